Context: an optimization exercise on an open-source flow, tuned for small area. The choices shown serve that exercise and are no tape-out recipe. RTL that was checked went through simulation tests only; none was proved equivalent to the original. Order is by start time. A run may have started before the one above it ended, and the first run may already hold edits. Some runs may be left out. An edit can pass the tests and still lose a function that they never use. For runs 13, 17, 23 and 24, only the layout was checked, not whether the RTL still works.

==> flow/design.v <==
module cordiciter(input clk,input signed  [15:0] Xin,input signed  [15:0] Yin,input   [15:0] Zin,input signed[15:0] prev_angle,output reg [15:0] Xout,output reg [15:0] Yout,output reg [15:0] Zout,input [2:0] i);
always @(posedge clk)
begin
    Xout<=Yin[15]? Xin-(Yin>>>i) : Xin+(Yin>>>i);
    Yout<=Yin[15]? Yin+(Xin>>>i) : Yin-(Xin>>>i);
    Zout<=Yin[15]? Zin-prev_angle : Zin+prev_angle;
end
endmodule
module Cordic(input clk,input signed  [15:0] Xin, input signed  [15:0] Yin, output reg signed  [15:0]norm, output reg signed  [15:0]inclination);
   localparam signed [17:0] allcosmulfactor = 18'sd40108;
   wire[15:0] Xi[0:7];  
   assign Xi[0]=Xin[15]?-Xin:Xin;  
   wire[15:0] Yi[0:7];  
   assign Yi[0]=Yin;
   wire[15:0] Z[0:7];  
   assign Z[0]=0;   
   wire signed [15:0]Xf;
   wire signed [15:0]Yf;
   wire [15:0] angle_rotated_total;
   wire [15:0] angles [0:7];
	assign angles[0] = 16'b0010000000000000; 
   assign angles[1] = 16'b0001001011100100; 
   assign angles[2] = 16'b0000100111111011; 
   assign angles[3] = 16'b0000010100010001; 
   assign angles[4] = 16'b0000001010001011;
   assign angles[5] = 16'b0000000101000101;
   assign angles[6] = 16'b0000000010100010;
   assign angles[7] = 16'b0000000001010001;
   reg [7:0] xsign;
   always @(posedge clk)
      xsign <= {xsign[6:0], Xin[15]};
   cordiciter c0(clk,Xi[0],Yi[0],Z[0],angles[0],Xi[1],Yi[1],Z[1],3'd0);
   cordiciter c1(clk,Xi[1],Yi[1],Z[1],angles[1],Xi[2],Yi[2],Z[2],3'd1);
   cordiciter c2(clk,Xi[2],Yi[2],Z[2],angles[2],Xi[3],Yi[3],Z[3],3'd2);
   cordiciter c3(clk,Xi[3],Yi[3],Z[3],angles[3],Xi[4],Yi[4],Z[4],3'd3);
   cordiciter c4(clk,Xi[4],Yi[4],Z[4],angles[4],Xi[5],Yi[5],Z[5],3'd4);
   cordiciter c5(clk,Xi[5],Yi[5],Z[5],angles[5],Xi[6],Yi[6],Z[6],3'd5);
   cordiciter c6(clk,Xi[6],Yi[6],Z[6],angles[6],Xi[7],Yi[7],Z[7],3'd6);
   cordiciter c7(clk,Xi[7],Yi[7],Z[7],angles[7],Xf,Yf,angle_rotated_total,3'd7);
   wire signed [33:0] norm_scaled = Xf*allcosmulfactor + 34'sd32768;
   always @(posedge clk)
   begin
        inclination<=xsign[7]?16'b1000000000000000-angle_rotated_total:angle_rotated_total;
        norm<=norm_scaled[31:16];
   end
endmodule
==> flow/run.sh <==
#!/bin/bash
# synth_recipe.tcl (not shown) runs the flow's synth.tcl, then flattens the netlist and writes it again
# the make line also repeats each setting of config.mk as NAME=value (left out here)
make -C /OpenROAD-flow-scripts/flow DESIGN_CONFIG=/design/flow/config.mk WORK_HOME=/design/flow/orfs CLKGATE_MAP_FILE= SYNTH_SCRIPT=/design/flow/synth_recipe.tcl finish
==> flow/config.mk <==
export PLATFORM = sky130hd
export DESIGN_NAME = Cordic
export DESIGN_NICKNAME = Cordic
export VERILOG_FILES = /design/flow/design.v
export SDC_FILE = /design/flow/constraint.sdc
export NUM_CORES = 4
export LEC_CHECK = 0
export CAP_MARGIN = 20
export CORE_MARGIN = 2
export CORE_UTILIZATION = 40
export SLEW_MARGIN = 20
==> flow/constraint.sdc <==
create_clock -name core_clock -period 7.0 [get_ports {clk}]
set_input_delay 1.4000 -clock core_clock [delete_from_list [all_inputs] [get_ports {clk}]]
set_output_delay 1.4000 -clock core_clock [all_outputs]
set_load 0.01 [all_outputs]
==> flow_metrics.py, run 1 <==
metrics = {
    "floorplan": {
        "die_area_um2": 76000,
        "core_um2": 73100,
        "die_y_um": 276,
        "die_w_um": 276,
        "rows": 99,
        "io_pins": 65,
        "initial_core_util_pct": 40.4,
    },
    "grt": {
        "grt_pass1_vias": 21800,
        "grt.total_usage_pct": 16.4,
        "grt_pass1_wl_um": 104000,
        "antenna_found_initial": 2,
        "grt_max_degree": 39,
        "grt_overflow": 0,
    },
    "logic_synthesis": {
        "synth_top_family_by_area": "adder cells",
        "synth-compound-area-share_pct": 14.8,
        "synth.avg_cell_area_um2": 8.67,
        "syn_nets": 3999,
        "synth.most_common_cell": "ha_1",
        "ys_seq_area_share_pct": 24.7,
        "ys_seq_elements": 364,
        "yosysTopAreaCell": "dfxtp_1",
        "synthMuxAreaShare_pct": 0.644,
        "synth-simple-area-share_pct": 14.7,
        "synth_ff_type": "dfxtp_1",
        "synth_edf_count": 0,
        "synthTopCellsByArea": "dfxtp_1 (25%), ha_1 (19%), xnor2_1 (8.5%)",
        "synth_top_area_share_pct": 24.7,
        "synth_common_cells": "ha_1 (449), inv_1 (432), dfxtp_1 (364), xnor2_1 (288), nor2_1 (275)",
        "synthAdderAreaFrac_pct": 26.5,
        "postSynth.asyncResetShare_pct": 0,
        "synth.distinct_cells": 77,
        "syn_inst": 3407,
        "yosysWarnings": 2,
        "syn_area_um2": 29500,
        "synthXorXnorAreaFrac_pct": 12.6,
    },
    "clocking": {
        "clk_path_buf_depth": 3,
        "cts_tree": "yes",
        "htreeDepth": 2,
        "post-cts-setup-buffer-count": 0,
        "cts-root-buf": "clkbuf_16",
        "numCtsBuffers": 45,
        "hold_buffers": 0,
        "clk_latency_ps": 590,
        "postCtsResizedCells": 0,
        "cts.sinks": 364,
        "clk_pin_slew_ps": 50,
    },
    "placement": {
        "port_buffers": 63,
        "dp_cells": 4394,
        "place.gp.congestion": 0.876,
        "hpwlAfterDp_um": 50400,
    },
    "sta": {
        "rsz0062_at_grt": "no",
        "period_needed_ps": 6400,
        "fmax_ghz": 0.156,
        "relSlewSlack_pct": 45.0,
        "slew_viol_final": 0,
        "whs_ps": 325,
        "clock_skew_ps": 26.0,
        "post-route-period-util_pct": 91.5,
        "worstMarginPinSlew_ps": 823,
        "setup_viol": 0,
        "setup_tns_ps": 0,
        "timing.final.hold_violations": 0,
    },
    "cells_and_area": {
        "antenna_cells": 0,
        "seqCellArea_um2": 7290,
        "nNetsFinal": 4074,
        "drive_above_1_share_pct": 3.39,
        "fillers": 7228,
        "multi_input_comb_area_um2": 20500,
        "fin_cells": 4474,
        "syn_to_final_growth_pct": 11.2,
    },
    "setup_path": {
        "cp_common_cell": "fa_1",
        "cp-start-kind": "flip-flop",
        "crit_fanout": 7,
        "path_delay_family": "adder cells",
        "reg2reg_to": "norm[14]$_DFF_P_",
        "required_ps": 7510,
        "worstPathArrival_ps": 6910,
        "crit_buf_inv": 4,
        "cp.depth": 21,
        "cp_cell_sequence": "ha_1 > inv_1 > fa_1 > inv_1 > fa_1 > fa_1 > fa_1 > inv_1 > fa_1 > inv_1 > ha_1 > and4_4 > a21boi_1 > a211o_4 > a211oi_2 > nor2_2 > nor4_2 > nand4_4 > a211o_1 > a221oi_2 > xnor2_1",
        "criticalPathCategory": "reg2reg",
        "r2r_cells": 21,
        "cp_slowest_cell": "nor4_2",
        "cp-end-kind": "flip-flop",
        "reg2reg_from": "c7.Xout[12]$_DFF_P_",
        "cp_slowest_stage_delay_ps": 560,
        "reg2reg_slack_ps": 600,
    },
    "routing": {
        "antenna_left": 0,
        "drcViolationCount": 0,
        "drt-pass1-iter-count": 18,
        "routed_wl_um": 61200,
        "wl_per_cell_um": 13.7,
        "avgViaCountPerCell": 4.94,
        "drt_iter0_markers": 999,
        "vias": 22100,
    },
    "min_path": {
        "holdCritStartpoint": "xsign[5]$_DFF_P_",
        "hold_class": "reg2reg",
        "holdPathEnd": "xsign[6]$_DFF_P_",
        "holdPathStages": 0,
    },
    "flow_run": {
        "cap_violations": 0,
    },
    "outcome": {
        "outcome": "no timing/DRC/antenna violations",
    },
}
cells in the final DEF, fill, tap and decap left out, types with 19 or more instances in the layout:
cell               n
xor2_1           138
and3_1            26
nor3b_1           29
a21o_1            49
o31ai_1           21
clkdlybuf4s50_1   63
fa_1             110
or3_1             38
ha_1             449
a21oi_1          228
dfxtp_1          364
or4_1             19
o21ai_0           88
clkbuf_16         46
nor3_1           114
o21ai_1           59
o21bai_1          34
and2_1            26
inv_1            432
nand2_1          158
nor2b_1           52
xnor2_1          288
nand2b_1          37
o21a_1            19
nand3_1           57
nor2_1           275
final cells by class:
type	instances	share of cell area (%)
Clock buffer	63	4.04
Clock inverter	17	0.751
Inverter	432	4.94
Multi-Input combinational cell	2567	62.3
Sequential cell	364	22.2
Tap cell	959	3.65
Timing Repair Buffer	72	2.13
logic make-up after synthesis:
| logic type | Yosys count |
|---|---|
| and+or+nand+nor | 884 |
| AOI/OAI and AO/OA | 679 |
| adders and majority gates | 559 |
| buffers and inverters | 476 |
| xor gates and xnor gates | 426 |
| DFF | 364 |
| muxes | 18 |
| other | 1 |
sequential cells by signal (all words and copies together), names as in the netlist, 16 cells and up:
| signal | count |
|---|---|
| c0.Xout | 16 |
| c1.Xout | 16 |
| c1.Yout | 16 |
| c2.Xout | 16 |
| c2.Yout | 16 |
| c3.Xout | 16 |
| c3.Yout | 16 |
| c4.Xout | 16 |
| c4.Yout | 16 |
| c5.Xout | 16 |
| c5.Yout | 16 |
| c6.Xout | 16 |
| c7.Xout | 16 |
| norm | 16 |
through the flow:
| stage | setup WS, ps | instance area, um^2 | util [%] |
|---|---|---|---|
| after floorplan | 1030 | 29500 | - |
| after global placement | 685 | 31300 | 42.8 |
| after detailed placement | 586 | 31300 | 42.8 |
| after CTS | 575 | 32800 | 44.9 |
| after global routing | 236 | 32800 | 44.9 |
| final | 598 | 32800 | 44.9 |
worst max-delay path by stage:
stage / start / endpoint / slack [ps]
6_report: c7.Xout[12]$_DFF_P_ / norm[14]$_DFF_P_ / 600
5_1_grt: c7.Xout[12]$_DFF_P_ / norm[11]$_DFF_P_ / 240
4_1_cts: c7.Xout[12]$_DFF_P_ / norm[14]$_DFF_P_ / 580
3_5_place_dp: c7.Xout[12]$_DFF_P_ / norm[14]$_DFF_P_ / 590
3_3_place_gp: c7.Xout[12]$_DFF_P_ / norm[14]$_DFF_P_ / 680
2_1_floorplan: c7.Xout[7]$_DFF_P_ / norm[14]$_DFF_P_ / 1030
layer usage:
metal  global-route usage [%]  wire (um)  part of all wire [%]  up-vias
met2                     29.0      29300                    48      273
met1                     20.7      28400                    46     9979
met5                        0          0                     0        -
met4                     5.38       1630                   2.7        0
li1                         -          -                     -    11800
met3                     2.03       1830                   3.0       96
worst register-to-register path, stage by stage (launching register included):
cell      delay, ps
dfxtp_1         520
ha_1            330
inv_1            80
fa_1            400
inv_1            80
fa_1            430
fa_1            480
fa_1            540
inv_1            50
fa_1            490
inv_1            40
ha_1            330
and4_4          210
a21boi_1        130
a211o_4         360
a211oi_2        340
nor2_2          100
nor4_2          560
nand4_4         200
a211o_1         280
a221oi_2        230
xnor2_1         140
Power of run 1 is not shown: default switching activity piles up to over one toggle a cycle in this logic, so the estimate is an artifact.
==> run 2, diff against run 1 <==
==> flow/design.v (replaced) <==
module Cordic(input clk, input signed [15:0] Xin, input signed [15:0] Yin, output signed [15:0] norm, output signed [15:0] inclination);
  reg r1_9;
  reg r1_10;
  reg r1_11;
  reg r1_12;
  reg r1_13;
  reg r1_14;
  reg r1_15;
  reg r2_15;
  reg r3_15;
  reg r4_15;
  reg r5_15;
  reg r6_15;
  reg r7_15;
  reg r8_15;
  reg r9_15;
  reg r1_16;
  reg r1_25;
  reg r1_26;
  reg r1_27;
  reg r1_28;
  reg r1_29;
  reg r1_30;
  reg r1_31;
  reg r1_32;
  reg r2_32;
  reg r3_32;
  reg r4_32;
  reg r5_32;
  reg r6_32;
  reg r7_32;
  reg r8_32;
  reg r9_32;
  reg r1_33;
  reg r1_34;
  reg r1_35;
  reg r1_36;
  reg r1_54;
  reg r1_56;
  reg r1_58;
  reg r1_60;
  reg r1_62;
  reg r2_62;
  reg r1_64;
  reg r2_64;
  reg r1_66;
  reg r2_66;
  reg r1_68;
  reg r2_68;
  reg r1_69;
  reg r2_70;
  reg r2_72;
  reg r2_74;
  reg r2_76;
  reg r2_78;
  reg r2_80;
  reg r2_95;
  reg r3_95;
  reg r4_95;
  reg r5_95;
  reg r6_95;
  reg r7_95;
  reg r8_95;
  reg r1_127;
  reg r1_131;
  reg r1_135;
  reg r1_139;
  reg r1_143;
  reg r2_145;
  reg r1_147;
  reg r2_149;
  reg r1_151;
  reg r2_153;
  reg r1_155;
  reg r2_157;
  reg r1_159;
  reg r1_160;
  reg r2_161;
  reg r2_165;
  reg r2_169;
  reg r2_173;
  reg r2_177;
  reg r2_181;
  reg r2_185;
  reg r2_187;
  reg r9_189;
  reg r2_190;
  reg r2_205;
  reg r2_207;
  reg r2_209;
  reg r2_211;
  reg r2_212;
  reg r3_217;
  reg r3_219;
  reg r3_221;
  reg r3_223;
  reg r3_225;
  reg r3_227;
  reg r3_229;
  reg r3_231;
  reg r3_233;
  reg r3_235;
  reg r2_253;
  reg r2_255;
  reg r2_257;
  reg r2_259;
  reg r2_261;
  reg r2_262;
  reg r3_263;
  reg r3_265;
  reg r3_267;
  reg r3_269;
  reg r3_271;
  reg r3_273;
  reg r3_275;
  reg r3_277;
  reg r3_279;
  reg r3_281;
  reg r3_296;
  reg r4_296;
  reg r5_296;
  reg r6_296;
  reg r7_296;
  reg r8_296;
  reg r9_297;
  reg r3_298;
  reg r3_312;
  reg r3_314;
  reg r3_316;
  reg r3_318;
  reg r3_320;
  reg r4_320;
  reg r3_322;
  reg r4_322;
  reg r3_323;
  reg r4_324;
  reg r4_326;
  reg r4_328;
  reg r4_330;
  reg r4_332;
  reg r4_334;
  reg r4_336;
  reg r4_338;
  reg r4_340;
  reg r4_342;
  reg r3_359;
  reg r3_361;
  reg r3_363;
  reg r3_365;
  reg r3_367;
  reg r3_368;
  reg r4_371;
  reg r4_373;
  reg r4_375;
  reg r4_377;
  reg r4_379;
  reg r4_381;
  reg r4_383;
  reg r4_385;
  reg r4_387;
  reg r4_402;
  reg r5_402;
  reg r6_402;
  reg r7_402;
  reg r8_402;
  reg r9_403;
  reg r4_404;
  reg r4_417;
  reg r4_419;
  reg r4_421;
  reg r5_421;
  reg r4_423;
  reg r5_423;
  reg r4_424;
  reg r5_425;
  reg r5_427;
  reg r5_429;
  reg r5_431;
  reg r5_433;
  reg r5_435;
  reg r5_437;
  reg r5_439;
  reg r5_441;
  reg r5_443;
  reg r5_445;
  reg r5_447;
  reg r4_463;
  reg r4_465;
  reg r4_467;
  reg r4_469;
  reg r4_471;
  reg r4_473;
  reg r4_474;
  reg r5_475;
  reg r5_477;
  reg r5_479;
  reg r5_481;
  reg r5_483;
  reg r5_485;
  reg r5_487;
  reg r5_489;
  reg r5_491;
  reg r5_506;
  reg r6_507;
  reg r7_507;
  reg r8_507;
  reg r9_507;
  reg r5_508;
  reg r5_520;
  reg r5_522;
  reg r5_523;
  reg r6_524;
  reg r6_526;
  reg r6_528;
  reg r6_530;
  reg r6_532;
  reg r6_534;
  reg r6_536;
  reg r6_538;
  reg r6_540;
  reg r6_542;
  reg r6_544;
  reg r6_546;
  reg r6_548;
  reg r6_550;
  reg r5_565;
  reg r5_567;
  reg r5_569;
  reg r5_571;
  reg r5_573;
  reg r5_575;
  reg r5_576;
  reg r6_577;
  reg r6_579;
  reg r6_581;
  reg r6_583;
  reg r6_585;
  reg r6_587;
  reg r6_589;
  reg r6_591;
  reg r6_593;
  reg r6_608;
  reg r7_608;
  reg r8_608;
  reg r9_609;
  reg r6_610;
  reg r6_621;
  reg r6_623;
  reg r6_624;
  reg r7_627;
  reg r7_629;
  reg r7_631;
  reg r7_633;
  reg r7_635;
  reg r7_637;
  reg r7_639;
  reg r7_641;
  reg r7_643;
  reg r7_645;
  reg r7_647;
  reg r7_649;
  reg r7_651;
  reg r6_663;
  reg r6_665;
  reg r6_667;
  reg r6_669;
  reg r6_671;
  reg r6_673;
  reg r6_675;
  reg r6_676;
  reg r7_679;
  reg r7_681;
  reg r7_683;
  reg r7_685;
  reg r7_687;
  reg r7_689;
  reg r7_691;
  reg r7_693;
  reg r7_708;
  reg r8_708;
  reg r9_709;
  reg r7_710;
  reg r7_720;
  reg r7_722;
  reg r7_724;
  reg r7_725;
  reg r8_738;
  reg r8_740;
  reg r8_742;
  reg r8_744;
  reg r8_746;
  reg r8_748;
  reg r8_750;
  reg r7_759;
  reg r7_761;
  reg r7_776;
  reg r7_795;
  reg r7_796;
  reg r8_806;
  reg r9_807;
  reg r8_817;
  reg r8_819;
  reg r8_821;
  reg r8_823;
  reg r8_825;
  reg r8_827;
  reg r8_829;
  reg r8_831;
  reg r8_833;
  reg r8_834;
  reg r9_849;
  reg r9_857;
  reg r9_863;
  reg r9_866;
  reg r9_867;
  reg r9_868;
  reg r8_920;
  reg r8_922;
  reg r8_923;
  reg r8_924;
  reg r8_925;
  reg r8_928;
  reg r9_958;
  reg r9_962;
  reg r9_968;
  reg r9_974;
  reg r9_978;
  reg r9_982;
  reg r9_986;
  reg r9_988;
  reg r9_989;
  reg r9_1056;
  reg r9_1062;
  reg r9_1068;
  reg r9_1069;
  reg r9_1072;
  reg r9_1073;
  reg r9_1076;
  reg r9_1082;
  reg r9_1088;
  reg r9_1089;
  wire n0 = Xin[0];
  wire n1 = Xin[1];
  wire n2 = Xin[2];
  wire n3 = Xin[3];
  wire n4 = Xin[4];
  wire n5 = Xin[5];
  wire n6 = Xin[6];
  wire n7 = Xin[7];
  wire n8 = Xin[8];
  wire n9 = Xin[9];
  wire n10 = Xin[10];
  wire n11 = Xin[11];
  wire n12 = Xin[12];
  wire n13 = Xin[13];
  wire n14 = Xin[14];
  wire n15 = Xin[15];
  wire n16 = Yin[0];
  wire n17 = Yin[1];
  wire n18 = Yin[2];
  wire n19 = Yin[3];
  wire n20 = Yin[4];
  wire n21 = Yin[5];
  wire n22 = Yin[6];
  wire n23 = Yin[7];
  wire n24 = Yin[8];
  wire n25 = Yin[9];
  wire n26 = Yin[10];
  wire n27 = Yin[11];
  wire n28 = Yin[12];
  wire n29 = Yin[13];
  wire n30 = Yin[14];
  wire n31 = Yin[15];
  wire n32 = ~(n15 ^ n31);
  wire n33 = n32;
  wire n34 = n15;
  wire n35 = n31;
  wire n36 = n0 ^ n33;
  wire n37 = n1 ^ n33;
  wire n38 = n2 ^ n33;
  wire n39 = n3 ^ n33;
  wire n40 = n4 ^ n33;
  wire n41 = n5 ^ n33;
  wire n42 = n6 ^ n33;
  wire n43 = n7 ^ n33;
  wire n44 = n8 ^ n33;
  wire n45 = r1_9 ^ r1_33;
  wire n46 = r1_10 ^ r1_33;
  wire n47 = r1_11 ^ r1_33;
  wire n48 = r1_12 ^ r1_33;
  wire n49 = r1_13 ^ r1_33;
  wire n50 = r1_14 ^ r1_33;
  wire n51 = r1_15 ^ r1_33;
  wire n52 = r1_16 ^ r1_33 ^ r1_36;
  wire n53 = (n16 & n33) | (n36 & (n16 ^ n33));
  wire n54 = n17 ^ n37 ^ n53;
  wire n55 = (n17 & n37) | (n53 & (n17 ^ n37));
  wire n56 = n18 ^ n38 ^ n55;
  wire n57 = (n18 & n38) | (n55 & (n18 ^ n38));
  wire n58 = n19 ^ n39 ^ n57;
  wire n59 = (n19 & n39) | (n57 & (n19 ^ n39));
  wire n60 = n20 ^ n40 ^ n59;
  wire n61 = (n20 & n40) | (n59 & (n20 ^ n40));
  wire n62 = n21 ^ n41 ^ n61;
  wire n63 = (n21 & n41) | (n61 & (n21 ^ n41));
  wire n64 = n22 ^ n42 ^ n63;
  wire n65 = (n22 & n42) | (n63 & (n22 ^ n42));
  wire n66 = n23 ^ n43 ^ n65;
  wire n67 = (n23 & n43) | (n65 & (n23 ^ n43));
  wire n68 = n24 ^ n44 ^ n67;
  wire n69 = (n24 & n44) | (n67 & (n24 ^ n44));
  wire n70 = r1_25 ^ n45 ^ r1_69;
  wire n71 = (r1_25 & n45) | (r1_69 & (r1_25 ^ n45));
  wire n72 = r1_26 ^ n46 ^ n71;
  wire n73 = (r1_26 & n46) | (n71 & (r1_26 ^ n46));
  wire n74 = r1_27 ^ n47 ^ n73;
  wire n75 = (r1_27 & n47) | (n73 & (r1_27 ^ n47));
  wire n76 = r1_28 ^ n48 ^ n75;
  wire n77 = (r1_28 & n48) | (n75 & (r1_28 ^ n48));
  wire n78 = r1_29 ^ n49 ^ n77;
  wire n79 = (r1_29 & n49) | (n77 & (r1_29 ^ n49));
  wire n80 = r1_30 ^ n50 ^ n79;
  wire n82 = r1_26 & n46;
  wire n83 = r1_26 | n46;
  wire n84 = (r1_27 & n47) | (n82 & (r1_27 ^ n47));
  wire n85 = (r1_27 & n47) | (n83 & (r1_27 ^ n47));
  wire n86 = (r1_28 & n48) | (n84 & (r1_28 ^ n48));
  wire n87 = (r1_28 & n48) | (n85 & (r1_28 ^ n48));
  wire n88 = (r1_29 & n49) | (n86 & (r1_29 ^ n49));
  wire n89 = (r1_29 & n49) | (n87 & (r1_29 ^ n49));
  wire n90 = (r1_30 & n50) | (n88 & (r1_30 ^ n50));
  wire n91 = (r1_30 & n50) | (n89 & (r1_30 ^ n50));
  wire n92 = n71 & n91;
  wire n93 = n90 | n92;
  wire n94 = r1_31 ^ n51;
  wire n95 = n93 ^ n94;
  wire n96 = n0 ^ n34;
  wire n97 = r1_16 ^ r1_35;
  wire n98 = n1 ^ n34;
  wire n99 = n17 ^ n35;
  wire n100 = n2 ^ n34;
  wire n101 = n18 ^ n35;
  wire n102 = n3 ^ n34;
  wire n103 = n19 ^ n35;
  wire n104 = n4 ^ n34;
  wire n105 = n20 ^ n35;
  wire n106 = n5 ^ n34;
  wire n107 = n21 ^ n35;
  wire n108 = n6 ^ n34;
  wire n109 = n22 ^ n35;
  wire n110 = n7 ^ n34;
  wire n111 = n23 ^ n35;
  wire n112 = n8 ^ n34;
  wire n113 = n24 ^ n35;
  wire n114 = r1_9 ^ r1_34;
  wire n115 = r1_25 ^ r1_35;
  wire n116 = r1_10 ^ r1_34;
  wire n117 = r1_26 ^ r1_35;
  wire n118 = r1_11 ^ r1_34;
  wire n119 = r1_27 ^ r1_35;
  wire n120 = r1_12 ^ r1_34;
  wire n121 = r1_28 ^ r1_35;
  wire n122 = r1_13 ^ r1_34;
  wire n123 = r1_29 ^ r1_35;
  wire n124 = r1_14 ^ r1_34;
  wire n125 = r1_30 ^ r1_35;
  wire n126 = r1_15 ^ r1_34;
  wire n127 = n15 ^ n31 ^ n96;
  wire n128 = (n15 & n31) | (n96 & (n15 ^ n31));
  wire n129 = n97 ^ r1_127;
  wire n130 = n97 & r1_127;
  wire n131 = n98 ^ n99 ^ n128;
  wire n132 = (n98 & n99) | (n128 & (n98 ^ n99));
  wire n133 = n130 ^ r1_131;
  wire n134 = n130 & r1_131;
  wire n135 = n100 ^ n101 ^ n132;
  wire n136 = (n100 & n101) | (n132 & (n100 ^ n101));
  wire n137 = n134 ^ r1_135;
  wire n138 = n134 & r1_135;
  wire n139 = n102 ^ n103 ^ n136;
  wire n140 = (n102 & n103) | (n136 & (n102 ^ n103));
  wire n141 = n138 ^ r1_139;
  wire n142 = n138 & r1_139;
  wire n143 = n104 ^ n105 ^ n140;
  wire n144 = (n104 & n105) | (n140 & (n104 ^ n105));
  wire n145 = n142 ^ r1_143;
  wire n146 = n142 & r1_143;
  wire n147 = n106 ^ n107 ^ n144;
  wire n148 = (n106 & n107) | (n144 & (n106 ^ n107));
  wire n149 = n146 ^ r1_147;
  wire n150 = n146 & r1_147;
  wire n151 = n108 ^ n109 ^ n148;
  wire n152 = (n108 & n109) | (n148 & (n108 ^ n109));
  wire n153 = n150 ^ r1_151;
  wire n154 = n150 & r1_151;
  wire n155 = n110 ^ n111 ^ n152;
  wire n156 = (n110 & n111) | (n152 & (n110 ^ n111));
  wire n157 = n154 ^ r1_155;
  wire n158 = n154 & r1_155;
  wire n159 = n112 ^ n113 ^ n156;
  wire n160 = (n112 & n113) | (n156 & (n112 ^ n113));
  wire n161 = n158 ^ r1_159;
  wire n162 = n158 & r1_159;
  wire n163 = n114 ^ n115 ^ r1_160;
  wire n164 = (n114 & n115) | (r1_160 & (n114 ^ n115));
  wire n165 = n162 ^ n163;
  wire n166 = n162 & n163;
  wire n167 = n116 ^ n117 ^ n164;
  wire n168 = (n116 & n117) | (n164 & (n116 ^ n117));
  wire n169 = n166 ^ n167;
  wire n170 = n166 & n167;
  wire n171 = n118 ^ n119 ^ n168;
  wire n172 = (n118 & n119) | (n168 & (n118 ^ n119));
  wire n173 = n170 ^ n171;
  wire n174 = n170 & n171;
  wire n175 = n120 ^ n121 ^ n172;
  wire n176 = (n120 & n121) | (n172 & (n120 ^ n121));
  wire n177 = n174 ^ n175;
  wire n178 = n174 & n175;
  wire n179 = n122 ^ n123 ^ n176;
  wire n180 = (n122 & n123) | (n176 & (n122 ^ n123));
  wire n181 = n178 ^ n179;
  wire n182 = n178 & n179;
  wire n183 = n124 ^ n125 ^ n180;
  wire n184 = (n124 & n125) | (n180 & (n124 ^ n125));
  wire n185 = n182 ^ n183;
  wire n186 = n182 & n183;
  wire n187 = n126 ^ n184 ^ n186;
  wire n189 = ~(r8_15 ^ r8_95);
  wire n190 = n95;
  wire n191 = r1_54 ^ n190;
  wire n192 = r1_56 ^ n190;
  wire n193 = r1_58 ^ n190;
  wire n194 = r1_60 ^ n190;
  wire n195 = r2_62 ^ r2_190;
  wire n196 = r2_64 ^ r2_190;
  wire n197 = r2_66 ^ r2_190;
  wire n198 = r2_68 ^ r2_190;
  wire n199 = r2_70 ^ r2_190;
  wire n200 = r2_72 ^ r2_190;
  wire n201 = r2_74 ^ r2_190;
  wire n202 = r2_76 ^ r2_190;
  wire n203 = r2_78 ^ r2_190;
  wire n204 = r2_80 ^ r2_190;
  wire n205 = n95 ^ n129 ^ n191;
  wire n206 = (n95 & n129) | (n191 & (n95 ^ n129));
  wire n207 = n133 ^ n192 ^ n206;
  wire n208 = (n133 & n192) | (n206 & (n133 ^ n192));
  wire n209 = n137 ^ n193 ^ n208;
  wire n210 = (n137 & n193) | (n208 & (n137 ^ n193));
  wire n211 = n141 ^ n194 ^ n210;
  wire n212 = (n141 & n194) | (n210 & (n141 ^ n194));
  wire n213 = r2_145 ^ n195 ^ r2_212;
  wire n214 = (r2_145 & n195) | (r2_212 & (r2_145 ^ n195));
  wire n215 = r2_149 ^ n196 ^ n214;
  wire n216 = (r2_149 & n196) | (n214 & (r2_149 ^ n196));
  wire n217 = r2_153 ^ n197 ^ n216;
  wire n218 = (r2_153 & n197) | (n216 & (r2_153 ^ n197));
  wire n219 = r2_157 ^ n198 ^ n218;
  wire n220 = (r2_157 & n198) | (n218 & (r2_157 ^ n198));
  wire n221 = r2_161 ^ n199 ^ n220;
  wire n222 = (r2_161 & n199) | (n220 & (r2_161 ^ n199));
  wire n223 = r2_165 ^ n200 ^ n222;
  wire n224 = (r2_165 & n200) | (n222 & (r2_165 ^ n200));
  wire n225 = r2_169 ^ n201 ^ n224;
  wire n226 = (r2_169 & n201) | (n224 & (r2_169 ^ n201));
  wire n227 = r2_173 ^ n202 ^ n226;
  wire n228 = (r2_173 & n202) | (n226 & (r2_173 ^ n202));
  wire n229 = r2_177 ^ n203 ^ n228;
  wire n230 = (r2_177 & n203) | (n228 & (r2_177 ^ n203));
  wire n231 = r2_181 ^ n204 ^ n230;
  wire n232 = (r2_181 & n204) | (n230 & (r2_181 ^ n204));
  wire n233 = r2_185 ^ n232;
  wire n234 = r2_185 & n232;
  wire n235 = r2_187 ^ n234;
  wire n237 = ~(n133 ^ n190);
  wire n238 = ~(n137 ^ n190);
  wire n239 = ~(n141 ^ n190);
  wire n240 = ~(n145 ^ n190);
  wire n241 = ~(n149 ^ n190);
  wire n242 = ~(r2_153 ^ r2_190);
  wire n243 = ~(r2_157 ^ r2_190);
  wire n244 = ~(r2_161 ^ r2_190);
  wire n245 = ~(r2_165 ^ r2_190);
  wire n246 = ~(r2_169 ^ r2_190);
  wire n247 = ~(r2_173 ^ r2_190);
  wire n248 = ~(r2_177 ^ r2_190);
  wire n249 = ~(r2_181 ^ r2_190);
  wire n250 = ~(r2_185 ^ r2_190);
  wire n251 = ~(r2_187 ^ r2_190);
  wire n252 = ~n95;
  wire n253 = n52 ^ n237 ^ n252;
  wire n254 = (n52 & n237) | (n252 & (n52 ^ n237));
  wire n255 = r1_54 ^ n238 ^ n254;
  wire n256 = (r1_54 & n238) | (n254 & (r1_54 ^ n238));
  wire n257 = r1_56 ^ n239 ^ n256;
  wire n258 = (r1_56 & n239) | (n256 & (r1_56 ^ n239));
  wire n259 = r1_58 ^ n240 ^ n258;
  wire n260 = (r1_58 & n240) | (n258 & (r1_58 ^ n240));
  wire n261 = r1_60 ^ n241 ^ n260;
  wire n262 = (r1_60 & n241) | (n260 & (r1_60 ^ n241));
  wire n263 = r2_62 ^ n242 ^ r2_262;
  wire n264 = (r2_62 & n242) | (r2_262 & (r2_62 ^ n242));
  wire n265 = r2_64 ^ n243 ^ n264;
  wire n266 = (r2_64 & n243) | (n264 & (r2_64 ^ n243));
  wire n267 = r2_66 ^ n244 ^ n266;
  wire n268 = (r2_66 & n244) | (n266 & (r2_66 ^ n244));
  wire n269 = r2_68 ^ n245 ^ n268;
  wire n270 = (r2_68 & n245) | (n268 & (r2_68 ^ n245));
  wire n271 = r2_70 ^ n246 ^ n270;
  wire n272 = (r2_70 & n246) | (n270 & (r2_70 ^ n246));
  wire n273 = r2_72 ^ n247 ^ n272;
  wire n274 = (r2_72 & n247) | (n272 & (r2_72 ^ n247));
  wire n275 = r2_74 ^ n248 ^ n274;
  wire n276 = (r2_74 & n248) | (n274 & (r2_74 ^ n248));
  wire n277 = r2_76 ^ n249 ^ n276;
  wire n278 = (r2_76 & n249) | (n276 & (r2_76 ^ n249));
  wire n279 = r2_78 ^ n250 ^ n278;
  wire n280 = (r2_78 & n250) | (n278 & (r2_78 ^ n250));
  wire n281 = r2_80 ^ n251 ^ n280;
  wire n283 = r2_72 & n247;
  wire n284 = r2_72 | n247;
  wire n285 = (r2_74 & n248) | (n283 & (r2_74 ^ n248));
  wire n286 = (r2_74 & n248) | (n284 & (r2_74 ^ n248));
  wire n287 = (r2_76 & n249) | (n285 & (r2_76 ^ n249));
  wire n288 = (r2_76 & n249) | (n286 & (r2_76 ^ n249));
  wire n289 = (r2_78 & n250) | (n287 & (r2_78 ^ n250));
  wire n290 = (r2_78 & n250) | (n288 & (r2_78 ^ n250));
  wire n291 = (r2_80 & n251) | (n289 & (r2_80 ^ n251));
  wire n292 = (r2_80 & n251) | (n290 & (r2_80 ^ n251));
  wire n293 = n272 & n292;
  wire n294 = n291 | n293;
  wire n295 = r2_95 ^ n251;
  wire n296 = n294 ^ n295;
  wire n297 = ~(r8_15 ^ r8_296);
  wire n298 = n296;
  wire n299 = r2_257 ^ n298;
  wire n300 = r2_259 ^ n298;
  wire n301 = r2_261 ^ n298;
  wire n302 = n263 ^ n298;
  wire n303 = n265 ^ n298;
  wire n304 = n267 ^ n298;
  wire n305 = r3_269 ^ r3_298;
  wire n306 = r3_271 ^ r3_298;
  wire n307 = r3_273 ^ r3_298;
  wire n308 = r3_275 ^ r3_298;
  wire n309 = r3_277 ^ r3_298;
  wire n310 = r3_279 ^ r3_298;
  wire n311 = r3_281 ^ r3_298;
  wire n312 = r2_205 ^ n296 ^ n299;
  wire n313 = (r2_205 & n296) | (n299 & (r2_205 ^ n296));
  wire n314 = r2_207 ^ n300 ^ n313;
  wire n315 = (r2_207 & n300) | (n313 & (r2_207 ^ n300));
  wire n316 = r2_209 ^ n301 ^ n315;
  wire n317 = (r2_209 & n301) | (n315 & (r2_209 ^ n301));
  wire n318 = r2_211 ^ n302 ^ n317;
  wire n319 = (r2_211 & n302) | (n317 & (r2_211 ^ n302));
  wire n320 = n213 ^ n303 ^ n319;
  wire n321 = (n213 & n303) | (n319 & (n213 ^ n303));
  wire n322 = n215 ^ n304 ^ n321;
  wire n323 = (n215 & n304) | (n321 & (n215 ^ n304));
  wire n324 = r3_217 ^ n305 ^ r3_323;
  wire n325 = (r3_217 & n305) | (r3_323 & (r3_217 ^ n305));
  wire n326 = r3_219 ^ n306 ^ n325;
  wire n327 = (r3_219 & n306) | (n325 & (r3_219 ^ n306));
  wire n328 = r3_221 ^ n307 ^ n327;
  wire n329 = (r3_221 & n307) | (n327 & (r3_221 ^ n307));
  wire n330 = r3_223 ^ n308 ^ n329;
  wire n331 = (r3_223 & n308) | (n329 & (r3_223 ^ n308));
  wire n332 = r3_225 ^ n309 ^ n331;
  wire n333 = (r3_225 & n309) | (n331 & (r3_225 ^ n309));
  wire n334 = r3_227 ^ n310 ^ n333;
  wire n335 = (r3_227 & n310) | (n333 & (r3_227 ^ n310));
  wire n336 = r3_229 ^ n311 ^ n335;
  wire n337 = (r3_229 & n311) | (n335 & (r3_229 ^ n311));
  wire n338 = r3_231 ^ n337;
  wire n339 = r3_231 & n337;
  wire n340 = r3_233 ^ n339;
  wire n341 = r3_233 & n339;
  wire n342 = r3_235 ^ n341;
  wire n344 = ~(r2_209 ^ n298);
  wire n345 = ~(r2_211 ^ n298);
  wire n346 = ~(n213 ^ n298);
  wire n347 = ~(n215 ^ n298);
  wire n348 = ~(n217 ^ n298);
  wire n349 = ~(r3_219 ^ r3_298);
  wire n350 = ~(r3_221 ^ r3_298);
  wire n351 = ~(r3_223 ^ r3_298);
  wire n352 = ~(r3_225 ^ r3_298);
  wire n353 = ~(r3_227 ^ r3_298);
  wire n354 = ~(r3_229 ^ r3_298);
  wire n355 = ~(r3_231 ^ r3_298);
  wire n356 = ~(r3_233 ^ r3_298);
  wire n357 = ~(r3_235 ^ r3_298);
  wire n358 = ~n296;
  wire n359 = r2_253 ^ n344 ^ n358;
  wire n360 = (r2_253 & n344) | (n358 & (r2_253 ^ n344));
  wire n361 = r2_255 ^ n345 ^ n360;
  wire n362 = (r2_255 & n345) | (n360 & (r2_255 ^ n345));
  wire n363 = r2_257 ^ n346 ^ n362;
  wire n364 = (r2_257 & n346) | (n362 & (r2_257 ^ n346));
  wire n365 = r2_259 ^ n347 ^ n364;
  wire n366 = (r2_259 & n347) | (n364 & (r2_259 ^ n347));
  wire n367 = r2_261 ^ n348 ^ n366;
  wire n368 = (r2_261 & n348) | (n366 & (r2_261 ^ n348));
  wire n369 = r3_263 ^ n349 ^ r3_368;
  wire n370 = (r3_263 & n349) | (r3_368 & (r3_263 ^ n349));
  wire n371 = r3_265 ^ n350 ^ n370;
  wire n372 = (r3_265 & n350) | (n370 & (r3_265 ^ n350));
  wire n373 = r3_267 ^ n351 ^ n372;
  wire n374 = (r3_267 & n351) | (n372 & (r3_267 ^ n351));
  wire n375 = r3_269 ^ n352 ^ n374;
  wire n376 = (r3_269 & n352) | (n374 & (r3_269 ^ n352));
  wire n377 = r3_271 ^ n353 ^ n376;
  wire n378 = (r3_271 & n353) | (n376 & (r3_271 ^ n353));
  wire n379 = r3_273 ^ n354 ^ n378;
  wire n380 = (r3_273 & n354) | (n378 & (r3_273 ^ n354));
  wire n381 = r3_275 ^ n355 ^ n380;
  wire n382 = (r3_275 & n355) | (n380 & (r3_275 ^ n355));
  wire n383 = r3_277 ^ n356 ^ n382;
  wire n384 = (r3_277 & n356) | (n382 & (r3_277 ^ n356));
  wire n385 = r3_279 ^ n357 ^ n384;
  wire n386 = (r3_279 & n357) | (n384 & (r3_279 ^ n357));
  wire n387 = r3_281 ^ n357 ^ n386;
  wire n389 = r3_273 & n354;
  wire n390 = r3_273 | n354;
  wire n391 = (r3_275 & n355) | (n389 & (r3_275 ^ n355));
  wire n392 = (r3_275 & n355) | (n390 & (r3_275 ^ n355));
  wire n393 = (r3_277 & n356) | (n391 & (r3_277 ^ n356));
  wire n394 = (r3_277 & n356) | (n392 & (r3_277 ^ n356));
  wire n395 = (r3_279 & n357) | (n393 & (r3_279 ^ n357));
  wire n396 = (r3_279 & n357) | (n394 & (r3_279 ^ n357));
  wire n397 = (r3_281 & n357) | (n395 & (r3_281 ^ n357));
  wire n398 = (r3_281 & n357) | (n396 & (r3_281 ^ n357));
  wire n399 = n378 & n398;
  wire n400 = n397 | n399;
  wire n401 = r3_296 ^ n357;
  wire n402 = n400 ^ n401;
  wire n403 = ~(r8_15 ^ r8_402);
  wire n404 = n402;
  wire n405 = r3_365 ^ n404;
  wire n406 = r3_367 ^ n404;
  wire n407 = n369 ^ n404;
  wire n408 = n371 ^ n404;
  wire n409 = r4_373 ^ r4_404;
  wire n410 = r4_375 ^ r4_404;
  wire n411 = r4_377 ^ r4_404;
  wire n412 = r4_379 ^ r4_404;
  wire n413 = r4_381 ^ r4_404;
  wire n414 = r4_383 ^ r4_404;
  wire n415 = r4_385 ^ r4_404;
  wire n416 = r4_387 ^ r4_404;
  wire n417 = r3_312 ^ n402 ^ n405;
  wire n418 = (r3_312 & n402) | (n405 & (r3_312 ^ n402));
  wire n419 = r3_314 ^ n406 ^ n418;
  wire n420 = (r3_314 & n406) | (n418 & (r3_314 ^ n406));
  wire n421 = r3_316 ^ n407 ^ n420;
  wire n422 = (r3_316 & n407) | (n420 & (r3_316 ^ n407));
  wire n423 = r3_318 ^ n408 ^ n422;
  wire n424 = (r3_318 & n408) | (n422 & (r3_318 ^ n408));
  wire n425 = r4_320 ^ n409 ^ r4_424;
  wire n426 = (r4_320 & n409) | (r4_424 & (r4_320 ^ n409));
  wire n427 = r4_322 ^ n410 ^ n426;
  wire n428 = (r4_322 & n410) | (n426 & (r4_322 ^ n410));
  wire n429 = r4_324 ^ n411 ^ n428;
  wire n430 = (r4_324 & n411) | (n428 & (r4_324 ^ n411));
  wire n431 = r4_326 ^ n412 ^ n430;
  wire n432 = (r4_326 & n412) | (n430 & (r4_326 ^ n412));
  wire n433 = r4_328 ^ n413 ^ n432;
  wire n434 = (r4_328 & n413) | (n432 & (r4_328 ^ n413));
  wire n435 = r4_330 ^ n414 ^ n434;
  wire n436 = (r4_330 & n414) | (n434 & (r4_330 ^ n414));
  wire n437 = r4_332 ^ n415 ^ n436;
  wire n438 = (r4_332 & n415) | (n436 & (r4_332 ^ n415));
  wire n439 = r4_334 ^ n416 ^ n438;
  wire n440 = (r4_334 & n416) | (n438 & (r4_334 ^ n416));
  wire n441 = r4_336 ^ n440;
  wire n442 = r4_336 & n440;
  wire n443 = r4_338 ^ n442;
  wire n444 = r4_338 & n442;
  wire n445 = r4_340 ^ n444;
  wire n446 = r4_340 & n444;
  wire n447 = r4_342 ^ n446;
  wire n449 = ~(r3_318 ^ n404);
  wire n450 = ~(r3_320 ^ n404);
  wire n451 = ~(r3_322 ^ n404);
  wire n452 = ~(n324 ^ n404);
  wire n453 = ~(n326 ^ n404);
  wire n454 = ~(n328 ^ n404);
  wire n455 = ~(r4_330 ^ r4_404);
  wire n456 = ~(r4_332 ^ r4_404);
  wire n457 = ~(r4_334 ^ r4_404);
  wire n458 = ~(r4_336 ^ r4_404);
  wire n459 = ~(r4_338 ^ r4_404);
  wire n460 = ~(r4_340 ^ r4_404);
  wire n461 = ~(r4_342 ^ r4_404);
  wire n462 = ~n402;
  wire n463 = r3_359 ^ n449 ^ n462;
  wire n464 = (r3_359 & n449) | (n462 & (r3_359 ^ n449));
  wire n465 = r3_361 ^ n450 ^ n464;
  wire n466 = (r3_361 & n450) | (n464 & (r3_361 ^ n450));
  wire n467 = r3_363 ^ n451 ^ n466;
  wire n468 = (r3_363 & n451) | (n466 & (r3_363 ^ n451));
  wire n469 = r3_365 ^ n452 ^ n468;
  wire n470 = (r3_365 & n452) | (n468 & (r3_365 ^ n452));
  wire n471 = r3_367 ^ n453 ^ n470;
  wire n472 = (r3_367 & n453) | (n470 & (r3_367 ^ n453));
  wire n473 = n369 ^ n454 ^ n472;
  wire n474 = (n369 & n454) | (n472 & (n369 ^ n454));
  wire n475 = r4_371 ^ n455 ^ r4_474;
  wire n476 = (r4_371 & n455) | (r4_474 & (r4_371 ^ n455));
  wire n477 = r4_373 ^ n456 ^ n476;
  wire n478 = (r4_373 & n456) | (n476 & (r4_373 ^ n456));
  wire n479 = r4_375 ^ n457 ^ n478;
  wire n480 = (r4_375 & n457) | (n478 & (r4_375 ^ n457));
  wire n481 = r4_377 ^ n458 ^ n480;
  wire n482 = (r4_377 & n458) | (n480 & (r4_377 ^ n458));
  wire n483 = r4_379 ^ n459 ^ n482;
  wire n484 = (r4_379 & n459) | (n482 & (r4_379 ^ n459));
  wire n485 = r4_381 ^ n460 ^ n484;
  wire n486 = (r4_381 & n460) | (n484 & (r4_381 ^ n460));
  wire n487 = r4_383 ^ n461 ^ n486;
  wire n488 = (r4_383 & n461) | (n486 & (r4_383 ^ n461));
  wire n489 = r4_385 ^ n461 ^ n488;
  wire n490 = (r4_385 & n461) | (n488 & (r4_385 ^ n461));
  wire n491 = r4_387 ^ n461 ^ n490;
  wire n493 = r4_379 & n459;
  wire n494 = r4_379 | n459;
  wire n495 = (r4_381 & n460) | (n493 & (r4_381 ^ n460));
  wire n496 = (r4_381 & n460) | (n494 & (r4_381 ^ n460));
  wire n497 = (r4_383 & n461) | (n495 & (r4_383 ^ n461));
  wire n498 = (r4_383 & n461) | (n496 & (r4_383 ^ n461));
  wire n499 = (r4_385 & n461) | (n497 & (r4_385 ^ n461));
  wire n500 = (r4_385 & n461) | (n498 & (r4_385 ^ n461));
  wire n501 = (r4_387 & n461) | (n499 & (r4_387 ^ n461));
  wire n502 = (r4_387 & n461) | (n500 & (r4_387 ^ n461));
  wire n503 = n482 & n502;
  wire n504 = n501 | n503;
  wire n505 = r4_402 ^ n461;
  wire n506 = n504 ^ n505;
  wire n507 = ~(r5_15 ^ r5_506);
  wire n508 = n506;
  wire n509 = r4_471 ^ n508;
  wire n510 = r4_473 ^ n508;
  wire n511 = r5_475 ^ r5_508;
  wire n512 = r5_477 ^ r5_508;
  wire n513 = r5_479 ^ r5_508;
  wire n514 = r5_481 ^ r5_508;
  wire n515 = r5_483 ^ r5_508;
  wire n516 = r5_485 ^ r5_508;
  wire n517 = r5_487 ^ r5_508;
  wire n518 = r5_489 ^ r5_508;
  wire n519 = r5_491 ^ r5_508;
  wire n520 = r4_417 ^ n506 ^ n509;
  wire n521 = (r4_417 & n506) | (n509 & (r4_417 ^ n506));
  wire n522 = r4_419 ^ n510 ^ n521;
  wire n523 = (r4_419 & n510) | (n521 & (r4_419 ^ n510));
  wire n524 = r5_421 ^ n511 ^ r5_523;
  wire n525 = (r5_421 & n511) | (r5_523 & (r5_421 ^ n511));
  wire n526 = r5_423 ^ n512 ^ n525;
  wire n527 = (r5_423 & n512) | (n525 & (r5_423 ^ n512));
  wire n528 = r5_425 ^ n513 ^ n527;
  wire n529 = (r5_425 & n513) | (n527 & (r5_425 ^ n513));
  wire n530 = r5_427 ^ n514 ^ n529;
  wire n531 = (r5_427 & n514) | (n529 & (r5_427 ^ n514));
  wire n532 = r5_429 ^ n515 ^ n531;
  wire n533 = (r5_429 & n515) | (n531 & (r5_429 ^ n515));
  wire n534 = r5_431 ^ n516 ^ n533;
  wire n535 = (r5_431 & n516) | (n533 & (r5_431 ^ n516));
  wire n536 = r5_433 ^ n517 ^ n535;
  wire n537 = (r5_433 & n517) | (n535 & (r5_433 ^ n517));
  wire n538 = r5_435 ^ n518 ^ n537;
  wire n539 = (r5_435 & n518) | (n537 & (r5_435 ^ n518));
  wire n540 = r5_437 ^ n519 ^ n539;
  wire n541 = (r5_437 & n519) | (n539 & (r5_437 ^ n519));
  wire n542 = r5_439 ^ n541;
  wire n543 = r5_439 & n541;
  wire n544 = r5_441 ^ n543;
  wire n545 = r5_441 & n543;
  wire n546 = r5_443 ^ n545;
  wire n547 = r5_443 & n545;
  wire n548 = r5_445 ^ n547;
  wire n549 = r5_445 & n547;
  wire n550 = r5_447 ^ n549;
  wire n552 = ~(n425 ^ n508);
  wire n553 = ~(n427 ^ n508);
  wire n554 = ~(n429 ^ n508);
  wire n555 = ~(n431 ^ n508);
  wire n556 = ~(n433 ^ n508);
  wire n557 = ~(n435 ^ n508);
  wire n558 = ~(r5_437 ^ r5_508);
  wire n559 = ~(r5_439 ^ r5_508);
  wire n560 = ~(r5_441 ^ r5_508);
  wire n561 = ~(r5_443 ^ r5_508);
  wire n562 = ~(r5_445 ^ r5_508);
  wire n563 = ~(r5_447 ^ r5_508);
  wire n564 = ~n506;
  wire n565 = r4_463 ^ n552 ^ n564;
  wire n566 = (r4_463 & n552) | (n564 & (r4_463 ^ n552));
  wire n567 = r4_465 ^ n553 ^ n566;
  wire n568 = (r4_465 & n553) | (n566 & (r4_465 ^ n553));
  wire n569 = r4_467 ^ n554 ^ n568;
  wire n570 = (r4_467 & n554) | (n568 & (r4_467 ^ n554));
  wire n571 = r4_469 ^ n555 ^ n570;
  wire n572 = (r4_469 & n555) | (n570 & (r4_469 ^ n555));
  wire n573 = r4_471 ^ n556 ^ n572;
  wire n574 = (r4_471 & n556) | (n572 & (r4_471 ^ n556));
  wire n575 = r4_473 ^ n557 ^ n574;
  wire n576 = (r4_473 & n557) | (n574 & (r4_473 ^ n557));
  wire n577 = r5_475 ^ n558 ^ r5_576;
  wire n578 = (r5_475 & n558) | (r5_576 & (r5_475 ^ n558));
  wire n579 = r5_477 ^ n559 ^ n578;
  wire n580 = (r5_477 & n559) | (n578 & (r5_477 ^ n559));
  wire n581 = r5_479 ^ n560 ^ n580;
  wire n582 = (r5_479 & n560) | (n580 & (r5_479 ^ n560));
  wire n583 = r5_481 ^ n561 ^ n582;
  wire n584 = (r5_481 & n561) | (n582 & (r5_481 ^ n561));
  wire n585 = r5_483 ^ n562 ^ n584;
  wire n586 = (r5_483 & n562) | (n584 & (r5_483 ^ n562));
  wire n587 = r5_485 ^ n563 ^ n586;
  wire n588 = (r5_485 & n563) | (n586 & (r5_485 ^ n563));
  wire n589 = r5_487 ^ n563 ^ n588;
  wire n590 = (r5_487 & n563) | (n588 & (r5_487 ^ n563));
  wire n591 = r5_489 ^ n563 ^ n590;
  wire n592 = (r5_489 & n563) | (n590 & (r5_489 ^ n563));
  wire n593 = r5_491 ^ n563 ^ n592;
  wire n595 = r5_483 & n562;
  wire n596 = r5_483 | n562;
  wire n597 = (r5_485 & n563) | (n595 & (r5_485 ^ n563));
  wire n598 = (r5_485 & n563) | (n596 & (r5_485 ^ n563));
  wire n599 = (r5_487 & n563) | (n597 & (r5_487 ^ n563));
  wire n600 = (r5_487 & n563) | (n598 & (r5_487 ^ n563));
  wire n601 = (r5_489 & n563) | (n599 & (r5_489 ^ n563));
  wire n602 = (r5_489 & n563) | (n600 & (r5_489 ^ n563));
  wire n603 = (r5_491 & n563) | (n601 & (r5_491 ^ n563));
  wire n604 = (r5_491 & n563) | (n602 & (r5_491 ^ n563));
  wire n605 = n584 & n604;
  wire n606 = n603 | n605;
  wire n607 = r5_506 ^ n563;
  wire n608 = n606 ^ n607;
  wire n609 = ~(r8_15 ^ r8_608);
  wire n610 = n608;
  wire n611 = r5_575 ^ n610;
  wire n612 = n577 ^ n610;
  wire n613 = r6_579 ^ r6_610;
  wire n614 = r6_581 ^ r6_610;
  wire n615 = r6_583 ^ r6_610;
  wire n616 = r6_585 ^ r6_610;
  wire n617 = r6_587 ^ r6_610;
  wire n618 = r6_589 ^ r6_610;
  wire n619 = r6_591 ^ r6_610;
  wire n620 = r6_593 ^ r6_610;
  wire n621 = r5_520 ^ n608 ^ n611;
  wire n622 = (r5_520 & n608) | (n611 & (r5_520 ^ n608));
  wire n623 = r5_522 ^ n612 ^ n622;
  wire n624 = (r5_522 & n612) | (n622 & (r5_522 ^ n612));
  wire n625 = r6_524 ^ n613 ^ r6_624;
  wire n626 = (r6_524 & n613) | (r6_624 & (r6_524 ^ n613));
  wire n627 = r6_526 ^ n614 ^ n626;
  wire n628 = (r6_526 & n614) | (n626 & (r6_526 ^ n614));
  wire n629 = r6_528 ^ n615 ^ n628;
  wire n630 = (r6_528 & n615) | (n628 & (r6_528 ^ n615));
  wire n631 = r6_530 ^ n616 ^ n630;
  wire n632 = (r6_530 & n616) | (n630 & (r6_530 ^ n616));
  wire n633 = r6_532 ^ n617 ^ n632;
  wire n634 = (r6_532 & n617) | (n632 & (r6_532 ^ n617));
  wire n635 = r6_534 ^ n618 ^ n634;
  wire n636 = (r6_534 & n618) | (n634 & (r6_534 ^ n618));
  wire n637 = r6_536 ^ n619 ^ n636;
  wire n638 = (r6_536 & n619) | (n636 & (r6_536 ^ n619));
  wire n639 = r6_538 ^ n620 ^ n638;
  wire n640 = (r6_538 & n620) | (n638 & (r6_538 ^ n620));
  wire n641 = r6_540 ^ n640;
  wire n642 = r6_540 & n640;
  wire n643 = r6_542 ^ n642;
  wire n644 = r6_542 & n642;
  wire n645 = r6_544 ^ n644;
  wire n646 = r6_544 & n644;
  wire n647 = r6_546 ^ n646;
  wire n648 = r6_546 & n646;
  wire n649 = r6_548 ^ n648;
  wire n650 = r6_548 & n648;
  wire n651 = r6_550 ^ n650;
  wire n653 = ~(n530 ^ n610);
  wire n654 = ~(n532 ^ n610);
  wire n655 = ~(n534 ^ n610);
  wire n656 = ~(n536 ^ n610);
  wire n657 = ~(n538 ^ n610);
  wire n658 = ~(n540 ^ n610);
  wire n659 = ~(r6_542 ^ r6_610);
  wire n660 = ~(r6_544 ^ r6_610);
  wire n661 = ~(r6_546 ^ r6_610);
  wire n662 = ~(r6_548 ^ r6_610);
  wire n663 = ~(n550 ^ n610);
  wire n664 = ~n608;
  wire n665 = r5_565 ^ n653 ^ n664;
  wire n666 = (r5_565 & n653) | (n664 & (r5_565 ^ n653));
  wire n667 = r5_567 ^ n654 ^ n666;
  wire n668 = (r5_567 & n654) | (n666 & (r5_567 ^ n654));
  wire n669 = r5_569 ^ n655 ^ n668;
  wire n670 = (r5_569 & n655) | (n668 & (r5_569 ^ n655));
  wire n671 = r5_571 ^ n656 ^ n670;
  wire n672 = (r5_571 & n656) | (n670 & (r5_571 ^ n656));
  wire n673 = r5_573 ^ n657 ^ n672;
  wire n674 = (r5_573 & n657) | (n672 & (r5_573 ^ n657));
  wire n675 = r5_575 ^ n658 ^ n674;
  wire n676 = (r5_575 & n658) | (n674 & (r5_575 ^ n658));
  wire n677 = r6_577 ^ n659 ^ r6_676;
  wire n678 = (r6_577 & n659) | (r6_676 & (r6_577 ^ n659));
  wire n679 = r6_579 ^ n660 ^ n678;
  wire n680 = (r6_579 & n660) | (n678 & (r6_579 ^ n660));
  wire n681 = r6_581 ^ n661 ^ n680;
  wire n682 = (r6_581 & n661) | (n680 & (r6_581 ^ n661));
  wire n683 = r6_583 ^ n662 ^ n682;
  wire n684 = (r6_583 & n662) | (n682 & (r6_583 ^ n662));
  wire n685 = r6_585 ^ r6_663 ^ n684;
  wire n686 = (r6_585 & r6_663) | (n684 & (r6_585 ^ r6_663));
  wire n687 = r6_587 ^ r6_663 ^ n686;
  wire n688 = (r6_587 & r6_663) | (n686 & (r6_587 ^ r6_663));
  wire n689 = r6_589 ^ r6_663 ^ n688;
  wire n690 = (r6_589 & r6_663) | (n688 & (r6_589 ^ r6_663));
  wire n691 = r6_591 ^ r6_663 ^ n690;
  wire n692 = (r6_591 & r6_663) | (n690 & (r6_591 ^ r6_663));
  wire n693 = r6_593 ^ r6_663 ^ n692;
  wire n695 = r6_585 & r6_663;
  wire n696 = r6_585 | r6_663;
  wire n697 = (r6_587 & r6_663) | (n695 & (r6_587 ^ r6_663));
  wire n698 = (r6_587 & r6_663) | (n696 & (r6_587 ^ r6_663));
  wire n699 = (r6_589 & r6_663) | (n697 & (r6_589 ^ r6_663));
  wire n700 = (r6_589 & r6_663) | (n698 & (r6_589 ^ r6_663));
  wire n701 = (r6_591 & r6_663) | (n699 & (r6_591 ^ r6_663));
  wire n702 = (r6_591 & r6_663) | (n700 & (r6_591 ^ r6_663));
  wire n703 = (r6_593 & r6_663) | (n701 & (r6_593 ^ r6_663));
  wire n704 = (r6_593 & r6_663) | (n702 & (r6_593 ^ r6_663));
  wire n705 = n684 & n704;
  wire n706 = n703 | n705;
  wire n707 = r6_608 ^ r6_663;
  wire n708 = n706 ^ n707;
  wire n709 = ~(r8_15 ^ r8_708);
  wire n710 = n708;
  wire n711 = n677 ^ n710;
  wire n712 = n679 ^ n710;
  wire n713 = n681 ^ n710;
  wire n714 = r7_683 ^ r7_710;
  wire n715 = r7_685 ^ r7_710;
  wire n716 = r7_687 ^ r7_710;
  wire n717 = r7_689 ^ r7_710;
  wire n718 = r7_691 ^ r7_710;
  wire n719 = r7_693 ^ r7_710;
  wire n720 = r6_621 ^ n708 ^ n711;
  wire n721 = (r6_621 & n708) | (n711 & (r6_621 ^ n708));
  wire n722 = r6_623 ^ n712 ^ n721;
  wire n723 = (r6_623 & n712) | (n721 & (r6_623 ^ n712));
  wire n724 = n625 ^ n713 ^ n723;
  wire n725 = (n625 & n713) | (n723 & (n625 ^ n713));
  wire n726 = r7_627 ^ n714 ^ r7_725;
  wire n727 = (r7_627 & n714) | (r7_725 & (r7_627 ^ n714));
  wire n728 = r7_629 ^ n715 ^ n727;
  wire n729 = (r7_629 & n715) | (n727 & (r7_629 ^ n715));
  wire n730 = r7_631 ^ n716 ^ n729;
  wire n731 = (r7_631 & n716) | (n729 & (r7_631 ^ n716));
  wire n732 = r7_633 ^ n717 ^ n731;
  wire n733 = (r7_633 & n717) | (n731 & (r7_633 ^ n717));
  wire n734 = r7_635 ^ n718 ^ n733;
  wire n735 = (r7_635 & n718) | (n733 & (r7_635 ^ n718));
  wire n736 = r7_637 ^ n719 ^ n735;
  wire n737 = (r7_637 & n719) | (n735 & (r7_637 ^ n719));
  wire n738 = r7_639 ^ n737;
  wire n739 = r7_639 & n737;
  wire n740 = r7_641 ^ n739;
  wire n741 = r7_641 & n739;
  wire n742 = r7_643 ^ n741;
  wire n743 = r7_643 & n741;
  wire n744 = r7_645 ^ n743;
  wire n745 = r7_645 & n743;
  wire n746 = r7_647 ^ n745;
  wire n747 = r7_647 & n745;
  wire n748 = r7_649 ^ n747;
  wire n749 = r7_649 & n747;
  wire n750 = r7_651 ^ n749;
  wire n752 = ~(n633 ^ n710);
  wire n753 = ~(n635 ^ n710);
  wire n754 = ~(n637 ^ n710);
  wire n755 = ~(n639 ^ n710);
  wire n756 = ~(n641 ^ n710);
  wire n757 = ~(n643 ^ n710);
  wire n758 = ~(n645 ^ n710);
  wire n759 = ~(n647 ^ n710);
  wire n760 = ~(r7_649 ^ r7_710);
  wire n761 = ~(n651 ^ n710);
  wire n762 = ~n708;
  wire n764 = (r6_665 & n752) | (n762 & (r6_665 ^ n752));
  wire n766 = (r6_667 & n753) | (n764 & (r6_667 ^ n753));
  wire n768 = (r6_669 & n754) | (n766 & (r6_669 ^ n754));
  wire n770 = (r6_671 & n755) | (n768 & (r6_671 ^ n755));
  wire n772 = (r6_673 & n756) | (n770 & (r6_673 ^ n756));
  wire n774 = (r6_675 & n757) | (n772 & (r6_675 ^ n757));
  wire n776 = (n677 & n758) | (n774 & (n677 ^ n758));
  wire n777 = r7_679 ^ r7_759 ^ r7_776;
  wire n778 = (r7_679 & r7_759) | (r7_776 & (r7_679 ^ r7_759));
  wire n779 = r7_681 ^ n760 ^ n778;
  wire n780 = (r7_681 & n760) | (n778 & (r7_681 ^ n760));
  wire n781 = r7_683 ^ r7_761 ^ n780;
  wire n782 = (r7_683 & r7_761) | (n780 & (r7_683 ^ r7_761));
  wire n783 = r7_685 ^ r7_761 ^ n782;
  wire n784 = (r7_685 & r7_761) | (n782 & (r7_685 ^ r7_761));
  wire n785 = r7_687 ^ r7_761 ^ n784;
  wire n786 = (r7_687 & r7_761) | (n784 & (r7_687 ^ r7_761));
  wire n787 = r7_689 ^ r7_761 ^ n786;
  wire n788 = (r7_689 & r7_761) | (n786 & (r7_689 ^ r7_761));
  wire n789 = r7_691 ^ r7_761 ^ n788;
  wire n790 = (r7_691 & r7_761) | (n788 & (r7_691 ^ r7_761));
  wire n791 = r7_693 ^ r7_761 ^ n790;
  wire n793 = n685 & n761;
  wire n794 = n685 | n761;
  wire n795 = (n687 & n761) | (n793 & (n687 ^ n761));
  wire n796 = (n687 & n761) | (n794 & (n687 ^ n761));
  wire n797 = (r7_689 & r7_761) | (r7_795 & (r7_689 ^ r7_761));
  wire n798 = (r7_689 & r7_761) | (r7_796 & (r7_689 ^ r7_761));
  wire n799 = (r7_691 & r7_761) | (n797 & (r7_691 ^ r7_761));
  wire n800 = (r7_691 & r7_761) | (n798 & (r7_691 ^ r7_761));
  wire n801 = (r7_693 & r7_761) | (n799 & (r7_693 ^ r7_761));
  wire n802 = (r7_693 & r7_761) | (n800 & (r7_693 ^ r7_761));
  wire n803 = n782 & n802;
  wire n804 = n801 | n803;
  wire n805 = r7_708 ^ r7_761;
  wire n806 = n804 ^ n805;
  wire n807 = ~(r8_15 ^ r8_806);
  wire n808 = n806;
  wire n809 = n777 ^ n808;
  wire n810 = n779 ^ n808;
  wire n811 = n781 ^ n808;
  wire n812 = n783 ^ n808;
  wire n813 = n785 ^ n808;
  wire n814 = n787 ^ n808;
  wire n815 = n789 ^ n808;
  wire n816 = n791 ^ n808;
  wire n817 = r7_720 ^ n806 ^ n809;
  wire n818 = (r7_720 & n806) | (n809 & (r7_720 ^ n806));
  wire n819 = r7_722 ^ n810 ^ n818;
  wire n820 = (r7_722 & n810) | (n818 & (r7_722 ^ n810));
  wire n821 = r7_724 ^ n811 ^ n820;
  wire n822 = (r7_724 & n811) | (n820 & (r7_724 ^ n811));
  wire n823 = n726 ^ n812 ^ n822;
  wire n824 = (n726 & n812) | (n822 & (n726 ^ n812));
  wire n825 = n728 ^ n813 ^ n824;
  wire n826 = (n728 & n813) | (n824 & (n728 ^ n813));
  wire n827 = n730 ^ n814 ^ n826;
  wire n828 = (n730 & n814) | (n826 & (n730 ^ n814));
  wire n829 = n732 ^ n815 ^ n828;
  wire n830 = (n732 & n815) | (n828 & (n732 ^ n815));
  wire n831 = n734 ^ n816 ^ n830;
  wire n832 = (n734 & n816) | (n830 & (n734 ^ n816));
  wire n833 = n736 ^ n832;
  wire n834 = n736 & n832;
  wire n835 = r8_738 ^ r8_834;
  wire n836 = r8_738 & r8_834;
  wire n837 = r8_740 ^ n836;
  wire n838 = r8_740 & n836;
  wire n839 = r8_742 ^ n838;
  wire n840 = r8_742 & n838;
  wire n841 = r8_744 ^ n840;
  wire n842 = r8_744 & n840;
  wire n843 = r8_746 ^ n842;
  wire n844 = r8_746 & n842;
  wire n845 = r8_748 ^ n844;
  wire n846 = r8_748 & n844;
  wire n847 = r8_750 ^ n846;
  wire n849 = n297 ^ n403 ^ r8_507;
  wire n850 = (n297 & n403) | (r8_507 & (n297 ^ n403));
  wire n851 = r9_609 ^ r9_807 ^ r9_849;
  wire n852 = (n609 & n807) | (n849 & (n609 ^ n807));
  wire n853 = ~(n297 ^ r8_507);
  wire n854 = n297 | r8_507;
  wire n855 = n709 ^ n850 ^ n853;
  wire n856 = (n709 & n850) | (n853 & (n709 ^ n850));
  wire n857 = n852 ^ n855;
  wire n858 = n852 & n855;
  wire n859 = ~(n189 ^ n854);
  wire n860 = n189 | n854;
  wire n861 = n609 ^ n856 ^ n859;
  wire n862 = (n609 & n856) | (n859 & (n609 ^ n856));
  wire n863 = n858 ^ n861;
  wire n864 = n858 & n861;
  wire n865 = n297 ^ r8_507 ^ n860;
  wire n866 = (n297 & r8_507) | (n860 & (n297 ^ r8_507));
  wire n867 = n862 ^ n864 ^ n865;
  wire n868 = (n862 & n864) | (n865 & (n862 ^ n864));
  wire n869 = r9_297 ^ r9_403 ^ r9_866;
  wire n870 = (r9_297 & r9_403) | (r9_866 & (r9_297 ^ r9_403));
  wire n871 = r9_807 ^ r9_868 ^ n869;
  wire n872 = (r9_807 & r9_868) | (n869 & (r9_807 ^ r9_868));
  wire n873 = ~(r9_189 ^ r9_297);
  wire n874 = r9_189 | r9_297;
  wire n875 = r9_709 ^ n870 ^ n873;
  wire n876 = (r9_709 & n870) | (n873 & (r9_709 ^ n870));
  wire n877 = n872 ^ n875;
  wire n878 = n872 & n875;
  wire n879 = r9_189 ^ r9_297 ^ n874;
  wire n880 = (r9_189 & r9_297) | (n874 & (r9_189 ^ r9_297));
  wire n881 = r9_609 ^ n876 ^ n879;
  wire n882 = (r9_609 & n876) | (n879 & (r9_609 ^ n876));
  wire n883 = r9_807 ^ n878 ^ n881;
  wire n884 = (r9_807 & n878) | (n881 & (r9_807 ^ n878));
  wire n885 = r9_507 ^ n873 ^ n880;
  wire n886 = (r9_507 & n873) | (n880 & (r9_507 ^ n873));
  wire n887 = r9_709 ^ n882 ^ n885;
  wire n888 = (r9_709 & n882) | (n885 & (r9_709 ^ n882));
  wire n889 = n884 ^ n887;
  wire n890 = n884 & n887;
  wire n891 = r9_297 ^ r9_403 ^ n874;
  wire n892 = (r9_297 & r9_403) | (n874 & (r9_297 ^ r9_403));
  wire n893 = r9_609 ^ n886 ^ n891;
  wire n894 = (r9_609 & n886) | (n891 & (r9_609 ^ n886));
  wire n895 = n888 ^ n890 ^ n893;
  wire n896 = (n888 & n890) | (n893 & (n888 ^ n890));
  wire n897 = r9_189 ^ r9_507 ^ n892;
  wire n898 = (r9_189 & r9_507) | (n892 & (r9_189 ^ r9_507));
  wire n899 = n894 ^ n896 ^ n897;
  wire n900 = (n894 & n896) | (n897 & (n894 ^ n896));
  wire n901 = ~(r9_403 ^ n898);
  wire n902 = r9_403 | n898;
  wire n903 = n900 ^ n901;
  wire n904 = n900 & n901;
  wire n905 = ~(r9_297 ^ n902);
  wire n906 = r9_297 | n902;
  wire n907 = n904 ^ n905;
  wire n908 = n904 & n905;
  wire n909 = ~(r9_189 ^ n906);
  wire n910 = r9_189 | n906;
  wire n911 = n908 ^ n909;
  wire n912 = n908 & n909;
  wire n913 = r9_32 ^ n910 ^ n912;
  wire n914 = (r9_32 & n910) | (n912 & (r9_32 ^ n910));
  wire n915 = ~(r9_15 ^ n914);
  wire n917 = ~n847;
  wire n918 = r8_817 ^ r8_821;
  wire n919 = n817 & n821;
  wire n920 = n819 ^ n823 ^ n919;
  wire n921 = (n819 & n823) | (n919 & (n819 ^ n823));
  wire n922 = n821 ^ n825 ^ n921;
  wire n923 = (n821 & n825) | (n921 & (n821 ^ n825));
  wire n924 = n817 ^ n823 ^ n827;
  wire n925 = (n817 & n823) | (n827 & (n817 ^ n823));
  wire n926 = r8_923 ^ r8_924;
  wire n927 = r8_923 & r8_924;
  wire n928 = n819 ^ n825 ^ n829;
  wire n929 = (r8_819 & r8_825) | (r8_829 & (r8_819 ^ r8_825));
  wire n930 = r8_925 ^ n927 ^ r8_928;
  wire n931 = (r8_925 & n927) | (r8_928 & (r8_925 ^ n927));
  wire n932 = r8_821 ^ r8_827 ^ r8_831;
  wire n933 = (r8_821 & r8_827) | (r8_831 & (r8_821 ^ r8_827));
  wire n934 = n929 ^ n931 ^ n932;
  wire n935 = (n929 & n931) | (n932 & (n929 ^ n931));
  wire n936 = r8_823 ^ r8_829 ^ r8_833;
  wire n937 = (r8_823 & r8_829) | (r8_833 & (r8_823 ^ r8_829));
  wire n938 = n933 ^ n935 ^ n936;
  wire n939 = (n933 & n935) | (n936 & (n933 ^ n935));
  wire n940 = r8_825 ^ r8_831 ^ n835;
  wire n941 = (r8_825 & r8_831) | (n835 & (r8_825 ^ r8_831));
  wire n942 = n937 ^ n939 ^ n940;
  wire n943 = (n937 & n939) | (n940 & (n937 ^ n939));
  wire n944 = r8_827 ^ r8_833 ^ n837;
  wire n945 = (r8_827 & r8_833) | (n837 & (r8_827 ^ r8_833));
  wire n946 = n941 ^ n943 ^ n944;
  wire n947 = (n941 & n943) | (n944 & (n941 ^ n943));
  wire n948 = r8_829 ^ n835 ^ n839;
  wire n949 = (r8_829 & n835) | (n839 & (r8_829 ^ n835));
  wire n950 = n945 ^ n947 ^ n948;
  wire n951 = (n945 & n947) | (n948 & (n945 ^ n947));
  wire n952 = r8_831 ^ n837 ^ n841;
  wire n953 = (r8_831 & n837) | (n841 & (r8_831 ^ n837));
  wire n954 = n949 ^ n951 ^ n952;
  wire n955 = (n949 & n951) | (n952 & (n949 ^ n951));
  wire n956 = r8_833 ^ n839 ^ n843;
  wire n957 = (r8_833 & n839) | (n843 & (r8_833 ^ n839));
  wire n958 = n953 ^ n955 ^ n956;
  wire n959 = (n953 & n955) | (n956 & (n953 ^ n955));
  wire n960 = n835 ^ n841 ^ n845;
  wire n961 = (n835 & n841) | (n845 & (n835 ^ n841));
  wire n962 = n957 ^ n959 ^ n960;
  wire n963 = (n957 & n959) | (n960 & (n957 ^ n959));
  wire n964 = ~(n837 ^ n843);
  wire n965 = n837 | n843;
  wire n966 = n917 ^ n961 ^ n964;
  wire n967 = (n917 & n961) | (n964 & (n917 ^ n961));
  wire n968 = n963 ^ n966;
  wire n969 = n963 & n966;
  wire n970 = ~(n839 ^ n965);
  wire n971 = n839 | n965;
  wire n972 = n845 ^ n967 ^ n970;
  wire n973 = (n845 & n967) | (n970 & (n845 ^ n967));
  wire n974 = n969 ^ n972;
  wire n975 = n969 & n972;
  wire n976 = n841 ^ n917 ^ n971;
  wire n977 = (n841 & n917) | (n971 & (n841 ^ n917));
  wire n978 = n973 ^ n975 ^ n976;
  wire n979 = (n973 & n975) | (n976 & (n973 ^ n975));
  wire n980 = ~(n843 ^ n977);
  wire n981 = n843 | n977;
  wire n982 = n979 ^ n980;
  wire n983 = n979 & n980;
  wire n984 = ~(n845 ^ n981);
  wire n985 = n845 | n981;
  wire n986 = n983 ^ n984;
  wire n987 = n983 & n984;
  wire n988 = n917 ^ n985 ^ n987;
  wire n989 = (n917 & n985) | (n987 & (n917 ^ n985));
  wire n990 = ~r9_989;
  wire n991 = ~r8_817;
  wire n992 = ~r8_819;
  wire n993 = ~n918;
  wire n994 = ~r8_920;
  wire n995 = ~r8_922;
  wire n996 = ~n926;
  wire n997 = ~n930;
  wire n998 = ~n934;
  wire n999 = ~n938;
  wire n1000 = ~n942;
  wire n1001 = ~n946;
  wire n1002 = ~n950;
  wire n1003 = ~n954;
  wire n1004 = ~n958;
  wire n1005 = ~n962;
  wire n1006 = ~n968;
  wire n1007 = ~n974;
  wire n1008 = ~n978;
  wire n1009 = ~r9_982;
  wire n1010 = ~r9_986;
  wire n1011 = ~r9_988;
  wire n1013 = n991 & n992;
  wire n1015 = n993 & n1013;
  wire n1017 = n994 & n1015;
  wire n1019 = (r8_817 & n995) | (n1017 & (r8_817 ^ n995));
  wire n1021 = (r8_819 & n996) | (n1019 & (r8_819 ^ n996));
  wire n1023 = (n918 & n997) | (n1021 & (n918 ^ n997));
  wire n1025 = (r8_920 & n998) | (n1023 & (r8_920 ^ n998));
  wire n1026 = r8_817 ^ r8_922 ^ n999;
  wire n1027 = (r8_817 & r8_922) | (n999 & (r8_817 ^ r8_922));
  wire n1029 = n1025 & n1026;
  wire n1030 = r8_819 ^ n926 ^ n1000;
  wire n1031 = (r8_819 & n926) | (n1000 & (r8_819 ^ n926));
  wire n1033 = (n1027 & n1029) | (n1030 & (n1027 ^ n1029));
  wire n1034 = n918 ^ n930 ^ n1001;
  wire n1035 = (n918 & n930) | (n1001 & (n918 ^ n930));
  wire n1037 = (n1031 & n1033) | (n1034 & (n1031 ^ n1033));
  wire n1038 = r8_920 ^ n934 ^ n1002;
  wire n1039 = (r8_920 & n934) | (n1002 & (r8_920 ^ n934));
  wire n1041 = (n1035 & n1037) | (n1038 & (n1035 ^ n1037));
  wire n1042 = r8_922 ^ n938 ^ n1003;
  wire n1043 = (r8_922 & n938) | (n1003 & (r8_922 ^ n938));
  wire n1045 = (n1039 & n1041) | (n1042 & (n1039 ^ n1041));
  wire n1046 = ~(n926 ^ n942);
  wire n1047 = n926 | n942;
  wire n1048 = n1004 ^ n1043 ^ n1046;
  wire n1049 = (n1004 & n1043) | (n1046 & (n1004 ^ n1043));
  wire n1051 = n1045 & n1048;
  wire n1052 = n930 ^ n946 ^ n1047;
  wire n1053 = (n930 & n946) | (n1047 & (n930 ^ n946));
  wire n1054 = n1005 ^ n1049 ^ n1052;
  wire n1055 = (n1005 & n1049) | (n1052 & (n1005 ^ n1049));
  wire n1056 = n1051 ^ n1054;
  wire n1057 = n1051 & n1054;
  wire n1058 = n934 ^ n950 ^ n1053;
  wire n1059 = (n934 & n950) | (n1053 & (n934 ^ n950));
  wire n1060 = n1006 ^ n1055 ^ n1058;
  wire n1061 = (n1006 & n1055) | (n1058 & (n1006 ^ n1055));
  wire n1062 = n1057 ^ n1060;
  wire n1063 = n1057 & n1060;
  wire n1064 = n938 ^ n954 ^ n1059;
  wire n1065 = (n938 & n954) | (n1059 & (n938 ^ n954));
  wire n1066 = n1007 ^ n1061 ^ n1064;
  wire n1067 = (n1007 & n1061) | (n1064 & (n1007 ^ n1061));
  wire n1068 = n1063 ^ n1066;
  wire n1069 = n1063 & n1066;
  wire n1070 = n942 ^ n958 ^ n1065;
  wire n1071 = (n942 & n958) | (n1065 & (n942 ^ n958));
  wire n1072 = n1008 ^ n1067 ^ n1070;
  wire n1073 = (n1008 & n1067) | (n1070 & (n1008 ^ n1067));
  wire n1074 = r9_1069 ^ r9_1072;
  wire n1075 = r9_1069 & r9_1072;
  wire n1076 = n946 ^ n962 ^ n1071;
  wire n1077 = (n946 & n962) | (n1071 & (n946 ^ n962));
  wire n1078 = n1009 ^ r9_1073 ^ r9_1076;
  wire n1079 = (n1009 & r9_1073) | (r9_1076 & (n1009 ^ r9_1073));
  wire n1080 = n1075 ^ n1078;
  wire n1081 = n1075 & n1078;
  wire n1082 = n950 ^ n968 ^ n1077;
  wire n1083 = (n950 & n968) | (n1077 & (n950 ^ n968));
  wire n1084 = n1010 ^ n1079 ^ r9_1082;
  wire n1085 = (n1010 & n1079) | (r9_1082 & (n1010 ^ n1079));
  wire n1086 = n1081 ^ n1084;
  wire n1087 = n1081 & n1084;
  wire n1088 = n954 ^ n974 ^ n1083;
  wire n1089 = (n954 & n974) | (n1083 & (n954 ^ n974));
  wire n1090 = n1011 ^ n1085 ^ r9_1088;
  wire n1091 = (n1011 & n1085) | (r9_1088 & (n1011 ^ n1085));
  wire n1092 = n1087 ^ n1090;
  wire n1093 = n1087 & n1090;
  wire n1094 = ~(r9_958 ^ r9_978);
  wire n1095 = r9_958 | r9_978;
  wire n1096 = n990 ^ r9_1089 ^ n1094;
  wire n1097 = (n990 & r9_1089) | (n1094 & (n990 ^ r9_1089));
  wire n1098 = n1091 ^ n1093 ^ n1096;
  wire n1099 = (n1091 & n1093) | (n1096 & (n1091 ^ n1093));
  wire n1100 = ~(r9_962 ^ n1095);
  wire n1101 = r9_962 | n1095;
  wire n1102 = r9_982 ^ n1097 ^ n1100;
  wire n1103 = (r9_982 & n1097) | (n1100 & (r9_982 ^ n1097));
  wire n1104 = n1099 ^ n1102;
  wire n1105 = n1099 & n1102;
  wire n1106 = ~(r9_968 ^ n1101);
  wire n1107 = r9_968 | n1101;
  wire n1108 = r9_986 ^ n1103 ^ n1106;
  wire n1109 = (r9_986 & n1103) | (n1106 & (r9_986 ^ n1103));
  wire n1110 = n1105 ^ n1108;
  wire n1111 = n1105 & n1108;
  wire n1112 = ~(r9_974 ^ n1107);
  wire n1113 = r9_974 | n1107;
  wire n1114 = r9_988 ^ n1109 ^ n1112;
  wire n1115 = (r9_988 & n1109) | (n1112 & (r9_988 ^ n1109));
  wire n1116 = n1111 ^ n1114;
  wire n1117 = n1111 & n1114;
  wire n1118 = r9_978 ^ r9_989 ^ n1113;
  wire n1119 = (r9_978 & r9_989) | (n1113 & (r9_978 ^ r9_989));
  wire n1120 = n1115 ^ n1117 ^ n1118;
  wire n1121 = (n1115 & n1117) | (n1118 & (n1115 ^ n1117));
  wire n1122 = ~(r9_982 ^ n1119);
  wire n1123 = r9_982 | n1119;
  wire n1124 = n1121 ^ n1122;
  wire n1125 = n1121 & n1122;
  wire n1126 = ~(r9_986 ^ n1123);
  wire n1127 = r9_986 | n1123;
  wire n1128 = n1125 ^ n1126;
  wire n1129 = n1125 & n1126;
  wire n1130 = ~(r9_988 ^ n1127);
  wire n1131 = r9_988 | n1127;
  wire n1132 = n1129 ^ n1130;
  wire n1133 = n1129 & n1130;
  wire n1134 = r9_989 ^ n1131 ^ n1133;
  always @(posedge clk) begin
    r1_9 <= n9;
    r1_10 <= n10;
    r1_11 <= n11;
    r1_12 <= n12;
    r1_13 <= n13;
    r1_14 <= n14;
    r1_15 <= n15;
    r2_15 <= r1_15;
    r3_15 <= r2_15;
    r4_15 <= r3_15;
    r5_15 <= r4_15;
    r6_15 <= r5_15;
    r7_15 <= r6_15;
    r8_15 <= r7_15;
    r9_15 <= r8_15;
    r1_16 <= n16;
    r1_25 <= n25;
    r1_26 <= n26;
    r1_27 <= n27;
    r1_28 <= n28;
    r1_29 <= n29;
    r1_30 <= n30;
    r1_31 <= n31;
    r1_32 <= n32;
    r2_32 <= r1_32;
    r3_32 <= r2_32;
    r4_32 <= r3_32;
    r5_32 <= r4_32;
    r6_32 <= r5_32;
    r7_32 <= r6_32;
    r8_32 <= r7_32;
    r9_32 <= r8_32;
    r1_33 <= n33;
    r1_34 <= n34;
    r1_35 <= n35;
    r1_36 <= n36;
    r1_54 <= n54;
    r1_56 <= n56;
    r1_58 <= n58;
    r1_60 <= n60;
    r1_62 <= n62;
    r2_62 <= r1_62;
    r1_64 <= n64;
    r2_64 <= r1_64;
    r1_66 <= n66;
    r2_66 <= r1_66;
    r1_68 <= n68;
    r2_68 <= r1_68;
    r1_69 <= n69;
    r2_70 <= n70;
    r2_72 <= n72;
    r2_74 <= n74;
    r2_76 <= n76;
    r2_78 <= n78;
    r2_80 <= n80;
    r2_95 <= n95;
    r3_95 <= r2_95;
    r4_95 <= r3_95;
    r5_95 <= r4_95;
    r6_95 <= r5_95;
    r7_95 <= r6_95;
    r8_95 <= r7_95;
    r1_127 <= n127;
    r1_131 <= n131;
    r1_135 <= n135;
    r1_139 <= n139;
    r1_143 <= n143;
    r2_145 <= n145;
    r1_147 <= n147;
    r2_149 <= n149;
    r1_151 <= n151;
    r2_153 <= n153;
    r1_155 <= n155;
    r2_157 <= n157;
    r1_159 <= n159;
    r1_160 <= n160;
    r2_161 <= n161;
    r2_165 <= n165;
    r2_169 <= n169;
    r2_173 <= n173;
    r2_177 <= n177;
    r2_181 <= n181;
    r2_185 <= n185;
    r2_187 <= n187;
    r9_189 <= n189;
    r2_190 <= n190;
    r2_205 <= n205;
    r2_207 <= n207;
    r2_209 <= n209;
    r2_211 <= n211;
    r2_212 <= n212;
    r3_217 <= n217;
    r3_219 <= n219;
    r3_221 <= n221;
    r3_223 <= n223;
    r3_225 <= n225;
    r3_227 <= n227;
    r3_229 <= n229;
    r3_231 <= n231;
    r3_233 <= n233;
    r3_235 <= n235;
    r2_253 <= n253;
    r2_255 <= n255;
    r2_257 <= n257;
    r2_259 <= n259;
    r2_261 <= n261;
    r2_262 <= n262;
    r3_263 <= n263;
    r3_265 <= n265;
    r3_267 <= n267;
    r3_269 <= n269;
    r3_271 <= n271;
    r3_273 <= n273;
    r3_275 <= n275;
    r3_277 <= n277;
    r3_279 <= n279;
    r3_281 <= n281;
    r3_296 <= n296;
    r4_296 <= r3_296;
    r5_296 <= r4_296;
    r6_296 <= r5_296;
    r7_296 <= r6_296;
    r8_296 <= r7_296;
    r9_297 <= n297;
    r3_298 <= n298;
    r3_312 <= n312;
    r3_314 <= n314;
    r3_316 <= n316;
    r3_318 <= n318;
    r3_320 <= n320;
    r4_320 <= r3_320;
    r3_322 <= n322;
    r4_322 <= r3_322;
    r3_323 <= n323;
    r4_324 <= n324;
    r4_326 <= n326;
    r4_328 <= n328;
    r4_330 <= n330;
    r4_332 <= n332;
    r4_334 <= n334;
    r4_336 <= n336;
    r4_338 <= n338;
    r4_340 <= n340;
    r4_342 <= n342;
    r3_359 <= n359;
    r3_361 <= n361;
    r3_363 <= n363;
    r3_365 <= n365;
    r3_367 <= n367;
    r3_368 <= n368;
    r4_371 <= n371;
    r4_373 <= n373;
    r4_375 <= n375;
    r4_377 <= n377;
    r4_379 <= n379;
    r4_381 <= n381;
    r4_383 <= n383;
    r4_385 <= n385;
    r4_387 <= n387;
    r4_402 <= n402;
    r5_402 <= r4_402;
    r6_402 <= r5_402;
    r7_402 <= r6_402;
    r8_402 <= r7_402;
    r9_403 <= n403;
    r4_404 <= n404;
    r4_417 <= n417;
    r4_419 <= n419;
    r4_421 <= n421;
    r5_421 <= r4_421;
    r4_423 <= n423;
    r5_423 <= r4_423;
    r4_424 <= n424;
    r5_425 <= n425;
    r5_427 <= n427;
    r5_429 <= n429;
    r5_431 <= n431;
    r5_433 <= n433;
    r5_435 <= n435;
    r5_437 <= n437;
    r5_439 <= n439;
    r5_441 <= n441;
    r5_443 <= n443;
    r5_445 <= n445;
    r5_447 <= n447;
    r4_463 <= n463;
    r4_465 <= n465;
    r4_467 <= n467;
    r4_469 <= n469;
    r4_471 <= n471;
    r4_473 <= n473;
    r4_474 <= n474;
    r5_475 <= n475;
    r5_477 <= n477;
    r5_479 <= n479;
    r5_481 <= n481;
    r5_483 <= n483;
    r5_485 <= n485;
    r5_487 <= n487;
    r5_489 <= n489;
    r5_491 <= n491;
    r5_506 <= n506;
    r6_507 <= n507;
    r7_507 <= r6_507;
    r8_507 <= r7_507;
    r9_507 <= r8_507;
    r5_508 <= n508;
    r5_520 <= n520;
    r5_522 <= n522;
    r5_523 <= n523;
    r6_524 <= n524;
    r6_526 <= n526;
    r6_528 <= n528;
    r6_530 <= n530;
    r6_532 <= n532;
    r6_534 <= n534;
    r6_536 <= n536;
    r6_538 <= n538;
    r6_540 <= n540;
    r6_542 <= n542;
    r6_544 <= n544;
    r6_546 <= n546;
    r6_548 <= n548;
    r6_550 <= n550;
    r5_565 <= n565;
    r5_567 <= n567;
    r5_569 <= n569;
    r5_571 <= n571;
    r5_573 <= n573;
    r5_575 <= n575;
    r5_576 <= n576;
    r6_577 <= n577;
    r6_579 <= n579;
    r6_581 <= n581;
    r6_583 <= n583;
    r6_585 <= n585;
    r6_587 <= n587;
    r6_589 <= n589;
    r6_591 <= n591;
    r6_593 <= n593;
    r6_608 <= n608;
    r7_608 <= r6_608;
    r8_608 <= r7_608;
    r9_609 <= n609;
    r6_610 <= n610;
    r6_621 <= n621;
    r6_623 <= n623;
    r6_624 <= n624;
    r7_627 <= n627;
    r7_629 <= n629;
    r7_631 <= n631;
    r7_633 <= n633;
    r7_635 <= n635;
    r7_637 <= n637;
    r7_639 <= n639;
    r7_641 <= n641;
    r7_643 <= n643;
    r7_645 <= n645;
    r7_647 <= n647;
    r7_649 <= n649;
    r7_651 <= n651;
    r6_663 <= n663;
    r6_665 <= n665;
    r6_667 <= n667;
    r6_669 <= n669;
    r6_671 <= n671;
    r6_673 <= n673;
    r6_675 <= n675;
    r6_676 <= n676;
    r7_679 <= n679;
    r7_681 <= n681;
    r7_683 <= n683;
    r7_685 <= n685;
    r7_687 <= n687;
    r7_689 <= n689;
    r7_691 <= n691;
    r7_693 <= n693;
    r7_708 <= n708;
    r8_708 <= r7_708;
    r9_709 <= n709;
    r7_710 <= n710;
    r7_720 <= n720;
    r7_722 <= n722;
    r7_724 <= n724;
    r7_725 <= n725;
    r8_738 <= n738;
    r8_740 <= n740;
    r8_742 <= n742;
    r8_744 <= n744;
    r8_746 <= n746;
    r8_748 <= n748;
    r8_750 <= n750;
    r7_759 <= n759;
    r7_761 <= n761;
    r7_776 <= n776;
    r7_795 <= n795;
    r7_796 <= n796;
    r8_806 <= n806;
    r9_807 <= n807;
    r8_817 <= n817;
    r8_819 <= n819;
    r8_821 <= n821;
    r8_823 <= n823;
    r8_825 <= n825;
    r8_827 <= n827;
    r8_829 <= n829;
    r8_831 <= n831;
    r8_833 <= n833;
    r8_834 <= n834;
    r9_849 <= n849;
    r9_857 <= n857;
    r9_863 <= n863;
    r9_866 <= n866;
    r9_867 <= n867;
    r9_868 <= n868;
    r8_920 <= n920;
    r8_922 <= n922;
    r8_923 <= n923;
    r8_924 <= n924;
    r8_925 <= n925;
    r8_928 <= n928;
    r9_958 <= n958;
    r9_962 <= n962;
    r9_968 <= n968;
    r9_974 <= n974;
    r9_978 <= n978;
    r9_982 <= n982;
    r9_986 <= n986;
    r9_988 <= n988;
    r9_989 <= n989;
    r9_1056 <= n1056;
    r9_1062 <= n1062;
    r9_1068 <= n1068;
    r9_1069 <= n1069;
    r9_1072 <= n1072;
    r9_1073 <= n1073;
    r9_1076 <= n1076;
    r9_1082 <= n1082;
    r9_1088 <= n1088;
    r9_1089 <= n1089;
  end
  assign norm = {n1134, n1132, n1128, n1124, n1120, n1116, n1110, n1104, n1098, n1092, n1086, n1080, n1074, r9_1068, r9_1062, r9_1056};
  assign inclination = {n915, n913, n911, n907, n903, n899, n895, n889, n883, n877, n871, r9_867, r9_863, r9_857, n851, 1'b1};
endmodule
==> flow_metrics.py, run 2 <==
metrics = {
    "clocking": {
        "clk_pin_slew_ps": 50,
        "post-cts-setup-buffer-count": 0,
        "clk_latency_ps": 540,
        "htreeDepth": 2,
        "clk_path_buf_depth": 3,
        "cts_tree": "yes",
        "numCtsBuffers": 39,
        "cts.sinks": 331,
        "cts-root-buf": "clkbuf_16",
        "hold_buffers": 0,
        "postCtsResizedCells": 0,
    },
    "cells_and_area": {
        "nNetsFinal": 1973,
        "final_common_cell": "inv_1",
        "drive_above_1_share_pct": 5.44,
        "final_cell_mix": "inv_1 (352), dfxtp_1 (331), fa_1 (238)",
        "fillers": 4100,
        "antenna_cells": 0,
        "syn_to_final_growth_pct": 13.1,
    },
    "flow_run": {
        "cap_violations": 0,
    },
    "logic_synthesis": {
        "yosysWarnings": 1,
        "synthTopCellsByArea": "dfxtp_1 (36%), fa_1 (26%), ha_1 (9.9%)",
        "synth_common_cells": "inv_1 (352), dfxtp_1 (331), fa_1 (238), ha_1 (147), xnor2_1 (100)",
        "syn_area_um2": 18500,
        "synth.distinct_cells": 56,
        "syn_inst": 1505,
        "synth.most_common_cell": "inv_1",
        "syn_nets": 1923,
        "ys_seq_elements": 331,
        "synth.avg_cell_area_um2": 12.3,
        "synth_top_area_share_pct": 35.7,
        "postSynth.asyncResetShare_pct": 0,
        "synth_ff_type": "dfxtp_1",
        "synth_edf_count": 0,
        "yosysTopAreaCell": "dfxtp_1",
        "ys_seq_area_share_pct": 35.7,
    },
    "setup_path": {
        "cp_cell_sequence": "inv_1 > ha_1 > fa_1 > fa_1 > fa_1 > inv_1 > ha_1 > inv_1 > fa_1 > fa_1 > inv_1 > ha_1 > ha_1 > ha_1 > fa_1 > xnor2_1 > clkdlybuf4s50_1",
        "required_ps": 5600,
        "worstPathArrival_ps": 5200,
        "criticalPathCategory": "reg2out",
        "cp_slowest_cell": "clkdlybuf4s50_1",
        "crit_fanout": 4,
        "cp_common_cell": "fa_1",
        "cp-end-kind": "primary output",
        "cp_slowest_stage_delay_ps": 570,
        "cp-start-kind": "flip-flop",
        "reg2reg_slack_ps": 1000,
    },
    "grt": {
        "grt_overflow": 0,
        "grt.total_usage_pct": 14.0,
        "grt_pass1_vias": 10700,
        "grt_max_degree": 21,
        "antenna_found_initial": 0,
        "grt_pass1_wl_um": 52400,
    },
    "placement": {
        "hpwlAfterDp_um": 25300,
        "place.gp.congestion": 0.783,
        "port_buffers": 63,
    },
    "routing": {
        "wl_per_cell_um": 14.0,
        "drcViolationCount": 0,
        "antenna_left": 0,
        "drt_iter0_markers": 304,
        "avgViaCountPerCell": 4.30,
        "drt-pass1-iter-count": 4,
        "routed_wl_um": 30600,
        "vias": 9374,
    },
    "floorplan": {
        "io_pins": 65,
        "die_y_um": 219,
        "die_area_um2": 48100,
        "die_w_um": 219,
        "rows": 78,
        "core_um2": 45600,
        "initial_core_util_pct": 40.7,
    },
    "sta": {
        "setup_tns_ps": 0,
        "post-route-period-util_pct": 94.3,
        "timing.final.hold_violations": 0,
        "relSlewSlack_pct": 47.2,
        "clock_skew_ps": 9.93,
        "slew_viol_final": 0,
        "fmax_ghz": 0.152,
        "rsz0062_at_grt": "no",
        "period_needed_ps": 6600,
        "setup_viol": 0,
        "worstMarginPinSlew_ps": 787,
    },
    "min_path": {
        "hold_class": "reg2reg",
    },
    "outcome": {
        "outcome": "no timing/DRC/antenna violations",
    },
}
run 2: changes by cell type after synthesis, moves of 42 or more:
cell     delta
o21ai_1    -59
nand3_1    -56
xnor2_1   -188
nor2b_1    -43
o21ai_0    -81
inv_1      -80
nor2_1    -262
a21oi_1   -217
nand2_1   -148
xor2_1     -42
ha_1      -302
nor3_1    -108
fa_1      +128
run 2: layer usage:
| metal | share of wire [%] | vias up | track usage, % |
|---|---|---|---|
| met5 | 0 | - | 0 |
| met1 | 44 | 4639 | 17.1 |
| met4 | 2.3 | 0 | 4.82 |
| met3 | 3.9 | 39 | 2.47 |
| met2 | 50 | 124 | 24.6 |
| li1 | - | 4572 | - |
run 2: area by class of cell:
type	count	area, um^2	share of cell area (%)
Clock buffer	51	1120	5.36
Clock inverter	15	239	1.14
Inverter	354	1340	6.37
Multi-Input combinational cell	759	10200	48.7
Sequential cell	331	6630	31.6
Tap cell	600	751	3.58
Timing Repair Buffer	70	683	3.26
run 2: logic make-up (layout without fill, tap and decap cells):
group,count (synthesis),after routing,share of synthesized area [%]
DFF,331,331,35.7
xor gates and xnor gates,239,239,14.5
adders and majority gates,385,385,35.6
other,1,1,0.0202
muxes,2,2,0.115
AOI/OAI and AO/OA,74,74,3.09
buffers and inverters,415,490,9.25
and+or+nand+nor,58,58,1.68
run 2: worst max-delay path: cells and delay by family (launching register included):
family                     cells  cell delay (ps)
xor gates and xnor gates       1              210
adders and majority gates     11             3180
DFF                            1              430
buffers and inverters          5              820
run 2: path summary, 6_finish.rpt:
check                               startpoint              end  depth (start not counted)
worst max-delay path            r9_297$_DFF_P_  inclination[15]                         17
worst min-delay path             r4_32$_DFF_P_    r5_32$_DFF_P_                          0
worst max register to register  r7_710$_DFF_P_   r8_833$_DFF_P_                         16
worst min register to register   r4_32$_DFF_P_    r5_32$_DFF_P_                          0
run 2: stage by stage:
step | std cells | utilization [%] | instance area, um^2 | worst slack [ps] | hold slack (ps)
2_1_floorplan | 1505 | - | 18500 | 1100 | 310
3_3_place_gp | 2114 | 43.0 | 19600 | 949 | 310
3_5_place_dp | 2114 | 43.0 | 19600 | 940 | 312
4_1_cts | 2180 | 46.0 | 21000 | 305 | 326
5_1_grt | 2180 | 46.0 | 21000 | 101 | 331
6_report | 2180 | 46.0 | 21000 | 399 | 324
Power of run 2 is left out for the same reason.
==> run 3, diff against run 2 <==
--- a/flow/config.mk
+++ b/flow/config.mk
@@ -10,2 +10,4 @@
 export CORE_UTILIZATION = 40
+export CTS_BUF_LIST = sky130_fd_sc_hd__clkbuf_8
+export CTS_CLUSTER_SIZE = 30
 export SLEW_MARGIN = 20
==> flow_metrics.py, run 3 <==
metrics = {
    "grt": {
        "antenna_found_initial": 0,
        "grt_max_degree": 21,
        "grt_pass1_vias": 10800,
        "grt.total_usage_pct": 14.0,
        "grt_pass1_wl_um": 52900,
        "grt_overflow": 0,
    },
    "setup_path": {
        "crit_fanout": 4,
        "r2r_cells": 16,
        "worstPathArrival_ps": 5250,
        "reg2reg_to": "r8_833$_DFF_P_",
        "cp-start-kind": "flip-flop",
        "required_ps": 5600,
        "worstSetupStartpoint": "r9_297$_DFF_P_",
        "cp-end-kind": "primary output",
        "crit_end": "inclination[15]",
        "reg2reg_from": "r7_710$_DFF_P_",
        "reg2reg_slack_ps": 1020,
        "criticalPathCategory": "reg2out",
    },
    "logic_synthesis": {
        "ys_seq_elements": 331,
        "synthMuxAreaShare_pct": 0.115,
        "synth_top_area_share_pct": 35.7,
        "synth.most_common_cell": "inv_1",
        "synth_top_family_by_area": "adder cells",
        "syn_area_um2": 18500,
        "synth-simple-area-share_pct": 1.68,
        "synth.distinct_cells": 56,
        "synthAdderAreaFrac_pct": 35.6,
        "synth_common_cells": "inv_1 (352), dfxtp_1 (331), fa_1 (238), ha_1 (147), xnor2_1 (100)",
        "synth.avg_cell_area_um2": 12.3,
        "synth_edf_count": 0,
        "synthTopCellsByArea": "dfxtp_1 (36%), fa_1 (26%), ha_1 (9.9%)",
        "synth_ff_type": "dfxtp_1",
        "yosysTopAreaCell": "dfxtp_1",
        "syn_nets": 1923,
        "postSynth.asyncResetShare_pct": 0,
        "synthXorXnorAreaFrac_pct": 14.5,
        "yosysWarnings": 1,
        "syn_inst": 1505,
        "synth-compound-area-share_pct": 3.09,
        "ys_seq_area_share_pct": 35.7,
    },
    "sta": {
        "period_needed_ps": 6650,
        "rsz0062_at_grt": "no",
        "clock_skew_ps": 45.8,
        "setup_tns_ps": 0,
        "slew_viol_final": 0,
        "worstMarginPinSlew_ps": 797,
        "fmax_ghz": 0.150,
        "relSlewSlack_pct": 46.5,
        "timing.final.hold_violations": 0,
        "setup_viol": 0,
        "post-route-period-util_pct": 95.0,
    },
    "routing": {
        "routed_wl_um": 30800,
        "drcViolationCount": 0,
        "drt_iter0_markers": 290,
        "avgViaCountPerCell": 4.27,
        "antenna_left": 0,
        "vias": 9472,
        "wl_per_cell_um": 13.9,
        "drt-pass1-iter-count": 4,
    },
    "floorplan": {
        "die_w_um": 219,
        "io_pins": 65,
        "core_um2": 45600,
        "initial_core_util_pct": 40.7,
        "rows": 78,
        "die_area_um2": 48100,
        "die_y_um": 219,
    },
    "placement": {
        "hpwlAfterDp_um": 25300,
        "port_buffers": 63,
        "place.gp.congestion": 0.783,
        "dp_cells": 2114,
        "placed_cell_area_um2": 19600,
    },
    "cells_and_area": {
        "fillers": 4130,
        "final_util_pct": 45.8,
        "nNetsFinal": 1991,
        "final_common_cell": "inv_1",
        "syn_to_final_growth_pct": 12.6,
        "antenna_cells": 0,
        "fin_cells": 2218,
        "drive_above_1_share_pct": 7.29,
        "final_cell_mix": "inv_1 (362), dfxtp_1 (331), fa_1 (238)",
        "postLayoutCellArea_um2": 20900,
    },
    "clocking": {
        "clk_path_buf_depth": 3,
        "post-cts-setup-buffer-count": 0,
        "cts.sinks": 331,
        "cts_tree": "yes",
        "postCtsResizedCells": 0,
        "htreeDepth": 2,
        "numCtsBuffers": 57,
        "clk_pin_slew_ps": 60,
        "hold_buffers": 0,
        "clk_latency_ps": 650,
        "cts-root-buf": "clkbuf_8",
    },
    "min_path": {
        "hold_class": "reg2reg",
    },
    "outcome": {
        "outcome": "no timing/DRC/antenna violations",
    },
    "flow_run": {
        "cap_violations": 0,
    },
}
-- run 3: cell counts after synthesis --
No cell type changed its count.
-- run 3: worst min-delay path by stage --
stage                  start       endpoint  slack, ps  depth (start not counted)
3_3_place_gp   r5_32$_DFF_P_  r6_32$_DFF_P_        310                          0
2_1_floorplan  r1_62$_DFF_P_  r2_62$_DFF_P_        310                          0
3_5_place_dp   r3_32$_DFF_P_  r4_32$_DFF_P_        310                          0
6_report       r7_15$_DFF_P_  r8_15$_DFF_P_        320                          0
4_1_cts        r7_15$_DFF_P_  r8_15$_DFF_P_        320                          0
5_1_grt        r4_15$_DFF_P_  r5_15$_DFF_P_        330                          0
-- run 3: cell families (layout without fill, tap and decap cells) --
group                      after synthesis  count (layout)
DFF                                    331             331
AOI/OAI and AO/OA                       74              74
buffers and inverters                  415             528
other                                    1               1
and+or+nand+nor                         58              58
xor gates and xnor gates               239             239
adders and majority gates              385             385
muxes                                    2               2
-- run 3: layout make-up --
type / count / area, um^2 / share of cell area [%]
Inverter: 354 / 1340 / 6.40
Tap cell: 600 / 751 / 3.59
Sequential cell: 331 / 6630 / 31.7
Clock buffer: 80 / 1100 / 5.27
Timing Repair Buffer: 70 / 683 / 3.27
Multi-Input combinational cell: 759 / 10200 / 48.9
Clock inverter: 24 / 176 / 0.845
-- run 3: stage by stage --
step                      hold slack [ps]  setup WS (ps)
after floorplan                       310           1100
after global placement                310            949
after detailed placement              312            940
after CTS                             322            220
after global routing                  331           18.3
final                                 319            349
-- run 3: per-layer routing --
| layer | share of wire (%) | track usage [%] | up-vias | wire length (um) |
|---|---|---|---|---|
| li1 | - | - | 4624 | - |
| met1 | 44 | 17.1 | 4666 | 13600 |
| met2 | 49 | 24.6 | 143 | 15200 |
| met3 | 4.6 | 2.99 | 39 | 1410 |
| met4 | 2.0 | 4.59 | 0 | 617 |
| met5 | 0 | 0 | - | 0 |
-- run 3: worst max-delay path, cell delays in order (launching register included) --
cell             delay (ps)
dfxtp_1                 420
inv_1                   100
ha_1                    330
fa_1                    430
fa_1                    430
fa_1                    510
inv_1                    40
ha_1                    160
inv_1                    70
fa_1                    200
fa_1                    170
inv_1                    40
ha_1                    180
ha_1                    190
ha_1                    200
fa_1                    380
xnor2_1                 210
clkdlybuf4s50_1         570
Power of run 3 is left out for the same reason.
==> run 4, diff against run 3 <==
--- a/flow/config.mk
+++ b/flow/config.mk
@@ -10,4 +10,3 @@
 export CORE_UTILIZATION = 40
-export CTS_BUF_LIST = sky130_fd_sc_hd__clkbuf_8
-export CTS_CLUSTER_SIZE = 30
+export CTS_BUF_LIST = sky130_fd_sc_hd__clkbuf_4
 export SLEW_MARGIN = 20
==> flow_metrics.py, run 4 <==
metrics = {
    "setup_path": {
        "cp-start-kind": "flip-flop",
        "worstPathArrival_ps": 5250,
        "reg2reg_from": "r7_710$_DFF_P_",
        "criticalPathCategory": "reg2out",
        "crit_fanout": 2,
        "cp-end-kind": "primary output",
        "reg2reg_slack_ps": 980,
        "reg2reg_to": "r8_833$_DFF_P_",
        "required_ps": 5600,
        "r2r_cells": 16,
    },
    "cells_and_area": {
        "multi_input_comb_area_um2": 10200,
        "postLayoutCellArea_um2": 20700,
        "drive_above_1_share_pct": 9.26,
        "syn_to_final_growth_pct": 11.5,
        "fillers": 4181,
        "nNetsFinal": 2021,
        "seqCellArea_um2": 6630,
        "final_cell_mix": "inv_1 (352), dfxtp_1 (329), fa_1 (238)",
        "final_common_cell": "inv_1",
    },
    "clocking": {
        "clk_pin_slew_ps": 60,
        "clk_latency_ps": 770,
        "htreeDepth": 3,
        "cts-root-buf": "clkbuf_4",
        "clk_path_buf_depth": 3,
        "post-cts-setup-buffer-count": 0,
        "numCtsBuffers": 87,
        "cts_tree": "yes",
        "postCtsResizedCells": 0,
        "cts.sinks": 331,
        "hold_buffers": 0,
    },
    "placement": {
        "hpwlAfterDp_um": 25300,
        "place.gp.congestion": 0.783,
        "placed_cell_area_um2": 19600,
        "port_buffers": 63,
    },
    "sta": {
        "rsz0062_at_grt": "no",
        "fmax_ghz": 0.150,
        "period_needed_ps": 6650,
        "clock_skew_ps": 56.5,
        "post-route-period-util_pct": 95.1,
        "relSlewSlack_pct": 47.5,
        "slew_viol_final": 0,
        "setup_viol": 0,
        "timing.final.hold_violations": 0,
        "worstMarginPinSlew_ps": 782,
        "whs_ps": 320,
        "setup_tns_ps": 0,
    },
    "logic_synthesis": {
        "synth_ff_type": "dfxtp_1",
        "syn_nets": 1923,
        "synth.most_common_cell": "inv_1",
        "synth.distinct_cells": 56,
        "synth.avg_cell_area_um2": 12.3,
        "syn_inst": 1505,
        "ys_seq_area_share_pct": 35.7,
        "synth_edf_count": 0,
        "yosysTopAreaCell": "dfxtp_1",
        "syn_area_um2": 18500,
        "synth_top_area_share_pct": 35.7,
        "postSynth.asyncResetShare_pct": 0,
        "ys_seq_elements": 331,
        "synth_common_cells": "inv_1 (352), dfxtp_1 (331), fa_1 (238), ha_1 (147), xnor2_1 (100)",
        "synthTopCellsByArea": "dfxtp_1 (36%), fa_1 (26%), ha_1 (9.9%)",
        "yosysWarnings": 1,
    },
    "flow_run": {
        "cap_violations": 0,
    },
    "routing": {
        "drt_iter0_markers": 292,
        "avgViaCountPerCell": 4.27,
        "drt-pass1-iter-count": 4,
        "vias": 9667,
        "wl_per_cell_um": 13.6,
        "antenna_left": 0,
        "drcViolationCount": 0,
        "routed_wl_um": 30800,
    },
    "floorplan": {
        "die_w_um": 219,
        "rows": 78,
        "initial_core_util_pct": 40.7,
        "die_y_um": 219,
        "core_um2": 45600,
        "io_pins": 65,
        "die_area_um2": 48100,
    },
    "min_path": {
        "holdPathStages": 0,
        "holdCritStartpoint": "r6_95$_DFF_P_",
        "holdPathEnd": "r7_95$_DFF_P_",
        "hold_class": "reg2reg",
    },
    "grt": {
        "use_met1_pct": 16.9,
        "grt_most_used_layer": "met2",
        "antenna_found_initial": 1,
        "met3_usage_pct": 3.22,
        "grt_max_degree": 21,
        "grt_pass1_wl_um": 52900,
        "use_met2_pct": 24.6,
        "grt_pass1_vias": 11000,
        "grt.total_usage_pct": 14.1,
        "grt_overflow": 0,
    },
    "outcome": {
        "outcome": "no timing/DRC/antenna violations",
    },
}
[run 4: cell counts after synthesis]
Identical to the previous run, type by type.
[run 4: kinds of logic (layout without fill, tap and decap cells)]
group           after synthesis  count (layout)  synth area share [%]
buf+inv                     415             573                  9.25
compound gates               74              74                  3.09
flops                       331             331                  35.7
xor+xnor                    239             239                  14.5
simple gates                 58              58                  1.68
mux                           2               2                 0.115
fa+ha+maj                   385             385                  35.6
other cells                   1               2                0.0202
[run 4: cell type report]
class	count	area share, %
clock inverter	29	0.810
tap	600	3.63
multi-input combinational	759	49.4
clock buffer	120	4.35
sequential	331	32.0
inverter	354	6.46
antenna	1	0.0121
timing repair buffer	70	3.33
[run 4: stage by stage]
step | worst slack (ps) | std cells | utilization, %
5_1_grt | 6.61 | 2264 | 45.4
4_1_cts | 55.6 | 2263 | 45.4
2_1_floorplan | 1100 | 1505 | -
3_3_place_gp | 949 | 2114 | 43.0
3_5_place_dp | 940 | 2114 | 43.0
6_report | 346 | 2264 | 45.4
[run 4: worst max path at each step]
stage	start	end	slack, ps	cells after the start
after CTS	r9_297$_DFF_P_	inclination[15]	60	17
after global routing	r9_978$_DFF_P_	norm[15]	7	15
after detailed placement	r9_297$_DFF_P_	inclination[15]	940	17
after floorplan	r3_298$_DFF_P_	r4_473$_DFF_P_	1100	22
final	r9_978$_DFF_P_	norm[15]	350	15
after global placement	r9_297$_DFF_P_	inclination[15]	950	17
[run 4: worst max-delay path, cell delays in order (launching register included)]
cell and delay [ps]:
dfxtp_1 310, inv_1 70, ha_1 290, fa_1 410, fa_1 430, fa_1 430
fa_1 510, inv_1 50, ha_1 190, fa_1 390, ha_1 210, ha_1 200
ha_1 200, xor2_1 160, xnor2_1 140, clkdlybuf4s50_1 550
[run 4: per-layer routing]
layer  wire, um  up-vias
li1           -     4720
met1      13600     4756
met2      15400      141
met3       1110       50
met4        648        0
met5          0        -
Power of run 4 is left out for the same reason.
--- run 5: outline of the changes from run 4 ---
flow/design.v: 1785 -> 1801 lines; modules unchanged: 0
  Cordic: edited, 1785 -> 1801 lines, shown in part
==> module Cordic, changes in run 5, first 115 of 3409 lines <==
@@ -1,2 +1,6 @@
 module Cordic(input clk, input signed [15:0] Xin, input signed [15:0] Yin, output signed [15:0] norm, output signed [15:0] inclination);
+  reg r1_5;
+  reg r1_6;
+  reg r1_7;
+  reg r1_8;
   reg r1_9;
@@ -8,11 +12,14 @@
   reg r1_15;
-  reg r2_15;
-  reg r3_15;
-  reg r4_15;
-  reg r5_15;
-  reg r6_15;
-  reg r7_15;
-  reg r8_15;
-  reg r9_15;
   reg r1_16;
+  reg r2_16;
+  reg r3_16;
+  reg r4_16;
+  reg r5_16;
+  reg r6_16;
+  reg r7_16;
+  reg r8_16;
+  reg r1_21;
+  reg r1_22;
+  reg r1_23;
+  reg r1_24;
   reg r1_25;
@@ -25,14 +32,12 @@
   reg r1_32;
-  reg r2_32;
-  reg r3_32;
-  reg r4_32;
-  reg r5_32;
-  reg r6_32;
-  reg r7_32;
-  reg r8_32;
-  reg r9_32;
-  reg r1_33;
-  reg r1_34;
+  reg r2_33;
+  reg r3_33;
+  reg r4_33;
+  reg r5_33;
+  reg r6_33;
+  reg r7_33;
+  reg r8_33;
   reg r1_35;
   reg r1_36;
+  reg r1_37;
   reg r1_54;
@@ -41,11 +46,7 @@
   reg r1_60;
-  reg r1_62;
+  reg r1_61;
   reg r2_62;
-  reg r1_64;
   reg r2_64;
-  reg r1_66;
   reg r2_66;
-  reg r1_68;
   reg r2_68;
-  reg r1_69;
   reg r2_70;
@@ -56,10 +57,10 @@
   reg r2_80;
-  reg r2_95;
-  reg r3_95;
-  reg r4_95;
-  reg r5_95;
-  reg r6_95;
-  reg r7_95;
-  reg r8_95;
-  reg r1_127;
+  reg r2_82;
+  reg r2_97;
+  reg r3_97;
+  reg r4_97;
+  reg r5_97;
+  reg r6_97;
+  reg r7_97;
+  reg r8_97;
   reg r1_131;
@@ -67,167 +68,139 @@
   reg r1_139;
-  reg r1_143;
-  reg r2_145;
-  reg r1_147;
-  reg r2_149;
-  reg r1_151;
-  reg r2_153;
-  reg r1_155;
-  reg r2_157;
-  reg r1_159;
-  reg r1_160;
-  reg r2_161;
-  reg r2_165;
-  reg r2_169;
-  reg r2_173;
-  reg r2_177;
-  reg r2_181;
-  reg r2_185;
+  reg r1_140;
+  reg r1_141;
+  reg r1_142;
+  reg r2_143;
+  reg r2_147;
+  reg r2_151;
+  reg r2_155;
+  reg r2_159;
+  reg r2_163;
+  reg r2_167;
+  reg r2_171;
removed: flow/run.sh
==> flow/flow/run.sh (new file) <==
#!/bin/bash
# The standard layout, except that Yosys's generic "abc -fast" step before
# full-adder extraction is skipped (SYNTH_ARGS=-noabc), so the ripple-carry
# adders written in the RTL map straight onto sky130 fa/ha cells.
set -euo pipefail
export SYNTH_ARGS=-noabc
bash standard.sh > standard.log 2>&1
==> flow/standard.sh (new file) <==
#!/bin/bash
# synth_recipe.tcl (not shown) runs the flow's synth.tcl, then flattens the netlist and writes it again
# the make line also repeats each setting of config.mk as NAME=value (left out here)
make -C /OpenROAD-flow-scripts/flow DESIGN_CONFIG=/design/flow/config.mk WORK_HOME=/design/flow/orfs CLKGATE_MAP_FILE= SYNTH_SCRIPT=/design/flow/synth_recipe.tcl "${@:-finish}"
--- a/flow/config.mk
+++ b/flow/config.mk
@@ -10,3 +10,2 @@
 export CORE_UTILIZATION = 40
-export CTS_BUF_LIST = sky130_fd_sc_hd__clkbuf_4
 export SLEW_MARGIN = 20
==> flow_metrics.py, run 5 <==
metrics = {
    "sta": {
        "rsz0062_at_grt": "no",
        "timing.final.hold_violations": 0,
        "clock_skew_ps": 8.54,
        "whs_ps": 324,
        "setup_tns_ps": 0,
        "worstMarginPinSlew_ps": 756,
        "post-route-period-util_pct": 92.7,
        "fmax_ghz": 0.154,
        "setup_viol": 0,
        "slew_viol_final": 0,
        "period_needed_ps": 6490,
        "relSlewSlack_pct": 49.2,
    },
    "cells_and_area": {
        "nNetsFinal": 1812,
        "antenna_cells": 0,
        "multi_input_comb_area_um2": 10600,
        "final_util_pct": 46.3,
        "syn_to_final_growth_pct": 14.3,
        "final_cell_mix": "dfxtp_1 (330), fa_1 (254), ha_1 (156)",
        "final_common_cell": "dfxtp_1",
        "drive_above_1_share_pct": 6.66,
        "fillers": 3954,
        "seqCellArea_um2": 6610,
    },
    "min_path": {
        "hold_class": "reg2reg",
        "holdPathEnd": "r8_550$_DFF_P_",
        "holdPathStages": 0,
        "holdCritStartpoint": "r7_550$_DFF_P_",
    },
    "setup_path": {
        "r2r_cells": 24,
        "crit_fanout": 2,
        "cp-start-kind": "flip-flop",
        "cp-end-kind": "primary output",
        "reg2reg_from": "r6_585$_DFF_P_",
        "worstSetupStartpoint": "r9_1070$_DFF_P_",
        "reg2reg_slack_ps": 690,
        "reg2reg_to": "r7_849$_DFF_P_",
        "required_ps": 5600,
        "worstPathArrival_ps": 5090,
        "criticalPathCategory": "reg2out",
    },
    "grt": {
        "grt_overflow": 0,
        "antenna_found_initial": 0,
        "grt.total_usage_pct": 13.3,
        "grt_pass1_vias": 10000,
        "grt_max_degree": 23,
        "grt_pass1_wl_um": 49600,
    },
    "floorplan": {
        "io_pins": 65,
        "die_w_um": 216,
        "rows": 77,
        "initial_core_util_pct": 40.5,
        "die_y_um": 216,
        "die_area_um2": 46500,
        "core_um2": 44200,
    },
    "logic_synthesis": {
        "yosysTopAreaCell": "dfxtp_1",
        "synth_edf_count": 0,
        "syn_inst": 1299,
        "postSynth.asyncResetShare_pct": 0,
        "synth.distinct_cells": 44,
        "synth_top_area_share_pct": 36.9,
        "ys_seq_elements": 330,
        "synth_common_cells": "dfxtp_1 (330), fa_1 (254), ha_1 (156), xnor2_1 (153), xor2_1 (134)",
        "synth.most_common_cell": "dfxtp_1",
        "syn_nets": 1742,
        "syn_area_um2": 17900,
        "yosysWarnings": 1,
        "ys_seq_area_share_pct": 36.9,
        "synth_ff_type": "dfxtp_1",
        "synthTopCellsByArea": "dfxtp_1 (37%), fa_1 (28%), ha_1 (11%)",
        "synth.avg_cell_area_um2": 13.8,
    },
    "placement": {
        "port_buffers": 63,
        "hpwlAfterDp_um": 23700,
        "place.gp.congestion": 0.775,
    },
    "outcome": {
        "outcome": "no timing/DRC/antenna violations",
    },
    "routing": {
        "drt-pass1-iter-count": 4,
        "routed_wl_um": 28500,
        "wl_per_cell_um": 14.3,
        "avgViaCountPerCell": 4.29,
        "vias": 8533,
        "wl_met1_um": 11100,
        "antenna_left": 0,
        "top_layer_used": "met4",
        "wl_met3_um": 938,
        "drt_iter0_markers": 160,
        "dr_wl_met2_um": 15800,
        "drcViolationCount": 0,
    },
    "clocking": {
        "htreeDepth": 2,
        "clk_pin_slew_ps": 60,
        "post-cts-setup-buffer-count": 0,
        "cts_tree": "yes",
        "numCtsBuffers": 39,
        "clk_path_buf_depth": 3,
        "clk_latency_ps": 540,
        "cts-root-buf": "clkbuf_16",
        "cts.sinks": 330,
    },
    "flow_run": {
        "cap_violations": 0,
    },
}
run 5: changes by cell type after synthesis, sizes merged, moves of 5 or more:
cell,previous run,this run
buf,47,42
or2,5,0
nor2,13,2
xnor2,100,157
xor2,97,134
ha,147,156
o211ai,5,0
a21o,10,15
xnor3,39,14
nor2b,9,3
o21a,11,5
fa,238,254
inv,353,106
run 5: cell type report:
cell class	instances	area share (%)
clock buffer	52	5.46
multi-input combinational	809	51.7
sequential	330	32.3
inverter	107	1.99
tap	592	3.62
clock inverter	16	1.17
timing repair buffer	82	3.79
run 5: per-stage QoR:
step	instances	cell area, um^2	setup slack (ps)
after global routing	1988	20500	255
after CTS	1988	20500	182
final	1988	20500	514
after detailed placement	1920	19100	697
after global placement	1920	19100	822
after floorplan	1299	17900	190
run 5: logic make-up after synthesis:
kind of cell / Yosys count / share of synthesized area, %
adder cells (fa/ha/maj): 410 / 39.3
flip-flops: 330 / 36.9
XOR/XNOR: 305 / 16.2
buffers and inverters: 160 / 3.98
AO/OA/AOI/OAI: 60 / 2.45
AND/OR/NAND/NOR: 33 / 1.12
other: 1 / 0.0209
run 5: timing repair:
item / CTS / global route
hold buffers: 0 / 0
hold endpoints to repair: 0 / 0
resized for setup: 0 / 1
endpoints found under the setup margin: 0 / 1
run 5: worst max path at each step:
stage	slack (ps)	cells past startpoint	endpoint
2_1_floorplan	190	19	r4_509$_DFF_P_
4_1_cts	180	16	norm[15]
3_5_place_dp	700	24	r7_849$_DFF_P_
5_1_grt	260	14	norm[14]
3_3_place_gp	820	24	r7_849$_DFF_P_
6_report	510	14	norm[14]
run 5: metal layers:
layer	vias up	track usage, %
met3	49	2.76
met1	4215	14.5
met4	0	4.09
met2	90	25.8
met5	-	0
li1	4179	-
run 5: worst max-delay path, cell delays in order (launching register included):
cell and delay (ps):
dfxtp_1 350, inv_1 100, fa_1 390, fa_1 420, fa_1 470, ha_1 220
fa_1 390, ha_1 210, ha_1 200, ha_1 210, fa_1 400, ha_1 210
ha_1 190, ha_1 280, clkdlybuf4s50_1 520
Power of run 5 is left out for the same reason.
==> run 6, diff against run 5 <==
--- a/flow/config.mk
+++ b/flow/config.mk
@@ -10,2 +10,5 @@
 export CORE_UTILIZATION = 40
+export CTS_BUF_LIST = sky130_fd_sc_hd__clkbuf_16
+export CTS_CLUSTER_DIAMETER = 100
+export CTS_CLUSTER_SIZE = 25
 export SLEW_MARGIN = 20
==> flow_metrics.py, run 6 <==
metrics = {
    "logic_synthesis": {
        "synth.avg_cell_area_um2": 13.8,
        "synth_ff_type": "dfxtp_1",
        "yosysWarnings": 1,
        "ys_seq_elements": 330,
        "synth.distinct_cells": 44,
        "syn_nets": 1742,
        "postSynth.asyncResetShare_pct": 0,
        "syn_area_um2": 17900,
        "synth_top_area_share_pct": 36.9,
        "synthTopCellsByArea": "dfxtp_1 (37%), fa_1 (28%), ha_1 (11%)",
        "yosysTopAreaCell": "dfxtp_1",
        "synth_common_cells": "dfxtp_1 (330), fa_1 (254), ha_1 (156), xnor2_1 (153), xor2_1 (134)",
        "ys_seq_area_share_pct": 36.9,
        "syn_inst": 1299,
        "synth_edf_count": 0,
        "synth.most_common_cell": "dfxtp_1",
    },
    "routing": {
        "vias": 8369,
        "avgViaCountPerCell": 4.31,
        "drt-pass1-iter-count": 4,
        "wl_met1_um": 11100,
        "routed_wl_um": 27800,
        "drt_iter0_markers": 144,
        "top_layer_used": "met4",
        "wl_per_cell_um": 14.3,
        "dr_wl_met2_um": 15600,
        "wl_met3_um": 477,
        "drcViolationCount": 0,
        "antenna_left": 0,
    },
    "setup_path": {
        "crit_fanout": 2,
        "cp-end-kind": "primary output",
        "cp_common_cell": "ha_1",
        "cp-start-kind": "flip-flop",
        "reg2reg_to": "r7_849$_DFF_P_",
        "worstPathArrival_ps": 5080,
        "r2r_cells": 24,
        "path_delay_family": "adder cells",
        "reg2reg_slack_ps": 670,
        "cp_slowest_stage_delay_ps": 520,
        "crit_buf_inv": 2,
        "reg2reg_from": "r6_585$_DFF_P_",
        "cp_slowest_cell": "clkdlybuf4s50_1",
        "criticalPathCategory": "reg2out",
        "required_ps": 5600,
        "cp_cell_sequence": "inv_1 > fa_1 > fa_1 > fa_1 > ha_1 > fa_1 > ha_1 > ha_1 > ha_1 > fa_1 > ha_1 > ha_1 > ha_1 > clkdlybuf4s50_1",
    },
    "sta": {
        "timing.final.hold_violations": 0,
        "clock_skew_ps": 15.9,
        "setup_viol": 0,
        "rsz0062_at_grt": "no",
        "whs_ps": 327,
        "slew_viol_final": 0,
        "period_needed_ps": 6480,
        "relSlewSlack_pct": 49.2,
        "fmax_ghz": 0.154,
        "post-route-period-util_pct": 92.6,
        "worstMarginPinSlew_ps": 756,
        "setup_tns_ps": 0,
    },
    "clocking": {
        "cts-root-buf": "clkbuf_16",
        "clk_path_buf_depth": 3,
        "cts_tree": "yes",
        "numCtsBuffers": 17,
        "htreeDepth": 1,
        "clk_pin_slew_ps": 90,
        "post-cts-setup-buffer-count": 0,
        "hold_buffers": 0,
        "clk_latency_ps": 510,
        "cts.sinks": 330,
    },
    "cells_and_area": {
        "fillers": 4030,
        "final_common_cell": "dfxtp_1",
        "final_cell_mix": "dfxtp_1 (330), fa_1 (254), ha_1 (156)",
        "antenna_cells": 0,
        "final_util_pct": 44.2,
        "syn_to_final_growth_pct": 9.29,
        "nNetsFinal": 1790,
        "drive_above_1_share_pct": 3.85,
    },
    "floorplan": {
        "initial_core_util_pct": 40.5,
        "die_y_um": 216,
        "io_pins": 65,
        "die_w_um": 216,
        "rows": 77,
        "core_um2": 44200,
        "die_area_um2": 46500,
    },
    "grt": {
        "grt_pass1_vias": 9824,
        "grt.total_usage_pct": 12.9,
        "grt_pass1_wl_um": 48700,
        "antenna_found_initial": 0,
        "grt_overflow": 0,
        "grt_max_degree": 26,
    },
    "placement": {
        "port_buffers": 63,
        "hpwlAfterDp_um": 23700,
        "place.gp.congestion": 0.775,
    },
    "min_path": {
        "holdCritStartpoint": "r5_433$_DFF_P_",
        "holdPathEnd": "r6_433$_DFF_P_",
        "holdPathStages": 0,
        "hold_class": "reg2reg",
    },
    "outcome": {
        "outcome": "no timing/DRC/antenna violations",
    },
    "flow_run": {
        "cap_violations": 0,
    },
}
run 6: area by class of cell:
class / count / area (um^2) / area share [%]
inverter: 107 / 407 / 2.08
timing repair buffer: 82 / 776 / 3.96
clock inverter: 4 / 27.5 / 0.141
sequential: 330 / 6610 / 33.8
multi-input combinational: 809 / 10600 / 54.1
clock buffer: 17 / 425 / 2.17
tap: 592 / 741 / 3.79
run 6: per-stage QoR:
step | std cells | setup slack, ps | instance area [um^2]
2_1_floorplan | 1299 | 190 | 17900
3_3_place_gp | 1920 | 822 | 19100
3_5_place_dp | 1920 | 697 | 19100
4_1_cts | 1941 | 187 | 19600
5_1_grt | 1941 | 255 | 19600
6_report | 1941 | 517 | 19600
run 6: worst max path at each step:
| stage | from | endpoint | slack [ps] | cells after the start |
|---|---|---|---|---|
| after global routing | r9_1070$_DFF_P_ | norm[14] | 260 | 14 |
| after CTS | r9_1070$_DFF_P_ | norm[15] | 190 | 16 |
| after detailed placement | r6_585$_DFF_P_ | r7_849$_DFF_P_ | 700 | 24 |
| after floorplan | r3_314$_DFF_P_ | r4_509$_DFF_P_ | 190 | 19 |
| after global placement | r6_585$_DFF_P_ | r7_849$_DFF_P_ | 820 | 24 |
| final | r9_1070$_DFF_P_ | norm[14] | 520 | 14 |
run 6: layer usage:
metal,GRT usage (%),vias up
met4,3.22,0
met5,0,-
met1,14.4,4148
li1,-,4118
met2,25.8,69
met3,1.30,34
run 6: worst register-to-register path, stage by stage, from the launching register on:
cell and delay (ps):
dfxtp_1 340, xnor2_1 150, fa_1 410, fa_1 430
fa_1 430, fa_1 460, or4b_1 190, a21oi_1 50
a221oi_4 330, xnor2_2 230, xor2_1 210, ha_1 250
a21o_1 160, ha_1 270, a21o_1 160, ha_1 270
a21o_1 170, ha_1 270, a21o_1 150, ha_1 270
a21o_1 160, ha_1 270, a21o_1 160, ha_1 270
a21o_1 170
run 6: what timing repair did:
action / 4_1_cts / 5_1_grt
endpoints found under the hold margin: 0 / 0
endpoints found under the setup margin: 0 / 1
resized for setup: 0 / 1
run 6: cell families after synthesis:
group / synth area share, %
xor gates and xnor gates: 16.2
and+or+nand+nor: 1.12
DFF: 36.9
AOI/OAI and AO/OA: 2.45
other: 0.0209
adders and majority gates: 39.3
buffers and inverters: 3.98
Power of run 6 is left out for the same reason.
--- run 7: outline of the changes from run 6 ---
flow/design.v: 1801 -> 1794 lines; modules unchanged: 0
  Cordic: edited, 1801 -> 1794 lines, shown in part
==> module Cordic, changes in run 7, first 115 of 3410 lines <==
@@ -1,13 +1,2 @@
 module Cordic(input clk, input signed [15:0] Xin, input signed [15:0] Yin, output signed [15:0] norm, output signed [15:0] inclination);
-  reg r1_5;
-  reg r1_6;
-  reg r1_7;
-  reg r1_8;
-  reg r1_9;
-  reg r1_10;
-  reg r1_11;
-  reg r1_12;
-  reg r1_13;
-  reg r1_14;
-  reg r1_15;
   reg r1_16;
@@ -20,13 +9,2 @@
   reg r8_16;
-  reg r1_21;
-  reg r1_22;
-  reg r1_23;
-  reg r1_24;
-  reg r1_25;
-  reg r1_26;
-  reg r1_27;
-  reg r1_28;
-  reg r1_29;
-  reg r1_30;
-  reg r1_31;
   reg r1_32;
@@ -39,28 +17,26 @@
   reg r8_33;
-  reg r1_35;
-  reg r1_36;
-  reg r1_37;
-  reg r1_54;
-  reg r1_56;
-  reg r1_58;
+  reg r1_34;
+  reg r1_45;
+  reg r1_46;
+  reg r1_47;
+  reg r1_48;
+  reg r1_49;
+  reg r1_50;
   reg r1_60;
   reg r1_61;
-  reg r2_62;
-  reg r2_64;
-  reg r2_66;
-  reg r2_68;
-  reg r2_70;
-  reg r2_72;
-  reg r2_74;
-  reg r2_76;
-  reg r2_78;
-  reg r2_80;
-  reg r2_82;
-  reg r2_97;
-  reg r3_97;
-  reg r4_97;
-  reg r5_97;
-  reg r6_97;
-  reg r7_97;
-  reg r8_97;
+  reg r1_62;
+  reg r1_63;
+  reg r1_64;
+  reg r1_65;
+  reg r1_84;
+  reg r1_86;
+  reg r1_88;
+  reg r1_90;
+  reg r1_92;
+  reg r1_94;
+  reg r1_96;
+  reg r1_98;
+  reg r1_100;
+  reg r1_101;
+  reg r1_127;
   reg r1_131;
@@ -68,9 +44,9 @@
   reg r1_139;
-  reg r1_140;
-  reg r1_141;
-  reg r1_142;
-  reg r2_143;
-  reg r2_147;
-  reg r2_151;
-  reg r2_155;
+  reg r1_143;
+  reg r1_147;
+  reg r1_151;
+  reg r1_152;
+  reg r1_153;
+  reg r1_157;
+  reg r1_158;
   reg r2_159;
@@ -82,185 +58,206 @@
   reg r2_183;
+  reg r2_185;
   reg r2_187;
-  reg r2_189;
-  reg r2_192;
-  reg r2_209;
+  reg r3_187;
+  reg r4_187;
+  reg r5_187;
+  reg r6_187;
+  reg r7_187;
+  reg r8_187;
+  reg r2_198;
+  reg r2_199;
+  reg r2_200;
+  reg r2_201;
+  reg r2_202;
+  reg r2_203;
==> flow/flow/run.sh (replaced) <==
#!/bin/bash
# Layout flow: the standard ORFS flow (same config.mk, same synth_recipe.tcl,
# same registers), except that
#  - flow/premap.py first maps the RTL's explicit full/half adders (wires fs/fc,
#    hs/hc) onto sky130 fa_1/ha_1 cells, and
#  - Yosys's generic "abc -fast" pass before adder extraction is skipped
#    (SYNTH_ARGS=-noabc).
# Each tool's output goes to a log file in this folder (and ORFS's own logs
# under orfs/logs).
set -euo pipefail
W=$(pwd)
python3 flow/premap.py design.v premapped.v > premap.log 2>&1
export SYNTH_ARGS=-noabc
export BUFFER_PORTS_ARGS="-buffer_cell sky130_fd_sc_hd__buf_1"
make -C "$FLOW_HOME" DESIGN_CONFIG="$W/config.mk" WORK_HOME="$W/orfs" CLKGATE_MAP_FILE= \
  SYNTH_SCRIPT="$W/synth_recipe.tcl" VERILOG_FILES="$W/premapped.v" finish > make.log 2>&1
R="$W/orfs/results/$FLOW_PLATFORM/Cordic/base"
: # left out here: write the final layout as DEF
==> flow/flow/premap.py (new file) <==
#!/usr/bin/env python3
"""Replace the full/half adders of the generated RTL (wires fs<n>/fc<n> and
hs<n>/hc<n> with the same operands) by sky130 fa_1/ha_1 cell instances, so that
synthesis keeps them as written.  Everything else, including every register, is
left as it is.  Usage: premap.py design.v out.v"""
import re, sys
src = open(sys.argv[1]).read()
pat = re.compile(r'^\s*wire\s+(f[sc]|h[sc])(\d+)\s*=\s*(.*?);\s*$', re.M)
fa_s, fa_c, ha_s, ha_c = {}, {}, {}, {}
for m in pat.finditer(src):
    kind, num, e = m.group(1), m.group(2), m.group(3)
    name = kind + num
    if kind == 'fs':
        ops = [x.strip() for x in e.split('^')]
        assert len(ops) == 3, e
        fa_s[tuple(sorted(ops))] = (name, ops)
    elif kind == 'fc':
        mm = re.match(r'\((\S+) & (\S+)\) \| \((\S+) & \((\S+) \^ (\S+)\)\)$', e)
        assert mm, e
        ops = [mm.group(1), mm.group(2), mm.group(3)]
        fa_c[tuple(sorted(ops))] = (name, ops)
    elif kind == 'hs':
        ops = [x.strip() for x in e.split('^')]
        ha_s[tuple(sorted(ops))] = (name, ops)
    else:
        ops = [x.strip() for x in e.split('&')]
        ha_c[tuple(sorted(ops))] = (name, ops)
mapped = set(); cells = []
k = 0
for key, (sn, ops) in fa_s.items():
    if key in fa_c:
        cn = fa_c[key][0]
        mapped |= {sn, cn}
        cells.append('  sky130_fd_sc_hd__fa_1 pfa%d (.A(%s), .B(%s), .CIN(%s), .SUM(%s), .COUT(%s));' % (k, ops[0], ops[1], ops[2], sn, cn))
        k += 1
for key, (sn, ops) in ha_s.items():
    if key in ha_c:
        cn = ha_c[key][0]
        mapped |= {sn, cn}
        cells.append('  sky130_fd_sc_hd__ha_1 pha%d (.A(%s), .B(%s), .SUM(%s), .COUT(%s));' % (k, ops[0], ops[1], sn, cn))
        k += 1
def repl(m):
    name = m.group(1) + m.group(2)
    if name in mapped: return '  wire %s;' % name
    return m.group(0)
out = pat.sub(repl, src)
out = out.replace('endmodule', '\n'.join(cells) + '\nendmodule', 1)
open(sys.argv[2], 'w').write(out)
print('premap: %d cells, %d wires' % (k, len(mapped)))
--- a/flow/config.mk
+++ b/flow/config.mk
@@ -7,2 +7,3 @@
 export LEC_CHECK = 0
+export ABC_AREA = 1
 export CAP_MARGIN = 20
==> flow_metrics.py, run 7 <==
metrics = {
    "sta": {
        "timing.final.hold_violations": 0,
        "fmax_ghz": 0.159,
        "period_needed_ps": 6300,
        "worstMarginPinSlew_ps": 741,
        "relSlewSlack_pct": 50.2,
        "setup_tns_ps": 0,
        "clock_skew_ps": 23.6,
        "whs_ps": 330,
        "rsz0062_at_grt": "no",
        "setup_viol": 0,
        "post-route-period-util_pct": 89.9,
        "slew_viol_final": 0,
    },
    "routing": {
        "drt_iter0_markers": 184,
        "vias": 7273,
        "antenna_left": 0,
        "routed_wl_um": 22300,
        "avgViaCountPerCell": 4.13,
        "drcViolationCount": 0,
        "wl_per_cell_um": 12.7,
        "drt-pass1-iter-count": 5,
    },
    "clocking": {
        "numCtsBuffers": 17,
        "cts_tree": "yes",
        "post-cts-setup-buffer-count": 0,
        "htreeDepth": 1,
        "cts-root-buf": "clkbuf_16",
        "postCtsResizedCells": 0,
        "cts.sinks": 326,
        "clk_pin_slew_ps": 100,
        "clk_latency_ps": 510,
        "clk_path_buf_depth": 3,
        "hold_buffers": 0,
    },
    "cells_and_area": {
        "nNetsFinal": 1646,
        "multi_input_comb_area_um2": 8530,
        "drive_above_1_share_pct": 2.83,
        "fillers": 3720,
        "seqCellArea_um2": 6530,
        "antenna_cells": 0,
        "final_common_cell": "dfxtp_1",
        "syn_to_final_growth_pct": 7.42,
        "final_cell_mix": "dfxtp_1 (326), fa_1 (249), inv_1 (189)",
    },
    "logic_synthesis": {
        "synth_ff_type": "dfxtp_1",
        "yosysTopAreaCell": "dfxtp_1",
        "ys_seq_elements": 326,
        "synth_common_cells": "dfxtp_1 (326), fa_1 (249), inv_1 (188), ha_1 (128), xor2_1 (112)",
        "synth.most_common_cell": "dfxtp_1",
        "syn_area_um2": 16000,
        "synth_top_area_share_pct": 40.8,
        "synth.distinct_cells": 24,
        "syn_nets": 1588,
        "syn_inst": 1178,
        "synthTopCellsByArea": "dfxtp_1 (41%), fa_1 (31%), ha_1 (10%)",
        "ys_seq_area_share_pct": 40.8,
        "synth_edf_count": 0,
        "synth.avg_cell_area_um2": 13.6,
        "postSynth.asyncResetShare_pct": 0,
        "yosysWarnings": 1,
    },
    "min_path": {
        "hold_class": "reg2reg",
    },
    "setup_path": {
        "crit_buf_inv": 3,
        "cp_slowest_cell": "fa_1",
        "cp_common_cell": "ha_1",
        "cp-start-kind": "flip-flop",
        "cp_slowest_stage_delay_ps": 470,
        "cp-end-kind": "primary output",
        "worstPathArrival_ps": 4900,
        "cp_cell_sequence": "inv_1 > fa_1 > fa_1 > fa_1 > ha_1 > fa_1 > ha_1 > ha_1 > ha_1 > fa_1 > ha_1 > ha_1 > ha_1 > xor2_1 > inv_1 > buf_1",
        "required_ps": 5600,
        "criticalPathCategory": "reg2out",
        "path_delay_family": "adder cells",
        "crit_fanout": 2,
    },
    "floorplan": {
        "die_y_um": 204,
        "die_area_um2": 41600,
        "io_pins": 65,
        "die_w_um": 204,
        "core_um2": 39600,
        "initial_core_util_pct": 40.4,
        "rows": 73,
    },
    "placement": {
        "hpwlAfterDp_um": 19000,
        "port_buffers": 63,
        "place.gp.congestion": 0.793,
    },
    "flow_run": {
        "cap_violations": 0,
    },
    "grt": {
        "grt.total_usage_pct": 11.8,
        "antenna_found_initial": 0,
        "grt_pass1_wl_um": 39700,
        "grt_max_degree": 26,
        "grt_overflow": 0,
        "grt_pass1_vias": 8516,
    },
    "outcome": {
        "outcome": "no timing/DRC/antenna violations",
    },
}
## run 7: cell count changes after synthesis, moves of 6 or more
cell      before  now
xnor2_1      153   56
xnor3_1       14    0
clkbuf_1      11    4
inv_1        106  188
a21oi_1       14    8
nand2_1        7   29
a21o_1        15    6
buf_2          8    2
xor2_1       134  112
nor2_1         2    8
buf_1         10    0
ha_1         156  128
## run 7: cells by family (layout without fill, tap and decap cells)
logic type / count (synthesis) / after routing / share of synthesized area, %
compound gates: 35 / 35 / 1.33
buf+inv: 222 / 282 / 5.86
other cells: 1 / 1 / 0.0234
xor+xnor: 173 / 173 / 9.71
fa+ha+maj: 377 / 377 / 41.2
flops: 326 / 326 / 40.8
simple gates: 44 / 44 / 1.10
## run 7: worst reg2reg max path: cells and delay by family, from the launching register on
kind / cells / cell delay [ps]
AOI/OAI and AO/OA: 3 / 460
xor gates and xnor gates: 2 / 670
adders and majority gates: 11 / 4410
buffers and inverters: 2 / 140
DFF: 1 / 350
and+or+nand+nor: 2 / 150
## run 7: final cells by class
class                           count  share of cell area [%]
Sequential cell                   326                    38.0
Clock inverter                      4                   0.189
Timing Repair Buffer               71                    1.73
Inverter                          190                    4.15
Tap cell                          525                    3.82
Multi-Input combinational cell    630                    49.7
Clock buffer                       17                    2.48
## run 7: path summary, 6_finish.rpt
path / endpoint / depth (start not counted) / slack, ps / from
worst min register to register: r7_315$_DFF_P_ / 0 / 330 / r6_315$_DFF_P_
worst max-delay path: norm[15] / 16 / 700 / r9_1029$_DFF_P_
worst min-delay path: r7_315$_DFF_P_ / 0 / 330 / r6_315$_DFF_P_
worst max register to register: r8_864$_DFF_P_ / 20 / 710 / r7_668$_DFF_P_
## run 7: stage by stage
stage	setup slack (ps)	std cells	area [um^2]	utilization, %
finish	704	1763	17200	43.3
global route	251	1763	17200	43.3
CTS	629	1763	17200	43.3
detailed placement	683	1742	16700	42.2
global placement	795	1742	16700	42.2
floorplan	947	1178	16000	-
## run 7: layer usage
layer | GRT usage, % | vias to the layer above | routed length, um
met5 | 0 | - | 0
met3 | 1.59 | 28 | 639
met4 | 2.95 | 0 | 435
li1 | - | 3618 | -
met1 | 12.3 | 3557 | 8340
met2 | 24.3 | 70 | 12900
Power of run 7 is left out for the same reason.
==> run 8, diff against run 7 <==
--- a/flow/flow/run.sh
+++ b/flow/flow/run.sh
@@ -13,3 +13,2 @@
 export SYNTH_ARGS=-noabc
-export BUFFER_PORTS_ARGS="-buffer_cell sky130_fd_sc_hd__buf_1"
 make -C "$FLOW_HOME" DESIGN_CONFIG="$W/config.mk" WORK_HOME="$W/orfs" CLKGATE_MAP_FILE= \
==> flow_metrics.py, run 8 <==
metrics = {
    "clocking": {
        "postCtsResizedCells": 0,
        "hold_buffers": 0,
        "cts.sinks": 326,
        "htreeDepth": 1,
        "clk_pin_slew_ps": 90,
        "clk_path_buf_depth": 3,
        "numCtsBuffers": 17,
        "post-cts-setup-buffer-count": 0,
        "cts_tree": "yes",
        "clk_latency_ps": 500,
        "cts-root-buf": "clkbuf_16",
    },
    "routing": {
        "vias": 7293,
        "avgViaCountPerCell": 4.13,
        "drt_iter0_markers": 103,
        "wl_per_cell_um": 12.5,
        "antenna_left": 0,
        "routed_wl_um": 22100,
        "drcViolationCount": 0,
        "drt-pass1-iter-count": 5,
    },
    "logic_synthesis": {
        "postSynth.asyncResetShare_pct": 0,
        "syn_inst": 1178,
        "synth.distinct_cells": 24,
        "synth_top_area_share_pct": 40.8,
        "synth_edf_count": 0,
        "syn_area_um2": 16000,
        "synthTopCellsByArea": "dfxtp_1 (41%), fa_1 (31%), ha_1 (10%)",
        "synth_ff_type": "dfxtp_1",
        "syn_nets": 1588,
        "ys_seq_elements": 326,
        "ys_seq_area_share_pct": 40.8,
        "yosysTopAreaCell": "dfxtp_1",
        "synth.avg_cell_area_um2": 13.6,
        "synth_common_cells": "dfxtp_1 (326), fa_1 (249), inv_1 (188), ha_1 (128), xor2_1 (112)",
        "yosysWarnings": 1,
        "synth.most_common_cell": "dfxtp_1",
    },
    "sta": {
        "setup_viol": 0,
        "clock_skew_ps": 11.2,
        "fmax_ghz": 0.151,
        "post-route-period-util_pct": 94.9,
        "relSlewSlack_pct": 49.4,
        "rsz0062_at_grt": "no",
        "period_needed_ps": 6640,
        "timing.final.hold_violations": 0,
        "worstMarginPinSlew_ps": 754,
        "setup_slack_ps": 356,
        "setup_tns_ps": 0,
        "slew_viol_final": 0,
    },
    "cells_and_area": {
        "final_cell_mix": "dfxtp_1 (326), fa_1 (249), inv_1 (189)",
        "final_common_cell": "dfxtp_1",
        "drive_above_1_share_pct": 2.99,
        "fin_cells": 1764,
        "syn_to_final_growth_pct": 9.94,
        "nNetsFinal": 1647,
        "antenna_cells": 0,
    },
    "setup_path": {
        "required_ps": 5600,
        "r2r_cells": 20,
        "crit_fanout": 2,
        "cp-end-kind": "primary output",
        "worstPathArrival_ps": 5240,
        "criticalPathCategory": "reg2out",
        "cp-start-kind": "flip-flop",
    },
    "min_path": {
        "hold_class": "reg2reg",
        "holdPathStages": 0,
    },
    "flow_run": {
        "cap_violations": 0,
    },
    "placement": {
        "place.gp.congestion": 0.778,
        "dp_cells": 1743,
        "place_ws_ps": 666,
        "hpwlAfterDp_um": 18900,
        "port_buffers": 63,
    },
    "floorplan": {
        "die_y_um": 204,
        "core_um2": 39600,
        "die_area_um2": 41600,
        "initial_core_util_pct": 40.4,
        "die_w_um": 204,
        "rows": 73,
        "io_pins": 65,
    },
    "grt": {
        "grt.total_usage_pct": 11.3,
        "grt_overflow": 0,
        "grt_pass1_vias": 8360,
        "grt_pass1_wl_um": 37800,
        "grt_max_degree": 26,
        "antenna_found_initial": 0,
    },
    "outcome": {
        "outcome": "no timing/DRC/antenna violations",
    },
}
run 8: cell counts after synthesis:
Identical to the previous run, type by type.
run 8: cell families (layout without fill, tap and decap cells):
logic type,count (synthesis),in the layout,share of synthesized area [%]
AND/OR/NAND/NOR,44,44,1.10
adder cells (fa/ha/maj),377,377,41.2
XOR/XNOR,173,173,9.71
flip-flops,326,326,40.8
AO/OA/AOI/OAI,35,35,1.33
buffers and inverters,222,283,5.86
other,1,1,0.0234
run 8: path summary, 6_finish.rpt:
path / to / from / slack (ps)
worst min register to register: r7_405$_DFF_P_ / r6_405$_DFF_P_ / 330
worst min-delay path: r7_405$_DFF_P_ / r6_405$_DFF_P_ / 330
worst max register to register: r8_969$_DFF_P_ / r7_668$_DFF_P_ / 670
worst max-delay path: norm[15] / r9_1029$_DFF_P_ / 360
run 8: worst max-delay path, cell delays in order, from the launching register on:
cell	delay, ps
dfxtp_1	380
inv_1	100
fa_1	400
fa_1	450
fa_1	460
ha_1	210
fa_1	390
ha_1	200
ha_1	200
ha_1	210
fa_1	390
ha_1	210
ha_1	200
ha_1	200
xor2_1	150
inv_1	50
clkdlybuf4s50_1	520
run 8: area by class of cell:
class	count	area [um^2]
Inverter	190	713
Timing Repair Buffer	72	698
Clock buffer	17	425
Multi-Input combinational cell	630	8530
Fill cell	3688	22100
Clock inverter	4	33.8
Tap cell	525	657
Sequential cell	326	6530
run 8: metal layers:
layer	vias to the layer above	global-route usage [%]	part of all wire [%]
met5	-	0	0
met4	0	2.67	2.4
met3	28	1.66	2.6
met2	69	24.6	58
met1	3572	10.8	37
li1	3624	-	-
run 8: metrics by stage:
step | cell area [um^2] | hold slack, ps | util, %
2_1_floorplan | 16000 | 310 | -
3_3_place_gp | 17100 | 312 | 43.2
3_5_place_dp | 17100 | 312 | 43.2
4_1_cts | 17600 | 327 | 44.4
5_1_grt | 17600 | 337 | 44.4
6_report | 17600 | 328 | 44.4
Power of run 8 is left out for the same reason.
==> run 9, diff against run 8 <==
==> flow/flow/run.sh (replaced) <==
#!/bin/bash
# Layout flow: the standard ORFS flow (same config.mk, same synth_recipe.tcl,
# same registers), except that
#  - flow/premap.py first maps the RTL's explicit full/half adders (wires fs/fc,
#    hs/hc) onto sky130 fa_1/ha_1 cells, so Yosys's adder extraction and its
#    generic "abc -fast" pass are not needed (ADDER_MAP_FILE empty,
#    SYNTH_ARGS=-noabc); ABC still maps all the other logic;
#  - the port buffers that ORFS puts on every input and output are buf_1.
# Each tool's output goes to a log file in this folder (and ORFS's own logs
# under orfs/logs).
set -euo pipefail
W=$(pwd)
python3 flow/premap.py design.v premapped.v > premap.log 2>&1
export SYNTH_ARGS=-noabc
export BUFFER_PORTS_ARGS="-buffer_cell sky130_fd_sc_hd__buf_1"
make -C "$FLOW_HOME" DESIGN_CONFIG="$W/config.mk" WORK_HOME="$W/orfs" CLKGATE_MAP_FILE= \
  SYNTH_SCRIPT="$W/synth_recipe.tcl" VERILOG_FILES="$W/premapped.v" ADDER_MAP_FILE= \
  finish > make.log 2>&1
R="$W/orfs/results/$FLOW_PLATFORM/Cordic/base"
: # left out here: write the final layout as DEF
--- a/flow/config.mk
+++ b/flow/config.mk
@@ -7,3 +7,2 @@
 export LEC_CHECK = 0
-export ABC_AREA = 1
 export CAP_MARGIN = 20
==> flow_metrics.py, run 9 <==
metrics = {
    "outcome": {
        "outcome": "no timing/DRC/antenna violations",
    },
    "sta": {
        "whs_ps": 327,
        "setup_viol": 0,
        "relSlewSlack_pct": 44.4,
        "post-route-period-util_pct": 92.3,
        "slew_viol_final": 0,
        "period_needed_ps": 6460,
        "timing.final.hold_violations": 0,
        "worstMarginPinSlew_ps": 828,
        "setup_tns_ps": 0,
        "clock_skew_ps": 13.0,
        "fmax_ghz": 0.155,
        "rsz0062_at_grt": "no",
    },
    "setup_path": {
        "cp_slowest_stage_delay_ps": 460,
        "crit_fanout": 3,
        "cp-end-kind": "primary output",
        "criticalPathCategory": "reg2out",
        "reg2reg_slack_ps": 610,
        "cp_common_cell": "ha_1",
        "cp_cell_sequence": "inv_1 > fa_1 > fa_1 > fa_1 > ha_1 > fa_1 > ha_1 > ha_1 > ha_1 > fa_1 > ha_1 > ha_1 > ha_1 > xor2_1 > xnor2_1 > buf_1",
        "required_ps": 5600,
        "cp-start-kind": "flip-flop",
        "worstPathArrival_ps": 5060,
        "cp_slowest_cell": "fa_1",
    },
    "routing": {
        "routed_wl_um": 21600,
        "drt_iter0_markers": 168,
        "vias": 7046,
        "wl_per_cell_um": 12.9,
        "drcViolationCount": 0,
        "avgViaCountPerCell": 4.20,
        "drt-pass1-iter-count": 4,
        "antenna_left": 0,
    },
    "clocking": {
        "post-cts-setup-buffer-count": 0,
        "postCtsResizedCells": 0,
        "htreeDepth": 1,
        "clk_path_buf_depth": 3,
        "clk_latency_ps": 500,
        "hold_buffers": 0,
        "cts_tree": "yes",
        "numCtsBuffers": 17,
        "cts-root-buf": "clkbuf_16",
        "cts.sinks": 326,
        "clk_pin_slew_ps": 90,
    },
    "placement": {
        "hpwlAfterDp_um": 18400,
        "port_buffers": 63,
        "placed_cell_area_um2": 16200,
        "place.gp.congestion": 0.791,
    },
    "logic_synthesis": {
        "syn_area_um2": 15400,
        "synth.most_common_cell": "dfxtp_1",
        "yosysTopAreaCell": "dfxtp_1",
        "postSynth.asyncResetShare_pct": 0,
        "ys_seq_elements": 326,
        "synth-simple-area-share_pct": 2.45,
        "ys_seq_area_share_pct": 42.3,
        "synth_common_cells": "dfxtp_1 (326), fa_1 (249), inv_1 (116), xor2_1 (115), xnor2_1 (78)",
        "yosysWarnings": 1,
        "synth.distinct_cells": 50,
        "synth_ff_type": "dfxtp_1",
        "synth-compound-area-share_pct": 1.79,
        "synthMuxAreaShare_pct": 0.340,
        "synth_top_family_by_area": "adder cells",
        "synthAdderAreaFrac_pct": 37.9,
        "synthTopCellsByArea": "dfxtp_1 (42%), fa_1 (32%), xor2_1 (6.5%)",
        "syn_nets": 1450,
        "synthXorXnorAreaFrac_pct": 10.9,
        "syn_inst": 1107,
        "synth_edf_count": 0,
        "synth_top_area_share_pct": 42.3,
        "synth.avg_cell_area_um2": 14.0,
    },
    "floorplan": {
        "die_area_um2": 40200,
        "die_w_um": 201,
        "rows": 71,
        "initial_core_util_pct": 40.8,
        "io_pins": 65,
        "core_um2": 37800,
        "die_y_um": 201,
    },
    "grt": {
        "antenna_found_initial": 0,
        "grt_max_degree": 26,
        "grt.total_usage_pct": 11.6,
        "grt_pass1_vias": 8295,
        "grt_overflow": 0,
        "grt_pass1_wl_um": 38300,
    },
    "cells_and_area": {
        "nNetsFinal": 1509,
        "final_cell_mix": "dfxtp_1 (326), fa_1 (249), inv_1 (116)",
        "multi_input_comb_area_um2": 8260,
        "seqCellArea_um2": 6530,
        "antenna_cells": 0,
        "drive_above_1_share_pct": 3.51,
        "final_common_cell": "dfxtp_1",
        "postLayoutCellArea_um2": 16600,
        "fillers": 3525,
        "syn_to_final_growth_pct": 7.74,
    },
    "flow_run": {
        "cap_violations": 0,
    },
    "min_path": {
        "hold_class": "reg2reg",
    },
}
## run 9: stage by stage
step / utilization (%) / worst slack [ps] / cells
floorplan: - / 784 / 1107
global placement: 42.8 / 680 / 1658
detailed placement: 42.8 / 566 / 1658
CTS: 44.0 / 443 / 1679
global route: 44.0 / 244 / 1679
finish: 44.0 / 540 / 1679
## run 9: kinds of logic (layout without fill, tap and decap cells)
logic type / Yosys count / count (layout)
flops: 326 / 326
fa+ha+maj: 321 / 321
xor+xnor: 193 / 193
buf+inv: 151 / 212
simple gates: 75 / 75
compound gates: 36 / 36
mux: 4 / 4
other cells: 1 / 1
## run 9: metal layers
metal | wire length (um) | up-vias | global-route usage [%]
met5 | 0 | - | 0
met3 | 518 | 45 | 1.61
met2 | 12300 | 84 | 23.8
met1 | 8010 | 3431 | 11.6
li1 | - | 3486 | -
met4 | 803 | 0 | 4.52
## run 9: worst paths after layout
path	from	endpoint	cells past startpoint
setup reg to reg	r7_668$_DFF_P_	r8_969$_DFF_P_	17
hold / removal	r7_187$_DFF_P_	r8_187$_DFF_P_	0
hold reg to reg	r7_187$_DFF_P_	r8_187$_DFF_P_	0
setup / recovery	r9_1029$_DFF_P_	norm[15]	16
## run 9: cell type report
class | instances | share of cell area (%)
Timing Repair Buffer | 73 | 1.87
Clock inverter | 4 | 0.180
Tap cell | 511 | 3.84
Sequential cell | 326 | 39.2
Multi-Input combinational cell | 630 | 49.7
Inverter | 118 | 2.66
Clock buffer | 17 | 2.56
## run 9: worst max-delay path, delay by kind of cell (launching register included)
kind                     cells  cell delay, ps
XOR/XNOR                     2             330
flip-flops                   1             410
buffers and inverters        2             280
adder cells (fa/ha/maj)     12            3530
Power of run 9 is left out for the same reason.
==> run 10, diff against run 9 <==
--- a/flow/config.mk
+++ b/flow/config.mk
@@ -12,3 +12,3 @@
 export CTS_CLUSTER_DIAMETER = 100
-export CTS_CLUSTER_SIZE = 25
+export CTS_CLUSTER_SIZE = 32
 export SLEW_MARGIN = 20
==> flow_metrics.py, run 10 <==
metrics = {
    "outcome": {
        "outcome": "no timing/DRC/antenna violations",
    },
    "grt": {
        "grt_pass1_wl_um": 38300,
        "grt_pass1_vias": 8268,
        "use_met1_pct": 11.7,
        "use_met2_pct": 23.8,
        "grt_most_used_layer": "met2",
        "grt_max_degree": 33,
        "grt_overflow": 0,
        "grt.total_usage_pct": 11.6,
        "met3_usage_pct": 1.62,
        "antenna_found_initial": 0,
    },
    "logic_synthesis": {
        "synth_top_area_share_pct": 42.3,
        "yosysWarnings": 1,
        "syn_inst": 1107,
        "postSynth.asyncResetShare_pct": 0,
        "syn_nets": 1450,
        "syn_area_um2": 15400,
        "synth_ff_type": "dfxtp_1",
        "synthTopCellsByArea": "dfxtp_1 (42%), fa_1 (32%), xor2_1 (6.5%)",
        "synth_common_cells": "dfxtp_1 (326), fa_1 (249), inv_1 (116), xor2_1 (115), xnor2_1 (78)",
        "yosysTopAreaCell": "dfxtp_1",
        "synth.most_common_cell": "dfxtp_1",
        "synth.distinct_cells": 50,
        "synth_edf_count": 0,
        "synth.avg_cell_area_um2": 14.0,
        "ys_seq_area_share_pct": 42.3,
        "ys_seq_elements": 326,
    },
    "placement": {
        "port_buffers": 63,
        "hpwlAfterDp_um": 18400,
        "place.gp.congestion": 0.791,
    },
    "clocking": {
        "cts-root-buf": "clkbuf_16",
        "clk_pin_slew_ps": 110,
        "clk_latency_ps": 500,
        "postCtsResizedCells": 0,
        "clk_path_buf_depth": 3,
        "cts.sinks": 326,
        "cts_tree": "yes",
        "htreeDepth": 1,
        "post-cts-setup-buffer-count": 0,
        "hold_buffers": 0,
        "numCtsBuffers": 15,
    },
    "floorplan": {
        "initial_core_util_pct": 40.8,
        "rows": 71,
        "io_pins": 65,
        "die_area_um2": 40200,
        "die_y_um": 201,
        "die_w_um": 201,
        "core_um2": 37800,
    },
    "cells_and_area": {
        "drive_above_1_share_pct": 3.60,
        "nNetsFinal": 1507,
        "final_common_cell": "dfxtp_1",
        "fillers": 3530,
        "antenna_cells": 0,
        "syn_to_final_growth_pct": 7.69,
        "final_cell_mix": "dfxtp_1 (326), fa_1 (249), inv_1 (116)",
    },
    "sta": {
        "rsz0062_at_grt": "no",
        "fmax_ghz": 0.154,
        "setup_viol": 0,
        "slew_viol_final": 0,
        "relSlewSlack_pct": 45.1,
        "timing.final.hold_violations": 0,
        "whs_ps": 336,
        "setup_tns_ps": 0,
        "post-route-period-util_pct": 92.6,
        "clock_skew_ps": 23.1,
        "period_needed_ps": 6480,
        "worstMarginPinSlew_ps": 818,
    },
    "routing": {
        "antenna_left": 0,
        "drt_iter0_markers": 185,
        "avgViaCountPerCell": 4.20,
        "vias": 7053,
        "wl_per_cell_um": 12.9,
        "drt-pass1-iter-count": 4,
        "routed_wl_um": 21600,
        "drcViolationCount": 0,
    },
    "setup_path": {
        "cp-end-kind": "primary output",
        "cp-start-kind": "flip-flop",
        "required_ps": 5600,
        "crit_fanout": 3,
        "criticalPathCategory": "reg2out",
        "worstPathArrival_ps": 5080,
    },
    "min_path": {
        "hold_class": "reg2reg",
    },
    "flow_run": {
        "cap_violations": 0,
    },
}
-- run 10: final cells by class --
cell class | instances | area, um^2 | area share (%)
Multi-Input combinational cell | 630 | 8260 | 49.7
Sequential cell | 326 | 6530 | 39.2
Tap cell | 511 | 639 | 3.84
Inverter | 118 | 443 | 2.66
Clock buffer | 15 | 375 | 2.26
Timing Repair Buffer | 73 | 312 | 1.87
Clock inverter | 6 | 72.6 | 0.436
-- run 10: path summary, 6_finish.rpt --
check                  start              to  slack, ps  cells after the start
max          r9_1029$_DFF_P_        norm[15]        520                     16
min           r5_405$_DFF_P_  r6_405$_DFF_P_        340                      0
max reg2reg    r1_60$_DFF_P_  r2_222$_DFF_P_        590                     16
min reg2reg   r5_405$_DFF_P_  r6_405$_DFF_P_        340                      0
-- run 10: logic make-up (layout without fill, tap and decap cells) --
family	after synthesis	after routing	synth area share [%]
compound gates	36	36	1.79
xor+xnor	193	193	10.9
fa+ha+maj	321	321	37.9
buf+inv	151	212	4.26
simple gates	75	75	2.45
flops	326	326	42.3
other cells	1	1	0.0243
mux	4	4	0.340
-- run 10: stage by stage --
| stage | util [%] | area, um^2 | setup WS, ps | std cells |
|---|---|---|---|---|
| global placement | 42.8 | 16200 | 680 | 1658 |
| CTS | 43.9 | 16600 | 424 | 1679 |
| finish | 43.9 | 16600 | 519 | 1679 |
| detailed placement | 42.8 | 16200 | 566 | 1658 |
| floorplan | - | 15400 | 784 | 1107 |
| global route | 43.9 | 16600 | 221 | 1679 |
-- run 10: routing by layer --
layer | share of wire [%] | wire [um]
met4 | 3.7 | 790
met5 | 0 | 0
met3 | 2.5 | 532
met1 | 37 | 8030
met2 | 57 | 12300
-- run 10: critical path, cell delays in order (launching register included) --
cell and delay [ps]:
dfxtp_1 420, inv_1 120, fa_1 400, fa_1 450
fa_1 460, ha_1 210, fa_1 390, ha_1 200
ha_1 190, ha_1 210, fa_1 390, ha_1 220
ha_1 200, ha_1 210, xor2_1 200, xnor2_1 130
buf_1 160
Power of run 10 is left out for the same reason.
==> run 11, diff against run 10 <==
--- a/flow/config.mk
+++ b/flow/config.mk
@@ -10,5 +10,5 @@
 export CORE_UTILIZATION = 40
-export CTS_BUF_LIST = sky130_fd_sc_hd__clkbuf_16
+export CTS_BUF_LIST = sky130_fd_sc_hd__clkbuf_8
 export CTS_CLUSTER_DIAMETER = 100
-export CTS_CLUSTER_SIZE = 32
+export CTS_CLUSTER_SIZE = 18
 export SLEW_MARGIN = 20
==> flow_metrics.py, run 11 <==
metrics = {
    "logic_synthesis": {
        "synth_edf_count": 0,
        "synth_common_cells": "dfxtp_1 (326), fa_1 (249), inv_1 (116), xor2_1 (115), xnor2_1 (78)",
        "postSynth.asyncResetShare_pct": 0,
        "syn_area_um2": 15400,
        "yosysTopAreaCell": "dfxtp_1",
        "syn_nets": 1450,
        "ys_seq_elements": 326,
        "synth.distinct_cells": 50,
        "yosysWarnings": 1,
        "synth.avg_cell_area_um2": 14.0,
        "ys_seq_area_share_pct": 42.3,
        "syn_inst": 1107,
        "synth.most_common_cell": "dfxtp_1",
        "synthTopCellsByArea": "dfxtp_1 (42%), fa_1 (32%), xor2_1 (6.5%)",
        "synth_top_area_share_pct": 42.3,
        "synth_ff_type": "dfxtp_1",
    },
    "setup_path": {
        "required_ps": 5600,
        "worstPathArrival_ps": 5120,
        "cp-start-kind": "flip-flop",
        "criticalPathCategory": "reg2out",
        "cp-end-kind": "primary output",
        "crit_fanout": 3,
    },
    "floorplan": {
        "io_pins": 65,
        "die_y_um": 201,
        "rows": 71,
        "die_area_um2": 40200,
        "core_um2": 37800,
        "die_w_um": 201,
        "initial_core_util_pct": 40.8,
    },
    "routing": {
        "drt_iter0_markers": 141,
        "drt-pass1-iter-count": 5,
        "avgViaCountPerCell": 4.23,
        "vias": 7112,
        "antenna_left": 0,
        "drcViolationCount": 0,
        "routed_wl_um": 21900,
        "wl_per_cell_um": 13.0,
    },
    "clocking": {
        "numCtsBuffers": 22,
        "clk_path_buf_depth": 3,
        "cts_tree": "yes",
        "postCtsResizedCells": 0,
        "hold_buffers": 0,
        "cts.sinks": 326,
        "clk_latency_ps": 560,
        "clk_pin_slew_ps": 100,
        "post-cts-setup-buffer-count": 0,
        "htreeDepth": 1,
        "cts-root-buf": "clkbuf_8",
    },
    "grt": {
        "grt_pass1_vias": 8346,
        "grt_max_degree": 19,
        "antenna_found_initial": 0,
        "grt_overflow": 0,
        "grt.total_usage_pct": 11.7,
        "grt_pass1_wl_um": 38600,
    },
    "placement": {
        "place.gp.congestion": 0.791,
        "placed_cell_area_um2": 16200,
        "hpwlAfterDp_um": 18400,
        "port_buffers": 63,
        "place_ws_ps": 566,
    },
    "cells_and_area": {
        "final_cell_mix": "dfxtp_1 (326), fa_1 (249), inv_1 (116)",
        "antenna_cells": 0,
        "postLayoutCellArea_um2": 16500,
        "syn_to_final_growth_pct": 7.14,
        "drive_above_1_share_pct": 4.01,
        "final_common_cell": "dfxtp_1",
        "nNetsFinal": 1514,
    },
    "outcome": {
        "outcome": "no timing/DRC/antenna violations",
    },
    "sta": {
        "clock_skew_ps": 22.6,
        "worstMarginPinSlew_ps": 819,
        "rsz0062_at_grt": "no",
        "relSlewSlack_pct": 45.0,
        "whs_ps": 315,
        "setup_viol": 0,
        "setup_tns_ps": 0,
        "post-route-period-util_pct": 93.2,
        "setup_slack_ps": 476,
        "timing.final.hold_violations": 0,
        "period_needed_ps": 6520,
        "slew_viol_final": 0,
        "fmax_ghz": 0.153,
    },
    "flow_run": {
        "cap_violations": 0,
    },
    "min_path": {
        "hold_class": "reg2reg",
    },
}
run 11: cell counts after synthesis:
Identical to the previous run, type by type.
run 11: stage by stage:
| step | instances | util, % |
|---|---|---|
| after floorplan | 1107 | - |
| after global routing | 1683 | 43.7 |
| after detailed placement | 1658 | 42.8 |
| after CTS | 1683 | 43.7 |
| final | 1683 | 43.7 |
| after global placement | 1658 | 42.8 |
run 11: path summary, 6_finish.rpt:
check | slack (ps) | from | depth (start not counted) | to
worst min-delay path | 320 | r3_187$_DFF_P_ | 0 | r4_187$_DFF_P_
worst max register to register | 580 | r7_668$_DFF_P_ | 17 | r8_864$_DFF_P_
worst min register to register | 320 | r3_187$_DFF_P_ | 0 | r4_187$_DFF_P_
worst max-delay path | 480 | r9_1029$_DFF_P_ | 16 | norm[15]
run 11: worst max-delay path, cell delays in order (launching register included):
cell	delay (ps)
dfxtp_1	420
inv_1	120
fa_1	400
fa_1	450
fa_1	460
ha_1	210
fa_1	390
ha_1	200
ha_1	190
ha_1	210
fa_1	390
ha_1	220
ha_1	200
ha_1	210
xor2_1	200
xnor2_1	130
buf_1	160
run 11: logic make-up (layout without fill, tap and decap cells):
family / Yosys count / after routing / share of synthesized area [%]
buffers and inverters: 151 / 216 / 4.26
adders and majority gates: 321 / 321 / 37.9
muxes: 4 / 4 / 0.340
AOI/OAI and AO/OA: 36 / 36 / 1.79
DFF: 326 / 326 / 42.3
xor gates and xnor gates: 193 / 193 / 10.9
other: 1 / 1 / 0.0243
and+or+nand+nor: 75 / 75 / 2.45
run 11: per-layer routing:
metal / up-vias / global-route usage (%) / routed length, um
li1: 3489 / - / -
met4: 0 / 4.47 / 905
met5: - / 0 / 0
met1: 3475 / 11.7 / 8070
met2: 95 / 24.0 / 12300
met3: 53 / 1.69 / 593
run 11: final cells by class:
cell class                 count  area [um^2]
clock buffer                  23          317
clock inverter                 2         46.3
fill                        3538        21300
inverter                     118          443
multi-input combinational    630         8260
sequential                   326         6530
tap                          511          639
timing repair buffer          73          312
Power of run 11 is left out for the same reason.
--- run 12: outline of the changes from run 11 ---
flow/design.v: 1794 -> 1780 lines; modules unchanged: 0
  Cordic: edited, 1794 -> 1780 lines, shown in part
==> module Cordic, changes in run 12, first 119 of 2437 lines <==
@@ -10,3 +10,3 @@
   reg r1_32;
-  reg r2_33;
+  reg r2_32;
   reg r3_33;
@@ -17,6 +17,2 @@
   reg r8_33;
-  reg r1_34;
-  reg r1_45;
-  reg r1_46;
-  reg r1_47;
   reg r1_48;
@@ -24,5 +20,2 @@
   reg r1_50;
-  reg r1_60;
-  reg r1_61;
-  reg r1_62;
   reg r1_63;
@@ -30,2 +23,6 @@
   reg r1_65;
+  reg r1_66;
+  reg r1_79;
+  reg r1_80;
+  reg r1_81;
   reg r1_84;
@@ -39,3 +36,8 @@
   reg r1_100;
-  reg r1_101;
+  reg r1_102;
+  reg r1_104;
+  reg r1_106;
+  reg r1_107;
+  reg r1_123;
+  reg r2_124;
   reg r1_127;
@@ -47,11 +49,9 @@
   reg r1_151;
-  reg r1_152;
-  reg r1_153;
-  reg r1_157;
-  reg r1_158;
-  reg r2_159;
-  reg r2_163;
-  reg r2_167;
-  reg r2_171;
-  reg r2_175;
+  reg r1_155;
+  reg r1_159;
+  reg r1_163;
+  reg r1_167;
+  reg r1_170;
+  reg r1_171;
+  reg r1_172;
   reg r2_179;
@@ -59,3 +59,2 @@
   reg r2_185;
-  reg r2_187;
   reg r3_187;
@@ -66,7 +65,2 @@
   reg r8_187;
-  reg r2_198;
-  reg r2_199;
-  reg r2_200;
-  reg r2_201;
-  reg r2_202;
   reg r2_203;
@@ -81,9 +75,8 @@
   reg r2_222;
-  reg r3_222;
-  reg r2_223;
-  reg r3_224;
-  reg r3_226;
-  reg r3_228;
-  reg r3_230;
-  reg r3_232;
+  reg r2_224;
+  reg r2_226;
+  reg r2_228;
+  reg r2_230;
+  reg r2_232;
+  reg r2_233;
   reg r3_234;
@@ -91,20 +84,22 @@
   reg r3_238;
-  reg r2_255;
-  reg r2_258;
-  reg r2_260;
-  reg r2_262;
-  reg r2_264;
-  reg r2_266;
-  reg r2_268;
+  reg r2_253;
+  reg r2_254;
   reg r2_270;
-  reg r2_271;
-  reg r3_297;
-  reg r4_297;
-  reg r3_308;
-  reg r3_309;
-  reg r3_310;
-  reg r3_311;
-  reg r3_312;
-  reg r3_313;
-  reg r3_314;
+  reg r2_274;
+  reg r2_276;
+  reg r2_278;
+  reg r2_280;
+  reg r2_281;
+  reg r2_296;
+  reg r2_299;
+  reg r2_300;
+  reg r2_301;
+  reg r2_302;
+  reg r2_303;
+  reg r2_304;
+  reg r2_305;
+  reg r2_306;
+  reg r2_308;
--- a/flow/config.mk
+++ b/flow/config.mk
@@ -12,3 +12,3 @@
 export CTS_CLUSTER_DIAMETER = 100
-export CTS_CLUSTER_SIZE = 18
+export CTS_CLUSTER_SIZE = 16
 export SLEW_MARGIN = 20
==> flow_metrics.py, run 12 <==
metrics = {
    "cells_and_area": {
        "syn_to_final_growth_pct": 6.91,
        "fillers": 3519,
        "postLayoutCellArea_um2": 16400,
        "nNetsFinal": 1519,
        "final_util_pct": 43.5,
        "final_cell_mix": "dfxtp_1 (319), fa_1 (243), inv_1 (130)",
        "final_common_cell": "dfxtp_1",
        "antenna_cells": 0,
        "drive_above_1_share_pct": 4.27,
    },
    "floorplan": {
        "die_area_um2": 39900,
        "core_um2": 37700,
        "die_y_um": 200,
        "rows": 71,
        "io_pins": 65,
        "die_w_um": 200,
        "initial_core_util_pct": 40.7,
    },
    "min_path": {
        "hold_class": "reg2reg",
    },
    "logic_synthesis": {
        "synth_top_family_by_area": "adder cells",
        "synthMuxAreaShare_pct": 0.131,
        "synth_edf_count": 0,
        "ys_seq_area_share_pct": 41.7,
        "postSynth.asyncResetShare_pct": 0,
        "synth.avg_cell_area_um2": 13.8,
        "synth.distinct_cells": 47,
        "synth_common_cells": "dfxtp_1 (319), fa_1 (251), inv_1 (129), xor2_1 (109), xnor2_1 (86)",
        "synth-simple-area-share_pct": 2.22,
        "synth.most_common_cell": "dfxtp_1",
        "synthXorXnorAreaFrac_pct": 11.3,
        "synth_ff_type": "dfxtp_1",
        "ys_seq_elements": 319,
        "synth_top_area_share_pct": 41.7,
        "synth-compound-area-share_pct": 1.55,
        "synthAdderAreaFrac_pct": 38.3,
        "syn_area_um2": 15300,
        "syn_nets": 1457,
        "yosysWarnings": 1,
        "yosysTopAreaCell": "dfxtp_1",
        "synthTopCellsByArea": "dfxtp_1 (42%), fa_1 (33%), xor2_1 (6.2%)",
        "syn_inst": 1111,
    },
    "clocking": {
        "clk_latency_ps": 560,
        "cts.sinks": 319,
        "cts_tree": "yes",
        "postCtsResizedCells": 0,
        "cts-root-buf": "clkbuf_8",
        "clk_path_buf_depth": 3,
        "hold_buffers": 0,
        "clk_pin_slew_ps": 100,
        "post-cts-setup-buffer-count": 0,
        "numCtsBuffers": 23,
        "htreeDepth": 1,
    },
    "routing": {
        "wl_per_cell_um": 12.6,
        "drcViolationCount": 0,
        "drt-pass1-iter-count": 4,
        "avgViaCountPerCell": 4.12,
        "routed_wl_um": 21200,
        "drt_iter0_markers": 155,
        "antenna_left": 0,
        "vias": 6942,
    },
    "grt": {
        "met3_usage_pct": 1.76,
        "grt_overflow": 0,
        "use_met2_pct": 23.7,
        "grt.total_usage_pct": 11.8,
        "grt_most_used_layer": "met2",
        "use_met1_pct": 12.4,
        "grt_max_degree": 17,
        "grt_pass1_vias": 8040,
        "grt_pass1_wl_um": 37600,
        "antenna_found_initial": 0,
    },
    "sta": {
        "post-route-period-util_pct": 93.9,
        "timing.final.hold_violations": 0,
        "worstMarginPinSlew_ps": 872,
        "relSlewSlack_pct": 41.9,
        "rsz0062_at_grt": "no",
        "setup_viol": 0,
        "period_needed_ps": 6570,
        "clock_skew_ps": 20.0,
        "whs_ps": 324,
        "slew_viol_final": 0,
        "fmax_ghz": 0.152,
    },
    "setup_path": {
        "criticalPathCategory": "reg2reg",
        "crit_fanout": 5,
        "worstPathArrival_ps": 7010,
        "cp-end-kind": "flip-flop",
        "required_ps": 7440,
        "cp-start-kind": "flip-flop",
    },
    "placement": {
        "place.gp.congestion": 0.789,
        "port_buffers": 63,
        "hpwlAfterDp_um": 17600,
        "placed_cell_area_um2": 16100,
    },
    "outcome": {
        "outcome": "no timing/DRC/antenna violations",
    },
    "flow_run": {
        "cap_violations": 0,
    },
}
run 12: cell type report:
type | count | area, um^2 | share of cell area, %
clock inverter | 1 | 3.75 | 0.0229
inverter | 129 | 484 | 2.96
multi-input combinational | 626 | 8230 | 50.2
timing repair buffer | 74 | 319 | 1.95
clock buffer | 23 | 317 | 1.93
sequential | 319 | 6390 | 39.0
tap | 511 | 639 | 3.90
run 12: worst paths after layout:
check,startpoint,end,slack [ps],depth (start not counted)
worst max-delay path,r7_850$_DFF_P_,r8_1125$_DFF_P_,430,15
worst min-delay path,r3_426$_DFF_P_,r4_426$_DFF_P_,320,0
worst max register to register,r7_850$_DFF_P_,r8_1125$_DFF_P_,430,15
worst min register to register,r3_426$_DFF_P_,r4_426$_DFF_P_,320,0
run 12: critical path, cell delays in order (launching register included):
cell and delay [ps]:
dfxtp_1 390, ha_1 230, fa_1 380, fa_1 370, ha_1 220, fa_1 420, fa_1 420, fa_1 430
fa_1 430, fa_1 420, fa_1 420, fa_1 420, fa_1 430, fa_1 550, fa_1 450, fa_1 470
run 12: logic make-up after synthesis:
| group | count (synthesis) |
|---|---|
| compound gates | 35 |
| xor+xnor | 196 |
| fa+ha+maj | 320 |
| buf+inv | 166 |
| flops | 319 |
| mux | 2 |
| other cells | 1 |
| simple gates | 72 |
run 12: layer usage:
metal / vias to the layer above / part of all wire, %
met2: 70 / 56
met3: 38 / 2.9
met4: 0 / 3.0
li1: 3460 / -
met1: 3374 / 38
met5: - / 0
run 12: stage by stage:
step	worst slack, ps	setup TNS, ps	cells
floorplan	-14.1	-14.1	1111
global placement	21.5	0	1659
detailed placement	-92.8	-136	1659
CTS	358	0	1683
global route	162	0	1683
finish	426	0	1683
Power of run 12 is left out for the same reason.
==> run 13, diff against run 12 <==
--- a/flow/design.v
+++ b/flow/design.v
@@ -9,4 +9,5 @@
   reg r8_16;
-  reg r1_32;
-  reg r2_32;
+  reg r9_16;
+  reg r1_33;
+  reg r2_33;
   reg r3_33;
@@ -17,6 +18,5 @@
   reg r8_33;
-  reg r1_48;
+  reg r9_33;
   reg r1_49;
   reg r1_50;
-  reg r1_63;
   reg r1_64;
@@ -24,7 +24,4 @@
   reg r1_66;
-  reg r1_79;
   reg r1_80;
   reg r1_81;
-  reg r1_84;
-  reg r1_86;
   reg r1_88;
@@ -33,11 +30,6 @@
   reg r1_94;
-  reg r1_96;
   reg r1_98;
-  reg r1_100;
-  reg r1_102;
   reg r1_104;
   reg r1_106;
-  reg r1_107;
-  reg r1_123;
-  reg r2_124;
+  reg r1_109;
   reg r1_127;
@@ -45,16 +37,16 @@
   reg r1_135;
-  reg r1_139;
-  reg r1_143;
-  reg r1_147;
-  reg r1_151;
-  reg r1_155;
-  reg r1_159;
-  reg r1_163;
-  reg r1_167;
-  reg r1_170;
-  reg r1_171;
-  reg r1_172;
-  reg r2_179;
-  reg r2_183;
-  reg r2_185;
+  reg r1_136;
+  reg r1_137;
+  reg r1_141;
+  reg r1_145;
+  reg r1_149;
+  reg r1_153;
+  reg r1_157;
+  reg r1_161;
+  reg r1_165;
+  reg r1_169;
+  reg r1_173;
+  reg r1_174;
+  reg r1_187;
+  reg r2_187;
   reg r3_187;
@@ -65,4 +57,11 @@
   reg r8_187;
-  reg r2_203;
-  reg r2_204;
+  reg r1_189;
+  reg r1_190;
+  reg r1_191;
+  reg r1_196;
+  reg r1_198;
+  reg r1_199;
+  reg r1_202;
+  reg r9_205;
+  reg r1_207;
   reg r2_208;
@@ -80,16 +79,12 @@
   reg r2_232;
-  reg r2_233;
-  reg r3_234;
-  reg r3_236;
-  reg r3_238;
-  reg r2_253;
-  reg r2_254;
-  reg r2_270;
-  reg r2_274;
-  reg r2_276;
-  reg r2_278;
-  reg r2_280;
-  reg r2_281;
-  reg r2_296;
-  reg r2_299;
+  reg r2_234;
+  reg r2_236;
+  reg r2_238;
+  reg r2_297;
+  reg r3_297;
+  reg r4_297;
+  reg r5_297;
+  reg r6_297;
+  reg r7_297;
+  reg r8_297;
   reg r2_300;
@@ -101,9 +96,12 @@
   reg r2_306;
+  reg r2_307;
   reg r2_308;
-  reg r3_315;
-  reg r4_315;
-  reg r5_315;
-  reg r6_315;
-  reg r7_315;
-  reg r8_315;
+  reg r2_309;
+  reg r2_310;
+  reg r2_311;
+  reg r2_312;
+  reg r2_313;
+  reg r2_314;
+  reg r9_315;
+  reg r3_317;
   reg r3_319;
@@ -120,9 +118,6 @@
   reg r3_341;
-  reg r3_342;
-  reg r3_372;
-  reg r3_378;
-  reg r3_382;
-  reg r3_384;
-  reg r3_392;
-  reg r3_405;
+  reg r3_343;
+  reg r3_345;
+  reg r3_347;
+  reg r3_404;
   reg r4_405;
@@ -132,8 +127,13 @@
   reg r8_405;
-  reg r3_407;
+  reg r9_405;
+  reg r3_409;
   reg r3_410;
   reg r3_411;
+  reg r3_412;
   reg r3_413;
   reg r3_414;
+  reg r3_415;
   reg r3_416;
+  reg r3_417;
+  reg r3_418;
   reg r3_419;
@@ -141,5 +141,4 @@
   reg r3_421;
-  reg r3_426;
+  reg r3_422;
   reg r4_426;
-  reg r3_427;
   reg r4_428;
@@ -160,4 +159,3 @@
   reg r3_471;
-  reg r3_474;
-  reg r3_475;
+  reg r3_472;
   reg r4_513;
@@ -179,2 +177,3 @@
   reg r4_530;
+  reg r9_531;
   reg r5_533;
@@ -200,6 +199,2 @@
   reg r5_618;
-  reg r6_619;
-  reg r7_619;
-  reg r8_619;
-  reg r5_626;
   reg r5_627;
@@ -234,5 +229,7 @@
   reg r5_690;
-  reg r5_691;
+  reg r5_692;
+  reg r5_693;
   reg r6_725;
-  reg r6_733;
+  reg r7_725;
+  reg r8_725;
   reg r6_734;
@@ -246,6 +243,3 @@
   reg r6_742;
-  reg r7_743;
-  reg r8_743;
-  reg r7_757;
-  reg r7_759;
+  reg r9_743;
   reg r7_761;
@@ -258,7 +252,6 @@
   reg r7_775;
-  reg r6_797;
-  reg r7_829;
-  reg r8_829;
-  reg r7_845;
-  reg r7_846;
+  reg r6_801;
+  reg r7_828;
+  reg r8_828;
+  reg r9_829;
   reg r7_850;
@@ -269,20 +262,15 @@
   reg r7_860;
-  reg r7_861;
+  reg r7_862;
+  reg r7_864;
+  reg r7_865;
   reg r8_880;
-  reg r9_887;
-  reg r9_893;
-  reg r9_900;
-  reg r9_905;
-  reg r9_909;
-  reg r9_916;
-  reg r9_924;
-  reg r9_930;
-  reg r9_937;
-  reg r9_941;
-  reg r9_945;
-  reg r9_950;
-  reg r9_954;
-  reg r9_957;
-  reg r9_959;
-  reg r8_997;
+  reg r9_882;
+  reg r9_883;
+  reg r6_885;
+  reg r7_885;
+  reg r8_885;
+  reg r9_885;
+  reg r9_891;
+  reg r9_892;
+  reg r9_918;
   reg r8_1001;
@@ -293,10 +281,10 @@
   reg r8_1029;
-  reg r8_1030;
-  reg r8_1031;
   reg r8_1032;
-  reg r8_1094;
+  reg r8_1033;
+  reg r8_1035;
+  reg r8_1085;
+  reg r8_1087;
+  reg r8_1089;
   reg r9_1094;
-  reg r8_1095;
-  reg r8_1099;
-  reg r8_1100;
+  reg r8_1096;
   reg r9_1101;
@@ -309,4 +297,5 @@
   reg r8_1125;
-  reg r8_1126;
   reg r9_1130;
+  reg r8_1132;
+  reg r8_1133;
   reg r9_1136;
@@ -353,3 +342,3 @@
   wire n32 = Yin[15];
-  wire n33 = r2_16 ^ r2_32;
+  wire n33 = n16 ^ n32;
   wire n34 = n16;
@@ -402,3 +391,3 @@
   wire n81 = ~n65;
-  wire n82 = ~r1_66;
+  wire n82 = ~n66;
   wire n83 = ~n16;
@@ -428,6 +417,6 @@
   wire fc107 = (n47 & n78) | (fc105 & (n47 ^ n78));
-  wire fs108 = r1_48 ^ r1_79 ^ r1_107;
-  wire fc109 = (r1_48 & r1_79) | (r1_107 & (r1_48 ^ r1_79));
-  wire fs110 = r1_49 ^ r1_80 ^ fc109;
-  wire fc111 = (r1_49 & r1_80) | (fc109 & (r1_49 ^ r1_80));
+  wire fs108 = n48 ^ n79 ^ fc107;
+  wire fc109 = (n48 & n79) | (fc107 & (n48 ^ n79));
+  wire fs110 = r1_49 ^ r1_80 ^ r1_109;
+  wire fc111 = (r1_49 & r1_80) | (r1_109 & (r1_49 ^ r1_80));
   wire fs112 = r1_50 ^ r1_81 ^ fc111;
@@ -443,3 +432,3 @@
   wire n123 = ~n120 & ~n122;
-  wire n124 = n82 ^ r1_123;
+  wire n124 = n82 ^ n123;
   wire fs125 = n16 ^ n32 ^ n51;
@@ -458,42 +447,42 @@
   wire fc138 = (n39 & n54) | (fc134 & (n39 ^ n54));
-  wire hs139 = hc136 ^ fs137;
-  wire hc140 = hc136 & fs137;
+  wire hs139 = r1_136 ^ r1_137;
+  wire hc140 = r1_136 & r1_137;
   wire fs141 = n40 ^ n55 ^ fc138;
   wire fc142 = (n40 & n55) | (fc138 & (n40 ^ n55));
-  wire hs143 = hc140 ^ fs141;
-  wire hc144 = hc140 & fs141;
+  wire hs143 = hc140 ^ r1_141;
+  wire hc144 = hc140 & r1_141;
   wire fs145 = n41 ^ n56 ^ fc142;
   wire fc146 = (n41 & n56) | (fc142 & (n41 ^ n56));
-  wire hs147 = hc144 ^ fs145;
-  wire hc148 = hc144 & fs145;
+  wire hs147 = hc144 ^ r1_145;
+  wire hc148 = hc144 & r1_145;
   wire fs149 = n42 ^ n57 ^ fc146;
   wire fc150 = (n42 & n57) | (fc146 & (n42 ^ n57));
-  wire hs151 = hc148 ^ fs149;
-  wire hc152 = hc148 & fs149;
+  wire hs151 = hc148 ^ r1_149;
+  wire hc152 = hc148 & r1_149;
   wire fs153 = n43 ^ n58 ^ fc150;
   wire fc154 = (n43 & n58) | (fc150 & (n43 ^ n58));
-  wire hs155 = hc152 ^ fs153;
-  wire hc156 = hc152 & fs153;
+  wire hs155 = hc152 ^ r1_153;
+  wire hc156 = hc152 & r1_153;
   wire fs157 = n44 ^ n59 ^ fc154;
   wire fc158 = (n44 & n59) | (fc154 & (n44 ^ n59));
-  wire hs159 = hc156 ^ fs157;
-  wire hc160 = hc156 & fs157;
+  wire hs159 = hc156 ^ r1_157;
+  wire hc160 = hc156 & r1_157;
   wire fs161 = n45 ^ n60 ^ fc158;
   wire fc162 = (n45 & n60) | (fc158 & (n45 ^ n60));
-  wire hs163 = hc160 ^ fs161;
-  wire hc164 = hc160 & fs161;
+  wire hs163 = hc160 ^ r1_161;
+  wire hc164 = hc160 & r1_161;
   wire fs165 = n46 ^ n61 ^ fc162;
   wire fc166 = (n46 & n61) | (fc162 & (n46 ^ n61));
-  wire hs167 = hc164 ^ fs165;
-  wire hc168 = hc164 & fs165;
+  wire hs167 = hc164 ^ r1_165;
+  wire hc168 = hc164 & r1_165;
   wire fs169 = n47 ^ n62 ^ fc166;
   wire fc170 = (n47 & n62) | (fc166 & (n47 ^ n62));
-  wire hs171 = hc168 ^ fs169;
-  wire hc172 = hc168 & fs169;
-  wire fs173 = r1_48 ^ r1_63 ^ r1_170;
-  wire fc174 = (r1_48 & r1_63) | (r1_170 & (r1_48 ^ r1_63));
-  wire hs175 = r1_172 ^ fs173;
-  wire hc176 = r1_172 & fs173;
-  wire fs177 = r1_49 ^ r1_64 ^ fc174;
-  wire fc178 = (r1_49 & r1_64) | (fc174 & (r1_49 ^ r1_64));
+  wire hs171 = hc168 ^ r1_169;
+  wire hc172 = hc168 & r1_169;
+  wire fs173 = n48 ^ n63 ^ fc170;
+  wire fc174 = (n48 & n63) | (fc170 & (n48 ^ n63));
+  wire hs175 = hc172 ^ r1_173;
+  wire hc176 = hc172 & r1_173;
+  wire fs177 = r1_49 ^ r1_64 ^ r1_174;
+  wire fc178 = (r1_49 & r1_64) | (r1_174 & (r1_49 ^ r1_64));
   wire hs179 = hc176 ^ fs177;
@@ -505,25 +494,25 @@
   wire fs185 = r1_66 ^ fc182 ^ hc184;
-  wire n187 = r2_32 ^ r2_124;
-  wire n188 = n82 ~^ r1_123;
+  wire n187 = n32 ^ n124;
+  wire n188 = n82 ~^ n123;
   wire n189 = n188;
-  wire n190 = r1_84 ^ n189;
-  wire n191 = r1_86 ^ n189;
-  wire n192 = r1_88 ^ n189;
-  wire n193 = r1_90 ^ n189;
-  wire n194 = r1_92 ^ n189;
-  wire n195 = r1_94 ^ n189;
-  wire n196 = r1_96 ^ n189;
-  wire n197 = r1_98 ^ n189;
-  wire n198 = r1_100 ^ n189;
-  wire n199 = r1_102 ^ n189;
-  wire n200 = r1_104 ^ n189;
-  wire n201 = r1_106 ^ n189;
+  wire n190 = fs84 ^ n189;
+  wire n191 = fs86 ^ n189;
+  wire n192 = r1_88 ^ r1_189;
+  wire n193 = r1_90 ^ r1_189;
+  wire n194 = r1_92 ^ r1_189;
+  wire n195 = r1_94 ^ r1_189;
+  wire n196 = fs96 ^ n189;
+  wire n197 = r1_98 ^ r1_189;
+  wire n198 = fs100 ^ n189;
+  wire n199 = fs102 ^ n189;
+  wire n200 = r1_104 ^ r1_189;
+  wire n201 = r1_106 ^ r1_189;
   wire n202 = fs108 ^ n189;
-  wire n203 = fs110 ^ n189;
-  wire n204 = fs112 ^ n189;
+  wire n203 = fs110 ^ r1_189;
+  wire n204 = fs112 ^ r1_189;
   wire n205 = r8_16 ^ r8_187;
-  wire n206 = r1_32 ~^ n124;
+  wire n206 = n32 ~^ n124;
   wire n207 = n206;
-  wire fs208 = r1_127 ^ n191 ^ n207;
-  wire fc209 = (r1_127 & n191) | (n207 & (r1_127 ^ n191));
+  wire fs208 = r1_127 ^ r1_191 ^ r1_207;
+  wire fc209 = (r1_127 & r1_191) | (r1_207 & (r1_127 ^ r1_191));
   wire fs210 = r1_131 ^ n192 ^ fc209;
@@ -532,38 +521,38 @@
   wire fc213 = (r1_135 & n193) | (fc211 & (r1_135 ^ n193));
-  wire fs214 = r1_139 ^ n194 ^ fc213;
-  wire fc215 = (r1_139 & n194) | (fc213 & (r1_139 ^ n194));
-  wire fs216 = r1_143 ^ n195 ^ fc215;
-  wire fc217 = (r1_143 & n195) | (fc215 & (r1_143 ^ n195));
-  wire fs218 = r1_147 ^ n196 ^ fc217;
-  wire fc219 = (r1_147 & n196) | (fc217 & (r1_147 ^ n196));
-  wire fs220 = r1_151 ^ n197 ^ fc219;
-  wire fc221 = (r1_151 & n197) | (fc219 & (r1_151 ^ n197));
-  wire fs222 = r1_155 ^ n198 ^ fc221;
-  wire fc223 = (r1_155 & n198) | (fc221 & (r1_155 ^ n198));
-  wire fs224 = r1_159 ^ n199 ^ fc223;
-  wire fc225 = (r1_159 & n199) | (fc223 & (r1_159 ^ n199));
-  wire fs226 = r1_163 ^ n200 ^ fc225;
-  wire fc227 = (r1_163 & n200) | (fc225 & (r1_163 ^ n200));
-  wire fs228 = r1_167 ^ n201 ^ fc227;
-  wire fc229 = (r1_167 & n201) | (fc227 & (r1_167 ^ n201));
-  wire fs230 = r1_171 ^ n202 ^ fc229;
-  wire fc231 = (r1_171 & n202) | (fc229 & (r1_171 ^ n202));
+  wire fs214 = hs139 ^ n194 ^ fc213;
+  wire fc215 = (hs139 & n194) | (fc213 & (hs139 ^ n194));
+  wire fs216 = hs143 ^ n195 ^ fc215;
+  wire fc217 = (hs143 & n195) | (fc215 & (hs143 ^ n195));
+  wire fs218 = hs147 ^ r1_196 ^ fc217;
+  wire fc219 = (hs147 & r1_196) | (fc217 & (hs147 ^ r1_196));
+  wire fs220 = hs151 ^ n197 ^ fc219;
+  wire fc221 = (hs151 & n197) | (fc219 & (hs151 ^ n197));
+  wire fs222 = hs155 ^ r1_198 ^ fc221;
+  wire fc223 = (hs155 & r1_198) | (fc221 & (hs155 ^ r1_198));
+  wire fs224 = hs159 ^ r1_199 ^ fc223;
+  wire fc225 = (hs159 & r1_199) | (fc223 & (hs159 ^ r1_199));
+  wire fs226 = hs163 ^ n200 ^ fc225;
+  wire fc227 = (hs163 & n200) | (fc225 & (hs163 ^ n200));
+  wire fs228 = hs167 ^ n201 ^ fc227;
+  wire fc229 = (hs167 & n201) | (fc227 & (hs167 ^ n201));
+  wire fs230 = hs171 ^ r1_202 ^ fc229;
+  wire fc231 = (hs171 & r1_202) | (fc229 & (hs171 ^ r1_202));
   wire fs232 = hs175 ^ n203 ^ fc231;
   wire fc233 = (hs175 & n203) | (fc231 & (hs175 ^ n203));
-  wire fs234 = r2_179 ^ r2_204 ^ r2_233;
-  wire fc235 = (r2_179 & r2_204) | (r2_233 & (r2_179 ^ r2_204));
-  wire hs236 = r2_183 ^ fc235;
-  wire hc237 = r2_183 & fc235;
-  wire hs238 = r2_185 ^ hc237;
+  wire fs234 = hs179 ^ n204 ^ fc233;
+  wire fc235 = (hs179 & n204) | (fc233 & (hs179 ^ n204));
+  wire hs236 = hs183 ^ fc235;
+  wire hc237 = hs183 & fc235;
+  wire hs238 = fs185 ^ hc237;
   wire n240 = ~r1_131;
   wire n241 = ~r1_135;
-  wire n242 = ~r1_139;
-  wire n243 = ~r1_143;
-  wire n244 = ~r1_147;
-  wire n245 = ~r1_151;
-  wire n246 = ~r1_155;
-  wire n247 = ~r1_159;
-  wire n248 = ~r1_163;
-  wire n249 = ~r1_167;
-  wire n250 = ~r1_171;
+  wire n242 = ~hs139;
+  wire n243 = ~hs143;
+  wire n244 = ~hs147;
+  wire n245 = ~hs151;
+  wire n246 = ~hs155;
+  wire n247 = ~hs159;
+  wire n248 = ~hs163;
+  wire n249 = ~hs167;
+  wire n250 = ~hs171;
   wire n251 = ~hs175;
@@ -572,7 +561,7 @@
   wire n254 = ~fs185;
-  wire n255 = n190 ^ n240;
-  wire n256 = ~n190 & ~n240;
+  wire n255 = r1_190 ^ n240;
+  wire n256 = ~r1_190 & ~n240;
   wire n257 = ~n256;
-  wire fs258 = n191 ^ n241 ^ n257;
-  wire fc259 = (n191 & n241) | (n257 & (n191 ^ n241));
+  wire fs258 = r1_191 ^ n241 ^ n257;
+  wire fc259 = (r1_191 & n241) | (n257 & (r1_191 ^ n241));
   wire fs260 = n192 ^ n242 ^ fc259;
@@ -585,10 +574,10 @@
   wire fc267 = (n195 & n245) | (fc265 & (n195 ^ n245));
-  wire fs268 = n196 ^ n246 ^ fc267;
-  wire fc269 = (n196 & n246) | (fc267 & (n196 ^ n246));
+  wire fs268 = r1_196 ^ n246 ^ fc267;
+  wire fc269 = (r1_196 & n246) | (fc267 & (r1_196 ^ n246));
   wire fs270 = n197 ^ n247 ^ fc269;
   wire fc271 = (n197 & n247) | (fc269 & (n197 ^ n247));
-  wire fs272 = n198 ^ n248 ^ fc271;
-  wire fc273 = (n198 & n248) | (fc271 & (n198 ^ n248));
-  wire fs274 = n199 ^ n249 ^ fc273;
-  wire fc275 = (n199 & n249) | (fc273 & (n199 ^ n249));
+  wire fs272 = r1_198 ^ n248 ^ fc271;
+  wire fc273 = (r1_198 & n248) | (fc271 & (r1_198 ^ n248));
+  wire fs274 = r1_199 ^ n249 ^ fc273;
+  wire fc275 = (r1_199 & n249) | (fc273 & (r1_199 ^ n249));
   wire fs276 = n200 ^ n250 ^ fc275;
@@ -597,11 +586,11 @@
   wire fc279 = (n201 & n251) | (fc277 & (n201 ^ n251));
-  wire fs280 = n202 ^ n252 ^ fc279;
-  wire fc281 = (n202 & n252) | (fc279 & (n202 ^ n252));
-  wire fs282 = r2_203 ^ r2_253 ^ r2_281;
-  wire fc283 = (r2_203 & r2_253) | (r2_281 & (r2_203 ^ r2_253));
-  wire fs284 = r2_204 ^ r2_254 ^ fc283;
+  wire fs280 = r1_202 ^ n252 ^ fc279;
+  wire fc281 = (r1_202 & n252) | (fc279 & (r1_202 ^ n252));
+  wire fs282 = n203 ^ n253 ^ fc281;
+  wire fc283 = (n203 & n253) | (fc281 & (n203 ^ n253));
+  wire fs284 = n204 ^ n254 ^ fc283;
   wire n286 = n201 & n251;
   wire n287 = ~n201 & ~n251;
-  wire n288 = (n202 & n252) | (n286 & (n202 ^ n252));
-  wire n289 = (n202 & n252) | (~n287 & (n202 ^ n252));
+  wire n288 = (r1_202 & n252) | (n286 & (r1_202 ^ n252));
+  wire n289 = (r1_202 & n252) | (~n287 & (r1_202 ^ n252));
   wire n290 = (n203 & n253) | (n288 & (n203 ^ n253));
@@ -613,3 +602,3 @@
   wire n296 = n254 ^ n295;
-  wire n297 = n187 ^ r2_296;
+  wire n297 = r1_187 ^ n296;
   wire n298 = n254 ~^ n295;
@@ -623,12 +612,12 @@
   wire n306 = fs268 ^ n299;
-  wire n307 = r2_270 ^ r2_299;
+  wire n307 = fs270 ^ n299;
   wire n308 = fs272 ^ n299;
-  wire n309 = r2_274 ^ r2_299;
-  wire n310 = r2_276 ^ r2_299;
-  wire n311 = r2_278 ^ r2_299;
-  wire n312 = r2_280 ^ r2_299;
-  wire n313 = fs282 ^ r2_299;
-  wire n314 = fs284 ^ r2_299;
-  wire n315 = r2_16 ^ n297;
-  wire n316 = n297;
+  wire n309 = fs274 ^ n299;
+  wire n310 = fs276 ^ n299;
+  wire n311 = fs278 ^ n299;
+  wire n312 = fs280 ^ n299;
+  wire n313 = fs282 ^ n299;
+  wire n314 = fs284 ^ n299;
+  wire n315 = r8_16 ^ r8_297;
+  wire n316 = r2_297;
   wire fs317 = r2_208 ^ r2_302 ^ n316;
@@ -643,23 +632,23 @@
   wire fc326 = (r2_216 & r2_306) | (fc324 & (r2_216 ^ r2_306));
-  wire fs327 = r2_218 ^ n307 ^ fc326;
-  wire fc328 = (r2_218 & n307) | (fc326 & (r2_218 ^ n307));
+  wire fs327 = r2_218 ^ r2_307 ^ fc326;
+  wire fc328 = (r2_218 & r2_307) | (fc326 & (r2_218 ^ r2_307));
   wire fs329 = r2_220 ^ r2_308 ^ fc328;
   wire fc330 = (r2_220 & r2_308) | (fc328 & (r2_220 ^ r2_308));
-  wire fs331 = r2_222 ^ n309 ^ fc330;
-  wire fc332 = (r2_222 & n309) | (fc330 & (r2_222 ^ n309));
-  wire fs333 = r2_224 ^ n310 ^ fc332;
-  wire fc334 = (r2_224 & n310) | (fc332 & (r2_224 ^ n310));
-  wire fs335 = r2_226 ^ n311 ^ fc334;
-  wire fc336 = (r2_226 & n311) | (fc334 & (r2_226 ^ n311));
-  wire fs337 = r2_228 ^ n312 ^ fc336;
-  wire fc338 = (r2_228 & n312) | (fc336 & (r2_228 ^ n312));
-  wire fs339 = r2_230 ^ n313 ^ fc338;
-  wire fc340 = (r2_230 & n313) | (fc338 & (r2_230 ^ n313));
-  wire fs341 = r2_232 ^ n314 ^ fc340;
-  wire fc342 = (r2_232 & n314) | (fc340 & (r2_232 ^ n314));
-  wire hs343 = r3_234 ^ r3_342;
-  wire hc344 = r3_234 & r3_342;
-  wire hs345 = r3_236 ^ hc344;
-  wire hc346 = r3_236 & hc344;
-  wire hs347 = r3_238 ^ hc346;
+  wire fs331 = r2_222 ^ r2_309 ^ fc330;
+  wire fc332 = (r2_222 & r2_309) | (fc330 & (r2_222 ^ r2_309));
+  wire fs333 = r2_224 ^ r2_310 ^ fc332;
+  wire fc334 = (r2_224 & r2_310) | (fc332 & (r2_224 ^ r2_310));
+  wire fs335 = r2_226 ^ r2_311 ^ fc334;
+  wire fc336 = (r2_226 & r2_311) | (fc334 & (r2_226 ^ r2_311));
+  wire fs337 = r2_228 ^ r2_312 ^ fc336;
+  wire fc338 = (r2_228 & r2_312) | (fc336 & (r2_228 ^ r2_312));
+  wire fs339 = r2_230 ^ r2_313 ^ fc338;
+  wire fc340 = (r2_230 & r2_313) | (fc338 & (r2_230 ^ r2_313));
+  wire fs341 = r2_232 ^ r2_314 ^ fc340;
+  wire fc342 = (r2_232 & r2_314) | (fc340 & (r2_232 ^ r2_314));
+  wire hs343 = r2_234 ^ fc342;
+  wire hc344 = r2_234 & fc342;
+  wire hs345 = r2_236 ^ hc344;
+  wire hc346 = r2_236 & hc344;
+  wire hs347 = r2_238 ^ hc346;
   wire n349 = ~r2_212;
@@ -675,5 +664,5 @@
   wire n359 = ~r2_232;
-  wire n360 = ~fs234;
-  wire n361 = ~hs236;
-  wire n362 = ~hs238;
+  wire n360 = ~r2_234;
+  wire n361 = ~r2_236;
+  wire n362 = ~r2_238;
   wire n363 = r2_300 ^ n349;
@@ -693,25 +682,25 @@
   wire fc377 = (r2_306 & n355) | (fc375 & (r2_306 ^ n355));
-  wire fs378 = n307 ^ n356 ^ fc377;
-  wire fc379 = (n307 & n356) | (fc377 & (n307 ^ n356));
+  wire fs378 = r2_307 ^ n356 ^ fc377;
+  wire fc379 = (r2_307 & n356) | (fc377 & (r2_307 ^ n356));
   wire fs380 = r2_308 ^ n357 ^ fc379;
   wire fc381 = (r2_308 & n357) | (fc379 & (r2_308 ^ n357));
-  wire fs382 = n309 ^ n358 ^ fc381;
-  wire fc383 = (n309 & n358) | (fc381 & (n309 ^ n358));
-  wire fs384 = n310 ^ n359 ^ fc383;
-  wire fc385 = (n310 & n359) | (fc383 & (n310 ^ n359));
-  wire fs386 = n311 ^ n360 ^ fc385;
-  wire fc387 = (n311 & n360) | (fc385 & (n311 ^ n360));
-  wire fs388 = n312 ^ n361 ^ fc387;
-  wire fc389 = (n312 & n361) | (fc387 & (n312 ^ n361));
-  wire fs390 = n313 ^ n362 ^ fc389;
-  wire fc391 = (n313 & n362) | (fc389 & (n313 ^ n362));
-  wire fs392 = n314 ^ n362 ^ fc391;
-  wire n394 = n311 & n360;
-  wire n395 = ~n311 & ~n360;
-  wire n396 = (n312 & n361) | (n394 & (n312 ^ n361));
-  wire n397 = (n312 & n361) | (~n395 & (n312 ^ n361));
-  wire n398 = (n313 & n362) | (n396 & (n313 ^ n362));
-  wire n399 = (n313 & n362) | (n397 & (n313 ^ n362));
-  wire n400 = (n314 & n362) | (n398 & (n314 ^ n362));
-  wire n401 = (n314 & n362) | (n399 & (n314 ^ n362));
+  wire fs382 = r2_309 ^ n358 ^ fc381;
+  wire fc383 = (r2_309 & n358) | (fc381 & (r2_309 ^ n358));
+  wire fs384 = r2_310 ^ n359 ^ fc383;
+  wire fc385 = (r2_310 & n359) | (fc383 & (r2_310 ^ n359));
+  wire fs386 = r2_311 ^ n360 ^ fc385;
+  wire fc387 = (r2_311 & n360) | (fc385 & (r2_311 ^ n360));
+  wire fs388 = r2_312 ^ n361 ^ fc387;
+  wire fc389 = (r2_312 & n361) | (fc387 & (r2_312 ^ n361));
+  wire fs390 = r2_313 ^ n362 ^ fc389;
+  wire fc391 = (r2_313 & n362) | (fc389 & (r2_313 ^ n362));
+  wire fs392 = r2_314 ^ n362 ^ fc391;
+  wire n394 = r2_311 & n360;
+  wire n395 = ~r2_311 & ~n360;
+  wire n396 = (r2_312 & n361) | (n394 & (r2_312 ^ n361));
+  wire n397 = (r2_312 & n361) | (~n395 & (r2_312 ^ n361));
+  wire n398 = (r2_313 & n362) | (n396 & (r2_313 ^ n362));
+  wire n399 = (r2_313 & n362) | (n397 & (r2_313 ^ n362));
+  wire n400 = (r2_314 & n362) | (n398 & (r2_314 ^ n362));
+  wire n401 = (r2_314 & n362) | (n399 & (r2_314 ^ n362));
   wire n402 = fc385 & n401;
@@ -719,3 +708,3 @@
   wire n404 = n362 ^ n403;
-  wire n405 = n297 ^ n404;
+  wire n405 = r3_297 ^ r3_404;
   wire n406 = n362 ~^ n403;
@@ -726,9 +715,9 @@
   wire n411 = fs370 ^ n407;
-  wire n412 = r3_372 ^ r3_407;
+  wire n412 = fs372 ^ n407;
   wire n413 = fs374 ^ n407;
   wire n414 = fs376 ^ n407;
-  wire n415 = r3_378 ^ r3_407;
+  wire n415 = fs378 ^ n407;
   wire n416 = fs380 ^ n407;
-  wire n417 = r3_382 ^ r3_407;
-  wire n418 = r3_384 ^ r3_407;
+  wire n417 = fs382 ^ n407;
+  wire n418 = fs384 ^ n407;
   wire n419 = fs386 ^ n407;
@@ -736,10 +725,10 @@
   wire n421 = fs390 ^ n407;
-  wire n422 = r3_392 ^ r3_407;
-  wire n423 = r8_16 ^ r8_405;
-  wire n424 = n297 ~^ n404;
+  wire n422 = fs392 ^ n407;
+  wire n423 = r9_16 ^ r9_405;
+  wire n424 = r3_297 ~^ r3_404;
   wire n425 = n424;
-  wire fs426 = fs317 ^ n411 ^ n425;
-  wire fc427 = (fs317 & n411) | (n425 & (fs317 ^ n411));
-  wire fs428 = r3_319 ^ n412 ^ r3_427;
-  wire fc429 = (r3_319 & n412) | (r3_427 & (r3_319 ^ n412));
+  wire fs426 = r3_317 ^ r3_411 ^ n425;
+  wire fc427 = (r3_317 & r3_411) | (n425 & (r3_317 ^ r3_411));
+  wire fs428 = r3_319 ^ r3_412 ^ fc427;
+  wire fc429 = (r3_319 & r3_412) | (fc427 & (r3_319 ^ r3_412));
   wire fs430 = r3_321 ^ r3_413 ^ fc429;
@@ -748,10 +737,10 @@
   wire fc433 = (r3_323 & r3_414) | (fc431 & (r3_323 ^ r3_414));
-  wire fs434 = r3_325 ^ n415 ^ fc433;
-  wire fc435 = (r3_325 & n415) | (fc433 & (r3_325 ^ n415));
+  wire fs434 = r3_325 ^ r3_415 ^ fc433;
+  wire fc435 = (r3_325 & r3_415) | (fc433 & (r3_325 ^ r3_415));
   wire fs436 = r3_327 ^ r3_416 ^ fc435;
   wire fc437 = (r3_327 & r3_416) | (fc435 & (r3_327 ^ r3_416));
-  wire fs438 = r3_329 ^ n417 ^ fc437;
-  wire fc439 = (r3_329 & n417) | (fc437 & (r3_329 ^ n417));
-  wire fs440 = r3_331 ^ n418 ^ fc439;
-  wire fc441 = (r3_331 & n418) | (fc439 & (r3_331 ^ n418));
+  wire fs438 = r3_329 ^ r3_417 ^ fc437;
+  wire fc439 = (r3_329 & r3_417) | (fc437 & (r3_329 ^ r3_417));
+  wire fs440 = r3_331 ^ r3_418 ^ fc439;
+  wire fc441 = (r3_331 & r3_418) | (fc439 & (r3_331 ^ r3_418));
   wire fs442 = r3_333 ^ r3_419 ^ fc441;
@@ -762,13 +751,13 @@
   wire fc447 = (r3_337 & r3_421) | (fc445 & (r3_337 ^ r3_421));
-  wire fs448 = r3_339 ^ n422 ^ fc447;
-  wire fc449 = (r3_339 & n422) | (fc447 & (r3_339 ^ n422));
+  wire fs448 = r3_339 ^ r3_422 ^ fc447;
+  wire fc449 = (r3_339 & r3_422) | (fc447 & (r3_339 ^ r3_422));
   wire hs450 = r3_341 ^ fc449;
   wire hc451 = r3_341 & fc449;
-  wire hs452 = hs343 ^ hc451;
-  wire hc453 = hs343 & hc451;
-  wire hs454 = hs345 ^ hc453;
-  wire hc455 = hs345 & hc453;
-  wire hs456 = hs347 ^ hc455;
+  wire hs452 = r3_343 ^ hc451;
+  wire hc453 = r3_343 & hc451;
+  wire hs454 = r3_345 ^ hc453;
+  wire hc455 = r3_345 & hc453;
+  wire hs456 = r3_347 ^ hc455;
   wire n458 = ~fs323;
-  wire n459 = ~fs325;
+  wire n459 = ~r3_325;
   wire n460 = ~r3_327;
@@ -781,16 +770,16 @@
   wire n467 = ~r3_341;
-  wire n468 = ~hs343;
-  wire n469 = ~hs345;
-  wire n470 = ~hs347;
+  wire n468 = ~r3_343;
+  wire n469 = ~r3_345;
+  wire n470 = ~r3_347;
   wire n471 = n408 ^ n458;
   wire n472 = ~n408 & ~n458;
-  wire n473 = ~n472;
-  wire fs474 = n409 ^ n459 ^ n473;
-  wire fc475 = (n409 & n459) | (n473 & (n409 ^ n459));
-  wire fs476 = r3_410 ^ n460 ^ r3_475;
-  wire fc477 = (r3_410 & n460) | (r3_475 & (r3_410 ^ n460));
+  wire n473 = ~r3_472;
+  wire fs474 = r3_409 ^ n459 ^ n473;
+  wire fc475 = (r3_409 & n459) | (n473 & (r3_409 ^ n459));
+  wire fs476 = r3_410 ^ n460 ^ fc475;
+  wire fc477 = (r3_410 & n460) | (fc475 & (r3_410 ^ n460));
   wire fs478 = r3_411 ^ n461 ^ fc477;
   wire fc479 = (r3_411 & n461) | (fc477 & (r3_411 ^ n461));
-  wire fs480 = n412 ^ n462 ^ fc479;
-  wire fc481 = (n412 & n462) | (fc479 & (n412 ^ n462));
+  wire fs480 = r3_412 ^ n462 ^ fc479;
+  wire fc481 = (r3_412 & n462) | (fc479 & (r3_412 ^ n462));
   wire fs482 = r3_413 ^ n463 ^ fc481;
@@ -799,10 +788,10 @@
   wire fc485 = (r3_414 & n464) | (fc483 & (r3_414 ^ n464));
-  wire fs486 = n415 ^ n465 ^ fc485;
-  wire fc487 = (n415 & n465) | (fc485 & (n415 ^ n465));
+  wire fs486 = r3_415 ^ n465 ^ fc485;
+  wire fc487 = (r3_415 & n465) | (fc485 & (r3_415 ^ n465));
   wire fs488 = r3_416 ^ n466 ^ fc487;
   wire fc489 = (r3_416 & n466) | (fc487 & (r3_416 ^ n466));
-  wire fs490 = n417 ^ n467 ^ fc489;
-  wire fc491 = (n417 & n467) | (fc489 & (n417 ^ n467));
-  wire fs492 = n418 ^ n468 ^ fc491;
-  wire fc493 = (n418 & n468) | (fc491 & (n418 ^ n468));
+  wire fs490 = r3_417 ^ n467 ^ fc489;
+  wire fc491 = (r3_417 & n467) | (fc489 & (r3_417 ^ n467));
+  wire fs492 = r3_418 ^ n468 ^ fc491;
+  wire fc493 = (r3_418 & n468) | (fc491 & (r3_418 ^ n468));
   wire fs494 = r3_419 ^ n469 ^ fc493;
@@ -813,3 +802,3 @@
   wire fc499 = (r3_421 & n470) | (fc497 & (r3_421 ^ n470));
-  wire fs500 = n422 ^ n470 ^ fc499;
+  wire fs500 = r3_422 ^ n470 ^ fc499;
   wire n502 = r3_419 & n469;
@@ -820,4 +809,4 @@
   wire n507 = (r3_421 & n470) | (n505 & (r3_421 ^ n470));
-  wire n508 = (n422 & n470) | (n506 & (n422 ^ n470));
-  wire n509 = (n422 & n470) | (n507 & (n422 ^ n470));
+  wire n508 = (r3_422 & n470) | (n506 & (r3_422 ^ n470));
+  wire n509 = (r3_422 & n470) | (n507 & (r3_422 ^ n470));
   wire n510 = fc493 & n509;
@@ -825,3 +814,3 @@
   wire n512 = n470 ^ n511;
-  wire n513 = r3_405 ^ n512;
+  wire n513 = n405 ^ n512;
   wire n514 = n470 ~^ n511;
@@ -829,3 +818,3 @@
   wire n516 = r3_471 ^ n515;
-  wire n517 = r3_474 ^ n515;
+  wire n517 = fs474 ^ n515;
   wire n518 = fs476 ^ n515;
@@ -984,3 +973,3 @@
   wire n675 = ~fs549;
-  wire n676 = ~r5_551;
+  wire n676 = ~fs551;
   wire n677 = ~r5_553;
@@ -1000,6 +989,6 @@
   wire fc691 = (n625 & n675) | (fc689 & (n625 ^ n675));
-  wire fs692 = r5_626 ^ n676 ^ r5_691;
-  wire fc693 = (r5_626 & n676) | (r5_691 & (r5_626 ^ n676));
-  wire fs694 = r5_627 ^ n677 ^ fc693;
-  wire fc695 = (r5_627 & n677) | (fc693 & (r5_627 ^ n677));
+  wire fs692 = n626 ^ n676 ^ fc691;
+  wire fc693 = (n626 & n676) | (fc691 & (n626 ^ n676));
+  wire fs694 = r5_627 ^ n677 ^ r5_693;
+  wire fc695 = (r5_627 & n677) | (r5_693 & (r5_627 ^ n677));
   wire fs696 = r5_628 ^ n678 ^ fc695;
@@ -1039,3 +1028,3 @@
   wire n731 = r5_690 ^ n727;
-  wire n732 = fs692 ^ n727;
+  wire n732 = r5_692 ^ n727;
   wire n733 = fs694 ^ n727;
@@ -1050,3 +1039,3 @@
   wire n742 = fs712 ^ n727;
-  wire n743 = r6_16 ^ r6_725;
+  wire n743 = r8_16 ^ r8_725;
   wire n744 = r6_725;
@@ -1088,4 +1077,4 @@
   wire n781 = ~hs660;
-  wire n782 = ~r6_662;
-  wire n783 = ~r6_664;
+  wire n782 = ~hs662;
+  wire n783 = ~hs664;
   wire n784 = ~r6_666;
@@ -1099,6 +1088,6 @@
   wire fc797 = (n732 & n781) | (fc795 & (n732 ^ n781));
-  wire fc799 = (r6_733 & n782) | (r6_797 & (r6_733 ^ n782));
-  wire fc801 = (r6_734 & n783) | (fc799 & (r6_734 ^ n783));
-  wire fs802 = r6_735 ^ n784 ^ fc801;
-  wire fc803 = (r6_735 & n784) | (fc801 & (r6_735 ^ n784));
+  wire fc799 = (n733 & n782) | (fc797 & (n733 ^ n782));
+  wire fc801 = (n734 & n783) | (fc799 & (n734 ^ n783));
+  wire fs802 = r6_735 ^ n784 ^ r6_801;
+  wire fc803 = (r6_735 & n784) | (r6_801 & (r6_735 ^ n784));
   wire fs804 = r6_736 ^ n785 ^ fc803;
@@ -1127,3 +1116,3 @@
   wire n828 = n786 ^ n827;
-  wire n829 = r6_725 ^ n828;
+  wire n829 = r8_725 ^ r8_828;
   wire n830 = n786 ~^ n827;
@@ -1138,3 +1127,3 @@
   wire n846 = fs816 ^ n831;
-  wire n847 = r8_16 ^ r8_829;
+  wire n847 = r9_16 ^ r9_829;
   wire n848 = r6_725 ~^ n828;
@@ -1153,8 +1142,8 @@
   wire fc861 = (fs755 & n844) | (fc859 & (fs755 ^ n844));
-  wire fs862 = r7_757 ^ r7_845 ^ r7_861;
-  wire fc863 = (r7_757 & r7_845) | (r7_861 & (r7_757 ^ r7_845));
-  wire fs864 = r7_759 ^ r7_846 ^ fc863;
-  wire fc865 = (r7_759 & r7_846) | (fc863 & (r7_759 ^ r7_846));
-  wire hs866 = r7_761 ^ fc865;
-  wire hc867 = r7_761 & fc865;
+  wire fs862 = fs757 ^ n845 ^ fc861;
+  wire fc863 = (fs757 & n845) | (fc861 & (fs757 ^ n845));
+  wire fs864 = fs759 ^ n846 ^ fc863;
+  wire fc865 = (fs759 & n846) | (fc863 & (fs759 ^ n846));
+  wire hs866 = r7_761 ^ r7_865;
+  wire hc867 = r7_761 & r7_865;
   wire hs868 = r7_763 ^ hc867;
@@ -1173,22 +1162,22 @@
   wire n882 = r8_16 ~^ r8_405;
-  wire fs883 = r8_315 ^ n531 ^ n882;
-  wire fc884 = (r8_315 & n531) | (n882 & (r8_315 ^ n531));
-  wire n885 = r8_16 ~^ r8_619;
-  wire n886 = r8_16 ~^ r8_829;
-  wire fs887 = fs883 ^ n885 ^ n886;
-  wire fc888 = (fs883 & n885) | (n886 & (fs883 ^ n885));
-  wire n889 = r8_315 ^ n531;
-  wire n890 = r8_315 & n531;
-  wire fs891 = r8_743 ^ fc884 ^ n889;
-  wire fc892 = (r8_743 & fc884) | (n889 & (r8_743 ^ fc884));
-  wire n893 = fc888 ^ fs891;
-  wire n894 = ~fc888 & ~fs891;
-  wire n896 = ~n205 & n890;
-  wire n897 = n205 ~^ n890;
-  wire fs898 = n885 ^ fc892 ^ n897;
-  wire fc899 = (n885 & fc892) | (n897 & (n885 ^ fc892));
+  wire fs883 = n315 ^ n531 ^ n882;
+  wire fc884 = (n315 & n531) | (n882 & (n315 ^ n531));
+  wire n885 = r5_16 ~^ n619;
+  wire n886 = r9_16 ~^ r9_829;
+  wire fs887 = r9_883 ^ r9_885 ^ n886;
+  wire fc888 = (r9_883 & r9_885) | (n886 & (r9_883 ^ r9_885));
+  wire n889 = n315 ^ n531;
+  wire n890 = r9_315 & r9_531;
+  wire fs891 = n743 ^ fc884 ^ n889;
+  wire fc892 = (n743 & fc884) | (n889 & (n743 ^ fc884));
+  wire n893 = fc888 ^ r9_891;
+  wire n894 = ~fc888 & ~r9_891;
+  wire n896 = ~r9_205 & n890;
+  wire n897 = r9_205 ~^ n890;
+  wire fs898 = r9_885 ^ r9_892 ^ n897;
+  wire fc899 = (r9_885 & r9_892) | (n897 & (r9_885 ^ r9_892));
   wire n900 = n894 ^ fs898;
   wire n901 = n894 & ~fs898;
-  wire fs902 = r8_315 ^ n531 ^ n896;
-  wire fc903 = (r8_315 & n531) | (n896 & (r8_315 ^ n531));
+  wire fs902 = r9_315 ^ r9_531 ^ n896;
+  wire fc903 = (r9_315 & r9_531) | (n896 & (r9_315 ^ r9_531));
   wire n904 = ~n901;
@@ -1196,10 +1185,10 @@
   wire fc906 = (fc899 & fs902) | (n904 & (fc899 ^ fs902));
-  wire fs907 = r8_315 ^ n882 ^ fc903;
-  wire fc908 = (r8_315 & n882) | (fc903 & (r8_315 ^ n882));
+  wire fs907 = r9_315 ^ r9_882 ^ fc903;
+  wire fc908 = (r9_315 & r9_882) | (fc903 & (r9_315 ^ r9_882));
   wire fs909 = n886 ^ fc906 ^ fs907;
   wire fc910 = (n886 & fc906) | (fs907 & (n886 ^ fc906));
-  wire n912 = ~n205 & r8_315;
-  wire n913 = n205 ~^ r8_315;
-  wire fs914 = r8_743 ^ fc908 ^ n913;
-  wire fc915 = (r8_743 & fc908) | (n913 & (r8_743 ^ fc908));
+  wire n912 = ~r9_205 & r9_315;
+  wire n913 = r9_205 ~^ r9_315;
+  wire fs914 = r9_743 ^ fc908 ^ n913;
+  wire fc915 = (r9_743 & fc908) | (n913 & (r9_743 ^ fc908));
   wire n916 = fc910 ^ fs914;
@@ -1207,6 +1196,6 @@
   wire n918 = r8_16 ~^ r8_187;
-  wire fs919 = r8_315 ^ n912 ^ n918;
-  wire fc920 = (r8_315 & n912) | (n918 & (r8_315 ^ n912));
-  wire fs921 = n885 ^ fc915 ^ fs919;
-  wire fc922 = (n885 & fc915) | (fs919 & (n885 ^ fc915));
+  wire fs919 = r9_315 ^ n912 ^ r9_918;
+  wire fc920 = (r9_315 & n912) | (r9_918 & (r9_315 ^ n912));
+  wire fs921 = r9_885 ^ fc915 ^ fs919;
+  wire fc922 = (r9_885 & fc915) | (fs919 & (r9_885 ^ fc915));
   wire n923 = ~fs921;
@@ -1214,12 +1203,12 @@
   wire fc925 = (n847 & n917) | (n923 & (n847 ^ n917));
-  wire fs926 = n531 ^ n913 ^ fc920;
-  wire fc927 = (n531 & n913) | (fc920 & (n531 ^ n913));
-  wire fs928 = r8_743 ^ fc922 ^ fs926;
-  wire fc929 = (r8_743 & fc922) | (fs926 & (r8_743 ^ fc922));
+  wire fs926 = r9_531 ^ n913 ^ fc920;
+  wire fc927 = (r9_531 & n913) | (fc920 & (r9_531 ^ n913));
+  wire fs928 = r9_743 ^ fc922 ^ fs926;
+  wire fc929 = (r9_743 & fc922) | (fs926 & (r9_743 ^ fc922));
   wire n930 = fc925 ^ fs928;
   wire n931 = fc925 & ~fs928;
-  wire fs932 = r8_315 ^ n882 ^ n912;
-  wire fc933 = (r8_315 & n882) | (n912 & (r8_315 ^ n882));
-  wire fs934 = n885 ^ fc927 ^ fs932;
-  wire fc935 = (n885 & fc927) | (fs932 & (n885 ^ fc927));
+  wire fs932 = r9_315 ^ r9_882 ^ n912;
+  wire fc933 = (r9_315 & r9_882) | (n912 & (r9_315 ^ r9_882));
+  wire fs934 = r9_885 ^ fc927 ^ fs932;
+  wire fc935 = (r9_885 & fc927) | (fs932 & (r9_885 ^ fc927));
   wire n936 = ~n931;
@@ -1227,4 +1216,4 @@
   wire fc938 = (fc929 & fs934) | (n936 & (fc929 ^ fs934));
-  wire fs939 = n531 ^ n918 ^ fc933;
-  wire fc940 = (n531 & n918) | (fc933 & (n531 ^ n918));
+  wire fs939 = r9_531 ^ r9_918 ^ fc933;
+  wire fc940 = (r9_531 & r9_918) | (fc933 & (r9_531 ^ r9_918));
   wire fs941 = fc935 ^ fc938 ^ fs939;
@@ -1235,8 +1224,8 @@
   wire n946 = ~fc942 & n943;
-  wire n948 = r8_315 & n944;
-  wire n949 = r8_315 ~^ n944;
+  wire n948 = r9_315 & n944;
+  wire n949 = r9_315 ~^ n944;
   wire hs950 = n946 ^ n949;
   wire hc951 = n946 & n949;
-  wire n952 = n205 ^ n948;
-  wire n953 = ~n205 & n948;
+  wire n952 = r9_205 ^ n948;
+  wire n953 = ~r9_205 & n948;
   wire hs954 = hc951 ^ n952;
@@ -1244,5 +1233,5 @@
   wire n956 = ~hc955;
-  wire fs957 = r8_33 ^ n953 ^ n956;
-  wire fc958 = (r8_33 & n953) | (n956 & (r8_33 ^ n953));
-  wire n959 = r8_16 ^ fc958;
+  wire fs957 = r9_33 ^ n953 ^ n956;
+  wire fc958 = (r9_33 & n953) | (n956 & (r9_33 ^ n953));
+  wire n959 = r9_16 ^ fc958;
   wire hs961 = r7_850 ^ r7_854;
@@ -1257,16 +1246,16 @@
   wire hc970 = fc966 & fs967;
-  wire fs971 = r7_852 ^ r7_858 ^ fs862;
-  wire fc972 = (r7_852 & r7_858) | (fs862 & (r7_852 ^ r7_858));
+  wire fs971 = r7_852 ^ r7_858 ^ r7_862;
+  wire fc972 = (r7_852 & r7_858) | (r7_862 & (r7_852 ^ r7_858));
   wire fs973 = fc968 ^ hc970 ^ fs971;
   wire fc974 = (fc968 & hc970) | (fs971 & (fc968 ^ hc970));
-  wire fs975 = r7_854 ^ r7_860 ^ fs864;
-  wire fc976 = (r7_854 & r7_860) | (fs864 & (r7_854 ^ r7_860));
+  wire fs975 = r7_854 ^ r7_860 ^ r7_864;
+  wire fc976 = (r7_854 & r7_860) | (r7_864 & (r7_854 ^ r7_860));
   wire fs977 = fc972 ^ fc974 ^ fs975;
   wire fc978 = (fc972 & fc974) | (fs975 & (fc972 ^ fc974));
-  wire fs979 = r7_856 ^ fs862 ^ hs866;
-  wire fc980 = (r7_856 & fs862) | (hs866 & (r7_856 ^ fs862));
+  wire fs979 = r7_856 ^ r7_862 ^ hs866;
+  wire fc980 = (r7_856 & r7_862) | (hs866 & (r7_856 ^ r7_862));
   wire fs981 = fc976 ^ fc978 ^ fs979;
   wire fc982 = (fc976 & fc978) | (fs979 & (fc976 ^ fc978));
-  wire fs983 = r7_858 ^ fs864 ^ hs868;
-  wire fc984 = (r7_858 & fs864) | (hs868 & (r7_858 ^ fs864));
+  wire fs983 = r7_858 ^ r7_864 ^ hs868;
+  wire fc984 = (r7_858 & r7_864) | (hs868 & (r7_858 ^ r7_864));
   wire fs985 = fc980 ^ fc982 ^ fs983;
@@ -1277,8 +1266,8 @@
   wire fc990 = (fc984 & fc986) | (fs987 & (fc984 ^ fc986));
-  wire fs991 = fs862 ^ hs868 ^ hs872;
-  wire fc992 = (fs862 & hs868) | (hs872 & (fs862 ^ hs868));
+  wire fs991 = r7_862 ^ hs868 ^ hs872;
+  wire fc992 = (r7_862 & hs868) | (hs872 & (r7_862 ^ hs868));
   wire fs993 = fc988 ^ fc990 ^ fs991;
   wire fc994 = (fc988 & fc990) | (fs991 & (fc988 ^ fc990));
-  wire fs995 = fs864 ^ hs870 ^ hs874;
-  wire fc996 = (fs864 & hs870) | (hs874 & (fs864 ^ hs870));
+  wire fs995 = r7_864 ^ hs870 ^ hs874;
+  wire fc996 = (r7_864 & hs870) | (hs874 & (r7_864 ^ hs870));
   wire fs997 = fc992 ^ fc994 ^ fs995;
@@ -1319,7 +1308,7 @@
   wire n1032 = ~hs878 & n1028;
-  wire hs1033 = r8_1030 ^ r8_1031;
-  wire hc1034 = r8_1030 & r8_1031;
+  wire hs1033 = hc1030 ^ n1031;
+  wire hc1034 = hc1030 & n1031;
   wire n1035 = ~hc1034;
-  wire fs1036 = r8_880 ^ r8_1032 ^ n1035;
-  wire fc1037 = (r8_880 & r8_1032) | (n1035 & (r8_880 ^ r8_1032));
+  wire fs1036 = r8_880 ^ r8_1032 ^ r8_1035;
+  wire fc1037 = (r8_880 & r8_1032) | (r8_1035 & (r8_880 ^ r8_1032));
   wire n1039 = ~r7_850 & ~r7_852;
@@ -1364,7 +1353,7 @@
   wire fc1090 = (fs973 & fs989) | (n1088 & (fs973 ^ fs989));
-  wire n1091 = ~fs1089;
-  wire fs1092 = fs1005 ^ fc1085 ^ n1091;
-  wire fc1093 = (fs1005 & fc1085) | (n1091 & (fs1005 ^ fc1085));
-  wire n1094 = n1087 ^ fs1092;
-  wire n1095 = n1087 & ~fs1092;
+  wire n1091 = ~r8_1089;
+  wire fs1092 = r8_1005 ^ r8_1085 ^ n1091;
+  wire fc1093 = (r8_1005 & r8_1085) | (n1091 & (r8_1005 ^ r8_1085));
+  wire n1094 = r8_1087 ^ fs1092;
+  wire n1095 = r8_1087 & ~fs1092;
   wire fs1096 = fs977 ^ fs993 ^ fc1090;
@@ -1372,6 +1361,6 @@
   wire n1098 = ~fc1093;
-  wire fs1099 = n1012 ^ fs1096 ^ n1098;
-  wire fc1100 = (n1012 & fs1096) | (n1098 & (n1012 ^ fs1096));
-  wire hs1101 = r8_1095 ^ r8_1099;
-  wire hc1102 = r8_1095 & r8_1099;
+  wire fs1099 = r8_1012 ^ r8_1096 ^ n1098;
+  wire fc1100 = (r8_1012 & r8_1096) | (n1098 & (r8_1012 ^ r8_1096));
+  wire hs1101 = n1095 ^ fs1099;
+  wire hc1102 = n1095 & fs1099;
   wire fs1103 = fs981 ^ fs997 ^ fc1097;
@@ -1379,4 +1368,4 @@
   wire n1105 = ~r8_1019;
-  wire fs1106 = r8_1100 ^ r8_1103 ^ n1105;
-  wire fc1107 = (r8_1100 & r8_1103) | (n1105 & (r8_1100 ^ r8_1103));
+  wire fs1106 = fc1100 ^ r8_1103 ^ n1105;
+  wire fc1107 = (fc1100 & r8_1103) | (n1105 & (fc1100 ^ r8_1103));
   wire hs1108 = hc1102 ^ fs1106;
@@ -1400,3 +1389,3 @@
   wire fc1126 = (fs993 & fc1118) | (n1124 & (fs993 ^ fc1118));
-  wire n1127 = ~hs1033;
+  wire n1127 = ~r8_1033;
   wire fs1128 = fc1121 ^ r8_1125 ^ n1127;
@@ -1405,6 +1394,6 @@
   wire hc1131 = hc1123 & fs1128;
-  wire fs1132 = r8_997 ^ r8_1019 ^ r8_1126;
-  wire fc1133 = (r8_997 & r8_1019) | (r8_1126 & (r8_997 ^ r8_1019));
-  wire fs1134 = fs1036 ^ fc1129 ^ fs1132;
-  wire fc1135 = (fs1036 & fc1129) | (fs1132 & (fs1036 ^ fc1129));
+  wire fs1132 = fs997 ^ hs1019 ^ fc1126;
+  wire fc1133 = (fs997 & hs1019) | (fc1126 & (fs997 ^ hs1019));
+  wire fs1134 = fs1036 ^ fc1129 ^ r8_1132;
+  wire fc1135 = (fs1036 & fc1129) | (r8_1132 & (fs1036 ^ fc1129));
   wire hs1136 = hc1131 ^ fs1134;
@@ -1413,4 +1402,4 @@
   wire n1140 = r8_1001 ~^ r8_1025;
-  wire fs1141 = fc1037 ^ fc1133 ^ n1140;
-  wire fc1142 = (fc1037 & fc1133) | (n1140 & (fc1037 ^ fc1133));
+  wire fs1141 = fc1037 ^ r8_1133 ^ n1140;
+  wire fc1142 = (fc1037 & r8_1133) | (n1140 & (fc1037 ^ r8_1133));
   wire fs1143 = fc1135 ^ hc1137 ^ fs1141;
@@ -1425,4 +1414,4 @@
   wire n1153 = r8_1012 ~^ n1146;
-  wire fs1154 = hs1033 ^ fc1148 ^ n1153;
-  wire fc1155 = (hs1033 & fc1148) | (n1153 & (hs1033 ^ fc1148));
+  wire fs1154 = r8_1033 ^ fc1148 ^ n1153;
+  wire fc1155 = (r8_1033 & fc1148) | (n1153 & (r8_1033 ^ fc1148));
   wire hs1156 = hc1150 ^ fs1154;
@@ -1445,4 +1434,4 @@
   wire hc1173 = fc1169 & n1170;
-  wire n1174 = hs1033 ^ n1171;
-  wire n1175 = ~hs1033 & n1171;
+  wire n1174 = r8_1033 ^ n1171;
+  wire n1175 = ~r8_1033 & n1171;
   wire hs1176 = hc1173 ^ n1174;
@@ -1464,5 +1453,6 @@
     r8_16 <= r7_16;
-    r1_32 <= n32;
-    r2_32 <= r1_32;
-    r3_33 <= n33;
+    r9_16 <= r8_16;
+    r1_33 <= n33;
+    r2_33 <= r1_33;
+    r3_33 <= r2_33;
     r4_33 <= r3_33;
@@ -1472,6 +1462,5 @@
     r8_33 <= r7_33;
-    r1_48 <= n48;
+    r9_33 <= r8_33;
     r1_49 <= n49;
     r1_50 <= n50;
-    r1_63 <= n63;
     r1_64 <= n64;
@@ -1479,7 +1468,4 @@
     r1_66 <= n66;
-    r1_79 <= n79;
     r1_80 <= n80;
     r1_81 <= n81;
-    r1_84 <= fs84;
-    r1_86 <= fs86;
     r1_88 <= fs88;
@@ -1488,11 +1474,6 @@
     r1_94 <= fs94;
-    r1_96 <= fs96;
     r1_98 <= fs98;
-    r1_100 <= fs100;
-    r1_102 <= fs102;
     r1_104 <= fs104;
     r1_106 <= fs106;
-    r1_107 <= fc107;
-    r1_123 <= n123;
-    r2_124 <= n124;
+    r1_109 <= fc109;
     r1_127 <= hs127;
@@ -1500,17 +1481,17 @@
     r1_135 <= hs135;
-    r1_139 <= hs139;
-    r1_143 <= hs143;
-    r1_147 <= hs147;
-    r1_151 <= hs151;
-    r1_155 <= hs155;
-    r1_159 <= hs159;
-    r1_163 <= hs163;
-    r1_167 <= hs167;
-    r1_170 <= fc170;
-    r1_171 <= hs171;
-    r1_172 <= hc172;
-    r2_179 <= hs179;
-    r2_183 <= hs183;
-    r2_185 <= fs185;
-    r3_187 <= n187;
+    r1_136 <= hc136;
+    r1_137 <= fs137;
+    r1_141 <= fs141;
+    r1_145 <= fs145;
+    r1_149 <= fs149;
+    r1_153 <= fs153;
+    r1_157 <= fs157;
+    r1_161 <= fs161;
+    r1_165 <= fs165;
+    r1_169 <= fs169;
+    r1_173 <= fs173;
+    r1_174 <= fc174;
+    r1_187 <= n187;
+    r2_187 <= r1_187;
+    r3_187 <= r2_187;
     r4_187 <= r3_187;
@@ -1520,4 +1501,11 @@
     r8_187 <= r7_187;
-    r2_203 <= n203;
-    r2_204 <= n204;
+    r1_189 <= n189;
+    r1_190 <= n190;
+    r1_191 <= n191;
+    r1_196 <= n196;
+    r1_198 <= n198;
+    r1_199 <= n199;
+    r1_202 <= n202;
+    r9_205 <= n205;
+    r1_207 <= n207;
     r2_208 <= fs208;
@@ -1535,16 +1523,12 @@
     r2_232 <= fs232;
-    r2_233 <= fc233;
-    r3_234 <= fs234;
-    r3_236 <= hs236;
-    r3_238 <= hs238;
-    r2_253 <= n253;
-    r2_254 <= n254;
-    r2_270 <= fs270;
-    r2_274 <= fs274;
-    r2_276 <= fs276;
-    r2_278 <= fs278;
-    r2_280 <= fs280;
-    r2_281 <= fc281;
-    r2_296 <= n296;
-    r2_299 <= n299;
+    r2_234 <= fs234;
+    r2_236 <= hs236;
+    r2_238 <= hs238;
+    r2_297 <= n297;
+    r3_297 <= r2_297;
+    r4_297 <= r3_297;
+    r5_297 <= r4_297;
+    r6_297 <= r5_297;
+    r7_297 <= r6_297;
+    r8_297 <= r7_297;
     r2_300 <= n300;
@@ -1556,9 +1540,12 @@
     r2_306 <= n306;
+    r2_307 <= n307;
     r2_308 <= n308;
-    r3_315 <= n315;
-    r4_315 <= r3_315;
-    r5_315 <= r4_315;
-    r6_315 <= r5_315;
-    r7_315 <= r6_315;
-    r8_315 <= r7_315;
+    r2_309 <= n309;
+    r2_310 <= n310;
+    r2_311 <= n311;
+    r2_312 <= n312;
+    r2_313 <= n313;
+    r2_314 <= n314;
+    r9_315 <= n315;
+    r3_317 <= fs317;
     r3_319 <= fs319;
@@ -1575,10 +1562,7 @@
     r3_341 <= fs341;
-    r3_342 <= fc342;
-    r3_372 <= fs372;
-    r3_378 <= fs378;
-    r3_382 <= fs382;
-    r3_384 <= fs384;
-    r3_392 <= fs392;
-    r3_405 <= n405;
-    r4_405 <= r3_405;
+    r3_343 <= hs343;
+    r3_345 <= hs345;
+    r3_347 <= hs347;
+    r3_404 <= n404;
+    r4_405 <= n405;
     r5_405 <= r4_405;
@@ -1587,8 +1571,13 @@
     r8_405 <= r7_405;
-    r3_407 <= n407;
+    r9_405 <= r8_405;
+    r3_409 <= n409;
     r3_410 <= n410;
     r3_411 <= n411;
+    r3_412 <= n412;
     r3_413 <= n413;
     r3_414 <= n414;
+    r3_415 <= n415;
     r3_416 <= n416;
+    r3_417 <= n417;
+    r3_418 <= n418;
     r3_419 <= n419;
@@ -1596,5 +1585,4 @@
     r3_421 <= n421;
-    r3_426 <= fs426;
-    r4_426 <= r3_426;
-    r3_427 <= fc427;
+    r3_422 <= n422;
+    r4_426 <= fs426;
     r4_428 <= fs428;
@@ -1615,4 +1603,3 @@
     r3_471 <= n471;
-    r3_474 <= fs474;
-    r3_475 <= fc475;
+    r3_472 <= n472;
     r4_513 <= n513;
@@ -1634,2 +1621,3 @@
     r4_530 <= n530;
+    r9_531 <= n531;
     r5_533 <= fs533;
@@ -1655,6 +1643,2 @@
     r5_618 <= n618;
-    r6_619 <= n619;
-    r7_619 <= r6_619;
-    r8_619 <= r7_619;
-    r5_626 <= n626;
     r5_627 <= n627;
@@ -1689,5 +1673,7 @@
     r5_690 <= fs690;
-    r5_691 <= fc691;
+    r5_692 <= fs692;
+    r5_693 <= fc693;
     r6_725 <= n725;
-    r6_733 <= n733;
+    r7_725 <= r6_725;
+    r8_725 <= r7_725;
     r6_734 <= n734;
@@ -1701,6 +1687,3 @@
     r6_742 <= n742;
-    r7_743 <= n743;
-    r8_743 <= r7_743;
-    r7_757 <= fs757;
-    r7_759 <= fs759;
+    r9_743 <= n743;
     r7_761 <= fs761;
@@ -1713,7 +1696,6 @@
     r7_775 <= hs775;
-    r6_797 <= fc797;
-    r7_829 <= n829;
-    r8_829 <= r7_829;
-    r7_845 <= n845;
-    r7_846 <= n846;
+    r6_801 <= fc801;
+    r7_828 <= n828;
+    r8_828 <= r7_828;
+    r9_829 <= n829;
     r7_850 <= fs850;
@@ -1724,20 +1706,15 @@
     r7_860 <= fs860;
-    r7_861 <= fc861;
+    r7_862 <= fs862;
+    r7_864 <= fs864;
+    r7_865 <= fc865;
     r8_880 <= hs880;
-    r9_887 <= fs887;
-    r9_893 <= n893;
-    r9_900 <= n900;
-    r9_905 <= fs905;
-    r9_909 <= fs909;
-    r9_916 <= n916;
-    r9_924 <= fs924;
-    r9_930 <= n930;
-    r9_937 <= fs937;
-    r9_941 <= fs941;
-    r9_945 <= n945;
-    r9_950 <= hs950;
-    r9_954 <= hs954;
-    r9_957 <= fs957;
-    r9_959 <= n959;
-    r8_997 <= fs997;
+    r9_882 <= n882;
+    r9_883 <= fs883;
+    r6_885 <= n885;
+    r7_885 <= r6_885;
+    r8_885 <= r7_885;
+    r9_885 <= r8_885;
+    r9_891 <= fs891;
+    r9_892 <= fc892;
+    r9_918 <= n918;
     r8_1001 <= fs1001;
@@ -1748,10 +1725,10 @@
     r8_1029 <= hs1029;
-    r8_1030 <= hc1030;
-    r8_1031 <= n1031;
     r8_1032 <= n1032;
-    r8_1094 <= n1094;
-    r9_1094 <= r8_1094;
-    r8_1095 <= n1095;
-    r8_1099 <= fs1099;
-    r8_1100 <= fc1100;
+    r8_1033 <= hs1033;
+    r8_1035 <= n1035;
+    r8_1085 <= fc1085;
+    r8_1087 <= n1087;
+    r8_1089 <= fs1089;
+    r9_1094 <= n1094;
+    r8_1096 <= fs1096;
     r9_1101 <= hs1101;
@@ -1764,4 +1741,5 @@
     r8_1125 <= fs1125;
-    r8_1126 <= fc1126;
     r9_1130 <= hs1130;
+    r8_1132 <= fs1132;
+    r8_1133 <= fc1133;
     r9_1136 <= hs1136;
@@ -1778,3 +1756,3 @@
   assign norm = {~r9_1184, r9_1181, r9_1176, r9_1172, r9_1168, r9_1163, r9_1156, r9_1149, r9_1143, r9_1136, r9_1130, r9_1122, r9_1115, r9_1108, r9_1101, ~r9_1094};
-  assign inclination = {r9_959, ~r9_957, r9_954, r9_950, ~r9_945, ~r9_941, ~r9_937, ~r9_930, r9_924, r9_916, ~r9_909, ~r9_905, ~r9_900, r9_893, ~r9_887, 1'b1};
+  assign inclination = {n959, ~fs957, hs954, hs950, ~n945, ~fs941, ~fs937, ~n930, fs924, n916, ~fs909, ~fs905, ~n900, n893, ~fs887, 1'b1};
 endmodule
==> flow_metrics.py, run 13 <==
metrics = {
    "routing": {
        "drcViolationCount": 0,
        "antenna_left": 0,
        "wl_per_cell_um": 12.5,
        "drt_iter0_markers": 143,
        "drt-pass1-iter-count": 4,
        "vias": 6946,
        "avgViaCountPerCell": 4.14,
        "routed_wl_um": 20900,
    },
    "cells_and_area": {
        "final_cell_mix": "dfxtp_1 (303), fa_1 (235), inv_1 (121)",
        "postLayoutCellArea_um2": 16400,
        "drive_above_1_share_pct": 7.28,
        "nNetsFinal": 1514,
        "syn_to_final_growth_pct": 8.11,
        "final_common_cell": "dfxtp_1",
        "antenna_cells": 0,
    },
    "placement": {
        "place.gp.congestion": 0.792,
        "port_buffers": 63,
        "placed_cell_area_um2": 16000,
        "hpwlAfterDp_um": 17700,
    },
    "logic_synthesis": {
        "synth_ff_type": "dfxtp_1",
        "syn_nets": 1437,
        "synth_common_cells": "dfxtp_1 (308), fa_1 (251), inv_1 (121), xor2_1 (108), xnor2_1 (84)",
        "syn_inst": 1091,
        "synth.most_common_cell": "dfxtp_1",
        "synth.distinct_cells": 51,
        "synth_edf_count": 0,
        "synthTopCellsByArea": "dfxtp_1 (41%), fa_1 (33%), xor2_1 (6.2%)",
        "postSynth.asyncResetShare_pct": 0,
        "syn_area_um2": 15100,
        "synth_top_area_share_pct": 40.7,
        "yosysWarnings": 1,
        "ys_seq_area_share_pct": 40.7,
        "synth.avg_cell_area_um2": 13.9,
        "yosysTopAreaCell": "dfxtp_1",
        "ys_seq_elements": 308,
    },
    "floorplan": {
        "io_pins": 65,
        "initial_core_util_pct": 40.4,
        "core_um2": 37500,
        "die_w_um": 199,
        "rows": 71,
        "die_area_um2": 39400,
        "die_y_um": 199,
    },
    "setup_path": {
        "cp_cell_sequence": "ha_1 > fa_1 > fa_1 > ha_1 > fa_1 > fa_1 > fa_1 > fa_1 > fa_2 > fa_1 > fa_1 > fa_1 > fa_1 > fa_1 > fa_1 > fa_1",
        "worstPathArrival_ps": 7130,
        "crit_fanout": 3,
        "cp_slowest_stage_delay_ps": 520,
        "cp_common_cell": "fa_1",
        "reg2reg_slack_ps": 300,
        "cp_slowest_cell": "fa_2",
        "required_ps": 7440,
        "cp-start-kind": "flip-flop",
        "criticalPathCategory": "reg2reg",
        "cp-end-kind": "flip-flop",
    },
    "clocking": {
        "numCtsBuffers": 23,
        "clk_latency_ps": 550,
        "htreeDepth": 1,
        "clk_path_buf_depth": 3,
        "cts_tree": "yes",
        "clk_pin_slew_ps": 100,
        "cts.sinks": 308,
        "hold_buffers": 0,
        "cts-root-buf": "clkbuf_8",
    },
    "outcome": {
        "outcome": "no timing/DRC/antenna violations",
    },
    "sta": {
        "fmax_ghz": 0.149,
        "period_needed_ps": 6700,
        "whs_ps": 320,
        "post-route-period-util_pct": 95.7,
        "relSlewSlack_pct": 51.8,
        "clock_skew_ps": 24.3,
        "rsz0062_at_grt": "no",
        "slew_viol_final": 0,
        "worstMarginPinSlew_ps": 708,
        "timing.final.hold_violations": 0,
        "setup_viol": 0,
    },
    "grt": {
        "grt.total_usage_pct": 11.5,
        "antenna_found_initial": 0,
        "grt_max_degree": 17,
        "grt_pass1_wl_um": 36500,
        "grt_overflow": 0,
        "grt_pass1_vias": 7992,
    },
    "flow_run": {
        "cap_violations": 0,
    },
    "min_path": {
        "hold_class": "reg2reg",
    },
}
-- run 13: logic make-up after synthesis --
kind of cell | count (synthesis) | synth area share (%)
and+or+nand+nor | 72 | 2.35
DFF | 308 | 40.7
buffers and inverters | 156 | 4.76
AOI/OAI and AO/OA | 37 | 1.78
other | 1 | 0.0248
xor gates and xnor gates | 193 | 11.2
adders and majority gates | 321 | 38.8
muxes | 3 | 0.306
-- run 13: metrics by stage --
stage / TNS (ps) / worst slack (ps) / utilization (%) / std cells
6_report: 0 / 304 / 43.7 / 1679
3_5_place_dp: -503 / -178 / 42.6 / 1651
5_1_grt: 0 / 2.99 / 43.7 / 1679
2_1_floorplan: 0 / 1.22 / - / 1091
4_1_cts: 0 / 6.70 / 43.5 / 1676
3_3_place_gp: -266 / -121 / 42.6 / 1651
-- run 13: metal layers --
metal	up-vias	GRT usage (%)	share of wire [%]
met4	0	2.96	1.9
met1	3393	12.0	38
met5	-	0	0
li1	3451	-	-
met2	75	23.8	57
met3	27	1.59	2.8
-- run 13: path summary, 6_finish.rpt --
kind                                     start               to  cells past startpoint
worst max-delay path            r7_854$_DFF_P_  r8_1132$_DFF_P_                     16
worst min-delay path            r8_885$_DFF_P_   r9_885$_DFF_P_                      0
worst max register to register  r7_854$_DFF_P_  r8_1132$_DFF_P_                     16
worst min register to register  r8_885$_DFF_P_   r9_885$_DFF_P_                      0
-- run 13: layout make-up --
type,count,area (um^2)
Sequential cell,308,6180
Fill cell,3482,21100
Clock inverter,2,23.8
Clock buffer,23,317
Inverter,121,454
Tap cell,511,639
Timing Repair Buffer,87,418
Multi-Input combinational cell,627,8340
-- run 13: what timing repair did --
action,in CTS,in global routing
buffers inserted,0,3
endpoints found under the setup margin,2,5
endpoints found under the hold margin,0,0
pin swaps,0,3
gates resized for setup,2,16
-- run 13: critical path: cells and delay by family, from the launching register on --
kind	cells	cell delay, ps
adders and majority gates	16	6210
DFF	1	360
Power of run 13 is left out for the same reason.
==> run 14, diff against run 13 <==
--- a/flow/design.v
+++ b/flow/design.v
@@ -10,3 +10,3 @@
   reg r9_16;
-  reg r1_33;
+  reg r1_32;
   reg r2_33;
@@ -26,10 +26,12 @@
   reg r1_81;
+  reg r1_86;
   reg r1_88;
   reg r1_90;
-  reg r1_92;
-  reg r1_94;
   reg r1_98;
+  reg r1_100;
   reg r1_104;
   reg r1_106;
+  reg r1_108;
   reg r1_109;
+  reg r1_124;
   reg r1_127;
@@ -37,9 +39,9 @@
   reg r1_135;
-  reg r1_136;
-  reg r1_137;
-  reg r1_141;
-  reg r1_145;
-  reg r1_149;
-  reg r1_153;
-  reg r1_157;
+  reg r1_139;
+  reg r1_143;
+  reg r1_147;
+  reg r1_151;
+  reg r1_155;
+  reg r1_159;
+  reg r1_160;
   reg r1_161;
@@ -49,3 +51,4 @@
   reg r1_174;
-  reg r1_187;
+  reg r2_183;
+  reg r2_185;
   reg r2_187;
@@ -59,9 +62,7 @@
   reg r1_190;
-  reg r1_191;
+  reg r1_194;
+  reg r1_195;
   reg r1_196;
-  reg r1_198;
   reg r1_199;
-  reg r1_202;
   reg r9_205;
-  reg r1_207;
   reg r2_208;
@@ -80,4 +81,3 @@
   reg r2_234;
-  reg r2_236;
-  reg r2_238;
+  reg r2_235;
   reg r2_297;
@@ -118,5 +118,9 @@
   reg r3_341;
+  reg r4_341;
   reg r3_343;
+  reg r4_343;
   reg r3_345;
+  reg r4_345;
   reg r3_347;
+  reg r4_347;
   reg r3_404;
@@ -127,4 +131,2 @@
   reg r8_405;
-  reg r9_405;
-  reg r3_409;
   reg r3_410;
@@ -142,2 +144,3 @@
   reg r3_422;
+  reg r9_423;
   reg r4_426;
@@ -154,9 +157,7 @@
   reg r4_448;
-  reg r4_450;
-  reg r4_452;
-  reg r4_454;
-  reg r4_456;
+  reg r4_449;
   reg r3_471;
-  reg r3_472;
-  reg r4_513;
+  reg r3_474;
+  reg r3_475;
+  reg r4_512;
   reg r5_513;
@@ -199,2 +200,3 @@
   reg r5_618;
+  reg r5_626;
   reg r5_627;
@@ -229,4 +231,3 @@
   reg r5_690;
-  reg r5_692;
-  reg r5_693;
+  reg r5_691;
   reg r6_725;
@@ -244,2 +245,3 @@
   reg r9_743;
+  reg r7_759;
   reg r7_761;
@@ -252,3 +254,3 @@
   reg r7_775;
-  reg r6_801;
+  reg r6_799;
   reg r7_828;
@@ -256,2 +258,3 @@
   reg r9_829;
+  reg r7_846;
   reg r7_850;
@@ -263,4 +266,4 @@
   reg r7_862;
-  reg r7_864;
-  reg r7_865;
+  reg r7_863;
+  reg r8_878;
   reg r8_880;
@@ -272,2 +275,3 @@
   reg r9_885;
+  reg r9_890;
   reg r9_891;
@@ -275,2 +279,3 @@
   reg r9_918;
+  reg r8_997;
   reg r8_1001;
@@ -280,9 +285,8 @@
   reg r8_1025;
+  reg r8_1028;
   reg r8_1029;
-  reg r8_1032;
-  reg r8_1033;
-  reg r8_1035;
+  reg r8_1030;
   reg r8_1085;
   reg r8_1087;
-  reg r8_1089;
+  reg r8_1091;
   reg r9_1094;
@@ -297,5 +301,4 @@
   reg r8_1125;
+  reg r8_1126;
   reg r9_1130;
-  reg r8_1132;
-  reg r8_1133;
   reg r9_1136;
@@ -342,3 +345,3 @@
   wire n32 = Yin[15];
-  wire n33 = n16 ^ n32;
+  wire n33 = r1_16 ^ r1_32;
   wire n34 = n16;
@@ -447,28 +450,28 @@
   wire fc138 = (n39 & n54) | (fc134 & (n39 ^ n54));
-  wire hs139 = r1_136 ^ r1_137;
-  wire hc140 = r1_136 & r1_137;
+  wire hs139 = hc136 ^ fs137;
+  wire hc140 = hc136 & fs137;
   wire fs141 = n40 ^ n55 ^ fc138;
   wire fc142 = (n40 & n55) | (fc138 & (n40 ^ n55));
-  wire hs143 = hc140 ^ r1_141;
-  wire hc144 = hc140 & r1_141;
+  wire hs143 = hc140 ^ fs141;
+  wire hc144 = hc140 & fs141;
   wire fs145 = n41 ^ n56 ^ fc142;
   wire fc146 = (n41 & n56) | (fc142 & (n41 ^ n56));
-  wire hs147 = hc144 ^ r1_145;
-  wire hc148 = hc144 & r1_145;
+  wire hs147 = hc144 ^ fs145;
+  wire hc148 = hc144 & fs145;
   wire fs149 = n42 ^ n57 ^ fc146;
   wire fc150 = (n42 & n57) | (fc146 & (n42 ^ n57));
-  wire hs151 = hc148 ^ r1_149;
-  wire hc152 = hc148 & r1_149;
+  wire hs151 = hc148 ^ fs149;
+  wire hc152 = hc148 & fs149;
   wire fs153 = n43 ^ n58 ^ fc150;
   wire fc154 = (n43 & n58) | (fc150 & (n43 ^ n58));
-  wire hs155 = hc152 ^ r1_153;
-  wire hc156 = hc152 & r1_153;
+  wire hs155 = hc152 ^ fs153;
+  wire hc156 = hc152 & fs153;
   wire fs157 = n44 ^ n59 ^ fc154;
   wire fc158 = (n44 & n59) | (fc154 & (n44 ^ n59));
-  wire hs159 = hc156 ^ r1_157;
-  wire hc160 = hc156 & r1_157;
+  wire hs159 = hc156 ^ fs157;
+  wire hc160 = hc156 & fs157;
   wire fs161 = n45 ^ n60 ^ fc158;
   wire fc162 = (n45 & n60) | (fc158 & (n45 ^ n60));
-  wire hs163 = hc160 ^ r1_161;
-  wire hc164 = hc160 & r1_161;
+  wire hs163 = r1_160 ^ r1_161;
+  wire hc164 = r1_160 & r1_161;
   wire fs165 = n46 ^ n61 ^ fc162;
@@ -494,3 +497,3 @@
   wire fs185 = r1_66 ^ fc182 ^ hc184;
-  wire n187 = n32 ^ n124;
+  wire n187 = r1_32 ^ r1_124;
   wire n188 = n82 ~^ n123;
@@ -498,10 +501,10 @@
   wire n190 = fs84 ^ n189;
-  wire n191 = fs86 ^ n189;
+  wire n191 = r1_86 ^ r1_189;
   wire n192 = r1_88 ^ r1_189;
   wire n193 = r1_90 ^ r1_189;
-  wire n194 = r1_92 ^ r1_189;
-  wire n195 = r1_94 ^ r1_189;
+  wire n194 = fs92 ^ n189;
+  wire n195 = fs94 ^ n189;
   wire n196 = fs96 ^ n189;
   wire n197 = r1_98 ^ r1_189;
-  wire n198 = fs100 ^ n189;
+  wire n198 = r1_100 ^ r1_189;
   wire n199 = fs102 ^ n189;
@@ -509,3 +512,3 @@
   wire n201 = r1_106 ^ r1_189;
-  wire n202 = fs108 ^ n189;
+  wire n202 = r1_108 ^ r1_189;
   wire n203 = fs110 ^ r1_189;
@@ -513,6 +516,6 @@
   wire n205 = r8_16 ^ r8_187;
-  wire n206 = n32 ~^ n124;
+  wire n206 = r1_32 ~^ r1_124;
   wire n207 = n206;
-  wire fs208 = r1_127 ^ r1_191 ^ r1_207;
-  wire fc209 = (r1_127 & r1_191) | (r1_207 & (r1_127 ^ r1_191));
+  wire fs208 = r1_127 ^ n191 ^ n207;
+  wire fc209 = (r1_127 & n191) | (n207 & (r1_127 ^ n191));
   wire fs210 = r1_131 ^ n192 ^ fc209;
@@ -521,14 +524,14 @@
   wire fc213 = (r1_135 & n193) | (fc211 & (r1_135 ^ n193));
-  wire fs214 = hs139 ^ n194 ^ fc213;
-  wire fc215 = (hs139 & n194) | (fc213 & (hs139 ^ n194));
-  wire fs216 = hs143 ^ n195 ^ fc215;
-  wire fc217 = (hs143 & n195) | (fc215 & (hs143 ^ n195));
-  wire fs218 = hs147 ^ r1_196 ^ fc217;
-  wire fc219 = (hs147 & r1_196) | (fc217 & (hs147 ^ r1_196));
-  wire fs220 = hs151 ^ n197 ^ fc219;
-  wire fc221 = (hs151 & n197) | (fc219 & (hs151 ^ n197));
-  wire fs222 = hs155 ^ r1_198 ^ fc221;
-  wire fc223 = (hs155 & r1_198) | (fc221 & (hs155 ^ r1_198));
-  wire fs224 = hs159 ^ r1_199 ^ fc223;
-  wire fc225 = (hs159 & r1_199) | (fc223 & (hs159 ^ r1_199));
+  wire fs214 = r1_139 ^ r1_194 ^ fc213;
+  wire fc215 = (r1_139 & r1_194) | (fc213 & (r1_139 ^ r1_194));
+  wire fs216 = r1_143 ^ r1_195 ^ fc215;
+  wire fc217 = (r1_143 & r1_195) | (fc215 & (r1_143 ^ r1_195));
+  wire fs218 = r1_147 ^ r1_196 ^ fc217;
+  wire fc219 = (r1_147 & r1_196) | (fc217 & (r1_147 ^ r1_196));
+  wire fs220 = r1_151 ^ n197 ^ fc219;
+  wire fc221 = (r1_151 & n197) | (fc219 & (r1_151 ^ n197));
+  wire fs222 = r1_155 ^ n198 ^ fc221;
+  wire fc223 = (r1_155 & n198) | (fc221 & (r1_155 ^ n198));
+  wire fs224 = r1_159 ^ r1_199 ^ fc223;
+  wire fc225 = (r1_159 & r1_199) | (fc223 & (r1_159 ^ r1_199));
   wire fs226 = hs163 ^ n200 ^ fc225;
@@ -537,4 +540,4 @@
   wire fc229 = (hs167 & n201) | (fc227 & (hs167 ^ n201));
-  wire fs230 = hs171 ^ r1_202 ^ fc229;
-  wire fc231 = (hs171 & r1_202) | (fc229 & (hs171 ^ r1_202));
+  wire fs230 = hs171 ^ n202 ^ fc229;
+  wire fc231 = (hs171 & n202) | (fc229 & (hs171 ^ n202));
   wire fs232 = hs175 ^ n203 ^ fc231;
@@ -543,13 +546,13 @@
   wire fc235 = (hs179 & n204) | (fc233 & (hs179 ^ n204));
-  wire hs236 = hs183 ^ fc235;
-  wire hc237 = hs183 & fc235;
-  wire hs238 = fs185 ^ hc237;
+  wire hs236 = r2_183 ^ r2_235;
+  wire hc237 = r2_183 & r2_235;
+  wire hs238 = r2_185 ^ hc237;
   wire n240 = ~r1_131;
   wire n241 = ~r1_135;
-  wire n242 = ~hs139;
-  wire n243 = ~hs143;
-  wire n244 = ~hs147;
-  wire n245 = ~hs151;
-  wire n246 = ~hs155;
-  wire n247 = ~hs159;
+  wire n242 = ~r1_139;
+  wire n243 = ~r1_143;
+  wire n244 = ~r1_147;
+  wire n245 = ~r1_151;
+  wire n246 = ~r1_155;
+  wire n247 = ~r1_159;
   wire n248 = ~hs163;
@@ -564,4 +567,4 @@
   wire n257 = ~n256;
-  wire fs258 = r1_191 ^ n241 ^ n257;
-  wire fc259 = (r1_191 & n241) | (n257 & (r1_191 ^ n241));
+  wire fs258 = n191 ^ n241 ^ n257;
+  wire fc259 = (n191 & n241) | (n257 & (n191 ^ n241));
   wire fs260 = n192 ^ n242 ^ fc259;
@@ -570,6 +573,6 @@
   wire fc263 = (n193 & n243) | (fc261 & (n193 ^ n243));
-  wire fs264 = n194 ^ n244 ^ fc263;
-  wire fc265 = (n194 & n244) | (fc263 & (n194 ^ n244));
-  wire fs266 = n195 ^ n245 ^ fc265;
-  wire fc267 = (n195 & n245) | (fc265 & (n195 ^ n245));
+  wire fs264 = r1_194 ^ n244 ^ fc263;
+  wire fc265 = (r1_194 & n244) | (fc263 & (r1_194 ^ n244));
+  wire fs266 = r1_195 ^ n245 ^ fc265;
+  wire fc267 = (r1_195 & n245) | (fc265 & (r1_195 ^ n245));
   wire fs268 = r1_196 ^ n246 ^ fc267;
@@ -578,4 +581,4 @@
   wire fc271 = (n197 & n247) | (fc269 & (n197 ^ n247));
-  wire fs272 = r1_198 ^ n248 ^ fc271;
-  wire fc273 = (r1_198 & n248) | (fc271 & (r1_198 ^ n248));
+  wire fs272 = n198 ^ n248 ^ fc271;
+  wire fc273 = (n198 & n248) | (fc271 & (n198 ^ n248));
   wire fs274 = r1_199 ^ n249 ^ fc273;
@@ -586,4 +589,4 @@
   wire fc279 = (n201 & n251) | (fc277 & (n201 ^ n251));
-  wire fs280 = r1_202 ^ n252 ^ fc279;
-  wire fc281 = (r1_202 & n252) | (fc279 & (r1_202 ^ n252));
+  wire fs280 = n202 ^ n252 ^ fc279;
+  wire fc281 = (n202 & n252) | (fc279 & (n202 ^ n252));
   wire fs282 = n203 ^ n253 ^ fc281;
@@ -593,4 +596,4 @@
   wire n287 = ~n201 & ~n251;
-  wire n288 = (r1_202 & n252) | (n286 & (r1_202 ^ n252));
-  wire n289 = (r1_202 & n252) | (~n287 & (r1_202 ^ n252));
+  wire n288 = (n202 & n252) | (n286 & (n202 ^ n252));
+  wire n289 = (n202 & n252) | (~n287 & (n202 ^ n252));
   wire n290 = (n203 & n253) | (n288 & (n203 ^ n253));
@@ -602,3 +605,3 @@
   wire n296 = n254 ^ n295;
-  wire n297 = r1_187 ^ n296;
+  wire n297 = n187 ^ n296;
   wire n298 = n254 ~^ n295;
@@ -650,5 +653,5 @@
   wire hc344 = r2_234 & fc342;
-  wire hs345 = r2_236 ^ hc344;
-  wire hc346 = r2_236 & hc344;
-  wire hs347 = r2_238 ^ hc346;
+  wire hs345 = hs236 ^ hc344;
+  wire hc346 = hs236 & hc344;
+  wire hs347 = hs238 ^ hc346;
   wire n349 = ~r2_212;
@@ -665,4 +668,4 @@
   wire n360 = ~r2_234;
-  wire n361 = ~r2_236;
-  wire n362 = ~r2_238;
+  wire n361 = ~hs236;
+  wire n362 = ~hs238;
   wire n363 = r2_300 ^ n349;
@@ -726,3 +729,3 @@
   wire n422 = fs392 ^ n407;
-  wire n423 = r9_16 ^ r9_405;
+  wire n423 = r8_16 ^ r8_405;
   wire n424 = r3_297 ~^ r3_404;
@@ -753,11 +756,11 @@
   wire fc449 = (r3_339 & r3_422) | (fc447 & (r3_339 ^ r3_422));
-  wire hs450 = r3_341 ^ fc449;
-  wire hc451 = r3_341 & fc449;
-  wire hs452 = r3_343 ^ hc451;
-  wire hc453 = r3_343 & hc451;
-  wire hs454 = r3_345 ^ hc453;
-  wire hc455 = r3_345 & hc453;
-  wire hs456 = r3_347 ^ hc455;
+  wire hs450 = r4_341 ^ r4_449;
+  wire hc451 = r4_341 & r4_449;
+  wire hs452 = r4_343 ^ hc451;
+  wire hc453 = r4_343 & hc451;
+  wire hs454 = r4_345 ^ hc453;
+  wire hc455 = r4_345 & hc453;
+  wire hs456 = r4_347 ^ hc455;
   wire n458 = ~fs323;
-  wire n459 = ~r3_325;
+  wire n459 = ~fs325;
   wire n460 = ~r3_327;
@@ -775,7 +778,7 @@
   wire n472 = ~n408 & ~n458;
-  wire n473 = ~r3_472;
-  wire fs474 = r3_409 ^ n459 ^ n473;
-  wire fc475 = (r3_409 & n459) | (n473 & (r3_409 ^ n459));
-  wire fs476 = r3_410 ^ n460 ^ fc475;
-  wire fc477 = (r3_410 & n460) | (fc475 & (r3_410 ^ n460));
+  wire n473 = ~n472;
+  wire fs474 = n409 ^ n459 ^ n473;
+  wire fc475 = (n409 & n459) | (n473 & (n409 ^ n459));
+  wire fs476 = r3_410 ^ n460 ^ r3_475;
+  wire fc477 = (r3_410 & n460) | (r3_475 & (r3_410 ^ n460));
   wire fs478 = r3_411 ^ n461 ^ fc477;
@@ -814,3 +817,3 @@
   wire n512 = n470 ^ n511;
-  wire n513 = n405 ^ n512;
+  wire n513 = r4_405 ^ r4_512;
   wire n514 = n470 ~^ n511;
@@ -818,3 +821,3 @@
   wire n516 = r3_471 ^ n515;
-  wire n517 = fs474 ^ n515;
+  wire n517 = r3_474 ^ n515;
   wire n518 = fs476 ^ n515;
@@ -833,3 +836,3 @@
   wire n531 = r8_16 ^ r8_513;
-  wire n532 = r4_513;
+  wire n532 = n513;
   wire fs533 = r4_426 ^ r4_520 ^ n532;
@@ -858,9 +861,9 @@
   wire hc556 = r4_448 & fc554;
-  wire hs557 = r4_450 ^ hc556;
-  wire hc558 = r4_450 & hc556;
-  wire hs559 = r4_452 ^ hc558;
-  wire hc560 = r4_452 & hc558;
-  wire hs561 = r4_454 ^ hc560;
-  wire hc562 = r4_454 & hc560;
-  wire hs563 = r4_456 ^ hc562;
+  wire hs557 = hs450 ^ hc556;
+  wire hc558 = hs450 & hc556;
+  wire hs559 = hs452 ^ hc558;
+  wire hc560 = hs452 & hc558;
+  wire hs561 = hs454 ^ hc560;
+  wire hc562 = hs454 & hc560;
+  wire hs563 = hs456 ^ hc562;
   wire n565 = ~fs434;
@@ -873,6 +876,6 @@
   wire n572 = ~r4_448;
-  wire n573 = ~r4_450;
-  wire n574 = ~r4_452;
-  wire n575 = ~r4_454;
-  wire n576 = ~r4_456;
+  wire n573 = ~hs450;
+  wire n574 = ~hs452;
+  wire n575 = ~hs454;
+  wire n576 = ~hs456;
   wire n577 = n516 ^ n565;
@@ -973,3 +976,3 @@
   wire n675 = ~fs549;
-  wire n676 = ~fs551;
+  wire n676 = ~r5_551;
   wire n677 = ~r5_553;
@@ -989,6 +992,6 @@
   wire fc691 = (n625 & n675) | (fc689 & (n625 ^ n675));
-  wire fs692 = n626 ^ n676 ^ fc691;
-  wire fc693 = (n626 & n676) | (fc691 & (n626 ^ n676));
-  wire fs694 = r5_627 ^ n677 ^ r5_693;
-  wire fc695 = (r5_627 & n677) | (r5_693 & (r5_627 ^ n677));
+  wire fs692 = r5_626 ^ n676 ^ r5_691;
+  wire fc693 = (r5_626 & n676) | (r5_691 & (r5_626 ^ n676));
+  wire fs694 = r5_627 ^ n677 ^ fc693;
+  wire fc695 = (r5_627 & n677) | (fc693 & (r5_627 ^ n677));
   wire fs696 = r5_628 ^ n678 ^ fc695;
@@ -1028,3 +1031,3 @@
   wire n731 = r5_690 ^ n727;
-  wire n732 = r5_692 ^ n727;
+  wire n732 = fs692 ^ n727;
   wire n733 = fs694 ^ n727;
@@ -1078,3 +1081,3 @@
   wire n782 = ~hs662;
-  wire n783 = ~hs664;
+  wire n783 = ~r6_664;
   wire n784 = ~r6_666;
@@ -1089,5 +1092,5 @@
   wire fc799 = (n733 & n782) | (fc797 & (n733 ^ n782));
-  wire fc801 = (n734 & n783) | (fc799 & (n734 ^ n783));
-  wire fs802 = r6_735 ^ n784 ^ r6_801;
-  wire fc803 = (r6_735 & n784) | (r6_801 & (r6_735 ^ n784));
+  wire fc801 = (r6_734 & n783) | (r6_799 & (r6_734 ^ n783));
+  wire fs802 = r6_735 ^ n784 ^ fc801;
+  wire fc803 = (r6_735 & n784) | (fc801 & (r6_735 ^ n784));
   wire fs804 = r6_736 ^ n785 ^ fc803;
@@ -1144,6 +1147,6 @@
   wire fc863 = (fs757 & n845) | (fc861 & (fs757 ^ n845));
-  wire fs864 = fs759 ^ n846 ^ fc863;
-  wire fc865 = (fs759 & n846) | (fc863 & (fs759 ^ n846));
-  wire hs866 = r7_761 ^ r7_865;
-  wire hc867 = r7_761 & r7_865;
+  wire fs864 = r7_759 ^ r7_846 ^ r7_863;
+  wire fc865 = (r7_759 & r7_846) | (r7_863 & (r7_759 ^ r7_846));
+  wire hs866 = r7_761 ^ fc865;
+  wire hc867 = r7_761 & fc865;
   wire hs868 = r7_763 ^ hc867;
@@ -1169,3 +1172,3 @@
   wire n889 = n315 ^ n531;
-  wire n890 = r9_315 & r9_531;
+  wire n890 = n315 & n531;
   wire fs891 = n743 ^ fc884 ^ n889;
@@ -1174,4 +1177,4 @@
   wire n894 = ~fc888 & ~r9_891;
-  wire n896 = ~r9_205 & n890;
-  wire n897 = r9_205 ~^ n890;
+  wire n896 = ~r9_205 & r9_890;
+  wire n897 = r9_205 ~^ r9_890;
   wire fs898 = r9_885 ^ r9_892 ^ n897;
@@ -1220,4 +1223,4 @@
   wire fc942 = (fc935 & fc938) | (fs939 & (fc935 ^ fc938));
-  wire n943 = n423 ^ fc940;
-  wire n944 = ~n423 & fc940;
+  wire n943 = r9_423 ^ fc940;
+  wire n944 = ~r9_423 & fc940;
   wire n945 = fc942 ^ n943;
@@ -1250,4 +1253,4 @@
   wire fc974 = (fc968 & hc970) | (fs971 & (fc968 ^ hc970));
-  wire fs975 = r7_854 ^ r7_860 ^ r7_864;
-  wire fc976 = (r7_854 & r7_860) | (r7_864 & (r7_854 ^ r7_860));
+  wire fs975 = r7_854 ^ r7_860 ^ fs864;
+  wire fc976 = (r7_854 & r7_860) | (fs864 & (r7_854 ^ r7_860));
   wire fs977 = fc972 ^ fc974 ^ fs975;
@@ -1258,4 +1261,4 @@
   wire fc982 = (fc976 & fc978) | (fs979 & (fc976 ^ fc978));
-  wire fs983 = r7_858 ^ r7_864 ^ hs868;
-  wire fc984 = (r7_858 & r7_864) | (hs868 & (r7_858 ^ r7_864));
+  wire fs983 = r7_858 ^ fs864 ^ hs868;
+  wire fc984 = (r7_858 & fs864) | (hs868 & (r7_858 ^ fs864));
   wire fs985 = fc980 ^ fc982 ^ fs983;
@@ -1270,4 +1273,4 @@
   wire fc994 = (fc988 & fc990) | (fs991 & (fc988 ^ fc990));
-  wire fs995 = r7_864 ^ hs870 ^ hs874;
-  wire fc996 = (r7_864 & hs870) | (hs874 & (r7_864 ^ hs870));
+  wire fs995 = fs864 ^ hs870 ^ hs874;
+  wire fc996 = (fs864 & hs870) | (hs874 & (fs864 ^ hs870));
   wire fs997 = fc992 ^ fc994 ^ fs995;
@@ -1306,9 +1309,9 @@
   wire hc1030 = fc1026 & n1027;
-  wire n1031 = hs878 ^ n1028;
-  wire n1032 = ~hs878 & n1028;
-  wire hs1033 = hc1030 ^ n1031;
-  wire hc1034 = hc1030 & n1031;
+  wire n1031 = r8_878 ^ r8_1028;
+  wire n1032 = ~r8_878 & r8_1028;
+  wire hs1033 = r8_1030 ^ n1031;
+  wire hc1034 = r8_1030 & n1031;
   wire n1035 = ~hc1034;
-  wire fs1036 = r8_880 ^ r8_1032 ^ r8_1035;
-  wire fc1037 = (r8_880 & r8_1032) | (r8_1035 & (r8_880 ^ r8_1032));
+  wire fs1036 = r8_880 ^ n1032 ^ n1035;
+  wire fc1037 = (r8_880 & n1032) | (n1035 & (r8_880 ^ n1032));
   wire n1039 = ~r7_850 & ~r7_852;
@@ -1353,5 +1356,5 @@
   wire fc1090 = (fs973 & fs989) | (n1088 & (fs973 ^ fs989));
-  wire n1091 = ~r8_1089;
-  wire fs1092 = r8_1005 ^ r8_1085 ^ n1091;
-  wire fc1093 = (r8_1005 & r8_1085) | (n1091 & (r8_1005 ^ r8_1085));
+  wire n1091 = ~fs1089;
+  wire fs1092 = r8_1005 ^ r8_1085 ^ r8_1091;
+  wire fc1093 = (r8_1005 & r8_1085) | (r8_1091 & (r8_1005 ^ r8_1085));
   wire n1094 = r8_1087 ^ fs1092;
@@ -1389,3 +1392,3 @@
   wire fc1126 = (fs993 & fc1118) | (n1124 & (fs993 ^ fc1118));
-  wire n1127 = ~r8_1033;
+  wire n1127 = ~hs1033;
   wire fs1128 = fc1121 ^ r8_1125 ^ n1127;
@@ -1394,6 +1397,6 @@
   wire hc1131 = hc1123 & fs1128;
-  wire fs1132 = fs997 ^ hs1019 ^ fc1126;
-  wire fc1133 = (fs997 & hs1019) | (fc1126 & (fs997 ^ hs1019));
-  wire fs1134 = fs1036 ^ fc1129 ^ r8_1132;
-  wire fc1135 = (fs1036 & fc1129) | (r8_1132 & (fs1036 ^ fc1129));
+  wire fs1132 = r8_997 ^ r8_1019 ^ r8_1126;
+  wire fc1133 = (r8_997 & r8_1019) | (r8_1126 & (r8_997 ^ r8_1019));
+  wire fs1134 = fs1036 ^ fc1129 ^ fs1132;
+  wire fc1135 = (fs1036 & fc1129) | (fs1132 & (fs1036 ^ fc1129));
   wire hs1136 = hc1131 ^ fs1134;
@@ -1402,4 +1405,4 @@
   wire n1140 = r8_1001 ~^ r8_1025;
-  wire fs1141 = fc1037 ^ r8_1133 ^ n1140;
-  wire fc1142 = (fc1037 & r8_1133) | (n1140 & (fc1037 ^ r8_1133));
+  wire fs1141 = fc1037 ^ fc1133 ^ n1140;
+  wire fc1142 = (fc1037 & fc1133) | (n1140 & (fc1037 ^ fc1133));
   wire fs1143 = fc1135 ^ hc1137 ^ fs1141;
@@ -1414,4 +1417,4 @@
   wire n1153 = r8_1012 ~^ n1146;
-  wire fs1154 = r8_1033 ^ fc1148 ^ n1153;
-  wire fc1155 = (r8_1033 & fc1148) | (n1153 & (r8_1033 ^ fc1148));
+  wire fs1154 = hs1033 ^ fc1148 ^ n1153;
+  wire fc1155 = (hs1033 & fc1148) | (n1153 & (hs1033 ^ fc1148));
   wire hs1156 = hc1150 ^ fs1154;
@@ -1434,4 +1437,4 @@
   wire hc1173 = fc1169 & n1170;
-  wire n1174 = r8_1033 ^ n1171;
-  wire n1175 = ~r8_1033 & n1171;
+  wire n1174 = hs1033 ^ n1171;
+  wire n1175 = ~hs1033 & n1171;
   wire hs1176 = hc1173 ^ n1174;
@@ -1454,4 +1457,4 @@
     r9_16 <= r8_16;
-    r1_33 <= n33;
-    r2_33 <= r1_33;
+    r1_32 <= n32;
+    r2_33 <= n33;
     r3_33 <= r2_33;
@@ -1470,10 +1473,12 @@
     r1_81 <= n81;
+    r1_86 <= fs86;
     r1_88 <= fs88;
     r1_90 <= fs90;
-    r1_92 <= fs92;
-    r1_94 <= fs94;
     r1_98 <= fs98;
+    r1_100 <= fs100;
     r1_104 <= fs104;
     r1_106 <= fs106;
+    r1_108 <= fs108;
     r1_109 <= fc109;
+    r1_124 <= n124;
     r1_127 <= hs127;
@@ -1481,9 +1486,9 @@
     r1_135 <= hs135;
-    r1_136 <= hc136;
-    r1_137 <= fs137;
-    r1_141 <= fs141;
-    r1_145 <= fs145;
-    r1_149 <= fs149;
-    r1_153 <= fs153;
-    r1_157 <= fs157;
+    r1_139 <= hs139;
+    r1_143 <= hs143;
+    r1_147 <= hs147;
+    r1_151 <= hs151;
+    r1_155 <= hs155;
+    r1_159 <= hs159;
+    r1_160 <= hc160;
     r1_161 <= fs161;
@@ -1493,4 +1498,5 @@
     r1_174 <= fc174;
-    r1_187 <= n187;
-    r2_187 <= r1_187;
+    r2_183 <= hs183;
+    r2_185 <= fs185;
+    r2_187 <= n187;
     r3_187 <= r2_187;
@@ -1503,9 +1509,7 @@
     r1_190 <= n190;
-    r1_191 <= n191;
+    r1_194 <= n194;
+    r1_195 <= n195;
     r1_196 <= n196;
-    r1_198 <= n198;
     r1_199 <= n199;
-    r1_202 <= n202;
     r9_205 <= n205;
-    r1_207 <= n207;
     r2_208 <= fs208;
@@ -1524,4 +1528,3 @@
     r2_234 <= fs234;
-    r2_236 <= hs236;
-    r2_238 <= hs238;
+    r2_235 <= fc235;
     r2_297 <= n297;
@@ -1562,5 +1565,9 @@
     r3_341 <= fs341;
+    r4_341 <= r3_341;
     r3_343 <= hs343;
+    r4_343 <= r3_343;
     r3_345 <= hs345;
+    r4_345 <= r3_345;
     r3_347 <= hs347;
+    r4_347 <= r3_347;
     r3_404 <= n404;
@@ -1571,4 +1578,2 @@
     r8_405 <= r7_405;
-    r9_405 <= r8_405;
-    r3_409 <= n409;
     r3_410 <= n410;
@@ -1586,2 +1591,3 @@
     r3_422 <= n422;
+    r9_423 <= n423;
     r4_426 <= fs426;
@@ -1598,10 +1604,8 @@
     r4_448 <= fs448;
-    r4_450 <= hs450;
-    r4_452 <= hs452;
-    r4_454 <= hs454;
-    r4_456 <= hs456;
+    r4_449 <= fc449;
     r3_471 <= n471;
-    r3_472 <= n472;
-    r4_513 <= n513;
-    r5_513 <= r4_513;
+    r3_474 <= fs474;
+    r3_475 <= fc475;
+    r4_512 <= n512;
+    r5_513 <= n513;
     r6_513 <= r5_513;
@@ -1643,2 +1647,3 @@
     r5_618 <= n618;
+    r5_626 <= n626;
     r5_627 <= n627;
@@ -1673,4 +1678,3 @@
     r5_690 <= fs690;
-    r5_692 <= fs692;
-    r5_693 <= fc693;
+    r5_691 <= fc691;
     r6_725 <= n725;
@@ -1688,2 +1692,3 @@
     r9_743 <= n743;
+    r7_759 <= fs759;
     r7_761 <= fs761;
@@ -1696,3 +1701,3 @@
     r7_775 <= hs775;
-    r6_801 <= fc801;
+    r6_799 <= fc799;
     r7_828 <= n828;
@@ -1700,2 +1705,3 @@
     r9_829 <= n829;
+    r7_846 <= n846;
     r7_850 <= fs850;
@@ -1707,4 +1713,4 @@
     r7_862 <= fs862;
-    r7_864 <= fs864;
-    r7_865 <= fc865;
+    r7_863 <= fc863;
+    r8_878 <= hs878;
     r8_880 <= hs880;
@@ -1716,2 +1722,3 @@
     r9_885 <= r8_885;
+    r9_890 <= n890;
     r9_891 <= fs891;
@@ -1719,2 +1726,3 @@
     r9_918 <= n918;
+    r8_997 <= fs997;
     r8_1001 <= fs1001;
@@ -1724,9 +1732,8 @@
     r8_1025 <= fs1025;
+    r8_1028 <= n1028;
     r8_1029 <= hs1029;
-    r8_1032 <= n1032;
-    r8_1033 <= hs1033;
-    r8_1035 <= n1035;
+    r8_1030 <= hc1030;
     r8_1085 <= fc1085;
     r8_1087 <= n1087;
-    r8_1089 <= fs1089;
+    r8_1091 <= n1091;
     r9_1094 <= n1094;
@@ -1741,5 +1748,4 @@
     r8_1125 <= fs1125;
+    r8_1126 <= fc1126;
     r9_1130 <= hs1130;
-    r8_1132 <= fs1132;
-    r8_1133 <= fc1133;
     r9_1136 <= hs1136;
==> flow_metrics.py, run 14 <==
metrics = {
    "outcome": {
        "outcome": "no timing/DRC/antenna violations",
    },
    "floorplan": {
        "die_y_um": 199,
        "initial_core_util_pct": 40.5,
        "core_um2": 37500,
        "rows": 71,
        "die_area_um2": 39500,
        "die_w_um": 199,
        "io_pins": 65,
    },
    "clocking": {
        "cts.sinks": 311,
        "htreeDepth": 1,
        "clk_path_buf_depth": 3,
        "clk_pin_slew_ps": 90,
        "clk_latency_ps": 550,
        "cts-root-buf": "clkbuf_8",
        "cts_tree": "yes",
        "numCtsBuffers": 23,
        "hold_buffers": 0,
        "post-cts-setup-buffer-count": 0,
    },
    "setup_path": {
        "crit_fanout": 3,
        "required_ps": 5600,
        "worstPathArrival_ps": 5260,
        "reg2reg_to": "r8_1029$_DFF_P_",
        "reg2reg_slack_ps": 410,
        "reg2reg_from": "r7_850$_DFF_P_",
        "cp-start-kind": "flip-flop",
        "cp-end-kind": "primary output",
        "r2r_cells": 17,
        "criticalPathCategory": "reg2out",
    },
    "logic_synthesis": {
        "synth.avg_cell_area_um2": 14.0,
        "syn_area_um2": 15200,
        "syn_nets": 1427,
        "ys_seq_area_share_pct": 41.0,
        "ys_seq_elements": 311,
        "synth_common_cells": "dfxtp_1 (311), fa_1 (251), inv_1 (122), xor2_1 (96), xnor2_1 (93)",
        "synth.most_common_cell": "dfxtp_1",
        "synth.distinct_cells": 51,
        "synthTopCellsByArea": "dfxtp_1 (41%), fa_1 (33%), xor2_1 (5.5%)",
        "synth_edf_count": 0,
        "yosysWarnings": 1,
        "synth_ff_type": "dfxtp_1",
        "yosysTopAreaCell": "dfxtp_1",
        "syn_inst": 1081,
        "synth_top_area_share_pct": 41.0,
        "postSynth.asyncResetShare_pct": 0,
    },
    "min_path": {
        "holdCritStartpoint": "r4_16$_DFF_P_",
        "hold_class": "reg2reg",
        "holdPathStages": 0,
        "holdPathEnd": "r5_16$_DFF_P_",
    },
    "routing": {
        "drcViolationCount": 0,
        "drt_iter0_markers": 129,
        "vias": 6824,
        "avgViaCountPerCell": 4.12,
        "antenna_left": 0,
        "routed_wl_um": 20700,
        "wl_per_cell_um": 12.5,
        "drt-pass1-iter-count": 4,
    },
    "cells_and_area": {
        "nNetsFinal": 1492,
        "antenna_cells": 0,
        "fin_cells": 1656,
        "drive_above_1_share_pct": 5.68,
        "syn_to_final_growth_pct": 7.29,
        "final_cell_mix": "dfxtp_1 (307), fa_1 (246), inv_1 (122)",
        "final_common_cell": "dfxtp_1",
    },
    "placement": {
        "dp_cells": 1632,
        "port_buffers": 63,
        "hpwlAfterDp_um": 17500,
        "place.gp.congestion": 0.785,
    },
    "sta": {
        "slew_viol_final": 0,
        "timing.final.hold_violations": 0,
        "post-route-period-util_pct": 95.2,
        "setup_viol": 0,
        "relSlewSlack_pct": 52.8,
        "worstMarginPinSlew_ps": 694,
        "clock_skew_ps": 14.6,
        "fmax_ghz": 0.150,
        "period_needed_ps": 6660,
    },
    "grt": {
        "antenna_found_initial": 0,
        "grt_overflow": 0,
        "grt_pass1_vias": 7853,
        "grt.total_usage_pct": 11.5,
        "grt_pass1_wl_um": 36700,
        "grt_max_degree": 17,
    },
    "flow_run": {
        "cap_violations": 0,
    },
}
==> run 14: final cells by class <==
| type | count | area [um^2] |
|---|---|---|
| Fill cell | 3545 | 21200 |
| Multi-Input combinational cell | 614 | 8290 |
| Sequential cell | 311 | 6230 |
| Tap cell | 511 | 639 |
| Inverter | 123 | 462 |
| Timing Repair Buffer | 73 | 325 |
| Clock buffer | 23 | 317 |
| Clock inverter | 1 | 11.3 |
==> run 14: repair_timing <==
action	CTS	global route
gates resized for setup	1	10
pin swaps	0	1
endpoints found under the hold margin	0	0
endpoints found under the setup margin	1	2
==> run 14: critical path: stages, from the launching register on <==
cell and delay (ps):
dfxtp_4 390, xor2_4 190, inv_1 110, fa_1 420
or3_1 420, fa_1 410, fa_1 450, nor2_2 160
fa_2 220, nand2b_1 70, fa_1 390, fa_2 380
nor2_1 110, ha_1 160, ha_1 140, inv_1 40
fa_1 360, xor2_1 140, clkbuf_2 150
==> run 14: routing by layer <==
metal	vias up	share of wire [%]	track usage, %	wire, um
met1	3339	39	12.5	8060
met4	0	2.4	3.10	490
li1	3380	-	-	-
met3	30	2.8	1.71	574
met2	75	56	23.0	11600
met5	-	0	0	0
==> run 14: cell families (layout without fill, tap and decap cells) <==
kind of cell / Yosys count / in the layout / share of synthesized area (%)
AOI/OAI and AO/OA: 32 / 32 / 1.62
xor gates and xnor gates: 191 / 191 / 11.2
adders and majority gates: 319 / 319 / 38.6
buffers and inverters: 156 / 220 / 4.67
DFF: 311 / 311 / 41.0
muxes: 4 / 4 / 0.511
other: 1 / 1 / 0.0247
and+or+nand+nor: 67 / 67 / 2.32
==> run 14: worst max path at each step <==
stage,startpoint,end,slack (ps),cells after the start
2_1_floorplan,Xin[15],r1_173$_DFF_P_,30,17
3_3_place_gp,Xin[15],r1_173$_DFF_P_,-70,16
3_5_place_dp,Xin[15],r1_173$_DFF_P_,-130,16
4_1_cts,r9_16$_DFF_P_,inclination[15],60,18
5_1_grt,r9_829$_DFF_P_,inclination[15],-20,18
6_report,r9_16$_DFF_P_,inclination[15],340,18
==> run 14: per-stage QoR <==
stage	util [%]	setup TNS [ps]	setup WS, ps	cell area (um^2)	hold WS [ps]
finish	43.4	0	339	16300	327
global route	43.4	-15.3	-15.3	16300	336
CTS	43.4	0	62.0	16300	328
detailed placement	42.5	-275	-129	15900	312
global placement	42.5	-132	-69.0	15900	313
floorplan	-	0	33.4	15200	310
Power of run 14 is left out for the same reason.
==> run 15, diff against run 14 <==
--- a/flow/config.mk
+++ b/flow/config.mk
@@ -9,3 +9,3 @@
 export CORE_MARGIN = 2
-export CORE_UTILIZATION = 40
+export CORE_UTILIZATION = 60
 export CTS_BUF_LIST = sky130_fd_sc_hd__clkbuf_8
@@ -13,2 +13,3 @@
 export CTS_CLUSTER_SIZE = 16
+export PLACE_DENSITY = 0.75
 export SLEW_MARGIN = 20
==> flow_metrics.py, run 15 <==
metrics = {
    "placement": {
        "dp_cells": 1452,
        "place_ws_ps": -120,
        "port_buffers": 63,
        "hpwlAfterDp_um": 17000,
        "place.gp.congestion": 0.821,
    },
    "logic_synthesis": {
        "ys_seq_elements": 311,
        "synth.distinct_cells": 51,
        "synthAdderAreaFrac_pct": 38.6,
        "syn_nets": 1427,
        "synthMuxAreaShare_pct": 0.511,
        "synth-simple-area-share_pct": 2.32,
        "ys_seq_area_share_pct": 41.0,
        "synthXorXnorAreaFrac_pct": 11.2,
        "yosysWarnings": 1,
        "synth.most_common_cell": "dfxtp_1",
        "synth.avg_cell_area_um2": 14.0,
        "synth_top_area_share_pct": 41.0,
        "synth-compound-area-share_pct": 1.62,
        "synth_top_family_by_area": "adder cells",
        "yosysTopAreaCell": "dfxtp_1",
        "syn_inst": 1081,
        "synth_ff_type": "dfxtp_1",
        "postSynth.asyncResetShare_pct": 0,
        "synthTopCellsByArea": "dfxtp_1 (41%), fa_1 (33%), xor2_1 (5.5%)",
        "synth_common_cells": "dfxtp_1 (311), fa_1 (251), inv_1 (122), xor2_1 (96), xnor2_1 (93)",
        "synth_edf_count": 0,
        "syn_area_um2": 15200,
    },
    "setup_path": {
        "reg2reg_from": "r7_850$_DFF_P_",
        "worstSetupStartpoint": "r9_890$_DFF_P_",
        "r2r_cells": 17,
        "reg2reg_to": "r8_1029$_DFF_P_",
        "criticalPathCategory": "reg2out",
        "path_delay_family": "adder cells",
        "reg2reg_slack_ps": 400,
        "cp_cell_sequence": "nor2b_1 > fa_1 > fa_1 > fa_1 > fa_1 > fa_1 > nand2b_1 > fa_1 > fa_1 > nor2_1 > ha_1 > ha_1 > inv_1 > fa_1 > xor2_1 > buf_1",
        "crit_buf_inv": 2,
        "cp-start-kind": "flip-flop",
        "cp_slowest_cell": "fa_1",
        "crit_fanout": 2,
        "required_ps": 5600,
        "cp_common_cell": "fa_1",
        "cp_slowest_stage_delay_ps": 490,
        "worstPathArrival_ps": 5300,
        "cp-end-kind": "primary output",
    },
    "clocking": {
        "clk_pin_slew_ps": 100,
        "cts-root-buf": "clkbuf_8",
        "clk_latency_ps": 550,
        "numCtsBuffers": 23,
        "cts_tree": "yes",
        "htreeDepth": 1,
        "clk_path_buf_depth": 3,
        "cts.sinks": 311,
    },
    "sta": {
        "relSlewSlack_pct": 51.5,
        "fmax_ghz": 0.149,
        "slew_viol_final": 0,
        "setup_slack_ps": 300,
        "timing.final.hold_violations": 0,
        "clock_skew_ps": 12.6,
        "worstMarginPinSlew_ps": 712,
        "whs_ps": 323,
        "setup_tns_ps": 0,
        "setup_viol": 0,
        "post-route-period-util_pct": 95.7,
        "period_needed_ps": 6700,
    },
    "cells_and_area": {
        "multi_input_comb_area_um2": 8280,
        "nNetsFinal": 1494,
        "fin_cells": 1478,
        "final_common_cell": "dfxtp_1",
        "syn_to_final_growth_pct": 5.84,
        "seqCellArea_um2": 6230,
        "drive_above_1_share_pct": 5.66,
        "antenna_cells": 0,
        "fillers": 1891,
        "final_cell_mix": "dfxtp_1 (308), fa_1 (247), inv_1 (122)",
    },
    "routing": {
        "drt-pass1-iter-count": 4,
        "routed_wl_um": 20100,
        "drcViolationCount": 0,
        "vias": 6896,
        "wl_per_cell_um": 13.6,
        "antenna_left": 0,
        "avgViaCountPerCell": 4.67,
        "drt_iter0_markers": 191,
    },
    "flow_run": {
        "cap_violations": 0,
    },
    "floorplan": {
        "core_um2": 25000,
        "die_w_um": 163,
        "die_y_um": 163,
        "die_area_um2": 26600,
        "rows": 58,
        "io_pins": 65,
        "initial_core_util_pct": 60.6,
    },
    "min_path": {
        "holdPathStages": 0,
        "hold_class": "reg2reg",
        "holdCritStartpoint": "r6_885$_DFF_P_",
        "holdPathEnd": "r7_885$_DFF_P_",
    },
    "grt": {
        "grt_pass1_wl_um": 35200,
        "antenna_found_initial": 0,
        "grt.total_usage_pct": 16.7,
        "grt_overflow": 0,
        "grt_max_degree": 17,
        "grt_pass1_vias": 7687,
    },
    "outcome": {
        "outcome": "no timing/DRC/antenna violations",
    },
}
run 15: cells by family after synthesis:
kind of cell,Yosys count
buf+inv,156
xor+xnor,191
fa+ha+maj,319
mux,4
other cells,1
simple gates,67
flops,311
compound gates,32
run 15: cell type report:
type / count / area share (%)
Inverter: 123 / 2.87
Clock buffer: 23 / 1.97
Sequential cell: 311 / 38.8
Timing Repair Buffer: 75 / 2.11
Tap cell: 330 / 2.57
Clock inverter: 2 / 0.117
Multi-Input combinational cell: 614 / 51.6
run 15: worst max-delay path by stage:
stage / slack [ps] / cells past startpoint / endpoint
detailed placement: -120 / 16 / r1_108$_DFF_P_
floorplan: 30 / 17 / r1_173$_DFF_P_
global route: -20 / 18 / inclination[15]
global placement: -50 / 16 / r1_173$_DFF_P_
CTS: 40 / 18 / inclination[15]
finish: 300 / 16 / inclination[15]
run 15: stage by stage:
| stage | instance area [um^2] | util (%) |
|---|---|---|
| global route | 16100 | 64.1 |
| detailed placement | 15700 | 62.7 |
| finish | 16100 | 64.1 |
| global placement | 15700 | 62.7 |
| CTS | 16000 | 64.0 |
| floorplan | 15200 | - |
run 15: per-layer routing:
layer  track usage [%]  vias up  wire length, um
li1                  -     3395                -
met1              17.9     3378             7540
met2              33.8       89            11500
met3              2.39       34              625
met4              4.59        0              497
met5                 0        -                0
run 15: what timing repair did:
item / CTS / global route
resized for setup: 0 / 7
hold buffers: 0 / 0
endpoints found under the setup margin: 0 / 2
buffers inserted: 0 / 1
run 15: worst reg2reg max path: stages, from the launching register on:
cell and delay, ps:
dfxtp_1 380, ha_1 230, fa_1 380, fa_1 390, ha_1 220, fa_1 410
fa_1 420, fa_1 420, fa_1 430, fa_1 430, fa_1 430, fa_1 430
fa_1 420, fa_1 430, nor2b_1 150, ha_1 210, fa_1 410, ha_1 300
Power of run 15 is left out for the same reason.
==> run 16, diff against run 15 <==
--- a/flow/config.mk
+++ b/flow/config.mk
@@ -9,7 +9,6 @@
 export CORE_MARGIN = 2
-export CORE_UTILIZATION = 60
+export CORE_UTILIZATION = 40
 export CTS_BUF_LIST = sky130_fd_sc_hd__clkbuf_8
-export CTS_CLUSTER_DIAMETER = 100
-export CTS_CLUSTER_SIZE = 16
-export PLACE_DENSITY = 0.75
+export CTS_CLUSTER_DIAMETER = 60
+export CTS_CLUSTER_SIZE = 20
 export SLEW_MARGIN = 20
==> flow_metrics.py, run 16 <==
metrics = {
    "outcome": {
        "outcome": "no timing/DRC/antenna violations",
    },
    "logic_synthesis": {
        "synth.most_common_cell": "dfxtp_1",
        "synthTopCellsByArea": "dfxtp_1 (41%), fa_1 (33%), xor2_1 (5.5%)",
        "postSynth.asyncResetShare_pct": 0,
        "synth_edf_count": 0,
        "syn_inst": 1081,
        "yosysTopAreaCell": "dfxtp_1",
        "ys_seq_area_share_pct": 41.0,
        "synth_top_family_by_area": "adder cells",
        "synth-simple-area-share_pct": 2.32,
        "synthAdderAreaFrac_pct": 38.6,
        "syn_area_um2": 15200,
        "synth_ff_type": "dfxtp_1",
        "synthXorXnorAreaFrac_pct": 11.2,
        "synth.distinct_cells": 51,
        "synth.avg_cell_area_um2": 14.0,
        "synth_top_area_share_pct": 41.0,
        "yosysWarnings": 1,
        "synth_common_cells": "dfxtp_1 (311), fa_1 (251), inv_1 (122), xor2_1 (96), xnor2_1 (93)",
        "synthMuxAreaShare_pct": 0.511,
        "syn_nets": 1427,
        "synth-compound-area-share_pct": 1.62,
        "ys_seq_elements": 311,
    },
    "cells_and_area": {
        "multi_input_comb_area_um2": 8300,
        "fillers": 3521,
        "final_cell_mix": "dfxtp_1 (307), fa_1 (245), inv_1 (123)",
        "syn_to_final_growth_pct": 8.61,
        "antenna_cells": 0,
        "nNetsFinal": 1494,
        "seqCellArea_um2": 6240,
        "final_common_cell": "dfxtp_1",
        "drive_above_1_share_pct": 7.06,
    },
    "setup_path": {
        "cp_slowest_cell": "fa_1",
        "path_delay_family": "adder cells",
        "reg2reg_from": "r7_850$_DFF_P_",
        "worstSetupStartpoint": "r9_16$_DFF_P_",
        "cp-end-kind": "primary output",
        "cp_slowest_stage_delay_ps": 420,
        "cp_common_cell": "fa_1",
        "cp_cell_sequence": "xor2_4 > inv_1 > fa_1 > or3_1 > fa_1 > fa_2 > nor2_2 > fa_2 > nand2b_1 > fa_1 > fa_2 > nor2_1 > ha_1 > ha_1 > inv_1 > fa_1 > xor2_1 > clkbuf_2",
        "required_ps": 5600,
        "crit_buf_inv": 3,
        "criticalPathCategory": "reg2out",
        "worstPathArrival_ps": 5240,
        "crit_fanout": 3,
        "cp-start-kind": "flip-flop",
    },
    "clocking": {
        "clk_latency_ps": 570,
        "clk_pin_slew_ps": 110,
        "cts-root-buf": "clkbuf_8",
        "numCtsBuffers": 25,
        "htreeDepth": 1,
        "hold_buffers": 0,
        "cts.sinks": 311,
        "cts_tree": "yes",
        "clk_path_buf_depth": 3,
    },
    "floorplan": {
        "rows": 71,
        "die_w_um": 199,
        "core_um2": 37500,
        "die_area_um2": 39500,
        "initial_core_util_pct": 40.5,
        "io_pins": 65,
        "die_y_um": 199,
    },
    "sta": {
        "worstMarginPinSlew_ps": 695,
        "post-route-period-util_pct": 94.9,
        "timing.final.hold_violations": 0,
        "relSlewSlack_pct": 52.7,
        "setup_viol": 0,
        "period_needed_ps": 6640,
        "clock_skew_ps": 21.7,
        "slew_viol_final": 0,
        "whs_ps": 311,
        "fmax_ghz": 0.151,
    },
    "grt": {
        "grt_pass1_wl_um": 36900,
        "use_met2_pct": 23.2,
        "antenna_found_initial": 0,
        "use_met1_pct": 12.4,
        "grt_most_used_layer": "met2",
        "grt_overflow": 0,
        "grt_pass1_vias": 7907,
        "grt.total_usage_pct": 11.6,
        "grt_max_degree": 21,
        "met3_usage_pct": 1.70,
    },
    "min_path": {
        "holdCritStartpoint": "r4_187$_DFF_P_",
        "hold_class": "reg2reg",
    },
    "routing": {
        "antenna_left": 0,
        "drt-pass1-iter-count": 4,
        "avgViaCountPerCell": 4.10,
        "drcViolationCount": 0,
        "routed_wl_um": 20800,
        "drt_iter0_markers": 126,
        "wl_per_cell_um": 12.4,
        "vias": 6855,
    },
    "placement": {
        "hpwlAfterDp_um": 17500,
        "port_buffers": 63,
        "place.gp.congestion": 0.785,
    },
    "flow_run": {
        "cap_violations": 0,
    },
}
[run 16: cell types whose count changed in the layout (fill, tap and decap cells not counted), sizes merged]
| cell | delta |
|---|---|
| buf | -3 |
| clkbuf | +4 |
| clkinv | +6 |
| clkinvlp | +1 |
| inv | +6 |
[run 16: per-stage QoR]
stage | setup WS [ps] | TNS (ps) | cells | instance area [um^2] | utilization [%]
detailed placement | -129 | -275 | 1632 | 15900 | 42.5
finish | 358 | 0 | 1673 | 16500 | 44.0
global route | -1.86 | -1.86 | 1673 | 16500 | 44.0
CTS | 11.8 | 0 | 1673 | 16400 | 43.9
floorplan | 33.4 | 0 | 1081 | 15200 | -
global placement | -69.0 | -132 | 1632 | 15900 | 42.5
[run 16: cell type report]
class                           count  area share, %
Inverter                          123           2.80
Sequential cell                   311           37.8
Clock buffer                       26           2.17
Multi-Input combinational cell    614           50.3
Clock inverter                     15           1.00
Tap cell                          511           3.88
Timing Repair Buffer               73           1.97
[run 16: worst paths after layout]
kind | endpoint | slack (ps) | cells after the start
worst max-delay path | inclination[15] | 360 | 18
worst min-delay path | r5_187$_DFF_P_ | 310 | 0
worst max register to register | r8_1029$_DFF_P_ | 410 | 17
worst min register to register | r5_187$_DFF_P_ | 310 | 0
[run 16: per-layer routing]
layer / up-vias / share of wire, % / wire length (um)
li1: 3405 / - / -
met3: 36 / 2.6 / 551
met2: 77 / 56 / 11700
met4: 0 / 3.0 / 619
met5: - / 0 / 0
met1: 3337 / 38 / 7940
[run 16: kinds of logic after synthesis]
family | after synthesis
AOI/OAI and AO/OA | 32
xor gates and xnor gates | 191
adders and majority gates | 319
buffers and inverters | 156
DFF | 311
muxes | 4
other | 1
and+or+nand+nor | 67
[run 16: worst reg2reg max path, stage by stage, from the launching register on]
cell and delay [ps]:
dfxtp_1 380, ha_1 230, fa_1 380, fa_1 380
ha_1 220, fa_1 420, fa_1 420, fa_1 430
fa_1 420, fa_1 420, fa_1 420, fa_1 430
fa_1 430, fa_1 450, nor2b_1 160, ha_1 210
fa_1 390, ha_1 290
[run 16: what timing repair did]
item / CTS / global route
pin swaps: 0 / 1
endpoints found under the setup margin: 2 / 2
resized for setup: 1 / 12
buffers inserted: 0 / 0
Power of run 16 is left out for the same reason.
==> run 17: too many edits to list; what changed since run 16 <==
flow/design.v: 1764 -> 1717 lines; modules unchanged: 0
  Cordic: edited, 1764 -> 1717 lines, shown in part
==> module Cordic, changes in run 17, first 121 of 3126 lines <==
@@ -11,22 +11,19 @@
   reg r1_32;
-  reg r2_33;
-  reg r3_33;
-  reg r4_33;
-  reg r5_33;
-  reg r6_33;
-  reg r7_33;
-  reg r8_33;
-  reg r9_33;
+  reg r2_32;
+  reg r3_32;
+  reg r4_32;
+  reg r5_32;
+  reg r6_32;
+  reg r7_32;
+  reg r8_32;
+  reg r9_32;
   reg r1_49;
   reg r1_50;
-  reg r1_64;
-  reg r1_65;
-  reg r1_66;
   reg r1_80;
   reg r1_81;
-  reg r1_86;
-  reg r1_88;
-  reg r1_90;
+  reg r1_84;
+  reg r1_92;
   reg r1_98;
   reg r1_100;
+  reg r1_102;
   reg r1_104;
@@ -36,111 +33,124 @@
   reg r1_124;
-  reg r1_127;
+  reg r1_128;
   reg r1_131;
-  reg r1_135;
-  reg r1_139;
+  reg r1_134;
+  reg r1_137;
+  reg r1_140;
   reg r1_143;
-  reg r1_147;
+  reg r1_144;
+  reg r1_145;
+  reg r1_148;
   reg r1_151;
-  reg r1_155;
-  reg r1_159;
+  reg r1_154;
+  reg r1_157;
   reg r1_160;
-  reg r1_161;
-  reg r1_165;
+  reg r1_163;
+  reg r1_166;
+  reg r2_167;
   reg r1_169;
-  reg r1_173;
+  reg r1_170;
+  reg r2_171;
+  reg r2_173;
+  reg r3_173;
+  reg r4_173;
+  reg r5_173;
+  reg r6_173;
+  reg r7_173;
+  reg r8_173;
   reg r1_174;
-  reg r2_183;
-  reg r2_185;
-  reg r2_187;
-  reg r3_187;
-  reg r4_187;
-  reg r5_187;
-  reg r6_187;
-  reg r7_187;
-  reg r8_187;
-  reg r1_189;
-  reg r1_190;
-  reg r1_194;
-  reg r1_195;
-  reg r1_196;
-  reg r1_199;
-  reg r9_205;
+  reg r1_176;
+  reg r1_177;
+  reg r1_178;
+  reg r1_180;
+  reg r1_181;
+  reg r9_190;
+  reg r2_193;
+  reg r2_196;
+  reg r2_199;
+  reg r2_202;
+  reg r2_205;
   reg r2_208;
-  reg r2_210;
-  reg r2_212;
+  reg r2_211;
   reg r2_214;
-  reg r2_216;
-  reg r2_218;
+  reg r2_217;
   reg r2_220;
-  reg r2_222;
-  reg r2_224;
+  reg r2_223;
   reg r2_226;
-  reg r2_228;
-  reg r2_230;
+  reg r2_229;
   reg r2_232;
-  reg r2_234;
-  reg r2_235;
-  reg r2_297;
-  reg r3_297;
-  reg r4_297;
--- a/flow/config.mk
+++ b/flow/config.mk
@@ -11,4 +11,4 @@
 export CTS_BUF_LIST = sky130_fd_sc_hd__clkbuf_8
-export CTS_CLUSTER_DIAMETER = 60
-export CTS_CLUSTER_SIZE = 20
+export CTS_CLUSTER_DIAMETER = 100
+export CTS_CLUSTER_SIZE = 16
 export SLEW_MARGIN = 20
==> flow_metrics.py, run 17 <==
metrics = {
    "routing": {
        "wl_met1_um": 7990,
        "vias": 6778,
        "dr_wl_met2_um": 11800,
        "drt-pass1-iter-count": 4,
        "avgViaCountPerCell": 4.23,
        "top_layer_used": "met4",
        "wl_met3_um": 511,
        "drt_iter0_markers": 173,
        "wl_per_cell_um": 13.0,
        "drcViolationCount": 0,
        "antenna_left": 0,
        "routed_wl_um": 20800,
    },
    "sta": {
        "post-route-period-util_pct": 95.9,
        "worstMarginPinSlew_ps": 857,
        "timing.final.hold_violations": 0,
        "clock_skew_ps": 24.4,
        "relSlewSlack_pct": 42.9,
        "setup_viol": 0,
        "period_needed_ps": 6710,
        "fmax_ghz": 0.149,
        "setup_tns_ps": 0,
        "slew_viol_final": 0,
        "rsz0062_at_grt": "no",
    },
    "floorplan": {
        "rows": 70,
        "io_pins": 65,
        "die_area_um2": 38600,
        "die_w_um": 196,
        "core_um2": 36500,
        "initial_core_util_pct": 40.6,
        "die_y_um": 196,
    },
    "grt": {
        "grt_max_degree": 17,
        "antenna_found_initial": 0,
        "grt_overflow": 0,
        "grt.total_usage_pct": 11.4,
        "grt_pass1_vias": 7723,
        "grt_pass1_wl_um": 35800,
    },
    "setup_path": {
        "cp_common_cell": "fa_2",
        "criticalPathCategory": "reg2out",
        "r2r_cells": 15,
        "cp-end-kind": "primary output",
        "path_delay_family": "adder cells",
        "worstPathArrival_ps": 5310,
        "crit_fanout": 3,
        "cp-start-kind": "flip-flop",
        "reg2reg_to": "r2_232$_DFF_P_",
        "reg2reg_from": "r1_32$_DFF_P_",
        "cp_cell_sequence": "xor2_2 > inv_1 > fa_2 > and2_1 > fa_2 > fa_2 > fa_1 > or3_4 > fa_2 > or3_4 > fa_2 > nor2_2 > ha_1 > inv_1 > fa_1 > xor2_1 > buf_2",
        "reg2reg_slack_ps": 310,
        "crit_buf_inv": 3,
        "required_ps": 5600,
        "cp_slowest_cell": "fa_1",
        "cp_slowest_stage_delay_ps": 490,
    },
    "clocking": {
        "clk_path_buf_depth": 3,
        "numCtsBuffers": 23,
        "cts_tree": "yes",
        "clk_pin_slew_ps": 90,
        "htreeDepth": 1,
        "cts.sinks": 307,
        "cts-root-buf": "clkbuf_8",
        "clk_latency_ps": 550,
        "hold_buffers": 0,
    },
    "logic_synthesis": {
        "synth.most_common_cell": "dfxtp_1",
        "syn_nets": 1390,
        "synth_top_area_share_pct": 41.5,
        "postSynth.asyncResetShare_pct": 0,
        "ys_seq_area_share_pct": 41.5,
        "yosysWarnings": 1,
        "synth_common_cells": "dfxtp_1 (307), fa_1 (244), inv_1 (120), xor2_1 (102), xnor2_1 (96)",
        "syn_inst": 1067,
        "syn_area_um2": 14800,
        "synth.distinct_cells": 48,
        "synth_edf_count": 0,
        "yosysTopAreaCell": "dfxtp_1",
        "ys_seq_elements": 307,
        "synthTopCellsByArea": "dfxtp_1 (41%), fa_1 (33%), xor2_1 (6.0%)",
        "synth.avg_cell_area_um2": 13.9,
        "synth_ff_type": "dfxtp_1",
    },
    "min_path": {
        "hold_class": "reg2reg",
        "holdCritStartpoint": "r5_173$_DFF_P_",
        "holdPathStages": 0,
        "holdPathEnd": "r6_173$_DFF_P_",
    },
    "cells_and_area": {
        "final_cell_mix": "dfxtp_1 (304), fa_1 (237), inv_1 (120)",
        "syn_to_final_growth_pct": 7.24,
        "drive_above_1_share_pct": 6.08,
        "final_common_cell": "dfxtp_1",
        "nNetsFinal": 1457,
        "antenna_cells": 0,
    },
    "flow_run": {
        "cap_violations": 0,
    },
    "outcome": {
        "outcome": "no timing/DRC/antenna violations",
    },
    "placement": {
        "port_buffers": 63,
        "place.gp.congestion": 0.775,
        "hpwlAfterDp_um": 17400,
    },
}
## run 17: changes by cell type in the layout (fill, tap and decap cells not counted), sizes merged, moves of 5 or more
cell / change
nor2: +9
nand2: -8
xor2: +7
ha: -16
clkinv: -5
buf: +7
inv: -10
fa: -7
## run 17: kinds of logic after synthesis
family	Yosys count	synth area share [%]
DFF	307	41.5
adders and majority gates	294	37.1
xor gates and xnor gates	201	12.0
buffers and inverters	157	4.74
and+or+nand+nor	68	2.47
AOI/OAI and AO/OA	38	1.97
other	1	0.0253
muxes	1	0.152
## run 17: layout make-up
type	count	area [um^2]
multi-input cells	603	8010
inverters	120	450
fillers	3343	20600
clock buffers	23	317
repair buffers	79	358
clock inverters	2	23.8
flip-flops and latches	307	6150
well taps	468	586
## run 17: worst max-delay path by stage
stage | endpoint | startpoint | slack [ps] | cells after the start
floorplan | r1_108$_DFF_P_ | Yin[15] | 20 | 16
global placement | r1_108$_DFF_P_ | Yin[15] | 60 | 15
detailed placement | r1_108$_DFF_P_ | Yin[15] | 40 | 15
CTS | inclination[15] | r9_16$_DFF_P_ | 10 | 17
global route | r2_232$_DFF_P_ | r1_32$_DFF_P_ | 20 | 15
finish | inclination[15] | r9_16$_DFF_P_ | 290 | 17
## run 17: per-layer routing
metal  track usage [%]  vias to the layer above
met1              12.1                     3332
li1                  -                     3347
met5                 0                        -
met2              23.4                       70
met4              2.69                        0
met3              1.69                       29
## run 17: metrics by stage
| stage | cells | setup WS [ps] | cell area (um^2) | hold slack [ps] | util, % |
|---|---|---|---|---|---|
| finish | 1602 | 285 | 15900 | 329 | 43.5 |
| global route | 1602 | 19.0 | 15900 | 338 | 43.5 |
| CTS | 1601 | 12.7 | 15900 | 326 | 43.4 |
| detailed placement | 1575 | 37.0 | 15500 | 312 | 42.4 |
| global placement | 1575 | 59.6 | 15500 | 311 | 42.4 |
| floorplan | 1067 | 15.4 | 14800 | 310 | - |
## run 17: timing repair
item                                   in CTS  in global routing
pin swaps                                   1                  6
setup endpoints to repair                   2                  3
buffers inserted                            1                  1
resized for setup                           5                  8
endpoints found under the hold margin       0                  0
Power of run 17 is left out for the same reason.
## Run 18: large edit since run 17, in outline
flow/design.v: 1717 -> 1695 lines; modules unchanged: 0
  Cordic: edited, 1717 -> 1695 lines, shown in part
==> module Cordic, changes in run 18, first 120 of 3026 lines <==
@@ -10,2 +10,10 @@
   reg r9_16;
+  reg r1_20;
+  reg r1_22;
+  reg r1_25;
+  reg r1_26;
+  reg r1_27;
+  reg r1_28;
+  reg r1_29;
+  reg r1_31;
   reg r1_32;
@@ -19,8 +27,14 @@
   reg r9_32;
+  reg r1_34;
+  reg r1_35;
   reg r1_49;
-  reg r1_50;
+  reg r1_65;
   reg r1_80;
-  reg r1_81;
   reg r1_84;
+  reg r1_86;
+  reg r1_88;
+  reg r1_90;
   reg r1_92;
+  reg r1_94;
+  reg r1_96;
   reg r1_98;
@@ -32,75 +46,67 @@
   reg r1_109;
+  reg r1_119;
+  reg r1_122;
+  reg r1_123;
   reg r1_124;
-  reg r1_128;
-  reg r1_131;
-  reg r1_134;
-  reg r1_137;
-  reg r1_140;
-  reg r1_143;
-  reg r1_144;
-  reg r1_145;
-  reg r1_148;
-  reg r1_151;
-  reg r1_154;
+  reg r1_130;
+  reg r1_136;
+  reg r1_139;
+  reg r2_152;
+  reg r2_155;
   reg r1_157;
-  reg r1_160;
-  reg r1_163;
-  reg r1_166;
-  reg r2_167;
-  reg r1_169;
-  reg r1_170;
-  reg r2_171;
-  reg r2_173;
-  reg r3_173;
-  reg r4_173;
-  reg r5_173;
-  reg r6_173;
-  reg r7_173;
-  reg r8_173;
-  reg r1_174;
-  reg r1_176;
-  reg r1_177;
-  reg r1_178;
-  reg r1_180;
-  reg r1_181;
-  reg r9_190;
-  reg r2_193;
-  reg r2_196;
-  reg r2_199;
-  reg r2_202;
-  reg r2_205;
-  reg r2_208;
-  reg r2_211;
+  reg r2_158;
+  reg r2_161;
+  reg r2_163;
+  reg r2_176;
+  reg r2_177;
+  reg r2_178;
+  reg r2_179;
+  reg r3_180;
+  reg r4_180;
+  reg r5_180;
+  reg r6_180;
+  reg r7_180;
+  reg r8_180;
+  reg r9_180;
+  reg r2_182;
+  reg r2_185;
+  reg r2_188;
+  reg r2_191;
+  reg r2_194;
+  reg r2_197;
+  reg r2_200;
+  reg r2_203;
+  reg r2_206;
+  reg r2_209;
+  reg r2_212;
+  reg r2_213;
   reg r2_214;
-  reg r2_217;
-  reg r2_220;
-  reg r2_223;
-  reg r2_226;
-  reg r2_229;
+  reg r3_225;
+  reg r2_227;
+  reg r2_230;
   reg r2_232;
-  reg r2_233;
-  reg r2_241;
-  reg r2_245;
+  reg r2_234;
+  reg r2_236;
==> flow_metrics.py, run 18 <==
metrics = {
    "placement": {
        "place.gp.congestion": 0.804,
        "hpwlAfterDp_um": 17200,
        "port_buffers": 63,
    },
    "outcome": {
        "outcome": "no timing/DRC/antenna violations",
    },
    "logic_synthesis": {
        "synth_top_area_share_pct": 41.6,
        "synthTopCellsByArea": "dfxtp_1 (42%), fa_1 (33%), xnor2_1 (6.3%)",
        "yosysTopAreaCell": "dfxtp_1",
        "ys_seq_elements": 305,
        "syn_nets": 1379,
        "synth_edf_count": 0,
        "synth.most_common_cell": "dfxtp_1",
        "syn_inst": 1055,
        "synth.avg_cell_area_um2": 13.9,
        "yosysWarnings": 1,
        "ys_seq_area_share_pct": 41.6,
        "syn_area_um2": 14700,
        "synth.distinct_cells": 40,
        "postSynth.asyncResetShare_pct": 0,
        "synth_common_cells": "dfxtp_1 (305), fa_1 (245), xnor2_1 (105), xor2_1 (101), inv_1 (100)",
        "synth_ff_type": "dfxtp_1",
    },
    "sta": {
        "slew_viol_final": 0,
        "whs_ps": 332,
        "clock_skew_ps": 19.3,
        "period_needed_ps": 6760,
        "relSlewSlack_pct": 60.3,
        "fmax_ghz": 0.148,
        "worstMarginPinSlew_ps": 591,
        "setup_viol": 0,
        "rsz0062_at_grt": "no",
        "timing.final.hold_violations": 0,
        "post-route-period-util_pct": 96.6,
    },
    "cells_and_area": {
        "drive_above_1_share_pct": 6.02,
        "antenna_cells": 0,
        "fillers": 3345,
        "final_cell_mix": "dfxtp_1 (304), fa_1 (238), xnor2_1 (104)",
        "nNetsFinal": 1454,
        "syn_to_final_growth_pct": 7.96,
        "final_common_cell": "dfxtp_1",
    },
    "routing": {
        "vias": 6718,
        "drcViolationCount": 0,
        "antenna_left": 0,
        "drt_iter0_markers": 146,
        "routed_wl_um": 20500,
        "wl_per_cell_um": 12.8,
        "drt-pass1-iter-count": 4,
        "avgViaCountPerCell": 4.20,
    },
    "grt": {
        "grt_pass1_wl_um": 35000,
        "grt.total_usage_pct": 11.2,
        "grt_pass1_vias": 7611,
        "grt_overflow": 0,
        "antenna_found_initial": 0,
        "grt_max_degree": 19,
    },
    "setup_path": {
        "worstPathArrival_ps": 7240,
        "cp-end-kind": "flip-flop",
        "criticalPathCategory": "reg2reg",
        "required_ps": 7480,
        "crit_fanout": 4,
        "cp-start-kind": "flip-flop",
    },
    "clocking": {
        "htreeDepth": 1,
        "clk_path_buf_depth": 3,
        "clk_latency_ps": 550,
        "cts_tree": "yes",
        "cts.sinks": 305,
        "cts-root-buf": "clkbuf_8",
        "clk_pin_slew_ps": 90,
        "numCtsBuffers": 23,
    },
    "flow_run": {
        "cap_violations": 0,
    },
    "floorplan": {
        "rows": 70,
        "core_um2": 36300,
        "initial_core_util_pct": 40.4,
        "die_y_um": 196,
        "die_w_um": 196,
        "io_pins": 65,
        "die_area_um2": 38300,
    },
    "min_path": {
        "hold_class": "reg2reg",
    },
}
## run 18: cell count changes after synthesis, moves of 3 or more
cell	before	now
inv_1	120	100
a22oi_1	6	3
clkbuf_1	3	8
nor2b_1	5	11
buf_2	6	3
xnor2_1	96	105
buf_1	2	5
maj3_1	2	7
nand2_1	12	20
buf_4	25	21
nor2_1	18	11
## run 18: final cells by class
cell class                      count  area (um^2)  area share (%)
Clock inverter                      2         20.0           0.126
Tap cell                          468          586            3.69
Sequential cell                   305         6110            38.5
Inverter                          100          375            2.37
Multi-Input combinational cell    613         8040            50.7
Clock buffer                       23          317            2.00
Timing Repair Buffer               87          418            2.63
## run 18: worst paths after layout
path	depth (start not counted)	startpoint	slack [ps]	to
max	19	r1_49$_DFF_P_	240	r2_267$_DFF_P_
min	0	r6_180$_DFF_P_	330	r7_180$_DFF_P_
max reg2reg	19	r1_49$_DFF_P_	240	r2_267$_DFF_P_
min reg2reg	0	r6_180$_DFF_P_	330	r7_180$_DFF_P_
## run 18: worst max-delay path: stages, from the launching register on
cell     delay (ps)
dfxtp_1         320
fa_1            440
fa_2            470
xor2_2          170
nand2_1          90
fa_1            380
fa_1            390
fa_1            390
fa_2            360
fa_1            390
fa_1            400
fa_1            390
fa_1            400
fa_1            400
fa_1            400
maj3_1          350
maj3_1          370
maj3_1          370
a21o_1          180
o21ai_0          50
## run 18: per-stage QoR
stage / util [%] / area [um^2] / setup slack (ps) / instances / TNS [ps]
floorplan: - / 14700 / -55.0 / 1055 / -55.0
global placement: 42.4 / 15400 / -73.8 / 1567 / -86.7
detailed placement: 42.4 / 15400 / -71.0 / 1567 / -83.4
CTS: 43.4 / 15800 / 19.1 / 1592 / 0
global route: 43.6 / 15900 / 8.01 / 1598 / 0
finish: 43.6 / 15900 / 236 / 1598 / 0
## run 18: metal layers
layer  wire length (um)  vias up  track usage, %
met5                  0        -               0
met4                673        0            3.70
met3                529       40            1.67
met2              11600       75            22.7
met1               7700     3278            11.8
li1                   -     3325               -
## run 18: what timing repair did
action / 4_1_cts / 5_1_grt
buffers inserted: 0 / 6
gates resized for setup: 6 / 8
pin swaps: 0 / 3
hold buffers: 0 / 0
gates cloned: 0 / 0
hold endpoints to repair: 0 / 0
endpoints found under the setup margin: 2 / 10
## run 18: logic make-up (layout without fill, tap and decap cells)
group	Yosys count	after routing	synth area share (%)
other	1	1	0.0255
DFF	305	305	41.6
AOI/OAI and AO/OA	31	31	1.35
xor gates and xnor gates	207	207	12.5
adders and majority gates	300	300	37.9
buffers and inverters	137	212	4.06
and+or+nand+nor	74	74	2.61
Power of run 18 is left out for the same reason.
==> run 19, diff against run 18 <==
--- a/flow/config.mk
+++ b/flow/config.mk
@@ -11,4 +11,4 @@
 export CTS_BUF_LIST = sky130_fd_sc_hd__clkbuf_8
-export CTS_CLUSTER_DIAMETER = 100
-export CTS_CLUSTER_SIZE = 16
+export CTS_CLUSTER_DIAMETER = 50
+export CTS_CLUSTER_SIZE = 19
 export SLEW_MARGIN = 20
==> flow_metrics.py, run 19 <==
metrics = {
    "logic_synthesis": {
        "synth.avg_cell_area_um2": 13.9,
        "synth_ff_type": "dfxtp_1",
        "synth_common_cells": "dfxtp_1 (305), fa_1 (245), xnor2_1 (105), xor2_1 (101), inv_1 (100)",
        "synth.most_common_cell": "dfxtp_1",
        "yosysWarnings": 1,
        "postSynth.asyncResetShare_pct": 0,
        "synthMuxAreaShare_pct": 0,
        "synth_edf_count": 0,
        "synth_top_family_by_area": "adder cells",
        "synth-simple-area-share_pct": 2.61,
        "synth_top_area_share_pct": 41.6,
        "ys_seq_elements": 305,
        "ys_seq_area_share_pct": 41.6,
        "synthTopCellsByArea": "dfxtp_1 (42%), fa_1 (33%), xnor2_1 (6.3%)",
        "yosysTopAreaCell": "dfxtp_1",
        "synth.distinct_cells": 40,
        "synthXorXnorAreaFrac_pct": 12.5,
        "synthAdderAreaFrac_pct": 37.9,
        "syn_nets": 1379,
        "synth-compound-area-share_pct": 1.35,
        "syn_area_um2": 14700,
        "syn_inst": 1055,
    },
    "sta": {
        "post-route-period-util_pct": 96.7,
        "period_needed_ps": 6770,
        "fmax_ghz": 0.148,
        "timing.final.hold_violations": 0,
        "relSlewSlack_pct": 60.2,
        "setup_viol": 0,
        "whs_ps": 328,
        "slew_viol_final": 0,
        "clock_skew_ps": 13.5,
        "worstMarginPinSlew_ps": 592,
        "rsz0062_at_grt": "yes",
    },
    "setup_path": {
        "crit_fanout": 4,
        "cp-start-kind": "flip-flop",
        "cp_slowest_stage_delay_ps": 470,
        "cp_slowest_cell": "fa_2",
        "required_ps": 7510,
        "cp_common_cell": "fa_1",
        "cp-end-kind": "flip-flop",
        "criticalPathCategory": "reg2reg",
        "cp_cell_sequence": "fa_1 > fa_2 > xor2_2 > nand2_1 > fa_1 > fa_1 > fa_1 > fa_2 > fa_1 > fa_2 > fa_1 > fa_1 > fa_1 > fa_1 > maj3_1 > maj3_1 > maj3_1 > a21o_1 > o21ai_0",
        "worstPathArrival_ps": 7280,
    },
    "cells_and_area": {
        "drive_above_1_share_pct": 8.61,
        "antenna_cells": 0,
        "fillers": 3315,
        "final_cell_mix": "dfxtp_1 (305), fa_1 (237), xnor2_1 (104)",
        "final_util_pct": 44.8,
        "syn_to_final_growth_pct": 10.8,
        "final_common_cell": "dfxtp_1",
        "postLayoutCellArea_um2": 16300,
        "nNetsFinal": 1461,
    },
    "grt": {
        "grt_pass1_vias": 7698,
        "grt.total_usage_pct": 11.3,
        "grt_pass1_wl_um": 35200,
        "grt_overflow": 0,
        "antenna_found_initial": 0,
        "grt_max_degree": 20,
    },
    "routing": {
        "vias": 6791,
        "antenna_left": 0,
        "wl_per_cell_um": 12.6,
        "avgViaCountPerCell": 4.17,
        "routed_wl_um": 20600,
        "drt_iter0_markers": 139,
        "drt-pass1-iter-count": 4,
        "drcViolationCount": 0,
    },
    "floorplan": {
        "core_um2": 36300,
        "initial_core_util_pct": 40.4,
        "rows": 70,
        "die_area_um2": 38300,
        "die_w_um": 196,
        "die_y_um": 196,
        "io_pins": 65,
    },
    "clocking": {
        "cts-root-buf": "clkbuf_8",
        "clk_pin_slew_ps": 90,
        "clk_latency_ps": 570,
        "clk_path_buf_depth": 3,
        "htreeDepth": 1,
        "cts.sinks": 305,
        "numCtsBuffers": 30,
        "cts_tree": "yes",
    },
    "placement": {
        "port_buffers": 63,
        "hpwlAfterDp_um": 17200,
        "place.gp.congestion": 0.804,
        "placed_cell_area_um2": 15400,
    },
    "min_path": {
        "hold_class": "reg2reg",
    },
    "outcome": {
        "outcome": "no timing/DRC/antenna violations",
    },
    "flow_run": {
        "cap_violations": 0,
    },
}
==> run 19: cell counts after synthesis <==
Identical to the previous run, type by type.
==> run 19: metrics by stage <==
step                setup WS, ps  TNS [ps]  instances
finish                       230         0       1629
global route               -16.5     -16.5       1629
CTS                         13.5         0       1623
detailed placement         -71.0     -83.4       1567
global placement           -73.8     -86.7       1567
floorplan                  -55.0     -55.0       1055
==> run 19: cells by family after synthesis <==
kind of cell | Yosys count
DFF | 305
and+or+nand+nor | 74
buffers and inverters | 137
xor gates and xnor gates | 207
other | 1
adders and majority gates | 300
AOI/OAI and AO/OA | 31
==> run 19: timing repair <==
item	in CTS	in global routing
hold buffers	0	0
gates resized for setup	7	7
endpoints found under the setup margin	3	9
setup buffers	0	6
pin swaps	0	3
gates cloned	0	0
==> run 19: final cells by class <==
type / instances / area [um^2] / area share (%)
Clock buffer: 33 / 454 / 2.79
Clock inverter: 23 / 292 / 1.79
Inverter: 100 / 375 / 2.31
Multi-Input combinational cell: 613 / 8040 / 49.4
Sequential cell: 305 / 6110 / 37.5
Tap cell: 468 / 586 / 3.60
Timing Repair Buffer: 87 / 418 / 2.57
==> run 19: critical path: cells and delay by family (launching register included) <==
| kind | cells | cell delay [ps] |
|---|---|---|
| adders and majority gates | 15 | 5880 |
| DFF | 1 | 330 |
| and+or+nand+nor | 1 | 90 |
| xor gates and xnor gates | 1 | 180 |
| AOI/OAI and AO/OA | 2 | 230 |
==> run 19: final timing paths <==
kind	startpoint	end	slack (ps)	cells past startpoint
max reg2reg	r1_49$_DFF_P_	r2_267$_DFF_P_	230	19
min	r3_32$_DFF_P_	r4_32$_DFF_P_	330	0
max	r1_49$_DFF_P_	r2_267$_DFF_P_	230	19
min reg2reg	r3_32$_DFF_P_	r4_32$_DFF_P_	330	0
==> run 19: routing by layer <==
metal	up-vias	routed length (um)	GRT usage, %
met5	-	0	0
met3	37	660	1.91
li1	3372	-	-
met1	3304	7640	11.7
met2	78	11700	22.9
met4	0	588	3.48
Power of run 19 is left out for the same reason.
==> run 20, diff against run 19 <==
--- a/flow/config.mk
+++ b/flow/config.mk
@@ -10,5 +10,5 @@
 export CORE_UTILIZATION = 40
-export CTS_BUF_LIST = sky130_fd_sc_hd__clkbuf_8
-export CTS_CLUSTER_DIAMETER = 50
-export CTS_CLUSTER_SIZE = 19
+export CTS_BUF_LIST = sky130_fd_sc_hd__clkbuf_16
+export CTS_CLUSTER_DIAMETER = 60
+export CTS_CLUSTER_SIZE = 30
 export SLEW_MARGIN = 20
==> flow_metrics.py, run 20 <==
metrics = {
    "outcome": {
        "outcome": "no timing/DRC/antenna violations",
    },
    "setup_path": {
        "worstPathArrival_ps": 7240,
        "worstSetupStartpoint": "r1_49$_DFF_P_",
        "path_delay_family": "adder cells",
        "reg2reg_slack_ps": 220,
        "criticalPathCategory": "reg2reg",
        "reg2reg_to": "r2_267$_DFF_P_",
        "crit_buf_inv": 0,
        "required_ps": 7460,
        "crit_end": "r2_267$_DFF_P_",
        "cp_cell_sequence": "fa_1 > fa_2 > xor2_2 > nand2_1 > fa_1 > fa_1 > fa_1 > fa_2 > fa_1 > fa_2 > fa_1 > fa_1 > fa_1 > fa_1 > maj3_1 > maj3_1 > maj3_1 > a21o_1 > o21ai_0",
        "cp_common_cell": "fa_1",
        "cp_slowest_stage_delay_ps": 470,
        "cp-end-kind": "flip-flop",
        "crit_fanout": 4,
        "r2r_cells": 19,
        "cp-start-kind": "flip-flop",
        "cp_slowest_cell": "fa_2",
        "cp.depth": 19,
        "reg2reg_from": "r1_49$_DFF_P_",
    },
    "sta": {
        "slew_viol_final": 0,
        "setup_tns_ps": 0,
        "whs_ps": 322,
        "worstMarginPinSlew_ps": 594,
        "timing.final.hold_violations": 0,
        "relSlewSlack_pct": 60.1,
        "period_needed_ps": 6780,
        "rsz0062_at_grt": "no",
        "clock_skew_ps": 18.1,
        "setup_viol": 0,
        "post-route-period-util_pct": 96.8,
        "fmax_ghz": 0.148,
    },
    "floorplan": {
        "rows": 70,
        "initial_core_util_pct": 40.4,
        "core_um2": 36300,
        "die_w_um": 196,
        "io_pins": 65,
        "die_y_um": 196,
        "die_area_um2": 38300,
    },
    "cells_and_area": {
        "final_cell_mix": "dfxtp_1 (305), fa_1 (237), xnor2_1 (104)",
        "final_util_pct": 45.3,
        "antenna_cells": 0,
        "final_common_cell": "dfxtp_1",
        "nNetsFinal": 1455,
        "drive_above_1_share_pct": 7.66,
        "syn_to_final_growth_pct": 12.2,
    },
    "placement": {
        "hpwlAfterDp_um": 17200,
        "port_buffers": 63,
        "place.gp.congestion": 0.804,
    },
    "logic_synthesis": {
        "ys_seq_area_share_pct": 41.6,
        "postSynth.asyncResetShare_pct": 0,
        "synth.distinct_cells": 40,
        "syn_nets": 1379,
        "yosysTopAreaCell": "dfxtp_1",
        "synth_top_area_share_pct": 41.6,
        "synthTopCellsByArea": "dfxtp_1 (42%), fa_1 (33%), xnor2_1 (6.3%)",
        "synth.avg_cell_area_um2": 13.9,
        "yosysWarnings": 1,
        "synthAdderAreaFrac_pct": 37.9,
        "synthXorXnorAreaFrac_pct": 12.5,
        "ys_seq_elements": 305,
        "synth.most_common_cell": "dfxtp_1",
        "synth_ff_type": "dfxtp_1",
        "syn_inst": 1055,
        "synth_top_family_by_area": "adder cells",
        "synth_edf_count": 0,
        "syn_area_um2": 14700,
        "synth-simple-area-share_pct": 2.61,
        "synthMuxAreaShare_pct": 0,
        "synth_common_cells": "dfxtp_1 (305), fa_1 (245), xnor2_1 (105), xor2_1 (101), inv_1 (100)",
        "synth-compound-area-share_pct": 1.35,
    },
    "routing": {
        "avgViaCountPerCell": 4.17,
        "drt_iter0_markers": 107,
        "routed_wl_um": 20600,
        "drt-pass1-iter-count": 4,
        "drcViolationCount": 0,
        "wl_per_cell_um": 12.8,
        "vias": 6748,
        "antenna_left": 0,
    },
    "grt": {
        "grt.total_usage_pct": 11.3,
        "grt_overflow": 0,
        "antenna_found_initial": 0,
        "grt_pass1_wl_um": 35300,
        "grt_max_degree": 31,
        "grt_pass1_vias": 7681,
    },
    "clocking": {
        "htreeDepth": 1,
        "numCtsBuffers": 24,
        "cts.sinks": 305,
        "cts_tree": "yes",
        "clk_pin_slew_ps": 100,
        "cts-root-buf": "clkbuf_16",
        "clk_path_buf_depth": 3,
        "clk_latency_ps": 540,
    },
    "min_path": {
        "hold_class": "reg2reg",
    },
    "flow_run": {
        "cap_violations": 0,
    },
}
## run 20: cell counts after synthesis
No cell type changed its count.
## run 20: stage by stage
stage	cells	cell area [um^2]	setup WS, ps
final	1617	16500	224
after global routing	1617	16500	27.0
after CTS	1611	16400	40.3
after detailed placement	1567	15400	-71.0
after global placement	1567	15400	-73.8
after floorplan	1055	14700	-55.0
## run 20: cells by family after synthesis
group | after synthesis
flip-flops | 305
adder cells (fa/ha/maj) | 300
AND/OR/NAND/NOR | 74
other | 1
buffers and inverters | 137
AO/OA/AOI/OAI | 31
XOR/XNOR | 207
## run 20: repair_timing
item                                    CTS  global route
pin swaps                                 0             3
gates resized for setup                   6             8
cloned                                    0             0
hold buffers                              0             0
setup buffers                             0             6
endpoints found under the setup margin    3             9
## run 20: metal layers
layer,vias to the layer above,global-route usage (%),routed length (um)
met4,0,3.03,481
met5,-,0,0
met1,3287,11.8,7630
li1,3355,-,-
met2,75,23.3,11900
met3,31,1.77,611
## run 20: worst min-delay path by stage
| stage | start | to | slack, ps | cells past startpoint |
|---|---|---|---|---|
| after floorplan | r1_34$_DFF_P_ | r2_16$_DFF_P_ | 310 | 0 |
| after global placement | r8_180$_DFF_P_ | r9_180$_DFF_P_ | 310 | 0 |
| after detailed placement | r3_16$_DFF_P_ | r4_16$_DFF_P_ | 310 | 0 |
| after CTS | r4_180$_DFF_P_ | r5_180$_DFF_P_ | 330 | 0 |
| after global routing | r6_32$_DFF_P_ | r7_32$_DFF_P_ | 340 | 0 |
| final | r4_180$_DFF_P_ | r5_180$_DFF_P_ | 320 | 0 |
## run 20: worst reg2reg max path: cells and delay by family, from the launching register on
family,cells,cell delay (ps)
and+or+nand+nor,1,90
DFF,1,320
xor gates and xnor gates,1,180
AOI/OAI and AO/OA,2,230
adders and majority gates,15,5900
## run 20: layout make-up
| class | count | area, um^2 |
|---|---|---|
| fill | 3282 | 19900 |
| multi-input combinational | 613 | 8040 |
| sequential | 305 | 6110 |
| clock buffer | 25 | 626 |
| tap | 468 | 586 |
| timing repair buffer | 87 | 418 |
| inverter | 100 | 375 |
| clock inverter | 19 | 325 |
Power of run 20 is left out for the same reason.
==> run 21, diff against run 20 <==
--- a/flow/config.mk
+++ b/flow/config.mk
@@ -10,5 +10,5 @@
 export CORE_UTILIZATION = 40
-export CTS_BUF_LIST = sky130_fd_sc_hd__clkbuf_16
-export CTS_CLUSTER_DIAMETER = 60
-export CTS_CLUSTER_SIZE = 30
+export CTS_BUF_LIST = sky130_fd_sc_hd__clkbuf_8
+export CTS_CLUSTER_DIAMETER = 130
+export CTS_CLUSTER_SIZE = 17
 export SLEW_MARGIN = 20
==> flow_metrics.py, run 21 <==
metrics = {
    "outcome": {
        "outcome": "no timing/DRC/antenna violations",
    },
    "setup_path": {
        "r2r_cells": 19,
        "criticalPathCategory": "reg2reg",
        "cp_slowest_cell": "fa_2",
        "cp_slowest_stage_delay_ps": 470,
        "cp-start-kind": "flip-flop",
        "cp_cell_sequence": "fa_1 > fa_2 > xor2_2 > nand2_1 > fa_1 > fa_1 > fa_1 > fa_2 > fa_1 > fa_2 > fa_1 > fa_1 > fa_1 > fa_1 > maj3_1 > maj3_1 > maj3_1 > a21o_1 > o21ai_0",
        "required_ps": 7460,
        "reg2reg_from": "r1_49$_DFF_P_",
        "crit_fanout": 4,
        "reg2reg_to": "r2_267$_DFF_P_",
        "cp-end-kind": "flip-flop",
        "reg2reg_slack_ps": 260,
        "worstPathArrival_ps": 7210,
        "cp_common_cell": "fa_1",
    },
    "min_path": {
        "holdPathEnd": "r7_269$_DFF_P_",
        "hold_class": "reg2reg",
        "holdCritStartpoint": "r6_269$_DFF_P_",
        "holdPathStages": 0,
    },
    "sta": {
        "setup_viol": 0,
        "fmax_ghz": 0.148,
        "clock_skew_ps": 11.7,
        "period_needed_ps": 6740,
        "rsz0062_at_grt": "no",
        "setup_tns_ps": 0,
        "timing.final.hold_violations": 0,
        "relSlewSlack_pct": 60.1,
        "slew_viol_final": 0,
        "post-route-period-util_pct": 96.3,
        "worstMarginPinSlew_ps": 594,
    },
    "placement": {
        "place.gp.congestion": 0.804,
        "hpwlAfterDp_um": 17200,
        "port_buffers": 63,
        "placed_cell_area_um2": 15400,
    },
    "cells_and_area": {
        "final_cell_mix": "dfxtp_1 (304), fa_1 (237), xnor2_1 (104)",
        "final_common_cell": "dfxtp_1",
        "fillers": 3334,
        "drive_above_1_share_pct": 5.86,
        "antenna_cells": 0,
        "postLayoutCellArea_um2": 15800,
        "syn_to_final_growth_pct": 7.68,
        "final_util_pct": 43.5,
        "seqCellArea_um2": 6110,
        "multi_input_comb_area_um2": 8040,
        "nNetsFinal": 1452,
    },
    "clocking": {
        "numCtsBuffers": 21,
        "clk_latency_ps": 530,
        "cts.sinks": 305,
        "cts-root-buf": "clkbuf_8",
        "cts_tree": "yes",
        "clk_pin_slew_ps": 100,
        "htreeDepth": 1,
        "clk_path_buf_depth": 3,
    },
    "routing": {
        "wl_per_cell_um": 12.7,
        "routed_wl_um": 20300,
        "vias": 6686,
        "antenna_left": 0,
        "avgViaCountPerCell": 4.19,
        "drt-pass1-iter-count": 4,
        "drt_iter0_markers": 164,
        "drcViolationCount": 0,
    },
    "logic_synthesis": {
        "synth.avg_cell_area_um2": 13.9,
        "postSynth.asyncResetShare_pct": 0,
        "synth_top_area_share_pct": 41.6,
        "synth.distinct_cells": 40,
        "synthTopCellsByArea": "dfxtp_1 (42%), fa_1 (33%), xnor2_1 (6.3%)",
        "yosysTopAreaCell": "dfxtp_1",
        "synthMuxAreaShare_pct": 0,
        "synthXorXnorAreaFrac_pct": 12.5,
        "syn_nets": 1379,
        "synth-simple-area-share_pct": 2.61,
        "synth_ff_type": "dfxtp_1",
        "synth_edf_count": 0,
        "syn_area_um2": 14700,
        "yosysWarnings": 1,
        "synth.most_common_cell": "dfxtp_1",
        "synth-compound-area-share_pct": 1.35,
        "syn_inst": 1055,
        "synthAdderAreaFrac_pct": 37.9,
        "ys_seq_elements": 305,
        "synth_common_cells": "dfxtp_1 (305), fa_1 (245), xnor2_1 (105), xor2_1 (101), inv_1 (100)",
        "synth_top_family_by_area": "adder cells",
        "ys_seq_area_share_pct": 41.6,
    },
    "floorplan": {
        "io_pins": 65,
        "core_um2": 36300,
        "die_area_um2": 38300,
        "rows": 70,
        "die_w_um": 196,
        "die_y_um": 196,
        "initial_core_util_pct": 40.4,
    },
    "grt": {
        "grt_pass1_vias": 7606,
        "grt_max_degree": 19,
        "met3_usage_pct": 1.74,
        "grt_pass1_wl_um": 34700,
        "grt_overflow": 0,
        "use_met2_pct": 22.6,
        "grt_most_used_layer": "met2",
        "grt.total_usage_pct": 11.1,
        "antenna_found_initial": 0,
        "use_met1_pct": 11.7,
    },
    "flow_run": {
        "cap_violations": 0,
    },
}
## run 21: changes by cell type in the layout (fill, tap and decap cells not counted), sizes merged
cell and change:
clkbuf -4, inv -9, clkinv -9
## run 21: critical path: cells and delay by family, from the launching register on
kind,cells,cell delay (ps)
fa+ha+maj,15,5860
xor+xnor,1,170
simple gates,1,90
flops,1,330
compound gates,2,230
## run 21: timing repair
item,CTS,global route
hold buffers,0,0
resized for setup,7,8
pin swaps,0,3
buffers inserted,0,6
setup endpoints to repair,3,10
hold endpoints to repair,0,0
## run 21: cell families (layout without fill, tap and decap cells)
| family | after synthesis | after routing |
|---|---|---|
| other | 1 | 1 |
| AO/OA/AOI/OAI | 31 | 31 |
| adder cells (fa/ha/maj) | 300 | 300 |
| buffers and inverters | 137 | 209 |
| AND/OR/NAND/NOR | 74 | 74 |
| XOR/XNOR | 207 | 207 |
| flip-flops | 305 | 305 |
## run 21: how the worst max path moves through the flow
stage,from,to,slack (ps)
after floorplan,Yin[15],r1_108$_DFF_P_,-50
after global placement,Yin[15],r1_108$_DFF_P_,-70
after detailed placement,Yin[15],r1_108$_DFF_P_,-70
after CTS,r9_180$_DFF_P_,inclination[15],50
after global routing,r9_180$_DFF_P_,inclination[15],40
final,r1_49$_DFF_P_,r2_267$_DFF_P_,260
## run 21: area by class of cell
class	instances	area share [%]
Multi-Input combinational cell	613	50.8
Tap cell	468	3.70
Timing Repair Buffer	87	2.64
Clock buffer	21	1.83
Clock inverter	1	0.0237
Sequential cell	305	38.6
Inverter	100	2.37
## run 21: per-stage QoR
stage | std cells | setup slack (ps) | hold WS [ps]
after floorplan | 1055 | -55.0 | 310
after global placement | 1567 | -73.8 | 313
after detailed placement | 1567 | -71.0 | 312
after CTS | 1589 | 51.5 | 329
after global routing | 1595 | 38.0 | 338
final | 1595 | 256 | 328
## run 21: per-layer routing
metal | wire length, um | part of all wire, %
met2 | 11500 | 57
met1 | 7660 | 38
met3 | 571 | 2.8
met5 | 0 | 0
met4 | 580 | 2.9
Power of run 21 is left out for the same reason.
==> run 22, diff against run 21 <==
--- a/flow/config.mk
+++ b/flow/config.mk
@@ -11,4 +11,4 @@
 export CTS_BUF_LIST = sky130_fd_sc_hd__clkbuf_8
-export CTS_CLUSTER_DIAMETER = 130
-export CTS_CLUSTER_SIZE = 17
+export CTS_CLUSTER_DIAMETER = 200
+export CTS_CLUSTER_SIZE = 16
 export SLEW_MARGIN = 20
==> flow_metrics.py, run 22 <==
metrics = {
    "setup_path": {
        "reg2reg_slack_ps": 240,
        "required_ps": 7480,
        "cp-start-kind": "flip-flop",
        "worstPathArrival_ps": 7240,
        "reg2reg_from": "r1_49$_DFF_P_",
        "crit_end": "r2_267$_DFF_P_",
        "crit_fanout": 4,
        "cp-end-kind": "flip-flop",
        "worstSetupStartpoint": "r1_49$_DFF_P_",
        "r2r_cells": 19,
        "reg2reg_to": "r2_267$_DFF_P_",
        "criticalPathCategory": "reg2reg",
    },
    "cells_and_area": {
        "fillers": 3345,
        "seqCellArea_um2": 6110,
        "fin_cells": 1598,
        "antenna_cells": 0,
        "final_cell_mix": "dfxtp_1 (304), fa_1 (238), xnor2_1 (104)",
        "postLayoutCellArea_um2": 15900,
        "nNetsFinal": 1454,
        "syn_to_final_growth_pct": 7.96,
        "drive_above_1_share_pct": 6.02,
        "multi_input_comb_area_um2": 8040,
        "final_common_cell": "dfxtp_1",
    },
    "floorplan": {
        "die_w_um": 196,
        "die_area_um2": 38300,
        "initial_core_util_pct": 40.4,
        "die_y_um": 196,
        "rows": 70,
        "io_pins": 65,
        "core_um2": 36300,
    },
    "routing": {
        "drcViolationCount": 0,
        "avgViaCountPerCell": 4.20,
        "vias": 6718,
        "drt_iter0_markers": 146,
        "routed_wl_um": 20500,
        "drt-pass1-iter-count": 4,
        "wl_per_cell_um": 12.8,
        "antenna_left": 0,
    },
    "clocking": {
        "clk_path_buf_depth": 3,
        "numCtsBuffers": 23,
        "cts-root-buf": "clkbuf_8",
        "htreeDepth": 1,
        "clk_latency_ps": 550,
        "cts.sinks": 305,
        "clk_pin_slew_ps": 90,
        "cts_tree": "yes",
        "hold_buffers": 0,
    },
    "sta": {
        "setup_viol": 0,
        "rsz0062_at_grt": "no",
        "slew_viol_final": 0,
        "worstMarginPinSlew_ps": 591,
        "clock_skew_ps": 19.3,
        "relSlewSlack_pct": 60.3,
        "period_needed_ps": 6760,
        "timing.final.hold_violations": 0,
        "fmax_ghz": 0.148,
        "post-route-period-util_pct": 96.6,
    },
    "logic_synthesis": {
        "postSynth.asyncResetShare_pct": 0,
        "yosysWarnings": 1,
        "syn_inst": 1055,
        "synth.avg_cell_area_um2": 13.9,
        "syn_area_um2": 14700,
        "ys_seq_area_share_pct": 41.6,
        "ys_seq_elements": 305,
        "synth.most_common_cell": "dfxtp_1",
        "synth.distinct_cells": 40,
        "synth_edf_count": 0,
        "synth_common_cells": "dfxtp_1 (305), fa_1 (245), xnor2_1 (105), xor2_1 (101), inv_1 (100)",
        "syn_nets": 1379,
        "synth_ff_type": "dfxtp_1",
        "yosysTopAreaCell": "dfxtp_1",
        "synth_top_area_share_pct": 41.6,
        "synthTopCellsByArea": "dfxtp_1 (42%), fa_1 (33%), xnor2_1 (6.3%)",
    },
    "grt": {
        "grt.total_usage_pct": 11.2,
        "grt_max_degree": 19,
        "grt_pass1_wl_um": 35000,
        "grt_pass1_vias": 7611,
        "grt_overflow": 0,
        "antenna_found_initial": 0,
    },
    "placement": {
        "dp_cells": 1567,
        "hpwlAfterDp_um": 17200,
        "port_buffers": 63,
        "place.gp.congestion": 0.804,
        "placed_cell_area_um2": 15400,
    },
    "outcome": {
        "outcome": "no timing/DRC/antenna violations",
    },
    "flow_run": {
        "cap_violations": 0,
    },
    "min_path": {
        "hold_class": "reg2reg",
        "holdCritStartpoint": "r6_180$_DFF_P_",
    },
}
[run 22: cell counts after synthesis]
Identical to the previous run, type by type.
[run 22: final cells by class]
cell class / count / area share, %
Timing Repair Buffer: 87 / 2.63
Multi-Input combinational cell: 613 / 50.7
Clock buffer: 23 / 2.00
Inverter: 100 / 2.37
Sequential cell: 305 / 38.5
Tap cell: 468 / 3.69
Clock inverter: 2 / 0.126
[run 22: how the worst min path moves through the flow]
| stage | to | slack, ps | depth (start not counted) |
|---|---|---|---|
| after floorplan | r2_16$_DFF_P_ | 310 | 0 |
| after CTS | r5_180$_DFF_P_ | 330 | 0 |
| after global placement | r9_180$_DFF_P_ | 310 | 0 |
| final | r7_180$_DFF_P_ | 330 | 0 |
| after global routing | r8_32$_DFF_P_ | 330 | 0 |
| after detailed placement | r4_16$_DFF_P_ | 310 | 0 |
[run 22: cell families after synthesis]
logic type / after synthesis / synth area share [%]
XOR/XNOR: 207 / 12.5
adder cells (fa/ha/maj): 300 / 37.9
buffers and inverters: 137 / 4.06
AND/OR/NAND/NOR: 74 / 2.61
other: 1 / 0.0255
AO/OA/AOI/OAI: 31 / 1.35
flip-flops: 305 / 41.6
[run 22: repair_timing]
action                                  in CTS  in global routing
pin swaps                                    0                  3
endpoints found under the setup margin       2                 10
setup buffers                                0                  6
gates resized for setup                      6                  8
[run 22: stage by stage]
stage               TNS (ps)  utilization (%)  worst slack (ps)  hold slack [ps]
global route               0             43.6              8.01              335
floorplan              -55.0                -             -55.0              310
detailed placement     -83.4             42.4             -71.0              312
global placement       -86.7             42.4             -73.8              313
finish                     0             43.6               236              332
CTS                        0             43.4              19.1              327
[run 22: worst max-delay path, cell delays in order, from the launching register on]
cell and delay [ps]:
dfxtp_1 320, fa_1 440, fa_2 470, xor2_2 170, nand2_1 90, fa_1 380, fa_1 390, fa_1 390
fa_2 360, fa_1 390, fa_1 400, fa_1 390, fa_1 400, fa_1 400, fa_1 400, maj3_1 350
maj3_1 370, maj3_1 370, a21o_1 180, o21ai_0 50
[run 22: metal layers]
| layer | global-route usage, % | vias up | share of wire, % |
|---|---|---|---|
| li1 | - | 3325 | - |
| met1 | 11.8 | 3278 | 38 |
| met2 | 22.7 | 75 | 57 |
| met3 | 1.67 | 40 | 2.6 |
| met4 | 3.70 | 0 | 3.3 |
| met5 | 0 | - | 0 |
Power of run 22 is left out for the same reason.
==> run 23, diff against run 22 <==
--- a/flow/design.v
+++ b/flow/design.v
@@ -10,7 +10,4 @@
   reg r9_16;
-  reg r1_20;
-  reg r1_22;
+  reg r1_23;
   reg r1_25;
-  reg r1_26;
-  reg r1_27;
   reg r1_28;
@@ -19,15 +16,15 @@
   reg r1_32;
-  reg r2_32;
-  reg r3_32;
-  reg r4_32;
-  reg r5_32;
-  reg r6_32;
-  reg r7_32;
-  reg r8_32;
-  reg r9_32;
-  reg r1_34;
+  reg r2_33;
+  reg r3_33;
+  reg r4_33;
+  reg r5_33;
+  reg r6_33;
+  reg r7_33;
+  reg r8_33;
+  reg r9_33;
   reg r1_35;
   reg r1_49;
-  reg r1_65;
-  reg r1_80;
+  reg r1_64;
+  reg r1_81;
+  reg r1_82;
   reg r1_84;
@@ -48,7 +45,11 @@
   reg r1_122;
-  reg r1_123;
-  reg r1_124;
-  reg r1_130;
-  reg r1_136;
+  reg r1_125;
+  reg r1_128;
+  reg r1_131;
+  reg r1_134;
+  reg r1_135;
   reg r1_139;
+  reg r1_145;
+  reg r1_148;
+  reg r2_149;
   reg r2_152;
@@ -82,3 +83,4 @@
   reg r2_213;
-  reg r2_214;
+  reg r3_218;
+  reg r3_221;
   reg r3_225;
@@ -98,9 +100,8 @@
   reg r3_269;
-  reg r4_269;
-  reg r5_269;
-  reg r6_269;
-  reg r7_269;
-  reg r8_269;
-  reg r3_285;
   reg r3_286;
+  reg r4_287;
+  reg r5_287;
+  reg r6_287;
+  reg r7_287;
+  reg r8_287;
   reg r9_287;
@@ -118,15 +119,11 @@
   reg r3_312;
-  reg r3_314;
-  reg r3_316;
-  reg r3_317;
+  reg r3_313;
   reg r3_318;
   reg r3_321;
-  reg r3_331;
-  reg r3_334;
-  reg r3_349;
+  reg r3_343;
+  reg r3_346;
   reg r3_352;
-  reg r3_358;
-  reg r3_360;
-  reg r3_361;
-  reg r3_377;
+  reg r3_362;
+  reg r3_363;
+  reg r3_376;
   reg r4_377;
@@ -137,8 +134,11 @@
   reg r3_379;
+  reg r3_380;
   reg r3_381;
+  reg r3_383;
   reg r3_384;
   reg r3_385;
-  reg r3_386;
-  reg r3_387;
+  reg r3_388;
   reg r3_390;
+  reg r3_391;
+  reg r3_392;
   reg r9_395;
@@ -160,4 +160,4 @@
   reg r4_427;
-  reg r3_429;
   reg r3_430;
+  reg r3_433;
   reg r4_481;
@@ -200,3 +200,7 @@
   reg r4_539;
-  reg r5_584;
+  reg r5_583;
+  reg r6_584;
+  reg r7_584;
+  reg r8_584;
+  reg r9_584;
   reg r5_591;
@@ -211,6 +215,3 @@
   reg r5_600;
-  reg r6_601;
-  reg r7_601;
-  reg r8_601;
-  reg r9_601;
+  reg r6_607;
   reg r6_609;
@@ -248,5 +249,3 @@
   reg r6_705;
-  reg r6_707;
-  reg r6_708;
-  reg r7_719;
+  reg r6_706;
   reg r7_721;
@@ -259,5 +258,5 @@
   reg r6_751;
-  reg r7_799;
-  reg r8_799;
-  reg r9_799;
+  reg r7_782;
+  reg r8_782;
+  reg r9_782;
   reg r7_801;
@@ -270,7 +269,6 @@
   reg r7_815;
-  reg r7_816;
-  reg r8_829;
+  reg r7_817;
+  reg r7_818;
   reg r8_831;
   reg r9_833;
-  reg r8_944;
   reg r8_948;
@@ -282,3 +280,4 @@
   reg r8_974;
-  reg r8_975;
+  reg r8_978;
+  reg r8_979;
   reg r8_1032;
@@ -296,4 +295,5 @@
   reg r8_1072;
-  reg r8_1073;
   reg r9_1077;
+  reg r8_1079;
+  reg r8_1080;
   reg r9_1083;
@@ -340,3 +340,3 @@
   wire n32 = Yin[15];
-  wire n33 = r9_16 ^ r9_32;
+  wire n33 = r1_16 ^ r1_32;
   wire n34 = n16;
@@ -373,3 +373,3 @@
   wire n65 = n15 ^ n34;
-  wire n66 = r1_16 ^ r1_34;
+  wire n66 = n16 ^ n34;
   wire n67 = ~n51;
@@ -387,4 +387,4 @@
   wire n79 = ~n63;
-  wire n80 = ~n64;
-  wire n81 = ~r1_65;
+  wire n80 = ~r1_64;
+  wire n81 = ~n65;
   wire n82 = ~n66;
@@ -417,7 +417,7 @@
   wire fc109 = (n48 & n79) | (fc107 & (n48 ^ n79));
-  wire fs110 = r1_49 ^ r1_80 ^ r1_109;
-  wire fc111 = (r1_49 & r1_80) | (r1_109 & (r1_49 ^ r1_80));
-  wire fs112 = n50 ^ n81 ^ fc111;
-  wire fc113 = (n50 & n81) | (fc111 & (n50 ^ n81));
-  wire hs114 = n82 ^ fc113;
+  wire fs110 = r1_49 ^ n80 ^ r1_109;
+  wire fc111 = (r1_49 & n80) | (r1_109 & (r1_49 ^ n80));
+  wire fs112 = n50 ^ r1_81 ^ fc111;
+  wire fc113 = (n50 & r1_81) | (fc111 & (n50 ^ r1_81));
+  wire hs114 = r1_82 ^ fc113;
   wire n116 = r1_32 ^ r1_84;
@@ -431,16 +431,16 @@
   wire n124 = n19 ~^ n35;
-  wire fs125 = r1_90 ^ r1_123 ^ r1_124;
-  wire fc126 = (r1_90 & r1_123) | (r1_124 & (r1_90 ^ r1_123));
-  wire n127 = r1_20 ~^ r1_35;
-  wire fs128 = r1_92 ^ fc126 ^ n127;
-  wire fc129 = (r1_92 & fc126) | (n127 & (r1_92 ^ fc126));
+  wire fs125 = fs90 ^ fc123 ^ n124;
+  wire fc126 = (fs90 & fc123) | (n124 & (fs90 ^ fc123));
+  wire n127 = n20 ~^ n35;
+  wire fs128 = fs92 ^ fc126 ^ n127;
+  wire fc129 = (fs92 & fc126) | (n127 & (fs92 ^ fc126));
   wire n130 = n21 ~^ n35;
-  wire fs131 = r1_94 ^ fc129 ^ r1_130;
-  wire fc132 = (r1_94 & fc129) | (r1_130 & (r1_94 ^ fc129));
-  wire n133 = r1_22 ~^ r1_35;
-  wire fs134 = r1_96 ^ fc132 ^ n133;
-  wire fc135 = (r1_96 & fc132) | (n133 & (r1_96 ^ fc132));
-  wire n136 = n23 ~^ n35;
-  wire fs137 = r1_98 ^ fc135 ^ r1_136;
-  wire fc138 = (r1_98 & fc135) | (r1_136 & (r1_98 ^ fc135));
+  wire fs131 = fs94 ^ fc129 ^ n130;
+  wire fc132 = (fs94 & fc129) | (n130 & (fs94 ^ fc129));
+  wire n133 = n22 ~^ n35;
+  wire fs134 = fs96 ^ fc132 ^ n133;
+  wire fc135 = (fs96 & fc132) | (n133 & (fs96 ^ fc132));
+  wire n136 = r1_23 ~^ r1_35;
+  wire fs137 = r1_98 ^ r1_135 ^ n136;
+  wire fc138 = (r1_98 & r1_135) | (n136 & (r1_98 ^ r1_135));
   wire n139 = n24 ~^ n35;
@@ -451,8 +451,8 @@
   wire fc144 = (r1_102 & fc141) | (n142 & (r1_102 ^ fc141));
-  wire n145 = r1_26 ~^ r1_35;
-  wire fs146 = r1_104 ^ fc144 ^ n145;
-  wire fc147 = (r1_104 & fc144) | (n145 & (r1_104 ^ fc144));
-  wire n148 = r1_27 ~^ r1_35;
-  wire fs149 = r1_106 ^ fc147 ^ n148;
-  wire fc150 = (r1_106 & fc147) | (n148 & (r1_106 ^ fc147));
+  wire n145 = n26 ~^ n35;
+  wire fs146 = r1_104 ^ fc144 ^ r1_145;
+  wire fc147 = (r1_104 & fc144) | (r1_145 & (r1_104 ^ fc144));
+  wire n148 = n27 ~^ n35;
+  wire fs149 = r1_106 ^ fc147 ^ r1_148;
+  wire fc150 = (r1_106 & fc147) | (r1_148 & (r1_106 ^ fc147));
   wire n151 = r1_28 ~^ r1_35;
@@ -495,12 +495,12 @@
   wire fc189 = (n168 & fc186) | (n187 & (n168 ^ fc186));
-  wire n190 = ~fs125;
+  wire n190 = ~r1_125;
   wire fs191 = n169 ^ fc189 ^ n190;
   wire fc192 = (n169 & fc189) | (n190 & (n169 ^ fc189));
-  wire n193 = ~fs128;
+  wire n193 = ~r1_128;
   wire fs194 = n170 ^ fc192 ^ n193;
   wire fc195 = (n170 & fc192) | (n193 & (n170 ^ fc192));
-  wire n196 = ~fs131;
+  wire n196 = ~r1_131;
   wire fs197 = n171 ^ fc195 ^ n196;
   wire fc198 = (n171 & fc195) | (n196 & (n171 ^ fc195));
-  wire n199 = ~fs134;
+  wire n199 = ~r1_134;
   wire fs200 = n172 ^ fc198 ^ n199;
@@ -519,5 +519,5 @@
   wire fc213 = (n176 & fc210) | (n211 & (n176 ^ fc210));
-  wire n214 = ~fs149;
-  wire fs215 = r2_177 ^ r2_213 ^ r2_214;
-  wire fc216 = (r2_177 & r2_213) | (r2_214 & (r2_177 ^ r2_213));
+  wire n214 = ~r2_149;
+  wire fs215 = r2_177 ^ r2_213 ^ n214;
+  wire fc216 = (r2_177 & r2_213) | (n214 & (r2_177 ^ r2_213));
   wire n217 = ~r2_152;
@@ -536,10 +536,10 @@
   wire fc231 = (r1_122 & n166) | (n229 & (r1_122 ^ n166));
-  wire fs232 = fs125 ^ n167 ^ fc231;
-  wire fc233 = (fs125 & n167) | (fc231 & (fs125 ^ n167));
-  wire fs234 = fs128 ^ n168 ^ fc233;
-  wire fc235 = (fs128 & n168) | (fc233 & (fs128 ^ n168));
-  wire fs236 = fs131 ^ n169 ^ fc235;
-  wire fc237 = (fs131 & n169) | (fc235 & (fs131 ^ n169));
-  wire fs238 = fs134 ^ n170 ^ fc237;
-  wire fc239 = (fs134 & n170) | (fc237 & (fs134 ^ n170));
+  wire fs232 = r1_125 ^ n167 ^ fc231;
+  wire fc233 = (r1_125 & n167) | (fc231 & (r1_125 ^ n167));
+  wire fs234 = r1_128 ^ n168 ^ fc233;
+  wire fc235 = (r1_128 & n168) | (fc233 & (r1_128 ^ n168));
+  wire fs236 = r1_131 ^ n169 ^ fc235;
+  wire fc237 = (r1_131 & n169) | (fc235 & (r1_131 ^ n169));
+  wire fs238 = r1_134 ^ n170 ^ fc237;
+  wire fc239 = (r1_134 & n170) | (fc237 & (r1_134 ^ n170));
   wire fs240 = fs137 ^ n171 ^ fc239;
@@ -589,3 +589,3 @@
   wire n286 = fs256 ^ n271;
-  wire n287 = r8_16 ^ r8_269;
+  wire n287 = r3_16 ^ r3_269;
   wire n288 = r2_163 ~^ n268;
@@ -616,9 +616,9 @@
   wire fc313 = (fs215 & n285) | (fc311 & (fs215 ^ n285));
-  wire fs314 = fs218 ^ n286 ^ fc313;
-  wire fc315 = (fs218 & n286) | (fc313 & (fs218 ^ n286));
-  wire hs316 = fs221 ^ fc315;
-  wire hc317 = fs221 & fc315;
+  wire fs314 = r3_218 ^ r3_286 ^ r3_313;
+  wire fc315 = (r3_218 & r3_286) | (r3_313 & (r3_218 ^ r3_286));
+  wire hs316 = r3_221 ^ fc315;
+  wire hc317 = r3_221 & fc315;
   wire n318 = r2_158 ~^ fc222;
-  wire hs319 = r3_317 ^ r3_318;
-  wire hc320 = r3_317 & r3_318;
+  wire hs319 = hc317 ^ r3_318;
+  wire hc320 = hc317 & r3_318;
   wire n321 = r2_161 ~^ n224;
@@ -663,5 +663,5 @@
   wire fc361 = (n223 & n284) | (fc359 & (n223 ^ n284));
-  wire fs362 = r3_225 ^ r3_285 ^ r3_361;
-  wire fc363 = (r3_225 & r3_285) | (r3_361 & (r3_225 ^ r3_285));
-  wire fs364 = r3_225 ^ r3_286 ^ fc363;
+  wire fs362 = n225 ^ n285 ^ fc361;
+  wire fc363 = (n225 & n285) | (fc361 & (n225 ^ n285));
+  wire fs364 = r3_225 ^ r3_286 ^ r3_363;
   wire n366 = ~fs221 & n283;
@@ -677,3 +677,3 @@
   wire n376 = n225 ^ n375;
-  wire n377 = n269 ^ n376;
+  wire n377 = r3_269 ^ r3_376;
   wire n378 = n225 ~^ n375;
@@ -682,18 +682,18 @@
   wire n381 = fs327 ^ n379;
-  wire n383 = r3_334 ^ r3_379;
+  wire n383 = fs334 ^ n379;
   wire n384 = fs337 ^ n379;
   wire n385 = fs340 ^ n379;
-  wire n386 = fs343 ^ n379;
-  wire n387 = fs346 ^ n379;
-  wire n388 = r3_349 ^ r3_379;
+  wire n386 = r3_343 ^ r3_379;
+  wire n387 = r3_346 ^ r3_379;
+  wire n388 = fs349 ^ n379;
   wire n389 = r3_352 ^ r3_379;
   wire n390 = fs355 ^ n379;
-  wire n391 = r3_358 ^ r3_379;
-  wire n392 = r3_360 ^ r3_379;
-  wire n393 = fs362 ^ r3_379;
+  wire n391 = fs358 ^ n379;
+  wire n392 = fs360 ^ n379;
+  wire n393 = r3_362 ^ r3_379;
   wire n394 = fs364 ^ r3_379;
   wire n395 = r8_16 ^ r8_377;
-  wire n396 = r3_377;
-  wire fs397 = r3_290 ^ n383 ^ n396;
-  wire fc398 = (r3_290 & n383) | (n396 & (r3_290 ^ n383));
+  wire n396 = n377;
+  wire fs397 = r3_290 ^ r3_383 ^ n396;
+  wire fc398 = (r3_290 & r3_383) | (n396 & (r3_290 ^ r3_383));
   wire fs399 = r3_292 ^ r3_384 ^ fc398;
@@ -702,8 +702,8 @@
   wire fc402 = (r3_294 & r3_385) | (fc400 & (r3_294 ^ r3_385));
-  wire fs403 = r3_296 ^ r3_386 ^ fc402;
-  wire fc404 = (r3_296 & r3_386) | (fc402 & (r3_296 ^ r3_386));
-  wire fs405 = r3_298 ^ r3_387 ^ fc404;
-  wire fc406 = (r3_298 & r3_387) | (fc404 & (r3_298 ^ r3_387));
-  wire fs407 = r3_300 ^ n388 ^ fc406;
-  wire fc408 = (r3_300 & n388) | (fc406 & (r3_300 ^ n388));
+  wire fs403 = r3_296 ^ n386 ^ fc402;
+  wire fc404 = (r3_296 & n386) | (fc402 & (r3_296 ^ n386));
+  wire fs405 = r3_298 ^ n387 ^ fc404;
+  wire fc406 = (r3_298 & n387) | (fc404 & (r3_298 ^ n387));
+  wire fs407 = r3_300 ^ r3_388 ^ fc406;
+  wire fc408 = (r3_300 & r3_388) | (fc406 & (r3_300 ^ r3_388));
   wire fs409 = r3_302 ^ n389 ^ fc408;
@@ -712,6 +712,6 @@
   wire fc412 = (r3_304 & r3_390) | (fc410 & (r3_304 ^ r3_390));
-  wire fs413 = r3_306 ^ n391 ^ fc412;
-  wire fc414 = (r3_306 & n391) | (fc412 & (r3_306 ^ n391));
-  wire fs415 = r3_308 ^ n392 ^ fc414;
-  wire fc416 = (r3_308 & n392) | (fc414 & (r3_308 ^ n392));
+  wire fs413 = r3_306 ^ r3_391 ^ fc412;
+  wire fc414 = (r3_306 & r3_391) | (fc412 & (r3_306 ^ r3_391));
+  wire fs415 = r3_308 ^ r3_392 ^ fc414;
+  wire fc416 = (r3_308 & r3_392) | (fc414 & (r3_308 ^ r3_392));
   wire fs417 = r3_310 ^ n393 ^ fc416;
@@ -720,6 +720,6 @@
   wire fc420 = (r3_312 & n394) | (fc418 & (r3_312 ^ n394));
-  wire hs421 = r3_314 ^ fc420;
-  wire hc422 = r3_314 & fc420;
-  wire hs423 = r3_316 ^ hc422;
-  wire hc424 = r3_316 & hc422;
+  wire hs421 = fs314 ^ fc420;
+  wire hc422 = fs314 & fc420;
+  wire hs423 = hs316 ^ hc422;
+  wire hc424 = hs316 & hc422;
   wire hs425 = hs319 ^ hc424;
@@ -727,3 +727,3 @@
   wire hs427 = hs322 ^ hc426;
-  wire n429 = fs296 ^ n380;
+  wire n429 = r3_296 ^ r3_380;
   wire n430 = fs296 & n380;
@@ -731,9 +731,9 @@
   wire fc432 = (r3_298 & r3_381) | (r3_430 & (r3_298 ^ r3_381));
-  wire n433 = r3_331 ~^ r3_379;
-  wire fs434 = r3_300 ^ fc432 ^ n433;
-  wire fc435 = (r3_300 & fc432) | (n433 & (r3_300 ^ fc432));
+  wire n433 = fs331 ~^ n379;
+  wire fs434 = r3_300 ^ fc432 ^ r3_433;
+  wire fc435 = (r3_300 & fc432) | (r3_433 & (r3_300 ^ fc432));
   wire n436 = ~r3_302;
   wire n437 = ~fc435;
-  wire fs438 = n383 ^ n436 ^ n437;
-  wire fc439 = (n383 & n436) | (n437 & (n383 ^ n436));
+  wire fs438 = r3_383 ^ n436 ^ n437;
+  wire fc439 = (r3_383 & n436) | (n437 & (r3_383 ^ n436));
   wire n440 = ~r3_304;
@@ -745,14 +745,14 @@
   wire n446 = ~r3_308;
-  wire fs447 = r3_386 ^ fc445 ^ n446;
-  wire fc448 = (r3_386 & fc445) | (n446 & (r3_386 ^ fc445));
+  wire fs447 = n386 ^ fc445 ^ n446;
+  wire fc448 = (n386 & fc445) | (n446 & (n386 ^ fc445));
   wire n449 = ~r3_310;
-  wire fs450 = r3_387 ^ fc448 ^ n449;
-  wire fc451 = (r3_387 & fc448) | (n449 & (r3_387 ^ fc448));
+  wire fs450 = n387 ^ fc448 ^ n449;
+  wire fc451 = (n387 & fc448) | (n449 & (n387 ^ fc448));
   wire n452 = ~r3_312;
-  wire fs453 = n388 ^ fc451 ^ n452;
-  wire fc454 = (n388 & fc451) | (n452 & (n388 ^ fc451));
-  wire n455 = ~r3_314;
+  wire fs453 = r3_388 ^ fc451 ^ n452;
+  wire fc454 = (r3_388 & fc451) | (n452 & (r3_388 ^ fc451));
+  wire n455 = ~fs314;
   wire fs456 = n389 ^ fc454 ^ n455;
   wire fc457 = (n389 & fc454) | (n455 & (n389 ^ fc454));
-  wire n458 = ~r3_316;
+  wire n458 = ~hs316;
   wire fs459 = r3_390 ^ fc457 ^ n458;
@@ -760,7 +760,7 @@
   wire n461 = ~hs319;
-  wire fs462 = n391 ^ fc460 ^ n461;
-  wire fc463 = (n391 & fc460) | (n461 & (n391 ^ fc460));
+  wire fs462 = r3_391 ^ fc460 ^ n461;
+  wire fc463 = (r3_391 & fc460) | (n461 & (r3_391 ^ fc460));
   wire n464 = ~hs322;
-  wire fs465 = n392 ^ fc463 ^ n464;
-  wire fc466 = (n392 & fc463) | (n464 & (n392 ^ fc463));
+  wire fs465 = r3_392 ^ fc463 ^ n464;
+  wire fc466 = (r3_392 & fc463) | (n464 & (r3_392 ^ fc463));
   wire fs467 = n393 ^ n464 ^ fc466;
@@ -768,6 +768,6 @@
   wire fs469 = n394 ^ n464 ^ fc468;
-  wire n471 = ~hs319 & n391;
-  wire n472 = hs319 & ~n391;
-  wire n473 = (~hs322 & n392) | (n471 & (~hs322 ^ n392));
-  wire n474 = (~hs322 & n392) | (~n472 & (~hs322 ^ n392));
+  wire n471 = ~hs319 & r3_391;
+  wire n472 = hs319 & ~r3_391;
+  wire n473 = (~hs322 & r3_392) | (n471 & (~hs322 ^ r3_392));
+  wire n474 = (~hs322 & r3_392) | (~n472 & (~hs322 ^ r3_392));
   wire n475 = (~hs322 & n393) | (n473 & (~hs322 ^ n393));
@@ -781,3 +781,3 @@
   wire n483 = n481;
-  wire n484 = r3_429 ^ n483;
+  wire n484 = n429 ^ n483;
   wire n485 = fs431 ^ n483;
@@ -878,3 +878,3 @@
   wire n583 = r4_427 ^ n582;
-  wire n584 = n482 ^ n583;
+  wire n584 = r5_482 ^ r5_583;
   wire n585 = n583;
@@ -894,4 +894,4 @@
   wire n600 = fs571 ^ n585;
-  wire n601 = r5_16 ^ r5_584;
-  wire n602 = r5_584;
+  wire n601 = r9_16 ^ r9_584;
+  wire n602 = n584;
   wire fs603 = r5_501 ^ r5_591 ^ n602;
@@ -975,3 +975,3 @@
   wire n683 = r5_531 ^ n682;
-  wire n684 = r5_584 ^ n683;
+  wire n684 = n584 ^ n683;
   wire n685 = n683;
@@ -997,6 +997,6 @@
   wire fc706 = (fs605 & n693) | (fc704 & (fs605 ^ n693));
-  wire fs707 = fs607 ^ n694 ^ fc706;
-  wire fc708 = (fs607 & n694) | (fc706 & (fs607 ^ n694));
-  wire fs709 = r6_609 ^ r6_695 ^ r6_708;
-  wire fc710 = (r6_609 & r6_695) | (r6_708 & (r6_609 ^ r6_695));
+  wire fs707 = r6_607 ^ r6_694 ^ r6_706;
+  wire fc708 = (r6_607 & r6_694) | (r6_706 & (r6_607 ^ r6_694));
+  wire fs709 = r6_609 ^ r6_695 ^ fc708;
+  wire fc710 = (r6_609 & r6_695) | (fc708 & (r6_609 ^ r6_695));
   wire fs711 = r6_611 ^ r6_696 ^ fc710;
@@ -1073,3 +1073,3 @@
   wire n798 = fs769 ^ n783;
-  wire n799 = r6_16 ^ n782;
+  wire n799 = r9_16 ^ r9_782;
   wire n800 = n782;
@@ -1079,4 +1079,4 @@
   wire fc804 = (r6_705 & n792) | (fc802 & (r6_705 ^ n792));
-  wire fs805 = r6_707 ^ n793 ^ fc804;
-  wire fc806 = (r6_707 & n793) | (fc804 & (r6_707 ^ n793));
+  wire fs805 = fs707 ^ n793 ^ fc804;
+  wire fc806 = (fs707 & n793) | (fc804 & (fs707 ^ n793));
   wire fs807 = fs709 ^ n794 ^ fc806;
@@ -1091,6 +1091,6 @@
   wire fc816 = (fs717 & n798) | (fc814 & (fs717 ^ n798));
-  wire hs817 = r7_719 ^ r7_816;
-  wire hc818 = r7_719 & r7_816;
-  wire hs819 = r7_721 ^ hc818;
-  wire hc820 = r7_721 & hc818;
+  wire hs817 = fs719 ^ fc816;
+  wire hc818 = fs719 & fc816;
+  wire hs819 = r7_721 ^ r7_818;
+  wire hc820 = r7_721 & r7_818;
   wire hs821 = r7_723 ^ hc820;
@@ -1109,4 +1109,4 @@
   wire fc835 = (r9_287 & r9_395) | (r9_833 & (r9_287 ^ r9_395));
-  wire fs836 = r9_601 ^ r9_799 ^ fs834;
-  wire fc837 = (r9_601 & r9_799) | (fs834 & (r9_601 ^ r9_799));
+  wire fs836 = n601 ^ n799 ^ fs834;
+  wire fc837 = (n601 & n799) | (fs834 & (n601 ^ n799));
   wire fs838 = r9_701 ^ fc835 ^ fc837;
@@ -1115,4 +1115,4 @@
   wire n841 = r9_180 & r9_287;
-  wire fs842 = r9_601 ^ r9_833 ^ n840;
-  wire fc843 = (r9_601 & r9_833) | (n840 & (r9_601 ^ r9_833));
+  wire fs842 = n601 ^ r9_833 ^ n840;
+  wire fc843 = (n601 & r9_833) | (n840 & (n601 ^ r9_833));
   wire n844 = fc839 ^ fs842;
@@ -1125,4 +1125,4 @@
   wire n852 = r9_395 & n499;
-  wire fs853 = r9_799 ^ n847 ^ n851;
-  wire fc854 = (r9_799 & n847) | (n851 & (r9_799 ^ n847));
+  wire fs853 = n799 ^ n847 ^ n851;
+  wire fc854 = (n799 & n847) | (n851 & (n799 ^ n847));
   wire n855 = hc850 ^ fs853;
@@ -1135,6 +1135,6 @@
   wire n863 = n856 & ~fs860;
-  wire n864 = r9_601 ^ n858;
-  wire n865 = r9_601 & n858;
-  wire fs866 = r9_799 ^ fc861 ^ n864;
-  wire fc867 = (r9_799 & fc861) | (n864 & (r9_799 ^ fc861));
+  wire n864 = n601 ^ n858;
+  wire n865 = n601 & n858;
+  wire fs866 = n799 ^ fc861 ^ n864;
+  wire fc867 = (n799 & fc861) | (n864 & (n799 ^ fc861));
   wire n868 = n863 ^ fs866;
@@ -1148,4 +1148,4 @@
   wire n877 = r9_180 ~^ r9_395;
-  wire fs878 = r9_601 ^ fc871 ^ n877;
-  wire fc879 = (r9_601 & fc871) | (n877 & (r9_601 ^ fc871));
+  wire fs878 = n601 ^ fc871 ^ n877;
+  wire fc879 = (n601 & fc871) | (n877 & (n601 ^ fc871));
   wire n880 = fc874 ^ fs878;
@@ -1172,4 +1172,4 @@
   wire n903 = ~hc902;
-  wire fs904 = n33 ^ n899 ^ n903;
-  wire fc905 = (n33 & n899) | (n903 & (n33 ^ n899));
+  wire fs904 = r9_33 ^ n899 ^ n903;
+  wire fc905 = (r9_33 & n899) | (n903 & (r9_33 ^ n899));
   wire n906 = r9_16 ^ fc905;
@@ -1193,4 +1193,4 @@
   wire fc925 = (fc919 & fc921) | (fs922 & (fc919 ^ fc921));
-  wire fs926 = r7_807 ^ r7_813 ^ hs817;
-  wire fc927 = (r7_807 & r7_813) | (hs817 & (r7_807 ^ r7_813));
+  wire fs926 = r7_807 ^ r7_813 ^ r7_817;
+  wire fc927 = (r7_807 & r7_813) | (r7_817 & (r7_807 ^ r7_813));
   wire fs928 = fc923 ^ fc925 ^ fs926;
@@ -1201,4 +1201,4 @@
   wire fc933 = (fc927 & fc929) | (fs930 & (fc927 ^ fc929));
-  wire fs934 = r7_811 ^ hs817 ^ hs821;
-  wire fc935 = (r7_811 & hs817) | (hs821 & (r7_811 ^ hs817));
+  wire fs934 = r7_811 ^ r7_817 ^ hs821;
+  wire fc935 = (r7_811 & r7_817) | (hs821 & (r7_811 ^ r7_817));
   wire fs936 = fc931 ^ fc933 ^ fs934;
@@ -1213,4 +1213,4 @@
   wire fc945 = (fc939 & fc941) | (fs942 & (fc939 ^ fc941));
-  wire fs946 = hs817 ^ hs823 ^ hs827;
-  wire fc947 = (hs817 & hs823) | (hs827 & (hs817 ^ hs823));
+  wire fs946 = r7_817 ^ hs823 ^ hs827;
+  wire fc947 = (r7_817 & hs823) | (hs827 & (r7_817 ^ hs823));
   wire fs948 = fc943 ^ fc945 ^ fs946;
@@ -1245,9 +1245,9 @@
   wire hc977 = r8_973 & r8_974;
-  wire n978 = r8_829 ^ r8_975;
-  wire n979 = ~r8_829 & r8_975;
-  wire hs980 = hc977 ^ n978;
-  wire hc981 = hc977 & n978;
+  wire n978 = hs829 ^ n975;
+  wire n979 = ~hs829 & n975;
+  wire hs980 = hc977 ^ r8_978;
+  wire hc981 = hc977 & r8_978;
   wire n982 = ~hc981;
-  wire fs983 = r8_831 ^ n979 ^ n982;
-  wire fc984 = (r8_831 & n979) | (n982 & (r8_831 ^ n979));
+  wire fs983 = r8_831 ^ r8_979 ^ n982;
+  wire fc984 = (r8_831 & r8_979) | (n982 & (r8_831 ^ r8_979));
   wire n986 = ~r7_801 & ~r7_803;
@@ -1333,6 +1333,6 @@
   wire hc1078 = hc1070 & fs1075;
-  wire fs1079 = r8_944 ^ r8_966 ^ r8_1073;
-  wire fc1080 = (r8_944 & r8_966) | (r8_1073 & (r8_944 ^ r8_966));
-  wire fs1081 = fs983 ^ fc1076 ^ fs1079;
-  wire fc1082 = (fs983 & fc1076) | (fs1079 & (fs983 ^ fc1076));
+  wire fs1079 = fs944 ^ hs966 ^ fc1073;
+  wire fc1080 = (fs944 & hs966) | (fc1073 & (fs944 ^ hs966));
+  wire fs1081 = fs983 ^ fc1076 ^ r8_1079;
+  wire fc1082 = (fs983 & fc1076) | (r8_1079 & (fs983 ^ fc1076));
   wire hs1083 = hc1078 ^ fs1081;
@@ -1341,4 +1341,4 @@
   wire n1087 = r8_948 ~^ r8_972;
-  wire fs1088 = fc984 ^ fc1080 ^ n1087;
-  wire fc1089 = (fc984 & fc1080) | (n1087 & (fc984 ^ fc1080));
+  wire fs1088 = fc984 ^ r8_1080 ^ n1087;
+  wire fc1089 = (fc984 & r8_1080) | (n1087 & (fc984 ^ r8_1080));
   wire fs1090 = fc1082 ^ hc1084 ^ fs1088;
@@ -1393,7 +1393,4 @@
     r9_16 <= r8_16;
-    r1_20 <= n20;
-    r1_22 <= n22;
+    r1_23 <= n23;
     r1_25 <= n25;
-    r1_26 <= n26;
-    r1_27 <= n27;
     r1_28 <= n28;
@@ -1402,15 +1399,15 @@
     r1_32 <= n32;
-    r2_32 <= r1_32;
-    r3_32 <= r2_32;
-    r4_32 <= r3_32;
-    r5_32 <= r4_32;
-    r6_32 <= r5_32;
-    r7_32 <= r6_32;
-    r8_32 <= r7_32;
-    r9_32 <= r8_32;
-    r1_34 <= n34;
+    r2_33 <= n33;
+    r3_33 <= r2_33;
+    r4_33 <= r3_33;
+    r5_33 <= r4_33;
+    r6_33 <= r5_33;
+    r7_33 <= r6_33;
+    r8_33 <= r7_33;
+    r9_33 <= r8_33;
     r1_35 <= n35;
     r1_49 <= n49;
-    r1_65 <= n65;
-    r1_80 <= n80;
+    r1_64 <= n64;
+    r1_81 <= n81;
+    r1_82 <= n82;
     r1_84 <= fs84;
@@ -1431,7 +1428,11 @@
     r1_122 <= fs122;
-    r1_123 <= fc123;
-    r1_124 <= n124;
-    r1_130 <= n130;
-    r1_136 <= n136;
+    r1_125 <= fs125;
+    r1_128 <= fs128;
+    r1_131 <= fs131;
+    r1_134 <= fs134;
+    r1_135 <= fc135;
     r1_139 <= n139;
+    r1_145 <= n145;
+    r1_148 <= n148;
+    r2_149 <= fs149;
     r2_152 <= fs152;
@@ -1465,3 +1466,4 @@
     r2_213 <= fc213;
-    r2_214 <= n214;
+    r3_218 <= fs218;
+    r3_221 <= fs221;
     r3_225 <= n225;
@@ -1481,10 +1483,9 @@
     r3_269 <= n269;
-    r4_269 <= r3_269;
-    r5_269 <= r4_269;
-    r6_269 <= r5_269;
-    r7_269 <= r6_269;
-    r8_269 <= r7_269;
-    r3_285 <= n285;
     r3_286 <= n286;
-    r9_287 <= n287;
+    r4_287 <= n287;
+    r5_287 <= r4_287;
+    r6_287 <= r5_287;
+    r7_287 <= r6_287;
+    r8_287 <= r7_287;
+    r9_287 <= r8_287;
     r3_290 <= fs290;
@@ -1501,16 +1502,12 @@
     r3_312 <= fs312;
-    r3_314 <= fs314;
-    r3_316 <= hs316;
-    r3_317 <= hc317;
+    r3_313 <= fc313;
     r3_318 <= n318;
     r3_321 <= n321;
-    r3_331 <= fs331;
-    r3_334 <= fs334;
-    r3_349 <= fs349;
+    r3_343 <= fs343;
+    r3_346 <= fs346;
     r3_352 <= fs352;
-    r3_358 <= fs358;
-    r3_360 <= fs360;
-    r3_361 <= fc361;
-    r3_377 <= n377;
-    r4_377 <= r3_377;
+    r3_362 <= fs362;
+    r3_363 <= fc363;
+    r3_376 <= n376;
+    r4_377 <= n377;
     r5_377 <= r4_377;
@@ -1520,8 +1517,11 @@
     r3_379 <= n379;
+    r3_380 <= n380;
     r3_381 <= n381;
+    r3_383 <= n383;
     r3_384 <= n384;
     r3_385 <= n385;
-    r3_386 <= n386;
-    r3_387 <= n387;
+    r3_388 <= n388;
     r3_390 <= n390;
+    r3_391 <= n391;
+    r3_392 <= n392;
     r9_395 <= n395;
@@ -1543,4 +1543,4 @@
     r4_427 <= hs427;
-    r3_429 <= n429;
     r3_430 <= n430;
+    r3_433 <= n433;
     r4_481 <= n481;
@@ -1583,3 +1583,7 @@
     r4_539 <= n539;
-    r5_584 <= n584;
+    r5_583 <= n583;
+    r6_584 <= n584;
+    r7_584 <= r6_584;
+    r8_584 <= r7_584;
+    r9_584 <= r8_584;
     r5_591 <= n591;
@@ -1594,6 +1598,3 @@
     r5_600 <= n600;
-    r6_601 <= n601;
-    r7_601 <= r6_601;
-    r8_601 <= r7_601;
-    r9_601 <= r8_601;
+    r6_607 <= fs607;
     r6_609 <= fs609;
@@ -1631,5 +1632,3 @@
     r6_705 <= fs705;
-    r6_707 <= fs707;
-    r6_708 <= fc708;
-    r7_719 <= fs719;
+    r6_706 <= fc706;
     r7_721 <= hs721;
@@ -1642,5 +1641,5 @@
     r6_751 <= fc751;
-    r7_799 <= n799;
-    r8_799 <= r7_799;
-    r9_799 <= r8_799;
+    r7_782 <= n782;
+    r8_782 <= r7_782;
+    r9_782 <= r8_782;
     r7_801 <= fs801;
@@ -1653,7 +1652,6 @@
     r7_815 <= fs815;
-    r7_816 <= fc816;
-    r8_829 <= hs829;
+    r7_817 <= hs817;
+    r7_818 <= hc818;
     r8_831 <= hs831;
     r9_833 <= n833;
-    r8_944 <= fs944;
     r8_948 <= fs948;
@@ -1665,3 +1663,4 @@
     r8_974 <= n974;
-    r8_975 <= n975;
+    r8_978 <= n978;
+    r8_979 <= n979;
     r8_1032 <= fc1032;
@@ -1679,4 +1678,5 @@
     r8_1072 <= fs1072;
-    r8_1073 <= fc1073;
     r9_1077 <= hs1077;
+    r8_1079 <= fs1079;
+    r8_1080 <= fc1080;
     r9_1083 <= hs1083;
--- a/flow/config.mk
+++ b/flow/config.mk
@@ -11,3 +11,3 @@
 export CTS_BUF_LIST = sky130_fd_sc_hd__clkbuf_8
-export CTS_CLUSTER_DIAMETER = 200
+export CTS_CLUSTER_DIAMETER = 100
 export CTS_CLUSTER_SIZE = 16
==> flow_metrics.py, run 23 <==
metrics = {
    "routing": {
        "avgViaCountPerCell": 4.20,
        "routed_wl_um": 21300,
        "drt-pass1-iter-count": 4,
        "antenna_left": 0,
        "drt_iter0_markers": 107,
        "drcViolationCount": 0,
        "vias": 6690,
        "wl_per_cell_um": 13.4,
    },
    "sta": {
        "clock_skew_ps": 21.4,
        "post-route-period-util_pct": 96.4,
        "fmax_ghz": 0.148,
        "relSlewSlack_pct": 52.4,
        "period_needed_ps": 6750,
        "setup_viol": 0,
        "whs_ps": 332,
        "worstMarginPinSlew_ps": 709,
        "rsz0062_at_grt": "no",
        "timing.final.hold_violations": 0,
        "slew_viol_final": 0,
    },
    "floorplan": {
        "die_w_um": 195,
        "io_pins": 65,
        "die_y_um": 195,
        "die_area_um2": 38200,
        "initial_core_util_pct": 40.3,
        "rows": 70,
        "core_um2": 36300,
    },
    "setup_path": {
        "cp-end-kind": "primary output",
        "reg2reg_slack_ps": 300,
        "reg2reg_from": "r7_805$_DFF_P_",
        "required_ps": 5600,
        "crit_fanout": 3,
        "criticalPathCategory": "reg2out",
        "reg2reg_to": "r8_1079$_DFF_P_",
        "cp-start-kind": "flip-flop",
        "r2r_cells": 16,
        "worstPathArrival_ps": 5350,
    },
    "logic_synthesis": {
        "synth_edf_count": 0,
        "ys_seq_area_share_pct": 41.7,
        "syn_nets": 1375,
        "synth.distinct_cells": 43,
        "yosysTopAreaCell": "dfxtp_1",
        "synth.most_common_cell": "dfxtp_1",
        "synth_common_cells": "dfxtp_1 (305), fa_1 (245), xnor2_1 (106), inv_1 (105), xor2_1 (95)",
        "synthTopCellsByArea": "dfxtp_1 (42%), fa_1 (33%), xnor2_1 (6.3%)",
        "synth.avg_cell_area_um2": 13.9,
        "synth_ff_type": "dfxtp_1",
        "ys_seq_elements": 305,
        "syn_area_um2": 14600,
        "yosysWarnings": 1,
        "synth_top_area_share_pct": 41.7,
        "syn_inst": 1051,
        "postSynth.asyncResetShare_pct": 0,
    },
    "min_path": {
        "holdPathStages": 0,
        "holdCritStartpoint": "r7_16$_DFF_P_",
        "hold_class": "reg2reg",
        "holdPathEnd": "r8_16$_DFF_P_",
    },
    "grt": {
        "grt_pass1_vias": 7568,
        "grt_pass1_wl_um": 36100,
        "antenna_found_initial": 0,
        "grt_max_degree": 17,
        "grt_overflow": 0,
        "grt.total_usage_pct": 11.8,
    },
    "clocking": {
        "cts_tree": "yes",
        "clk_pin_slew_ps": 90,
        "htreeDepth": 1,
        "clk_latency_ps": 550,
        "numCtsBuffers": 23,
        "cts-root-buf": "clkbuf_8",
        "clk_path_buf_depth": 3,
        "hold_buffers": 0,
        "cts.sinks": 305,
    },
    "cells_and_area": {
        "antenna_cells": 0,
        "drive_above_1_share_pct": 6.76,
        "multi_input_comb_area_um2": 8000,
        "nNetsFinal": 1449,
        "final_cell_mix": "dfxtp_1 (303), fa_1 (231), xnor2_1 (105)",
        "seqCellArea_um2": 6110,
        "final_common_cell": "dfxtp_1",
        "fillers": 3334,
        "syn_to_final_growth_pct": 8.25,
    },
    "placement": {
        "port_buffers": 63,
        "hpwlAfterDp_um": 18000,
        "place.gp.congestion": 0.778,
    },
    "outcome": {
        "outcome": "no timing/DRC/antenna violations",
    },
    "flow_run": {
        "cap_violations": 0,
    },
}
run 23: repair_timing:
item | in CTS | in global routing
setup endpoints to repair | 2 | 5
resized for setup | 8 | 16
buffers inserted | 2 | 1
endpoints found under the hold margin | 0 | 0
pin swaps | 1 | 10
run 23: cells by family after synthesis:
| family | Yosys count | share of synthesized area [%] |
|---|---|---|
| flip-flops | 305 | 41.7 |
| adder cells (fa/ha/maj) | 298 | 37.9 |
| XOR/XNOR | 202 | 12.1 |
| buffers and inverters | 141 | 4.17 |
| AND/OR/NAND/NOR | 73 | 2.50 |
| AO/OA/AOI/OAI | 27 | 1.29 |
| multiplexers | 4 | 0.273 |
| other | 1 | 0.0256 |
run 23: critical path, cell delays in order (launching register included):
cell     delay (ps)
dfxtp_2         340
xnor2_2         180
inv_2            70
fa_2            370
and3_4          190
fa_2            360
fa_2            360
fa_1            450
or3_4           390
fa_2            390
or3_4           350
fa_2            390
nor2_2          110
ha_1            140
inv_1            40
fa_1            370
xor2_1          160
buf_2           150
run 23: cell type report:
cell class                      instances  share of cell area (%)
Clock buffer                           24                    2.08
Tap cell                              468                    3.69
Clock inverter                          1                   0.103
Inverter                              105                    2.49
Sequential cell                       305                    38.5
Timing Repair Buffer                   85                    2.62
Multi-Input combinational cell        605                    50.5
run 23: routing by layer:
metal  global-route usage [%]  vias up  routed length [um]
li1                         -     3306                   -
met1                     12.3     3261                7980
met2                     23.8       84               12000
met3                     1.68       39                 520
met4                     4.41        0                 789
met5                        0        -                   0
run 23: worst max-delay path by stage:
stage | start | endpoint | slack (ps) | cells after the start
after floorplan | Yin[15] | r1_108$_DFF_P_ | -5 | 16
after global placement | Xin[15] | r1_108$_DFF_P_ | -50 | 16
after detailed placement | Xin[15] | r1_108$_DFF_P_ | -80 | 16
after CTS | r9_584$_DFF_P_ | inclination[15] | 2 | 17
after global routing | r9_395$_DFF_P_ | inclination[15] | 4 | 16
final | r9_16$_DFF_P_ | inclination[15] | 250 | 17
run 23: stage by stage:
step	worst slack [ps]	utilization, %	instance area, um^2	setup TNS, ps	cells
2_1_floorplan	-5.14	-	14700	-5.14	1051
3_3_place_gp	-51.3	42.4	15400	-51.3	1565
3_5_place_dp	-80.6	42.4	15400	-86.4	1565
4_1_cts	2.47	43.5	15800	0	1592
5_1_grt	4.36	43.6	15900	0	1593
6_report	253	43.6	15900	0	1593
Power of run 23 is left out for the same reason.
==> run 24, diff against run 23 <==
--- a/flow/design.v
+++ b/flow/design.v
@@ -10,4 +10,7 @@
   reg r9_16;
-  reg r1_23;
+  reg r1_20;
+  reg r1_22;
   reg r1_25;
+  reg r1_26;
+  reg r1_27;
   reg r1_28;
@@ -16,15 +19,15 @@
   reg r1_32;
-  reg r2_33;
-  reg r3_33;
-  reg r4_33;
-  reg r5_33;
-  reg r6_33;
-  reg r7_33;
-  reg r8_33;
-  reg r9_33;
+  reg r2_32;
+  reg r3_32;
+  reg r4_32;
+  reg r5_32;
+  reg r6_32;
+  reg r7_32;
+  reg r8_32;
+  reg r9_32;
+  reg r1_34;
   reg r1_35;
   reg r1_49;
-  reg r1_64;
-  reg r1_81;
-  reg r1_82;
+  reg r1_65;
+  reg r1_80;
   reg r1_84;
@@ -45,11 +48,7 @@
   reg r1_122;
-  reg r1_125;
-  reg r1_128;
-  reg r1_131;
-  reg r1_134;
-  reg r1_135;
+  reg r1_123;
+  reg r1_124;
+  reg r1_130;
+  reg r1_136;
   reg r1_139;
-  reg r1_145;
-  reg r1_148;
-  reg r2_149;
   reg r2_152;
@@ -83,4 +82,3 @@
   reg r2_213;
-  reg r3_218;
-  reg r3_221;
+  reg r2_214;
   reg r3_225;
@@ -99,4 +97,5 @@
   reg r2_267;
-  reg r3_269;
+  reg r3_285;
   reg r3_286;
+  reg r3_287;
   reg r4_287;
@@ -119,11 +118,14 @@
   reg r3_312;
-  reg r3_313;
+  reg r3_314;
+  reg r3_316;
+  reg r3_317;
   reg r3_318;
   reg r3_321;
-  reg r3_343;
-  reg r3_346;
+  reg r3_331;
+  reg r3_334;
+  reg r3_349;
   reg r3_352;
-  reg r3_362;
-  reg r3_363;
-  reg r3_376;
+  reg r3_358;
+  reg r3_361;
+  reg r3_377;
   reg r4_377;
@@ -133,13 +135,11 @@
   reg r8_377;
+  reg r9_377;
   reg r3_379;
-  reg r3_380;
   reg r3_381;
-  reg r3_383;
   reg r3_384;
   reg r3_385;
-  reg r3_388;
+  reg r3_386;
+  reg r3_387;
   reg r3_390;
-  reg r3_391;
   reg r3_392;
-  reg r9_395;
   reg r4_397;
@@ -160,4 +160,4 @@
   reg r4_427;
+  reg r3_429;
   reg r3_430;
-  reg r3_433;
   reg r4_481;
@@ -200,7 +200,3 @@
   reg r4_539;
-  reg r5_583;
-  reg r6_584;
-  reg r7_584;
-  reg r8_584;
-  reg r9_584;
+  reg r5_584;
   reg r5_591;
@@ -215,3 +211,6 @@
   reg r5_600;
-  reg r6_607;
+  reg r6_601;
+  reg r7_601;
+  reg r8_601;
+  reg r9_601;
   reg r6_609;
@@ -249,3 +248,5 @@
   reg r6_705;
-  reg r6_706;
+  reg r6_707;
+  reg r6_708;
+  reg r7_719;
   reg r7_721;
@@ -258,5 +259,5 @@
   reg r6_751;
-  reg r7_782;
-  reg r8_782;
-  reg r9_782;
+  reg r7_799;
+  reg r8_799;
+  reg r9_799;
   reg r7_801;
@@ -269,6 +270,6 @@
   reg r7_815;
-  reg r7_817;
-  reg r7_818;
+  reg r7_816;
+  reg r8_829;
   reg r8_831;
-  reg r9_833;
+  reg r8_944;
   reg r8_948;
@@ -280,8 +281,7 @@
   reg r8_974;
-  reg r8_978;
-  reg r8_979;
-  reg r8_1032;
-  reg r8_1034;
-  reg r8_1036;
+  reg r8_975;
+  reg r8_1040;
+  reg r8_1041;
   reg r9_1041;
+  reg r8_1042;
   reg r8_1043;
@@ -295,5 +295,4 @@
   reg r8_1072;
+  reg r8_1073;
   reg r9_1077;
-  reg r8_1079;
-  reg r8_1080;
   reg r9_1083;
@@ -340,3 +339,3 @@
   wire n32 = Yin[15];
-  wire n33 = r1_16 ^ r1_32;
+  wire n33 = r9_16 ^ r9_32;
   wire n34 = n16;
@@ -373,3 +372,3 @@
   wire n65 = n15 ^ n34;
-  wire n66 = n16 ^ n34;
+  wire n66 = r1_16 ^ r1_34;
   wire n67 = ~n51;
@@ -387,4 +386,4 @@
   wire n79 = ~n63;
-  wire n80 = ~r1_64;
-  wire n81 = ~n65;
+  wire n80 = ~n64;
+  wire n81 = ~r1_65;
   wire n82 = ~n66;
@@ -417,7 +416,7 @@
   wire fc109 = (n48 & n79) | (fc107 & (n48 ^ n79));
-  wire fs110 = r1_49 ^ n80 ^ r1_109;
-  wire fc111 = (r1_49 & n80) | (r1_109 & (r1_49 ^ n80));
-  wire fs112 = n50 ^ r1_81 ^ fc111;
-  wire fc113 = (n50 & r1_81) | (fc111 & (n50 ^ r1_81));
-  wire hs114 = r1_82 ^ fc113;
+  wire fs110 = r1_49 ^ r1_80 ^ r1_109;
+  wire fc111 = (r1_49 & r1_80) | (r1_109 & (r1_49 ^ r1_80));
+  wire fs112 = n50 ^ n81 ^ fc111;
+  wire fc113 = (n50 & n81) | (fc111 & (n50 ^ n81));
+  wire hs114 = n82 ^ fc113;
   wire n116 = r1_32 ^ r1_84;
@@ -431,16 +430,16 @@
   wire n124 = n19 ~^ n35;
-  wire fs125 = fs90 ^ fc123 ^ n124;
-  wire fc126 = (fs90 & fc123) | (n124 & (fs90 ^ fc123));
-  wire n127 = n20 ~^ n35;
-  wire fs128 = fs92 ^ fc126 ^ n127;
-  wire fc129 = (fs92 & fc126) | (n127 & (fs92 ^ fc126));
+  wire fs125 = r1_90 ^ r1_123 ^ r1_124;
+  wire fc126 = (r1_90 & r1_123) | (r1_124 & (r1_90 ^ r1_123));
+  wire n127 = r1_20 ~^ r1_35;
+  wire fs128 = r1_92 ^ fc126 ^ n127;
+  wire fc129 = (r1_92 & fc126) | (n127 & (r1_92 ^ fc126));
   wire n130 = n21 ~^ n35;
-  wire fs131 = fs94 ^ fc129 ^ n130;
-  wire fc132 = (fs94 & fc129) | (n130 & (fs94 ^ fc129));
-  wire n133 = n22 ~^ n35;
-  wire fs134 = fs96 ^ fc132 ^ n133;
-  wire fc135 = (fs96 & fc132) | (n133 & (fs96 ^ fc132));
-  wire n136 = r1_23 ~^ r1_35;
-  wire fs137 = r1_98 ^ r1_135 ^ n136;
-  wire fc138 = (r1_98 & r1_135) | (n136 & (r1_98 ^ r1_135));
+  wire fs131 = r1_94 ^ fc129 ^ r1_130;
+  wire fc132 = (r1_94 & fc129) | (r1_130 & (r1_94 ^ fc129));
+  wire n133 = r1_22 ~^ r1_35;
+  wire fs134 = r1_96 ^ fc132 ^ n133;
+  wire fc135 = (r1_96 & fc132) | (n133 & (r1_96 ^ fc132));
+  wire n136 = n23 ~^ n35;
+  wire fs137 = r1_98 ^ fc135 ^ r1_136;
+  wire fc138 = (r1_98 & fc135) | (r1_136 & (r1_98 ^ fc135));
   wire n139 = n24 ~^ n35;
@@ -451,8 +450,8 @@
   wire fc144 = (r1_102 & fc141) | (n142 & (r1_102 ^ fc141));
-  wire n145 = n26 ~^ n35;
-  wire fs146 = r1_104 ^ fc144 ^ r1_145;
-  wire fc147 = (r1_104 & fc144) | (r1_145 & (r1_104 ^ fc144));
-  wire n148 = n27 ~^ n35;
-  wire fs149 = r1_106 ^ fc147 ^ r1_148;
-  wire fc150 = (r1_106 & fc147) | (r1_148 & (r1_106 ^ fc147));
+  wire n145 = r1_26 ~^ r1_35;
+  wire fs146 = r1_104 ^ fc144 ^ n145;
+  wire fc147 = (r1_104 & fc144) | (n145 & (r1_104 ^ fc144));
+  wire n148 = r1_27 ~^ r1_35;
+  wire fs149 = r1_106 ^ fc147 ^ n148;
+  wire fc150 = (r1_106 & fc147) | (n148 & (r1_106 ^ fc147));
   wire n151 = r1_28 ~^ r1_35;
@@ -495,12 +494,12 @@
   wire fc189 = (n168 & fc186) | (n187 & (n168 ^ fc186));
-  wire n190 = ~r1_125;
+  wire n190 = ~fs125;
   wire fs191 = n169 ^ fc189 ^ n190;
   wire fc192 = (n169 & fc189) | (n190 & (n169 ^ fc189));
-  wire n193 = ~r1_128;
+  wire n193 = ~fs128;
   wire fs194 = n170 ^ fc192 ^ n193;
   wire fc195 = (n170 & fc192) | (n193 & (n170 ^ fc192));
-  wire n196 = ~r1_131;
+  wire n196 = ~fs131;
   wire fs197 = n171 ^ fc195 ^ n196;
   wire fc198 = (n171 & fc195) | (n196 & (n171 ^ fc195));
-  wire n199 = ~r1_134;
+  wire n199 = ~fs134;
   wire fs200 = n172 ^ fc198 ^ n199;
@@ -519,5 +518,5 @@
   wire fc213 = (n176 & fc210) | (n211 & (n176 ^ fc210));
-  wire n214 = ~r2_149;
-  wire fs215 = r2_177 ^ r2_213 ^ n214;
-  wire fc216 = (r2_177 & r2_213) | (n214 & (r2_177 ^ r2_213));
+  wire n214 = ~fs149;
+  wire fs215 = r2_177 ^ r2_213 ^ r2_214;
+  wire fc216 = (r2_177 & r2_213) | (r2_214 & (r2_177 ^ r2_213));
   wire n217 = ~r2_152;
@@ -536,10 +535,10 @@
   wire fc231 = (r1_122 & n166) | (n229 & (r1_122 ^ n166));
-  wire fs232 = r1_125 ^ n167 ^ fc231;
-  wire fc233 = (r1_125 & n167) | (fc231 & (r1_125 ^ n167));
-  wire fs234 = r1_128 ^ n168 ^ fc233;
-  wire fc235 = (r1_128 & n168) | (fc233 & (r1_128 ^ n168));
-  wire fs236 = r1_131 ^ n169 ^ fc235;
-  wire fc237 = (r1_131 & n169) | (fc235 & (r1_131 ^ n169));
-  wire fs238 = r1_134 ^ n170 ^ fc237;
-  wire fc239 = (r1_134 & n170) | (fc237 & (r1_134 ^ n170));
+  wire fs232 = fs125 ^ n167 ^ fc231;
+  wire fc233 = (fs125 & n167) | (fc231 & (fs125 ^ n167));
+  wire fs234 = fs128 ^ n168 ^ fc233;
+  wire fc235 = (fs128 & n168) | (fc233 & (fs128 ^ n168));
+  wire fs236 = fs131 ^ n169 ^ fc235;
+  wire fc237 = (fs131 & n169) | (fc235 & (fs131 ^ n169));
+  wire fs238 = fs134 ^ n170 ^ fc237;
+  wire fc239 = (fs134 & n170) | (fc237 & (fs134 ^ n170));
   wire fs240 = fs137 ^ n171 ^ fc239;
@@ -589,3 +588,3 @@
   wire n286 = fs256 ^ n271;
-  wire n287 = r3_16 ^ r3_269;
+  wire n287 = r2_16 ^ n269;
   wire n288 = r2_163 ~^ n268;
@@ -616,9 +615,9 @@
   wire fc313 = (fs215 & n285) | (fc311 & (fs215 ^ n285));
-  wire fs314 = r3_218 ^ r3_286 ^ r3_313;
-  wire fc315 = (r3_218 & r3_286) | (r3_313 & (r3_218 ^ r3_286));
-  wire hs316 = r3_221 ^ fc315;
-  wire hc317 = r3_221 & fc315;
+  wire fs314 = fs218 ^ n286 ^ fc313;
+  wire fc315 = (fs218 & n286) | (fc313 & (fs218 ^ n286));
+  wire hs316 = fs221 ^ fc315;
+  wire hc317 = fs221 & fc315;
   wire n318 = r2_158 ~^ fc222;
-  wire hs319 = hc317 ^ r3_318;
-  wire hc320 = hc317 & r3_318;
+  wire hs319 = r3_317 ^ r3_318;
+  wire hc320 = r3_317 & r3_318;
   wire n321 = r2_161 ~^ n224;
@@ -663,5 +662,5 @@
   wire fc361 = (n223 & n284) | (fc359 & (n223 ^ n284));
-  wire fs362 = n225 ^ n285 ^ fc361;
-  wire fc363 = (n225 & n285) | (fc361 & (n225 ^ n285));
-  wire fs364 = r3_225 ^ r3_286 ^ r3_363;
+  wire fs362 = r3_225 ^ r3_285 ^ r3_361;
+  wire fc363 = (r3_225 & r3_285) | (r3_361 & (r3_225 ^ r3_285));
+  wire fs364 = r3_225 ^ r3_286 ^ fc363;
   wire n366 = ~fs221 & n283;
@@ -677,3 +676,3 @@
   wire n376 = n225 ^ n375;
-  wire n377 = r3_269 ^ r3_376;
+  wire n377 = n269 ^ n376;
   wire n378 = n225 ~^ n375;
@@ -682,18 +681,18 @@
   wire n381 = fs327 ^ n379;
-  wire n383 = fs334 ^ n379;
+  wire n383 = r3_334 ^ r3_379;
   wire n384 = fs337 ^ n379;
   wire n385 = fs340 ^ n379;
-  wire n386 = r3_343 ^ r3_379;
-  wire n387 = r3_346 ^ r3_379;
-  wire n388 = fs349 ^ n379;
+  wire n386 = fs343 ^ n379;
+  wire n387 = fs346 ^ n379;
+  wire n388 = r3_349 ^ r3_379;
   wire n389 = r3_352 ^ r3_379;
   wire n390 = fs355 ^ n379;
-  wire n391 = fs358 ^ n379;
+  wire n391 = r3_358 ^ r3_379;
   wire n392 = fs360 ^ n379;
-  wire n393 = r3_362 ^ r3_379;
+  wire n393 = fs362 ^ r3_379;
   wire n394 = fs364 ^ r3_379;
-  wire n395 = r8_16 ^ r8_377;
-  wire n396 = n377;
-  wire fs397 = r3_290 ^ r3_383 ^ n396;
-  wire fc398 = (r3_290 & r3_383) | (n396 & (r3_290 ^ r3_383));
+  wire n395 = r9_16 ^ r9_377;
+  wire n396 = r3_377;
+  wire fs397 = r3_290 ^ n383 ^ n396;
+  wire fc398 = (r3_290 & n383) | (n396 & (r3_290 ^ n383));
   wire fs399 = r3_292 ^ r3_384 ^ fc398;
@@ -702,8 +701,8 @@
   wire fc402 = (r3_294 & r3_385) | (fc400 & (r3_294 ^ r3_385));
-  wire fs403 = r3_296 ^ n386 ^ fc402;
-  wire fc404 = (r3_296 & n386) | (fc402 & (r3_296 ^ n386));
-  wire fs405 = r3_298 ^ n387 ^ fc404;
-  wire fc406 = (r3_298 & n387) | (fc404 & (r3_298 ^ n387));
-  wire fs407 = r3_300 ^ r3_388 ^ fc406;
-  wire fc408 = (r3_300 & r3_388) | (fc406 & (r3_300 ^ r3_388));
+  wire fs403 = r3_296 ^ r3_386 ^ fc402;
+  wire fc404 = (r3_296 & r3_386) | (fc402 & (r3_296 ^ r3_386));
+  wire fs405 = r3_298 ^ r3_387 ^ fc404;
+  wire fc406 = (r3_298 & r3_387) | (fc404 & (r3_298 ^ r3_387));
+  wire fs407 = r3_300 ^ n388 ^ fc406;
+  wire fc408 = (r3_300 & n388) | (fc406 & (r3_300 ^ n388));
   wire fs409 = r3_302 ^ n389 ^ fc408;
@@ -712,4 +711,4 @@
   wire fc412 = (r3_304 & r3_390) | (fc410 & (r3_304 ^ r3_390));
-  wire fs413 = r3_306 ^ r3_391 ^ fc412;
-  wire fc414 = (r3_306 & r3_391) | (fc412 & (r3_306 ^ r3_391));
+  wire fs413 = r3_306 ^ n391 ^ fc412;
+  wire fc414 = (r3_306 & n391) | (fc412 & (r3_306 ^ n391));
   wire fs415 = r3_308 ^ r3_392 ^ fc414;
@@ -720,6 +719,6 @@
   wire fc420 = (r3_312 & n394) | (fc418 & (r3_312 ^ n394));
-  wire hs421 = fs314 ^ fc420;
-  wire hc422 = fs314 & fc420;
-  wire hs423 = hs316 ^ hc422;
-  wire hc424 = hs316 & hc422;
+  wire hs421 = r3_314 ^ fc420;
+  wire hc422 = r3_314 & fc420;
+  wire hs423 = r3_316 ^ hc422;
+  wire hc424 = r3_316 & hc422;
   wire hs425 = hs319 ^ hc424;
@@ -727,3 +726,3 @@
   wire hs427 = hs322 ^ hc426;
-  wire n429 = r3_296 ^ r3_380;
+  wire n429 = fs296 ^ n380;
   wire n430 = fs296 & n380;
@@ -731,9 +730,9 @@
   wire fc432 = (r3_298 & r3_381) | (r3_430 & (r3_298 ^ r3_381));
-  wire n433 = fs331 ~^ n379;
-  wire fs434 = r3_300 ^ fc432 ^ r3_433;
-  wire fc435 = (r3_300 & fc432) | (r3_433 & (r3_300 ^ fc432));
+  wire n433 = r3_331 ~^ r3_379;
+  wire fs434 = r3_300 ^ fc432 ^ n433;
+  wire fc435 = (r3_300 & fc432) | (n433 & (r3_300 ^ fc432));
   wire n436 = ~r3_302;
   wire n437 = ~fc435;
-  wire fs438 = r3_383 ^ n436 ^ n437;
-  wire fc439 = (r3_383 & n436) | (n437 & (r3_383 ^ n436));
+  wire fs438 = n383 ^ n436 ^ n437;
+  wire fc439 = (n383 & n436) | (n437 & (n383 ^ n436));
   wire n440 = ~r3_304;
@@ -745,14 +744,14 @@
   wire n446 = ~r3_308;
-  wire fs447 = n386 ^ fc445 ^ n446;
-  wire fc448 = (n386 & fc445) | (n446 & (n386 ^ fc445));
+  wire fs447 = r3_386 ^ fc445 ^ n446;
+  wire fc448 = (r3_386 & fc445) | (n446 & (r3_386 ^ fc445));
   wire n449 = ~r3_310;
-  wire fs450 = n387 ^ fc448 ^ n449;
-  wire fc451 = (n387 & fc448) | (n449 & (n387 ^ fc448));
+  wire fs450 = r3_387 ^ fc448 ^ n449;
+  wire fc451 = (r3_387 & fc448) | (n449 & (r3_387 ^ fc448));
   wire n452 = ~r3_312;
-  wire fs453 = r3_388 ^ fc451 ^ n452;
-  wire fc454 = (r3_388 & fc451) | (n452 & (r3_388 ^ fc451));
-  wire n455 = ~fs314;
+  wire fs453 = n388 ^ fc451 ^ n452;
+  wire fc454 = (n388 & fc451) | (n452 & (n388 ^ fc451));
+  wire n455 = ~r3_314;
   wire fs456 = n389 ^ fc454 ^ n455;
   wire fc457 = (n389 & fc454) | (n455 & (n389 ^ fc454));
-  wire n458 = ~hs316;
+  wire n458 = ~r3_316;
   wire fs459 = r3_390 ^ fc457 ^ n458;
@@ -760,4 +759,4 @@
   wire n461 = ~hs319;
-  wire fs462 = r3_391 ^ fc460 ^ n461;
-  wire fc463 = (r3_391 & fc460) | (n461 & (r3_391 ^ fc460));
+  wire fs462 = n391 ^ fc460 ^ n461;
+  wire fc463 = (n391 & fc460) | (n461 & (n391 ^ fc460));
   wire n464 = ~hs322;
@@ -768,4 +767,4 @@
   wire fs469 = n394 ^ n464 ^ fc468;
-  wire n471 = ~hs319 & r3_391;
-  wire n472 = hs319 & ~r3_391;
+  wire n471 = ~hs319 & n391;
+  wire n472 = hs319 & ~n391;
   wire n473 = (~hs322 & r3_392) | (n471 & (~hs322 ^ r3_392));
@@ -781,3 +780,3 @@
   wire n483 = n481;
-  wire n484 = n429 ^ n483;
+  wire n484 = r3_429 ^ n483;
   wire n485 = fs431 ^ n483;
@@ -878,3 +877,3 @@
   wire n583 = r4_427 ^ n582;
-  wire n584 = r5_482 ^ r5_583;
+  wire n584 = n482 ^ n583;
   wire n585 = n583;
@@ -894,4 +893,4 @@
   wire n600 = fs571 ^ n585;
-  wire n601 = r9_16 ^ r9_584;
-  wire n602 = n584;
+  wire n601 = r5_16 ^ r5_584;
+  wire n602 = r5_584;
   wire fs603 = r5_501 ^ r5_591 ^ n602;
@@ -975,3 +974,3 @@
   wire n683 = r5_531 ^ n682;
-  wire n684 = n584 ^ n683;
+  wire n684 = r5_584 ^ n683;
   wire n685 = n683;
@@ -997,6 +996,6 @@
   wire fc706 = (fs605 & n693) | (fc704 & (fs605 ^ n693));
-  wire fs707 = r6_607 ^ r6_694 ^ r6_706;
-  wire fc708 = (r6_607 & r6_694) | (r6_706 & (r6_607 ^ r6_694));
-  wire fs709 = r6_609 ^ r6_695 ^ fc708;
-  wire fc710 = (r6_609 & r6_695) | (fc708 & (r6_609 ^ r6_695));
+  wire fs707 = fs607 ^ n694 ^ fc706;
+  wire fc708 = (fs607 & n694) | (fc706 & (fs607 ^ n694));
+  wire fs709 = r6_609 ^ r6_695 ^ r6_708;
+  wire fc710 = (r6_609 & r6_695) | (r6_708 & (r6_609 ^ r6_695));
   wire fs711 = r6_611 ^ r6_696 ^ fc710;
@@ -1073,3 +1072,3 @@
   wire n798 = fs769 ^ n783;
-  wire n799 = r9_16 ^ r9_782;
+  wire n799 = r6_16 ^ n782;
   wire n800 = n782;
@@ -1079,4 +1078,4 @@
   wire fc804 = (r6_705 & n792) | (fc802 & (r6_705 ^ n792));
-  wire fs805 = fs707 ^ n793 ^ fc804;
-  wire fc806 = (fs707 & n793) | (fc804 & (fs707 ^ n793));
+  wire fs805 = r6_707 ^ n793 ^ fc804;
+  wire fc806 = (r6_707 & n793) | (fc804 & (r6_707 ^ n793));
   wire fs807 = fs709 ^ n794 ^ fc806;
@@ -1091,6 +1090,6 @@
   wire fc816 = (fs717 & n798) | (fc814 & (fs717 ^ n798));
-  wire hs817 = fs719 ^ fc816;
-  wire hc818 = fs719 & fc816;
-  wire hs819 = r7_721 ^ r7_818;
-  wire hc820 = r7_721 & r7_818;
+  wire hs817 = r7_719 ^ r7_816;
+  wire hc818 = r7_719 & r7_816;
+  wire hs819 = r7_721 ^ hc818;
+  wire hc820 = r7_721 & hc818;
   wire hs821 = r7_723 ^ hc820;
@@ -1106,7 +1105,7 @@
   wire hs831 = r7_733 ^ hc830;
-  wire n833 = r8_16 ~^ r8_482;
-  wire fs834 = r9_287 ^ r9_395 ^ r9_833;
-  wire fc835 = (r9_287 & r9_395) | (r9_833 & (r9_287 ^ r9_395));
-  wire fs836 = n601 ^ n799 ^ fs834;
-  wire fc837 = (n601 & n799) | (fs834 & (n601 ^ n799));
+  wire n833 = r9_16 ~^ r9_482;
+  wire fs834 = r9_287 ^ n395 ^ n833;
+  wire fc835 = (r9_287 & n395) | (n833 & (r9_287 ^ n395));
+  wire fs836 = r9_601 ^ r9_799 ^ fs834;
+  wire fc837 = (r9_601 & r9_799) | (fs834 & (r9_601 ^ r9_799));
   wire fs838 = r9_701 ^ fc835 ^ fc837;
@@ -1115,4 +1114,4 @@
   wire n841 = r9_180 & r9_287;
-  wire fs842 = n601 ^ r9_833 ^ n840;
-  wire fc843 = (n601 & r9_833) | (n840 & (n601 ^ r9_833));
+  wire fs842 = r9_601 ^ n833 ^ n840;
+  wire fc843 = (r9_601 & n833) | (n840 & (r9_601 ^ n833));
   wire n844 = fc839 ^ fs842;
@@ -1123,6 +1122,6 @@
   wire hc850 = n845 & n848;
-  wire n851 = r9_395 ^ n499;
-  wire n852 = r9_395 & n499;
-  wire fs853 = n799 ^ n847 ^ n851;
-  wire fc854 = (n799 & n847) | (n851 & (n799 ^ n847));
+  wire n851 = n395 ^ n499;
+  wire n852 = n395 & n499;
+  wire fs853 = r9_799 ^ n847 ^ n851;
+  wire fc854 = (r9_799 & n847) | (n851 & (r9_799 ^ n847));
   wire n855 = hc850 ^ fs853;
@@ -1135,6 +1134,6 @@
   wire n863 = n856 & ~fs860;
-  wire n864 = n601 ^ n858;
-  wire n865 = n601 & n858;
-  wire fs866 = n799 ^ fc861 ^ n864;
-  wire fc867 = (n799 & fc861) | (n864 & (n799 ^ fc861));
+  wire n864 = r9_601 ^ n858;
+  wire n865 = r9_601 & n858;
+  wire fs866 = r9_799 ^ fc861 ^ n864;
+  wire fc867 = (r9_799 & fc861) | (n864 & (r9_799 ^ fc861));
   wire n868 = n863 ^ fs866;
@@ -1146,6 +1145,6 @@
   wire fc874 = (fc867 & fs870) | (n872 & (fc867 ^ fs870));
-  wire n876 = ~r9_180 & r9_395;
-  wire n877 = r9_180 ~^ r9_395;
-  wire fs878 = n601 ^ fc871 ^ n877;
-  wire fc879 = (n601 & fc871) | (n877 & (n601 ^ fc871));
+  wire n876 = ~r9_180 & n395;
+  wire n877 = r9_180 ~^ n395;
+  wire fs878 = r9_601 ^ fc871 ^ n877;
+  wire fc879 = (r9_601 & fc871) | (n877 & (r9_601 ^ fc871));
   wire n880 = fc874 ^ fs878;
@@ -1158,4 +1157,4 @@
   wire n888 = n881 & ~fs885;
-  wire fs889 = r9_180 ^ r9_395 ^ n883;
-  wire fc890 = (r9_180 & r9_395) | (n883 & (r9_180 ^ r9_395));
+  wire fs889 = r9_180 ^ n395 ^ n883;
+  wire fc890 = (r9_180 & n395) | (n883 & (r9_180 ^ n395));
   wire n891 = ~n888;
@@ -1172,4 +1171,4 @@
   wire n903 = ~hc902;
-  wire fs904 = r9_33 ^ n899 ^ n903;
-  wire fc905 = (r9_33 & n899) | (n903 & (r9_33 ^ n899));
+  wire fs904 = n33 ^ n899 ^ n903;
+  wire fc905 = (n33 & n899) | (n903 & (n33 ^ n899));
   wire n906 = r9_16 ^ fc905;
@@ -1193,4 +1192,4 @@
   wire fc925 = (fc919 & fc921) | (fs922 & (fc919 ^ fc921));
-  wire fs926 = r7_807 ^ r7_813 ^ r7_817;
-  wire fc927 = (r7_807 & r7_813) | (r7_817 & (r7_807 ^ r7_813));
+  wire fs926 = r7_807 ^ r7_813 ^ hs817;
+  wire fc927 = (r7_807 & r7_813) | (hs817 & (r7_807 ^ r7_813));
   wire fs928 = fc923 ^ fc925 ^ fs926;
@@ -1201,4 +1200,4 @@
   wire fc933 = (fc927 & fc929) | (fs930 & (fc927 ^ fc929));
-  wire fs934 = r7_811 ^ r7_817 ^ hs821;
-  wire fc935 = (r7_811 & r7_817) | (hs821 & (r7_811 ^ r7_817));
+  wire fs934 = r7_811 ^ hs817 ^ hs821;
+  wire fc935 = (r7_811 & hs817) | (hs821 & (r7_811 ^ hs817));
   wire fs936 = fc931 ^ fc933 ^ fs934;
@@ -1213,4 +1212,4 @@
   wire fc945 = (fc939 & fc941) | (fs942 & (fc939 ^ fc941));
-  wire fs946 = r7_817 ^ hs823 ^ hs827;
-  wire fc947 = (r7_817 & hs823) | (hs827 & (r7_817 ^ hs823));
+  wire fs946 = hs817 ^ hs823 ^ hs827;
+  wire fc947 = (hs817 & hs823) | (hs827 & (hs817 ^ hs823));
   wire fs948 = fc943 ^ fc945 ^ fs946;
@@ -1245,9 +1244,9 @@
   wire hc977 = r8_973 & r8_974;
-  wire n978 = hs829 ^ n975;
-  wire n979 = ~hs829 & n975;
-  wire hs980 = hc977 ^ r8_978;
-  wire hc981 = hc977 & r8_978;
+  wire n978 = r8_829 ^ r8_975;
+  wire n979 = ~r8_829 & r8_975;
+  wire hs980 = hc977 ^ n978;
+  wire hc981 = hc977 & n978;
   wire n982 = ~hc981;
-  wire fs983 = r8_831 ^ r8_979 ^ n982;
-  wire fc984 = (r8_831 & r8_979) | (n982 & (r8_831 ^ r8_979));
+  wire fs983 = r8_831 ^ n979 ^ n982;
+  wire fc984 = (r8_831 & n979) | (n982 & (r8_831 ^ n979));
   wire n986 = ~r7_801 & ~r7_803;
@@ -1292,14 +1291,14 @@
   wire fc1037 = (fs920 & fs936) | (n1035 & (fs920 ^ fs936));
-  wire n1038 = ~r8_1036;
-  wire fs1039 = r8_952 ^ r8_1032 ^ n1038;
-  wire fc1040 = (r8_952 & r8_1032) | (n1038 & (r8_952 ^ r8_1032));
-  wire n1041 = r8_1034 ^ fs1039;
-  wire n1042 = r8_1034 & ~fs1039;
+  wire n1038 = ~fs1036;
+  wire fs1039 = fs952 ^ fc1032 ^ n1038;
+  wire fc1040 = (fs952 & fc1032) | (n1038 & (fs952 ^ fc1032));
+  wire n1041 = n1034 ^ fs1039;
+  wire n1042 = n1034 & ~fs1039;
   wire fs1043 = fs924 ^ fs940 ^ fc1037;
   wire fc1044 = (fs924 & fs940) | (fc1037 & (fs924 ^ fs940));
-  wire n1045 = ~fc1040;
+  wire n1045 = ~r8_1040;
   wire fs1046 = r8_959 ^ r8_1043 ^ n1045;
   wire fc1047 = (r8_959 & r8_1043) | (n1045 & (r8_959 ^ r8_1043));
-  wire hs1048 = n1042 ^ fs1046;
-  wire hc1049 = n1042 & fs1046;
+  wire hs1048 = r8_1042 ^ fs1046;
+  wire hc1049 = r8_1042 & fs1046;
   wire fs1050 = fs928 ^ fs944 ^ fc1044;
@@ -1333,6 +1332,6 @@
   wire hc1078 = hc1070 & fs1075;
-  wire fs1079 = fs944 ^ hs966 ^ fc1073;
-  wire fc1080 = (fs944 & hs966) | (fc1073 & (fs944 ^ hs966));
-  wire fs1081 = fs983 ^ fc1076 ^ r8_1079;
-  wire fc1082 = (fs983 & fc1076) | (r8_1079 & (fs983 ^ fc1076));
+  wire fs1079 = r8_944 ^ r8_966 ^ r8_1073;
+  wire fc1080 = (r8_944 & r8_966) | (r8_1073 & (r8_944 ^ r8_966));
+  wire fs1081 = fs983 ^ fc1076 ^ fs1079;
+  wire fc1082 = (fs983 & fc1076) | (fs1079 & (fs983 ^ fc1076));
   wire hs1083 = hc1078 ^ fs1081;
@@ -1341,4 +1340,4 @@
   wire n1087 = r8_948 ~^ r8_972;
-  wire fs1088 = fc984 ^ r8_1080 ^ n1087;
-  wire fc1089 = (fc984 & r8_1080) | (n1087 & (fc984 ^ r8_1080));
+  wire fs1088 = fc984 ^ fc1080 ^ n1087;
+  wire fc1089 = (fc984 & fc1080) | (n1087 & (fc984 ^ fc1080));
   wire fs1090 = fc1082 ^ hc1084 ^ fs1088;
@@ -1393,4 +1392,7 @@
     r9_16 <= r8_16;
-    r1_23 <= n23;
+    r1_20 <= n20;
+    r1_22 <= n22;
     r1_25 <= n25;
+    r1_26 <= n26;
+    r1_27 <= n27;
     r1_28 <= n28;
@@ -1399,15 +1401,15 @@
     r1_32 <= n32;
-    r2_33 <= n33;
-    r3_33 <= r2_33;
-    r4_33 <= r3_33;
-    r5_33 <= r4_33;
-    r6_33 <= r5_33;
-    r7_33 <= r6_33;
-    r8_33 <= r7_33;
-    r9_33 <= r8_33;
+    r2_32 <= r1_32;
+    r3_32 <= r2_32;
+    r4_32 <= r3_32;
+    r5_32 <= r4_32;
+    r6_32 <= r5_32;
+    r7_32 <= r6_32;
+    r8_32 <= r7_32;
+    r9_32 <= r8_32;
+    r1_34 <= n34;
     r1_35 <= n35;
     r1_49 <= n49;
-    r1_64 <= n64;
-    r1_81 <= n81;
-    r1_82 <= n82;
+    r1_65 <= n65;
+    r1_80 <= n80;
     r1_84 <= fs84;
@@ -1428,11 +1430,7 @@
     r1_122 <= fs122;
-    r1_125 <= fs125;
-    r1_128 <= fs128;
-    r1_131 <= fs131;
-    r1_134 <= fs134;
-    r1_135 <= fc135;
+    r1_123 <= fc123;
+    r1_124 <= n124;
+    r1_130 <= n130;
+    r1_136 <= n136;
     r1_139 <= n139;
-    r1_145 <= n145;
-    r1_148 <= n148;
-    r2_149 <= fs149;
     r2_152 <= fs152;
@@ -1466,4 +1464,3 @@
     r2_213 <= fc213;
-    r3_218 <= fs218;
-    r3_221 <= fs221;
+    r2_214 <= n214;
     r3_225 <= n225;
@@ -1482,5 +1479,6 @@
     r2_267 <= n267;
-    r3_269 <= n269;
+    r3_285 <= n285;
     r3_286 <= n286;
-    r4_287 <= n287;
+    r3_287 <= n287;
+    r4_287 <= r3_287;
     r5_287 <= r4_287;
@@ -1502,12 +1500,15 @@
     r3_312 <= fs312;
-    r3_313 <= fc313;
+    r3_314 <= fs314;
+    r3_316 <= hs316;
+    r3_317 <= hc317;
     r3_318 <= n318;
     r3_321 <= n321;
-    r3_343 <= fs343;
-    r3_346 <= fs346;
+    r3_331 <= fs331;
+    r3_334 <= fs334;
+    r3_349 <= fs349;
     r3_352 <= fs352;
-    r3_362 <= fs362;
-    r3_363 <= fc363;
-    r3_376 <= n376;
-    r4_377 <= n377;
+    r3_358 <= fs358;
+    r3_361 <= fc361;
+    r3_377 <= n377;
+    r4_377 <= r3_377;
     r5_377 <= r4_377;
@@ -1516,13 +1517,11 @@
     r8_377 <= r7_377;
+    r9_377 <= r8_377;
     r3_379 <= n379;
-    r3_380 <= n380;
     r3_381 <= n381;
-    r3_383 <= n383;
     r3_384 <= n384;
     r3_385 <= n385;
-    r3_388 <= n388;
+    r3_386 <= n386;
+    r3_387 <= n387;
     r3_390 <= n390;
-    r3_391 <= n391;
     r3_392 <= n392;
-    r9_395 <= n395;
     r4_397 <= fs397;
@@ -1543,4 +1542,4 @@
     r4_427 <= hs427;
+    r3_429 <= n429;
     r3_430 <= n430;
-    r3_433 <= n433;
     r4_481 <= n481;
@@ -1583,7 +1582,3 @@
     r4_539 <= n539;
-    r5_583 <= n583;
-    r6_584 <= n584;
-    r7_584 <= r6_584;
-    r8_584 <= r7_584;
-    r9_584 <= r8_584;
+    r5_584 <= n584;
     r5_591 <= n591;
@@ -1598,3 +1593,6 @@
     r5_600 <= n600;
-    r6_607 <= fs607;
+    r6_601 <= n601;
+    r7_601 <= r6_601;
+    r8_601 <= r7_601;
+    r9_601 <= r8_601;
     r6_609 <= fs609;
@@ -1632,3 +1630,5 @@
     r6_705 <= fs705;
-    r6_706 <= fc706;
+    r6_707 <= fs707;
+    r6_708 <= fc708;
+    r7_719 <= fs719;
     r7_721 <= hs721;
@@ -1641,5 +1641,5 @@
     r6_751 <= fc751;
-    r7_782 <= n782;
-    r8_782 <= r7_782;
-    r9_782 <= r8_782;
+    r7_799 <= n799;
+    r8_799 <= r7_799;
+    r9_799 <= r8_799;
     r7_801 <= fs801;
@@ -1652,6 +1652,6 @@
     r7_815 <= fs815;
-    r7_817 <= hs817;
-    r7_818 <= hc818;
+    r7_816 <= fc816;
+    r8_829 <= hs829;
     r8_831 <= hs831;
-    r9_833 <= n833;
+    r8_944 <= fs944;
     r8_948 <= fs948;
@@ -1663,8 +1663,7 @@
     r8_974 <= n974;
-    r8_978 <= n978;
-    r8_979 <= n979;
-    r8_1032 <= fc1032;
-    r8_1034 <= n1034;
-    r8_1036 <= fs1036;
-    r9_1041 <= n1041;
+    r8_975 <= n975;
+    r8_1040 <= fc1040;
+    r8_1041 <= n1041;
+    r9_1041 <= r8_1041;
+    r8_1042 <= n1042;
     r8_1043 <= fs1043;
@@ -1678,5 +1677,4 @@
     r8_1072 <= fs1072;
+    r8_1073 <= fc1073;
     r9_1077 <= hs1077;
-    r8_1079 <= fs1079;
-    r8_1080 <= fc1080;
     r9_1083 <= hs1083;
==> flow_metrics.py, run 24 <==
metrics = {
    "outcome": {
        "outcome": "no timing/DRC/antenna violations",
    },
    "cells_and_area": {
        "nNetsFinal": 1453,
        "drive_above_1_share_pct": 6.83,
        "final_cell_mix": "dfxtp_1 (300), fa_1 (234), xnor2_1 (107)",
        "antenna_cells": 0,
        "final_common_cell": "dfxtp_1",
        "seqCellArea_um2": 6100,
        "syn_to_final_growth_pct": 7.95,
        "multi_input_comb_area_um2": 8110,
        "fillers": 3403,
    },
    "setup_path": {
        "cp_slowest_cell": "fa_2",
        "worstPathArrival_ps": 7250,
        "reg2reg_slack_ps": 240,
        "cp_cell_sequence": "fa_1 > fa_2 > xor2_2 > nand2_1 > fa_1 > fa_1 > fa_2 > fa_1 > fa_1 > fa_2 > fa_1 > fa_1 > fa_1 > fa_1 > maj3_1 > maj3_1 > maj3_2 > a21o_1 > o21ai_0",
        "cp_common_cell": "fa_1",
        "cp_slowest_stage_delay_ps": 470,
        "crit_fanout": 4,
        "required_ps": 7490,
        "cp-end-kind": "flip-flop",
        "criticalPathCategory": "reg2reg",
        "cp-start-kind": "flip-flop",
    },
    "clocking": {
        "cts_tree": "yes",
        "cts-root-buf": "clkbuf_8",
        "cts.sinks": 304,
        "clk_latency_ps": 550,
        "numCtsBuffers": 22,
        "clk_path_buf_depth": 3,
        "clk_pin_slew_ps": 100,
        "htreeDepth": 1,
    },
    "logic_synthesis": {
        "yosysWarnings": 1,
        "synth.avg_cell_area_um2": 13.9,
        "synth.most_common_cell": "dfxtp_1",
        "postSynth.asyncResetShare_pct": 0,
        "syn_inst": 1057,
        "synth.distinct_cells": 46,
        "synth_top_area_share_pct": 41.4,
        "ys_seq_area_share_pct": 41.4,
        "yosysTopAreaCell": "dfxtp_1",
        "syn_nets": 1381,
        "synthTopCellsByArea": "dfxtp_1 (41%), fa_1 (33%), xnor2_1 (6.5%)",
        "synth_ff_type": "dfxtp_1",
        "synth_edf_count": 0,
        "ys_seq_elements": 304,
        "synth_common_cells": "dfxtp_1 (304), fa_1 (245), xnor2_1 (110), inv_1 (100), xor2_1 (91)",
        "syn_area_um2": 14700,
    },
    "floorplan": {
        "die_y_um": 196,
        "die_area_um2": 38300,
        "core_um2": 36400,
        "io_pins": 65,
        "rows": 70,
        "die_w_um": 196,
        "initial_core_util_pct": 40.4,
    },
    "sta": {
        "setup_viol": 0,
        "period_needed_ps": 6760,
        "slew_viol_final": 0,
        "relSlewSlack_pct": 66.5,
        "setup_tns_ps": 0,
        "post-route-period-util_pct": 96.6,
        "fmax_ghz": 0.148,
        "timing.final.hold_violations": 0,
        "worstMarginPinSlew_ps": 500,
        "clock_skew_ps": 17.1,
    },
    "grt": {
        "antenna_found_initial": 0,
        "grt.total_usage_pct": 11.3,
        "grt_pass1_wl_um": 35000,
        "met3_usage_pct": 1.77,
        "use_met2_pct": 22.8,
        "grt_pass1_vias": 7687,
        "grt_max_degree": 19,
        "use_met1_pct": 11.5,
        "grt_overflow": 0,
        "grt_most_used_layer": "met2",
    },
    "flow_run": {
        "cap_violations": 0,
    },
    "placement": {
        "port_buffers": 63,
        "hpwlAfterDp_um": 17500,
        "place.gp.congestion": 0.807,
    },
    "routing": {
        "antenna_left": 0,
        "routed_wl_um": 20600,
        "drt-pass1-iter-count": 4,
        "avgViaCountPerCell": 4.24,
        "wl_per_cell_um": 12.9,
        "drt_iter0_markers": 125,
        "drcViolationCount": 0,
        "vias": 6775,
    },
    "min_path": {
        "hold_class": "reg2reg",
    },
}
-- run 24: cells by family (layout without fill, tap and decap cells) --
group	count (synthesis)	in the layout	share of synthesized area, %
adder cells (fa/ha/maj)	298	298	37.7
other	1	1	0.0255
AND/OR/NAND/NOR	78	78	2.62
AO/OA/AOI/OAI	36	36	1.82
multiplexers	1	1	0.0935
flip-flops	304	304	41.4
XOR/XNOR	202	202	12.2
buffers and inverters	137	208	4.18
-- run 24: per-layer routing --
| metal | vias up | share of wire [%] |
|---|---|---|
| met1 | 3321 | 37 |
| met4 | 0 | 3.8 |
| met3 | 46 | 2.8 |
| met2 | 82 | 56 |
| li1 | 3326 | - |
| met5 | - | 0 |
-- run 24: final cells by class --
class / instances / area share, %
clock inverters: 1 / 0.0552
inverters: 100 / 2.36
clock buffers: 22 / 1.91
repair buffers: 85 / 2.54
flip-flops and latches: 304 / 38.4
multi-input cells: 616 / 51.1
well taps: 468 / 3.69
-- run 24: what timing repair did --
action / 4_1_cts / 5_1_grt
endpoints found under the setup margin: 3 / 3
buffers inserted: 0 / 5
hold buffers: 0 / 0
cloned: 0 / 0
gates resized for setup: 12 / 16
pin swaps: 0 / 8
-- run 24: critical path: cells and delay by family, from the launching register on --
kind                     cells  cell delay [ps]
flip-flops                   1              330
XOR/XNOR                     1              180
adder cells (fa/ha/maj)     15             5840
AO/OA/AOI/OAI                2              250
AND/OR/NAND/NOR              1               90
-- run 24: final timing paths --
kind,from,endpoint,cells past startpoint
setup / recovery,r1_49$_DFF_P_,r2_267$_DFF_P_,19
hold / removal,r5_482$_DFF_P_,r6_482$_DFF_P_,0
setup reg to reg,r1_49$_DFF_P_,r2_267$_DFF_P_,19
hold reg to reg,r5_482$_DFF_P_,r6_482$_DFF_P_,0
-- run 24: per-stage QoR --
step	cell area [um^2]	hold slack (ps)	utilization [%]	cells	setup slack (ps)
floorplan	14700	310	-	1057	2.53
global placement	15400	313	42.3	1568	10.4
detailed placement	15400	312	42.3	1568	-42.5
CTS	15800	321	43.3	1591	3.42
global route	15900	327	43.6	1596	-5.39
finish	15900	325	43.6	1596	238
Power of run 24 is left out for the same reason.
==> run 25, diff against run 24 <==
==> flow/design.v: back to that of run 18 <==
--- a/flow/config.mk
+++ b/flow/config.mk
@@ -7,3 +7,3 @@
 export LEC_CHECK = 0
-export CAP_MARGIN = 20
+export CAP_MARGIN = 0
 export CORE_MARGIN = 2
@@ -13,2 +13,2 @@
 export CTS_CLUSTER_SIZE = 16
-export SLEW_MARGIN = 20
+export SLEW_MARGIN = 0
==> flow_metrics.py, run 25 <==
metrics = {
    "logic_synthesis": {
        "synth_top_area_share_pct": 41.6,
        "synthTopCellsByArea": "dfxtp_1 (42%), fa_1 (33%), xnor2_1 (6.3%)",
        "synth.distinct_cells": 40,
        "yosysTopAreaCell": "dfxtp_1",
        "postSynth.asyncResetShare_pct": 0,
        "yosysWarnings": 1,
        "ys_seq_area_share_pct": 41.6,
        "ys_seq_elements": 305,
        "syn_inst": 1055,
        "syn_area_um2": 14700,
        "synth.avg_cell_area_um2": 13.9,
        "synth_common_cells": "dfxtp_1 (305), fa_1 (245), xnor2_1 (105), xor2_1 (101), inv_1 (100)",
        "synth.most_common_cell": "dfxtp_1",
        "syn_nets": 1379,
        "synth_edf_count": 0,
        "synth_ff_type": "dfxtp_1",
    },
    "setup_path": {
        "cp_common_cell": "fa_1",
        "cp-start-kind": "flip-flop",
        "cp_cell_sequence": "fa_1 > fa_2 > xor2_2 > nand2_1 > fa_1 > fa_1 > fa_1 > fa_2 > fa_1 > fa_1 > fa_1 > fa_1 > fa_1 > fa_1 > maj3_1 > maj3_1 > maj3_1 > a21o_1 > o21ai_0",
        "criticalPathCategory": "reg2reg",
        "cp_slowest_stage_delay_ps": 470,
        "cp_slowest_cell": "fa_2",
        "crit_fanout": 4,
        "worstPathArrival_ps": 7240,
        "cp-end-kind": "flip-flop",
        "required_ps": 7480,
    },
    "routing": {
        "wl_per_cell_um": 12.8,
        "drcViolationCount": 0,
        "drt-pass1-iter-count": 4,
        "antenna_left": 0,
        "drt_iter0_markers": 146,
        "vias": 6718,
        "routed_wl_um": 20500,
        "avgViaCountPerCell": 4.20,
    },
    "placement": {
        "port_buffers": 63,
        "place.gp.congestion": 0.804,
        "hpwlAfterDp_um": 17200,
    },
    "floorplan": {
        "die_w_um": 196,
        "core_um2": 36300,
        "initial_core_util_pct": 40.4,
        "die_y_um": 196,
        "die_area_um2": 38300,
        "io_pins": 65,
        "rows": 70,
    },
    "min_path": {
        "hold_class": "reg2reg",
    },
    "cells_and_area": {
        "final_util_pct": 43.6,
        "final_common_cell": "dfxtp_1",
        "antenna_cells": 0,
        "nNetsFinal": 1454,
        "syn_to_final_growth_pct": 7.96,
        "final_cell_mix": "dfxtp_1 (304), fa_1 (238), xnor2_1 (104)",
        "drive_above_1_share_pct": 6.02,
    },
    "grt": {
        "grt_overflow": 0,
        "grt_pass1_vias": 7611,
        "grt_max_degree": 19,
        "grt_pass1_wl_um": 35000,
        "antenna_found_initial": 0,
        "grt.total_usage_pct": 11.2,
    },
    "sta": {
        "post-route-period-util_pct": 96.6,
        "fmax_ghz": 0.148,
        "slew_viol_final": 0,
        "worstMarginPinSlew_ps": 591,
        "rsz0062_at_grt": "no",
        "relSlewSlack_pct": 60.3,
        "clock_skew_ps": 19.3,
        "timing.final.hold_violations": 0,
        "period_needed_ps": 6760,
        "whs_ps": 332,
        "setup_viol": 0,
    },
    "clocking": {
        "cts-root-buf": "clkbuf_8",
        "clk_pin_slew_ps": 90,
        "clk_latency_ps": 550,
        "cts_tree": "yes",
        "htreeDepth": 1,
        "numCtsBuffers": 23,
        "clk_path_buf_depth": 3,
        "cts.sinks": 305,
    },
    "flow_run": {
        "cap_violations": 0,
    },
    "outcome": {
        "outcome": "no timing/DRC/antenna violations",
    },
}
[run 25: cell types whose count changed after synthesis, moves of 3 or more]
cell | before | now
xnor2_1 | 110 | 105
nor2_1 | 17 | 11
clkbuf_1 | 5 | 8
nor2b_1 | 8 | 11
xor2_1 | 91 | 101
o21a_1 | 4 | 0
o21ai_0 | 8 | 11
nor3_1 | 9 | 3
and2_1 | 9 | 6
[run 25: worst paths after layout]
kind | startpoint | end | slack (ps) | cells after the start
worst max register to register | r1_49$_DFF_P_ | r2_267$_DFF_P_ | 240 | 19
worst min register to register | r6_180$_DFF_P_ | r7_180$_DFF_P_ | 330 | 0
worst max-delay path | r1_49$_DFF_P_ | r2_267$_DFF_P_ | 240 | 19
worst min-delay path | r6_180$_DFF_P_ | r7_180$_DFF_P_ | 330 | 0
[run 25: area by class of cell]
type,count,area (um^2)
Sequential cell,305,6110
Tap cell,468,586
Multi-Input combinational cell,613,8040
Clock inverter,2,20.0
Clock buffer,23,317
Timing Repair Buffer,87,418
Inverter,100,375
Fill cell,3345,20500
[run 25: cell families after synthesis]
group / count (synthesis) / share of synthesized area (%)
AOI/OAI and AO/OA: 31 / 1.35
xor gates and xnor gates: 207 / 12.5
adders and majority gates: 300 / 37.9
buffers and inverters: 137 / 4.06
DFF: 305 / 41.6
other: 1 / 0.0255
and+or+nand+nor: 74 / 2.61
[run 25: routing by layer]
layer  global-route usage [%]  wire length [um]  vias to the layer above  share of wire, %
li1                         -                 -                     3325                 -
met1                     11.8              7700                     3278                38
met2                     22.7             11600                       75                57
met3                     1.67               529                       40               2.6
met4                     3.70               673                        0               3.3
met5                        0                 0                        -                 0
[run 25: per-stage QoR]
stage / setup TNS (ps) / area [um^2] / std cells / worst slack [ps]
after floorplan: -55.0 / 14700 / 1055 / -55.0
after global placement: -86.7 / 15400 / 1567 / -73.8
after detailed placement: -83.4 / 15400 / 1567 / -71.0
after CTS: 0 / 15800 / 1592 / 19.1
after global routing: 0 / 15900 / 1598 / 8.01
final: 0 / 15900 / 1598 / 236
[run 25: critical path: cells and delay by family (launching register included)]
family	cells	cell delay (ps)
AOI/OAI and AO/OA	2	230
adders and majority gates	15	5900
and+or+nand+nor	1	90
xor gates and xnor gates	1	170
DFF	1	320
[run 25: timing repair]
action,4_1_cts,5_1_grt
endpoints found under the hold margin,0,0
pin swaps,0,3
setup endpoints to repair,2,10
hold buffers,0,0
buffers inserted,0,6
resized for setup,6,8
Power of run 25 is left out for the same reason.
==> run 26, diff against run 25 <==
--- a/flow/config.mk
+++ b/flow/config.mk
@@ -7,3 +7,3 @@
 export LEC_CHECK = 0
-export CAP_MARGIN = 0
+export CAP_MARGIN = 5
 export CORE_MARGIN = 2
@@ -13,2 +13,2 @@
 export CTS_CLUSTER_SIZE = 16
-export SLEW_MARGIN = 0
+export SLEW_MARGIN = 5
==> flow_metrics.py, run 26 <==
metrics = {
    "sta": {
        "setup_tns_ps": 0,
        "setup_viol": 0,
        "worstMarginPinSlew_ps": 591,
        "timing.final.hold_violations": 0,
        "whs_ps": 332,
        "post-route-period-util_pct": 96.6,
        "relSlewSlack_pct": 60.3,
        "rsz0062_at_grt": "no",
        "clock_skew_ps": 19.3,
        "slew_viol_final": 0,
        "fmax_ghz": 0.148,
        "period_needed_ps": 6760,
    },
    "floorplan": {
        "die_w_um": 196,
        "die_area_um2": 38300,
        "initial_core_util_pct": 40.4,
        "rows": 70,
        "core_um2": 36300,
        "die_y_um": 196,
        "io_pins": 65,
    },
    "cells_and_area": {
        "final_cell_mix": "dfxtp_1 (304), fa_1 (238), xnor2_1 (104)",
        "syn_to_final_growth_pct": 7.96,
        "antenna_cells": 0,
        "fin_cells": 1598,
        "drive_above_1_share_pct": 6.02,
        "final_common_cell": "dfxtp_1",
        "fillers": 3345,
        "nNetsFinal": 1454,
        "final_util_pct": 43.6,
    },
    "logic_synthesis": {
        "syn_nets": 1379,
        "synth_common_cells": "dfxtp_1 (305), fa_1 (245), xnor2_1 (105), xor2_1 (101), inv_1 (100)",
        "ys_seq_elements": 305,
        "synth.most_common_cell": "dfxtp_1",
        "syn_inst": 1055,
        "yosysWarnings": 1,
        "ys_seq_area_share_pct": 41.6,
        "yosysTopAreaCell": "dfxtp_1",
        "syn_area_um2": 14700,
        "synth.distinct_cells": 40,
        "synthTopCellsByArea": "dfxtp_1 (42%), fa_1 (33%), xnor2_1 (6.3%)",
        "synth_ff_type": "dfxtp_1",
        "synth_top_area_share_pct": 41.6,
        "postSynth.asyncResetShare_pct": 0,
        "synth_edf_count": 0,
        "synth.avg_cell_area_um2": 13.9,
    },
    "setup_path": {
        "required_ps": 7480,
        "criticalPathCategory": "reg2reg",
        "worstPathArrival_ps": 7240,
        "crit_fanout": 4,
        "cp-start-kind": "flip-flop",
        "cp-end-kind": "flip-flop",
    },
    "clocking": {
        "cts.sinks": 305,
        "cts_tree": "yes",
        "htreeDepth": 1,
        "clk_pin_slew_ps": 90,
        "clk_path_buf_depth": 3,
        "numCtsBuffers": 23,
        "hold_buffers": 0,
        "clk_latency_ps": 550,
        "cts-root-buf": "clkbuf_8",
    },
    "placement": {
        "dp_cells": 1567,
        "port_buffers": 63,
        "place.gp.congestion": 0.804,
        "hpwlAfterDp_um": 17200,
    },
    "grt": {
        "antenna_found_initial": 0,
        "grt_pass1_wl_um": 35000,
        "grt_pass1_vias": 7611,
        "grt_max_degree": 19,
        "grt.total_usage_pct": 11.2,
        "grt_overflow": 0,
    },
    "routing": {
        "avgViaCountPerCell": 4.20,
        "drt_iter0_markers": 146,
        "drcViolationCount": 0,
        "routed_wl_um": 20500,
        "drt-pass1-iter-count": 4,
        "vias": 6718,
        "wl_per_cell_um": 12.8,
        "antenna_left": 0,
    },
    "outcome": {
        "outcome": "no timing/DRC/antenna violations",
    },
    "min_path": {
        "hold_class": "reg2reg",
    },
    "flow_run": {
        "cap_violations": 0,
    },
}
run 26: metrics by stage:
step                      area [um^2]  setup slack [ps]
after floorplan                 14700             -55.0
after global placement          15400             -73.8
after detailed placement        15400             -71.0
after CTS                       15800              19.1
after global routing            15900              8.01
final                           15900               236
run 26: layout make-up:
cell class	count	area [um^2]	area share, %
clock buffer	23	317	2.00
multi-input combinational	613	8040	50.7
clock inverter	2	20.0	0.126
tap	468	586	3.69
inverter	100	375	2.37
timing repair buffer	87	418	2.63
sequential	305	6110	38.5
run 26: worst max-delay path, stage by stage, from the launching register on:
cell and delay, ps:
dfxtp_1 320, fa_1 440, fa_2 470, xor2_2 170
nand2_1 90, fa_1 380, fa_1 390, fa_1 390
fa_2 360, fa_1 390, fa_1 400, fa_1 390
fa_1 400, fa_1 400, fa_1 400, maj3_1 350
maj3_1 370, maj3_1 370, a21o_1 180, o21ai_0 50
run 26: metal layers:
layer  global-route usage, %  vias up  wire length, um
met4                    3.70        0              673
met3                    1.67       40              529
met5                       0        -                0
met1                    11.8     3278             7700
met2                    22.7       75            11600
li1                        -     3325                -
run 26: worst paths after layout:
kind	startpoint	to	slack (ps)	cells past startpoint
worst min-delay path	r6_180$_DFF_P_	r7_180$_DFF_P_	330	0
worst max register to register	r1_49$_DFF_P_	r2_267$_DFF_P_	240	19
worst max-delay path	r1_49$_DFF_P_	r2_267$_DFF_P_	240	19
worst min register to register	r6_180$_DFF_P_	r7_180$_DFF_P_	330	0
run 26: kinds of logic after synthesis:
logic type,share of synthesized area (%)
and+or+nand+nor,2.61
other,0.0255
DFF,41.6
adders and majority gates,37.9
xor gates and xnor gates,12.5
buffers and inverters,4.06
AOI/OAI and AO/OA,1.35
run 26: what timing repair did:
item / in CTS / in global routing
hold endpoints to repair: 0 / 0
pin swaps: 0 / 3
setup buffers: 0 / 6
resized for setup: 6 / 8
endpoints found under the setup margin: 2 / 10
Power of run 26 is left out for the same reason.

==> separate check: timing with driven ports <==
Ports are ideal in the flow. The routed layouts listed here were re-timed in OpenROAD. Step 1, drivers: a clkbuf_16 drives clk and a buf_2 each remaining input, both assumed. Step 2 also shifts input and output timing later by t, the mid clock arrival at the registers, as if the neighbouring blocks saw the same clock. Three values: ideal ports, drivers, drivers and shift; two values: the first two.
| run | t (ns) | slack for setup (ns) | latest minus earliest clock arrival (ns) | worst slew at a driven data input, ns |
|---|---|---|---|---|
| run 1 | 0.632 | 0.598 / 0.598 / 0.598 | 0.026 / 0.026 | 0.04 |
| run 2 | 0.593 | 0.399 / 0.343 / 0.936 | 0.011 / 0.011 | 0.03 |
| run 3 | 0.671 | 0.349 / 0.301 / 0.972 | 0.047 / 0.047 | 0.03 |
| run 4 | 0.783 | 0.346 / 0.301 / 0.983 | 0.056 / 0.056 | 0.03 |
| run 5 | 0.581 | 0.514 / 0.463 / 0.688 | 0.010 / 0.010 | 0.04 |
| run 6 | 0.556 | 0.517 / 0.464 / 0.672 | 0.021 / 0.021 | 0.04 |
| run 7 | 0.548 | 0.704 / 0.652 / 0.710 | 0.025 / 0.025 | 0.03 |
| run 8 | 0.550 | 0.356 / 0.303 / 0.674 | 0.012 / 0.011 | 0.03 |
| run 9 | 0.544 | 0.540 / 0.487 / 0.611 | 0.016 / 0.016 | 0.04 |
| run 10 | 0.540 | 0.519 / 0.468 / 0.591 | 0.027 / 0.027 | 0.04 |
| run 11 | 0.589 | 0.476 / 0.431 / 0.582 | 0.036 / 0.036 | 0.04 |
| run 12 | 0.601 | 0.426 / 0.426 / -0.082 | 0.023 / 0.023 | 0.03 |
| run 13 | 0.587 | 0.304 / 0.273 / -0.147 | 0.025 / 0.025 | 0.04 |
| run 14 | 0.591 | 0.339 / 0.291 / -0.125 | 0.022 / 0.021 | 0.03 |
| run 15 | 0.590 | 0.300 / 0.256 / -0.110 | 0.017 / 0.016 | 0.03 |
| run 16 | 0.610 | 0.358 / 0.309 / -0.145 | 0.023 / 0.024 | 0.03 |
| run 17 | 0.579 | 0.285 / 0.242 / 0.056 | 0.024 / 0.024 | 0.03 |
| run 18 | 0.585 | 0.236 / 0.236 / -0.059 | 0.031 / 0.031 | 0.04 |
| run 19 | 0.612 | 0.230 / 0.215 / -0.057 | 0.018 / 0.018 | 0.04 |
| run 20 | 0.573 | 0.224 / 0.224 / -0.069 | 0.021 / 0.021 | 0.04 |
| run 21 | 0.568 | 0.256 / 0.256 / -0.053 | 0.014 / 0.013 | 0.04 |
| run 22 | 0.585 | 0.236 / 0.236 / -0.059 | 0.031 / 0.031 | 0.04 |
| run 23 | 0.585 | 0.253 / 0.205 / -0.035 | 0.026 / 0.026 | 0.05 |
| run 24 | 0.587 | 0.238 / 0.209 / -0.006 | 0.019 / 0.019 | 0.03 |
| run 25 | 0.585 | 0.236 / 0.236 / -0.059 | 0.031 / 0.031 | 0.04 |
| run 26 | 0.585 | 0.236 / 0.236 / -0.059 | 0.031 / 0.031 | 0.04 |
Met with ideal ports but missed after step 2: setup timing in 14 of these runs. The setup slack of run 12, which loses most, moves by 0.000 ns with the drivers and by -0.508 ns with both steps.
